This design comes from an exercise in tuning for small area on the open sky130 flow, not from production work. Where RTL was checked, it was by simulation tests only, not by an equivalence proof against the original. Runs are listed by start time; runs that overlapped did not see each other's results, and the first one shown may already differ from the original design. Not every run is shown, and edits may drop behaviour that the tests do not exercise. No functional check of the RTL was part of runs 1 and 3 to 6.

**design/flow/config.mk**
```make
export PLATFORM = sky130hd
export DESIGN_NAME = Lab1
export DESIGN_NICKNAME = Lab1
export VERILOG_FILES = /design/flow/design.v
export SDC_FILE = /design/flow/constraint.sdc
export NUM_CORES = 4
export LEC_CHECK = 0
export CAP_MARGIN = 20
export CORE_MARGIN = 2
export CORE_UTILIZATION = 40
export SLEW_MARGIN = 20
```
**design/flow/design.v**
```verilog
module Debounce(
	input i_in,
	input i_clk,
	input i_rst,
	output o_debounced,
	output o_neg,
	output o_pos
);
	parameter CNT_N = 7;
	localparam CNT_BIT = $clog2(CNT_N+1);
	logic o_debounced_r, o_debounced_w;
	logic [CNT_BIT-1:0] counter_r, counter_w;
	logic neg_r, neg_w, pos_r, pos_w;
	assign o_debounced = o_debounced_r;
	assign o_pos = pos_r;
	assign o_neg = neg_r;
	always_comb begin
		pos_w = ~o_debounced_r &  o_debounced_w;
		neg_w =  o_debounced_r & ~o_debounced_w;
		if (i_in != o_debounced_r) begin
			counter_w = counter_r - 1;
		end else begin
			counter_w = CNT_N;
		end
		if (counter_r == 0) begin
			o_debounced_w = ~o_debounced_r;
		end else begin
			o_debounced_w = o_debounced_r;
		end
	end
	always_ff @(posedge i_clk) begin
		if (i_rst) begin
			o_debounced_r <= 1'b1;
			counter_r <= CNT_N;
			neg_r <= 1'b0;
			pos_r <= 1'b0;
		end else begin
			o_debounced_r <= o_debounced_w;
			counter_r <= counter_w;
			neg_r <= neg_w;
			pos_r <= pos_w;
		end
	end
endmodule
module SevenHexDecoder(
	input [6:0] i_hex,
	output logic [6:0] o_seven_hun,
	output logic [6:0] o_seven_ten,
	output logic [6:0] o_seven_one
);
	parameter D0 = 7'b1000000;
	parameter D1 = 7'b1111001;
	parameter D2 = 7'b0100100;
	parameter D3 = 7'b0110000;
	parameter D4 = 7'b0011001;
	parameter D5 = 7'b0010010;
	parameter D6 = 7'b0000010;
	parameter D7 = 7'b1011000;
	parameter D8 = 7'b0000000;
	parameter D9 = 7'b0010000;
	parameter DX = 7'b1111111;
	always_comb begin
		if (i_hex >= 100) begin
			case(i_hex / 100)
				0: o_seven_hun = D0;
				1: o_seven_hun = D1;
				2: o_seven_hun = D2;
				3: o_seven_hun = D3;
				4: o_seven_hun = D4;
				5: o_seven_hun = D5;
				6: o_seven_hun = D6;
				7: o_seven_hun = D7;
				8: o_seven_hun = D8;
				9: o_seven_hun = D9;
				default: o_seven_hun = DX;
			endcase
		end
		else o_seven_hun = DX;
		if (i_hex >= 10) begin
			case(i_hex / 10 % 10)
				0: o_seven_ten = D0;
				1: o_seven_ten = D1;
				2: o_seven_ten = D2;
				3: o_seven_ten = D3;
				4: o_seven_ten = D4;
				5: o_seven_ten = D5;
				6: o_seven_ten = D6;
				7: o_seven_ten = D7;
				8: o_seven_ten = D8;
				9: o_seven_ten = D9;
				default: o_seven_ten = DX;
			endcase
		end
		else o_seven_ten = DX;
		case(i_hex % 10)
			0: o_seven_one = D0;
			1: o_seven_one = D1;
			2: o_seven_one = D2;
			3: o_seven_one = D3;
			4: o_seven_one = D4;
			5: o_seven_one = D5;
			6: o_seven_one = D6;
			7: o_seven_one = D7;
			8: o_seven_one = D8;
			9: o_seven_one = D9;
			default: o_seven_one = DX;
		endcase
	end
endmodule
module Top(
	input i_clk,
	input i_rst,
	input i_start,
	input [17:0] i_sw,
	output reg [6:0] o_random_out
);
	parameter SHOW_NUM = 15;
	parameter DELAY0 = 34;
	parameter DELAY1 = 131;
	parameter DELAY2 = 242;
	parameter DELAY3 = 297;
	parameter DELAY4 = 372;
	reg[3:0] run_num;
	reg sw;
	reg[31:0] rdm, counter_total, counter, delay;
	always @(posedge i_clk) begin
		if (i_rst)
			sw <= 0;
		else if (i_start)
			sw <= ~sw;
	end
	always @(posedge i_clk) begin
		if (i_rst) begin
			counter_total <= 0;
			run_num <= 0;
			counter <= 0;
			rdm <= 0;
			delay <= 0;
		end
		else begin
		counter_total <= counter_total + 1;
		if (sw == 1) begin
			if (run_num < SHOW_NUM) begin
				if (counter < delay) begin
					counter <= counter + 1;
				end
				else begin
					rdm <= (48271 * counter_total + 22695433 * rdm + 48271 * delay) % 32'hFFFFFFFF;
					run_num <= run_num + 1;
					counter <= 0;
				end
			end
			if (run_num<5) begin
				delay <= DELAY0;
			end
			else if(run_num<9) begin
				delay <= DELAY1;
			end
			else if(run_num<12) begin
				delay <= DELAY2;
			end
			else if(run_num<14) begin
				delay <= DELAY3;
			end
			else begin
				delay <= DELAY4;
			end
		end
		else begin
			run_num <= 0;
			counter <= 0;
		end
		end
	end
	always @(*) begin
		if (sw == 1) begin
			if (run_num == SHOW_NUM && i_sw[17])
				o_random_out = i_sw[16:10];
			else begin
				if(i_sw[6:0] == 0)
					o_random_out = rdm % 128 + 1;
				else 
					o_random_out = (rdm % i_sw[6:0]) + 1;
			end
		end
		else begin
			o_random_out = 0;
		end
	end
endmodule
module Lab1(
	input CLOCK_50,
	input RST,
	input KEY0,
	input [17:0] SW,
	output [6:0] HEX0,
	output [6:0] HEX1,
	output [6:0] HEX2
);
	logic keydown;
	logic [6:0] random_value;
	Debounce deb0(
		.i_in(KEY0),
		.i_clk(CLOCK_50),
		.i_rst(RST),
		.o_neg(keydown)
	);
	Top top0(
		.i_clk(CLOCK_50),
		.i_rst(RST),
		.i_start(keydown),
		.i_sw(SW),
		.o_random_out(random_value)
	);
	SevenHexDecoder seven_dec0(
		.i_hex(random_value),
		.o_seven_hun(HEX2),
		.o_seven_ten(HEX1),
		.o_seven_one(HEX0)
	);
endmodule
```
**design/flow/constraint.sdc**
```tcl
create_clock -name core_clock -period 160.0 [get_ports {CLOCK_50}]
set_input_delay 32.0000 -clock core_clock [delete_from_list [all_inputs] [get_ports {CLOCK_50}]]
set_output_delay 32.0000 -clock core_clock [all_outputs]
set_load 0.01 [all_outputs]
```
**design/flow/run.sh**
```bash
#!/bin/bash
# synth_recipe.tcl (not shown) runs the flow's synth.tcl, then flattens the netlist and writes it again
# the make line also repeats each setting of config.mk as NAME=value (left out here)
make -C /OpenROAD-flow-scripts/flow DESIGN_CONFIG=/design/flow/config.mk WORK_HOME=/design/flow/orfs CLKGATE_MAP_FILE= SYNTH_SCRIPT=/design/flow/synth_recipe.tcl finish
```
==> implementation parameters, run 1 <==
Parameter                              Value

Status
  Status ... no timing/DRC/antenna violations

Critical path
  Critical path fanouts, max ... 22
  Worst setup path category ... primary input to output pin
  Crit start category ... primary input
  Number of cell instances on the worst register-to-register path ... slightly below 50
  Largest stage delay on the critical path ... about 670 ps
  Crit path buf inv count ... 22
  Data arrival time at the worst-slack endpoint ... 120190 ps
  Reg2reg setup slack ... 148480 ps
  End of the worst register-to-register path ... top0.rdm[7]
  WP data required ... around 130000 ps
  Kind of end point of the critical path ... output pin
  Delay-heaviest family, CP ... compound AO/OA/AOI/OAI gates
  Cell seen most often among critical-path stages ... sky130_fd_sc_hd__o21a_1
  Critical register-to-register path startpoint ... top0.delay[5]
  Cell with the biggest individual delay on the critical path ... sky130_fd_sc_hd__or4_4

Floorplanning
  Initial standard-cell utilization of the core ... 40.4%
  Row count ... between 100 and 150
  Horizontal extent of the die ... between 300 and 400 um
  # IOs ... 42
  Height of the chip ... about 340 um
  Area of the core region ... between 100000 and 150000 um^2
  Total Die Area ... 115000 um^2

Routing
  Antenna viol nets, final ... 0
  Via count ... between 40000 and 50000
  Drt total wl ... 127000 um
  Residual DRC ... 0
  Detailed Routing Iterations Pass 1 ... 5
  Detail-routed net length per standard cell ... roughly 18 um
  Iteration-0 DRC count of the detailed router ... 2651
  Via-per-instance ratio ... roughly 5.6

Global route
  Global Route Usage Sum ... 22.0%
  Total global routing overflow ... 0
  Initial antenna violation count ... 1
  Wire length of the first global-routing pass ... 210000 um
  Number of global-route vias before repair ... around 39000
  Maximum number of pins on one net before global-route repair ... 78

Synth
  Number of enable-type register cells in the synthesized netlist ... 0
  Most used flip-flop cell after synthesis ... sky130_fd_sc_hd__dfxtp_1
  Area of the mapped netlist ... around 45000 um^2
  Sequential area share after synthesis ... around 5.1%
  Synth Instances ... approximately 5600
  Syn avg cell area ... approximately 8 um^2
  Flip-flop and latch count after synthesis ... about 110
  Proportion of synthesized flip-flops having asynchronous set or reset ... 0%
  Count of different cell masters after synthesis ... 140
  Total of warnings raised by yosys ... 3

Cells and area
  Most frequent standard cell in the layout excluding fill and tap cells ... sky130_fd_sc_hd__inv_1
  Antenna fix cells ... 0
  Final standard cell count with taps included and fillers excluded ... between 7000 and 8000
  Area growth from synthesis to layout ... 6.92%
  Cell area after layout ... around 48000 um^2
  Proportion of layout cells with a drive suffix above 1 ... 6.73%
  Most frequent cells in the layout ... sky130_fd_sc_hd__inv_1, sky130_fd_sc_hd__ha_1, sky130_fd_sc_hd__nor2_1
  Total Nets Final ... ~6700
  Finished Core Util ... 43.2%

STA
  Final Max Tran Viols ... 0
  Final Hold Fails ... 0
  Slew of the pin with the lowest slew margin ... about 1100 ps
  Worst-case clock skew ... around 19 ps
  WHS ... between 300 and 400 ps
  Time the final worst path needs with I/O delays and setup ... approximately 150000 ps
  Post-route fraction of the period consumed by the critical path ... 95.1%
  Final number of setup-violating endpoints ... 0
  Slew margin rel. ... between 20 and 30%
  Max Fclk ... 6.57 MHz

Placed design
  Estimated wirelength of the detail-placed design ... ~110000 um
  Number of placed instances with taps included ... approximately 7100
  Placement Cell Area ... ~47000 um^2
  Final estimated routing congestion in global placement ... about 0.9
  Buffers added on ports ... 33

Clock tree
  CTS tree ... yes
  Clock buffers created by TritonCTS ... 17
  Clock slew at the register clock pins of the worst setup and hold paths ... 60 ps
  Library cell used as clock root buffer ... sky130_fd_sc_hd__clkbuf_16
  TritonCTS Sinks ... approximately 110
  Insertion delay to the later sink of the worst-skew pair ... ~450 ps
  Number of H-tree levels ... 4
  Number of buffers on the longest clock path ... 2

Hold path
  Worst hold start ... deb0.counter_r[0]
  Capture endpoint of the worst hold path ... deb0.counter_r[0]
  Worst min path class ... register to register
  Worst Hold Depth ... 1

Run
  Max Cap Violations ... 0
state kept, by name, indices dropped and copies added (netlist names):
| signal | cells |
|---|---|
| top0.sw | 1 |
| top0.counter_total | 32 |
| top0.delay | 8 |
| top0.rdm | 32 |
| deb0.neg_r | 1 |
| top0.counter | 32 |
| deb0.o_debounced_r | 1 |
| top0.run_num | 4 |
| deb0.counter_r | 3 |
cell usage after synthesis, drive strengths merged, types with 26 or more instances:
master / number / area share, %
a211o: 26 / 0.51
a31oi: 60 / 0.90
a211oi: 55 / 1.0
mux2: 56 / 1.4
xor2: 87 / 1.7
o21ai: 198 / 2.3
ha: 632 / 18
o21bai: 36 / 0.60
buf: 55 / 0.69
or4: 29 / 0.50
nor2b: 57 / 0.79
nor4: 56 / 0.98
nand4: 63 / 0.94
dfxtp: 114 / 5.1
nor3: 221 / 2.6
or2: 50 / 0.70
a21oi: 238 / 2.7
nand3: 148 / 1.8
nand2: 364 / 3.0
o21a: 158 / 2.6
or3: 44 / 0.62
fa: 428 / 19
mux2i: 50 / 1.2
inv: 816 / 6.8
clkbuf: 83 / 0.70
o31ai: 84 / 1.5
and3: 56 / 0.78
xnor2: 240 / 4.7
nor2: 468 / 3.9
nand2b: 63 / 0.88
o211ai: 46 / 0.80
and2: 59 / 0.83
a21o: 69 / 1.2
metrics by stage:
step	setup WS, ps	setup TNS, ps
3_5_place_dp	1900	0
5_1_grt	-227	-1270
2_1_floorplan	12920	0
3_3_place_gp	2810	0
4_1_cts	1500	0
6_report	7810	0
layout make-up:
class / instances / area (um^2)
Clock inverter: 14 / 144
Tap cell: 1488 / 1860
Timing Repair Buffer: 123 / 1010
Multi-Input combinational cell: 4558 / 39200
Inverter: 816 / 3070
Clock buffer: 18 / 439
Sequential cell: 114 / 2280
Fill cell: 11200 / 63000
kinds of logic (layout without fill, tap and decap cells):
| kind of cell | Yosys count | in the layout | synth area share [%] |
|---|---|---|---|
| compound gates | 1273 | 1274 | 20.4 |
| xor+xnor | 327 | 327 | 6.40 |
| fa+ha+maj | 1063 | 1063 | 36.8 |
| buf+inv | 954 | 971 | 8.21 |
| flops | 114 | 114 | 5.08 |
| mux | 106 | 106 | 2.56 |
| other cells | 1 | 5 | 0.00835 |
| simple gates | 1783 | 1783 | 20.6 |
layer usage:
metal | up-vias | share of wire [%] | global-route usage [%]
met5 | - | 0.0071 | 0
met4 | 2 | 1.8 | 4.31
met3 | 124 | 3.3 | 1.47
met2 | 788 | 46 | 36.8
met1 | 19300 | 49 | 31.1
li1 | 19700 | - | -
how the worst max path moves through the flow:
stage                     startpoint  endpoint  slack [ps]  depth (start not counted)
after floorplan                SW[0]   HEX0[0]       12920                        437
after global placement         SW[0]   HEX0[0]        2810                        406
after detailed placement       SW[0]   HEX0[0]        1900                        411
after CTS                      SW[0]   HEX0[0]        1500                        411
after global routing           SW[6]   HEX0[0]        -230                        418
final                          SW[6]   HEX0[0]        7810                        411
timing repair:
action,in CTS,in global routing
hold buffers,0,0
resized for setup,0,61
endpoints found under the setup margin,0,16
buffers inserted,0,18
Power of run 1 is left out: the tool's default activity adds up to more than one toggle a clock period on the data nets, which glitch-free logic cannot reach.
==> run 2, diff against run 1 <==
==> design/flow/design.v (replaced) <==
module Debounce(
	input i_in,
	input i_clk,
	input i_rst,
	output o_debounced,
	output o_neg,
	output o_pos
);
	parameter CNT_N = 7;
	localparam CNT_BIT = $clog2(CNT_N+1);
	logic o_debounced_r, o_debounced_w;
	logic [CNT_BIT-1:0] counter_r, counter_w;
	logic neg_r, neg_w, pos_r, pos_w;
	assign o_debounced = o_debounced_r;
	assign o_pos = pos_r;
	assign o_neg = neg_r;
	always_comb begin
		pos_w = ~o_debounced_r &  o_debounced_w;
		neg_w =  o_debounced_r & ~o_debounced_w;
		if (i_in != o_debounced_r) begin
			counter_w = counter_r - 1;
		end else begin
			counter_w = CNT_N;
		end
		if (counter_r == 0) begin
			o_debounced_w = ~o_debounced_r;
		end else begin
			o_debounced_w = o_debounced_r;
		end
	end
	always_ff @(posedge i_clk) begin
		if (i_rst) begin
			o_debounced_r <= 1'b1;
			counter_r <= CNT_N;
			neg_r <= 1'b0;
			pos_r <= 1'b0;
		end else begin
			o_debounced_r <= o_debounced_w;
			counter_r <= counter_w;
			neg_r <= neg_w;
			pos_r <= pos_w;
		end
	end
endmodule
module SevenHexDecoder(
	input [6:0] i_hex,
	output logic [6:0] o_seven_hun,
	output logic [6:0] o_seven_ten,
	output logic [6:0] o_seven_one
);
	always_comb begin
		case (i_hex)
			7'd0: {o_seven_hun, o_seven_ten, o_seven_one} = 21'b1111111_1111111_1000000;
			7'd1: {o_seven_hun, o_seven_ten, o_seven_one} = 21'b1111111_1111111_1111001;
			7'd2: {o_seven_hun, o_seven_ten, o_seven_one} = 21'b1111111_1111111_0100100;
			7'd3: {o_seven_hun, o_seven_ten, o_seven_one} = 21'b1111111_1111111_0110000;
			7'd4: {o_seven_hun, o_seven_ten, o_seven_one} = 21'b1111111_1111111_0011001;
			7'd5: {o_seven_hun, o_seven_ten, o_seven_one} = 21'b1111111_1111111_0010010;
			7'd6: {o_seven_hun, o_seven_ten, o_seven_one} = 21'b1111111_1111111_0000010;
			7'd7: {o_seven_hun, o_seven_ten, o_seven_one} = 21'b1111111_1111111_1011000;
			7'd8: {o_seven_hun, o_seven_ten, o_seven_one} = 21'b1111111_1111111_0000000;
			7'd9: {o_seven_hun, o_seven_ten, o_seven_one} = 21'b1111111_1111111_0010000;
			7'd10: {o_seven_hun, o_seven_ten, o_seven_one} = 21'b1111111_1111001_1000000;
			7'd11: {o_seven_hun, o_seven_ten, o_seven_one} = 21'b1111111_1111001_1111001;
			7'd12: {o_seven_hun, o_seven_ten, o_seven_one} = 21'b1111111_1111001_0100100;
			7'd13: {o_seven_hun, o_seven_ten, o_seven_one} = 21'b1111111_1111001_0110000;
			7'd14: {o_seven_hun, o_seven_ten, o_seven_one} = 21'b1111111_1111001_0011001;
			7'd15: {o_seven_hun, o_seven_ten, o_seven_one} = 21'b1111111_1111001_0010010;
			7'd16: {o_seven_hun, o_seven_ten, o_seven_one} = 21'b1111111_1111001_0000010;
			7'd17: {o_seven_hun, o_seven_ten, o_seven_one} = 21'b1111111_1111001_1011000;
			7'd18: {o_seven_hun, o_seven_ten, o_seven_one} = 21'b1111111_1111001_0000000;
			7'd19: {o_seven_hun, o_seven_ten, o_seven_one} = 21'b1111111_1111001_0010000;
			7'd20: {o_seven_hun, o_seven_ten, o_seven_one} = 21'b1111111_0100100_1000000;
			7'd21: {o_seven_hun, o_seven_ten, o_seven_one} = 21'b1111111_0100100_1111001;
			7'd22: {o_seven_hun, o_seven_ten, o_seven_one} = 21'b1111111_0100100_0100100;
			7'd23: {o_seven_hun, o_seven_ten, o_seven_one} = 21'b1111111_0100100_0110000;
			7'd24: {o_seven_hun, o_seven_ten, o_seven_one} = 21'b1111111_0100100_0011001;
			7'd25: {o_seven_hun, o_seven_ten, o_seven_one} = 21'b1111111_0100100_0010010;
			7'd26: {o_seven_hun, o_seven_ten, o_seven_one} = 21'b1111111_0100100_0000010;
			7'd27: {o_seven_hun, o_seven_ten, o_seven_one} = 21'b1111111_0100100_1011000;
			7'd28: {o_seven_hun, o_seven_ten, o_seven_one} = 21'b1111111_0100100_0000000;
			7'd29: {o_seven_hun, o_seven_ten, o_seven_one} = 21'b1111111_0100100_0010000;
			7'd30: {o_seven_hun, o_seven_ten, o_seven_one} = 21'b1111111_0110000_1000000;
			7'd31: {o_seven_hun, o_seven_ten, o_seven_one} = 21'b1111111_0110000_1111001;
			7'd32: {o_seven_hun, o_seven_ten, o_seven_one} = 21'b1111111_0110000_0100100;
			7'd33: {o_seven_hun, o_seven_ten, o_seven_one} = 21'b1111111_0110000_0110000;
			7'd34: {o_seven_hun, o_seven_ten, o_seven_one} = 21'b1111111_0110000_0011001;
			7'd35: {o_seven_hun, o_seven_ten, o_seven_one} = 21'b1111111_0110000_0010010;
			7'd36: {o_seven_hun, o_seven_ten, o_seven_one} = 21'b1111111_0110000_0000010;
			7'd37: {o_seven_hun, o_seven_ten, o_seven_one} = 21'b1111111_0110000_1011000;
			7'd38: {o_seven_hun, o_seven_ten, o_seven_one} = 21'b1111111_0110000_0000000;
			7'd39: {o_seven_hun, o_seven_ten, o_seven_one} = 21'b1111111_0110000_0010000;
			7'd40: {o_seven_hun, o_seven_ten, o_seven_one} = 21'b1111111_0011001_1000000;
			7'd41: {o_seven_hun, o_seven_ten, o_seven_one} = 21'b1111111_0011001_1111001;
			7'd42: {o_seven_hun, o_seven_ten, o_seven_one} = 21'b1111111_0011001_0100100;
			7'd43: {o_seven_hun, o_seven_ten, o_seven_one} = 21'b1111111_0011001_0110000;
			7'd44: {o_seven_hun, o_seven_ten, o_seven_one} = 21'b1111111_0011001_0011001;
			7'd45: {o_seven_hun, o_seven_ten, o_seven_one} = 21'b1111111_0011001_0010010;
			7'd46: {o_seven_hun, o_seven_ten, o_seven_one} = 21'b1111111_0011001_0000010;
			7'd47: {o_seven_hun, o_seven_ten, o_seven_one} = 21'b1111111_0011001_1011000;
			7'd48: {o_seven_hun, o_seven_ten, o_seven_one} = 21'b1111111_0011001_0000000;
			7'd49: {o_seven_hun, o_seven_ten, o_seven_one} = 21'b1111111_0011001_0010000;
			7'd50: {o_seven_hun, o_seven_ten, o_seven_one} = 21'b1111111_0010010_1000000;
			7'd51: {o_seven_hun, o_seven_ten, o_seven_one} = 21'b1111111_0010010_1111001;
			7'd52: {o_seven_hun, o_seven_ten, o_seven_one} = 21'b1111111_0010010_0100100;
			7'd53: {o_seven_hun, o_seven_ten, o_seven_one} = 21'b1111111_0010010_0110000;
			7'd54: {o_seven_hun, o_seven_ten, o_seven_one} = 21'b1111111_0010010_0011001;
			7'd55: {o_seven_hun, o_seven_ten, o_seven_one} = 21'b1111111_0010010_0010010;
			7'd56: {o_seven_hun, o_seven_ten, o_seven_one} = 21'b1111111_0010010_0000010;
			7'd57: {o_seven_hun, o_seven_ten, o_seven_one} = 21'b1111111_0010010_1011000;
			7'd58: {o_seven_hun, o_seven_ten, o_seven_one} = 21'b1111111_0010010_0000000;
			7'd59: {o_seven_hun, o_seven_ten, o_seven_one} = 21'b1111111_0010010_0010000;
			7'd60: {o_seven_hun, o_seven_ten, o_seven_one} = 21'b1111111_0000010_1000000;
			7'd61: {o_seven_hun, o_seven_ten, o_seven_one} = 21'b1111111_0000010_1111001;
			7'd62: {o_seven_hun, o_seven_ten, o_seven_one} = 21'b1111111_0000010_0100100;
			7'd63: {o_seven_hun, o_seven_ten, o_seven_one} = 21'b1111111_0000010_0110000;
			7'd64: {o_seven_hun, o_seven_ten, o_seven_one} = 21'b1111111_0000010_0011001;
			7'd65: {o_seven_hun, o_seven_ten, o_seven_one} = 21'b1111111_0000010_0010010;
			7'd66: {o_seven_hun, o_seven_ten, o_seven_one} = 21'b1111111_0000010_0000010;
			7'd67: {o_seven_hun, o_seven_ten, o_seven_one} = 21'b1111111_0000010_1011000;
			7'd68: {o_seven_hun, o_seven_ten, o_seven_one} = 21'b1111111_0000010_0000000;
			7'd69: {o_seven_hun, o_seven_ten, o_seven_one} = 21'b1111111_0000010_0010000;
			7'd70: {o_seven_hun, o_seven_ten, o_seven_one} = 21'b1111111_1011000_1000000;
			7'd71: {o_seven_hun, o_seven_ten, o_seven_one} = 21'b1111111_1011000_1111001;
			7'd72: {o_seven_hun, o_seven_ten, o_seven_one} = 21'b1111111_1011000_0100100;
			7'd73: {o_seven_hun, o_seven_ten, o_seven_one} = 21'b1111111_1011000_0110000;
			7'd74: {o_seven_hun, o_seven_ten, o_seven_one} = 21'b1111111_1011000_0011001;
			7'd75: {o_seven_hun, o_seven_ten, o_seven_one} = 21'b1111111_1011000_0010010;
			7'd76: {o_seven_hun, o_seven_ten, o_seven_one} = 21'b1111111_1011000_0000010;
			7'd77: {o_seven_hun, o_seven_ten, o_seven_one} = 21'b1111111_1011000_1011000;
			7'd78: {o_seven_hun, o_seven_ten, o_seven_one} = 21'b1111111_1011000_0000000;
			7'd79: {o_seven_hun, o_seven_ten, o_seven_one} = 21'b1111111_1011000_0010000;
			7'd80: {o_seven_hun, o_seven_ten, o_seven_one} = 21'b1111111_0000000_1000000;
			7'd81: {o_seven_hun, o_seven_ten, o_seven_one} = 21'b1111111_0000000_1111001;
			7'd82: {o_seven_hun, o_seven_ten, o_seven_one} = 21'b1111111_0000000_0100100;
			7'd83: {o_seven_hun, o_seven_ten, o_seven_one} = 21'b1111111_0000000_0110000;
			7'd84: {o_seven_hun, o_seven_ten, o_seven_one} = 21'b1111111_0000000_0011001;
			7'd85: {o_seven_hun, o_seven_ten, o_seven_one} = 21'b1111111_0000000_0010010;
			7'd86: {o_seven_hun, o_seven_ten, o_seven_one} = 21'b1111111_0000000_0000010;
			7'd87: {o_seven_hun, o_seven_ten, o_seven_one} = 21'b1111111_0000000_1011000;
			7'd88: {o_seven_hun, o_seven_ten, o_seven_one} = 21'b1111111_0000000_0000000;
			7'd89: {o_seven_hun, o_seven_ten, o_seven_one} = 21'b1111111_0000000_0010000;
			7'd90: {o_seven_hun, o_seven_ten, o_seven_one} = 21'b1111111_0010000_1000000;
			7'd91: {o_seven_hun, o_seven_ten, o_seven_one} = 21'b1111111_0010000_1111001;
			7'd92: {o_seven_hun, o_seven_ten, o_seven_one} = 21'b1111111_0010000_0100100;
			7'd93: {o_seven_hun, o_seven_ten, o_seven_one} = 21'b1111111_0010000_0110000;
			7'd94: {o_seven_hun, o_seven_ten, o_seven_one} = 21'b1111111_0010000_0011001;
			7'd95: {o_seven_hun, o_seven_ten, o_seven_one} = 21'b1111111_0010000_0010010;
			7'd96: {o_seven_hun, o_seven_ten, o_seven_one} = 21'b1111111_0010000_0000010;
			7'd97: {o_seven_hun, o_seven_ten, o_seven_one} = 21'b1111111_0010000_1011000;
			7'd98: {o_seven_hun, o_seven_ten, o_seven_one} = 21'b1111111_0010000_0000000;
			7'd99: {o_seven_hun, o_seven_ten, o_seven_one} = 21'b1111111_0010000_0010000;
			7'd100: {o_seven_hun, o_seven_ten, o_seven_one} = 21'b1111001_1000000_1000000;
			7'd101: {o_seven_hun, o_seven_ten, o_seven_one} = 21'b1111001_1000000_1111001;
			7'd102: {o_seven_hun, o_seven_ten, o_seven_one} = 21'b1111001_1000000_0100100;
			7'd103: {o_seven_hun, o_seven_ten, o_seven_one} = 21'b1111001_1000000_0110000;
			7'd104: {o_seven_hun, o_seven_ten, o_seven_one} = 21'b1111001_1000000_0011001;
			7'd105: {o_seven_hun, o_seven_ten, o_seven_one} = 21'b1111001_1000000_0010010;
			7'd106: {o_seven_hun, o_seven_ten, o_seven_one} = 21'b1111001_1000000_0000010;
			7'd107: {o_seven_hun, o_seven_ten, o_seven_one} = 21'b1111001_1000000_1011000;
			7'd108: {o_seven_hun, o_seven_ten, o_seven_one} = 21'b1111001_1000000_0000000;
			7'd109: {o_seven_hun, o_seven_ten, o_seven_one} = 21'b1111001_1000000_0010000;
			7'd110: {o_seven_hun, o_seven_ten, o_seven_one} = 21'b1111001_1111001_1000000;
			7'd111: {o_seven_hun, o_seven_ten, o_seven_one} = 21'b1111001_1111001_1111001;
			7'd112: {o_seven_hun, o_seven_ten, o_seven_one} = 21'b1111001_1111001_0100100;
			7'd113: {o_seven_hun, o_seven_ten, o_seven_one} = 21'b1111001_1111001_0110000;
			7'd114: {o_seven_hun, o_seven_ten, o_seven_one} = 21'b1111001_1111001_0011001;
			7'd115: {o_seven_hun, o_seven_ten, o_seven_one} = 21'b1111001_1111001_0010010;
			7'd116: {o_seven_hun, o_seven_ten, o_seven_one} = 21'b1111001_1111001_0000010;
			7'd117: {o_seven_hun, o_seven_ten, o_seven_one} = 21'b1111001_1111001_1011000;
			7'd118: {o_seven_hun, o_seven_ten, o_seven_one} = 21'b1111001_1111001_0000000;
			7'd119: {o_seven_hun, o_seven_ten, o_seven_one} = 21'b1111001_1111001_0010000;
			7'd120: {o_seven_hun, o_seven_ten, o_seven_one} = 21'b1111001_0100100_1000000;
			7'd121: {o_seven_hun, o_seven_ten, o_seven_one} = 21'b1111001_0100100_1111001;
			7'd122: {o_seven_hun, o_seven_ten, o_seven_one} = 21'b1111001_0100100_0100100;
			7'd123: {o_seven_hun, o_seven_ten, o_seven_one} = 21'b1111001_0100100_0110000;
			7'd124: {o_seven_hun, o_seven_ten, o_seven_one} = 21'b1111001_0100100_0011001;
			7'd125: {o_seven_hun, o_seven_ten, o_seven_one} = 21'b1111001_0100100_0010010;
			7'd126: {o_seven_hun, o_seven_ten, o_seven_one} = 21'b1111001_0100100_0000010;
			7'd127: {o_seven_hun, o_seven_ten, o_seven_one} = 21'b1111001_0100100_1011000;
			default: {o_seven_hun, o_seven_ten, o_seven_one} = 21'h1fffff;
		endcase
	end
endmodule
module Top(
	input i_clk,
	input i_rst,
	input i_start,
	input [17:0] i_sw,
	output logic [6:0] o_random_out
);
	parameter SHOW_NUM = 15;
	parameter DELAY0 = 34;
	parameter DELAY1 = 131;
	parameter DELAY2 = 242;
	parameter DELAY3 = 297;
	parameter DELAY4 = 372;
	localparam [31:0] MUL_T = 32'd48271;      
	localparam [31:0] MUL_R = 32'd22695433;   
	function automatic [8:0] delay_of(input [3:0] n);
		if (n < 5)       delay_of = DELAY0;
		else if (n < 9)  delay_of = DELAY1;
		else if (n < 12) delay_of = DELAY2;
		else if (n < 14) delay_of = DELAY3;
		else             delay_of = DELAY4;
	endfunction
	function automatic [31:0] cdelay_rot(input [3:0] n);
		logic [31:0] c;
		if (n < 5)       c = MUL_T * DELAY0;
		else if (n < 9)  c = MUL_T * DELAY1;
		else if (n < 12) c = MUL_T * DELAY2;
		else if (n < 14) c = MUL_T * DELAY3;
		else             c = MUL_T * DELAY4;
		cdelay_rot = {c[30:0], c[31]};
	endfunction
	function automatic [31:0] add32(input [31:0] a, input [31:0] b, input ci);
		logic c;
		c = ci;
		for (int i = 0; i < 32; i++) begin
			add32[i] = a[i] ^ b[i] ^ c;
			c = (a[i] & b[i]) | (a[i] & c) | (b[i] & c);
		end
	endfunction
	logic sw;             
	logic idle;           
	logic [3:0] run_num;  
	logic [8:0] left;     
	logic [31:0] rdm;
	logic [31:0] tmul;    
	logic [31:0] prod;    
	wire done = (run_num == SHOW_NUM);
	wire draw = sw && !done && (idle || left == 0);
	wire [31:0] sum = add32(tmul, prod & {32{!idle}}, 1'b0);
	wire [31:0] rdm_new = (&sum) ? 32'd0 : sum;
	wire [4:0] idx = left[4:0];
	wire [31:0] mul_r_rot = {MUL_R[30:0], MUL_R[31]};
	wire [31:0] cdel = cdelay_rot(run_num);
	wire prod_k = mul_r_rot[idx];
	wire prod_c = cdel[idx];
	wire [31:0] prod_next = add32({prod[30:0], prod_c}, rdm & {32{prod_k}}, 1'b0);
	always_ff @(posedge i_clk) begin
		if (i_rst) begin
			sw <= 0;
			idle <= 1;
			run_num <= 0;
			rdm <= 0;
			tmul <= 0;
		end
		else begin
			tmul <= add32(tmul, MUL_T, 1'b0);
			if (i_start)
				sw <= ~sw;
			if (sw)
				idle <= 0;
			if (!sw)
				run_num <= 0;
			else if (draw)
				run_num <= run_num + 1;
			if (draw)
				rdm <= rdm_new;
		end
	end
	always_ff @(posedge i_clk) begin
		if (!sw)
			left <= DELAY0;
		else if (draw)
			left <= delay_of(run_num + 1);
		else
			left <= left - 1;
		prod <= prod_next;
	end
	wire [6:0] m = i_sw[6:0];
	logic [6:0] r [0:32];
	assign r[0] = 7'd0;
	genvar j, i;
	generate
		for (j = 0; j < 32; j++) begin : stage
			wire [7:0] t = {r[j], rdm[31-j]};
			wire [8:0] c;
			wire [7:0] d;
			assign c[0] = 1'b1;
			for (i = 0; i < 8; i++) begin : bit_
				wire mb = (i < 7) ? ~m[i] : 1'b1;
				assign d[i] = t[i] ^ mb ^ c[i];
				assign c[i+1] = (t[i] & mb) | (t[i] & c[i]) | (mb & c[i]);
			end
			wire [6:0] keep = (j >= 6) ? 7'h7f : ((7'd1 << (j + 1)) - 7'd1);
			assign r[j+1] = (c[8] ? d[6:0] : t[6:0]) & keep;
		end
	endgenerate
	always_comb begin
		if (!sw)
			o_random_out = 0;
		else if (done && i_sw[17])
			o_random_out = i_sw[16:10];
		else
			o_random_out = r[32] + 7'd1;
	end
endmodule
module Lab1(
	input CLOCK_50,
	input RST,
	input KEY0,
	input [17:0] SW,
	output [6:0] HEX0,
	output [6:0] HEX1,
	output [6:0] HEX2
);
	logic keydown;
	logic [6:0] random_value;
	Debounce deb0(
		.i_in(KEY0),
		.i_clk(CLOCK_50),
		.i_rst(RST),
		.o_neg(keydown)
	);
	Top top0(
		.i_clk(CLOCK_50),
		.i_rst(RST),
		.i_start(keydown),
		.i_sw(SW),
		.o_random_out(random_value)
	);
	SevenHexDecoder seven_dec0(
		.i_hex(random_value),
		.o_seven_hun(HEX2),
		.o_seven_ten(HEX1),
		.o_seven_one(HEX0)
	);
endmodule
==> run 2 against run 1 <==
  * Still clean
  * Clock skew decreased by 8.8 ps
  * Synthesized cell count decreased by 65%
  * Die area decreased by 62%
  * Worst setup slack got worse by 2000 ps
  * Core utilization increased by 0.46 points
  * Global-route usage decreased by 3.5 points
  * Final cell count decreased by 65%
  * Sequential cell count increased by 2
  * Critical path depth decreased by 51
  * Via count decreased by 65%
  * Fmax decreased by 1.3%
  * Hold slack got worse by 1.7 ps
==> implementation parameters, run 2 <==
Parameter                              Value

Cells and area
  Most frequent standard cell in the layout excluding fill and tap cells ... sky130_fd_sc_hd__nor2_1
  Total Nets Final ... about 2300
  Largest registers ... top0.prod (32), top0.rdm (32), top0.tmul (32)
  Area occupied by multi-input gates ... 13500 um^2
  Cell area after layout ... about 18000 um^2
  Area growth from synthesis to layout ... 8.01%
  Storage cell area ... about 2300 um^2
  Proportion of layout cells with a drive suffix above 1 ... roughly a tenth
  Filler Cell Count ... 4159
  Most frequent cells in the layout ... sky130_fd_sc_hd__nor2_1, sky130_fd_sc_hd__fa_1, sky130_fd_sc_hd__inv_1

Critical path
  Reg2reg setup slack ... 144560 ps
  WP data required ... ~130000 ps
  Cell with the biggest individual delay on the critical path ... sky130_fd_sc_hd__or4_4
  Critical path fanouts, max ... 19
  Worst setup path category ... primary input to output pin
  Crit start category ... primary input
  Data arrival time at the worst-slack endpoint ... 122160 ps
  Kind of end point of the critical path ... output pin
  Largest stage delay on the critical path ... 670 ps
  Cell seen most often among critical-path stages ... sky130_fd_sc_hd__fa_1

Placed design
  Estimated wirelength of the detail-placed design ... a little over 30000 um
  Buffers added on ports ... 33
  Placement Cell Area ... about 18000 um^2
  Final estimated routing congestion in global placement ... roughly 0.91

STA
  Final number of setup-violating endpoints ... 0
  Post-route fraction of the period consumed by the critical path ... ~96%
  Slew margin rel. ... a little under two fifths
  Setup repair after global routing missed its margin ... false
  Worst-case clock skew ... about 9.9 ps
  Time the final worst path needs with I/O delays and setup ... 154160 ps
  Max Fclk ... 6.49 MHz
  Final-layout setup total negative slack ... 0 ps
  Final Max Tran Viols ... 0
  Slew of the pin with the lowest slew margin ... around 930 ps
  Final Hold Fails ... 0

Global route
  Maximum number of pins on one net before global-route repair ... between 70 and 80
  Initial antenna violation count ... 1
  Total global routing overflow ... 0
  Number of global-route vias before repair ... approximately 14000
  Global Route Usage Sum ... between 10% and 20%
  Wire length of the first global-routing pass ... slightly below 70000 um

Floorplanning
  Initial standard-cell utilization of the core ... 40.5%
  Row count ... 75
  Horizontal extent of the die ... about 210 um
  Height of the chip ... 210 um
  # IOs ... 42
  Total Die Area ... roughly 44000 um^2
  Area of the core region ... ~42000 um^2

Synth
  Post-synthesis share of cell area spent on full adders, half adders and majority gates ... around a third
  Compound-gate portion of the synthesized area ... between 10% and 20%
  Proportion of synthesized flip-flops having asynchronous set or reset ... 0%
  Area share of the leading cell type in the synthesized netlist ... 23.9%
  Total of warnings raised by yosys ... 4
  Largest family of logic cells by synthesized area ... adder cells
  Synth Area in XOR/XNOR ... under 10%
  Leading cell types by count after synthesis ... sky130_fd_sc_hd__nor2_1, sky130_fd_sc_hd__fa_1, sky130_fd_sc_hd__inv_1
  Simple-gate share of the synthesized area ... a little under a fifth
  Synth area leader ... sky130_fd_sc_hd__fa_1
  Sequential area share after synthesis ... 13.7%
  Number of enable-type register cells in the synthesized netlist ... 0
  Count of different cell masters after synthesis ... 113
  Area of the mapped netlist ... between 15000 and 20000 um^2
  Library cell with the highest instance count after synthesis ... sky130_fd_sc_hd__nor2_1
  Flip-flop and latch count after synthesis ... 116
  Multiplexer share of the synthesized area ... ~7%
  Syn avg cell area ... ~8.6 um^2
  Most used flip-flop cell after synthesis ... sky130_fd_sc_hd__dfxtp_1
  Synth Instances ... between 1500 and 2000
  Largest cells by area after synthesis ... sky130_fd_sc_hd__fa_1, sky130_fd_sc_hd__dfxtp_1, sky130_fd_sc_hd__ha_1

Hold path
  Worst min path class ... register to register

Routing
  Antenna viol nets, final ... 0
  Residual DRC ... 0
  Via-per-instance ratio ... between 5 and 6
  Drt total wl ... between 30000 and 40000 um
  Detail-routed net length per standard cell ... ~16 um
  Iteration-0 DRC count of the detailed router ... 685
  Detailed Routing Iterations Pass 1 ... 5
  Via count ... 14000

Clock tree
  Number of H-tree levels ... 4
  Clock buffers created by TritonCTS ... 17
  Insertion delay to the later sink of the worst-skew pair ... 410 ps
  CTS tree ... yes
  Number of buffers on the longest clock path ... 2
  Library cell used as clock root buffer ... sky130_fd_sc_hd__clkbuf_16
  TritonCTS Sinks ... ~120
  Clock slew at the register clock pins of the worst setup and hold paths ... about 50 ps

Status
  Status ... no timing/DRC/antenna violations

Run
  Max Cap Violations ... 0
[run 2: changes by cell type after synthesis, moves of 71 or more]
cell / delta
sky130_fd_sc_hd__nand3_1: -118
sky130_fd_sc_hd__xnor2_1: -201
sky130_fd_sc_hd__ha_1: -524
sky130_fd_sc_hd__nor3_1: -149
sky130_fd_sc_hd__xor2_1: -71
sky130_fd_sc_hd__o21a_1: -152
sky130_fd_sc_hd__o21ai_0: -102
sky130_fd_sc_hd__a21oi_1: -105
sky130_fd_sc_hd__nor2_1: -203
sky130_fd_sc_hd__nand2_1: -237
sky130_fd_sc_hd__inv_1: -647
sky130_fd_sc_hd__o31ai_1: -72
sky130_fd_sc_hd__fa_1: -226
[run 2: kinds of logic (layout without fill, tap and decap cells)]
family                   Yosys count  after routing
XOR/XNOR                          54             54
buffers and inverters            268            252
AND/OR/NAND/NOR                  655            655
other                              1              6
adder cells (fa/ha/maj)          310            310
AO/OA/AOI/OAI                    448            448
multiplexers                     109            109
flip-flops                       116            116
[run 2: final timing paths]
| kind | startpoint | end | cells after the start |
|---|---|---|---|
| hold / removal | deb0.counter_r[0] | deb0.counter_r[0] | 1 |
| setup / recovery | SW[6] | HEX0[6] | 360 |
| setup reg to reg | top0.idle | top0.rdm[25] | 41 |
| hold reg to reg | deb0.counter_r[0] | deb0.counter_r[0] | 1 |
[run 2: critical path, delay by kind of cell]
kind,cells,cell delay (ps)
mux,22,6790
buf+inv,44,4840
fa+ha+maj,168,56600
compound gates,71,13990
simple gates,55,7750
[run 2: what timing repair did]
action                                  4_1_cts  5_1_grt
gates resized for setup                       0        9
endpoints found under the setup margin        0       16
buffers inserted                              0        0
hold buffers                                  0        0
[run 2: layout make-up]
type	count	share of cell area [%]
clock inverter	14	1.23
multi-input combinational	1581	74.0
clock buffer	18	2.40
timing repair buffer	53	2.50
antenna	1	0.0137
tap	539	3.69
sequential	116	12.7
inverter	167	3.43
[run 2: routing by layer]
metal	vias to the layer above	wire length, um	track usage [%]
li1	6819	-	-
met1	6863	18600	25.7
met2	293	19100	31.1
met3	46	1170	1.30
met4	0	784	5.01
met5	-	0	0
[run 2: through the flow]
step | hold WS [ps] | instances | setup slack (ps) | util [%]
after floorplan | 358 | 1965 | 13510 | -
after global placement | 365 | 2456 | 6100 | 42.0
after detailed placement | 377 | 2456 | 4820 | 42.0
after CTS | 390 | 2488 | 4460 | 43.6
after global routing | 402 | 2489 | 296 | 43.7
final | 383 | 2489 | 5840 | 43.7
Power of run 2 is left out for the same reason.
==> run 3, diff against run 2 <==
--- a/design/flow/design.v
+++ b/design/flow/design.v
@@ -271,8 +271,28 @@
 	end
-	wire [6:0] m = i_sw[6:0];
-	logic [6:0] r [0:32];
+	wire [6:0] rem_inc;    
+	RemInc rem0(.i_rdm(rdm), .i_m(i_sw[6:0]), .o_rem_inc(rem_inc));
+	always_comb begin
+		if (!sw)
+			o_random_out = 0;
+		else if (done && i_sw[17])
+			o_random_out = i_sw[16:10];
+		else
+			o_random_out = rem_inc;
+	end
+endmodule
+module NrCell(input t, input b, input ci, output s, output co);
+	assign s = t ^ b ^ ci;
+	assign co = (t & b) | (t & ci) | (b & ci);
+endmodule
+module RemInc(input [31:0] i_rdm, input [6:0] i_m, output [6:0] o_rem_inc);
+	wire [31:0] rdm = i_rdm;
+	wire [6:0] m = i_m;
+	wire [6:0] o;
+	assign o_rem_inc = o;
+	logic [6:0] r [0:7];
 	assign r[0] = 7'd0;
+	wire [6:0] nm = ~m;
 	genvar j, i;
 	generate
-		for (j = 0; j < 32; j++) begin : stage
+		for (j = 0; j < 7; j++) begin : rs
 			wire [7:0] t = {r[j], rdm[31-j]};
@@ -282,3 +302,3 @@
 			for (i = 0; i < 8; i++) begin : bit_
-				wire mb = (i < 7) ? ~m[i] : 1'b1;
+				wire mb = (i < 7) ? nm[i] : 1'b1;
 				assign d[i] = t[i] ^ mb ^ c[i];
@@ -286,3 +306,3 @@
 			end
-			wire [6:0] keep = (j >= 6) ? 7'h7f : ((7'd1 << (j + 1)) - 7'd1);
+			wire [6:0] keep = (7'd1 << (j + 1)) - 7'd1;
 			assign r[j+1] = (c[8] ? d[6:0] : t[6:0]) & keep;
@@ -290,10 +310,25 @@
 	endgenerate
-	always_comb begin
-		if (!sw)
-			o_random_out = 0;
-		else if (done && i_sw[17])
-			o_random_out = i_sw[16:10];
-		else
-			o_random_out = r[32] + 7'd1;
-	end
+	logic [7:0] q [7:32];
+	assign q[7] = {1'b0, r[7]};
+	generate
+		for (j = 7; j < 32; j++) begin : ns
+			wire sub = ~q[j][7];
+			wire [7:0] t = {q[j][6:0], rdm[31-j]};
+			wire [8:0] c;
+			assign c[0] = sub;
+			for (i = 0; i < 8; i++) begin : bit_
+				NrCell u(.t(t[i]), .b(i < 7 ? m[i] ^ sub : sub), .ci(c[i]), .s(q[j+1][i]), .co(c[i+1]));
+			end
+		end
+	endgenerate
+	wire neg = q[32][7];
+	wire [7:0] cc;
+	assign cc[0] = 1'b1;
+	generate
+		for (i = 0; i < 7; i++) begin : fin
+			wire a = m[i] & neg;
+			assign o[i] = q[32][i] ^ a ^ cc[i];
+			assign cc[i+1] = (q[32][i] & a) | (q[32][i] & cc[i]) | (a & cc[i]);
+		end
+	endgenerate
 endmodule
--- a/design/flow/config.mk
+++ b/design/flow/config.mk
@@ -11 +11,3 @@
 export SLEW_MARGIN = 20
+export SYNTH_HIERARCHICAL = 1
+export SYNTH_MINIMUM_KEEP_SIZE = 0
==> run 3 against run 2 <==
  * Count of clock-buffer cells in the layout unchanged
  * Clock skew up 5.5 ps
  * Fmax down 3.1%
  * Area after synthesis down 10%
  * Synthesized cell count down 27%
  * Sequential cell count unchanged
  * Still clean
  * Hold slack better by 28 ps
  * Core utilization up 7.4 points
  * Sequential share of layout area down 0.60 points
==> implementation parameters, run 3 <==
Parameter                              Value

Floorplanning
  Area of the core region ... ~38000 um^2
  Horizontal extent of the die ... approximately 200 um
  # IOs ... 42
  Height of the chip ... roughly 200 um
  Row count ... 71
  Total Die Area ... 39700 um^2
  Initial standard-cell utilization of the core ... ~41%

Clock tree
  Number of buffers on the longest clock path ... 2
  Number of H-tree levels ... 4
  Insertion delay to the later sink of the worst-skew pair ... between 400 and 500 ps
  Clock buffers created by TritonCTS ... 17
  Library cell used as clock root buffer ... sky130_fd_sc_hd__clkbuf_16
  CTS tree ... yes
  Clock slew at the register clock pins of the worst setup and hold paths ... ~60 ps
  TritonCTS Sinks ... ~120
  Post-CTS Hold Fix Bufs ... 0

Routing
  Iteration-0 DRC count of the detailed router ... 350
  Detail-routed net length per standard cell ... about 15 um
  Antenna viol nets, final ... 0
  Via count ... 10600
  Drt total wl ... about 33000 um
  Residual DRC ... 0
  Detailed Routing Iterations Pass 1 ... 5
  Via-per-instance ratio ... around 4.9

Cells and area
  Area growth from synthesis to layout ... 26.1%
  Filler Cell Count ... around 3300
  Total Nets Final ... just under 2000
  Largest registers ... top0.prod (32), top0.rdm (32), top0.tmul (32)
  Antenna fix cells ... 0
  Proportion of layout cells with a drive suffix above 1 ... a little over two fifths
  Cell area after layout ... 19200 um^2
  Most frequent cells in the layout ... sky130_fd_sc_hd__fa_2, sky130_fd_sc_hd__buf_4, sky130_fd_sc_hd__xnor2_1
  Most frequent standard cell in the layout excluding fill and tap cells ... sky130_fd_sc_hd__fa_2

STA
  Final Max Tran Viols ... 0
  Time the final worst path needs with I/O delays and setup ... roughly 160000 ps
  Setup repair after global routing missed its margin ... true
  WHS ... between 400 and 500 ps
  Slew margin rel. ... 40.4%
  Slew of the pin with the lowest slew margin ... between 800 and 900 ps
  Max Fclk ... 6.29 MHz
  Final number of setup-violating endpoints ... 0
  Final Hold Fails ... 0
  Post-route fraction of the period consumed by the critical path ... 99.4%
  Worst-case clock skew ... 15.4 ps

Placed design
  Buffers added on ports ... 33
  Final estimated routing congestion in global placement ... 0.876
  Estimated wirelength of the detail-placed design ... 24700 um
  Placement Cell Area ... around 17000 um^2

Critical path
  Critical register-to-register path startpoint ... top0.left[0]
  Reg2reg setup slack ... roughly 150000 ps
  Largest stage delay on the critical path ... around 650 ps
  WP data required ... 128000 ps
  Delay-heaviest family, CP ... adder cells
  Crit path buf inv count ... 8
  Number of cell instances on the worst register-to-register path ... 39
  Kind of end point of the critical path ... output pin
  Cell with the biggest individual delay on the critical path ... sky130_fd_sc_hd__fa_2
  Number of cells on the critical path ... 290
  Cell seen most often among critical-path stages ... sky130_fd_sc_hd__fa_2
  Data arrival time at the worst-slack endpoint ... 127050 ps
  Crit path launch ... SW[5]
  Termination of the worst setup path ... HEX0[6]
  Critical path fanouts, max ... 6
  End of the worst register-to-register path ... top0.prod[31]
  Crit start category ... primary input
  Worst setup path category ... primary input to output pin

Hold path
  Worst min path class ... register to register

Global route
  Number of global-route vias before repair ... ~11000
  Wire length of the first global-routing pass ... between 50000 and 60000 um
  Initial antenna violation count ... 0
  Maximum number of pins on one net before global-route repair ... 45
  Global Route Usage Sum ... 17.6%
  Total global routing overflow ... 0

Synth
  Area of the mapped netlist ... ~15000 um^2
  Syn avg cell area ... ~11 um^2
  Total of warnings raised by yosys ... 14
  Synth Instances ... approximately 1400

Run
  Max Cap Violations ... 0

Status
  Status ... no timing/DRC/antenna violations
-- run 3: cell types whose count changed in the layout (fill, tap and decap cells not counted), sizes merged, moves of 44 or more --
cell | before | now
a21oi | 128 | 44
buf | 25 | 253
fa | 202 | 280
ha | 108 | 64
inv | 168 | 112
nand2 | 127 | 54
nor2 | 263 | 59
xnor2 | 39 | 188
-- run 3: how the worst min path moves through the flow --
stage,startpoint,endpoint,slack (ps),cells past startpoint
final,deb0.counter_r[0],deb0.counter_r[0],410,1
after global routing,deb0.counter_r[0],deb0.counter_r[0],440,1
after CTS,deb0.counter_r[0],deb0.counter_r[0],410,1
after detailed placement,deb0.counter_r[0],deb0.counter_r[0],400,1
after global placement,deb0.counter_r[0],deb0.counter_r[0],400,1
after floorplan,deb0.counter_r[0],deb0.counter_r[0],380,1
-- run 3: stage by stage --
step	setup slack, ps	util, %	std cells	TNS [ps]
after global placement	-1030	46.1	2052	-14060
after floorplan	34.9	-	1444	0
after global routing	-1500	51.1	2140	-21070
after CTS	0.838	48.6	2104	0
final	948	51.1	2140	0
after detailed placement	-2300	46.1	2052	-34220
-- run 3: cell type report --
type	count	area (um^2)	share of cell area [%]
multi-input cells	1109	13100	68.5
flip-flops and latches	116	2320	12.1
repair buffers	265	2080	10.8
well taps	511	639	3.33
clock buffers	18	439	2.29
inverters	107	407	2.12
clock inverters	14	166	0.867
-- run 3: repair_timing --
item | in CTS | in global routing
resized for setup | 96 | 200
endpoints found under the setup margin | 16 | 16
buffers inserted | 20 | 34
pin swaps | 28 | 69
cloned | 0 | 1
-- run 3: metal layers --
metal | track usage, % | up-vias | wire length (um)
met5 | 0 | - | 0
met1 | 23.8 | 5379 | 14800
met4 | 3.32 | 0 | 287
li1 | - | 5047 | -
met3 | 1.30 | 17 | 589
met2 | 31.4 | 108 | 17200
Power of run 3 is left out for the same reason.
==> run 4, diff against run 3 <==
==> design/flow/design.v (replaced) <==
module Debounce(
	input i_in,
	input i_clk,
	input i_rst,
	output o_debounced,
	output o_neg,
	output o_pos
);
	parameter CNT_N = 7;
	localparam CNT_BIT = $clog2(CNT_N+1);
	logic o_debounced_r, o_debounced_w;
	logic [CNT_BIT-1:0] counter_r, counter_w;
	logic neg_r, neg_w, pos_r, pos_w;
	assign o_debounced = o_debounced_r;
	assign o_pos = pos_r;
	assign o_neg = neg_r;
	always_comb begin
		pos_w = ~o_debounced_r &  o_debounced_w;
		neg_w =  o_debounced_r & ~o_debounced_w;
		if (i_in != o_debounced_r) begin
			counter_w = counter_r - 1;
		end else begin
			counter_w = CNT_N;
		end
		if (counter_r == 0) begin
			o_debounced_w = ~o_debounced_r;
		end else begin
			o_debounced_w = o_debounced_r;
		end
	end
	always_ff @(posedge i_clk) begin
		if (i_rst) begin
			o_debounced_r <= 1'b1;
			counter_r <= CNT_N;
			neg_r <= 1'b0;
			pos_r <= 1'b0;
		end else begin
			o_debounced_r <= o_debounced_w;
			counter_r <= counter_w;
			neg_r <= neg_w;
			pos_r <= pos_w;
		end
	end
endmodule
module SevenHexDecoder(
	input [6:0] i_hex,
	output logic [6:0] o_seven_hun,
	output logic [6:0] o_seven_ten,
	output logic [6:0] o_seven_one
);
	function automatic [6:0] seg(input [3:0] d);
		case (d)
			0: seg = 7'b1000000; 1: seg = 7'b1111001; 2: seg = 7'b0100100; 3: seg = 7'b0110000;
			4: seg = 7'b0011001; 5: seg = 7'b0010010; 6: seg = 7'b0000010; 7: seg = 7'b1011000;
			8: seg = 7'b0000000; 9: seg = 7'b0010000; default: seg = 7'b1111111;
		endcase
	endfunction
	wire [3:0] q = i_hex / 10;
	wire [3:0] ones = i_hex % 10;
	wire hun = q >= 10;
	wire [3:0] tens = hun ? q - 4'd10 : q;
	assign o_seven_hun = hun ? 7'b1111001 : 7'b1111111;
	assign o_seven_ten = (q != 0) ? seg(tens) : 7'b1111111;
	assign o_seven_one = seg(ones);
endmodule
module Top(
	input i_clk,
	input i_rst,
	input i_start,
	input [17:0] i_sw,
	output logic [6:0] o_random_out
);
	parameter SHOW_NUM = 15;
	parameter DELAY0 = 34;
	parameter DELAY1 = 131;
	parameter DELAY2 = 242;
	parameter DELAY3 = 297;
	parameter DELAY4 = 372;
	localparam [31:0] MUL_T = 32'd48271;      
	localparam [31:0] MUL_R = 32'd22695433;   
	function automatic [8:0] delay_of(input [3:0] n);
		if (n < 5)       delay_of = DELAY0;
		else if (n < 9)  delay_of = DELAY1;
		else if (n < 12) delay_of = DELAY2;
		else if (n < 14) delay_of = DELAY3;
		else             delay_of = DELAY4;
	endfunction
	function automatic [31:0] cdelay_rot(input [3:0] n);
		logic [31:0] c;
		if (n < 5)       c = MUL_T * DELAY0;
		else if (n < 9)  c = MUL_T * DELAY1;
		else if (n < 12) c = MUL_T * DELAY2;
		else if (n < 14) c = MUL_T * DELAY3;
		else             c = MUL_T * DELAY4;
		cdelay_rot = {c[30:0], c[31]};
	endfunction
	logic sw;             
	logic idle;           
	logic [3:0] run_num;  
	logic [8:0] left;     
	logic [31:0] rdm;
	logic [31:0] tmul;    
	logic [31:0] prod;    
	wire done = (run_num == SHOW_NUM);
	wire draw = sw && !done && (idle || left == 0);
	wire [31:0] prod_g = prod & {32{!idle}};
	wire [31:0] sum;
	wire [32:0] sum_c;
	assign sum_c[0] = 1'b0;
	genvar i;
	generate
		for (i = 0; i < 32; i++) begin : sum_add
			FullAdd u(.a(tmul[i]), .b(prod_g[i]), .ci(sum_c[i]), .s(sum[i]), .co(sum_c[i+1]));
		end
	endgenerate
	wire [31:0] rdm_new = (&sum) ? 32'd0 : sum;
	wire [4:0] idx = left[4:0];
	wire [31:0] mul_r_rot = {MUL_R[30:0], MUL_R[31]};
	wire [31:0] cdel = cdelay_rot(run_num);
	wire prod_k = mul_r_rot[idx];
	wire prod_c = cdel[idx];
	wire [31:0] pp = rdm & {32{prod_k}};
	wire [31:0] prod_next;
	wire [31:0] prod_cy;
	assign prod_next[0] = prod_c ^ pp[0];
	assign prod_cy[0] = prod_c & pp[0];
	generate
		for (i = 1; i < 31; i++) begin : prod_add
			FullAdd u(.a(prod[i-1]), .b(pp[i]), .ci(prod_cy[i-1]), .s(prod_next[i]), .co(prod_cy[i]));
		end
	endgenerate
	assign prod_next[31] = prod[30] ^ pp[31] ^ prod_cy[30];
	logic [31:0] tmul_next;
	always_comb begin
		logic c;
		c = 1'b0;
		for (int k = 0; k < 32; k++) begin
			tmul_next[k] = tmul[k] ^ MUL_T[k] ^ c;
			c = (tmul[k] & MUL_T[k]) | (tmul[k] & c) | (MUL_T[k] & c);
		end
	end
	always_ff @(posedge i_clk) begin
		if (i_rst) begin
			sw <= 0;
			idle <= 1;
			run_num <= 0;
			rdm <= 0;
			tmul <= 0;
		end
		else begin
			tmul <= tmul_next;
			if (i_start)
				sw <= ~sw;
			if (sw)
				idle <= 0;
			if (!sw)
				run_num <= 0;
			else if (draw)
				run_num <= run_num + 1;
			if (draw)
				rdm <= rdm_new;
		end
	end
	always_ff @(posedge i_clk) begin
		if (!sw)
			left <= DELAY0;
		else if (draw)
			left <= delay_of(run_num + 1);
		else
			left <= left - 1;
		prod <= prod_next;
	end
	wire [6:0] rem_inc;    
	RemInc rem0(.i_rdm(rdm), .i_m(i_sw[6:0]), .o_rem_inc(rem_inc));
	always_comb begin
		if (!sw)
			o_random_out = 0;
		else if (done && i_sw[17])
			o_random_out = i_sw[16:10];
		else
			o_random_out = rem_inc;
	end
endmodule
module RemInc(input [31:0] i_rdm, input [6:0] i_m, output [6:0] o_rem_inc);
	wire [31:0] rdm = i_rdm;
	wire [6:0] m = i_m;
	wire [6:0] nm = ~m;
	genvar j, i;
	logic [6:0] r [0:7];
	assign r[0] = 7'd0;
	generate
		for (j = 0; j < 7; j++) begin : rs
			wire [7:0] t = {r[j], rdm[31-j]};
			wire [8:0] c;
			wire [7:0] d;
			assign c[0] = 1'b1;
			for (i = 0; i < 8; i++) begin : bit_
				wire mb = (i < 7) ? nm[i] : 1'b1;
				assign d[i] = t[i] ^ mb ^ c[i];
				assign c[i+1] = (t[i] & mb) | (t[i] & c[i]) | (mb & c[i]);
			end
			wire [6:0] keep = (7'd1 << (j + 1)) - 7'd1;
			assign r[j+1] = (c[8] ? d[6:0] : t[6:0]) & keep;
		end
	endgenerate
	logic [7:0] q [7:32];
	assign q[7] = {1'b0, r[7]};
	generate
		for (j = 7; j < 32; j++) begin : ns
			wire sub = ~q[j][7];
			wire [7:0] t = {q[j][6:0], rdm[31-j]};
			wire [8:0] c;
			assign c[0] = sub;
			for (i = 0; i < 8; i++) begin : bit_
				FullAdd u(.a(t[i]), .b(i < 7 ? m[i] ^ sub : sub), .ci(c[i]), .s(q[j+1][i]), .co(c[i+1]));
			end
		end
	endgenerate
	wire neg = q[32][7];
	wire [7:0] cc;
	assign cc[0] = 1'b1;
	generate
		for (i = 0; i < 7; i++) begin : fin
			wire a = m[i] & neg;
			assign o_rem_inc[i] = q[32][i] ^ a ^ cc[i];
			assign cc[i+1] = (q[32][i] & a) | (q[32][i] & cc[i]) | (a & cc[i]);
		end
	endgenerate
endmodule
module FullAdd(input a, input b, input ci, output s, output co);
	assign s = a ^ b ^ ci;
	assign co = (a & b) | (a & ci) | (b & ci);
endmodule
module Lab1(
	input CLOCK_50,
	input RST,
	input KEY0,
	input [17:0] SW,
	output [6:0] HEX0,
	output [6:0] HEX1,
	output [6:0] HEX2
);
	logic keydown;
	logic [6:0] random_value;
	Debounce deb0(
		.i_in(KEY0),
		.i_clk(CLOCK_50),
		.i_rst(RST),
		.o_neg(keydown)
	);
	Top top0(
		.i_clk(CLOCK_50),
		.i_rst(RST),
		.i_start(keydown),
		.i_sw(SW),
		.o_random_out(random_value)
	);
	SevenHexDecoder seven_dec0(
		.i_hex(random_value),
		.o_seven_hun(HEX2),
		.o_seven_ten(HEX1),
		.o_seven_one(HEX0)
	);
endmodule
==> run 4 against run 3 <==
  * Clock skew about the same
  * Synthesized cell count is 1.7% higher
  * Count of clock-buffer cells in the layout increased by 2
  * Worst setup slack gained 1200 ps
  * Cell area shrank 3.3%
  * First-iteration DRC count fell by 19%
  * Via count shrank 1.9%
  * Wire length fell by 3.1%
  * Die area decreased by 0.76%
  * Core utilization shrank 1.5 points
  * Register-to-register slack gained 30 ps
  * Critical path type unchanged
  * Largest cell class unchanged
==> implementation parameters, run 4 <==
Parameter                              Value

Status
  Status ... no timing/DRC/antenna violations

STA
  Final number of setup-violating endpoints ... 0
  Setup repair after global routing missed its margin ... true
  Max Fclk ... between 6 and 7 MHz
  Worst-case clock skew ... approximately 15 ps
  Final Hold Fails ... 0
  Time the final worst path needs with I/O delays and setup ... 157890 ps
  Slew of the pin with the lowest slew margin ... between 1000 and 1500 ps
  Post-route fraction of the period consumed by the critical path ... 98.7%
  Slew margin rel. ... between 30% and 40%
  Final Max Tran Viols ... 0

Floorplanning
  Total Die Area ... 39400 um^2
  Height of the chip ... between 150 and 200 um
  Initial standard-cell utilization of the core ... between 40% and 50%
  Area of the core region ... 37400 um^2
  # IOs ... 42
  Horizontal extent of the die ... ~200 um
  Row count ... 71

Synth
  Synth Instances ... 1463
  Syn avg cell area ... roughly 10 um^2
  Total of warnings raised by yosys ... 12
  Area of the mapped netlist ... ~15000 um^2

Cells and area
  Total Nets Final ... about 2000
  Proportion of layout cells with a drive suffix above 1 ... 37.6%
  Most frequent cells in the layout ... sky130_fd_sc_hd__fa_2, sky130_fd_sc_hd__buf_4, sky130_fd_sc_hd__xnor2_1
  Antenna fix cells ... 0
  Area growth from synthesis to layout ... 22.8%
  Largest registers ... top0.prod (32), top0.rdm (32), top0.tmul (32)
  Final standard cell count with taps included and fillers excluded ... between 2000 and 2500
  Most frequent standard cell in the layout excluding fill and tap cells ... sky130_fd_sc_hd__fa_2
  Finished Core Util ... between 40% and 50%
  Cell area after layout ... about 19000 um^2

Routing
  Detailed Routing Iterations Pass 1 ... 4
  Iteration-0 DRC count of the detailed router ... between 200 and 300
  Residual DRC ... 0
  Via-per-instance ratio ... ~4.9
  Via count ... just over 10000
  Antenna viol nets, final ... 0
  Detail-routed net length per standard cell ... 14.9 um
  Drt total wl ... about 32000 um

Placed design
  Number of placed instances with taps included ... approximately 2100
  Estimated wirelength of the detail-placed design ... approximately 24000 um
  Buffers added on ports ... 33
  Final estimated routing congestion in global placement ... 0.795
  Placement Cell Area ... around 17000 um^2

Critical path
  Crit start category ... primary input
  Number of cell instances on the worst register-to-register path ... 38
  Delay-heaviest family, CP ... adder cells
  Kind of end point of the critical path ... output pin
  Number of cells on the critical path ... just under 300
  Cell with the biggest individual delay on the critical path ... sky130_fd_sc_hd__fa_2
  WP data required ... 128000 ps
  Crit path buf inv count ... 8
  Data arrival time at the worst-slack endpoint ... between 100000 and 150000 ps
  Largest stage delay on the critical path ... a little over 600 ps
  Worst setup path category ... primary input to output pin
  Critical path fanouts, max ... 4
  Cell seen most often among critical-path stages ... sky130_fd_sc_hd__fa_2

Clock tree
  Insertion delay to the later sink of the worst-skew pair ... 410 ps
  Clock buffers created by TritonCTS ... 17
  Clock slew at the register clock pins of the worst setup and hold paths ... around 50 ps
  Library cell used as clock root buffer ... sky130_fd_sc_hd__clkbuf_16
  CTS tree ... yes
  Number of H-tree levels ... 4
  Number of buffers on the longest clock path ... 2
  Post-CTS Hold Fix Bufs ... 0
  TritonCTS Sinks ... between 100 and 150

Global route
  Number of global-route vias before repair ... 11400
  Global Route Usage Sum ... between 10% and 20%
  Initial antenna violation count ... 0
  Wire length of the first global-routing pass ... 54600 um
  Maximum number of pins on one net before global-route repair ... 73
  Total global routing overflow ... 0

Hold path
  Worst Hold Depth ... 1
  Worst min path class ... register to register

Run
  Max Cap Violations ... 0
-- run 4: path summary, 6_finish.rpt --
check,start,to,slack [ps]
worst min register to register,deb0.counter_r[0],deb0.counter_r[0],410
worst max-delay path,SW[0],HEX0[6],2110
worst max register to register,top0.prod[0],top0.rdm[22],145100
worst min-delay path,deb0.counter_r[0],deb0.counter_r[0],410
-- run 4: area by class of cell --
cell class | instances | area (um^2)
Clock buffer | 20 | 447
Tap cell | 511 | 639
Timing Repair Buffer | 228 | 1710
Inverter | 94 | 364
Clock inverter | 12 | 179
Fill cell | 3388 | 18800
Sequential cell | 116 | 2320
Multi-Input combinational cell | 1153 | 12900
-- run 4: layer usage --
layer	global-route usage, %	share of wire (%)	vias up
met5	0	0	-
met4	3.43	1.4	0
met3	1.25	1.5	35
met2	32.0	53	112
met1	21.6	44	5230
li1	-	-	4978
-- run 4: metrics by stage --
stage | setup slack (ps) | setup TNS (ps) | hold slack (ps)
floorplan | 3.20 | 0 | 383
global placement | -722 | -8050 | 396
detailed placement | -1780 | -25090 | 398
CTS | 26.4 | 0 | 414
global route | -278 | -1690 | 429
finish | 2110 | 0 | 411
-- run 4: what timing repair did --
item / in CTS / in global routing
buffers inserted: 12 / 20
gates resized for setup: 73 / 141
setup endpoints to repair: 16 / 16
pin swaps: 50 / 67
Power of run 4 is left out for the same reason.
==> run 5, diff against run 4 <==
--- a/design/flow/design.v
+++ b/design/flow/design.v
@@ -212,6 +212,9 @@
 			wire [8:0] c;
-			assign c[0] = sub;
-			for (i = 0; i < 8; i++) begin : bit_
-				FullAdd u(.a(t[i]), .b(i < 7 ? m[i] ^ sub : sub), .ci(c[i]), .s(q[j+1][i]), .co(c[i+1]));
+			assign q[j+1][0] = t[0] ^ m[0];
+			assign c[1] = sub ? (t[0] | nm[0]) : (t[0] & m[0]);
+			for (i = 1; i < 7; i++) begin : bit_
+				FullAdd u(.a(t[i]), .b(m[i] ^ sub), .ci(c[i]), .s(q[j+1][i]), .co(c[i+1]));
 			end
+			wire t7s = t[7] ^ sub;
+			assign q[j+1][7] = t7s ^ c[7];
 		end
==> run 5 against run 4 <==
  * Still clean
  * Critical endpoint is now HEX0[5]
  * Register-to-register slack got worse by 540 ps
  * Non-clock buffer count fell by 80
  * Worst setup slack improved by 630 ps
  * Wire length rose by 11%
  * Critical path type unchanged
  * Count of clock-buffer cells in the layout fell by 2
  * Final cell count fell by 0.52%
  * Hold slack improved by 0.70 ps
==> implementation parameters, run 5 <==
Parameter                              Value

Global route
  Number of global-route vias before repair ... between 10000 and 15000
  Maximum number of pins on one net before global-route repair ... 76
  Global Route Usage Sum ... between 10% and 20%
  Wire length of the first global-routing pass ... around 59000 um
  Total global routing overflow ... 0
  Initial antenna violation count ... 0

Critical path
  Number of cells on the critical path ... 336
  Cell seen most often among critical-path stages ... sky130_fd_sc_hd__fa_2
  Crit path launch ... SW[3]
  Data arrival time at the worst-slack endpoint ... ~130000 ps
  Crit start category ... primary input
  Critical path fanouts, max ... 6
  Number of cell instances on the worst register-to-register path ... 39
  Critical register-to-register path startpoint ... top0.idle
  WP data required ... 128000 ps
  Reg2reg setup slack ... between 100000 and 150000 ps
  Termination of the worst setup path ... HEX0[5]
  Delay-heaviest family, CP ... adder cells
  End of the worst register-to-register path ... top0.rdm[27]
  Crit path buf inv count ... 16
  Cell with the biggest individual delay on the critical path ... sky130_fd_sc_hd__or4_4
  Kind of end point of the critical path ... output pin
  Largest stage delay on the critical path ... ~590 ps
  Worst setup path category ... primary input to output pin

Hold path
  Worst min path class ... register to register

Clock tree
  TritonCTS Sinks ... roughly 120
  CTS tree ... yes
  Post-CTS Hold Fix Bufs ... 0
  Clock buffers created by TritonCTS ... 17
  Number of H-tree levels ... 4
  Insertion delay to the later sink of the worst-skew pair ... roughly 420 ps
  Library cell used as clock root buffer ... sky130_fd_sc_hd__clkbuf_16
  Number of buffers on the longest clock path ... 2
  Clock slew at the register clock pins of the worst setup and hold paths ... around 60 ps

Floorplanning
  # IOs ... 42
  Area of the core region ... roughly 38000 um^2
  Row count ... between 70 and 80
  Initial standard-cell utilization of the core ... between 40% and 50%
  Height of the chip ... approximately 200 um
  Horizontal extent of the die ... between 200 and 250 um
  Total Die Area ... approximately 40000 um^2

STA
  Slew margin rel. ... between 30% and 40%
  Final Hold Fails ... 0
  Slew of the pin with the lowest slew margin ... 1040 ps
  Worst-case clock skew ... 16.5 ps
  Time the final worst path needs with I/O delays and setup ... between 150000 and 200000 ps
  Max Fclk ... between 6 and 7 MHz
  WHS ... between 400 and 500 ps
  Post-route fraction of the period consumed by the critical path ... 98.3%
  Final number of setup-violating endpoints ... 0
  Worst Slack Setup Final ... ~2700 ps
  Final Max Tran Viols ... 0

Routing
  Detail-routed net length per standard cell ... between 15 and 20 um
  Drt total wl ... 35600 um
  Via count ... ~11000
  Residual DRC ... 0
  Antenna viol nets, final ... 0
  Via-per-instance ratio ... approximately 5.1
  Detailed Routing Iterations Pass 1 ... 5
  Iteration-0 DRC count of the detailed router ... 409

Cells and area
  Area growth from synthesis to layout ... 21.2%
  Antenna fix cells ... 0
  Total Nets Final ... 1921
  Cell area after layout ... between 15000 and 20000 um^2
  Most frequent cells in the layout ... sky130_fd_sc_hd__fa_2, sky130_fd_sc_hd__xnor2_1, sky130_fd_sc_hd__dfxtp_1
  Largest registers ... top0.prod (32), top0.rdm (32), top0.tmul (32)
  Final standard cell count with taps included and fillers excluded ... between 2000 and 2500
  Most frequent standard cell in the layout excluding fill and tap cells ... sky130_fd_sc_hd__fa_2
  Proportion of layout cells with a drive suffix above 1 ... ~28%
  Filler Cell Count ... around 3400

Synth
  Synth Instances ... between 1500 and 2000
  Area of the mapped netlist ... between 15000 and 20000 um^2
  Total of warnings raised by yosys ... 12
  Syn avg cell area ... ~10 um^2

Placed design
  Post-placement setup slack ... -1350 ps
  Buffers added on ports ... 33
  Final estimated routing congestion in global placement ... 0.861
  Number of placed instances with taps included ... around 2100
  Estimated wirelength of the detail-placed design ... 26700 um
  Placement Cell Area ... between 15000 and 20000 um^2

Run
  Max Cap Violations ... 0

Status
  Status ... no timing/DRC/antenna violations
## run 5: cell count changes in the layout (fill, tap and decap cells not counted), moves of 11 or more
cell / delta
sky130_fd_sc_hd__xor2_1: +70
sky130_fd_sc_hd__nand3b_1: +31
sky130_fd_sc_hd__dlymetal6s2s_1: +11
sky130_fd_sc_hd__fa_1: +23
sky130_fd_sc_hd__xnor2_4: +13
sky130_fd_sc_hd__xnor2_1: -29
sky130_fd_sc_hd__inv_2: -20
sky130_fd_sc_hd__xnor2_2: +16
sky130_fd_sc_hd__mux2_2: +12
sky130_fd_sc_hd__buf_4: -77
sky130_fd_sc_hd__nand3_1: -34
sky130_fd_sc_hd__fa_2: -73
## run 5: how the worst min path moves through the flow
stage,from,to,slack [ps],cells past startpoint
final,deb0.counter_r[0],deb0.counter_r[0],410,1
after global routing,deb0.counter_r[0],deb0.counter_r[0],430,1
after CTS,deb0.counter_r[0],deb0.counter_r[0],420,1
after detailed placement,deb0.counter_r[0],deb0.counter_r[0],400,1
after global placement,deb0.counter_r[0],deb0.counter_r[0],400,1
after floorplan,deb0.counter_r[0],deb0.counter_r[0],380,1
## run 5: stage by stage
step	TNS [ps]	utilization [%]
after floorplan	0	-
after global placement	-4130	45.7
after detailed placement	-18140	45.8
after CTS	-5.30	48.1
after global routing	-1050	49.4
final	0	49.4
## run 5: final cells by class
cell class | count | area [um^2] | share of cell area [%]
well taps | 511 | 639 | 3.43
clock buffers | 18 | 439 | 2.36
flip-flops and latches | 116 | 2320 | 12.5
repair buffers | 148 | 1220 | 6.57
inverters | 80 | 300 | 1.61
multi-input cells | 1236 | 13500 | 72.6
clock inverters | 14 | 175 | 0.940
## run 5: metal layers
layer	up-vias	wire length [um]	share of wire (%)	global-route usage, %
met4	0	460	1.3	3.25
li1	5158	-	-	-
met5	-	0	0	0
met2	149	18200	51	32.4
met1	5444	16000	45	23.9
met3	30	850	2.4	1.89
## run 5: what timing repair did
item                                    CTS  global route
pin swaps                                26            70
gates resized for setup                  24            97
endpoints found under the setup margin   16            16
buffers inserted                         16            20
Power of run 5 is left out for the same reason.
==> run 6, diff against run 5 <==
--- a/design/flow/design.v
+++ b/design/flow/design.v
@@ -205,19 +205,12 @@
 	endgenerate
-	logic [7:0] q [7:32];
-	assign q[7] = {1'b0, r[7]};
+	logic [6:0] q [7:32];
+	logic sub [7:32];
+	assign q[7] = r[7];
+	assign sub[7] = 1'b1;
 	generate
 		for (j = 7; j < 32; j++) begin : ns
-			wire sub = ~q[j][7];
-			wire [7:0] t = {q[j][6:0], rdm[31-j]};
-			wire [8:0] c;
-			assign q[j+1][0] = t[0] ^ m[0];
-			assign c[1] = sub ? (t[0] | nm[0]) : (t[0] & m[0]);
-			for (i = 1; i < 7; i++) begin : bit_
-				FullAdd u(.a(t[i]), .b(m[i] ^ sub), .ci(c[i]), .s(q[j+1][i]), .co(c[i+1]));
-			end
-			wire t7s = t[7] ^ sub;
-			assign q[j+1][7] = t7s ^ c[7];
-		end
-	endgenerate
-	wire neg = q[32][7];
+			NrStage st(.i_r(q[j]), .i_sub(sub[j]), .i_b(rdm[31-j]), .i_m(m), .o_r(q[j+1]), .o_sub(sub[j+1]));
+		end
+	endgenerate
+	wire neg = ~sub[32];
 	wire [7:0] cc;
@@ -231,2 +224,15 @@
 	endgenerate
+endmodule
+module NrStage(input [6:0] i_r, input i_sub, input i_b, input [6:0] i_m, output [6:0] o_r, output o_sub);
+	wire [7:0] t = {i_r, i_b};
+	wire [7:0] c;
+	assign o_r[0] = i_b ^ i_m[0];
+	assign c[1] = i_sub ? (i_b | ~i_m[0]) : (i_b & i_m[0]);
+	genvar i;
+	generate
+		for (i = 1; i < 7; i++) begin : bit_
+			FullAdd u(.a(t[i]), .b(i_m[i] ^ i_sub), .ci(c[i]), .s(o_r[i]), .co(c[i+1]));
+		end
+	endgenerate
+	assign o_sub = ~(t[7] ^ i_sub ^ c[7]);
 endmodule
==> run 6 against run 5 <==
  * Final cell count down 9.9%
  * Hold slack better by 7.3 ps
  * Wire length down 20%
  * Critical path depth decreased by 66
  * Cell area is 12% lower
  * Worst setup slack better by 610 ps
  * Critical path type unchanged
==> implementation parameters, run 6 <==
Parameter                              Value

STA
  Max Fclk ... 6.38 MHz
  Slew margin rel. ... 31.9%
  Final Max Tran Viols ... 0
  Final number of setup-violating endpoints ... 0
  Worst-case clock skew ... ~11 ps
  Slew of the pin with the lowest slew margin ... between 1000 and 1500 ps
  Time the final worst path needs with I/O delays and setup ... roughly 160000 ps
  Final Hold Fails ... 0
  Post-route fraction of the period consumed by the critical path ... 97.9%

Clock tree
  Number of buffers on the longest clock path ... 2
  Clock buffers created by TritonCTS ... 17
  TritonCTS Sinks ... between 100 and 150
  Post-CTS Hold Fix Bufs ... 0
  Insertion delay to the later sink of the worst-skew pair ... about 400 ps
  CTS tree ... yes
  Number of H-tree levels ... 4
  Library cell used as clock root buffer ... sky130_fd_sc_hd__clkbuf_16
  Clock slew at the register clock pins of the worst setup and hold paths ... 50 ps

Synth
  Synth Instances ... around 1400
  Total of warnings raised by yosys ... 16
  Area of the mapped netlist ... between 10000 and 15000 um^2
  Syn avg cell area ... around 11 um^2

Global route
  Total global routing overflow ... 0
  Wire length of the first global-routing pass ... ~50000 um
  Global Route Usage Sum ... ~15%
  Number of global-route vias before repair ... 9744
  Initial antenna violation count ... 0
  Maximum number of pins on one net before global-route repair ... 73

Cells and area
  Proportion of layout cells with a drive suffix above 1 ... 15.3%
  Area growth from synthesis to layout ... 10.2%
  Total Nets Final ... roughly 1800
  Most frequent cells in the layout ... sky130_fd_sc_hd__fa_1, sky130_fd_sc_hd__xor2_1, sky130_fd_sc_hd__dfxtp_1
  Largest registers ... top0.prod (32), top0.rdm (32), top0.tmul (32)
  Most frequent standard cell in the layout excluding fill and tap cells ... sky130_fd_sc_hd__fa_1
  Finished Core Util ... roughly 45%
  Antenna fix cells ... 0

Routing
  Via count ... roughly 9600
  Residual DRC ... 0
  Detailed Routing Iterations Pass 1 ... 5
  Iteration-0 DRC count of the detailed router ... just under 300
  Detail-routed net length per standard cell ... approximately 15 um
  Antenna viol nets, final ... 0
  Drt total wl ... roughly 28000 um
  Via-per-instance ratio ... between 5 and 6

Critical path
  Largest stage delay on the critical path ... 580 ps
  Worst setup path category ... primary input to output pin
  Data arrival time at the worst-slack endpoint ... approximately 120000 ps
  WP data required ... 128000 ps
  Delay-heaviest family, CP ... adder cells
  Crit path buf inv count ... 8
  Crit start category ... primary input
  Cell seen most often among critical-path stages ... sky130_fd_sc_hd__fa_1
  Cell with the biggest individual delay on the critical path ... sky130_fd_sc_hd__clkdlybuf4s50_1
  Critical path fanouts, max ... 21
  Kind of end point of the critical path ... output pin

Status
  Status ... no timing/DRC/antenna violations

Placed design
  Final estimated routing congestion in global placement ... 0.808
  Estimated wirelength of the detail-placed design ... 21000 um
  Buffers added on ports ... 33

Floorplanning
  Height of the chip ... between 150 and 200 um
  Area of the core region ... around 37000 um^2
  Row count ... 70
  Total Die Area ... 38600 um^2
  Initial standard-cell utilization of the core ... between 40% and 50%
  Horizontal extent of the die ... between 150 and 200 um
  # IOs ... 42

Run
  Max Cap Violations ... 0

Hold path
  Worst min path class ... register to register
==> run 6: metal layers <==
layer  part of all wire [%]  up-vias  GRT usage (%)
met4                   0.85        0           2.86
met2                     49      147           26.0
li1                       -     4648              -
met3                    2.6       16           1.66
met1                     48     4831           21.8
met5                      0        -              0
==> run 6: what timing repair did <==
action	in CTS	in global routing
endpoints found under the setup margin	4	16
resized for setup	1	39
setup buffers	0	58
==> run 6: area by class of cell <==
cell class,count,area [um^2]
repair buffers,106,842
clock buffers,19,453
flip-flops and latches,116,2320
fillers,3444,20200
inverters,61,233
clock inverters,13,204
well taps,468,586
multi-input cells,1129,11700
==> run 6: worst register-to-register path: cells and delay by family (launching register included) <==
family	cells	cell delay, ps
adders and majority gates	32	12340
DFF	1	740
muxes	1	710
buffers and inverters	1	350
xor gates and xnor gates	2	270
AOI/OAI and AO/OA	1	190
and+or+nand+nor	1	120
==> run 6: final timing paths <==
kind,from,endpoint,slack [ps],depth (start not counted)
max reg2reg,top0.left[0],top0.prod[31],145140,38
min,deb0.counter_r[0],deb0.counter_r[0],420,1
max,SW[6],HEX0[5],3350,270
min reg2reg,deb0.counter_r[0],deb0.counter_r[0],420,1
==> run 6: stage by stage <==
stage	worst slack [ps]	hold slack, ps	TNS (ps)	instance area, um^2	std cells
6_report	3350	419	0	16300	1912
5_1_grt	-61.0	445	-61.0	16300	1912
4_1_cts	7.32	418	0	15800	1854
3_5_place_dp	-1.15	403	-1.15	15200	1822
3_3_place_gp	861	394	0	15200	1822
2_1_floorplan	7780	383	0	14800	1390
Power of run 6 is left out for the same reason.
==> run 7, diff against run 6 <==
--- a/design/flow/design.v
+++ b/design/flow/design.v
@@ -57,8 +57,20 @@
 	endfunction
-	wire [3:0] q = i_hex / 10;
-	wire [3:0] ones = i_hex % 10;
-	wire hun = q >= 10;
-	wire [3:0] tens = hun ? q - 4'd10 : q;
+	function automatic [3:0] add3(input [3:0] d);
+		case (d)
+			5: add3 = 8; 6: add3 = 9; 7: add3 = 10; 8: add3 = 11; 9: add3 = 12;
+			default: add3 = d;
+		endcase
+	endfunction
+	wire [3:0] a1 = add3({1'b0, i_hex[6:4]});
+	wire [3:0] a2 = add3({a1[2:0], i_hex[3]});
+	wire [3:0] a3 = add3({a2[2:0], i_hex[2]});
+	wire [3:0] a4 = add3({a3[2:0], i_hex[1]});
+	wire [3:0] ones = {a4[2:0], i_hex[0]};
+	wire [3:0] b1 = add3({1'b0, a1[3], a2[3], a3[3]});
+	wire [4:0] tens_h = {b1, a4[3]};    
+	wire hun = tens_h[4];
+	wire [3:0] tens = tens_h[3:0];
+	wire blank_ten = ~hun & (tens == 0);
 	assign o_seven_hun = hun ? 7'b1111001 : 7'b1111111;
-	assign o_seven_ten = (q != 0) ? seg(tens) : 7'b1111111;
+	assign o_seven_ten = blank_ten ? 7'b1111111 : seg(tens);
 	assign o_seven_one = seg(ones);
==> run 7 against run 6 <==
  * Critical path depth rose by 1
  * Sequential share of layout area rose by 0.39 points
  * Synthesized cell count decreased by 1.2%
  * Still clean
  * Register-to-register slack worse by 380 ps
  * Largest cell class unchanged
  * Global-route usage grew 0.24 points
  * First-iteration DRC count increased by 25%
  * Fmax about the same
  * Die area fell by 1.8%
  * Highest routed layer unchanged
  * Core utilization is 0.25 points lower
  * Count of clock-buffer cells in the layout up 5
  * Non-clock buffer count decreased by 20
  * Hold slack got worse by 6.6 ps
==> implementation parameters, run 7 <==
Parameter                              Value

Status
  Status ... no timing/DRC/antenna violations

Run
  Max Cap Violations ... 0

Critical path
  Crit start category ... primary input
  Delay-heaviest family, CP ... adder cells
  WP data required ... 128000 ps
  Data arrival time at the worst-slack endpoint ... 124680 ps
  Cell seen most often among critical-path stages ... sky130_fd_sc_hd__fa_1
  Crit path buf inv count ... 7
  Critical path fanouts, max ... 11
  Kind of end point of the critical path ... output pin
  Cell with the biggest individual delay on the critical path ... sky130_fd_sc_hd__clkdlybuf4s50_1
  Largest stage delay on the critical path ... approximately 550 ps
  Worst setup path category ... primary input to output pin

Cells and area
  Most frequent standard cell in the layout excluding fill and tap cells ... sky130_fd_sc_hd__fa_1
  Total Nets Final ... between 1500 and 2000
  Filler Cell Count ... ~3500
  Most frequent cells in the layout ... sky130_fd_sc_hd__fa_1, sky130_fd_sc_hd__xor2_1, sky130_fd_sc_hd__dfxtp_1
  Antenna fix cells ... 0
  Area growth from synthesis to layout ... 9.23%
  Proportion of layout cells with a drive suffix above 1 ... 13.1%
  Largest registers ... top0.prod (32), top0.rdm (32), top0.tmul (32)

Routing
  Residual DRC ... 0
  Drt total wl ... ~28000 um
  Antenna viol nets, final ... 0
  Via-per-instance ratio ... around 5.1
  Detailed Routing Iterations Pass 1 ... 5
  Via count ... approximately 9400
  Iteration-0 DRC count of the detailed router ... roughly 370
  Detail-routed net length per standard cell ... approximately 15 um

STA
  Post-route fraction of the period consumed by the critical path ... 97.9%
  Final Hold Fails ... 0
  Final Max Tran Viols ... 0
  Final-layout setup total negative slack ... 0 ps
  Worst-case clock skew ... just under 10 ps
  Final number of setup-violating endpoints ... 0
  Time the final worst path needs with I/O delays and setup ... roughly 160000 ps
  WHS ... ~410 ps
  Slew of the pin with the lowest slew margin ... 980 ps
  Slew margin rel. ... around 35%
  Max Fclk ... 6.38 MHz

Clock tree
  TritonCTS Sinks ... around 120
  Clock buffers created by TritonCTS ... 17
  Number of buffers on the longest clock path ... 2
  CTS tree ... yes
  Clock slew at the register clock pins of the worst setup and hold paths ... 60 ps
  Number of H-tree levels ... 4
  Insertion delay to the later sink of the worst-skew pair ... around 420 ps
  Library cell used as clock root buffer ... sky130_fd_sc_hd__clkbuf_16

Floorplanning
  Row count ... 69
  # IOs ... between 40 and 50
  Total Die Area ... approximately 38000 um^2
  Area of the core region ... ~36000 um^2
  Horizontal extent of the die ... roughly 200 um
  Height of the chip ... between 150 and 200 um
  Initial standard-cell utilization of the core ... between 40 and 50%

Global route
  Maximum number of pins on one net before global-route repair ... between 70 and 80
  Global Route Usage Sum ... 15.7%
  Total global routing overflow ... 0
  Global-route track usage on met2 ... 26.4%
  Initial antenna violation count ... 1
  Global routing usage on met3 ... about 1.9%
  Global-route met1 utilization ... 21.9%
  Wire length of the first global-routing pass ... between 40000 and 50000 um
  Busiest metal layer after global routing ... met2
  Number of global-route vias before repair ... just under 10000

Synth
  Syn avg cell area ... roughly 11 um^2
  Synth Instances ... 1369
  Area of the mapped netlist ... roughly 15000 um^2
  Total of warnings raised by yosys ... 16

Placed design
  Estimated wirelength of the detail-placed design ... 20900 um
  Buffers added on ports ... 33
  Final estimated routing congestion in global placement ... 0.835

Hold path
  Worst min path class ... register to register
run 7: cell count changes in the layout (fill, tap and decap cells not counted), sizes merged, moves of 3 or more:
cell,change
a21oi,-9
a311oi,-3
a32oi,+3
buf,-20
clkbuf,+5
nand2,-11
nor2,+3
nor2b,+5
xnor2,+3
run 7: through the flow:
stage | area [um^2] | setup WS, ps | cells | utilization, %
final | 15900 | 3320 | 1863 | 44.5
after global routing | 15900 | -68.9 | 1863 | 44.5
after CTS | 15500 | 452 | 1825 | 43.4
after detailed placement | 14900 | 606 | 1793 | 41.7
after global placement | 14900 | 1350 | 1793 | 41.7
after floorplan | 14600 | 8000 | 1373 | -
run 7: repair_timing:
| action | 4_1_cts | 5_1_grt |
|---|---|---|
| setup endpoints to repair | 0 | 16 |
| resized for setup | 0 | 39 |
| hold endpoints to repair | 0 | 0 |
| buffers inserted | 0 | 38 |
| hold buffers | 0 | 0 |
run 7: layout make-up:
| class | count | area [um^2] | area share (%) |
|---|---|---|---|
| clock inverters | 8 | 124 | 0.779 |
| multi-input cells | 1107 | 11500 | 72.2 |
| clock buffers | 24 | 482 | 3.03 |
| well taps | 461 | 577 | 3.63 |
| inverters | 61 | 230 | 1.45 |
| repair buffers | 86 | 688 | 4.33 |
| flip-flops and latches | 116 | 2320 | 14.6 |
run 7: final timing paths:
check | start | slack [ps] | cells past startpoint | to
hold / removal | deb0.counter_r[0] | 410 | 1 | deb0.counter_r[0]
setup / recovery | SW[6] | 3320 | 271 | HEX1[4]
hold reg to reg | deb0.counter_r[0] | 410 | 1 | deb0.counter_r[0]
setup reg to reg | top0.idle | 144760 | 39 | top0.rdm[14]
run 7: layer usage:
metal	part of all wire [%]	wire, um
met2	48	13500
met1	48	13400
met3	3.3	939
met5	0	0
met4	1.1	304
Power of run 7 is left out for the same reason.
==> run 8, diff against run 7 <==
==> design/flow/flow/run.sh (new file) <==
#!/bin/bash
# Standard layout, with the glue logic of the standard synthesis remapped for area:
# 1. the standard synthesis (standard.sh), unchanged;
# 2. yosys re-reads its netlist, keeps every flip-flop, full adder, half adder and tie cell as it
#    is, turns the other cells back into logic and maps that logic again with an area-oriented
#    ABC script, and writes the netlist back in place of the synthesis result;
# 3. the rest of the standard layout (standard.sh finish) on that netlist.
set -euo pipefail
W=$PWD
R=$W/orfs/results/$FLOW_PLATFORM/Lab1/base
LIB=$FLOW_HOME/platforms/$FLOW_PLATFORM/lib/sky130_fd_sc_hd__tt_025C_1v80.lib
YOSYS=$FLOW_HOME/../tools/install/yosys/bin/yosys

bash standard.sh "$R/1_2_yosys.v" > $W/flow_synth.log 2>&1
cp "$R/1_2_yosys.v" $W/std_1_2_yosys.v

python3 $W/flow/comb_lib.py "$LIB" $W/comb.lib > $W/comb_lib.log 2>&1
$YOSYS -p "read_liberty -lib $LIB; read_liberty -overwrite $W/comb.lib; read_verilog $W/std_1_2_yosys.v; \
hierarchy -check -top $FLOW_TOP; flatten; opt_clean -purge; \
abc -liberty $LIB -dont_use *lpflow* -dont_use *probe* -script $W/flow/remap.abc; opt_clean -purge; \
write_verilog -noattr $W/remap_raw.v" > $W/flow_remap.log 2>&1
$YOSYS -p "read_liberty -lib $LIB; read_verilog $W/remap_raw.v; hierarchy -check -top $FLOW_TOP; \
hilomap -singleton -hicell sky130_fd_sc_hd__conb_1 HI -locell sky130_fd_sc_hd__conb_1 LO; \
insbuf -buf sky130_fd_sc_hd__buf_1 A X; splitnets; opt_clean -purge; check -assert; \
stat -liberty $LIB; write_verilog -noattr -noexpr -nohex -nodec $W/remap.v" > $W/flow_remap2.log 2>&1
cp $W/remap.v "$R/1_2_yosys.v"

bash standard.sh > $W/flow_layout.log 2>&1
cmp -s $W/remap.v "$R/1_2_yosys.v" || { echo "synthesis result was rebuilt" >&2; exit 1; }
==> design/flow/flow/comb_lib.py (new file) <==
# Writes the platform library's combinational cells (no flip-flops, latches, full or half
# adders, tie, tap, fill or low-power cells) to a liberty file, for remapping the glue logic.
import re, sys
src = open(sys.argv[1]).read()
m = re.search(r'\n\s*cell\s*\(', src)
header = src[:m.start()]
cell_re = re.compile(r'\n\s*cell\s*\(\s*"?(\w+)"?\s*\)\s*\{')
pos = m.start()
out = []
skip = ['__df', '__edf', '__sdf', '__dl', '__fa_', '__ha_', '__conb', '__tap', '__fill', '__decap',
        '__diode', '__probe', '__lpflow', '__macro', '__sdl', '__einv', '__ebuf']
while True:
    m = cell_re.search(src, pos)
    if not m:
        break
    depth = 0
    j = m.end() - 1
    while True:
        c = src[j]
        if c == '{':
            depth += 1
        elif c == '}':
            depth -= 1
            if depth == 0:
                break
        j += 1
    if not any(k in m.group(1) for k in skip):
        out.append(src[m.start():j + 1])
    pos = j + 1
open(sys.argv[2], 'w').write(header + ''.join(out) + '\n}\n')
==> design/flow/flow/remap.abc (new file) <==
strash
dch
map -a
topo
==> design/flow/standard.sh (new file) <==
#!/bin/bash
# synth_recipe.tcl (not shown) runs the flow's synth.tcl, then flattens the netlist and writes it again
# the make line also repeats each setting of config.mk as NAME=value (left out here)
make -C /OpenROAD-flow-scripts/flow DESIGN_CONFIG=/design/flow/config.mk WORK_HOME=/design/flow/orfs CLKGATE_MAP_FILE= SYNTH_SCRIPT=/design/flow/synth_recipe.tcl "${@:-finish}"
removed: design/flow/run.sh
==> run 8 against run 7 <==
  * Area after synthesis is 8.1% lower
  * Count of clock-buffer cells in the layout shrank 5
  * Core utilization rose by 4.0 points
  * First-iteration DRC count increased by 38%
  * Register-to-register slack improved by 410 ps
  * Global-route usage grew 2.1 points
  * Clock skew is 2.3 ps higher
  * Critical path depth increased by 66
  * Non-clock buffer count is 11 higher
  * Final cell count rose by 8.8%
  * Hold slack worse by 17 ps
  * Largest cell class unchanged
  * Highest routed layer unchanged
==> implementation parameters, run 8 <==
Parameter                              Value

Critical path
  Worst setup path category ... primary input to output pin
  Critical path fanouts, max ... 11
  Delay-heaviest family, CP ... adder cells
  Crit path buf inv count ... 25
  Data arrival time at the worst-slack endpoint ... 123670 ps
  Largest stage delay on the critical path ... roughly 560 ps
  Cell seen most often among critical-path stages ... sky130_fd_sc_hd__fa_1
  Cell with the biggest individual delay on the critical path ... sky130_fd_sc_hd__clkdlybuf4s50_1
  Number of cells on the critical path ... 337
  Crit start category ... primary input
  Number of cell instances on the worst register-to-register path ... between 40 and 50
  Kind of end point of the critical path ... output pin
  WP data required ... approximately 130000 ps

STA
  Final Hold Fails ... 0
  Time the final worst path needs with I/O delays and setup ... 155670 ps
  Post-route fraction of the period consumed by the critical path ... between 90 and 100%
  Worst-case clock skew ... between 10 and 15 ps
  Final number of setup-violating endpoints ... 0
  Slew margin rel. ... between 50 and 60%
  Max Fclk ... around 6.4 MHz
  Final Max Tran Viols ... 0
  Slew of the pin with the lowest slew margin ... about 740 ps
  Final-layout setup total negative slack ... 0 ps
  Worst Slack Setup Final ... about 4300 ps

Placed design
  Buffers added on ports ... 33
  Estimated wirelength of the detail-placed design ... between 20000 and 25000 um
  Final estimated routing congestion in global placement ... about 0.85
  Post-placement setup slack ... -1500 ps

Cells and area
  Area occupied by multi-input gates ... 10800 um^2
  Filler Cell Count ... ~3200
  Most frequent cells in the layout ... sky130_fd_sc_hd__nor2_1, sky130_fd_sc_hd__fa_1, sky130_fd_sc_hd__xor2_1
  Finished Core Util ... roughly half
  Total Nets Final ... about 1900
  Antenna fix cells ... 0
  Most frequent standard cell in the layout excluding fill and tap cells ... sky130_fd_sc_hd__nor2_1
  Proportion of layout cells with a drive suffix above 1 ... between 10% and 20%
  Area growth from synthesis to layout ... 18.6%
  Largest registers ... top0.prod (32), top0.rdm (32), top0.tmul (32)
  Storage cell area ... ~2300 um^2

Routing
  Antenna viol nets, final ... 0
  Iteration-0 DRC count of the detailed router ... roughly 510
  Residual DRC ... 0
  Via count ... around 10000
  Drt total wl ... 29000 um
  Detail-routed net length per standard cell ... ~14 um
  Detailed Routing Iterations Pass 1 ... 5
  Via-per-instance ratio ... 4.91

Global route
  Wire length of the first global-routing pass ... a little over 50000 um
  Total global routing overflow ... 0
  Global Route Usage Sum ... roughly 18%
  Global-route track usage on met2 ... 32.4%
  Busiest metal layer after global routing ... met2
  Number of global-route vias before repair ... roughly 11000
  Global routing usage on met3 ... between 2 and 2.5%
  Global-route met1 utilization ... between 20% and 30%
  Initial antenna violation count ... 1
  Maximum number of pins on one net before global-route repair ... between 60 and 70

Clock tree
  CTS tree ... yes
  TritonCTS Sinks ... 116
  Clock buffers created by TritonCTS ... 17
  Number of H-tree levels ... 4
  Library cell used as clock root buffer ... sky130_fd_sc_hd__clkbuf_16
  Number of buffers on the longest clock path ... 2
  Insertion delay to the later sink of the worst-skew pair ... about 420 ps
  Clock slew at the register clock pins of the worst setup and hold paths ... approximately 50 ps

Floorplanning
  Area of the core region ... 32700 um^2
  Initial standard-cell utilization of the core ... a little over 40%
  Height of the chip ... between 150 and 200 um
  # IOs ... 42
  Row count ... 66
  Total Die Area ... about 35000 um^2
  Horizontal extent of the die ... 187 um

Status
  Status ... no timing/DRC/antenna violations

Synth
  Synth Instances ... approximately 1500
  Area of the mapped netlist ... 13400 um^2
  Syn avg cell area ... between 9 and 10 um^2
  Total of warnings raised by yosys ... 16

Hold path
  Worst min path class ... register to register
  Worst Hold Depth ... 1

Run
  Max Cap Violations ... 0
-- run 8: per-layer routing --
| metal | vias up | routed length (um) | part of all wire, % |
|---|---|---|---|
| met4 | 0 | 365 | 1.3 |
| li1 | 4833 | - | - |
| met1 | 4944 | 12400 | 43 |
| met3 | 24 | 981 | 3.4 |
| met5 | - | 0 | 0 |
| met2 | 152 | 15200 | 52 |
-- run 8: repair_timing --
item | in CTS | in global routing
pin swaps | 3 | 25
hold buffers | 0 | 0
buffers inserted | 0 | 27
endpoints found under the setup margin | 14 | 16
gates resized for setup | 14 | 109
-- run 8: final timing paths --
check,slack [ps],start,end
setup / recovery,4330,SW[6],HEX0[1]
hold / removal,400,deb0.counter_r[0],deb0.counter_r[0]
setup reg to reg,145170,top0.left[0],top0.prod[31]
hold reg to reg,400,deb0.counter_r[0],deb0.counter_r[0]
-- run 8: through the flow --
stage          instances  hold WS (ps)  cell area (um^2)
5_1_grt             2027           429             15900
3_3_place_gp        1968           379             14500
4_1_cts             2000           397             15300
3_5_place_dp        1968           384             14500
2_1_floorplan       1462           369             13400
6_report            2027           395             15900
-- run 8: area by class of cell --
cell class | count | area share [%]
multi-input cells | 1144 | 67.9
flip-flops and latches | 116 | 14.7
repair buffers | 97 | 5.26
inverters | 196 | 4.70
well taps | 442 | 3.49
clock buffers | 19 | 2.79
clock inverters | 13 | 1.15
-- run 8: worst reg2reg max path: cells and delay by family (launching register included) --
| kind | cells | cell delay [ps] |
|---|---|---|
| compound gates | 2 | 250 |
| xor+xnor | 2 | 350 |
| fa+ha+maj | 32 | 12480 |
| buf+inv | 3 | 840 |
| flops | 1 | 540 |
| simple gates | 2 | 320 |
Power of run 8 is left out for the same reason.
==> run 9, diff against run 8 <==
==> design/flow/run.sh (new file) <==
#!/bin/bash
# synth_recipe.tcl (not shown) runs the flow's synth.tcl, then flattens the netlist and writes it again
# the make line also repeats each setting of config.mk as NAME=value (left out here)
make -C /OpenROAD-flow-scripts/flow DESIGN_CONFIG=/design/flow/config.mk WORK_HOME=/design/flow/orfs CLKGATE_MAP_FILE= SYNTH_SCRIPT=/design/flow/synth_recipe.tcl finish
--- a/design/flow/config.mk
+++ b/design/flow/config.mk
@@ -10,2 +10,3 @@
 export CORE_UTILIZATION = 40
+export CTS_BUF_LIST = sky130_fd_sc_hd__clkbuf_4
 export SLEW_MARGIN = 20
removed: design/flow/flow/run.sh
removed: design/flow/flow/comb_lib.py
removed: design/flow/flow/remap.abc
removed: design/flow/standard.sh
==> run 9 against run 8 <==
  * Worst setup slack worse by 1000 ps
  * Non-clock buffer count is 11 lower
  * Clock skew is 4.4 ps higher
  * Core utilization is 4.9 points lower
  * Sequential share of layout area is 0.24 points higher
  * Critical path type unchanged
  * Largest cell class unchanged
  * Highest routed layer unchanged
==> implementation parameters, run 9 <==
Parameter                              Value

Clock tree
  CTS tree ... yes
  Insertion delay to the later sink of the worst-skew pair ... just over 500 ps
  Post-CTS Hold Fix Bufs ... 0
  Number of H-tree levels ... 4
  TritonCTS Sinks ... between 100 and 150
  Number of buffers on the longest clock path ... 2
  Library cell used as clock root buffer ... sky130_fd_sc_hd__clkbuf_4
  Clock buffers created by TritonCTS ... 17
  Clock slew at the register clock pins of the worst setup and hold paths ... roughly 110 ps

Placed design
  Estimated wirelength of the detail-placed design ... approximately 21000 um
  Placement Cell Area ... 14900 um^2
  Buffers added on ports ... 33
  Number of placed instances with taps included ... between 1500 and 2000
  Final estimated routing congestion in global placement ... about 0.84

Run
  Max Cap Violations ... 0

Floorplanning
  Row count ... 69
  Height of the chip ... approximately 190 um
  # IOs ... 42
  Total Die Area ... 37900 um^2
  Initial standard-cell utilization of the core ... about two fifths
  Horizontal extent of the die ... 195 um
  Area of the core region ... around 36000 um^2

Cells and area
  Final standard cell count with taps included and fillers excluded ... about 1900
  Cell area after layout ... ~16000 um^2
  Largest registers ... top0.prod (32), top0.rdm (32), top0.tmul (32)
  Most frequent cells in the layout ... sky130_fd_sc_hd__fa_1, sky130_fd_sc_hd__xor2_1, sky130_fd_sc_hd__dfxtp_1
  Total Nets Final ... about 1700
  Area growth from synthesis to layout ... 7.08%
  Area occupied by multi-input gates ... 11500 um^2
  Proportion of layout cells with a drive suffix above 1 ... a little over an eighth
  Filler Cell Count ... between 3000 and 4000
  Storage cell area ... around 2300 um^2
  Antenna fix cells ... 0
  Most frequent standard cell in the layout excluding fill and tap cells ... sky130_fd_sc_hd__fa_1

Routing
  Residual DRC ... 0
  Via count ... around 9400
  Detailed Routing Iterations Pass 1 ... 4
  Antenna viol nets, final ... 0
  Via-per-instance ratio ... around 5.0
  Drt total wl ... 27700 um
  Detail-routed net length per standard cell ... 14.9 um
  Iteration-0 DRC count of the detailed router ... about 400

Critical path
  Crit start category ... primary input
  Worst setup path category ... primary input to output pin
  Largest stage delay on the critical path ... 500 ps
  Kind of end point of the critical path ... output pin
  Cell with the biggest individual delay on the critical path ... sky130_fd_sc_hd__or3_1
  Data arrival time at the worst-slack endpoint ... 124680 ps
  Critical path fanouts, max ... 11
  Cell seen most often among critical-path stages ... sky130_fd_sc_hd__fa_1
  WP data required ... 128000 ps

STA
  Post-route fraction of the period consumed by the critical path ... 97.9%
  Final number of setup-violating endpoints ... 0
  Slew of the pin with the lowest slew margin ... ~970 ps
  Final Max Tran Viols ... 0
  Max Fclk ... about 6.4 MHz
  Slew margin rel. ... between 30% and 40%
  Final Hold Fails ... 0
  Final-layout setup total negative slack ... 0 ps
  Worst-case clock skew ... ~17 ps
  Time the final worst path needs with I/O delays and setup ... around 160000 ps

Global route
  Initial antenna violation count ... 1
  Global Route Usage Sum ... roughly 15%
  Number of global-route vias before repair ... approximately 9700
  Total global routing overflow ... 0
  Wire length of the first global-routing pass ... a little under 50000 um
  Maximum number of pins on one net before global-route repair ... 73

Synth
  Area of the mapped netlist ... about 15000 um^2
  Total of warnings raised by yosys ... 16
  Synth Instances ... roughly 1400
  Syn avg cell area ... between 10 and 15 um^2

Hold path
  Worst min path class ... register to register

Status
  Status ... no timing/DRC/antenna violations
-- run 9: repair_timing --
item                                    CTS  global route
setup buffers                             0            38
endpoints found under the setup margin    0            16
resized for setup                         0            39
-- run 9: final cells by class --
cell class / count / area share [%]
clock buffers: 21 / 1.01
repair buffers: 86 / 4.42
multi-input cells: 1107 / 73.6
well taps: 461 / 3.70
flip-flops and latches: 116 / 14.9
clock inverters: 11 / 0.867
inverters: 61 / 1.48
-- run 9: final timing paths --
path | from | endpoint | slack [ps] | cells after the start
setup / recovery | SW[6] | HEX1[4] | 3320 | 273
setup reg to reg | top0.idle | top0.rdm[21] | 144810 | 39
hold / removal | deb0.counter_r[0] | deb0.counter_r[0] | 420 | 1
hold reg to reg | deb0.counter_r[0] | deb0.counter_r[0] | 420 | 1
-- run 9: through the flow --
step	hold WS [ps]	utilization (%)	setup slack [ps]
2_1_floorplan	383	-	8000
3_3_place_gp	397	41.7	1350
3_5_place_dp	396	41.7	606
4_1_cts	426	42.5	452
5_1_grt	461	43.6	-68.9
6_report	425	43.6	3320
-- run 9: routing by layer --
layer	track usage, %	vias up	share of wire [%]
met3	2.15	15	3.1
met2	26.0	158	48
met5	0	-	0
li1	-	4521	-
met4	2.09	0	0.83
met1	21.7	4696	48
-- run 9: worst max-delay path, delay by kind of cell --
| family | cells | cell delay [ps] |
|---|---|---|
| adder cells (fa/ha/maj) | 177 | 68380 |
| AO/OA/AOI/OAI | 12 | 2000 |
| XOR/XNOR | 27 | 8810 |
| AND/OR/NAND/NOR | 25 | 4500 |
| multiplexers | 26 | 8030 |
| buffers and inverters | 6 | 880 |
Power of run 9 is left out for the same reason.
==> run 10, diff against run 9 <==
--- a/design/flow/config.mk
+++ b/design/flow/config.mk
@@ -10,3 +10,4 @@
 export CORE_UTILIZATION = 40
-export CTS_BUF_LIST = sky130_fd_sc_hd__clkbuf_4
+export CTS_BUF_LIST = sky130_fd_sc_hd__clkbuf_2 sky130_fd_sc_hd__clkbuf_4
+export CTS_CLUSTER_SIZE = 30
 export SLEW_MARGIN = 20
==> run 10 against run 9 <==
  * Still clean
  * Wire length is the same
  * Via count stayed put
  * Sequential share of layout area unchanged
  * Fmax is the same
  * Core utilization is the same
  * Synthesized cell count unchanged
  * Register-to-register slack is essentially flat
==> implementation parameters, run 10 <==
Parameter                              Value

Clock tree
  Number of H-tree levels ... 4
  Clock buffers created by TritonCTS ... 17
  Library cell used as clock root buffer ... sky130_fd_sc_hd__clkbuf_4
  TritonCTS Sinks ... between 100 and 150
  Number of buffers on the longest clock path ... 2
  Insertion delay to the later sink of the worst-skew pair ... about 510 ps
  CTS tree ... yes
  Clock slew at the register clock pins of the worst setup and hold paths ... ~110 ps

Critical path
  Critical register-to-register path startpoint ... top0.idle
  Crit start category ... primary input
  Reg2reg setup slack ... between 100000 and 150000 ps
  Data arrival time at the worst-slack endpoint ... 124680 ps
  Critical path fanouts, max ... 11
  Cell with the biggest individual delay on the critical path ... sky130_fd_sc_hd__or3_1
  Kind of end point of the critical path ... output pin
  Number of cell instances on the worst register-to-register path ... 39
  End of the worst register-to-register path ... top0.rdm[21]
  Cell seen most often among critical-path stages ... sky130_fd_sc_hd__fa_1
  WP data required ... ~130000 ps
  Largest stage delay on the critical path ... approximately 500 ps
  Worst setup path category ... primary input to output pin

STA
  Post-route fraction of the period consumed by the critical path ... just under 100%
  Slew margin rel. ... approximately a third
  Max Fclk ... ~6.4 MHz
  Final number of setup-violating endpoints ... 0
  Final Max Tran Viols ... 0
  Final Hold Fails ... 0
  Time the final worst path needs with I/O delays and setup ... 156680 ps
  Worst-case clock skew ... around 17 ps
  Slew of the pin with the lowest slew margin ... ~1000 ps

Routing
  Via-per-instance ratio ... roughly 5.0
  Detail-routed net length per standard cell ... 14.9 um
  Via count ... about 9400
  Residual DRC ... 0
  Drt total wl ... 27700 um
  Detailed Routing Iterations Pass 1 ... 4
  Iteration-0 DRC count of the detailed router ... roughly 400
  Antenna viol nets, final ... 0

Floorplanning
  # IOs ... 42
  Total Die Area ... around 38000 um^2
  Row count ... a little under 70
  Height of the chip ... slightly below 200 um
  Initial standard-cell utilization of the core ... around two fifths
  Horizontal extent of the die ... just under 200 um
  Area of the core region ... between 30000 and 40000 um^2

Global route
  Initial antenna violation count ... 1
  Global Route Usage Sum ... between 15 and 20%
  Total global routing overflow ... 0
  Wire length of the first global-routing pass ... roughly 49000 um
  Maximum number of pins on one net before global-route repair ... 73
  Number of global-route vias before repair ... between 9000 and 10000

Hold path
  Worst min path class ... register to register
  Worst hold start ... deb0.counter_r[0]
  Capture endpoint of the worst hold path ... deb0.counter_r[0]
  Worst Hold Depth ... 1

Placed design
  Final estimated routing congestion in global placement ... 0.835
  Buffers added on ports ... 33
  Placement Cell Area ... around 15000 um^2
  Estimated wirelength of the detail-placed design ... ~21000 um

Cells and area
  Largest registers ... top0.prod (32), top0.rdm (32), top0.tmul (32)
  Most frequent standard cell in the layout excluding fill and tap cells ... sky130_fd_sc_hd__fa_1
  Total Nets Final ... between 1500 and 2000
  Antenna fix cells ... 0
  Filler Cell Count ... ~3500
  Most frequent cells in the layout ... sky130_fd_sc_hd__fa_1, sky130_fd_sc_hd__xor2_1, sky130_fd_sc_hd__dfxtp_1
  Cell area after layout ... 15600 um^2
  Proportion of layout cells with a drive suffix above 1 ... 13.2%
  Area growth from synthesis to layout ... 7.08%

Status
  Status ... no timing/DRC/antenna violations

Synth
  Synth Instances ... approximately 1400
  Total of warnings raised by yosys ... 16
  Syn avg cell area ... 10.6 um^2
  Area of the mapped netlist ... between 10000 and 15000 um^2

Run
  Max Cap Violations ... 0
run 10: stage by stage:
stage	utilization (%)	TNS, ps	worst slack, ps	hold slack (ps)	std cells
floorplan	-	0	8000	383	1373
global placement	41.7	0	1350	397	1793
detailed placement	41.7	0	606	396	1793
CTS	42.5	0	452	426	1825
global route	43.6	-71.9	-68.9	461	1863
finish	43.6	0	3320	425	1863
run 10: routing by layer:
metal  vias up  global-route usage, %  share of wire, %
met5         -                      0                 0
met2       158                   26.0                48
met4         0                   2.09              0.83
li1       4521                      -                 -
met1      4696                   21.7                48
met3        15                   2.15               3.1
run 10: cell type report:
type	instances	area (um^2)	area share [%]
Clock inverter	11	135	0.867
Sequential cell	116	2320	14.9
Timing Repair Buffer	86	688	4.42
Multi-Input combinational cell	1107	11500	73.6
Inverter	61	230	1.48
Clock buffer	21	158	1.01
Tap cell	461	577	3.70
run 10: timing repair:
item	in CTS	in global routing
resized for setup	0	39
hold buffers	0	0
endpoints found under the setup margin	0	16
setup buffers	0	38
run 10: worst max-delay path by stage:
stage / startpoint / to / slack (ps) / cells past startpoint
after CTS: SW[6] / HEX1[4] / 450 / 270
after global routing: SW[6] / HEX1[4] / -70 / 273
final: SW[6] / HEX1[4] / 3320 / 273
after global placement: SW[6] / HEX1[4] / 1350 / 270
after detailed placement: SW[6] / HEX1[4] / 610 / 270
after floorplan: SW[5] / HEX1[4] / 8000 / 297
run 10: critical path, delay by kind of cell:
kind	cells	cell delay, ps
mux	26	8030
simple gates	25	4500
buf+inv	6	880
compound gates	12	2000
xor+xnor	27	8810
fa+ha+maj	177	68380
Power of run 10 is left out for the same reason.
==> run 11, diff against run 10 <==
--- a/design/flow/config.mk
+++ b/design/flow/config.mk
@@ -9,5 +9,4 @@
 export CORE_MARGIN = 2
-export CORE_UTILIZATION = 40
-export CTS_BUF_LIST = sky130_fd_sc_hd__clkbuf_2 sky130_fd_sc_hd__clkbuf_4
-export CTS_CLUSTER_SIZE = 30
+export CORE_UTILIZATION = 70
+export CTS_BUF_LIST = sky130_fd_sc_hd__clkbuf_4
 export SLEW_MARGIN = 20
==> run 11 against run 10 <==
  * Still clean on timing, DRC and antenna
  * Count of clock-buffer cells in the layout decreased by 2
  * Non-clock buffer count up 1
  * Die area fell by 42%
  * Fmax about the same
  * Final cell count fell by 10%
  * Area after synthesis is the same
  * Wire length increased by 1.0%
  * Synthesized cell count unchanged
  * Register-to-register slack improved by 110 ps
  * Sequential share of layout area rose by 0.19 points
==> implementation parameters, run 11 <==
Parameter                              Value

Routing
  Residual DRC ... 0
  Via-per-instance ratio ... around 5.7
  Detail-routed net length per standard cell ... roughly 17 um
  Iteration-0 DRC count of the detailed router ... 430
  Drt total wl ... 28000 um
  Antenna viol nets, final ... 0
  Via count ... roughly 9600
  Detailed Routing Iterations Pass 1 ... 5

Critical path
  Largest stage delay on the critical path ... 540 ps
  Worst setup path category ... primary input to output pin
  Crit start category ... primary input
  End of the worst register-to-register path ... top0.rdm[21]
  Cell with the biggest individual delay on the critical path ... sky130_fd_sc_hd__clkdlybuf4s50_1
  Data arrival time at the worst-slack endpoint ... approximately 120000 ps
  Number of cell instances on the worst register-to-register path ... 40
  WP data required ... ~130000 ps
  Kind of end point of the critical path ... output pin
  Reg2reg setup slack ... 144920 ps
  Cell seen most often among critical-path stages ... sky130_fd_sc_hd__fa_1
  Critical path fanouts, max ... 24
  Critical register-to-register path startpoint ... top0.idle

Placed design
  Estimated wirelength of the detail-placed design ... just over 20000 um
  Number of placed instances with taps included ... around 1600
  Buffers added on ports ... 33
  Final estimated routing congestion in global placement ... ~0.86

Clock tree
  Number of H-tree levels ... 4
  Clock buffers created by TritonCTS ... 17
  Number of buffers on the longest clock path ... 2
  Clock slew at the register clock pins of the worst setup and hold paths ... about 90 ps
  CTS tree ... yes
  Post-CTS Hold Fix Bufs ... 0
  Library cell used as clock root buffer ... sky130_fd_sc_hd__clkbuf_4
  TritonCTS Sinks ... around 120
  Insertion delay to the later sink of the worst-skew pair ... approximately 500 ps

Synth
  Total of warnings raised by yosys ... 16
  Area of the mapped netlist ... between 10000 and 15000 um^2
  Synth Instances ... ~1400
  Syn avg cell area ... roughly 11 um^2

STA
  Final Max Tran Viols ... 0
  Slew margin rel. ... 37.8%
  Max Fclk ... 6.38 MHz
  Final number of setup-violating endpoints ... 0
  Final-layout setup total negative slack ... 0 ps
  Worst-case clock skew ... approximately 19 ps
  Final Hold Fails ... 0
  Post-route fraction of the period consumed by the critical path ... between 90% and 100%
  WHS ... approximately 440 ps
  Time the final worst path needs with I/O delays and setup ... ~160000 ps
  Slew of the pin with the lowest slew margin ... around 930 ps

Floorplanning
  Initial standard-cell utilization of the core ... 71.7%
  Total Die Area ... roughly 22000 um^2
  Horizontal extent of the die ... around 150 um
  Row count ... 52
  # IOs ... between 40 and 50
  Height of the chip ... between 100 and 150 um
  Area of the core region ... ~20000 um^2

Cells and area
  Largest registers ... top0.prod (32), top0.rdm (32), top0.tmul (32)
  Final standard cell count with taps included and fillers excluded ... ~1700
  Most frequent standard cell in the layout excluding fill and tap cells ... sky130_fd_sc_hd__fa_1
  Antenna fix cells ... 0
  Area growth from synthesis to layout ... 5.76%
  Proportion of layout cells with a drive suffix above 1 ... 13.2%
  Finished Core Util ... approximately three quarters
  Most frequent cells in the layout ... sky130_fd_sc_hd__fa_1, sky130_fd_sc_hd__xor2_1, sky130_fd_sc_hd__dfxtp_1
  Total Nets Final ... around 1700

Global route
  Maximum number of pins on one net before global-route repair ... 73
  Global Route Usage Sum ... about 27%
  Wire length of the first global-routing pass ... 48900 um
  Number of global-route vias before repair ... ~10000
  Initial antenna violation count ... 0
  Total global routing overflow ... 0

Hold path
  Capture endpoint of the worst hold path ... deb0.counter_r[0]
  Worst hold start ... deb0.counter_r[0]
  Worst min path class ... register to register
  Worst Hold Depth ... 1

Status
  Status ... no timing/DRC/antenna violations

Run
  Max Cap Violations ... 0
[run 11: metal layers]
| metal | GRT usage, % | wire, um |
|---|---|---|
| met5 | 0 | 0 |
| met4 | 6.19 | 504 |
| met1 | 38.0 | 12300 |
| met3 | 2.52 | 945 |
| met2 | 47.6 | 14300 |
[run 11: worst max-delay path by stage]
stage                     start      end  slack, ps  cells after the start
final                     SW[6]  HEX1[4]       3170                    272
after global routing      SW[6]  HEX1[4]       -200                    273
after CTS                 SW[6]  HEX1[4]        470                    272
after detailed placement  SW[6]  HEX1[4]        560                    272
after global placement    SW[6]  HEX1[4]       1440                    272
after floorplan           SW[5]  HEX1[4]       8000                    297
[run 11: per-stage QoR]
step	area, um^2	worst slack (ps)
after global routing	15400	-203
after global placement	14700	1440
after CTS	15000	468
after detailed placement	14700	560
final	15400	3170
after floorplan	14600	8000
[run 11: repair_timing]
item	4_1_cts	5_1_grt
gates resized for setup	0	39
setup buffers	0	36
setup endpoints to repair	0	16
[run 11: area by class of cell]
class	instances	area [um^2]
Multi-Input combinational cell	1107	11500
Fill cell	1465	4910
Sequential cell	116	2320
Timing Repair Buffer	87	711
Tap cell	270	338
Inverter	61	230
Clock inverter	12	186
Clock buffer	19	143
[run 11: worst max-delay path, delay by kind of cell]
family,cells,cell delay [ps]
XOR/XNOR,27,8780
multiplexers,26,8020
AO/OA/AOI/OAI,13,2180
buffers and inverters,7,1150
adder cells (fa/ha/maj),178,68500
AND/OR/NAND/NOR,21,4020
Power of run 11 is left out for the same reason.
==> run 12, diff against run 11 <==
==> design/flow/flow/run.sh (new file) <==
#!/bin/bash
# Standard layout, with the glue logic of the standard synthesis remapped for area:
# 1. the standard synthesis (standard.sh), unchanged;
# 2. yosys re-reads its netlist, keeps every flip-flop, full adder, half adder and tie cell as it
#    is, turns the other cells back into logic and maps that logic again with an area-oriented
#    ABC script, and writes the netlist back in place of the synthesis result;
# 3. the rest of the standard layout (standard.sh finish) on that netlist.
set -euo pipefail
W=$PWD
R=$W/orfs/results/$FLOW_PLATFORM/Lab1/base
LIB=$FLOW_HOME/platforms/$FLOW_PLATFORM/lib/sky130_fd_sc_hd__tt_025C_1v80.lib
YOSYS=$FLOW_HOME/../tools/install/yosys/bin/yosys

bash standard.sh "$R/1_2_yosys.v" > $W/flow_synth.log 2>&1
cp "$R/1_2_yosys.v" $W/std_1_2_yosys.v

python3 $W/flow/comb_lib.py "$LIB" $W/comb.lib > $W/comb_lib.log 2>&1
$YOSYS -p "read_liberty -lib $LIB; read_liberty -overwrite $W/comb.lib; read_verilog $W/std_1_2_yosys.v; \
hierarchy -check -top $FLOW_TOP; flatten; opt_clean -purge; \
abc -liberty $LIB -dont_use *lpflow* -dont_use *probe* -script $W/flow/remap.abc; opt_clean -purge; \
write_verilog -noattr $W/remap_raw.v" > $W/flow_remap.log 2>&1
$YOSYS -p "read_liberty -lib $LIB; read_verilog $W/remap_raw.v; hierarchy -check -top $FLOW_TOP; \
hilomap -singleton -hicell sky130_fd_sc_hd__conb_1 HI -locell sky130_fd_sc_hd__conb_1 LO; \
insbuf -buf sky130_fd_sc_hd__buf_1 A X; splitnets; opt_clean -purge; check -assert; \
stat -liberty $LIB; write_verilog -noattr -noexpr -nohex -nodec $W/remap.v" > $W/flow_remap2.log 2>&1
cp $W/remap.v "$R/1_2_yosys.v"

bash standard.sh > $W/flow_layout.log 2>&1
cmp -s $W/remap.v "$R/1_2_yosys.v" || { echo "synthesis result was rebuilt" >&2; exit 1; }
==> design/flow/flow/comb_lib.py (new file) <==
# Writes the platform library's combinational cells (no flip-flops, latches, full or half
# adders, tie, tap, fill or low-power cells) to a liberty file, for remapping the glue logic.
import re, sys
src = open(sys.argv[1]).read()
m = re.search(r'\n\s*cell\s*\(', src)
header = src[:m.start()]
cell_re = re.compile(r'\n\s*cell\s*\(\s*"?(\w+)"?\s*\)\s*\{')
pos = m.start()
out = []
skip = ['__df', '__edf', '__sdf', '__dl', '__fa_', '__ha_', '__conb', '__tap', '__fill', '__decap',
        '__diode', '__probe', '__lpflow', '__macro', '__sdl', '__einv', '__ebuf']
while True:
    m = cell_re.search(src, pos)
    if not m:
        break
    depth = 0
    j = m.end() - 1
    while True:
        c = src[j]
        if c == '{':
            depth += 1
        elif c == '}':
            depth -= 1
            if depth == 0:
                break
        j += 1
    if not any(k in m.group(1) for k in skip):
        out.append(src[m.start():j + 1])
    pos = j + 1
open(sys.argv[2], 'w').write(header + ''.join(out) + '\n}\n')
==> design/flow/flow/remap.abc (new file) <==
strash
dch
map -a
topo
==> design/flow/standard.sh (new file) <==
#!/bin/bash
# synth_recipe.tcl (not shown) runs the flow's synth.tcl, then flattens the netlist and writes it again
# the make line also repeats each setting of config.mk as NAME=value (left out here)
make -C /OpenROAD-flow-scripts/flow DESIGN_CONFIG=/design/flow/config.mk WORK_HOME=/design/flow/orfs CLKGATE_MAP_FILE= SYNTH_SCRIPT=/design/flow/synth_recipe.tcl "${@:-finish}"
--- a/design/flow/config.mk
+++ b/design/flow/config.mk
@@ -9,4 +9,5 @@
 export CORE_MARGIN = 2
-export CORE_UTILIZATION = 70
+export CORE_UTILIZATION = 40
 export CTS_BUF_LIST = sky130_fd_sc_hd__clkbuf_4
+export GPL_TIMING_DRIVEN = 0
 export SLEW_MARGIN = 20
removed: design/flow/run.sh
==> run 12 against run 11 <==
  * Count of clock-buffer cells in the layout increased by 2
  * Still clean on timing, DRC and antenna
  * Largest cell class unchanged
  * Fmax increased by 0.29%
  * Wire length increased by 3.4%
  * Cell area increased by 2.1%
  * Worst setup slack improved by 450 ps
  * Die area increased by 59%
  * Critical path depth increased by 58
==> implementation parameters, run 12 <==
Parameter                              Value

Routing
  Iteration-0 DRC count of the detailed router ... a little over 500
  Antenna viol nets, final ... 0
  Via count ... 9980
  Detailed Routing Iterations Pass 1 ... 5
  Residual DRC ... 0
  Detail-routed net length per standard cell ... about 14 um
  Via-per-instance ratio ... slightly below 5
  Drt total wl ... approximately 29000 um

Global route
  Number of global-route vias before repair ... between 10000 and 15000
  Maximum number of pins on one net before global-route repair ... 69
  Wire length of the first global-routing pass ... 49600 um
  Total global routing overflow ... 0
  Global Route Usage Sum ... roughly 17%
  Initial antenna violation count ... 1

Floorplanning
  Row count ... 66
  Height of the chip ... between 150 and 200 um
  Area of the core region ... 32700 um^2
  Total Die Area ... 34900 um^2
  Horizontal extent of the die ... 187 um
  # IOs ... 42
  Initial standard-cell utilization of the core ... between 40% and 50%

STA
  Post-route fraction of the period consumed by the critical path ... a little over nine tenths
  Time the final worst path needs with I/O delays and setup ... between 150000 and 200000 ps
  Final number of setup-violating endpoints ... 0
  Final-layout setup total negative slack ... 0 ps
  Slew of the pin with the lowest slew margin ... around 840 ps
  Max Fclk ... between 6 and 7 MHz
  Final Hold Fails ... 0
  Final Max Tran Viols ... 0
  Slew margin rel. ... 44.0%
  Worst-case clock skew ... 18.4 ps

Critical path
  Kind of end point of the critical path ... output pin
  Data arrival time at the worst-slack endpoint ... 124380 ps
  Largest stage delay on the critical path ... 530 ps
  WP data required ... around 130000 ps
  Number of cell instances on the worst register-to-register path ... 40
  Critical path fanouts, max ... 18
  Crit start category ... primary input
  Cell seen most often among critical-path stages ... sky130_fd_sc_hd__fa_1
  Cell with the biggest individual delay on the critical path ... sky130_fd_sc_hd__fa_2
  Worst setup path category ... primary input to output pin

Clock tree
  Number of buffers on the longest clock path ... 2
  TritonCTS Sinks ... 116
  CTS tree ... yes
  Library cell used as clock root buffer ... sky130_fd_sc_hd__clkbuf_4
  Clock slew at the register clock pins of the worst setup and hold paths ... about 100 ps
  Clock buffers created by TritonCTS ... 17
  Number of H-tree levels ... 4
  Insertion delay to the later sink of the worst-skew pair ... between 500 and 600 ps
  Post-CTS Hold Fix Bufs ... 0

Cells and area
  Most frequent standard cell in the layout excluding fill and tap cells ... sky130_fd_sc_hd__nor2_1
  Area growth from synthesis to layout ... 17.5%
  Proportion of layout cells with a drive suffix above 1 ... 13.7%
  Most frequent cells in the layout ... sky130_fd_sc_hd__nor2_1, sky130_fd_sc_hd__fa_1, sky130_fd_sc_hd__clkinv_1
  Largest registers ... top0.prod (32), top0.rdm (32), top0.tmul (32)
  Filler Cell Count ... between 3000 and 4000
  Total Nets Final ... ~1900
  Cell area after layout ... 15700 um^2

Placed design
  Buffers added on ports ... 33
  Final estimated routing congestion in global placement ... about 0.84
  Placement Cell Area ... between 10000 and 15000 um^2
  Estimated wirelength of the detail-placed design ... approximately 22000 um

Synth
  Synth Instances ... 1451
  Total of warnings raised by yosys ... 16
  Area of the mapped netlist ... ~13000 um^2
  Syn avg cell area ... slightly above 9 um^2

Status
  Status ... no timing/DRC/antenna violations

Run
  Max Cap Violations ... 0

Hold path
  Worst Hold Depth ... 1
  Worst min path class ... register to register
-- run 12: worst paths after layout --
| kind | start | endpoint | slack (ps) |
|---|---|---|---|
| hold / removal | deb0.counter_r[0] | deb0.counter_r[0] | 400 |
| setup / recovery | SW[3] | HEX0[0] | 3620 |
| hold reg to reg | deb0.counter_r[0] | deb0.counter_r[0] | 400 |
| setup reg to reg | top0.left[0] | top0.prod[31] | 145060 |
-- run 12: critical path, delay by kind of cell --
family,cells,cell delay [ps]
fa+ha+maj,178,69240
simple gates,61,8930
xor+xnor,44,7820
compound gates,25,3230
buf+inv,22,3140
-- run 12: metrics by stage --
stage                     std cells  hold slack (ps)  utilization, %  setup WS [ps]
after floorplan                1462              369               -           1020
after global placement         1937              378            43.7          -9770
after detailed placement       1939              385            43.9          -9740
after CTS                      1985              411            45.9           10.3
after global routing           2031              430            48.1           -256
final                          2031              405            48.1           3620
-- run 12: per-layer routing --
layer	up-vias	wire [um]	global-route usage, %
met4	0	403	3.82
met1	4955	12600	22.3
li1	4833	-	-
met2	164	15200	31.3
met5	-	0	0
met3	28	710	1.97
-- run 12: area by class of cell --
class | count | area (um^2) | area share, %
clock buffers | 21 | 158 | 1.00
clock inverters | 10 | 110 | 0.700
plain buffers | 6 | 22.5 | 0.143
flip-flops and latches | 116 | 2320 | 14.8
inverters | 196 | 751 | 4.78
well taps | 442 | 553 | 3.52
multi-input cells | 1144 | 11000 | 69.7
diodes | 1 | 2.50 | 0.0159
repair buffers | 95 | 838 | 5.33
-- run 12: timing repair --
item	CTS	global route
setup endpoints to repair	16	16
resized for setup	77	101
buffers inserted	15	45
pin swaps	9	29
Power of run 12 is left out for the same reason.
==> run 13, diff against run 12 <==
==> design/flow/flow/run.sh (replaced) <==
#!/bin/bash
# Standard layout with two changes:
# 1. port buffers are buf_1 instead of the default buffer cell;
# 2. clock tree from clkbuf_4/clkbuf_8 buffers, without dummy loads.
set -euo pipefail
W=$PWD
R=$W/orfs/results/$FLOW_PLATFORM/Lab1/base
LIB=$FLOW_HOME/platforms/$FLOW_PLATFORM/lib/sky130_fd_sc_hd__tt_025C_1v80.lib
YOSYS=$FLOW_HOME/../tools/install/yosys/bin/yosys

bash standard.sh \
  "BUFFER_PORTS_ARGS=-buffer_cell sky130_fd_sc_hd__buf_1" \
  "CTS_ARGS=-sink_clustering_enable -repair_clock_nets -dont_use_dummy_load -buf_list {sky130_fd_sc_hd__clkbuf_4 sky130_fd_sc_hd__clkbuf_8}" \
  finish > $W/flow_layout.log 2>&1
--- a/design/flow/config.mk
+++ b/design/flow/config.mk
@@ -10,4 +10,2 @@
 export CORE_UTILIZATION = 40
-export CTS_BUF_LIST = sky130_fd_sc_hd__clkbuf_4
-export GPL_TIMING_DRIVEN = 0
 export SLEW_MARGIN = 20
removed: design/flow/flow/comb_lib.py
removed: design/flow/flow/remap.abc
==> run 13 against run 12 <==
  * Still clean
  * Wire length fell by 3.9%
  * Non-clock buffer count down 17
  * Fmax shrank 0.14%
  * Clock skew increased by 5.1 ps
  * Critical path type unchanged
  * Critical endpoint is now HEX1[4]
  * Largest cell class unchanged
==> implementation parameters, run 13 <==
Parameter                              Value

Clock tree
  CTS tree ... yes
  Number of H-tree levels ... 4
  Library cell used as clock root buffer ... sky130_fd_sc_hd__clkbuf_8
  Insertion delay to the later sink of the worst-skew pair ... roughly 430 ps
  Number of buffers on the longest clock path ... 2
  Clock slew at the register clock pins of the worst setup and hold paths ... roughly 60 ps
  TritonCTS Sinks ... 116
  Clock buffers created by TritonCTS ... 17

STA
  Worst-case clock skew ... ~24 ps
  Post-route fraction of the period consumed by the critical path ... approximately 100%
  Final-layout setup total negative slack ... 0 ps
  Slew margin rel. ... 32.0%
  Final number of setup-violating endpoints ... 0
  Time the final worst path needs with I/O delays and setup ... roughly 160000 ps
  Slew of the pin with the lowest slew margin ... around 1000 ps
  Final Hold Fails ... 0
  Max Fclk ... 6.39 MHz
  WHS ... 415 ps
  Final Max Tran Viols ... 0

Routing
  Detail-routed net length per standard cell ... ~15 um
  Drt total wl ... 27800 um
  Antenna viol nets, final ... 0
  Residual DRC ... 0
  Iteration-0 DRC count of the detailed router ... 393
  Via count ... ~9300
  Via-per-instance ratio ... a little over 5
  Detailed Routing Iterations Pass 1 ... 4

Cells and area
  Filler Cell Count ... ~3500
  Area growth from synthesis to layout ... 5.38%
  Total Nets Final ... 1706
  Storage cell area ... ~2300 um^2
  Largest registers ... top0.prod (32), top0.rdm (32), top0.tmul (32)
  Proportion of layout cells with a drive suffix above 1 ... between 10% and 20%
  Antenna fix cells ... 0
  Most frequent cells in the layout ... sky130_fd_sc_hd__fa_1, sky130_fd_sc_hd__xor2_1, sky130_fd_sc_hd__dfxtp_1
  Finished Core Util ... about 43%
  Most frequent standard cell in the layout excluding fill and tap cells ... sky130_fd_sc_hd__fa_1
  Area occupied by multi-input gates ... ~11000 um^2

Placed design
  Buffers added on ports ... 33
  Estimated wirelength of the detail-placed design ... 21000 um
  Final estimated routing congestion in global placement ... ~0.83

Critical path
  Number of cell instances on the worst register-to-register path ... 39
  Critical register-to-register path startpoint ... top0.idle
  WP data required ... ~130000 ps
  End of the worst register-to-register path ... top0.rdm[21]
  Reg2reg setup slack ... between 100000 and 150000 ps
  Worst setup path category ... primary input to output pin
  Crit path launch ... SW[6]
  Largest stage delay on the critical path ... 490 ps
  Crit start category ... primary input
  Cell with the biggest individual delay on the critical path ... sky130_fd_sc_hd__or3_1
  Cell seen most often among critical-path stages ... sky130_fd_sc_hd__fa_1
  Kind of end point of the critical path ... output pin
  Data arrival time at the worst-slack endpoint ... around 120000 ps
  Critical path fanouts, max ... 31
  Termination of the worst setup path ... HEX1[4]

Synth
  Syn avg cell area ... 10.6 um^2
  Area of the mapped netlist ... ~15000 um^2
  Synth Instances ... between 1000 and 1500
  Total of warnings raised by yosys ... 16

Global route
  Initial antenna violation count ... 1
  Number of global-route vias before repair ... roughly 9600
  Global Route Usage Sum ... between 15 and 20%
  Wire length of the first global-routing pass ... around 49000 um
  Total global routing overflow ... 0
  Maximum number of pins on one net before global-route repair ... 73

Floorplanning
  Height of the chip ... ~200 um
  # IOs ... 42
  Area of the core region ... 35700 um^2
  Horizontal extent of the die ... around 190 um
  Total Die Area ... 37900 um^2
  Initial standard-cell utilization of the core ... between 40% and 50%
  Row count ... 69

Hold path
  Worst min path class ... register to register
  Worst Hold Depth ... 1
  Worst hold start ... deb0.counter_r[0]

Run
  Max Cap Violations ... 0

Status
  Status ... no timing/DRC/antenna violations
==> run 13: final cells by class <==
| class | count | area share [%] |
|---|---|---|
| Multi-Input combinational cell | 1107 | 74.7 |
| Sequential cell | 116 | 15.1 |
| Tap cell | 461 | 3.76 |
| Timing Repair Buffer | 84 | 3.42 |
| Clock buffer | 17 | 1.53 |
| Inverter | 61 | 1.50 |
==> run 13: worst max-delay path, delay by kind of cell <==
family                   cells  cell delay [ps]
AND/OR/NAND/NOR             25             4470
buffers and inverters        7              730
XOR/XNOR                    27             8860
multiplexers                26             8060
AO/OA/AOI/OAI               12             2020
adder cells (fa/ha/maj)    177            68250
==> run 13: what timing repair did <==
action,in CTS,in global routing
setup buffers,0,35
gates resized for setup,0,37
endpoints found under the setup margin,0,16
hold buffers,0,0
==> run 13: per-stage QoR <==
| stage | worst slack [ps] | cell area, um^2 | cells |
|---|---|---|---|
| 2_1_floorplan | 8000 | 14600 | 1373 |
| 3_3_place_gp | 1670 | 14800 | 1794 |
| 3_5_place_dp | 858 | 14800 | 1794 |
| 4_1_cts | 751 | 15000 | 1811 |
| 5_1_grt | -83.2 | 15300 | 1846 |
| 6_report | 3410 | 15300 | 1846 |
==> run 13: worst min-delay path by stage <==
| stage | end | slack [ps] |
|---|---|---|
| finish | deb0.counter_r[0] | 420 |
| global route | deb0.counter_r[0] | 430 |
| CTS | deb0.counter_r[0] | 420 |
| detailed placement | deb0.counter_r[0] | 410 |
| global placement | deb0.counter_r[0] | 390 |
| floorplan | deb0.counter_r[0] | 380 |
==> run 13: routing by layer <==
metal / GRT usage (%) / vias to the layer above / wire, um
met5: 0 / - / 0
li1: - / 4491 / -
met3: 1.79 / 21 / 642
met1: 21.6 / 4641 / 13300
met2: 26.3 / 142 / 13700
met4: 2.63 / 0 / 248
Power of run 13 is left out for the same reason.
==> run 14, diff against run 13 <==
--- a/design/flow/flow/run.sh
+++ b/design/flow/flow/run.sh
@@ -1,5 +1,9 @@
 #!/bin/bash
-# Standard layout with two changes:
-# 1. port buffers are buf_1 instead of the default buffer cell;
-# 2. clock tree from clkbuf_4/clkbuf_8 buffers, without dummy loads.
+# Standard layout with three changes:
+# 1. after the standard synthesis (standard.sh, unchanged), the logic that does not feed the
+#    HEX outputs (the generator's next-state logic) is remapped for area: yosys turns those cells
+#    back into logic and maps it again with an area-oriented ABC script; every flip-flop, full
+#    adder, half adder and tie cell, and all logic feeding the outputs, stay as synthesized;
+# 2. port buffers are buf_1 instead of the default buffer cell;
+# 3. clock tree from clkbuf_4/clkbuf_8 buffers, without dummy loads.
 set -euo pipefail
@@ -10,2 +14,31 @@
 
+bash standard.sh "$R/1_2_yosys.v" > $W/flow_synth.log 2>&1
+cp "$R/1_2_yosys.v" $W/std_1_2_yosys.v
+
+python3 $W/flow/comb_lib.py "$LIB" $W/comb.lib > $W/comb_lib.log 2>&1
+cat > $W/remap.ys <<EOF
+read_liberty -lib $LIB
+read_verilog $W/std_1_2_yosys.v
+hierarchy -check -top $FLOW_TOP
+select -set outcone o:* %ci*:-sky130_fd_sc_hd__dfxtp_1[D,CLK]
+select -set keep t:sky130_fd_sc_hd__dfxtp_1 t:sky130_fd_sc_hd__fa_1 t:sky130_fd_sc_hd__ha_1 t:sky130_fd_sc_hd__conb_1
+select -set gen t:* @outcone %d @keep %d
+submod -name genlogic @gen
+read_liberty -overwrite $W/comb.lib
+flatten genlogic
+opt_clean -purge genlogic
+abc -liberty $LIB -dont_use *lpflow* -dont_use *probe* -script $W/flow/remap.abc genlogic
+opt_clean -purge genlogic
+read_liberty -lib -overwrite $LIB
+flatten
+opt_clean -purge
+write_verilog -noattr $W/remap_raw.v
+EOF
+$YOSYS -s $W/remap.ys > $W/flow_remap.log 2>&1
+$YOSYS -p "read_liberty -lib $LIB; read_verilog $W/remap_raw.v; hierarchy -check -top $FLOW_TOP; \
+hilomap -singleton -hicell sky130_fd_sc_hd__conb_1 HI -locell sky130_fd_sc_hd__conb_1 LO; \
+insbuf -buf sky130_fd_sc_hd__buf_1 A X; splitnets; opt_clean -purge; check -assert; \
+stat -liberty $LIB; write_verilog -noattr -noexpr -nohex -nodec $W/remap.v" > $W/flow_remap2.log 2>&1
+cp $W/remap.v "$R/1_2_yosys.v"
+
 bash standard.sh \
@@ -14 +47,2 @@
   finish > $W/flow_layout.log 2>&1
+cmp -s $W/remap.v "$R/1_2_yosys.v" || { echo "synthesis result was rebuilt" >&2; exit 1; }
==> design/flow/flow/comb_lib.py (new file) <==
# Writes the platform library's combinational cells (no flip-flops, latches, full or half
# adders, tie, tap, fill or low-power cells) to a liberty file, for remapping the glue logic.
import re, sys
src = open(sys.argv[1]).read()
m = re.search(r'\n\s*cell\s*\(', src)
header = src[:m.start()]
cell_re = re.compile(r'\n\s*cell\s*\(\s*"?(\w+)"?\s*\)\s*\{')
pos = m.start()
out = []
skip = ['__df', '__edf', '__sdf', '__dl', '__fa_', '__ha_', '__conb', '__tap', '__fill', '__decap',
        '__diode', '__probe', '__lpflow', '__macro', '__sdl', '__einv', '__ebuf']
while True:
    m = cell_re.search(src, pos)
    if not m:
        break
    depth = 0
    j = m.end() - 1
    while True:
        c = src[j]
        if c == '{':
            depth += 1
        elif c == '}':
            depth -= 1
            if depth == 0:
                break
        j += 1
    if not any(k in m.group(1) for k in skip):
        out.append(src[m.start():j + 1])
    pos = j + 1
open(sys.argv[2], 'w').write(header + ''.join(out) + '\n}\n')
==> design/flow/flow/remap.abc (new file) <==
strash
dch
map -a
topo
==> run 14 against run 13 <==
  * Cell area is 0.68% lower
  * First-iteration DRC count is 10% lower
  * Via count is 3.0% higher
  * Area after synthesis is 1.8% lower
  * Sequential share of layout area is 0.10 points higher
  * Final cell count is 4.3% higher
  * Fmax hardly changed
  * Wire length is 1.3% higher
  * Core utilization is 0.13 points higher
  * Critical path type unchanged
  * Critical endpoint unchanged
  * Largest cell class unchanged
==> implementation parameters, run 14 <==
Parameter                              Value

STA
  Slew margin rel. ... around a third
  Post-route fraction of the period consumed by the critical path ... between 90% and 100%
  Max Fclk ... around 6.4 MHz
  Final Max Tran Viols ... 0
  Time the final worst path needs with I/O delays and setup ... 156530 ps
  Worst-case clock skew ... ~30 ps
  Final number of setup-violating endpoints ... 0
  Slew of the pin with the lowest slew margin ... a little under 1000 ps
  Final Hold Fails ... 0

Synth
  Area of the mapped netlist ... 14300 um^2
  Synth Instances ... about 1400
  Total of warnings raised by yosys ... 16
  Syn avg cell area ... 10.1 um^2

Placed design
  Placement Cell Area ... roughly 15000 um^2
  Buffers added on ports ... 33
  Final estimated routing congestion in global placement ... around 0.83
  Estimated wirelength of the detail-placed design ... around 22000 um

Routing
  Detailed Routing Iterations Pass 1 ... 5
  Drt total wl ... 28200 um
  Detailed-routed wire length on met3 ... 847 um
  Residual DRC ... 0
  Via-per-instance ratio ... between 4 and 5
  Iteration-0 DRC count of the detailed router ... 352
  Met1 layer wirelength in the final routing ... approximately 14000 um
  Total length of routed met2 wires ... 13600 um
  Top routing layer used ... met4
  Antenna viol nets, final ... 0
  Detail-routed net length per standard cell ... 14.6 um
  Via count ... between 9000 and 10000

Floorplanning
  Area of the core region ... 35400 um^2
  # IOs ... 42
  Height of the chip ... 193 um
  Horizontal extent of the die ... between 150 and 200 um
  Row count ... roughly 70
  Initial standard-cell utilization of the core ... about two fifths
  Total Die Area ... approximately 37000 um^2

Critical path
  Critical path fanouts, max ... 33
  Worst setup path category ... primary input to output pin
  Delay-heaviest family, CP ... adder cells
  Data arrival time at the worst-slack endpoint ... 124530 ps
  Crit path buf inv count ... 8
  Kind of end point of the critical path ... output pin
  Crit start category ... primary input
  Largest stage delay on the critical path ... 510 ps
  Cell with the biggest individual delay on the critical path ... sky130_fd_sc_hd__or3_1
  Cell seen most often among critical-path stages ... sky130_fd_sc_hd__fa_1
  WP data required ... 128000 ps

Cells and area
  Cell area after layout ... 15200 um^2
  Antenna fix cells ... 0
  Proportion of layout cells with a drive suffix above 1 ... 10.7%
  Most frequent cells in the layout ... sky130_fd_sc_hd__fa_1, sky130_fd_sc_hd__nor2_1, sky130_fd_sc_hd__xor2_1
  Area growth from synthesis to layout ... 6.60%
  Most frequent standard cell in the layout excluding fill and tap cells ... sky130_fd_sc_hd__fa_1
  Largest registers ... top0.prod (32), top0.rdm (32), top0.tmul (32)
  Total Nets Final ... approximately 1800

Clock tree
  CTS tree ... yes
  Number of buffers on the longest clock path ... 2
  Number of H-tree levels ... 4
  Clock slew at the register clock pins of the worst setup and hold paths ... 50 ps
  TritonCTS Sinks ... 116
  Insertion delay to the later sink of the worst-skew pair ... around 420 ps
  Clock buffers created by TritonCTS ... 17
  Library cell used as clock root buffer ... sky130_fd_sc_hd__clkbuf_8

Global route
  Total global routing overflow ... 0
  Maximum number of pins on one net before global-route repair ... 69
  Number of global-route vias before repair ... 9914
  Initial antenna violation count ... 0
  Global Route Usage Sum ... 16.3%
  Wire length of the first global-routing pass ... between 40000 and 50000 um

Run
  Max Cap Violations ... 0

Hold path
  Worst min path class ... register to register

Status
  Status ... no timing/DRC/antenna violations
## run 14: cell type report
| class | count | area (um^2) |
|---|---|---|
| inverters | 165 | 621 |
| flip-flops and latches | 116 | 2320 |
| repair buffers | 78 | 479 |
| well taps | 461 | 577 |
| fillers | 3511 | 20200 |
| multi-input cells | 1088 | 11000 |
| clock buffers | 17 | 234 |
## run 14: final timing paths
path | start | to | slack, ps | depth (start not counted)
worst max-delay path | SW[6] | HEX1[4] | 3470 | 273
worst min-delay path | deb0.counter_r[0] | deb0.counter_r[0] | 390 | 1
worst max register to register | top0.idle | top0.rdm[0] | 144860 | 40
worst min register to register | deb0.counter_r[0] | deb0.counter_r[0] | 390 | 1
## run 14: worst reg2reg max path: cells and delay by family, from the launching register on
kind                     cells  cell delay, ps
adder cells (fa/ha/maj)     32           12980
buffers and inverters        2             630
AND/OR/NAND/NOR              4             660
flip-flops                   1             310
AO/OA/AOI/OAI                2             470
## run 14: stage by stage
| step | TNS [ps] | utilization [%] | instances | hold WS (ps) | worst slack, ps |
|---|---|---|---|---|---|
| final | 0 | 43.0 | 1925 | 394 | 3470 |
| after global routing | -183 | 43.0 | 1925 | 418 | -151 |
| after CTS | 0 | 42.3 | 1901 | 399 | 1270 |
| after detailed placement | 0 | 41.6 | 1884 | 386 | 1290 |
| after global placement | 0 | 41.6 | 1884 | 378 | 2220 |
| after floorplan | 0 | - | 1423 | 369 | 8000 |
## run 14: timing repair
| item | in CTS | in global routing |
|---|---|---|
| gates resized for setup | 0 | 39 |
| buffers inserted | 0 | 24 |
| endpoints found under the setup margin | 0 | 16 |
| hold buffers | 0 | 0 |
## run 14: routing by layer
metal | up-vias | track usage (%)
met4 | 0 | 2.88
met2 | 149 | 27.4
met3 | 16 | 1.88
met1 | 4782 | 23.0
li1 | 4626 | -
met5 | - | 0
Power of run 14 is left out for the same reason.
==> run 15, diff against run 14 <==
--- a/design/flow/design.v
+++ b/design/flow/design.v
@@ -51,13 +51,15 @@
 	function automatic [6:0] seg(input [3:0] d);
-		case (d)
-			0: seg = 7'b1000000; 1: seg = 7'b1111001; 2: seg = 7'b0100100; 3: seg = 7'b0110000;
-			4: seg = 7'b0011001; 5: seg = 7'b0010010; 6: seg = 7'b0000010; 7: seg = 7'b1011000;
-			8: seg = 7'b0000000; 9: seg = 7'b0010000; default: seg = 7'b1111111;
-		endcase
+		seg[0] = ~((~d[2] & ~d[0]) | d[1] | (d[2] & d[0]) | d[3]);
+		seg[1] = ~(~d[2] | (~d[1] & ~d[0]) | (d[1] & d[0]));
+		seg[2] = ~d[2] & d[1] & ~d[0];
+		seg[3] = (~d[3] & ~d[2] & ~d[1] & d[0]) | (d[2] & ~d[1] & ~d[0]) | (d[2] & d[1] & d[0]);
+		seg[4] = d[0] | (d[2] & ~d[1]);
+		seg[5] = ~((~d[1] & ~d[0]) | d[2] | d[3]);
+		seg[6] = (~d[3] & ~d[2] & ~d[1]) | (d[2] & d[1] & d[0]);
 	endfunction
 	function automatic [3:0] add3(input [3:0] d);
-		case (d)
-			5: add3 = 8; 6: add3 = 9; 7: add3 = 10; 8: add3 = 11; 9: add3 = 12;
-			default: add3 = d;
-		endcase
+		add3[0] = (d[3] & ~d[0]) | (~d[3] & ~d[2] & d[0]) | (d[2] & d[1] & ~d[0]);
+		add3[1] = (d[3] & ~d[0]) | (~d[2] & d[1]) | (d[1] & d[0]);
+		add3[2] = (d[3] & d[0]) | (d[2] & ~d[1] & ~d[0]);
+		add3[3] = (d[2] & d[0]) | (d[2] & d[1]) | d[3];
 	endfunction
@@ -69,8 +71,7 @@
 	wire [3:0] b1 = add3({1'b0, a1[3], a2[3], a3[3]});
-	wire [4:0] tens_h = {b1, a4[3]};    
-	wire hun = tens_h[4];
-	wire [3:0] tens = tens_h[3:0];
-	wire blank_ten = ~hun & (tens == 0);
-	assign o_seven_hun = hun ? 7'b1111001 : 7'b1111111;
-	assign o_seven_ten = blank_ten ? 7'b1111111 : seg(tens);
+	wire hun = b1[3];
+	wire [3:0] tens = {b1[2:0], a4[3]};
+	wire blank_ten = ~hun & (tens == 4'd0);
+	assign o_seven_hun = {4'b1111, ~hun, ~hun, 1'b1};
+	assign o_seven_ten = seg(tens) | {7{blank_ten}};
 	assign o_seven_one = seg(ones);
==> run 15 against run 14 <==
  * Count of clock-buffer cells in the layout stayed put
  * Critical path depth is 4 lower
  * Still clean on timing, DRC and antenna
  * Highest routed layer unchanged
  * Critical endpoint is now HEX0[3]
  * Worst setup slack better by 130 ps
==> implementation parameters, run 15 <==
Parameter                              Value

STA
  Post-route fraction of the period consumed by the critical path ... a little over nine tenths
  Final number of setup-violating endpoints ... 0
  Slew margin rel. ... ~48%
  Max Fclk ... ~6.4 MHz
  Final Hold Fails ... 0
  Setup repair after global routing missed its margin ... false
  Worst-case clock skew ... about 23 ps
  Time the final worst path needs with I/O delays and setup ... about 160000 ps
  Final-layout setup total negative slack ... 0 ps
  Final Max Tran Viols ... 0
  Slew of the pin with the lowest slew margin ... about 780 ps

Routing
  Detailed Routing Iterations Pass 1 ... 5
  Antenna viol nets, final ... 0
  Detail-routed net length per standard cell ... ~15 um
  Iteration-0 DRC count of the detailed router ... 400
  Drt total wl ... 28400 um
  Residual DRC ... 0
  Via count ... approximately 9500
  Via-per-instance ratio ... approximately 5

Global route
  Initial antenna violation count ... 0
  Global-route met1 utilization ... ~23%
  Global routing usage on met3 ... under 10%
  Wire length of the first global-routing pass ... a little under 50000 um
  Global Route Usage Sum ... between 15 and 20%
  Busiest metal layer after global routing ... met2
  Number of global-route vias before repair ... ~10000
  Global-route track usage on met2 ... roughly 28%
  Total global routing overflow ... 0
  Maximum number of pins on one net before global-route repair ... 57

Placed design
  Number of placed instances with taps included ... 1884
  Estimated wirelength of the detail-placed design ... approximately 22000 um
  Placement Cell Area ... 14700 um^2
  Buffers added on ports ... 33
  Final estimated routing congestion in global placement ... ~0.84

Critical path
  Critical register-to-register path startpoint ... top0.run_num[2]
  Crit path launch ... SW[6]
  Crit path buf inv count ... 8
  Cell with the biggest individual delay on the critical path ... sky130_fd_sc_hd__fa_1
  WP data required ... 128000 ps
  Data arrival time at the worst-slack endpoint ... 124410 ps
  Delay-heaviest family, CP ... adder cells
  Largest stage delay on the critical path ... 550 ps
  Critical path fanouts, max ... 33
  Kind of end point of the critical path ... output pin
  Crit start category ... primary input
  Worst setup path category ... primary input to output pin
  Cell seen most often among critical-path stages ... sky130_fd_sc_hd__fa_1

Cells and area
  Total Nets Final ... about 1800
  Final standard cell count with taps included and fillers excluded ... around 1900
  Storage cell area ... roughly 2300 um^2
  Most frequent standard cell in the layout excluding fill and tap cells ... sky130_fd_sc_hd__fa_1
  Most frequent cells in the layout ... sky130_fd_sc_hd__fa_1, sky130_fd_sc_hd__nor2_1, sky130_fd_sc_hd__xor2_1
  Finished Core Util ... 42.6%
  Antenna fix cells ... 0
  Largest registers ... top0.prod (32), top0.rdm (32), top0.tmul (32)
  Proportion of layout cells with a drive suffix above 1 ... a little under a tenth
  Cell area after layout ... roughly 15000 um^2
  Area growth from synthesis to layout ... 5.38%
  Filler Cell Count ... approximately 3500
  Area occupied by multi-input gates ... 10900 um^2

Floorplanning
  Initial standard-cell utilization of the core ... between 40% and 50%
  Total Die Area ... around 37000 um^2
  Horizontal extent of the die ... 193 um
  # IOs ... 42
  Row count ... 69
  Height of the chip ... between 150 and 200 um
  Area of the core region ... 35300 um^2

Clock tree
  Clock buffers created by TritonCTS ... 17
  Number of H-tree levels ... 4
  Insertion delay to the later sink of the worst-skew pair ... around 410 ps
  CTS tree ... yes
  Library cell used as clock root buffer ... sky130_fd_sc_hd__clkbuf_8
  Clock slew at the register clock pins of the worst setup and hold paths ... around 70 ps
  Post-CTS Hold Fix Bufs ... 0
  TritonCTS Sinks ... between 100 and 150
  Number of buffers on the longest clock path ... 2

Synth
  Synth Instances ... between 1000 and 1500
  Area of the mapped netlist ... roughly 14000 um^2
  Total of warnings raised by yosys ... 16
  Syn avg cell area ... about 10 um^2

Hold path
  Worst hold start ... deb0.counter_r[0]
  Worst min path class ... register to register

Status
  Status ... no timing/DRC/antenna violations

Run
  Max Cap Violations ... 0
[run 15: cell count changes in the layout (fill, tap and decap cells not counted), sizes merged, moves of 9 or more]
cell   delta
o21ai    +11
ha       -10
nand2    -12
nor2     -10
buf      -18
a21oi    +10
nor4      +9
[run 15: repair_timing]
item	CTS	global route
setup endpoints to repair	0	16
setup buffers	0	5
resized for setup	0	31
[run 15: final cells by class]
| type | instances | area share, % |
|---|---|---|
| tap | 461 | 3.84 |
| timing repair buffer | 60 | 2.26 |
| clock buffer | 17 | 1.56 |
| sequential | 116 | 15.4 |
| inverter | 170 | 4.25 |
| multi-input combinational | 1082 | 72.6 |
[run 15: metrics by stage]
step	worst slack [ps]	hold slack (ps)
5_1_grt	48.8	425
3_5_place_dp	1800	383
6_report	3590	397
3_3_place_gp	2880	377
4_1_cts	1800	403
2_1_floorplan	8540	369
[run 15: final timing paths]
path / cells past startpoint / slack (ps) / to
setup / recovery: 269 / 3590 / HEX0[3]
setup reg to reg: 40 / 144810 / top0.prod[31]
hold / removal: 1 / 400 / deb0.counter_r[0]
hold reg to reg: 1 / 400 / deb0.counter_r[0]
[run 15: layer usage]
| metal | up-vias | routed length, um |
|---|---|---|
| li1 | 4632 | - |
| met1 | 4707 | 13300 |
| met2 | 183 | 13900 |
| met3 | 24 | 947 |
| met4 | 0 | 265 |
| met5 | - | 0 |
Power of run 15 is left out for the same reason.
==> run 16, diff against run 15 <==
--- a/design/flow/flow/run.sh
+++ b/design/flow/flow/run.sh
@@ -3,5 +3,7 @@
 # 1. after the standard synthesis (standard.sh, unchanged), the logic that does not feed the
-#    HEX outputs (the generator's next-state logic) is remapped for area: yosys turns those cells
-#    back into logic and maps it again with an area-oriented ABC script; every flip-flop, full
-#    adder, half adder and tie cell, and all logic feeding the outputs, stay as synthesized;
+#    HEX outputs (the generator's next-state logic), and the last few levels of logic before the
+#    outputs (the seven-segment decoder), are remapped for area: yosys turns those cells back into
+#    logic and maps it again with an area-oriented ABC script; every flip-flop, full adder, half
+#    adder and tie cell, and the rest of the logic feeding the outputs (the divider), stay as
+#    synthesized;
 # 2. port buffers are buf_1 instead of the default buffer cell;
@@ -23,4 +25,5 @@
 select -set outcone o:* %ci*:-sky130_fd_sc_hd__dfxtp_1[D,CLK]
+select -set near o:* %ci20
 select -set keep t:sky130_fd_sc_hd__dfxtp_1 t:sky130_fd_sc_hd__fa_1 t:sky130_fd_sc_hd__ha_1 t:sky130_fd_sc_hd__conb_1
-select -set gen t:* @outcone %d @keep %d
+select -set gen t:* @outcone %d @near %u @keep %d
 submod -name genlogic @gen
==> run 16 against run 15 <==
  * Via count fell by 0.30%
  * Highest routed layer unchanged
  * Still clean on timing, DRC and antenna
  * Core utilization rose by 0.59 points
  * Wire length rose by 0.25%
  * First-iteration DRC count rose by 3.3%
  * Non-clock buffer count rose by 11
  * Critical path depth fell by 1
==> implementation parameters, run 16 <==
Parameter                              Value

Floorplanning
  Initial standard-cell utilization of the core ... 40.4%
  # IOs ... 42
  Horizontal extent of the die ... roughly 190 um
  Area of the core region ... around 34000 um^2
  Row count ... 68
  Total Die Area ... 36200 um^2
  Height of the chip ... roughly 190 um

Critical path
  Cell seen most often among critical-path stages ... sky130_fd_sc_hd__fa_1
  Crit path buf inv count ... 8
  Critical path fanouts, max ... 17
  Data arrival time at the worst-slack endpoint ... approximately 120000 ps
  Crit start category ... primary input
  Worst setup path category ... primary input to output pin
  Largest stage delay on the critical path ... 530 ps
  Cell with the biggest individual delay on the critical path ... sky130_fd_sc_hd__fa_1
  Delay-heaviest family, CP ... adder cells
  Kind of end point of the critical path ... output pin
  WP data required ... about 130000 ps

Cells and area
  Cell area after layout ... 14800 um^2
  Largest registers ... top0.prod (32), top0.rdm (32), top0.tmul (32)
  Finished Core Util ... between 40 and 50%
  Most frequent cells in the layout ... sky130_fd_sc_hd__fa_1, sky130_fd_sc_hd__nor2_1, sky130_fd_sc_hd__xor2_1
  Most frequent standard cell in the layout excluding fill and tap cells ... sky130_fd_sc_hd__fa_1
  Proportion of layout cells with a drive suffix above 1 ... a little under a tenth
  Total Nets Final ... around 1800
  Area growth from synthesis to layout ... 6.96%
  Antenna fix cells ... 0

Clock tree
  Clock buffers created by TritonCTS ... 17
  Number of H-tree levels ... 4
  TritonCTS Sinks ... around 120
  Number of buffers on the longest clock path ... 2
  Clock slew at the register clock pins of the worst setup and hold paths ... ~60 ps
  Post-CTS Hold Fix Bufs ... 0
  Library cell used as clock root buffer ... sky130_fd_sc_hd__clkbuf_8
  CTS tree ... yes
  Insertion delay to the later sink of the worst-skew pair ... ~440 ps

STA
  Worst-case clock skew ... around 34 ps
  Post-route fraction of the period consumed by the critical path ... ~98%
  Max Fclk ... ~6.4 MHz
  Final number of setup-violating endpoints ... 0
  Final Max Tran Viols ... 0
  Final Hold Fails ... 0
  Time the final worst path needs with I/O delays and setup ... 156490 ps
  Slew of the pin with the lowest slew margin ... 766 ps
  Slew margin rel. ... between 40% and 50%

Run
  Max Cap Violations ... 0

Routing
  Via count ... between 9000 and 10000
  Drt total wl ... about 29000 um
  Detail-routed net length per standard cell ... roughly 15 um
  Iteration-0 DRC count of the detailed router ... 413
  Antenna viol nets, final ... 0
  Residual DRC ... 0
  Via-per-instance ratio ... roughly 5.0
  Detailed Routing Iterations Pass 1 ... 5

Global route
  Maximum number of pins on one net before global-route repair ... a little under 70
  Wire length of the first global-routing pass ... 49700 um
  Total global routing overflow ... 0
  Number of global-route vias before repair ... 9899
  Global Route Usage Sum ... between 10% and 20%
  Initial antenna violation count ... 0

Synth
  Synth Instances ... 1411
  Syn avg cell area ... 9.83 um^2
  Area of the mapped netlist ... about 14000 um^2
  Total of warnings raised by yosys ... 16

Placed design
  Placement Cell Area ... around 14000 um^2
  Buffers added on ports ... 33
  Estimated wirelength of the detail-placed design ... about 22000 um
  Final estimated routing congestion in global placement ... 0.922

Status
  Status ... no timing/DRC/antenna violations

Hold path
  Worst min path class ... register to register
run 16: worst register-to-register path, delay by kind of cell, from the launching register on:
family	cells	cell delay (ps)
simple gates	2	240
compound gates	4	880
flops	1	610
buf+inv	1	460
fa+ha+maj	31	12130
xor+xnor	2	340
run 16: what timing repair did:
action / in CTS / in global routing
endpoints found under the setup margin: 0 / 16
gates resized for setup: 0 / 37
endpoints found under the hold margin: 0 / 0
setup buffers: 0 / 21
run 16: cell type report:
cell class | count | area [um^2]
fillers | 3399 | 19500
multi-input cells | 1075 | 10600
flip-flops and latches | 116 | 2320
inverters | 177 | 666
well taps | 455 | 569
repair buffers | 71 | 419
clock buffers | 17 | 234
run 16: path summary, 6_finish.rpt:
kind / cells past startpoint / slack [ps] / start / end
min reg2reg: 1 / 400 / deb0.counter_r[0] / deb0.counter_r[0]
max: 268 / 3510 / SW[6] / HEX0[3]
min: 1 / 400 / deb0.counter_r[0] / deb0.counter_r[0]
max reg2reg: 40 / 145220 / top0.run_num[3] / top0.prod[31]
run 16: per-layer routing:
metal / vias up / track usage [%] / share of wire (%)
met2: 179 / 29.1 / 49
met1: 4717 / 23.0 / 47
met5: - / 0 / 0
met3: 25 / 2.36 / 3.3
met4: 0 / 3.16 / 0.88
li1: 4596 / - / -
run 16: metrics by stage:
stage | setup TNS [ps] | instances | worst slack [ps] | hold slack [ps]
6_report | 0 | 1911 | 3510 | 399
5_1_grt | -153 | 1911 | -72.7 | 422
4_1_cts | 0 | 1890 | 837 | 403
3_5_place_dp | 0 | 1873 | 876 | 388
3_3_place_gp | 0 | 1873 | 1910 | 378
2_1_floorplan | 0 | 1415 | 7770 | 369
Power of run 16 is left out for the same reason.
==> run 17, diff against run 16 <==
--- a/design/flow/flow/run.sh
+++ b/design/flow/flow/run.sh
@@ -25,3 +25,3 @@
 select -set outcone o:* %ci*:-sky130_fd_sc_hd__dfxtp_1[D,CLK]
-select -set near o:* %ci20
+select -set near o:* %ci40
 select -set keep t:sky130_fd_sc_hd__dfxtp_1 t:sky130_fd_sc_hd__fa_1 t:sky130_fd_sc_hd__ha_1 t:sky130_fd_sc_hd__conb_1
==> run 17 against run 16 <==
  * Count of clock-buffer cells in the layout unchanged
  * Sequential share of layout area decreased by 0.28 points
  * Register-to-register slack got worse by 280 ps
  * Fmax about the same
  * First-iteration DRC count decreased by 8.2%
  * Critical endpoint unchanged
==> implementation parameters, run 17 <==
Parameter                              Value

Placed design
  Estimated wirelength of the detail-placed design ... about 22000 um
  Number of placed instances with taps included ... approximately 1900
  Buffers added on ports ... 33
  Final estimated routing congestion in global placement ... 0.845

STA
  Slew of the pin with the lowest slew margin ... between 700 and 800 ps
  Final Hold Fails ... 0
  Final number of setup-violating endpoints ... 0
  Max Fclk ... between 6 and 7 MHz
  Time the final worst path needs with I/O delays and setup ... approximately 160000 ps
  Final Max Tran Viols ... 0
  Slew margin rel. ... around half
  Worst-case clock skew ... ~23 ps
  Post-route fraction of the period consumed by the critical path ... between 90% and 100%
  WHS ... 409 ps

Routing
  Detail-routed net length per standard cell ... roughly 15 um
  Drt total wl ... just under 30000 um
  Detailed Routing Iterations Pass 1 ... 5
  Residual DRC ... 0
  Antenna viol nets, final ... 0
  Via-per-instance ratio ... 4.91
  Via count ... roughly 9700
  Iteration-0 DRC count of the detailed router ... 379

Floorplanning
  Row count ... between 60 and 70
  Initial standard-cell utilization of the core ... roughly two fifths
  Height of the chip ... approximately 190 um
  # IOs ... between 40 and 50
  Horizontal extent of the die ... about 190 um
  Total Die Area ... about 36000 um^2
  Area of the core region ... 33700 um^2

Cells and area
  Most frequent standard cell in the layout excluding fill and tap cells ... sky130_fd_sc_hd__fa_1
  Finished Core Util ... 44.8%
  Proportion of layout cells with a drive suffix above 1 ... between 10% and 20%
  Total Nets Final ... between 1500 and 2000
  Area occupied by multi-input gates ... roughly 11000 um^2
  Area growth from synthesis to layout ... 9.62%
  Most frequent cells in the layout ... sky130_fd_sc_hd__fa_1, sky130_fd_sc_hd__nor2_1, sky130_fd_sc_hd__xor2_1
  Storage cell area ... between 2000 and 2500 um^2
  Filler Cell Count ... 3313
  Antenna fix cells ... 0
  Largest registers ... top0.prod (32), top0.rdm (32), top0.tmul (32)
  Final standard cell count with taps included and fillers excluded ... around 2000

Clock tree
  Insertion delay to the later sink of the worst-skew pair ... 440 ps
  Library cell used as clock root buffer ... sky130_fd_sc_hd__clkbuf_8
  CTS tree ... yes
  Number of buffers on the longest clock path ... 2
  TritonCTS Sinks ... roughly 120
  Clock buffers created by TritonCTS ... 17
  Number of H-tree levels ... 4
  Clock slew at the register clock pins of the worst setup and hold paths ... roughly 50 ps

Global route
  Global Route Usage Sum ... between 10% and 20%
  Total global routing overflow ... 0
  Maximum number of pins on one net before global-route repair ... 69
  Initial antenna violation count ... 1
  Wire length of the first global-routing pass ... 49600 um
  Number of global-route vias before repair ... approximately 10000

Critical path
  Largest stage delay on the critical path ... between 400 and 500 ps
  WP data required ... approximately 130000 ps
  Kind of end point of the critical path ... output pin
  Crit start category ... primary input
  Cell with the biggest individual delay on the critical path ... sky130_fd_sc_hd__or3_1
  Data arrival time at the worst-slack endpoint ... 124370 ps
  Crit path launch ... SW[6]
  Worst setup path category ... primary input to output pin
  Number of cell instances on the worst register-to-register path ... 40
  Critical path fanouts, max ... 11
  Reg2reg setup slack ... ~140000 ps
  End of the worst register-to-register path ... top0.rdm[22]
  Cell seen most often among critical-path stages ... sky130_fd_sc_hd__fa_1
  Critical register-to-register path startpoint ... top0.idle

Status
  Status ... no timing/DRC/antenna violations

Synth
  Total of warnings raised by yosys ... 16
  Syn avg cell area ... about 9.6 um^2
  Area of the mapped netlist ... ~14000 um^2
  Synth Instances ... between 1000 and 1500

Hold path
  Worst min path class ... register to register
  Worst Hold Depth ... 1
  Worst hold start ... deb0.counter_r[0]
  Capture endpoint of the worst hold path ... deb0.counter_r[0]

Run
  Max Cap Violations ... 0
==> run 17: layout make-up <==
| type | count | area share (%) |
|---|---|---|
| multi-input combinational | 1106 | 70.4 |
| sequential | 116 | 15.4 |
| inverter | 182 | 4.53 |
| timing repair buffer | 104 | 4.41 |
| tap | 448 | 3.71 |
| clock buffer | 17 | 1.55 |
==> run 17: worst max path at each step <==
stage / endpoint / slack (ps) / depth (start not counted)
floorplan: HEX0[3] / 5600 / 301
global placement: HEX0[3] / 1420 / 290
detailed placement: HEX0[3] / 310 / 290
CTS: HEX0[3] / 180 / 290
global route: HEX0[3] / -20 / 295
finish: HEX0[3] / 3630 / 291
==> run 17: per-stage QoR <==
stage | cell area [um^2] | setup TNS, ps | setup slack (ps)
2_1_floorplan | 13800 | 0 | 5600
4_1_cts | 14700 | 0 | 177
3_5_place_dp | 14500 | 0 | 314
5_1_grt | 15100 | -23.6 | -15.1
3_3_place_gp | 14500 | 0 | 1420
6_report | 15100 | 0 | 3630
==> run 17: worst max-delay path, delay by kind of cell <==
family,cells,cell delay (ps)
buffers and inverters,16,2070
adders and majority gates,177,69100
AOI/OAI and AO/OA,18,2540
xor gates and xnor gates,35,8700
muxes,15,4480
and+or+nand+nor,30,5410
==> run 17: repair_timing <==
item,4_1_cts,5_1_grt
resized for setup,0,33
endpoints found under the setup margin,0,16
buffers inserted,0,43
hold buffers,0,0
==> run 17: per-layer routing <==
metal,global-route usage (%),share of wire [%],vias to the layer above
li1,-,-,4760
met1,22.7,45,4739
met2,29.8,50,166
met3,2.34,3.3,18
met4,3.10,0.84,0
met5,0,0,-
Power of run 17 is left out for the same reason.
==> run 18, diff against run 17 <==
--- a/design/flow/flow/run.sh
+++ b/design/flow/flow/run.sh
@@ -25,3 +25,3 @@
 select -set outcone o:* %ci*:-sky130_fd_sc_hd__dfxtp_1[D,CLK]
-select -set near o:* %ci40
+select -set near o:* %ci20
 select -set keep t:sky130_fd_sc_hd__dfxtp_1 t:sky130_fd_sc_hd__fa_1 t:sky130_fd_sc_hd__ha_1 t:sky130_fd_sc_hd__conb_1
==> design/flow/flow/remap.abc (replaced) <==
strash
&get -n
&st
&synch2
&nf -R 1000
&put
strash
&get -n
&st
&dch -f
&nf -R 1000
&put
topo
==> run 18 against run 17 <==
  * Still clean
  * Critical path depth shrank 25
  * Clock skew increased by 11 ps
  * Final cell count shrank 11%
  * Hold slack worse by 20 ps
  * First-iteration DRC count fell by 28%
  * Critical path type unchanged
  * Highest routed layer unchanged
==> implementation parameters, run 18 <==
Parameter                              Value

Routing
  Residual DRC ... 0
  Detailed Routing Iterations Pass 1 ... 4
  Via count ... ~8900
  Detail-routed net length per standard cell ... 15.3 um
  Via-per-instance ratio ... 5.08
  Drt total wl ... ~27000 um
  Antenna viol nets, final ... 0
  Iteration-0 DRC count of the detailed router ... between 200 and 300

Global route
  Global-route track usage on met2 ... 28.3%
  Total global routing overflow ... 0
  Global Route Usage Sum ... about 16%
  Number of global-route vias before repair ... between 9000 and 10000
  Initial antenna violation count ... 0
  Maximum number of pins on one net before global-route repair ... just over 70
  Wire length of the first global-routing pass ... between 40000 and 50000 um
  Global routing usage on met3 ... ~1.9%
  Global-route met1 utilization ... roughly 22%
  Busiest metal layer after global routing ... met2

Hold path
  Worst hold start ... deb0.counter_r[0]
  Worst Hold Depth ... 1
  Capture endpoint of the worst hold path ... deb0.counter_r[0]
  Worst min path class ... register to register

Critical path
  Reg2reg setup slack ... 144970 ps
  Cell with the biggest individual delay on the critical path ... sky130_fd_sc_hd__or3_4
  Critical register-to-register path startpoint ... top0.left[1]
  Worst setup path category ... primary input to output pin
  Delay-heaviest family, CP ... adder cells
  Crit start category ... primary input
  Crit path buf inv count ... 7
  End of the worst register-to-register path ... top0.prod[31]
  Cell seen most often among critical-path stages ... sky130_fd_sc_hd__fa_1
  Kind of end point of the critical path ... output pin
  Critical path fanouts, max ... 14
  Number of cell instances on the worst register-to-register path ... 39
  WP data required ... roughly 130000 ps
  Data arrival time at the worst-slack endpoint ... 124480 ps
  Largest stage delay on the critical path ... between 400 and 500 ps

Cells and area
  Cell area after layout ... 14600 um^2
  Antenna fix cells ... 0
  Largest registers ... top0.prod (32), top0.rdm (32), top0.tmul (32)
  Finished Core Util ... between 40% and 50%
  Most frequent standard cell in the layout excluding fill and tap cells ... sky130_fd_sc_hd__fa_1
  Most frequent cells in the layout ... sky130_fd_sc_hd__fa_1, sky130_fd_sc_hd__xor2_1, sky130_fd_sc_hd__dfxtp_1
  Area growth from synthesis to layout ... 6.38%
  Total Nets Final ... between 1500 and 2000
  Proportion of layout cells with a drive suffix above 1 ... between 9 and 10%

STA
  Slew margin rel. ... 35.1%
  Final-layout setup total negative slack ... 0 ps
  Final Hold Fails ... 0
  Final number of setup-violating endpoints ... 0
  Final Max Tran Viols ... 0
  Max Fclk ... about 6.4 MHz
  Post-route fraction of the period consumed by the critical path ... between 90% and 100%
  Worst-case clock skew ... approximately 34 ps
  Time the final worst path needs with I/O delays and setup ... 156480 ps
  Worst Slack Setup Final ... 3520 ps
  Slew of the pin with the lowest slew margin ... 969 ps

Floorplanning
  Row count ... 67
  Horizontal extent of the die ... approximately 190 um
  Height of the chip ... about 190 um
  Area of the core region ... between 30000 and 40000 um^2
  Initial standard-cell utilization of the core ... around two fifths
  # IOs ... 42
  Total Die Area ... about 36000 um^2

Synth
  Area of the mapped netlist ... approximately 14000 um^2
  Synth Instances ... 1273
  Syn avg cell area ... approximately 11 um^2
  Total of warnings raised by yosys ... 16

Run
  Max Cap Violations ... 0

Clock tree
  Number of H-tree levels ... 4
  Number of buffers on the longest clock path ... 2
  Library cell used as clock root buffer ... sky130_fd_sc_hd__clkbuf_8
  Clock slew at the register clock pins of the worst setup and hold paths ... 60 ps
  Clock buffers created by TritonCTS ... 17
  TritonCTS Sinks ... 116
  Insertion delay to the later sink of the worst-skew pair ... between 400 and 500 ps
  CTS tree ... yes

Status
  Status ... no timing/DRC/antenna violations

Placed design
  Estimated wirelength of the detail-placed design ... just over 20000 um
  Placement Cell Area ... roughly 14000 um^2
  Post-placement setup slack ... between 300 and 400 ps
  Final estimated routing congestion in global placement ... between 0.8 and 0.9
  Buffers added on ports ... 33
run 18: worst max-delay path by stage:
stage / startpoint / to / slack (ps) / cells after the start
after floorplan: SW[6] / HEX0[3] / 7750 / 293
after global placement: SW[5] / HEX0[3] / 1540 / 269
after detailed placement: SW[5] / HEX0[3] / 350 / 269
after CTS: SW[5] / HEX0[3] / 190 / 269
after global routing: SW[5] / HEX0[1] / -20 / 270
final: SW[5] / HEX0[1] / 3520 / 266
run 18: stage by stage:
stage	hold WS, ps	std cells
5_1_grt	416	1750
6_report	389	1750
3_5_place_dp	383	1725
2_1_floorplan	362	1277
4_1_cts	397	1742
3_3_place_gp	369	1725
run 18: area by class of cell:
cell class | count | area, um^2
Sequential cell | 116 | 2320
Tap cell | 448 | 561
Inverter | 49 | 185
Fill cell | 3183 | 19100
Multi-Input combinational cell | 1065 | 11000
Clock buffer | 17 | 234
Timing Repair Buffer | 55 | 299
run 18: per-layer routing:
| layer | vias up | part of all wire (%) |
|---|---|---|
| met2 | 98 | 51 |
| met1 | 4481 | 46 |
| met3 | 11 | 2.1 |
| li1 | 4300 | - |
| met5 | - | 0 |
| met4 | 0 | 0.78 |
run 18: repair_timing:
item	CTS	global route
hold buffers	0	0
endpoints found under the hold margin	0	0
gates resized for setup	0	42
setup buffers	0	7
setup endpoints to repair	0	16
Power of run 18 is left out for the same reason.
==> run 19, diff against run 18 <==
--- a/design/flow/flow/run.sh
+++ b/design/flow/flow/run.sh
@@ -25,3 +25,3 @@
 select -set outcone o:* %ci*:-sky130_fd_sc_hd__dfxtp_1[D,CLK]
-select -set near o:* %ci20
+select -set near o:* %ci26
 select -set keep t:sky130_fd_sc_hd__dfxtp_1 t:sky130_fd_sc_hd__fa_1 t:sky130_fd_sc_hd__ha_1 t:sky130_fd_sc_hd__conb_1
==> run 19 against run 18 <==
  * Synthesized cell count decreased by 0.24%
  * First-iteration DRC count increased by 60%
  * Clock skew decreased by 8.9 ps
  * Die area decreased by 0.55%
  * Fmax decreased by 0.37%
  * Register-to-register slack got worse by 90 ps
  * Core utilization increased by 1.2 points
  * Via count increased by 2.3%
  * Non-clock buffer count increased by 51
  * Sequential share of layout area decreased by 0.38 points
  * Hold slack improved by 2.7 ps
==> implementation parameters, run 19 <==
Parameter                              Value

Cells and area
  Area growth from synthesis to layout ... 9.63%
  Most frequent cells in the layout ... sky130_fd_sc_hd__fa_1, sky130_fd_sc_hd__xor2_1, sky130_fd_sc_hd__dfxtp_1
  Total Nets Final ... roughly 1700
  Proportion of layout cells with a drive suffix above 1 ... ~12%
  Antenna fix cells ... 0
  Largest registers ... top0.prod (32), top0.rdm (32), top0.tmul (32)
  Most frequent standard cell in the layout excluding fill and tap cells ... sky130_fd_sc_hd__fa_1
  Finished Core Util ... 44.5%
  Final standard cell count with taps included and fillers excluded ... about 1800

Placed design
  Estimated wirelength of the detail-placed design ... around 20000 um
  Buffers added on ports ... 33
  Final estimated routing congestion in global placement ... around 0.83
  Number of placed instances with taps included ... ~1700

Global route
  Wire length of the first global-routing pass ... between 40000 and 50000 um
  Initial antenna violation count ... 0
  Number of global-route vias before repair ... 9421
  Global Route Usage Sum ... roughly 16%
  Total global routing overflow ... 0
  Maximum number of pins on one net before global-route repair ... 71

Synth
  Total of warnings raised by yosys ... 16
  Syn avg cell area ... 10.8 um^2
  Area of the mapped netlist ... ~14000 um^2
  Synth Instances ... 1270

Clock tree
  Number of buffers on the longest clock path ... 2
  Post-CTS Hold Fix Bufs ... 0
  CTS tree ... yes
  TritonCTS Sinks ... around 120
  Number of H-tree levels ... 4
  Library cell used as clock root buffer ... sky130_fd_sc_hd__clkbuf_8
  Clock buffers created by TritonCTS ... 17
  Clock slew at the register clock pins of the worst setup and hold paths ... 60 ps
  Insertion delay to the later sink of the worst-skew pair ... 440 ps

STA
  Final number of setup-violating endpoints ... 0
  Post-route fraction of the period consumed by the critical path ... 98.2%
  WHS ... 392 ps
  Slew margin rel. ... 40.7%
  Final Hold Fails ... 0
  Time the final worst path needs with I/O delays and setup ... ~160000 ps
  Slew of the pin with the lowest slew margin ... ~890 ps
  Final-layout setup total negative slack ... 0 ps
  Max Fclk ... 6.37 MHz
  Worst-case clock skew ... between 20 and 30 ps
  Final Max Tran Viols ... 0

Routing
  Via count ... 9098
  Via-per-instance ratio ... around 5
  Drt total wl ... ~28000 um
  Iteration-0 DRC count of the detailed router ... approximately 440
  Detailed Routing Iterations Pass 1 ... 5
  Antenna viol nets, final ... 0
  Residual DRC ... 0
  Detail-routed net length per standard cell ... around 15 um

Critical path
  Cell with the biggest individual delay on the critical path ... sky130_fd_sc_hd__fa_1
  Crit start category ... primary input
  Kind of end point of the critical path ... output pin
  Largest stage delay on the critical path ... about 540 ps
  WP data required ... around 130000 ps
  Critical path fanouts, max ... 14
  Data arrival time at the worst-slack endpoint ... between 100000 and 150000 ps
  Worst setup path category ... primary input to output pin
  Cell seen most often among critical-path stages ... sky130_fd_sc_hd__fa_1

Floorplanning
  Horizontal extent of the die ... 189 um
  Row count ... 67
  # IOs ... between 40 and 50
  Area of the core region ... 33600 um^2
  Initial standard-cell utilization of the core ... 40.6%
  Height of the chip ... roughly 190 um
  Total Die Area ... between 30000 and 40000 um^2

Hold path
  Worst min path class ... register to register

Run
  Max Cap Violations ... 0

Status
  Status ... no timing/DRC/antenna violations
## run 19: stage by stage
stage / setup slack, ps / area (um^2)
5_1_grt: -198 / 15000
3_5_place_dp: 187 / 14200
2_1_floorplan: 6660 / 13700
3_3_place_gp: 907 / 14200
4_1_cts: 148 / 14400
6_report: 2930 / 15000
## run 19: metal layers
layer | share of wire, % | up-vias | wire (um) | GRT usage, %
met5 | 0 | - | 0 | 0
met4 | 1.1 | 0 | 310 | 4.15
met3 | 3.0 | 23 | 836 | 2.05
met2 | 48 | 170 | 13200 | 26.3
met1 | 48 | 4520 | 13300 | 22.9
li1 | - | 4385 | - | -
## run 19: what timing repair did
action / 4_1_cts / 5_1_grt
endpoints found under the setup margin: 6 / 16
buffers inserted: 0 / 57
pin swaps: 0 / 1
gates resized for setup: 4 / 35
endpoints found under the hold margin: 0 / 0
## run 19: layout make-up
type,instances,area (um^2)
multi-input cells,1064,11000
well taps,448,561
flip-flops and latches,116,2320
repair buffers,106,686
inverters,50,189
fillers,3201,18600
clock buffers,17,234
## run 19: worst paths after layout
check	startpoint	end	slack (ps)	cells after the start
worst min-delay path	deb0.counter_r[0]	deb0.counter_r[0]	390	1
worst max register to register	top0.idle	top0.rdm[23]	144880	39
worst max-delay path	SW[6]	HEX0[1]	2930	275
worst min register to register	deb0.counter_r[0]	deb0.counter_r[0]	390	1
## run 19: worst max-delay path: cells and delay by family
family                   cells  cell delay (ps)
AO/OA/AOI/OAI               14             1920
multiplexers                24             7460
AND/OR/NAND/NOR             19             3710
adder cells (fa/ha/maj)    177            69680
buffers and inverters        9             1040
XOR/XNOR                    32             9120
Power of run 19 is left out for the same reason.
==> run 20, diff against run 19 <==
--- a/design/flow/flow/run.sh
+++ b/design/flow/flow/run.sh
@@ -2,3 +2,4 @@
 # Standard layout with three changes:
-# 1. after the standard synthesis (standard.sh, unchanged), the logic that does not feed the
+# 1. after the standard synthesis (standard.sh; its ABC step told that the design's inputs
+#    are driven by buf_8 cells, so it does not buffer them itself), the logic that does not feed the
 #    HEX outputs (the generator's next-state logic), and the last few levels of logic before the
@@ -16,3 +17,3 @@
 
-bash standard.sh "$R/1_2_yosys.v" > $W/flow_synth.log 2>&1
+bash standard.sh ABC_DRIVER_CELL=sky130_fd_sc_hd__buf_8 "$R/1_2_yosys.v" > $W/flow_synth.log 2>&1
 cp "$R/1_2_yosys.v" $W/std_1_2_yosys.v
@@ -25,3 +26,3 @@
 select -set outcone o:* %ci*:-sky130_fd_sc_hd__dfxtp_1[D,CLK]
-select -set near o:* %ci26
+select -set near o:* %ci20
 select -set keep t:sky130_fd_sc_hd__dfxtp_1 t:sky130_fd_sc_hd__fa_1 t:sky130_fd_sc_hd__ha_1 t:sky130_fd_sc_hd__conb_1
==> run 20 against run 19 <==
  * Still clean
  * Critical path depth did not move
  * Final cell count fell by 1.9%
  * Register-to-register slack improved by 180 ps
  * Area after synthesis fell by 1.2%
  * Sequential share of layout area rose by 0.35 points
  * Hold slack improved by 2.7 ps
  * Sequential cell count did not move
==> implementation parameters, run 20 <==
Parameter                              Value

Status
  Status ... no timing/DRC/antenna violations

Global route
  Global Route Usage Sum ... 16.3%
  Initial antenna violation count ... 1
  Total global routing overflow ... 0
  Wire length of the first global-routing pass ... 47100 um
  Maximum number of pins on one net before global-route repair ... 71
  Number of global-route vias before repair ... between 9000 and 10000

Critical path
  Kind of end point of the critical path ... output pin
  Worst setup path category ... primary input to output pin
  Largest stage delay on the critical path ... between 500 and 600 ps
  Reg2reg setup slack ... 145060 ps
  Cell with the biggest individual delay on the critical path ... sky130_fd_sc_hd__fa_1
  WP data required ... 128000 ps
  Delay-heaviest family, CP ... adder cells
  Data arrival time at the worst-slack endpoint ... ~120000 ps
  Crit start category ... primary input
  Crit path buf inv count ... 11
  Critical path fanouts, max ... 11
  Cell seen most often among critical-path stages ... sky130_fd_sc_hd__fa_1

Clock tree
  Clock buffers created by TritonCTS ... 17
  Insertion delay to the later sink of the worst-skew pair ... roughly 420 ps
  Clock slew at the register clock pins of the worst setup and hold paths ... around 60 ps
  TritonCTS Sinks ... approximately 120
  Number of H-tree levels ... 4
  Library cell used as clock root buffer ... sky130_fd_sc_hd__clkbuf_8
  CTS tree ... yes
  Post-CTS Hold Fix Bufs ... 0
  Number of buffers on the longest clock path ... 2

Routing
  Top routing layer used ... met4
  Via-per-instance ratio ... ~5.0
  Detailed Routing Iterations Pass 1 ... 5
  Via count ... 8902
  Drt total wl ... about 27000 um
  Residual DRC ... 0
  Met1 layer wirelength in the final routing ... 13100 um
  Detailed-routed wire length on met3 ... approximately 740 um
  Detail-routed net length per standard cell ... approximately 15 um
  Iteration-0 DRC count of the detailed router ... 438
  Total length of routed met2 wires ... 12700 um
  Antenna viol nets, final ... 0

STA
  Time the final worst path needs with I/O delays and setup ... between 150000 and 200000 ps
  Final Hold Fails ... 0
  Slew margin rel. ... roughly a quarter
  Post-route fraction of the period consumed by the critical path ... a little over nine tenths
  Max Fclk ... between 6 and 7 MHz
  WHS ... 395 ps
  Setup repair after global routing missed its margin ... false
  Slew of the pin with the lowest slew margin ... 1150 ps
  Worst-case clock skew ... 22.9 ps
  Final-layout setup total negative slack ... 0 ps
  Final number of setup-violating endpoints ... 0
  Final Max Tran Viols ... 0

Floorplanning
  Total Die Area ... roughly 35000 um^2
  # IOs ... 42
  Height of the chip ... around 190 um
  Row count ... 67
  Horizontal extent of the die ... roughly 190 um
  Initial standard-cell utilization of the core ... approximately two fifths
  Area of the core region ... between 30000 and 40000 um^2

Synth
  Total of warnings raised by yosys ... 16
  Synth Instances ... ~1300
  Area of the mapped netlist ... around 13000 um^2
  Syn avg cell area ... roughly 11 um^2

Placed design
  Placement Cell Area ... about 14000 um^2
  Final estimated routing congestion in global placement ... 0.828
  Estimated wirelength of the detail-placed design ... between 20000 and 25000 um
  Number of placed instances with taps included ... 1738
  Buffers added on ports ... 33

Run
  Max Cap Violations ... 0

Cells and area
  Most frequent cells in the layout ... sky130_fd_sc_hd__fa_1, sky130_fd_sc_hd__xor2_1, sky130_fd_sc_hd__dfxtp_1
  Most frequent standard cell in the layout excluding fill and tap cells ... sky130_fd_sc_hd__fa_1
  Final standard cell count with taps included and fillers excluded ... around 1800
  Largest registers ... top0.prod (32), top0.rdm (32), top0.tmul (32)
  Proportion of layout cells with a drive suffix above 1 ... a little over 9%
  Filler Cell Count ... roughly 3300
  Cell area after layout ... around 15000 um^2
  Total Nets Final ... roughly 1600
  Area growth from synthesis to layout ... 8.53%
  Antenna fix cells ... 0

Hold path
  Worst min path class ... register to register
run 20: per-stage QoR:
step,util [%],worst slack [ps]
after floorplan,-,5970
after global placement,42.7,2530
after detailed placement,42.7,1620
after CTS,43.4,1590
after global routing,43.9,35.4
final,43.9,3700
run 20: layout make-up:
type	instances	area [um^2]	area share, %
Sequential cell	116	2320	15.9
Timing Repair Buffer	62	352	2.40
Tap cell	448	561	3.83
Multi-Input combinational cell	1072	11000	74.9
Inverter	52	200	1.37
Clock buffer	17	234	1.60
run 20: timing repair:
action                                 4_1_cts  5_1_grt
setup buffers                                0       12
gates resized for setup                      0       29
setup endpoints to repair                    0       16
endpoints found under the hold margin        0        0
run 20: path summary, 6_finish.rpt:
check                           cells after the start                 to               from
worst max-delay path                              275            HEX0[1]              SW[6]
worst min-delay path                                1  deb0.counter_r[0]  deb0.counter_r[0]
worst max register to register                     40       top0.rdm[13]          top0.idle
worst min register to register                      1  deb0.counter_r[0]  deb0.counter_r[0]
run 20: layer usage:
metal / up-vias / global-route usage [%]
met5: - / 0
met3: 13 / 1.80
met4: 0 / 2.76
li1: 4291 / -
met2: 152 / 26.8
met1: 4446 / 23.7
Power of run 20 is left out for the same reason.
==> run 21, diff against run 20 <==
--- a/design/flow/flow/run.sh
+++ b/design/flow/flow/run.sh
@@ -2,4 +2,3 @@
 # Standard layout with three changes:
-# 1. after the standard synthesis (standard.sh; its ABC step told that the design's inputs
-#    are driven by buf_8 cells, so it does not buffer them itself), the logic that does not feed the
+# 1. after the standard synthesis (standard.sh, unchanged), the logic that does not feed the
 #    HEX outputs (the generator's next-state logic), and the last few levels of logic before the
@@ -17,3 +16,3 @@
 
-bash standard.sh ABC_DRIVER_CELL=sky130_fd_sc_hd__buf_8 "$R/1_2_yosys.v" > $W/flow_synth.log 2>&1
+bash standard.sh "$R/1_2_yosys.v" > $W/flow_synth.log 2>&1
 cp "$R/1_2_yosys.v" $W/std_1_2_yosys.v
@@ -26,3 +25,3 @@
 select -set outcone o:* %ci*:-sky130_fd_sc_hd__dfxtp_1[D,CLK]
-select -set near o:* %ci20
+select -set near o:* %ci8
 select -set keep t:sky130_fd_sc_hd__dfxtp_1 t:sky130_fd_sc_hd__fa_1 t:sky130_fd_sc_hd__ha_1 t:sky130_fd_sc_hd__conb_1
==> run 21 against run 20 <==
  * Still clean
  * Fmax down 0.17%
  * Via count up 3.3%
  * First-iteration DRC count down 12%
  * Core utilization down 1.1 points
  * Critical path type unchanged
  * Critical endpoint is now HEX0[6]
==> implementation parameters, run 21 <==
Parameter                              Value

Critical path
  Worst setup path category ... primary input to output pin
  Crit start category ... primary input
  Cell seen most often among critical-path stages ... sky130_fd_sc_hd__fa_1
  Largest stage delay on the critical path ... about 540 ps
  Cell with the biggest individual delay on the critical path ... sky130_fd_sc_hd__fa_1
  Crit path buf inv count ... 10
  Critical path fanouts, max ... 19
  WP data required ... ~130000 ps
  Kind of end point of the critical path ... output pin
  Data arrival time at the worst-slack endpoint ... 124560 ps
  Delay-heaviest family, CP ... adder cells

Global route
  Wire length of the first global-routing pass ... 48100 um
  Initial antenna violation count ... 0
  Number of global-route vias before repair ... roughly 9600
  Maximum number of pins on one net before global-route repair ... between 70 and 80
  Total global routing overflow ... 0
  Global Route Usage Sum ... between 15 and 20%

STA
  Worst-case clock skew ... ~26 ps
  Setup repair after global routing missed its margin ... false
  Final Hold Fails ... 0
  Max Fclk ... ~6.4 MHz
  Final-layout setup total negative slack ... 0 ps
  Post-route fraction of the period consumed by the critical path ... 97.8%
  Final number of setup-violating endpoints ... 0
  Final Max Tran Viols ... 0
  Slew of the pin with the lowest slew margin ... ~860 ps
  Time the final worst path needs with I/O delays and setup ... between 150000 and 200000 ps
  Slew margin rel. ... 42.4%

Routing
  Antenna viol nets, final ... 0
  Residual DRC ... 0
  Iteration-0 DRC count of the detailed router ... just under 400
  Via count ... between 9000 and 10000
  Detailed Routing Iterations Pass 1 ... 5
  Detail-routed net length per standard cell ... between 15 and 20 um
  Via-per-instance ratio ... about 5.2
  Drt total wl ... ~27000 um

Placed design
  Number of placed instances with taps included ... around 1800
  Final estimated routing congestion in global placement ... roughly 0.88
  Estimated wirelength of the detail-placed design ... between 20000 and 25000 um
  Buffers added on ports ... 33

Cells and area
  Most frequent cells in the layout ... sky130_fd_sc_hd__fa_1, sky130_fd_sc_hd__xor2_1, sky130_fd_sc_hd__dfxtp_1
  Proportion of layout cells with a drive suffix above 1 ... 9.40%
  Area growth from synthesis to layout ... 5.89%
  Antenna fix cells ... 0
  Final standard cell count with taps included and fillers excluded ... between 1500 and 2000
  Most frequent standard cell in the layout excluding fill and tap cells ... sky130_fd_sc_hd__fa_1
  Largest registers ... top0.prod (32), top0.rdm (32), top0.tmul (32)
  Total Nets Final ... 1641

Run
  Max Cap Violations ... 0

Clock tree
  CTS tree ... yes
  Insertion delay to the later sink of the worst-skew pair ... around 420 ps
  Post-CTS Hold Fix Bufs ... 0
  Number of buffers on the longest clock path ... 2
  TritonCTS Sinks ... 116
  Clock buffers created by TritonCTS ... 17
  Clock slew at the register clock pins of the worst setup and hold paths ... ~50 ps
  Library cell used as clock root buffer ... sky130_fd_sc_hd__clkbuf_8
  Number of H-tree levels ... 4

Floorplanning
  Initial standard-cell utilization of the core ... 40.4%
  Area of the core region ... approximately 34000 um^2
  Row count ... 68
  Total Die Area ... 36300 um^2
  Horizontal extent of the die ... about 190 um
  Height of the chip ... between 150 and 200 um
  # IOs ... between 40 and 50

Synth
  Total of warnings raised by yosys ... 16
  Syn avg cell area ... between 10 and 15 um^2
  Synth Instances ... ~1300
  Area of the mapped netlist ... approximately 14000 um^2

Status
  Status ... no timing/DRC/antenna violations

Hold path
  Worst min path class ... register to register
run 21: final timing paths:
kind / start / endpoint / slack (ps) / cells after the start
max: SW[6] / HEX0[6] / 3440 / 270
min reg2reg: deb0.counter_r[0] / deb0.counter_r[0] / 380 / 1
max reg2reg: top0.idle / top0.rdm[17] / 144910 / 40
min: deb0.counter_r[0] / deb0.counter_r[0] / 380 / 1
run 21: layout make-up:
cell class	instances	area, um^2
repair buffers	58	322
inverters	56	219
fillers	3383	19700
clock buffers	17	234
multi-input cells	1083	11100
flip-flops and latches	116	2320
well taps	455	569
run 21: repair_timing:
action                                 in CTS  in global routing
buffers inserted                            0                  5
resized for setup                           0                 37
setup endpoints to repair                   0                 16
endpoints found under the hold margin       0                  0
run 21: per-stage QoR:
step	util, %	worst slack (ps)	area [um^2]	hold slack [ps]
finish	42.8	3440	14700	384
global route	42.8	10.7	14700	424
CTS	42.5	1250	14600	387
detailed placement	41.8	1310	14400	373
global placement	41.8	2100	14400	369
floorplan	-	7640	13900	362
run 21: metal layers:
layer | wire length, um | vias to the layer above | track usage, %
met5 | 0 | - | 0
met2 | 13200 | 162 | 27.0
li1 | - | 4362 | -
met3 | 815 | 18 | 2.10
met4 | 227 | 0 | 2.50
met1 | 13000 | 4653 | 22.7
Power of run 21 is left out for the same reason.
==> run 22, diff against run 21 <==
--- a/design/flow/flow/run.sh
+++ b/design/flow/flow/run.sh
@@ -25,3 +25,3 @@
 select -set outcone o:* %ci*:-sky130_fd_sc_hd__dfxtp_1[D,CLK]
-select -set near o:* %ci8
+select -set near o:* %ci14
 select -set keep t:sky130_fd_sc_hd__dfxtp_1 t:sky130_fd_sc_hd__fa_1 t:sky130_fd_sc_hd__ha_1 t:sky130_fd_sc_hd__conb_1
==> run 22 against run 21 <==
  * Non-clock buffer count shrank 9
  * Synthesized cell count shrank 3.1%
  * Via count shrank 3.2%
  * Sequential share of layout area grew 0.25 points
  * Final cell count shrank 2.8%
  * Clock skew shrank 2.6 ps
  * Global-route usage grew 0.10 points
  * Count of clock-buffer cells in the layout is the same
  * Wire length shrank 0.76%
  * Fmax is essentially flat
  * Worst setup slack lost 6.3 ps
  * Critical path type unchanged
  * Largest cell class unchanged
==> implementation parameters, run 22 <==
Parameter                              Value

Status
  Status ... no timing/DRC/antenna violations

STA
  Setup repair after global routing missed its margin ... false
  Final number of setup-violating endpoints ... 0
  Final Max Tran Viols ... 0
  Slew of the pin with the lowest slew margin ... ~1100 ps
  Final-layout setup total negative slack ... 0 ps
  Final Hold Fails ... 0
  Max Fclk ... 6.39 MHz
  Post-route fraction of the period consumed by the critical path ... 97.9%
  Time the final worst path needs with I/O delays and setup ... 156560 ps
  Slew margin rel. ... 28.2%
  Worst-case clock skew ... between 20 and 25 ps

Routing
  Residual DRC ... 0
  Via-per-instance ratio ... between 5 and 6
  Iteration-0 DRC count of the detailed router ... 317
  Drt total wl ... ~27000 um
  Antenna viol nets, final ... 0
  Detail-routed net length per standard cell ... about 16 um
  Detailed-routed wire length on met3 ... 949 um
  Via count ... 8902
  Top routing layer used ... met4
  Total length of routed met2 wires ... 12800 um
  Met1 layer wirelength in the final routing ... between 10000 and 15000 um
  Detailed Routing Iterations Pass 1 ... 5

Clock tree
  TritonCTS Sinks ... between 100 and 150
  Number of H-tree levels ... 4
  Clock buffers created by TritonCTS ... 17
  Clock slew at the register clock pins of the worst setup and hold paths ... roughly 60 ps
  Insertion delay to the later sink of the worst-skew pair ... about 430 ps
  CTS tree ... yes
  Library cell used as clock root buffer ... sky130_fd_sc_hd__clkbuf_8
  Number of buffers on the longest clock path ... 2
  Post-CTS Hold Fix Bufs ... 0

Critical path
  Reg2reg setup slack ... about 140000 ps
  Data arrival time at the worst-slack endpoint ... roughly 120000 ps
  WP data required ... 128000 ps
  Kind of end point of the critical path ... output pin
  Crit start category ... primary input
  End of the worst register-to-register path ... top0.rdm[18]
  Number of cells on the critical path ... between 200 and 300
  Number of cell instances on the worst register-to-register path ... 40
  Termination of the worst setup path ... HEX0[2]
  Cell seen most often among critical-path stages ... sky130_fd_sc_hd__fa_1
  Cell with the biggest individual delay on the critical path ... sky130_fd_sc_hd__fa_1
  Delay-heaviest family, CP ... adder cells
  Crit path buf inv count ... 6
  Crit path launch ... SW[6]
  Critical path fanouts, max ... 16
  Worst setup path category ... primary input to output pin
  Largest stage delay on the critical path ... about 550 ps
  Critical register-to-register path startpoint ... top0.idle

Floorplanning
  Horizontal extent of the die ... 189 um
  Height of the chip ... between 150 and 200 um
  Area of the core region ... 33600 um^2
  # IOs ... 42
  Row count ... 67
  Total Die Area ... 35800 um^2
  Initial standard-cell utilization of the core ... 40.8%

Global route
  Initial antenna violation count ... 0
  Total global routing overflow ... 0
  Wire length of the first global-routing pass ... 47600 um
  Number of global-route vias before repair ... 9394
  Global Route Usage Sum ... between 10% and 20%
  Maximum number of pins on one net before global-route repair ... 71

Placed design
  Buffers added on ports ... 33
  Estimated wirelength of the detail-placed design ... roughly 21000 um
  Final estimated routing congestion in global placement ... about 0.84

Synth
  Syn avg cell area ... between 10 and 15 um^2
  Total of warnings raised by yosys ... 16
  Synth Instances ... 1266
  Area of the mapped netlist ... 13700 um^2

Cells and area
  Antenna fix cells ... 0
  Filler Cell Count ... 3277
  Area growth from synthesis to layout ... 5.65%
  Largest registers ... top0.prod (32), top0.rdm (32), top0.tmul (32)
  Most frequent cells in the layout ... sky130_fd_sc_hd__fa_1, sky130_fd_sc_hd__xor2_1, sky130_fd_sc_hd__dfxtp_1
  Proportion of layout cells with a drive suffix above 1 ... 9.17%
  Most frequent standard cell in the layout excluding fill and tap cells ... sky130_fd_sc_hd__fa_1
  Total Nets Final ... 1598

Run
  Max Cap Violations ... 0

Hold path
  Worst min path class ... register to register
run 22: cell type report:
| type | instances | area [um^2] | area share (%) |
|---|---|---|---|
| clock buffer | 17 | 234 | 1.61 |
| sequential | 116 | 2320 | 16.0 |
| timing repair buffer | 49 | 254 | 1.75 |
| inverter | 53 | 200 | 1.38 |
| multi-input combinational | 1052 | 10900 | 75.4 |
| tap | 448 | 561 | 3.87 |
run 22: worst min-delay path by stage:
| stage | from | to | depth (start not counted) |
|---|---|---|---|
| 4_1_cts | deb0.counter_r[0] | deb0.counter_r[0] | 1 |
| 6_report | deb0.counter_r[0] | deb0.counter_r[0] | 1 |
| 3_5_place_dp | deb0.counter_r[0] | deb0.counter_r[0] | 1 |
| 3_3_place_gp | deb0.counter_r[0] | deb0.counter_r[0] | 1 |
| 2_1_floorplan | deb0.counter_r[0] | deb0.counter_r[0] | 1 |
| 5_1_grt | deb0.counter_r[0] | deb0.counter_r[0] | 1 |
run 22: worst register-to-register path: cells and delay by family, from the launching register on:
kind / cells / cell delay [ps]
compound gates: 2 / 760
fa+ha+maj: 32 / 12880
buf+inv: 2 / 690
flops: 1 / 300
simple gates: 4 / 440
run 22: per-stage QoR:
stage / util, % / hold WS [ps] / worst slack, ps / std cells / area, um^2
2_1_floorplan: - / 362 / 8170 / 1270 / 13700
3_3_place_gp: 42.1 / 370 / 2200 / 1715 / 14200
3_5_place_dp: 42.1 / 386 / 1040 / 1715 / 14200
4_1_cts: 42.8 / 402 / 1110 / 1732 / 14400
5_1_grt: 43.1 / 422 / 33.3 / 1735 / 14500
6_report: 43.1 / 394 / 3440 / 1735 / 14500
run 22: routing by layer:
| metal | track usage (%) | vias to the layer above |
|---|---|---|
| li1 | - | 4249 |
| met1 | 22.8 | 4464 |
| met3 | 2.48 | 26 |
| met4 | 3.03 | 0 |
| met2 | 26.7 | 163 |
| met5 | 0 | - |
run 22: timing repair:
item | in CTS | in global routing
setup buffers | 0 | 3
hold endpoints to repair | 0 | 0
endpoints found under the setup margin | 0 | 16
gates resized for setup | 0 | 41
Power of run 22 is left out for the same reason.
==> run 23, diff against run 22 <==
--- a/design/flow/flow/run.sh
+++ b/design/flow/flow/run.sh
@@ -9,3 +9,4 @@
 # 2. port buffers are buf_1 instead of the default buffer cell;
-# 3. clock tree from clkbuf_4/clkbuf_8 buffers, without dummy loads.
+# 3. clock tree from clkbuf_8/clkbuf_16 buffers in clusters of up to 30 flip-flops, without dummy
+#    loads.
 set -euo pipefail
@@ -48,3 +49,3 @@
   "BUFFER_PORTS_ARGS=-buffer_cell sky130_fd_sc_hd__buf_1" \
-  "CTS_ARGS=-sink_clustering_enable -repair_clock_nets -dont_use_dummy_load -buf_list {sky130_fd_sc_hd__clkbuf_4 sky130_fd_sc_hd__clkbuf_8}" \
+  "CTS_ARGS=-sink_clustering_enable -repair_clock_nets -dont_use_dummy_load -sink_clustering_size 30 -sink_clustering_max_diameter 300 -buf_list {sky130_fd_sc_hd__clkbuf_8 sky130_fd_sc_hd__clkbuf_16}" \
   finish > $W/flow_layout.log 2>&1
==> run 23 against run 22 <==
  * Worst setup slack improved by 16 ps
  * Wire length hardly changed
  * Global-route usage about the same
  * Highest routed layer unchanged
  * Sequential cell count did not move
  * Via count is 0.42% higher
  * Register-to-register slack got worse by 20 ps
  * Core utilization rose by 0.56 points
  * Count of clock-buffer cells in the layout unchanged
  * Area after synthesis stayed put
  * Critical path depth increased by 1
  * Non-clock buffer count did not move
==> implementation parameters, run 23 <==
Parameter                              Value

STA
  Post-route fraction of the period consumed by the critical path ... 97.8%
  Max Fclk ... roughly 6.4 MHz
  Time the final worst path needs with I/O delays and setup ... approximately 160000 ps
  Final number of setup-violating endpoints ... 0
  Worst-case clock skew ... roughly 16 ps
  Setup repair after global routing missed its margin ... false
  Slew margin rel. ... just under 30%
  Final-layout setup total negative slack ... 0 ps
  Slew of the pin with the lowest slew margin ... 1060 ps
  Final Hold Fails ... 0
  Final Max Tran Viols ... 0

Critical path
  Critical path fanouts, max ... 16
  Worst setup path category ... primary input to output pin
  Crit start category ... primary input
  Kind of end point of the critical path ... output pin
  Data arrival time at the worst-slack endpoint ... roughly 120000 ps
  Cell seen most often among critical-path stages ... sky130_fd_sc_hd__fa_1
  WP data required ... approximately 130000 ps
  Largest stage delay on the critical path ... 550 ps
  Cell with the biggest individual delay on the critical path ... sky130_fd_sc_hd__fa_1

Routing
  Residual DRC ... 0
  Via count ... between 8000 and 9000
  Top routing layer used ... met4
  Via-per-instance ratio ... around 5.2
  Iteration-0 DRC count of the detailed router ... about 320
  Detailed-routed wire length on met3 ... 1050 um
  Detail-routed net length per standard cell ... about 16 um
  Met1 layer wirelength in the final routing ... approximately 13000 um
  Antenna viol nets, final ... 0
  Detailed Routing Iterations Pass 1 ... 5
  Drt total wl ... about 27000 um
  Total length of routed met2 wires ... 12700 um

Cells and area
  Area growth from synthesis to layout ... 7.02%
  Finished Core Util ... between 40 and 50%
  Most frequent cells in the layout ... sky130_fd_sc_hd__fa_1, sky130_fd_sc_hd__xor2_1, sky130_fd_sc_hd__dfxtp_1
  Cell area after layout ... ~15000 um^2
  Antenna fix cells ... 0
  Most frequent standard cell in the layout excluding fill and tap cells ... sky130_fd_sc_hd__fa_1
  Largest registers ... top0.prod (32), top0.rdm (32), top0.tmul (32)
  Total Nets Final ... between 1500 and 2000
  Proportion of layout cells with a drive suffix above 1 ... 9.09%

Synth
  Syn avg cell area ... approximately 11 um^2
  Area of the mapped netlist ... 13700 um^2
  Synth Instances ... approximately 1300
  Total of warnings raised by yosys ... 16

Global route
  Initial antenna violation count ... 0
  Total global routing overflow ... 0
  Wire length of the first global-routing pass ... approximately 48000 um
  Maximum number of pins on one net before global-route repair ... 71
  Global Route Usage Sum ... approximately 16%
  Number of global-route vias before repair ... between 9000 and 10000

Clock tree
  Number of buffers on the longest clock path ... 2
  TritonCTS Sinks ... about 120
  CTS tree ... yes
  Clock slew at the register clock pins of the worst setup and hold paths ... about 50 ps
  Number of H-tree levels ... 4
  Insertion delay to the later sink of the worst-skew pair ... slightly above 400 ps
  Library cell used as clock root buffer ... sky130_fd_sc_hd__clkbuf_16
  Clock buffers created by TritonCTS ... 17

Floorplanning
  Horizontal extent of the die ... ~190 um
  Total Die Area ... between 30000 and 40000 um^2
  Initial standard-cell utilization of the core ... roughly 41%
  Area of the core region ... 33600 um^2
  # IOs ... 42
  Height of the chip ... about 190 um
  Row count ... 67

Hold path
  Worst min path class ... register to register

Placed design
  Final estimated routing congestion in global placement ... approximately 0.84
  Estimated wirelength of the detail-placed design ... 20700 um
  Placement Cell Area ... between 10000 and 15000 um^2
  Buffers added on ports ... 33

Status
  Status ... no timing/DRC/antenna violations

Run
  Max Cap Violations ... 0
-- run 23: cell types whose count changed in the layout (fill, tap and decap cells not counted) --
cell                        before  now
sky130_fd_sc_hd__clkbuf_16       0   17
sky130_fd_sc_hd__clkbuf_8       17    0
sky130_fd_sc_hd__nor2_1        110  111
sky130_fd_sc_hd__nor2_2          3    2
-- run 23: layer usage --
| layer | up-vias | track usage, % |
|---|---|---|
| met1 | 4473 | 22.8 |
| met2 | 183 | 26.6 |
| met5 | - | 0 |
| met3 | 32 | 2.59 |
| li1 | 4251 | - |
| met4 | 0 | 3.49 |
-- run 23: path summary, 6_finish.rpt --
kind | cells after the start | slack (ps) | endpoint | start
setup / recovery | 268 | 3450 | HEX0[3] | SW[6]
hold / removal | 1 | 390 | deb0.counter_r[0] | deb0.counter_r[0]
setup reg to reg | 40 | 144860 | top0.rdm[18] | top0.idle
hold reg to reg | 1 | 390 | deb0.counter_r[0] | deb0.counter_r[0]
-- run 23: timing repair --
action,in CTS,in global routing
buffers inserted,0,3
endpoints found under the setup margin,0,16
hold buffers,0,0
resized for setup,0,40
-- run 23: through the flow --
| step | setup WS [ps] | hold slack [ps] | cells |
|---|---|---|---|
| 2_1_floorplan | 8170 | 362 | 1270 |
| 3_3_place_gp | 2200 | 370 | 1715 |
| 3_5_place_dp | 1040 | 386 | 1715 |
| 4_1_cts | 1120 | 398 | 1732 |
| 5_1_grt | 16.5 | 418 | 1735 |
| 6_report | 3450 | 391 | 1735 |
-- run 23: critical path: cells and delay by family --
| kind | cells | cell delay [ps] |
|---|---|---|
| AND/OR/NAND/NOR | 20 | 4390 |
| XOR/XNOR | 27 | 9300 |
| adder cells (fa/ha/maj) | 177 | 68130 |
| buffers and inverters | 6 | 670 |
| multiplexers | 26 | 8160 |
| AO/OA/AOI/OAI | 12 | 1770 |
-- run 23: final cells by class --
class | count | area [um^2]
clock buffers | 17 | 425
fillers | 3256 | 18900
inverters | 53 | 200
multi-input cells | 1052 | 10900
flip-flops and latches | 116 | 2320
well taps | 448 | 561
repair buffers | 49 | 254
Power of run 23 is left out for the same reason.
==> run 24, diff against run 23 <==
--- a/design/flow/flow/run.sh
+++ b/design/flow/flow/run.sh
@@ -9,4 +9,3 @@
 # 2. port buffers are buf_1 instead of the default buffer cell;
-# 3. clock tree from clkbuf_8/clkbuf_16 buffers in clusters of up to 30 flip-flops, without dummy
-#    loads.
+# 3. clock tree from clkbuf_4/clkbuf_8 buffers, without dummy loads.
 set -euo pipefail
@@ -49,3 +48,3 @@
   "BUFFER_PORTS_ARGS=-buffer_cell sky130_fd_sc_hd__buf_1" \
-  "CTS_ARGS=-sink_clustering_enable -repair_clock_nets -dont_use_dummy_load -sink_clustering_size 30 -sink_clustering_max_diameter 300 -buf_list {sky130_fd_sc_hd__clkbuf_8 sky130_fd_sc_hd__clkbuf_16}" \
+  "CTS_ARGS=-sink_clustering_enable -repair_clock_nets -dont_use_dummy_load -buf_list {sky130_fd_sc_hd__clkbuf_4 sky130_fd_sc_hd__clkbuf_8}" \
   finish > $W/flow_layout.log 2>&1
==> design/flow/flow/remap.abc (replaced) <==
strash
&get -n
&st
&deepsyn -J 100 -T 600
&synch2
&nf -R 1000
&put
topo
==> run 24 against run 23 <==
  * Critical path depth grew 6
  * Fmax about the same
  * Final cell count is 4.1% lower
  * Core utilization shrank 0.087 points
  * Sequential share of layout area increased by 0.47 points
  * Worst setup slack better by 19 ps
  * Sequential cell count unchanged
  * First-iteration DRC count shrank 24%
==> implementation parameters, run 24 <==
Parameter                              Value

Placed design
  Placement Cell Area ... approximately 14000 um^2
  Final estimated routing congestion in global placement ... between 0.8 and 0.9
  Buffers added on ports ... 33
  Estimated wirelength of the detail-placed design ... 19500 um

Floorplanning
  Initial standard-cell utilization of the core ... a little over 40%
  Height of the chip ... roughly 190 um
  Area of the core region ... 32700 um^2
  # IOs ... 42
  Total Die Area ... between 30000 and 40000 um^2
  Horizontal extent of the die ... ~190 um
  Row count ... 66

STA
  Slew of the pin with the lowest slew margin ... between 700 and 800 ps
  Slew margin rel. ... 51.2%
  Worst-case clock skew ... 37.3 ps
  Final Hold Fails ... 0
  Post-route fraction of the period consumed by the critical path ... 97.8%
  Time the final worst path needs with I/O delays and setup ... approximately 160000 ps
  Final number of setup-violating endpoints ... 0
  Final Max Tran Viols ... 0
  Max Fclk ... 6.39 MHz

Hold path
  Worst Hold Depth ... 1
  Worst hold start ... deb0.counter_r[0]
  Capture endpoint of the worst hold path ... deb0.counter_r[0]
  Worst min path class ... register to register

Cells and area
  Largest registers ... top0.prod (32), top0.rdm (32), top0.tmul (32)
  Most frequent standard cell in the layout excluding fill and tap cells ... sky130_fd_sc_hd__fa_1
  Total Nets Final ... approximately 1500
  Most frequent cells in the layout ... sky130_fd_sc_hd__fa_1, sky130_fd_sc_hd__xor2_1, sky130_fd_sc_hd__dfxtp_1
  Cell area after layout ... 14300 um^2
  Antenna fix cells ... 0
  Area growth from synthesis to layout ... 6.74%
  Proportion of layout cells with a drive suffix above 1 ... between 10% and 20%

Critical path
  Reg2reg setup slack ... 144700 ps
  Data arrival time at the worst-slack endpoint ... 124530 ps
  End of the worst register-to-register path ... top0.rdm[23]
  Cell with the biggest individual delay on the critical path ... sky130_fd_sc_hd__fa_1
  Critical path fanouts, max ... 18
  WP data required ... around 130000 ps
  Number of cell instances on the worst register-to-register path ... 40
  Kind of end point of the critical path ... output pin
  Crit path launch ... SW[6]
  Critical register-to-register path startpoint ... top0.idle
  Crit start category ... primary input
  Cell seen most often among critical-path stages ... sky130_fd_sc_hd__fa_1
  Worst setup path category ... primary input to output pin
  Largest stage delay on the critical path ... about 550 ps

Clock tree
  Clock slew at the register clock pins of the worst setup and hold paths ... roughly 50 ps
  CTS tree ... yes
  TritonCTS Sinks ... between 100 and 150
  Number of H-tree levels ... 4
  Clock buffers created by TritonCTS ... 17
  Insertion delay to the later sink of the worst-skew pair ... roughly 420 ps
  Number of buffers on the longest clock path ... 2
  Post-CTS Hold Fix Bufs ... 0
  Library cell used as clock root buffer ... sky130_fd_sc_hd__clkbuf_8

Routing
  Via-per-instance ratio ... approximately 4.9
  Antenna viol nets, final ... 0
  Drt total wl ... ~25000 um
  Detailed Routing Iterations Pass 1 ... 4
  Iteration-0 DRC count of the detailed router ... around 240
  Residual DRC ... 0
  Via count ... approximately 8200
  Detail-routed net length per standard cell ... 15.1 um

Global route
  Initial antenna violation count ... 0
  Number of global-route vias before repair ... 8764
  Wire length of the first global-routing pass ... 43800 um
  Maximum number of pins on one net before global-route repair ... ~40
  Global Route Usage Sum ... about 15%
  Total global routing overflow ... 0

Synth
  Synth Instances ... between 1000 and 1500
  Syn avg cell area ... ~11 um^2
  Area of the mapped netlist ... roughly 13000 um^2
  Total of warnings raised by yosys ... 16

Status
  Status ... no timing/DRC/antenna violations

Run
  Max Cap Violations ... 0
[run 24: worst max path at each step]
| stage | slack (ps) | to | cells after the start |
|---|---|---|---|
| after floorplan | 8030 | HEX0[1] | 298 |
| after global placement | 2050 | HEX0[1] | 272 |
| after detailed placement | 1080 | HEX0[1] | 272 |
| after CTS | 1010 | HEX0[1] | 272 |
| after global routing | -20 | HEX0[1] | 273 |
| final | 3470 | HEX0[1] | 274 |
[run 24: per-layer routing]
| layer | track usage, % | wire length, um | vias to the layer above |
|---|---|---|---|
| met1 | 21.5 | 12100 | 4142 |
| met5 | 0 | 0 | - |
| met3 | 2.37 | 851 | 15 |
| met2 | 24.9 | 11900 | 136 |
| li1 | - | - | 3933 |
| met4 | 2.47 | 194 | 0 |
[run 24: per-stage QoR]
step                hold slack [ps]  setup WS [ps]  instances  utilization [%]  TNS (ps)
floorplan                       362           8030       1185                -         0
global placement                370           2050       1627             42.2         0
detailed placement              377           1080       1627             42.2         0
CTS                             389           1010       1644             42.9         0
global route                    414          -22.7       1664             43.6     -22.7
finish                          382           3470       1664             43.6         0
[run 24: cell type report]
| class | count | area, um^2 |
|---|---|---|
| fillers | 3193 | 18400 |
| multi-input cells | 964 | 10500 |
| flip-flops and latches | 116 | 2320 |
| well taps | 442 | 553 |
| repair buffers | 69 | 404 |
| clock buffers | 17 | 234 |
| inverters | 56 | 211 |
[run 24: repair_timing]
| item | CTS | global route |
|---|---|---|
| setup buffers | 0 | 20 |
| gates resized for setup | 0 | 36 |
| endpoints found under the setup margin | 0 | 16 |
[run 24: worst max-delay path, delay by kind of cell]
kind                       cells  cell delay, ps
and+or+nand+nor               23            4180
xor gates and xnor gates      27            9150
adders and majority gates    177           68200
AOI/OAI and AO/OA             13            2050
buffers and inverters          8             770
muxes                         26            8090
Power of run 24 is left out for the same reason.
==> run 25, diff against run 24 <==
--- a/design/flow/flow/run.sh
+++ b/design/flow/flow/run.sh
@@ -25,3 +25,3 @@
 select -set outcone o:* %ci*:-sky130_fd_sc_hd__dfxtp_1[D,CLK]
-select -set near o:* %ci14
+select -set near o:* %ci20
 select -set keep t:sky130_fd_sc_hd__dfxtp_1 t:sky130_fd_sc_hd__fa_1 t:sky130_fd_sc_hd__ha_1 t:sky130_fd_sc_hd__conb_1
==> run 25 against run 24 <==
  * Synthesized cell count decreased by 1.1%
  * Count of clock-buffer cells in the layout unchanged
  * Global-route usage increased by 0.34 points
  * Sequential cell count unchanged
  * Hold slack got worse by 1.1 ps
  * Wire length increased by 0.83%
  * Area after synthesis decreased by 0.65%
  * First-iteration DRC count increased by 7.8%
  * Final cell count increased by 4.1%
  * Non-clock buffer count increased by 80
  * Critical endpoint is now HEX1[2]
  * Critical path depth increased by 7
  * Core utilization increased by 2.0 points
==> implementation parameters, run 25 <==
Parameter                              Value

Status
  Status ... no timing/DRC/antenna violations

STA
  Slew margin rel. ... a little under two fifths
  Post-route fraction of the period consumed by the critical path ... 98.0%
  Worst-case clock skew ... 30.2 ps
  Final number of setup-violating endpoints ... 0
  Final-layout setup total negative slack ... 0 ps
  Time the final worst path needs with I/O delays and setup ... approximately 160000 ps
  Final Hold Fails ... 0
  Max Fclk ... around 6.4 MHz
  Slew of the pin with the lowest slew margin ... between 900 and 1000 ps
  Worst Slack Setup Final ... around 3300 ps
  Final Max Tran Viols ... 0

Critical path
  Termination of the worst setup path ... HEX1[2]
  End of the worst register-to-register path ... top0.prod[31]
  Number of cells on the critical path ... roughly 280
  Largest stage delay on the critical path ... 510 ps
  Crit path launch ... SW[6]
  Cell seen most often among critical-path stages ... sky130_fd_sc_hd__fa_1
  Kind of end point of the critical path ... output pin
  Number of cell instances on the worst register-to-register path ... 38
  Data arrival time at the worst-slack endpoint ... between 100000 and 150000 ps
  Critical register-to-register path startpoint ... top0.left[1]
  Crit start category ... primary input
  Cell with the biggest individual delay on the critical path ... sky130_fd_sc_hd__fa_1
  Reg2reg setup slack ... 145060 ps
  Delay-heaviest family, CP ... adder cells
  WP data required ... about 130000 ps
  Worst setup path category ... primary input to output pin
  Crit path buf inv count ... 7
  Critical path fanouts, max ... 8

Routing
  Detailed Routing Iterations Pass 1 ... 4
  Residual DRC ... 0
  Detail-routed net length per standard cell ... ~15 um
  Via count ... around 8400
  Iteration-0 DRC count of the detailed router ... approximately 260
  Drt total wl ... 25300 um
  Via-per-instance ratio ... just under 5
  Antenna viol nets, final ... 0

Cells and area
  Antenna fix cells ... 0
  Largest registers ... top0.prod (32), top0.rdm (32), top0.tmul (32)
  Total Nets Final ... ~1600
  Area growth from synthesis to layout ... 12.0%
  Proportion of layout cells with a drive suffix above 1 ... 16.8%
  Most frequent standard cell in the layout excluding fill and tap cells ... sky130_fd_sc_hd__fa_1
  Filler Cell Count ... between 3000 and 4000
  Most frequent cells in the layout ... sky130_fd_sc_hd__fa_1, sky130_fd_sc_hd__xor2_1, sky130_fd_sc_hd__dfxtp_1, sky130_fd_sc_hd__buf_4, sky130_fd_sc_hd__nor2b_1
  Final standard cell count with taps included and fillers excluded ... around 1700

Floorplanning
  Horizontal extent of the die ... about 190 um
  Total Die Area ... between 30000 and 40000 um^2
  Initial standard-cell utilization of the core ... 40.7%
  Height of the chip ... roughly 190 um
  Row count ... 66
  Area of the core region ... approximately 33000 um^2
  # IOs ... 42

Clock tree
  Insertion delay to the later sink of the worst-skew pair ... around 450 ps
  Number of H-tree levels ... 4
  Number of buffers on the longest clock path ... 2
  Post-CTS Hold Fix Bufs ... 0
  Library cell used as clock root buffer ... sky130_fd_sc_hd__clkbuf_8
  CTS tree ... yes
  Clock buffers created by TritonCTS ... 17
  Clock slew at the register clock pins of the worst setup and hold paths ... ~40 ps
  TritonCTS Sinks ... between 100 and 150

Global route
  Wire length of the first global-routing pass ... around 43000 um
  Global Route Usage Sum ... between 10% and 20%
  Maximum number of pins on one net before global-route repair ... between 50 and 60
  Number of global-route vias before repair ... approximately 8700
  Initial antenna violation count ... 0
  Total global routing overflow ... 0

Hold path
  Worst Hold Depth ... 1
  Worst min path class ... register to register

Placed design
  Estimated wirelength of the detail-placed design ... 19100 um
  Buffers added on ports ... 33
  Number of placed instances with taps included ... 1613
  Final estimated routing congestion in global placement ... about 0.78
  Post-placement setup slack ... -577 ps

Synth
  Synth Instances ... between 1000 and 1500
  Syn avg cell area ... 11.4 um^2
  Area of the mapped netlist ... 13300 um^2
  Total of warnings raised by yosys ... 16

Run
  Max Cap Violations ... 0
==> run 25: cell count changes in the layout (fill, tap and decap cells not counted), moves of 4 or more <==
| cell | delta |
|---|---|
| sky130_fd_sc_hd__xnor2_1 | +8 |
| sky130_fd_sc_hd__buf_4 | +80 |
| sky130_fd_sc_hd__nor2_1 | -5 |
| sky130_fd_sc_hd__nand2_1 | -11 |
| sky130_fd_sc_hd__inv_1 | -6 |
| sky130_fd_sc_hd__and2_0 | +4 |
| sky130_fd_sc_hd__xor2_1 | -9 |
| sky130_fd_sc_hd__a31oi_1 | -8 |
| sky130_fd_sc_hd__clkinv_1 | +4 |
==> run 25: stage by stage <==
step,util (%),area [um^2],hold slack [ps]
CTS,42.9,14000,386
global placement,42.1,13700,370
floorplan,-,13300,362
finish,45.6,14900,381
detailed placement,42.1,13700,375
global route,45.6,14900,396
==> run 25: worst min-delay path by stage <==
stage / slack (ps) / endpoint / start
6_report: 380 / deb0.counter_r[0] / deb0.counter_r[0]
5_1_grt: 400 / deb0.counter_r[0] / deb0.counter_r[0]
4_1_cts: 390 / deb0.counter_r[0] / deb0.counter_r[0]
3_5_place_dp: 370 / deb0.counter_r[0] / deb0.counter_r[0]
3_3_place_gp: 370 / deb0.counter_r[0] / deb0.counter_r[0]
2_1_floorplan: 360 / deb0.counter_r[0] / deb0.counter_r[0]
==> run 25: repair_timing <==
action	in CTS	in global routing
pin swaps	0	2
endpoints found under the setup margin	9	16
cloned	0	0
resized for setup	8	34
buffers inserted	0	103
==> run 25: layout make-up <==
type	count	area [um^2]	area share, %
Clock buffer	17	234	1.57
Multi-Input combinational cell	955	10500	70.9
Sequential cell	116	2320	15.6
Inverter	54	204	1.37
Timing Repair Buffer	149	1000	6.76
Tap cell	442	553	3.72
==> run 25: layer usage <==
metal  share of wire (%)  routed length, um  up-vias  track usage, %
li1                    -                  -     4051               -
met1                  46              11600     4283            20.6
met2                  51              12800       92            26.7
met3                 2.1                526       20            1.86
met4                 1.3                320        0            4.25
met5                   0                  0        -               0
Power of run 25 is left out for the same reason.
==> run 26, diff against run 25 <==
--- a/design/flow/flow/run.sh
+++ b/design/flow/flow/run.sh
@@ -25,3 +25,3 @@
 select -set outcone o:* %ci*:-sky130_fd_sc_hd__dfxtp_1[D,CLK]
-select -set near o:* %ci20
+select -set near o:* %ci14
 select -set keep t:sky130_fd_sc_hd__dfxtp_1 t:sky130_fd_sc_hd__fa_1 t:sky130_fd_sc_hd__ha_1 t:sky130_fd_sc_hd__conb_1
@@ -48,3 +48,3 @@
   "BUFFER_PORTS_ARGS=-buffer_cell sky130_fd_sc_hd__buf_1" \
-  "CTS_ARGS=-sink_clustering_enable -repair_clock_nets -dont_use_dummy_load -buf_list {sky130_fd_sc_hd__clkbuf_4 sky130_fd_sc_hd__clkbuf_8}" \
+  "CTS_ARGS=-sink_clustering_enable -repair_clock_nets -dont_use_dummy_load -sink_clustering_size 20 -sink_clustering_max_diameter 150 -buf_list {sky130_fd_sc_hd__clkbuf_4 sky130_fd_sc_hd__clkbuf_8}" \
   finish > $W/flow_layout.log 2>&1
==> run 26 against run 25 <==
  * Core utilization is 2.0 points lower
  * Critical path type unchanged
  * Critical endpoint is now HEX0[1]
  * Sequential share of layout area is 0.66 points higher
  * Non-clock buffer count is 80 lower
  * Sequential cell count stayed put
  * Hold slack better by 1.1 ps
  * Still clean
==> implementation parameters, run 26 <==
Parameter                              Value

STA
  Post-route fraction of the period consumed by the critical path ... 97.8%
  Time the final worst path needs with I/O delays and setup ... 156530 ps
  Worst-case clock skew ... 37.3 ps
  Final Hold Fails ... 0
  Max Fclk ... around 6.4 MHz
  Final Max Tran Viols ... 0
  Final number of setup-violating endpoints ... 0
  Slew of the pin with the lowest slew margin ... a little over 700 ps
  Slew margin rel. ... 51.2%

Routing
  Residual DRC ... 0
  Antenna viol nets, final ... 0
  Detailed Routing Iterations Pass 1 ... 4
  Iteration-0 DRC count of the detailed router ... around 240
  Drt total wl ... about 25000 um
  Detail-routed net length per standard cell ... between 15 and 20 um
  Via count ... roughly 8200
  Via-per-instance ratio ... around 4.9

Cells and area
  Antenna fix cells ... 0
  Proportion of layout cells with a drive suffix above 1 ... 10.9%
  Area growth from synthesis to layout ... 6.74%
  Most frequent cells in the layout ... sky130_fd_sc_hd__fa_1, sky130_fd_sc_hd__xor2_1, sky130_fd_sc_hd__dfxtp_1
  Largest registers ... top0.prod (32), top0.rdm (32), top0.tmul (32)
  Finished Core Util ... between 40% and 50%
  Most frequent standard cell in the layout excluding fill and tap cells ... sky130_fd_sc_hd__fa_1
  Total Nets Final ... 1533

Clock tree
  Library cell used as clock root buffer ... sky130_fd_sc_hd__clkbuf_8
  Number of buffers on the longest clock path ... 2
  Insertion delay to the later sink of the worst-skew pair ... ~420 ps
  Number of H-tree levels ... 4
  CTS tree ... yes
  Post-CTS Hold Fix Bufs ... 0
  Clock slew at the register clock pins of the worst setup and hold paths ... 50 ps
  TritonCTS Sinks ... about 120
  Clock buffers created by TritonCTS ... 17

Global route
  Total global routing overflow ... 0
  Maximum number of pins on one net before global-route repair ... 41
  Wire length of the first global-routing pass ... around 44000 um
  Busiest metal layer after global routing ... met2
  Global Route Usage Sum ... roughly 15%
  Global routing usage on met3 ... under 10%
  Global-route met1 utilization ... approximately 22%
  Number of global-route vias before repair ... a little under 9000
  Global-route track usage on met2 ... between 20 and 25%
  Initial antenna violation count ... 0

Status
  Status ... no timing/DRC/antenna violations

Critical path
  End of the worst register-to-register path ... top0.rdm[23]
  Largest stage delay on the critical path ... around 550 ps
  Cell seen most often among critical-path stages ... sky130_fd_sc_hd__fa_1
  Worst setup path category ... primary input to output pin
  Cell with the biggest individual delay on the critical path ... sky130_fd_sc_hd__fa_1
  WP data required ... 128000 ps
  Reg2reg setup slack ... between 100000 and 150000 ps
  Critical path fanouts, max ... 18
  Critical register-to-register path startpoint ... top0.idle
  Kind of end point of the critical path ... output pin
  Number of cell instances on the worst register-to-register path ... 40
  Data arrival time at the worst-slack endpoint ... around 120000 ps
  Crit start category ... primary input

Synth
  Synth Instances ... between 1000 and 1500
  Syn avg cell area ... roughly 11 um^2
  Total of warnings raised by yosys ... 16
  Area of the mapped netlist ... approximately 13000 um^2

Placed design
  Estimated wirelength of the detail-placed design ... 19500 um
  Buffers added on ports ... 33
  Final estimated routing congestion in global placement ... approximately 0.83

Floorplanning
  # IOs ... 42
  Row count ... 66
  Horizontal extent of the die ... 187 um
  Height of the chip ... between 150 and 200 um
  Initial standard-cell utilization of the core ... about two fifths
  Area of the core region ... roughly 33000 um^2
  Total Die Area ... between 30000 and 40000 um^2

Hold path
  Worst hold start ... deb0.counter_r[0]
  Worst Hold Depth ... 1
  Capture endpoint of the worst hold path ... deb0.counter_r[0]
  Worst min path class ... register to register

Run
  Max Cap Violations ... 0
==> run 26: changes by cell type in the layout (fill, tap and decap cells not counted), moves of 4 or more <==
cell / change
sky130_fd_sc_hd__a31oi_1: +8
sky130_fd_sc_hd__nor2_1: +5
sky130_fd_sc_hd__clkinv_1: -4
sky130_fd_sc_hd__buf_4: -80
sky130_fd_sc_hd__xnor2_1: -8
sky130_fd_sc_hd__nand2_1: +11
sky130_fd_sc_hd__inv_1: +6
sky130_fd_sc_hd__and2_0: -4
sky130_fd_sc_hd__xor2_1: +9
==> run 26: through the flow <==
stage | area [um^2] | TNS (ps) | hold slack, ps | cells | worst slack (ps)
after floorplan | 13400 | 0 | 362 | 1185 | 8030
after global placement | 13800 | 0 | 370 | 1627 | 2050
after detailed placement | 13800 | 0 | 377 | 1627 | 1080
after CTS | 14000 | 0 | 389 | 1644 | 1010
after global routing | 14300 | -22.7 | 414 | 1664 | -22.7
final | 14300 | 0 | 382 | 1664 | 3470
==> run 26: metal layers <==
layer | wire length, um | vias up | share of wire [%]
met5 | 0 | - | 0
met4 | 194 | 0 | 0.77
met3 | 851 | 15 | 3.4
met2 | 11900 | 136 | 47
met1 | 12100 | 4142 | 48
li1 | - | 3933 | -
==> run 26: area by class of cell <==
| class | instances | area, um^2 |
|---|---|---|
| fillers | 3193 | 18400 |
| multi-input cells | 964 | 10500 |
| flip-flops and latches | 116 | 2320 |
| well taps | 442 | 553 |
| repair buffers | 69 | 404 |
| clock buffers | 17 | 234 |
| inverters | 56 | 211 |
==> run 26: worst max-delay path, delay by kind of cell <==
kind	cells	cell delay (ps)
AND/OR/NAND/NOR	23	4180
adder cells (fa/ha/maj)	177	68200
XOR/XNOR	27	9150
multiplexers	26	8090
AO/OA/AOI/OAI	13	2050
buffers and inverters	8	770
==> run 26: repair_timing <==
item / 4_1_cts / 5_1_grt
setup buffers: 0 / 20
setup endpoints to repair: 0 / 16
gates resized for setup: 0 / 36
endpoints found under the hold margin: 0 / 0
==> run 26: how the worst max path moves through the flow <==
| stage | end | startpoint | cells past startpoint |
|---|---|---|---|
| CTS | HEX0[1] | SW[4] | 272 |
| global route | HEX0[1] | SW[6] | 273 |
| detailed placement | HEX0[1] | SW[4] | 272 |
| finish | HEX0[1] | SW[6] | 274 |
| global placement | HEX0[1] | SW[4] | 272 |
| floorplan | HEX0[1] | SW[6] | 298 |
Power of run 26 is left out for the same reason.
==> run 27, diff against run 26 <==
--- a/design/flow/flow/run.sh
+++ b/design/flow/flow/run.sh
@@ -48,3 +48,3 @@
   "BUFFER_PORTS_ARGS=-buffer_cell sky130_fd_sc_hd__buf_1" \
-  "CTS_ARGS=-sink_clustering_enable -repair_clock_nets -dont_use_dummy_load -sink_clustering_size 20 -sink_clustering_max_diameter 150 -buf_list {sky130_fd_sc_hd__clkbuf_4 sky130_fd_sc_hd__clkbuf_8}" \
+  "CTS_ARGS=-sink_clustering_enable -repair_clock_nets -dont_use_dummy_load -sink_clustering_size 30 -sink_clustering_max_diameter 250 -buf_list {sky130_fd_sc_hd__clkbuf_8}" \
   finish > $W/flow_layout.log 2>&1
==> run 27 against run 26 <==
  * Fmax did not move
  * Critical path depth unchanged
  * Die area is the same
  * First-iteration DRC count did not move
  * Largest cell class unchanged
  * Worst setup slack did not move
  * Count of clock-buffer cells in the layout did not move
  * Hold slack unchanged
  * Sequential cell count stayed put
  * Synthesized cell count unchanged
  * Non-clock buffer count stayed put
  * Core utilization unchanged
  * Area after synthesis is the same
==> implementation parameters, run 27 <==
Parameter                              Value

STA
  Final-layout setup total negative slack ... 0 ps
  Slew of the pin with the lowest slew margin ... approximately 730 ps
  Max Fclk ... around 6.4 MHz
  Time the final worst path needs with I/O delays and setup ... ~160000 ps
  Post-route fraction of the period consumed by the critical path ... 97.8%
  Final number of setup-violating endpoints ... 0
  WHS ... 382 ps
  Worst-case clock skew ... 37.3 ps
  Final Max Tran Viols ... 0
  Slew margin rel. ... 51.2%
  Final Hold Fails ... 0

Clock tree
  Number of buffers on the longest clock path ... 2
  CTS tree ... yes
  Library cell used as clock root buffer ... sky130_fd_sc_hd__clkbuf_8
  Clock slew at the register clock pins of the worst setup and hold paths ... 50 ps
  Clock buffers created by TritonCTS ... 17
  Number of H-tree levels ... 4
  Insertion delay to the later sink of the worst-skew pair ... about 420 ps
  TritonCTS Sinks ... around 120

Global route
  Maximum number of pins on one net before global-route repair ... 41
  Total global routing overflow ... 0
  Initial antenna violation count ... 0
  Wire length of the first global-routing pass ... 43800 um
  Global Route Usage Sum ... around 15%
  Number of global-route vias before repair ... approximately 8800

Cells and area
  Antenna fix cells ... 0
  Largest registers ... top0.prod (32), top0.rdm (32), top0.tmul (32)
  Filler Cell Count ... between 3000 and 4000
  Cell area after layout ... between 10000 and 15000 um^2
  Proportion of layout cells with a drive suffix above 1 ... a little over a tenth
  Most frequent cells in the layout ... sky130_fd_sc_hd__fa_1, sky130_fd_sc_hd__xor2_1, sky130_fd_sc_hd__dfxtp_1
  Most frequent standard cell in the layout excluding fill and tap cells ... sky130_fd_sc_hd__fa_1
  Area growth from synthesis to layout ... 6.74%
  Total Nets Final ... 1533

Routing
  Detail-routed net length per standard cell ... 15.1 um
  Drt total wl ... between 20000 and 30000 um
  Iteration-0 DRC count of the detailed router ... ~240
  Residual DRC ... 0
  Via-per-instance ratio ... a little under 5
  Via count ... approximately 8200
  Detailed Routing Iterations Pass 1 ... 4
  Antenna viol nets, final ... 0

Synth
  Synth Instances ... ~1200
  Total of warnings raised by yosys ... 16
  Syn avg cell area ... around 11 um^2
  Area of the mapped netlist ... roughly 13000 um^2

Critical path
  Critical path fanouts, max ... 18
  Largest stage delay on the critical path ... between 500 and 600 ps
  Data arrival time at the worst-slack endpoint ... between 100000 and 150000 ps
  Worst setup path category ... primary input to output pin
  Kind of end point of the critical path ... output pin
  WP data required ... ~130000 ps
  Crit start category ... primary input
  Cell with the biggest individual delay on the critical path ... sky130_fd_sc_hd__fa_1
  Cell seen most often among critical-path stages ... sky130_fd_sc_hd__fa_1

Floorplanning
  Initial standard-cell utilization of the core ... between 40% and 50%
  Height of the chip ... between 150 and 200 um
  Row count ... 66
  Horizontal extent of the die ... approximately 190 um
  Area of the core region ... about 33000 um^2
  Total Die Area ... around 35000 um^2
  # IOs ... 42

Run
  Max Cap Violations ... 0

Hold path
  Worst min path class ... register to register

Placed design
  Estimated wirelength of the detail-placed design ... slightly below 20000 um
  Final estimated routing congestion in global placement ... between 0.8 and 0.9
  Buffers added on ports ... 33
  Placement Cell Area ... ~14000 um^2

Status
  Status ... no timing/DRC/antenna violations
[run 27: cell counts in the layout (fill, tap and decap cells not counted)]
No cell type changed its count.
[run 27: stage by stage]
step                instances  setup WS [ps]  util, %
finish                   1664           3470     43.6
global route             1664          -22.7     43.6
CTS                      1644           1010     42.9
detailed placement       1627           1080     42.2
global placement         1627           2050     42.2
floorplan                1185           8030        -
[run 27: final cells by class]
cell class	instances	area (um^2)	share of cell area, %
Clock buffer	17	234	1.64
Inverter	56	211	1.48
Multi-Input combinational cell	964	10500	73.9
Sequential cell	116	2320	16.3
Tap cell	442	553	3.88
Timing Repair Buffer	69	404	2.84
[run 27: critical path: cells and delay by family]
family	cells	cell delay (ps)
multiplexers	26	8090
XOR/XNOR	27	9150
buffers and inverters	8	770
AND/OR/NAND/NOR	23	4180
adder cells (fa/ha/maj)	177	68200
AO/OA/AOI/OAI	13	2050
[run 27: path summary, 6_finish.rpt]
kind                                   startpoint                end  slack, ps  cells past startpoint
worst max-delay path                        SW[6]            HEX0[1]       3470                    274
worst min-delay path            deb0.counter_r[0]  deb0.counter_r[0]        380                      1
worst max register to register          top0.idle       top0.rdm[23]     144700                     40
worst min register to register  deb0.counter_r[0]  deb0.counter_r[0]        380                      1
[run 27: repair_timing]
action                     in CTS  in global routing
gates resized for setup         0                 36
buffers inserted                0                 20
setup endpoints to repair       0                 16
hold buffers                    0                  0
[run 27: routing by layer]
layer | wire length [um] | vias up | share of wire [%] | track usage, %
met4 | 194 | 0 | 0.77 | 2.47
li1 | - | 3933 | - | -
met2 | 11900 | 136 | 47 | 24.9
met5 | 0 | - | 0 | 0
met1 | 12100 | 4142 | 48 | 21.5
met3 | 851 | 15 | 3.4 | 2.37
Power of run 27 is left out for the same reason.
==> run 28, diff against run 27 <==
--- a/design/flow/flow/run.sh
+++ b/design/flow/flow/run.sh
@@ -48,3 +48,3 @@
   "BUFFER_PORTS_ARGS=-buffer_cell sky130_fd_sc_hd__buf_1" \
-  "CTS_ARGS=-sink_clustering_enable -repair_clock_nets -dont_use_dummy_load -sink_clustering_size 30 -sink_clustering_max_diameter 250 -buf_list {sky130_fd_sc_hd__clkbuf_8}" \
+  "CTS_ARGS=-sink_clustering_enable -repair_clock_nets -dont_use_dummy_load -buf_list {sky130_fd_sc_hd__clkbuf_4 sky130_fd_sc_hd__clkbuf_8}" \
   finish > $W/flow_layout.log 2>&1
--- a/design/flow/config.mk
+++ b/design/flow/config.mk
@@ -10,2 +10,3 @@
 export CORE_UTILIZATION = 40
+export GPL_TIMING_DRIVEN = 0
 export SLEW_MARGIN = 20
==> run 28 against run 27 <==
  * Critical endpoint unchanged
  * Die area did not move
  * Critical path type unchanged
  * Via count rose by 0.12%
  * Highest routed layer unchanged
  * Hold slack improved by 0.58 ps
  * Sequential share of layout area fell by 0.30 points
  * Count of clock-buffer cells in the layout did not move
  * Clock skew fell by 10 ps
  * Wire length fell by 2.5%
  * Non-clock buffer count rose by 22
  * Fmax rose by 0.17%
==> implementation parameters, run 28 <==
Parameter                              Value

Status
  Status ... no timing/DRC/antenna violations

STA
  Worst Slack Setup Final ... 3730 ps
  Final-layout setup total negative slack ... 0 ps
  Final Max Tran Viols ... 0
  Final number of setup-violating endpoints ... 0
  Max Fclk ... around 6.4 MHz
  Setup repair after global routing missed its margin ... false
  Post-route fraction of the period consumed by the critical path ... 97.7%
  Time the final worst path needs with I/O delays and setup ... ~160000 ps
  Slew margin rel. ... 43.4%
  Worst-case clock skew ... ~27 ps
  Final Hold Fails ... 0
  Slew of the pin with the lowest slew margin ... approximately 850 ps

Hold path
  Worst min path class ... register to register
  Worst Hold Depth ... 1
  Capture endpoint of the worst hold path ... deb0.counter_r[0]
  Worst hold start ... deb0.counter_r[0]

Critical path
  End of the worst register-to-register path ... top0.rdm[9]
  Cell with the biggest individual delay on the critical path ... sky130_fd_sc_hd__fa_1
  Largest stage delay on the critical path ... between 500 and 600 ps
  Crit start category ... primary input
  Kind of end point of the critical path ... output pin
  Data arrival time at the worst-slack endpoint ... 124270 ps
  Critical register-to-register path startpoint ... top0.idle
  Worst setup path category ... primary input to output pin
  Reg2reg setup slack ... between 100000 and 150000 ps
  Cell seen most often among critical-path stages ... sky130_fd_sc_hd__fa_1
  WP data required ... 128000 ps
  Number of cell instances on the worst register-to-register path ... 38
  Critical path fanouts, max ... 22
  Crit path launch ... SW[4]

Routing
  Detail-routed net length per standard cell ... approximately 15 um
  Iteration-0 DRC count of the detailed router ... ~260
  Via count ... between 8000 and 9000
  Antenna viol nets, final ... 0
  Residual DRC ... 0
  Via-per-instance ratio ... a little under 5
  Detailed Routing Iterations Pass 1 ... 4
  Drt total wl ... approximately 24000 um

Global route
  Global Route Usage Sum ... between 15 and 20%
  Initial antenna violation count ... 0
  Number of global-route vias before repair ... approximately 9000
  Wire length of the first global-routing pass ... roughly 44000 um
  Total global routing overflow ... 0
  Maximum number of pins on one net before global-route repair ... 35

Clock tree
  TritonCTS Sinks ... around 120
  CTS tree ... yes
  Library cell used as clock root buffer ... sky130_fd_sc_hd__clkbuf_8
  Post-CTS Hold Fix Bufs ... 0
  Number of buffers on the longest clock path ... 2
  Number of H-tree levels ... 4
  Postcts setup bufs ... 0
  Clock buffers created by TritonCTS ... 17
  Clock slew at the register clock pins of the worst setup and hold paths ... about 50 ps
  Insertion delay to the later sink of the worst-skew pair ... between 400 and 500 ps

Synth
  Syn avg cell area ... between 10 and 15 um^2
  Synth Instances ... 1181
  Total of warnings raised by yosys ... 16
  Area of the mapped netlist ... around 13000 um^2

Cells and area
  Proportion of layout cells with a drive suffix above 1 ... approximately 8.4%
  Area growth from synthesis to layout ... 8.79%
  Cell area after layout ... 14500 um^2
  Most frequent standard cell in the layout excluding fill and tap cells ... sky130_fd_sc_hd__fa_1
  Total Nets Final ... approximately 1600
  Finished Core Util ... 44.4%
  Filler Cell Count ... approximately 3200
  Antenna fix cells ... 0
  Most frequent cells in the layout ... sky130_fd_sc_hd__fa_1, sky130_fd_sc_hd__xor2_1, sky130_fd_sc_hd__dfxtp_1
  Largest registers ... top0.prod (32), top0.rdm (32), top0.tmul (32)

Floorplanning
  Row count ... 66
  # IOs ... 42
  Area of the core region ... approximately 33000 um^2
  Total Die Area ... roughly 35000 um^2
  Horizontal extent of the die ... 187 um
  Initial standard-cell utilization of the core ... 40.8%
  Height of the chip ... 187 um

Placed design
  Buffers added on ports ... 33
  Estimated wirelength of the detail-placed design ... 19800 um
  Post-placement setup slack ... 3320 ps
  Final estimated routing congestion in global placement ... approximately 0.83
  Placement Cell Area ... 14300 um^2

Run
  Max Cap Violations ... 0
-- run 28: changes by cell type in the layout (fill, tap and decap cells not counted), sizes merged --
cell / delta
buf: +27
clkbuf: -5
-- run 28: stage by stage --
stage | hold slack [ps] | std cells
2_1_floorplan | 362 | 1185
3_3_place_gp | 370 | 1660
3_5_place_dp | 375 | 1669
4_1_cts | 387 | 1686
5_1_grt | 402 | 1686
6_report | 383 | 1686
-- run 28: final cells by class --
class / count / area, um^2 / share of cell area [%]
inverters: 56 / 211 / 1.46
well taps: 442 / 553 / 3.81
flip-flops and latches: 116 / 2320 / 16.0
repair buffers: 42 / 342 / 2.35
plain buffers: 49 / 374 / 2.58
multi-input cells: 964 / 10500 / 72.2
clock buffers: 17 / 234 / 1.61
-- run 28: critical path, delay by kind of cell --
family	cells	cell delay (ps)
buffers and inverters	36	5420
adder cells (fa/ha/maj)	177	68100
AO/OA/AOI/OAI	14	2490
AND/OR/NAND/NOR	22	3740
multiplexers	26	6940
XOR/XNOR	27	5620
-- run 28: worst max-delay path by stage --
| stage | endpoint | slack, ps | cells past startpoint |
|---|---|---|---|
| after floorplan | HEX0[1] | 8030 | 298 |
| after global placement | HEX0[1] | 1010 | 300 |
| after detailed placement | HEX0[1] | 3320 | 301 |
| after CTS | HEX0[1] | 3220 | 301 |
| after global routing | HEX0[1] | 30 | 303 |
| final | HEX0[1] | 3730 | 302 |
-- run 28: timing repair --
item | in CTS | in global routing
resized for setup | 0 | 5
hold endpoints to repair | 0 | 0
endpoints found under the setup margin | 0 | 10
-- run 28: layer usage --
layer	vias to the layer above	part of all wire (%)	track usage (%)
li1	3972	-	-
met1	4140	50	22.1
met2	110	47	24.8
met3	14	2.1	1.69
met4	0	0.54	2.11
met5	-	0	0
Power of run 28 is left out for the same reason.
==> run 29, diff against run 28 <==
--- a/design/flow/flow/run.sh
+++ b/design/flow/flow/run.sh
@@ -2,3 +2,4 @@
 # Standard layout with three changes:
-# 1. after the standard synthesis (standard.sh, unchanged), the logic that does not feed the
+# 1. after the standard synthesis (standard.sh; its ABC step told that the design's inputs
+#    are driven by buf_8 cells, so it does not buffer them itself), the logic that does not feed the
 #    HEX outputs (the generator's next-state logic), and the last few levels of logic before the
@@ -16,3 +17,3 @@
 
-bash standard.sh "$R/1_2_yosys.v" > $W/flow_synth.log 2>&1
+bash standard.sh ABC_DRIVER_CELL=sky130_fd_sc_hd__buf_8 "$R/1_2_yosys.v" > $W/flow_synth.log 2>&1
 cp "$R/1_2_yosys.v" $W/std_1_2_yosys.v
--- a/design/flow/config.mk
+++ b/design/flow/config.mk
@@ -10,3 +10,2 @@
 export CORE_UTILIZATION = 40
-export GPL_TIMING_DRIVEN = 0
 export SLEW_MARGIN = 20
==> run 29 against run 28 <==
  * Core utilization rose by 0.35 points
  * Clock skew up 1.1 ps
  * Wire length increased by 7.8%
  * Critical path depth shrank 27
  * Count of clock-buffer cells in the layout unchanged
  * Non-clock buffer count up 1
  * Via count up 2.5%
  * Global-route usage rose by 1.4 points
  * Sequential share of layout area about the same
  * Final cell count grew 0.95%
  * Area after synthesis fell by 2.0%
==> implementation parameters, run 29 <==
Parameter                              Value

Hold path
  Worst min path class ... register to register
  Worst hold start ... deb0.counter_r[0]
  Worst Hold Depth ... 1
  Capture endpoint of the worst hold path ... deb0.counter_r[0]

Cells and area
  Filler Cell Count ... slightly above 3000
  Area occupied by multi-input gates ... ~11000 um^2
  Most frequent standard cell in the layout excluding fill and tap cells ... sky130_fd_sc_hd__fa_1
  Area growth from synthesis to layout ... 10.7%
  Proportion of layout cells with a drive suffix above 1 ... about an eighth
  Storage cell area ... 2320 um^2
  Finished Core Util ... between 40 and 50%
  Largest registers ... top0.prod (32), top0.rdm (32), top0.tmul (32)
  Total Nets Final ... 1571
  Antenna fix cells ... 0
  Most frequent cells in the layout ... sky130_fd_sc_hd__fa_1, sky130_fd_sc_hd__xor2_1, sky130_fd_sc_hd__dfxtp_1

Synth
  Syn avg cell area ... 11.2 um^2
  Synth Instances ... between 1000 and 1500
  Total of warnings raised by yosys ... 16
  Area of the mapped netlist ... approximately 13000 um^2

Floorplanning
  # IOs ... 42
  Horizontal extent of the die ... around 180 um
  Row count ... 66
  Initial standard-cell utilization of the core ... around two fifths
  Height of the chip ... 185 um
  Area of the core region ... roughly 32000 um^2
  Total Die Area ... about 34000 um^2

Critical path
  Kind of end point of the critical path ... output pin
  Reg2reg setup slack ... about 140000 ps
  Cell seen most often among critical-path stages ... sky130_fd_sc_hd__fa_1
  Crit start category ... primary input
  Cell with the biggest individual delay on the critical path ... sky130_fd_sc_hd__fa_1
  Critical path fanouts, max ... 15
  Critical register-to-register path startpoint ... top0.run_num[3]
  Number of cell instances on the worst register-to-register path ... 44
  WP data required ... roughly 130000 ps
  Worst setup path category ... primary input to output pin
  Largest stage delay on the critical path ... roughly 540 ps
  End of the worst register-to-register path ... top0.prod[31]
  Data arrival time at the worst-slack endpoint ... 124790 ps

Clock tree
  Number of H-tree levels ... 4
  Post-CTS Hold Fix Bufs ... 0
  Clock buffers created by TritonCTS ... 17
  Insertion delay to the later sink of the worst-skew pair ... 420 ps
  CTS tree ... yes
  Clock slew at the register clock pins of the worst setup and hold paths ... roughly 80 ps
  TritonCTS Sinks ... between 100 and 150
  Number of buffers on the longest clock path ... 2
  Library cell used as clock root buffer ... sky130_fd_sc_hd__clkbuf_8

Routing
  Via count ... 8446
  Antenna viol nets, final ... 0
  Detailed Routing Iterations Pass 1 ... 4
  Residual DRC ... 0
  Via-per-instance ratio ... 4.96
  Drt total wl ... 26400 um
  Iteration-0 DRC count of the detailed router ... 302
  Detail-routed net length per standard cell ... about 15 um

Global route
  Maximum number of pins on one net before global-route repair ... 57
  Total global routing overflow ... 0
  Global Route Usage Sum ... approximately 16%
  Wire length of the first global-routing pass ... 45200 um
  Number of global-route vias before repair ... roughly 9100
  Initial antenna violation count ... 0

STA
  Slew of the pin with the lowest slew margin ... 791 ps
  Time the final worst path needs with I/O delays and setup ... about 160000 ps
  Slew margin rel. ... a little under half
  Final number of setup-violating endpoints ... 0
  Final Max Tran Viols ... 0
  Post-route fraction of the period consumed by the critical path ... between 90% and 100%
  Worst-case clock skew ... ~28 ps
  Max Fclk ... between 6 and 7 MHz
  Final Hold Fails ... 0
  WHS ... ~390 ps

Run
  Max Cap Violations ... 0

Status
  Status ... no timing/DRC/antenna violations

Placed design
  Buffers added on ports ... 33
  Final estimated routing congestion in global placement ... 0.826
  Estimated wirelength of the detail-placed design ... 20100 um
-- run 29: critical path, delay by kind of cell --
family	cells	cell delay, ps
xor gates and xnor gates	28	8970
adders and majority gates	177	68140
buffers and inverters	8	840
and+or+nand+nor	22	4170
muxes	26	8030
AOI/OAI and AO/OA	14	2490
-- run 29: through the flow --
step                      setup WS (ps)  instances  TNS, ps  cell area [um^2]
after floorplan                    6200       1175        0             13100
after global placement             1320       1639        0             13800
after detailed placement            424       1639        0             13800
after CTS                           491       1656        0             14100
after global routing               -102       1702     -202             14500
final                              3210       1702        0             14500
-- run 29: layer usage --
metal / GRT usage [%] / vias up / part of all wire, %
met3: 1.73 / 10 / 2.1
li1: - / 4022 / -
met2: 28.0 / 102 / 48
met1: 23.4 / 4312 / 49
met4: 2.00 / 0 / 0.29
met5: 0 / - / 0
-- run 29: cell type report --
| cell class | count | area share, % |
|---|---|---|
| tap | 442 | 3.82 |
| clock buffer | 17 | 1.61 |
| sequential | 116 | 16.0 |
| multi-input combinational | 984 | 73.2 |
| timing repair buffer | 92 | 3.98 |
| inverter | 51 | 1.36 |
-- run 29: worst max path at each step --
stage,startpoint,to,depth (start not counted)
2_1_floorplan,SW[6],HEX0[1],276
3_3_place_gp,SW[4],HEX0[1],274
3_5_place_dp,SW[4],HEX0[1],274
4_1_cts,SW[4],HEX0[1],274
5_1_grt,SW[4],HEX0[1],275
6_report,SW[4],HEX0[1],275
-- run 29: timing repair --
item	CTS	global route
setup buffers	0	46
setup endpoints to repair	0	16
resized for setup	0	34
Power of run 29 is left out for the same reason.
==> run 30, diff against run 29 <==
--- a/design/flow/flow/run.sh
+++ b/design/flow/flow/run.sh
@@ -2,8 +2,8 @@
 # Standard layout with three changes:
-# 1. after the standard synthesis (standard.sh; its ABC step told that the design's inputs
-#    are driven by buf_8 cells, so it does not buffer them itself), the logic that does not feed the
-#    HEX outputs (the generator's next-state logic), and the last few levels of logic before the
-#    outputs (the seven-segment decoder), are remapped for area: yosys turns those cells back into
+# 1. after the standard synthesis (standard.sh, unchanged), the logic that does not feed the
+#    HEX outputs (the generator's next-state logic), the last few levels of logic before the
+#    outputs (the seven-segment decoder) and the restoring first stages of the divider (the logic
+#    feeding the first non-restoring stage's inputs), are remapped for area: yosys turns those cells back into
 #    logic and maps it again with an area-oriented ABC script; every flip-flop, full adder, half
-#    adder and tie cell, and the rest of the logic feeding the outputs (the divider), stay as
+#    adder and tie cell, and the rest of the logic feeding the outputs (the non-restoring divider stages), stay as
 #    synthesized;
@@ -17,3 +17,3 @@
 
-bash standard.sh ABC_DRIVER_CELL=sky130_fd_sc_hd__buf_8 "$R/1_2_yosys.v" > $W/flow_synth.log 2>&1
+bash standard.sh "$R/1_2_yosys.v" > $W/flow_synth.log 2>&1
 cp "$R/1_2_yosys.v" $W/std_1_2_yosys.v
@@ -27,4 +27,5 @@
 select -set near o:* %ci14
+select -set rtop w:top0.rem0.ns[7].st.bit_*.u.a w:top0.rem0.q[7][6] %ci*:-sky130_fd_sc_hd__dfxtp_1[D,CLK]
 select -set keep t:sky130_fd_sc_hd__dfxtp_1 t:sky130_fd_sc_hd__fa_1 t:sky130_fd_sc_hd__ha_1 t:sky130_fd_sc_hd__conb_1
-select -set gen t:* @outcone %d @near %u @keep %d
+select -set gen t:* @outcone %d @near %u @rtop %u @keep %d
 submod -name genlogic @gen
==> run 30 against run 29 <==
  * Still clean on timing, DRC and antenna
  * Fmax increased by 0.52%
  * First-iteration DRC count is 2.6% higher
  * Synthesized cell count down 1.6%
  * Clock skew fell by 1.2 ps
  * Count of clock-buffer cells in the layout unchanged
  * Core utilization is 1.9 points lower
  * Wire length shrank 6.9%
  * Highest routed layer unchanged
==> implementation parameters, run 30 <==
Parameter                              Value

Placed design
  Buffers added on ports ... 33
  Post-placement setup slack ... between 1500 and 2000 ps
  Final estimated routing congestion in global placement ... 0.809
  Estimated wirelength of the detail-placed design ... about 19000 um
  Number of placed instances with taps included ... between 1500 and 2000

Global route
  Global Route Usage Sum ... between 10% and 20%
  Maximum number of pins on one net before global-route repair ... between 50 and 60
  Number of global-route vias before repair ... about 8500
  Total global routing overflow ... 0
  Wire length of the first global-routing pass ... between 40000 and 50000 um
  Initial antenna violation count ... 0

Routing
  Via count ... about 7900
  Iteration-0 DRC count of the detailed router ... 310
  Detail-routed net length per standard cell ... between 15 and 20 um
  Drt total wl ... 24600 um
  Via-per-instance ratio ... 4.91
  Antenna viol nets, final ... 0
  Detailed Routing Iterations Pass 1 ... 4
  Residual DRC ... 0

Floorplanning
  Area of the core region ... about 32000 um^2
  # IOs ... 42
  Total Die Area ... around 34000 um^2
  Row count ... between 60 and 70
  Initial standard-cell utilization of the core ... between 40% and 50%
  Horizontal extent of the die ... 185 um
  Height of the chip ... approximately 190 um

Critical path
  Critical register-to-register path startpoint ... top0.prod[0]
  Delay-heaviest family, CP ... adder cells
  Crit start category ... primary input
  Crit path buf inv count ... 6
  Largest stage delay on the critical path ... around 540 ps
  Reg2reg setup slack ... approximately 150000 ps
  WP data required ... roughly 130000 ps
  End of the worst register-to-register path ... top0.rdm[19]
  Critical path fanouts, max ... 8
  Data arrival time at the worst-slack endpoint ... roughly 120000 ps
  Cell with the biggest individual delay on the critical path ... sky130_fd_sc_hd__fa_1
  Worst setup path category ... primary input to output pin
  Kind of end point of the critical path ... output pin
  Cell seen most often among critical-path stages ... sky130_fd_sc_hd__fa_1
  Number of cell instances on the worst register-to-register path ... 39

Cells and area
  Finished Core Util ... 42.9%
  Largest registers ... top0.prod (32), top0.rdm (32), top0.tmul (32)
  Most frequent cells in the layout ... sky130_fd_sc_hd__fa_1, sky130_fd_sc_hd__xor2_1, sky130_fd_sc_hd__dfxtp_1
  Area growth from synthesis to layout ... 5.77%
  Antenna fix cells ... 0
  Total Nets Final ... around 1500
  Final standard cell count with taps included and fillers excluded ... 1609
  Proportion of layout cells with a drive suffix above 1 ... roughly 7.9%
  Most frequent standard cell in the layout excluding fill and tap cells ... sky130_fd_sc_hd__fa_1

Clock tree
  Library cell used as clock root buffer ... sky130_fd_sc_hd__clkbuf_8
  CTS tree ... yes
  Number of H-tree levels ... 4
  Clock buffers created by TritonCTS ... 17
  TritonCTS Sinks ... ~120
  Post-CTS Hold Fix Bufs ... 0
  Number of buffers on the longest clock path ... 2
  Clock slew at the register clock pins of the worst setup and hold paths ... about 80 ps
  Insertion delay to the later sink of the worst-skew pair ... between 400 and 500 ps

STA
  Final number of setup-violating endpoints ... 0
  Final Hold Fails ... 0
  Final Max Tran Viols ... 0
  Slew of the pin with the lowest slew margin ... 788 ps
  Worst-case clock skew ... 27.1 ps
  Post-route fraction of the period consumed by the critical path ... between 90% and 100%
  Time the final worst path needs with I/O delays and setup ... approximately 160000 ps
  Worst Slack Setup Final ... 4020 ps
  Final-layout setup total negative slack ... 0 ps
  Slew margin rel. ... between 40 and 50%
  Max Fclk ... around 6.4 MHz

Synth
  Synth Instances ... ~1100
  Area of the mapped netlist ... between 10000 and 15000 um^2
  Syn avg cell area ... around 11 um^2
  Total of warnings raised by yosys ... 16

Status
  Status ... no timing/DRC/antenna violations

Run
  Max Cap Violations ... 0

Hold path
  Worst Hold Depth ... 1
  Worst hold start ... deb0.counter_r[0]
  Capture endpoint of the worst hold path ... deb0.counter_r[0]
  Worst min path class ... register to register
==> run 30: worst reg2reg max path: cells and delay by family (launching register included) <==
family                     cells  cell delay [ps]
AOI/OAI and AO/OA              2              310
adders and majority gates     32            12960
and+or+nand+nor                4              830
buffers and inverters          1              320
DFF                            1              320
==> run 30: how the worst max path moves through the flow <==
stage / cells past startpoint / endpoint / slack (ps) / startpoint
after detailed placement: 266 / HEX1[2] / 1640 / SW[0]
after global routing: 270 / HEX1[2] / -40 / SW[3]
final: 270 / HEX1[2] / 4020 / SW[4]
after global placement: 267 / HEX1[2] / 2470 / SW[0]
after CTS: 266 / HEX1[2] / 1610 / SW[0]
after floorplan: 291 / HEX1[2] / 8660 / SW[0]
==> run 30: stage by stage <==
stage | hold slack (ps) | instance area, um^2
final | 389 | 13900
after global routing | 415 | 13900
after CTS | 394 | 13800
after detailed placement | 375 | 13600
after global placement | 369 | 13600
after floorplan | 362 | 13200
==> run 30: timing repair <==
action,4_1_cts,5_1_grt
buffers inserted,0,2
setup endpoints to repair,0,16
resized for setup,0,30
==> run 30: cell type report <==
class | instances | area (um^2)
multi-input cells | 937 | 10400
fillers | 3102 | 18500
inverters | 50 | 188
clock buffers | 17 | 234
well taps | 442 | 553
flip-flops and latches | 116 | 2320
repair buffers | 47 | 243
==> run 30: metal layers <==
| layer | vias up | share of wire (%) | GRT usage [%] |
|---|---|---|---|
| met1 | 4017 | 49 | 22.2 |
| met4 | 0 | 0.42 | 2.32 |
| met3 | 8 | 3.3 | 2.83 |
| met5 | - | 0 | 0 |
| li1 | 3783 | - | - |
| met2 | 93 | 47 | 25.8 |
Power of run 30 is left out for the same reason.
==> run 31, diff against run 30 <==
--- a/design/flow/flow/run.sh
+++ b/design/flow/flow/run.sh
@@ -2,9 +2,9 @@
 # Standard layout with three changes:
-# 1. after the standard synthesis (standard.sh, unchanged), the logic that does not feed the
-#    HEX outputs (the generator's next-state logic), the last few levels of logic before the
-#    outputs (the seven-segment decoder) and the restoring first stages of the divider (the logic
-#    feeding the first non-restoring stage's inputs), are remapped for area: yosys turns those cells back into
-#    logic and maps it again with an area-oriented ABC script; every flip-flop, full adder, half
-#    adder and tie cell, and the rest of the logic feeding the outputs (the non-restoring divider stages), stay as
-#    synthesized;
+# 1. after the standard synthesis (standard.sh, unchanged), three parts of the logic are
+#    remapped for area: the logic that does not feed the HEX outputs (the generator's next-state
+#    logic), the last few levels of logic before the outputs (the seven-segment decoder), and the
+#    restoring first stages of the divider (the logic feeding the first non-restoring stage).
+#    yosys turns those cells back into logic and maps it again with an area-oriented ABC script.
+#    Every flip-flop, full adder, half adder and tie cell, and the rest of the logic feeding the
+#    outputs (the non-restoring divider stages), stay as synthesized;
 # 2. port buffers are buf_1 instead of the default buffer cell;
==> run 31 against run 30 <==
  * Still clean
  * Register-to-register slack barely moved
  * First-iteration DRC count did not move
  * Cell area did not move
  * Wire length did not move
  * Count of clock-buffer cells in the layout did not move
  * Sequential share of layout area did not move
  * Clock skew did not move
  * Critical path depth did not move
  * Largest cell class unchanged
==> implementation parameters, run 31 <==
Parameter                              Value

Clock tree
  Clock slew at the register clock pins of the worst setup and hold paths ... ~80 ps
  Clock buffers created by TritonCTS ... 17
  TritonCTS Sinks ... between 100 and 150
  Insertion delay to the later sink of the worst-skew pair ... ~430 ps
  Library cell used as clock root buffer ... sky130_fd_sc_hd__clkbuf_8
  Number of buffers on the longest clock path ... 2
  Number of H-tree levels ... 4
  CTS tree ... yes

Placed design
  Buffers added on ports ... 33
  Estimated wirelength of the detail-placed design ... approximately 19000 um
  Placement Cell Area ... between 10000 and 15000 um^2
  Number of placed instances with taps included ... ~1600
  Post-placement setup slack ... 1640 ps
  Final estimated routing congestion in global placement ... ~0.81

Cells and area
  Storage cell area ... 2320 um^2
  Antenna fix cells ... 0
  Filler Cell Count ... roughly 3100
  Most frequent cells in the layout ... sky130_fd_sc_hd__fa_1, sky130_fd_sc_hd__xor2_1, sky130_fd_sc_hd__dfxtp_1
  Most frequent standard cell in the layout excluding fill and tap cells ... sky130_fd_sc_hd__fa_1
  Area occupied by multi-input gates ... 10400 um^2
  Finished Core Util ... a little over two fifths
  Total Nets Final ... approximately 1500
  Cell area after layout ... 13900 um^2
  Largest registers ... top0.prod (32), top0.rdm (32), top0.tmul (32)
  Proportion of layout cells with a drive suffix above 1 ... just under 8%
  Area growth from synthesis to layout ... 5.77%
  Final standard cell count with taps included and fillers excluded ... roughly 1600

Routing
  Drt total wl ... between 20000 and 25000 um
  Iteration-0 DRC count of the detailed router ... 310
  Antenna viol nets, final ... 0
  Detailed Routing Iterations Pass 1 ... 4
  Via count ... a little under 8000
  Detail-routed net length per standard cell ... about 15 um
  Via-per-instance ratio ... 4.91
  Residual DRC ... 0

Floorplanning
  Area of the core region ... about 32000 um^2
  Row count ... 66
  Height of the chip ... 185 um
  Initial standard-cell utilization of the core ... 40.5%
  Total Die Area ... approximately 34000 um^2
  # IOs ... between 40 and 50
  Horizontal extent of the die ... between 150 and 200 um

Critical path
  Delay-heaviest family, CP ... adder cells
  Data arrival time at the worst-slack endpoint ... about 120000 ps
  Termination of the worst setup path ... HEX1[2]
  Critical register-to-register path startpoint ... top0.prod[0]
  End of the worst register-to-register path ... top0.rdm[19]
  Number of cell instances on the worst register-to-register path ... 39
  Reg2reg setup slack ... ~150000 ps
  Crit start category ... primary input
  Largest stage delay on the critical path ... approximately 540 ps
  Crit path buf inv count ... 6
  Crit path launch ... SW[4]
  Cell with the biggest individual delay on the critical path ... sky130_fd_sc_hd__fa_1
  Kind of end point of the critical path ... output pin
  Cell seen most often among critical-path stages ... sky130_fd_sc_hd__fa_1
  Worst setup path category ... primary input to output pin
  Number of cells on the critical path ... 270
  Critical path fanouts, max ... 8
  WP data required ... approximately 130000 ps

Global route
  Initial antenna violation count ... 0
  Global Route Usage Sum ... 15.7%
  Wire length of the first global-routing pass ... approximately 43000 um
  Number of global-route vias before repair ... about 8500
  Maximum number of pins on one net before global-route repair ... 58
  Total global routing overflow ... 0

Hold path
  Worst min path class ... register to register

Status
  Status ... no timing/DRC/antenna violations

STA
  Max Fclk ... between 6 and 7 MHz
  Final number of setup-violating endpoints ... 0
  Worst-case clock skew ... around 27 ps
  Worst Slack Setup Final ... roughly 4000 ps
  Time the final worst path needs with I/O delays and setup ... approximately 160000 ps
  Final Max Tran Viols ... 0
  Slew margin rel. ... 47.5%
  Final Hold Fails ... 0
  Post-route fraction of the period consumed by the critical path ... a little over nine tenths
  Slew of the pin with the lowest slew margin ... 788 ps

Run
  Max Cap Violations ... 0

Synth
  Synth Instances ... about 1100
  Syn avg cell area ... 11.5 um^2
  Area of the mapped netlist ... about 13000 um^2
  Total of warnings raised by yosys ... 16
==> run 31: how the worst min path moves through the flow <==
stage,slack [ps],cells after the start,to,from
floorplan,360,1,deb0.counter_r[0],deb0.counter_r[0]
global placement,370,1,deb0.counter_r[0],deb0.counter_r[0]
detailed placement,380,1,deb0.counter_r[0],deb0.counter_r[0]
CTS,390,1,deb0.counter_r[0],deb0.counter_r[0]
global route,410,1,deb0.counter_r[0],deb0.counter_r[0]
finish,390,1,deb0.counter_r[0],deb0.counter_r[0]
==> run 31: metal layers <==
metal / track usage, % / part of all wire [%] / up-vias
met1: 22.2 / 49 / 4017
met2: 25.8 / 47 / 93
met3: 2.83 / 3.3 / 8
met5: 0 / 0 / -
met4: 2.32 / 0.42 / 0
li1: - / - / 3783
==> run 31: cell type report <==
class | count | area share [%]
repair buffers | 47 | 1.74
well taps | 442 | 3.97
clock buffers | 17 | 1.68
flip-flops and latches | 116 | 16.7
inverters | 50 | 1.35
multi-input cells | 937 | 74.6
==> run 31: through the flow <==
step                hold slack, ps  setup TNS (ps)
finish                         389               0
global route                   415           -46.8
CTS                            394               0
detailed placement             375               0
global placement               369               0
floorplan                      362               0
==> run 31: worst register-to-register path: cells and delay by family (launching register included) <==
family | cells | cell delay, ps
DFF | 1 | 320
adders and majority gates | 32 | 12960
and+or+nand+nor | 4 | 830
AOI/OAI and AO/OA | 2 | 310
buffers and inverters | 1 | 320
==> run 31: what timing repair did <==
action | CTS | global route
setup buffers | 0 | 2
hold buffers | 0 | 0
resized for setup | 0 | 30
setup endpoints to repair | 0 | 16
Power of run 31 is left out for the same reason.
==> run 32, diff against run 31 <==
--- a/design/flow/flow/run.sh
+++ b/design/flow/flow/run.sh
@@ -7,4 +7,5 @@
 #    yosys turns those cells back into logic and maps it again with an area-oriented ABC script.
-#    Every flip-flop, full adder, half adder and tie cell, and the rest of the logic feeding the
-#    outputs (the non-restoring divider stages), stay as synthesized;
+#    Every flip-flop, the tie cells, the full and half adders outside the restoring stages, and
+#    the rest of the logic feeding the outputs (the non-restoring divider stages), stay as
+#    synthesized;
 # 2. port buffers are buf_1 instead of the default buffer cell;
@@ -29,3 +30,3 @@
 select -set keep t:sky130_fd_sc_hd__dfxtp_1 t:sky130_fd_sc_hd__fa_1 t:sky130_fd_sc_hd__ha_1 t:sky130_fd_sc_hd__conb_1
-select -set gen t:* @outcone %d @near %u @rtop %u @keep %d
+select -set gen t:* @outcone %d @near %u @keep %d @rtop t:sky130_fd_sc_hd__dfxtp_1 %d %u
 submod -name genlogic @gen
--- a/design/flow/flow/comb_lib.py
+++ b/design/flow/flow/comb_lib.py
@@ -1,3 +1,3 @@
-# Writes the platform library's combinational cells (no flip-flops, latches, full or half
-# adders, tie, tap, fill or low-power cells) to a liberty file, for remapping the glue logic.
+# Writes the platform library's combinational cells (no flip-flops, latches, tie, tap, fill or
+# low-power cells) to a liberty file, for remapping logic.
 import re, sys
@@ -9,3 +9,3 @@
 out = []
-skip = ['__df', '__edf', '__sdf', '__dl', '__fa_', '__ha_', '__conb', '__tap', '__fill', '__decap',
+skip = ['__df', '__edf', '__sdf', '__dl', '__conb', '__tap', '__fill', '__decap',
         '__diode', '__probe', '__lpflow', '__macro', '__sdl', '__einv', '__ebuf']
==> run 32 against run 31 <==
  * Count of clock-buffer cells in the layout unchanged
  * Still clean on timing, DRC and antenna
  * First-iteration DRC count fell by 13%
  * Clock skew rose by 5.8 ps
==> implementation parameters, run 32 <==
Parameter                              Value

STA
  Final Max Tran Viols ... 0
  Time the final worst path needs with I/O delays and setup ... between 150000 and 200000 ps
  Post-route fraction of the period consumed by the critical path ... 96.7%
  Slew of the pin with the lowest slew margin ... roughly 860 ps
  Max Fclk ... about 6.5 MHz
  Final Hold Fails ... 0
  Setup repair after global routing missed its margin ... false
  Worst-case clock skew ... ~33 ps
  Slew margin rel. ... between 40 and 50%
  Final-layout setup total negative slack ... 0 ps
  Worst Slack Setup Final ... between 5000 and 6000 ps
  Final number of setup-violating endpoints ... 0
  WHS ... 384 ps

Routing
  Iteration-0 DRC count of the detailed router ... 271
  Detail-routed net length per standard cell ... ~15 um
  Via count ... 7800
  Detailed Routing Iterations Pass 1 ... 5
  Via-per-instance ratio ... roughly 5
  Antenna viol nets, final ... 0
  Residual DRC ... 0
  Drt total wl ... ~23000 um

Placed design
  Buffers added on ports ... 33
  Estimated wirelength of the detail-placed design ... about 18000 um
  Post-placement setup slack ... approximately 5100 ps
  Final estimated routing congestion in global placement ... 0.815

Critical path
  Kind of end point of the critical path ... output pin
  WP data required ... ~130000 ps
  Cell seen most often among critical-path stages ... sky130_fd_sc_hd__fa_1
  Critical path fanouts, max ... just over 40
  Crit start category ... primary input
  Cell with the biggest individual delay on the critical path ... sky130_fd_sc_hd__a22oi_1
  Largest stage delay on the critical path ... between 600 and 700 ps
  Worst setup path category ... primary input to output pin
  Data arrival time at the worst-slack endpoint ... approximately 120000 ps

Global route
  Global routing usage on met3 ... 2.18%
  Wire length of the first global-routing pass ... between 40000 and 50000 um
  Global Route Usage Sum ... between 10% and 20%
  Number of global-route vias before repair ... between 8000 and 9000
  Initial antenna violation count ... 0
  Total global routing overflow ... 0
  Global-route track usage on met2 ... roughly 25%
  Maximum number of pins on one net before global-route repair ... 59
  Global-route met1 utilization ... a little over a fifth
  Busiest metal layer after global routing ... met2

Clock tree
  Postcts setup bufs ... 0
  Insertion delay to the later sink of the worst-skew pair ... about 420 ps
  Post-CTS Hold Fix Bufs ... 0
  CTS tree ... yes
  Library cell used as clock root buffer ... sky130_fd_sc_hd__clkbuf_8
  Number of H-tree levels ... 4
  Number of buffers on the longest clock path ... 2
  TritonCTS Sinks ... between 100 and 150
  PostCTS Resize Cnt ... 0
  Clock slew at the register clock pins of the worst setup and hold paths ... roughly 60 ps
  Clock buffers created by TritonCTS ... 17

Cells and area
  Antenna fix cells ... 0
  Area growth from synthesis to layout ... 4.84%
  Total Nets Final ... approximately 1500
  Most frequent standard cell in the layout excluding fill and tap cells ... sky130_fd_sc_hd__fa_1
  Largest registers ... top0.prod (32), top0.rdm (32), top0.tmul (32)
  Most frequent cells in the layout ... sky130_fd_sc_hd__fa_1, sky130_fd_sc_hd__xor2_1, sky130_fd_sc_hd__dfxtp_1
  Proportion of layout cells with a drive suffix above 1 ... 5.63%

Floorplanning
  Initial standard-cell utilization of the core ... 40.9%
  Total Die Area ... approximately 34000 um^2
  Horizontal extent of the die ... 184 um
  Height of the chip ... 184 um
  Row count ... between 60 and 70
  Area of the core region ... 31700 um^2
  # IOs ... between 40 and 50

Synth
  Total of warnings raised by yosys ... 16
  Syn avg cell area ... 11.3 um^2
  Area of the mapped netlist ... 13000 um^2
  Synth Instances ... ~1200

Run
  Max Cap Violations ... 0

Status
  Status ... no timing/DRC/antenna violations

Hold path
  Worst min path class ... register to register
==> run 32: final cells by class <==
cell class | instances | area [um^2]
tap | 402 | 503
inverter | 44 | 165
timing repair buffer | 46 | 231
fill | 3045 | 18100
sequential | 116 | 2320
multi-input combinational | 949 | 10100
clock buffer | 17 | 234
==> run 32: worst paths after layout <==
kind,from,endpoint,slack [ps],cells after the start
worst max-delay path,SW[2],HEX1[2],5340,264
worst max register to register,top0.idle,top0.rdm[23],145110,40
worst min register to register,deb0.counter_r[0],deb0.counter_r[0],380,1
worst min-delay path,deb0.counter_r[0],deb0.counter_r[0],380,1
==> run 32: worst max-delay path: cells and delay by family <==
family	cells	cell delay [ps]
fa+ha+maj	163	63560
simple gates	20	2750
mux	25	8530
compound gates	20	4360
buf+inv	5	1070
xor+xnor	31	10300
==> run 32: routing by layer <==
layer  vias up  routed length [um]
met2       127               10700
met1      3876               11600
met3        21                 746
met5         -                   0
li1       3776                   -
met4         0                 269
==> run 32: metrics by stage <==
step,area [um^2],utilization (%),std cells
after CTS,13600,42.8,1574
final,13600,42.8,1574
after global placement,13400,42.1,1557
after global routing,13600,42.8,1574
after floorplan,13000,-,1155
after detailed placement,13400,42.1,1557
Power of run 32 is left out for the same reason.
==> run 33, diff against run 32 <==
--- a/design/flow/flow/run.sh
+++ b/design/flow/flow/run.sh
@@ -27,3 +27,3 @@
 select -set outcone o:* %ci*:-sky130_fd_sc_hd__dfxtp_1[D,CLK]
-select -set near o:* %ci14
+select -set near o:* %ci26
 select -set rtop w:top0.rem0.ns[7].st.bit_*.u.a w:top0.rem0.q[7][6] %ci*:-sky130_fd_sc_hd__dfxtp_1[D,CLK]
==> run 33 against run 32 <==
  * Still clean
  * Critical path depth increased by 3
  * Synthesized cell count unchanged
  * Via count grew 2.1%
  * Sequential cell count stayed put
  * Core utilization grew 0.34 points
  * Hold slack improved by 5.4 ps
  * Die area fell by 0.30%
  * Critical path type unchanged
  * Largest cell class unchanged
==> implementation parameters, run 33 <==
Parameter                              Value

Critical path
  Reg2reg setup slack ... approximately 150000 ps
  Crit start category ... primary input
  Number of cells on the critical path ... approximately 270
  Cell with the biggest individual delay on the critical path ... sky130_fd_sc_hd__xnor3_1
  Largest stage delay on the critical path ... ~520 ps
  Critical register-to-register path startpoint ... top0.run_num[1]
  Kind of end point of the critical path ... output pin
  Worst setup path category ... primary input to output pin
  Critical path fanouts, max ... 14
  Crit path buf inv count ... 6
  Delay-heaviest family, CP ... adder cells
  Number of cell instances on the worst register-to-register path ... between 40 and 50
  End of the worst register-to-register path ... top0.prod[31]
  Cell seen most often among critical-path stages ... sky130_fd_sc_hd__fa_1
  WP data required ... 128000 ps
  Data arrival time at the worst-slack endpoint ... about 120000 ps

Floorplanning
  Area of the core region ... ~32000 um^2
  Height of the chip ... between 150 and 200 um
  Initial standard-cell utilization of the core ... between 40 and 50%
  # IOs ... 42
  Total Die Area ... between 30000 and 40000 um^2
  Row count ... 65
  Horizontal extent of the die ... 184 um

Routing
  Detailed Routing Iterations Pass 1 ... 5
  Via count ... approximately 8000
  Drt total wl ... around 23000 um
  Residual DRC ... 0
  Iteration-0 DRC count of the detailed router ... 246
  Detail-routed net length per standard cell ... ~15 um
  Via-per-instance ratio ... 5.04
  Antenna viol nets, final ... 0

Clock tree
  Number of buffers on the longest clock path ... 2
  Library cell used as clock root buffer ... sky130_fd_sc_hd__clkbuf_8
  PostCTS Resize Cnt ... 0
  TritonCTS Sinks ... 116
  Post-CTS Hold Fix Bufs ... 0
  Postcts setup bufs ... 0
  Insertion delay to the later sink of the worst-skew pair ... between 400 and 500 ps
  Number of H-tree levels ... 4
  Clock buffers created by TritonCTS ... 17
  CTS tree ... yes
  Clock slew at the register clock pins of the worst setup and hold paths ... 50 ps

Cells and area
  Largest registers ... top0.prod (32), top0.rdm (32), top0.tmul (32)
  Most frequent cells in the layout ... sky130_fd_sc_hd__fa_1, sky130_fd_sc_hd__xor2_1, sky130_fd_sc_hd__dfxtp_1
  Total Nets Final ... between 1000 and 1500
  Most frequent standard cell in the layout excluding fill and tap cells ... sky130_fd_sc_hd__fa_1
  Antenna fix cells ... 0
  Proportion of layout cells with a drive suffix above 1 ... around 6.3%
  Area growth from synthesis to layout ... 5.99%

Hold path
  Worst Hold Depth ... 1
  Worst hold start ... deb0.counter_r[0]
  Capture endpoint of the worst hold path ... deb0.counter_r[0]
  Worst min path class ... register to register

STA
  Post-route fraction of the period consumed by the critical path ... 97.0%
  Final Hold Fails ... 0
  Worst-case clock skew ... roughly 21 ps
  Max Fclk ... between 6 and 7 MHz
  Final number of setup-violating endpoints ... 0
  Time the final worst path needs with I/O delays and setup ... 155270 ps
  Final Max Tran Viols ... 0
  Final-layout setup total negative slack ... 0 ps
  Slew of the pin with the lowest slew margin ... 800 ps
  Slew margin rel. ... between 40% and 50%
  Setup repair after global routing missed its margin ... false

Placed design
  Buffers added on ports ... 33
  Final estimated routing congestion in global placement ... roughly 0.84
  Estimated wirelength of the detail-placed design ... roughly 18000 um

Global route
  Global Route Usage Sum ... between 15 and 20%
  Wire length of the first global-routing pass ... 42200 um
  Initial antenna violation count ... 0
  Number of global-route vias before repair ... between 8000 and 9000
  Maximum number of pins on one net before global-route repair ... 66
  Total global routing overflow ... 0

Synth
  Syn avg cell area ... between 10 and 15 um^2
  Synth Instances ... 1151
  Total of warnings raised by yosys ... 16
  Area of the mapped netlist ... ~13000 um^2

Status
  Status ... no timing/DRC/antenna violations

Run
  Max Cap Violations ... 0
## run 33: cell types whose count changed in the layout (fill, tap and decap cells not counted), moves of 5 or more
cell                      delta
sky130_fd_sc_hd__and2_0     +36
sky130_fd_sc_hd__mux2_1      +5
sky130_fd_sc_hd__mux2_2      -5
sky130_fd_sc_hd__nand2_1    -10
sky130_fd_sc_hd__nor2_1     -18
sky130_fd_sc_hd__nor2b_1    -24
sky130_fd_sc_hd__o21ai_0     +7
sky130_fd_sc_hd__xnor2_1    +20
sky130_fd_sc_hd__xnor3_1    -11
sky130_fd_sc_hd__xnor3_2     +6
sky130_fd_sc_hd__xor2_1     -13
## run 33: area by class of cell
class                      instances  area, um^2
clock buffer                      17         234
fill                            3033       18000
inverter                          40         150
multi-input combinational        958       10200
sequential                       116        2320
tap                              402         503
timing repair buffer              47         243
## run 33: layer usage
layer	vias to the layer above	GRT usage (%)	wire, um
li1	3809	-	-
met1	4055	21.3	11200
met2	87	25.4	11100
met3	14	1.88	516
met4	0	3.46	214
met5	-	0	0
## run 33: worst max path at each step
stage | start | end | slack (ps)
global placement | SW[6] | HEX1[5] | 3830
global route | SW[5] | HEX1[5] | 5
finish | SW[5] | HEX1[5] | 4730
detailed placement | SW[6] | HEX1[5] | 2980
CTS | SW[6] | HEX1[5] | 2770
floorplan | SW[5] | HEX1[5] | 10780
## run 33: metrics by stage
stage | instance area [um^2] | worst slack (ps) | hold WS, ps | utilization (%) | std cells
global route | 13700 | 5.13 | 439 | 43.2 | 1580
detailed placement | 13400 | 2980 | 374 | 42.2 | 1563
finish | 13700 | 4730 | 389 | 43.2 | 1580
floorplan | 12900 | 10780 | 362 | - | 1155
CTS | 13600 | 2770 | 387 | 42.9 | 1580
global placement | 13400 | 3830 | 370 | 42.2 | 1563
Power of run 33 is left out for the same reason.
==> run 34, diff against run 33 <==
--- a/design/flow/flow/run.sh
+++ b/design/flow/flow/run.sh
@@ -7,5 +7,4 @@
 #    yosys turns those cells back into logic and maps it again with an area-oriented ABC script.
-#    Every flip-flop, the tie cells, the full and half adders outside the restoring stages, and
-#    the rest of the logic feeding the outputs (the non-restoring divider stages), stay as
-#    synthesized;
+#    Every flip-flop, the tie cells, the full adders outside the restoring stages, and the rest
+#    of the logic feeding the outputs (the non-restoring divider stages), stay as synthesized;
 # 2. port buffers are buf_1 instead of the default buffer cell;
@@ -27,5 +26,5 @@
 select -set outcone o:* %ci*:-sky130_fd_sc_hd__dfxtp_1[D,CLK]
-select -set near o:* %ci26
+select -set near o:* %ci14
 select -set rtop w:top0.rem0.ns[7].st.bit_*.u.a w:top0.rem0.q[7][6] %ci*:-sky130_fd_sc_hd__dfxtp_1[D,CLK]
-select -set keep t:sky130_fd_sc_hd__dfxtp_1 t:sky130_fd_sc_hd__fa_1 t:sky130_fd_sc_hd__ha_1 t:sky130_fd_sc_hd__conb_1
+select -set keep t:sky130_fd_sc_hd__dfxtp_1 t:sky130_fd_sc_hd__fa_1 t:sky130_fd_sc_hd__conb_1
 select -set gen t:* @outcone %d @near %u @keep %d @rtop t:sky130_fd_sc_hd__dfxtp_1 %d %u
==> run 34 against run 33 <==
  * Hold slack better by 31 ps
  * Area after synthesis is 1.5% lower
  * Core utilization is 0.68 points lower
  * Register-to-register slack worse by 600 ps
  * Wire length is 3.2% higher
  * Critical path depth is 6 lower
  * Via count is 0.24% higher
  * Final cell count is 0.89% lower
  * Sequential share of layout area is 0.41 points higher
  * Non-clock buffer count is 1 lower
  * Largest cell class unchanged
==> implementation parameters, run 34 <==
Parameter                              Value

Routing
  Drt total wl ... between 20000 and 25000 um
  Detail-routed net length per standard cell ... between 15 and 20 um
  Via count ... roughly 8000
  Antenna viol nets, final ... 0
  Via-per-instance ratio ... roughly 5
  Residual DRC ... 0
  Detailed Routing Iterations Pass 1 ... 5
  Iteration-0 DRC count of the detailed router ... roughly 300

STA
  Worst-case clock skew ... around 37 ps
  Final-layout setup total negative slack ... 0 ps
  Setup repair after global routing missed its margin ... false
  Final number of setup-violating endpoints ... 0
  Post-route fraction of the period consumed by the critical path ... 96.9%
  Time the final worst path needs with I/O delays and setup ... ~160000 ps
  Max Fclk ... ~6.4 MHz
  Worst Slack Setup Final ... between 4000 and 5000 ps
  Slew of the pin with the lowest slew margin ... 857 ps
  WHS ... 420 ps
  Final Max Tran Viols ... 0
  Final Hold Fails ... 0
  Slew margin rel. ... 42.5%

Clock tree
  Library cell used as clock root buffer ... sky130_fd_sc_hd__clkbuf_8
  Post-CTS Hold Fix Bufs ... 0
  Insertion delay to the later sink of the worst-skew pair ... roughly 430 ps
  Number of H-tree levels ... 4
  TritonCTS Sinks ... around 120
  Number of buffers on the longest clock path ... 2
  Clock slew at the register clock pins of the worst setup and hold paths ... roughly 70 ps
  Clock buffers created by TritonCTS ... 17
  CTS tree ... yes

Global route
  Global Route Usage Sum ... 15.5%
  Total global routing overflow ... 0
  Wire length of the first global-routing pass ... ~42000 um
  Maximum number of pins on one net before global-route repair ... 56
  Number of global-route vias before repair ... 8383
  Initial antenna violation count ... 0

Cells and area
  Antenna fix cells ... 0
  Most frequent cells in the layout ... sky130_fd_sc_hd__fa_1, sky130_fd_sc_hd__xor2_1, sky130_fd_sc_hd__dfxtp_1
  Largest registers ... top0.prod (32), top0.rdm (32), top0.tmul (32)
  Most frequent standard cell in the layout excluding fill and tap cells ... sky130_fd_sc_hd__fa_1
  Total Nets Final ... approximately 1400
  Proportion of layout cells with a drive suffix above 1 ... under 10%
  Cell area after layout ... about 13000 um^2
  Area growth from synthesis to layout ... 5.07%

Critical path
  Largest stage delay on the critical path ... roughly 530 ps
  Worst setup path category ... primary input to output pin
  WP data required ... about 130000 ps
  Kind of end point of the critical path ... output pin
  Data arrival time at the worst-slack endpoint ... about 120000 ps
  Crit start category ... primary input
  Cell with the biggest individual delay on the critical path ... sky130_fd_sc_hd__xnor3_1
  Critical path fanouts, max ... 33
  Cell seen most often among critical-path stages ... sky130_fd_sc_hd__fa_1

Placed design
  Post-placement setup slack ... ~4200 ps
  Placement Cell Area ... 13100 um^2
  Buffers added on ports ... 33
  Final estimated routing congestion in global placement ... 0.864
  Estimated wirelength of the detail-placed design ... roughly 18000 um

Floorplanning
  Height of the chip ... 182 um
  Row count ... 65
  # IOs ... between 40 and 50
  Total Die Area ... about 33000 um^2
  Initial standard-cell utilization of the core ... 40.4%
  Area of the core region ... around 31000 um^2
  Horizontal extent of the die ... around 180 um

Synth
  Syn avg cell area ... about 11 um^2
  Area of the mapped netlist ... around 13000 um^2
  Synth Instances ... 1143
  Total of warnings raised by yosys ... 16

Status
  Status ... no timing/DRC/antenna violations

Run
  Max Cap Violations ... 0

Hold path
  Worst min path class ... register to register
[run 34: path summary, 6_finish.rpt]
check             slack, ps  depth (start not counted)              start                 to
setup / recovery       4960                        261              SW[1]            HEX0[1]
hold / removal          420                          1  deb0.counter_r[0]  deb0.counter_r[0]
setup reg to reg     144740                         40          top0.idle       top0.rdm[18]
hold reg to reg         420                          1  deb0.counter_r[0]  deb0.counter_r[0]
[run 34: cell type report]
| class | count | area, um^2 |
|---|---|---|
| Inverter | 13 | 52.6 |
| Fill cell | 3036 | 18100 |
| Clock buffer | 17 | 234 |
| Timing Repair Buffer | 46 | 231 |
| Multi-Input combinational cell | 972 | 10000 |
| Tap cell | 402 | 503 |
| Sequential cell | 116 | 2320 |
[run 34: critical path: cells and delay by family]
family          cells  cell delay (ps)
fa+ha+maj         166            64940
xor+xnor           34            11350
mux                21             7210
compound gates     17             3070
simple gates       18             2980
buf+inv             5             1290
[run 34: what timing repair did]
| item | in CTS | in global routing |
|---|---|---|
| endpoints found under the setup margin | 0 | 7 |
| gates resized for setup | 0 | 5 |
| setup buffers | 0 | 0 |
[run 34: metal layers]
metal / track usage (%) / vias to the layer above / share of wire (%)
li1: - / 3840 / -
met1: 21.9 / 4005 / 49
met2: 25.6 / 124 / 48
met3: 2.18 / 15 / 2.5
met4: 3.16 / 0 / 0.83
met5: 0 / - / 0
[run 34: stage by stage]
step,util (%),std cells
after floorplan,-,1147
after global placement,41.7,1549
after detailed placement,41.7,1549
after CTS,42.5,1566
after global routing,42.5,1566
final,42.5,1566
Power of run 34 is left out for the same reason.
==> run 35, diff against run 34 <==
--- a/design/flow/flow/run.sh
+++ b/design/flow/flow/run.sh
@@ -50,3 +50,3 @@
   "BUFFER_PORTS_ARGS=-buffer_cell sky130_fd_sc_hd__buf_1" \
-  "CTS_ARGS=-sink_clustering_enable -repair_clock_nets -dont_use_dummy_load -buf_list {sky130_fd_sc_hd__clkbuf_4 sky130_fd_sc_hd__clkbuf_8}" \
+  "CTS_ARGS=-sink_clustering_enable -repair_clock_nets -dont_use_dummy_load -sink_clustering_size 20 -sink_clustering_max_diameter 200 -sink_clustering_levels 1 -sink_buffer_max_cap_derate 0.5 -buf_list {sky130_fd_sc_hd__clkbuf_4 sky130_fd_sc_hd__clkbuf_8}" \
   finish > $W/flow_layout.log 2>&1
==> run 35 against run 34 <==
  * Still clean
  * Worst setup slack got worse by 10 ps
  * Global-route usage hardly changed
  * Count of clock-buffer cells in the layout unchanged
  * Area after synthesis is the same
  * Fmax barely moved
  * Cell area barely moved
  * Via count barely moved
  * Largest cell class unchanged
==> implementation parameters, run 35 <==
Parameter                              Value

Critical path
  Reg2reg setup slack ... ~140000 ps
  Crit path launch ... SW[1]
  Termination of the worst setup path ... HEX0[1]
  Data arrival time at the worst-slack endpoint ... approximately 120000 ps
  Cell seen most often among critical-path stages ... sky130_fd_sc_hd__fa_1
  Number of cell instances on the worst register-to-register path ... 40
  Critical path fanouts, max ... 33
  Worst setup path category ... primary input to output pin
  Largest stage delay on the critical path ... roughly 530 ps
  Cell with the biggest individual delay on the critical path ... sky130_fd_sc_hd__xnor3_1
  Kind of end point of the critical path ... output pin
  Critical register-to-register path startpoint ... top0.idle
  WP data required ... around 130000 ps
  Crit start category ... primary input
  End of the worst register-to-register path ... top0.rdm[18]

Hold path
  Worst min path class ... register to register

STA
  Time the final worst path needs with I/O delays and setup ... approximately 160000 ps
  Final number of setup-violating endpoints ... 0
  Final Max Tran Viols ... 0
  Worst-case clock skew ... between 30 and 40 ps
  WHS ... between 400 and 500 ps
  Post-route fraction of the period consumed by the critical path ... 96.9%
  Setup repair after global routing missed its margin ... false
  Slew margin rel. ... 41.0%
  Slew of the pin with the lowest slew margin ... between 800 and 900 ps
  Final Hold Fails ... 0
  Final-layout setup total negative slack ... 0 ps
  Max Fclk ... between 6 and 7 MHz

Routing
  Antenna viol nets, final ... 0
  Drt total wl ... around 24000 um
  Residual DRC ... 0
  Iteration-0 DRC count of the detailed router ... 325
  Detailed Routing Iterations Pass 1 ... 4
  Via count ... roughly 8000
  Via-per-instance ratio ... a little over 5
  Detail-routed net length per standard cell ... around 15 um

Cells and area
  Largest registers ... top0.prod (32), top0.rdm (32), top0.tmul (32)
  Proportion of layout cells with a drive suffix above 1 ... under 10%
  Area growth from synthesis to layout ... 5.04%
  Most frequent cells in the layout ... sky130_fd_sc_hd__fa_1, sky130_fd_sc_hd__xor2_1, sky130_fd_sc_hd__dfxtp_1
  Cell area after layout ... 13400 um^2
  Most frequent standard cell in the layout excluding fill and tap cells ... sky130_fd_sc_hd__fa_1
  Finished Core Util ... 42.5%
  Total Nets Final ... about 1400

Global route
  Initial antenna violation count ... 1
  Total global routing overflow ... 0
  Wire length of the first global-routing pass ... ~42000 um
  Maximum number of pins on one net before global-route repair ... 56
  Number of global-route vias before repair ... around 8400
  Global Route Usage Sum ... between 10% and 20%

Placed design
  Buffers added on ports ... 33
  Estimated wirelength of the detail-placed design ... 17700 um
  Final estimated routing congestion in global placement ... 0.864
  Placement Cell Area ... roughly 13000 um^2

Floorplanning
  Row count ... 65
  Total Die Area ... around 33000 um^2
  Area of the core region ... between 30000 and 40000 um^2
  Height of the chip ... ~180 um
  Horizontal extent of the die ... around 180 um
  Initial standard-cell utilization of the core ... about 40%
  # IOs ... 42

Clock tree
  Number of buffers on the longest clock path ... 2
  Clock slew at the register clock pins of the worst setup and hold paths ... ~70 ps
  PostCTS Resize Cnt ... 0
  Insertion delay to the later sink of the worst-skew pair ... 560 ps
  CTS tree ... yes
  Postcts setup bufs ... 0
  TritonCTS Sinks ... roughly 120
  Number of H-tree levels ... 4
  Post-CTS Hold Fix Bufs ... 0
  Clock buffers created by TritonCTS ... 17
  Library cell used as clock root buffer ... sky130_fd_sc_hd__clkbuf_4

Synth
  Total of warnings raised by yosys ... 16
  Syn avg cell area ... ~11 um^2
  Synth Instances ... between 1000 and 1500
  Area of the mapped netlist ... roughly 13000 um^2

Status
  Status ... no timing/DRC/antenna violations

Run
  Max Cap Violations ... 0
run 35: worst min-delay path by stage:
stage                       from                end  slack, ps  depth (start not counted)
6_report       deb0.counter_r[0]  deb0.counter_r[0]        420                          1
5_1_grt        deb0.counter_r[0]  deb0.counter_r[0]        460                          1
4_1_cts        deb0.counter_r[0]  deb0.counter_r[0]        430                          1
3_5_place_dp   deb0.counter_r[0]  deb0.counter_r[0]        410                          1
3_3_place_gp   deb0.counter_r[0]  deb0.counter_r[0]        400                          1
2_1_floorplan  deb0.counter_r[0]  deb0.counter_r[0]        390                          1
run 35: final cells by class:
| class | count | area [um^2] |
|---|---|---|
| repair buffers | 46 | 231 |
| diodes | 1 | 2.50 |
| flip-flops and latches | 116 | 2320 |
| inverters | 13 | 52.6 |
| clock buffers | 17 | 228 |
| fillers | 3036 | 18100 |
| multi-input cells | 972 | 10000 |
| well taps | 402 | 503 |
run 35: metrics by stage:
stage | instances | setup slack [ps]
final | 1567 | 4950
after global routing | 1567 | 74.2
after CTS | 1566 | 4220
after detailed placement | 1549 | 4180
after global placement | 1549 | 5170
after floorplan | 1147 | 11340
run 35: routing by layer:
metal	vias up	wire length, um	global-route usage, %
met5	-	0	0
met3	19	600	2.06
met4	0	189	2.94
met2	125	11300	25.6
li1	3843	-	-
met1	3998	11700	22.0
run 35: critical path: cells and delay by family:
family                   cells  cell delay, ps
adder cells (fa/ha/maj)    166           64940
XOR/XNOR                    34           11360
buffers and inverters        5            1290
multiplexers                21            7220
AND/OR/NAND/NOR             18            2990
AO/OA/AOI/OAI               17            3080
Power of run 35 is left out for the same reason.
==> run 36, diff against run 35 <==
--- a/design/flow/flow/run.sh
+++ b/design/flow/flow/run.sh
@@ -50,3 +50,3 @@
   "BUFFER_PORTS_ARGS=-buffer_cell sky130_fd_sc_hd__buf_1" \
-  "CTS_ARGS=-sink_clustering_enable -repair_clock_nets -dont_use_dummy_load -sink_clustering_size 20 -sink_clustering_max_diameter 200 -sink_clustering_levels 1 -sink_buffer_max_cap_derate 0.5 -buf_list {sky130_fd_sc_hd__clkbuf_4 sky130_fd_sc_hd__clkbuf_8}" \
+  "CTS_ARGS=-sink_clustering_enable -repair_clock_nets -dont_use_dummy_load -sink_clustering_size 30 -sink_clustering_max_diameter 300 -sink_buffer_max_cap_derate 1 -buf_list {sky130_fd_sc_hd__clkbuf_8}" \
   finish > $W/flow_layout.log 2>&1
==> run 36 against run 35 <==
  * Still clean
  * Synthesized cell count is the same
  * Fmax is essentially flat
  * Highest routed layer unchanged
  * Worst setup slack gained 10 ps
  * Hold slack lost 0.62 ps
  * Register-to-register slack is essentially flat
  * Critical endpoint unchanged
  * Largest cell class unchanged
  * Critical path depth is the same
  * Area after synthesis is the same
  * Wire length is essentially flat
  * Final cell count is essentially flat
  * Core utilization is essentially flat
==> implementation parameters, run 36 <==
Parameter                              Value

Status
  Status ... no timing/DRC/antenna violations

STA
  Worst-case clock skew ... around 37 ps
  Post-route fraction of the period consumed by the critical path ... 96.9%
  Final Max Tran Viols ... 0
  Slew margin rel. ... around 43%
  Time the final worst path needs with I/O delays and setup ... between 150000 and 200000 ps
  Final number of setup-violating endpoints ... 0
  Final-layout setup total negative slack ... 0 ps
  Worst Slack Setup Final ... 4960 ps
  Setup repair after global routing missed its margin ... false
  Slew of the pin with the lowest slew margin ... between 800 and 900 ps
  Max Fclk ... approximately 6.4 MHz
  Final Hold Fails ... 0

Critical path
  Critical path fanouts, max ... 33
  Data arrival time at the worst-slack endpoint ... ~120000 ps
  Number of cell instances on the worst register-to-register path ... 40
  Cell seen most often among critical-path stages ... sky130_fd_sc_hd__fa_1
  Largest stage delay on the critical path ... 530 ps
  Kind of end point of the critical path ... output pin
  Cell with the biggest individual delay on the critical path ... sky130_fd_sc_hd__xnor3_1
  Worst setup path category ... primary input to output pin
  WP data required ... about 130000 ps
  Crit start category ... primary input

Floorplanning
  Horizontal extent of the die ... ~180 um
  Total Die Area ... ~33000 um^2
  Initial standard-cell utilization of the core ... about two fifths
  Area of the core region ... 31500 um^2
  Row count ... 65
  Height of the chip ... between 150 and 200 um
  # IOs ... 42

Placed design
  Final estimated routing congestion in global placement ... ~0.86
  Estimated wirelength of the detail-placed design ... about 18000 um
  Buffers added on ports ... 33
  Post-placement setup slack ... 4180 ps

Synth
  Synth Instances ... ~1100
  Total of warnings raised by yosys ... 16
  Syn avg cell area ... roughly 11 um^2
  Area of the mapped netlist ... 12700 um^2

Clock tree
  TritonCTS Sinks ... around 120
  Clock slew at the register clock pins of the worst setup and hold paths ... 70 ps
  Insertion delay to the later sink of the worst-skew pair ... ~430 ps
  PostCTS Resize Cnt ... 0
  Library cell used as clock root buffer ... sky130_fd_sc_hd__clkbuf_8
  Clock buffers created by TritonCTS ... 17
  Number of H-tree levels ... 4
  Post-CTS Hold Fix Bufs ... 0
  Postcts setup bufs ... 0
  CTS tree ... yes
  Number of buffers on the longest clock path ... 2

Cells and area
  Area growth from synthesis to layout ... 5.07%
  Proportion of layout cells with a drive suffix above 1 ... under 10%
  Most frequent cells in the layout ... sky130_fd_sc_hd__fa_1, sky130_fd_sc_hd__xor2_1, sky130_fd_sc_hd__dfxtp_1
  Total Nets Final ... between 1000 and 1500
  Most frequent standard cell in the layout excluding fill and tap cells ... sky130_fd_sc_hd__fa_1
  Largest registers ... top0.prod (32), top0.rdm (32), top0.tmul (32)
  Antenna fix cells ... 0

Global route
  Total global routing overflow ... 0
  Global Route Usage Sum ... 15.5%
  Wire length of the first global-routing pass ... approximately 42000 um
  Maximum number of pins on one net before global-route repair ... between 50 and 60
  Number of global-route vias before repair ... approximately 8400
  Initial antenna violation count ... 0

Hold path
  Worst Hold Depth ... 1
  Worst min path class ... register to register

Routing
  Iteration-0 DRC count of the detailed router ... a little over 300
  Drt total wl ... about 24000 um
  Antenna viol nets, final ... 0
  Residual DRC ... 0
  Detail-routed net length per standard cell ... 15.2 um
  Via count ... between 7000 and 8000
  Via-per-instance ratio ... approximately 5.1
  Detailed Routing Iterations Pass 1 ... 5

Run
  Max Cap Violations ... 0
run 36: metal layers:
| metal | vias up | share of wire (%) | global-route usage [%] |
|---|---|---|---|
| li1 | 3840 | - | - |
| met1 | 4005 | 49 | 21.9 |
| met2 | 124 | 48 | 25.6 |
| met3 | 15 | 2.5 | 2.18 |
| met4 | 0 | 0.83 | 3.16 |
| met5 | - | 0 | 0 |
run 36: final timing paths:
kind                                   startpoint           endpoint  slack, ps
worst max-delay path                        SW[1]            HEX0[1]       4960
worst min-delay path            deb0.counter_r[0]  deb0.counter_r[0]        420
worst max register to register          top0.idle       top0.rdm[18]     144740
worst min register to register  deb0.counter_r[0]  deb0.counter_r[0]        420
run 36: cell type report:
cell class	instances	area, um^2
Fill cell	3036	18100
Multi-Input combinational cell	972	10000
Sequential cell	116	2320
Tap cell	402	503
Clock buffer	17	234
Timing Repair Buffer	46	231
Inverter	13	52.6
run 36: metrics by stage:
stage | hold WS (ps) | util (%) | cells | area (um^2)
6_report | 420 | 42.5 | 1566 | 13400
5_1_grt | 456 | 42.5 | 1566 | 13400
4_1_cts | 425 | 42.5 | 1566 | 13400
3_5_place_dp | 407 | 41.7 | 1549 | 13100
3_3_place_gp | 397 | 41.7 | 1549 | 13100
2_1_floorplan | 388 | - | 1147 | 12700
run 36: critical path: cells and delay by family:
| family | cells | cell delay, ps |
|---|---|---|
| buffers and inverters | 5 | 1290 |
| XOR/XNOR | 34 | 11350 |
| AND/OR/NAND/NOR | 18 | 2980 |
| multiplexers | 21 | 7210 |
| adder cells (fa/ha/maj) | 166 | 64940 |
| AO/OA/AOI/OAI | 17 | 3070 |
Power of run 36 is left out for the same reason.
==> run 37, diff against run 36 <==
--- a/design/flow/flow/run.sh
+++ b/design/flow/flow/run.sh
@@ -2,3 +2,4 @@
 # Standard layout with three changes:
-# 1. after the standard synthesis (standard.sh, unchanged), three parts of the logic are
+# 1. after the standard synthesis (standard.sh; its ABC step is told that the design's
+#    inputs are driven by buf_8 cells, so it does not buffer them), three parts of the logic are
 #    remapped for area: the logic that does not feed the HEX outputs (the generator's next-state
@@ -17,3 +18,3 @@
 
-bash standard.sh "$R/1_2_yosys.v" > $W/flow_synth.log 2>&1
+bash standard.sh ABC_DRIVER_CELL=sky130_fd_sc_hd__buf_8 "$R/1_2_yosys.v" > $W/flow_synth.log 2>&1
 cp "$R/1_2_yosys.v" $W/std_1_2_yosys.v
@@ -50,3 +51,3 @@
   "BUFFER_PORTS_ARGS=-buffer_cell sky130_fd_sc_hd__buf_1" \
-  "CTS_ARGS=-sink_clustering_enable -repair_clock_nets -dont_use_dummy_load -sink_clustering_size 30 -sink_clustering_max_diameter 300 -sink_buffer_max_cap_derate 1 -buf_list {sky130_fd_sc_hd__clkbuf_8}" \
+  "CTS_ARGS=-sink_clustering_enable -repair_clock_nets -dont_use_dummy_load -buf_list {sky130_fd_sc_hd__clkbuf_4 sky130_fd_sc_hd__clkbuf_8}" \
   finish > $W/flow_layout.log 2>&1
==> run 37 against run 36 <==
  * Still clean
  * Register-to-register slack gained 60 ps
  * Final cell count shrank 0.57%
  * Non-clock buffer count is 2 higher
  * Critical path depth rose by 4
  * Critical endpoint is now HEX1[0]
  * Largest cell class unchanged
  * Highest routed layer unchanged
==> implementation parameters, run 37 <==
Parameter                              Value

Critical path
  Critical path fanouts, max ... 31
  Kind of end point of the critical path ... output pin
  End of the worst register-to-register path ... top0.prod[31]
  Data arrival time at the worst-slack endpoint ... ~120000 ps
  Reg2reg setup slack ... 144800 ps
  Cell seen most often among critical-path stages ... sky130_fd_sc_hd__fa_1
  Cell with the biggest individual delay on the critical path ... sky130_fd_sc_hd__or3_1
  Crit start category ... primary input
  Number of cell instances on the worst register-to-register path ... 43
  Critical register-to-register path startpoint ... top0.run_num[2]
  Largest stage delay on the critical path ... between 400 and 500 ps
  Worst setup path category ... primary input to output pin
  WP data required ... 128000 ps

Global route
  Initial antenna violation count ... 0
  Wire length of the first global-routing pass ... ~41000 um
  Total global routing overflow ... 0
  Number of global-route vias before repair ... 8459
  Maximum number of pins on one net before global-route repair ... 40
  Global-route met1 utilization ... 21.5%
  Busiest metal layer after global routing ... met2
  Global Route Usage Sum ... ~15%
  Global routing usage on met3 ... under 10%
  Global-route track usage on met2 ... approximately a quarter

Placed design
  Final estimated routing congestion in global placement ... 0.757
  Buffers added on ports ... 33
  Post-placement setup slack ... about 3300 ps
  Number of placed instances with taps included ... between 1500 and 2000
  Estimated wirelength of the detail-placed design ... roughly 18000 um

Routing
  Detailed Routing Iterations Pass 1 ... 5
  Via-per-instance ratio ... around 5
  Residual DRC ... 0
  Antenna viol nets, final ... 0
  Detail-routed net length per standard cell ... between 15 and 20 um
  Drt total wl ... roughly 24000 um
  Via count ... 7860
  Iteration-0 DRC count of the detailed router ... roughly 260

Clock tree
  Postcts setup bufs ... 0
  TritonCTS Sinks ... roughly 120
  Library cell used as clock root buffer ... sky130_fd_sc_hd__clkbuf_8
  Clock slew at the register clock pins of the worst setup and hold paths ... around 50 ps
  Clock buffers created by TritonCTS ... 17
  Number of H-tree levels ... 4
  Number of buffers on the longest clock path ... 2
  CTS tree ... yes
  Insertion delay to the later sink of the worst-skew pair ... ~430 ps

STA
  Post-route fraction of the period consumed by the critical path ... between 90% and 100%
  Max Fclk ... around 6.4 MHz
  Slew of the pin with the lowest slew margin ... around 690 ps
  Final Hold Fails ... 0
  Worst-case clock skew ... 24.8 ps
  Setup repair after global routing missed its margin ... false
  Final number of setup-violating endpoints ... 0
  Slew margin rel. ... between 50% and 60%
  Final-layout setup total negative slack ... 0 ps
  Time the final worst path needs with I/O delays and setup ... about 160000 ps
  Final Max Tran Viols ... 0
  Worst Slack Setup Final ... approximately 3800 ps

Synth
  Area of the mapped netlist ... around 12000 um^2
  Synth Instances ... approximately 1100
  Syn avg cell area ... around 11 um^2
  Total of warnings raised by yosys ... 16

Hold path
  Worst Hold Depth ... 1
  Capture endpoint of the worst hold path ... deb0.counter_r[0]
  Worst min path class ... register to register
  Worst hold start ... deb0.counter_r[0]

Floorplanning
  # IOs ... between 40 and 50
  Initial standard-cell utilization of the core ... between 40% and 50%
  Total Die Area ... around 32000 um^2
  Height of the chip ... ~180 um
  Area of the core region ... 30400 um^2
  Horizontal extent of the die ... 180 um
  Row count ... between 60 and 70

Cells and area
  Filler Cell Count ... approximately 2800
  Final standard cell count with taps included and fillers excluded ... 1557
  Area growth from synthesis to layout ... 8.03%
  Proportion of layout cells with a drive suffix above 1 ... roughly 7.7%
  Total Nets Final ... between 1000 and 1500
  Most frequent cells in the layout ... sky130_fd_sc_hd__fa_1, sky130_fd_sc_hd__xor2_1, sky130_fd_sc_hd__dfxtp_1
  Most frequent standard cell in the layout excluding fill and tap cells ... sky130_fd_sc_hd__fa_1
  Largest registers ... top0.prod (32), top0.rdm (32), top0.tmul (32)
  Antenna fix cells ... 0

Run
  Max Cap Violations ... 0

Status
  Status ... no timing/DRC/antenna violations
run 37: area by class of cell:
type | instances | area, um^2 | area share (%)
Inverter | 19 | 71.3 | 0.536
Timing Repair Buffer | 48 | 246 | 1.85
Tap cell | 396 | 495 | 3.72
Sequential cell | 116 | 2320 | 17.4
Multi-Input combinational cell | 961 | 9950 | 74.7
Clock buffer | 17 | 234 | 1.76
run 37: layer usage:
layer	wire length [um]	vias to the layer above	share of wire [%]
met5	0	-	0
li1	-	3769	-
met3	545	11	2.3
met1	11200	3993	48
met2	11600	87	49
met4	250	0	1.1
run 37: timing repair:
action                     4_1_cts  5_1_grt
gates resized for setup          0       21
hold endpoints to repair         0        0
setup endpoints to repair        0       14
hold buffers                     0        0
run 37: critical path: cells and delay by family:
family	cells	cell delay [ps]
xor gates and xnor gates	31	10050
adders and majority gates	165	65780
AOI/OAI and AO/OA	15	3180
buffers and inverters	6	1020
muxes	25	8240
and+or+nand+nor	23	3790
run 37: how the worst max path moves through the flow:
| stage | from | to | slack [ps] | cells past startpoint |
|---|---|---|---|---|
| after detailed placement | SW[5] | HEX1[0] | 3250 | 266 |
| after floorplan | SW[5] | HEX1[0] | 9500 | 265 |
| after global routing | SW[5] | HEX1[0] | 10 | 265 |
| after CTS | SW[5] | HEX1[0] | 2750 | 266 |
| after global placement | SW[5] | HEX1[0] | 4000 | 266 |
| final | SW[5] | HEX1[0] | 3780 | 265 |
run 37: through the flow:
| stage | hold slack, ps | utilization, % | instance area, um^2 |
|---|---|---|---|
| floorplan | 388 | - | 12400 |
| global placement | 396 | 42.9 | 13000 |
| detailed placement | 409 | 42.9 | 13000 |
| CTS | 420 | 43.6 | 13300 |
| global route | 464 | 43.8 | 13300 |
| finish | 413 | 43.8 | 13300 |
Power of run 37 is left out for the same reason.
==> run 38, diff against run 37 <==
--- a/design/flow/flow/run.sh
+++ b/design/flow/flow/run.sh
@@ -6,3 +6,4 @@
 #    logic), the last few levels of logic before the outputs (the seven-segment decoder), and the
-#    restoring first stages of the divider (the logic feeding the first non-restoring stage).
+#    restoring first stages of the divider (the logic feeding the first non-restoring stage,
+#    and that stage's logic fed by its constant sub input).
 #    yosys turns those cells back into logic and maps it again with an area-oriented ABC script.
@@ -30,3 +31,4 @@
 select -set keep t:sky130_fd_sc_hd__dfxtp_1 t:sky130_fd_sc_hd__fa_1 t:sky130_fd_sc_hd__conb_1
-select -set gen t:* @outcone %d @near %u @keep %d @rtop t:sky130_fd_sc_hd__dfxtp_1 %d %u
+select -set s7 w:top0.rem0.ns[7].st.i_sub %co4 t:sky130_fd_sc_hd__fa_1 %d
+select -set gen t:* @outcone %d @near %u @keep %d @rtop t:sky130_fd_sc_hd__dfxtp_1 %d %u @s7 %u
 submod -name genlogic @gen
==> run 38 against run 37 <==
  * Sequential share of layout area hardly changed
  * Critical endpoint is now HEX1[1]
  * Still clean on timing, DRC and antenna
  * Wire length rose by 1.9%
  * Synthesized cell count increased by 1.2%
  * Via count increased by 1.1%
  * Critical path type unchanged
  * Sequential cell count is the same
  * Clock skew down 2.2 ps
  * Count of clock-buffer cells in the layout unchanged
  * First-iteration DRC count increased by 1.5%
  * Largest cell class unchanged
  * Cell area barely moved
  * Global-route usage is 0.57 points higher
  * Core utilization fell by 0.16 points
==> implementation parameters, run 38 <==
Parameter                              Value

Routing
  Drt total wl ... 24000 um
  Antenna viol nets, final ... 0
  Detailed Routing Iterations Pass 1 ... 4
  Via-per-instance ratio ... ~5.1
  Residual DRC ... 0
  Via count ... around 8000
  Detail-routed net length per standard cell ... approximately 15 um
  Iteration-0 DRC count of the detailed router ... ~270

Synth
  Total of warnings raised by yosys ... 16
  Synth Instances ... around 1100
  Area of the mapped netlist ... around 12000 um^2
  Syn avg cell area ... 11.0 um^2

Cells and area
  Total Nets Final ... 1412
  Most frequent standard cell in the layout excluding fill and tap cells ... sky130_fd_sc_hd__fa_1
  Antenna fix cells ... 0
  Finished Core Util ... a little over two fifths
  Most frequent cells in the layout ... sky130_fd_sc_hd__fa_1, sky130_fd_sc_hd__xor2_1, sky130_fd_sc_hd__dfxtp_1
  Area growth from synthesis to layout ... 7.91%
  Filler Cell Count ... around 2900
  Largest registers ... top0.prod (32), top0.rdm (32), top0.tmul (32)
  Proportion of layout cells with a drive suffix above 1 ... 5.89%

Clock tree
  Number of H-tree levels ... 4
  Insertion delay to the later sink of the worst-skew pair ... 450 ps
  Clock slew at the register clock pins of the worst setup and hold paths ... approximately 50 ps
  TritonCTS Sinks ... 116
  Post-CTS Hold Fix Bufs ... 0
  CTS tree ... yes
  Number of buffers on the longest clock path ... 2
  Library cell used as clock root buffer ... sky130_fd_sc_hd__clkbuf_8
  Clock buffers created by TritonCTS ... 17

STA
  Final Max Tran Viols ... 0
  Worst-case clock skew ... between 20 and 25 ps
  Final-layout setup total negative slack ... 0 ps
  Time the final worst path needs with I/O delays and setup ... between 150000 and 200000 ps
  Post-route fraction of the period consumed by the critical path ... between 90 and 100%
  Max Fclk ... roughly 6.4 MHz
  Slew of the pin with the lowest slew margin ... slightly above 900 ps
  Final Hold Fails ... 0
  Final number of setup-violating endpoints ... 0
  Setup repair after global routing missed its margin ... false
  Slew margin rel. ... between 30% and 40%
  Worst Slack Setup Final ... 4680 ps

Global route
  Number of global-route vias before repair ... between 8000 and 9000
  Wire length of the first global-routing pass ... ~42000 um
  Total global routing overflow ... 0
  Maximum number of pins on one net before global-route repair ... between 50 and 60
  Global Route Usage Sum ... 15.9%
  Initial antenna violation count ... 0

Critical path
  Largest stage delay on the critical path ... 510 ps
  Worst setup path category ... primary input to output pin
  Data arrival time at the worst-slack endpoint ... approximately 120000 ps
  Cell with the biggest individual delay on the critical path ... sky130_fd_sc_hd__nor4_2
  Cell seen most often among critical-path stages ... sky130_fd_sc_hd__fa_1
  Critical path fanouts, max ... 32
  Kind of end point of the critical path ... output pin
  Crit start category ... primary input
  WP data required ... about 130000 ps

Placed design
  Post-placement setup slack ... between 4000 and 5000 ps
  Final estimated routing congestion in global placement ... 0.765
  Estimated wirelength of the detail-placed design ... 18500 um
  Buffers added on ports ... 33

Floorplanning
  Total Die Area ... ~32000 um^2
  Area of the core region ... approximately 31000 um^2
  Row count ... 64
  # IOs ... between 40 and 50
  Horizontal extent of the die ... approximately 180 um
  Height of the chip ... approximately 180 um
  Initial standard-cell utilization of the core ... about two fifths

Hold path
  Worst min path class ... register to register

Run
  Max Cap Violations ... 0

Status
  Status ... no timing/DRC/antenna violations
[run 38: repair_timing]
action / 4_1_cts / 5_1_grt
buffers inserted: 0 / 0
setup endpoints to repair: 0 / 14
gates resized for setup: 0 / 6
[run 38: per-stage QoR]
| stage | instance area (um^2) | hold WS, ps | instances |
|---|---|---|---|
| 2_1_floorplan | 12400 | 388 | 1130 |
| 3_3_place_gp | 13000 | 398 | 1551 |
| 3_5_place_dp | 13000 | 422 | 1551 |
| 4_1_cts | 13300 | 433 | 1568 |
| 5_1_grt | 13300 | 467 | 1568 |
| 6_report | 13300 | 426 | 1568 |
[run 38: final cells by class]
| class | count | area [um^2] | area share, % |
|---|---|---|---|
| Multi-Input combinational cell | 976 | 9960 | 74.8 |
| Inverter | 17 | 63.8 | 0.480 |
| Tap cell | 396 | 495 | 3.72 |
| Clock buffer | 17 | 234 | 1.76 |
| Sequential cell | 116 | 2320 | 17.5 |
| Timing Repair Buffer | 46 | 231 | 1.74 |
[run 38: final timing paths]
path | start | endpoint | slack, ps | depth (start not counted)
setup / recovery | SW[3] | HEX1[1] | 4680 | 263
hold / removal | deb0.counter_r[0] | deb0.counter_r[0] | 430 | 1
setup reg to reg | top0.run_num[2] | top0.prod[31] | 145210 | 41
hold reg to reg | deb0.counter_r[0] | deb0.counter_r[0] | 430 | 1
[run 38: layer usage]
layer,global-route usage (%),share of wire [%]
met1,21.7,47
met2,26.2,49
met3,2.53,2.2
met4,4.75,1.7
met5,0,0
[run 38: critical path: cells and delay by family]
family / cells / cell delay, ps
buffers and inverters: 4 / 800
AND/OR/NAND/NOR: 17 / 2660
XOR/XNOR: 33 / 10800
multiplexers: 22 / 7680
AO/OA/AOI/OAI: 25 / 4820
adder cells (fa/ha/maj): 162 / 64440
Power of run 38 is left out for the same reason.

## afterwards: timing with drivers on the ports
No port has a modelled driver above. Below, the same layouts with a new extraction and two added sets of constraints.
Step 1 sets driving cells, clkbuf_16 on the clock port and buf_2 on the other inputs (assumed; they add their load-dependent delay and slew).
Step 2 adds t to the input delays and takes it off the output delays; t is the mean of the earliest and latest rising clock arrival at the registers after step 1. Input paths then give back, and output paths get back, about the clock's delay inside the block.
Slacks: ideal ports / drivers / drivers and shift; pairs: ideal ports / drivers.
run	shift t [ns]	setup WS [ns]	latest minus earliest clock arrival (ns)	worst slew at a driven data input, ns
run 1	0.504	7.815 / 7.779 / 7.779	0.019 / 0.018	0.12
run 2	0.457	5.839 / 5.783 / 5.783	0.010 / 0.010	0.07
run 3	0.448	0.948 / 0.928 / 0.928	0.016 / 0.015	0.05
run 4	0.444	2.113 / 2.095 / 2.095	0.015 / 0.016	0.06
run 5	0.455	2.746 / 2.724 / 2.724	0.016 / 0.016	0.04
run 6	0.442	3.355 / 3.336 / 3.336	0.012 / 0.011	0.04
run 7	0.453	3.319 / 3.294 / 3.294	0.010 / 0.010	0.03
run 8	0.458	4.326 / 4.306 / 4.306	0.013 / 0.012	0.04
run 9	0.538	3.318 / 3.293 / 3.293	0.017 / 0.017	0.03
run 10	0.538	3.318 / 3.293 / 3.293	0.017 / 0.017	0.03
run 11	0.523	3.171 / 3.147 / 3.147	0.019 / 0.018	0.04
run 12	0.546	3.623 / 3.597 / 3.597	0.018 / 0.018	0.06
run 13	0.454	3.408 / 3.386 / 3.386	0.024 / 0.023	0.04
run 14	0.449	3.466 / 3.446 / 3.446	0.030 / 0.030	0.04
run 15	0.438	3.593 / 3.572 / 3.572	0.023 / 0.023	0.05
run 16	0.467	3.510 / 3.488 / 3.488	0.034 / 0.033	0.06
run 17	0.459	3.630 / 3.606 / 3.606	0.023 / 0.023	0.04
run 18	0.455	3.519 / 3.500 / 3.500	0.034 / 0.035	0.04
run 19	0.464	2.935 / 2.912 / 2.912	0.025 / 0.026	0.04
run 20	0.449	3.704 / 3.682 / 3.682	0.023 / 0.023	0.03
run 21	0.447	3.444 / 3.423 / 3.423	0.026 / 0.027	0.04
run 22	0.456	3.438 / 3.419 / 3.419	0.024 / 0.024	0.04
run 23	0.448	3.453 / 3.435 / 3.435	0.015 / 0.015	0.04
run 24	0.439	3.472 / 3.451 / 3.451	0.038 / 0.037	0.03
run 25	0.467	3.258 / 3.234 / 3.234	0.030 / 0.030	0.04
run 26	0.439	3.472 / 3.451 / 3.451	0.038 / 0.037	0.03
run 27	0.439	3.472 / 3.451 / 3.451	0.038 / 0.037	0.03
run 28	0.434	3.732 / 3.713 / 3.713	0.027 / 0.027	0.04
run 29	0.438	3.209 / 3.189 / 3.189	0.028 / 0.029	0.04
run 30	0.454	4.015 / 3.988 / 3.988	0.028 / 0.027	0.04
run 31	0.454	4.015 / 3.988 / 3.988	0.028 / 0.027	0.04
run 32	0.441	5.343 / 5.322 / 5.322	0.033 / 0.033	0.04
run 33	0.461	4.730 / 4.705 / 4.705	0.022 / 0.022	0.03
run 34	0.448	4.957 / 4.934 / 4.934	0.037 / 0.037	0.03
run 35	0.583	4.947 / 4.924 / 4.924	0.035 / 0.035	0.03
run 36	0.448	4.957 / 4.934 / 4.934	0.037 / 0.037	0.03
run 37	0.453	3.778 / 3.757 / 3.757	0.025 / 0.025	0.04
run 38	0.476	4.678 / 4.658 / 4.658	0.023 / 0.023	0.04
After both steps every run listed still meets setup and hold. The setup slack of run 2, which loses most, moves by -0.056 ns with the drivers and by -0.056 ns with both steps.
